Context: an optimization exercise on an open-source flow, tuned for small area, a short achievable clock period and few clock cycles per item. The choices shown serve that exercise and are no tape-out recipe. Where RTL was checked, it was by simulation tests only, not by an equivalence proof against the original. Order is by start time. A run may have started before the one above it ended, and the first run may already hold edits. Not every run is shown, and edits may drop behaviour that the tests do not exercise. For runs 3 to 12, 14, 15, 17 to 19, 22 and 23, only the layout was checked, not whether the RTL still works. No activity file was given, so power comes from the tool's default toggle rates.

### flow/design.v
`timescale 1ns / 1ps
module MedianFilter(
    input reset,
    input enable,
    input CLK,
	 input Nxt_block_sig,
    input [7:0]height,
    input [7:0]width,
    input [8:0]data,
	 output [8:0]data_out,
    output [15:0]index,
    output [7:0]addr_x0,
    output [7:0]addr_y0,
    output [7:0]gdata,
    output Gvector_sig,
	 output reg swmv
    );
reg [2:0]state;
reg [2:0]next_state;
parameter idle = 3'd0;
parameter cout = 3'd1;
parameter gen = 3'd2;
parameter mfgen = 3'd3;
parameter waiting = 3'd4;
reg cout_fin; 
reg halt;
reg gen_fin; 
reg mfgen_start;
reg mfgen_fin;
assign addr_x0 = center_x;
assign addr_y0 = center_y;
assign gdata = swmv  ? medfilt_data : idata;
assign Gvector_sig = (state == waiting);
always @(posedge CLK or posedge reset)
	begin
		if (reset)
			state <= idle;
		else
			state <= next_state;
	end
always @(*)
	begin
		case (state)
			idle :
				begin
					if (enable == 1'b1) 
						next_state <= cout;
					else	
						next_state <= idle;
				end
			cout :
				begin
					if (cout_fin)
						next_state <= gen;
					else
						next_state <= cout;
				end
			gen :
				if (gen_fin && mfgen_start)
					next_state <= mfgen;
				else if (gen_fin)
					next_state <= waiting;
				else 
					next_state <= gen;
			mfgen :
				if (mfgen_fin)
					next_state <= waiting;
				else
					next_state <= mfgen;
			waiting :
				begin
					if (Nxt_block_sig && halt)
						next_state <= idle;
					else if (Nxt_block_sig)
						next_state <= cout;
					else
						next_state <= waiting;
				end
			default :
				next_state <= idle;
		endcase
	end
reg [7:0]center_x;  
reg [7:0]center_y;
reg [1:0]c0;
always @(posedge CLK)
	begin
		if (state == idle)
			begin
				cout_fin <= 1'b0;
				center_x <= 8'd0;
				center_y <= 8'd1;
				c0 <= 1'd0;
				halt <= 0;
			end
		else if(state == cout) 
			begin
				case (c0)
					2'd0 : 
						begin
							c0 <= 1'd1;
							if(center_x == width)
								begin
									center_x <= 8'd1;
									center_y <= center_y + 8'd1;
								end
							else
								center_x <= center_x + 8'd1;
							cout_fin <= 1'b1;
						end
					2'd1 :
						begin
							c0 <= 2'd0;
							cout_fin <= 1'b0;
							halt <= (center_x == width && center_y == height);
						end
				endcase
			end
	end
reg [8:0]idata;
reg data_fin;
reg [1:0]dataState;
reg rise;
parameter s0 = 2'd0;
parameter s1 = 2'd1;
parameter s2 = 2'd2;
assign index = swmv?(addr_y0-1)*width + addr_x0-1:(addr_row-1)*width + addr_col-1; 
assign data_out = medfilt_data;
always @(posedge CLK or posedge reset)
	begin
		if (reset)
			begin
				idata <= 9'd0;
				data_fin <= 1'b0;
				dataState <= s0;
				swmv <= 1'b0;
			end
		else
			case (dataState)
				s0 :
					begin
						if ( state == gen && data_call )
							begin
								swmv <= 1'b0;
								if (addr_col < 8'b1 
								|| addr_col > width 
								|| addr_row < 8'b1 
								|| addr_row >height ) 
									begin
										idata <= 9'd0;
										data_fin <= 1'b1;
										dataState <= s2;
									end
								else
									begin
										dataState <= s1;
									end
							end
						else if ( mfgen_fin )
							begin
								idata <= medfilt_data;
								dataState <= s1;
								swmv <= 1'b1;
							end
						else
							dataState <= s0;
					end
				s1 :
					begin
						swmv <= 1'b0;
						if( data_call ) 
							begin
								idata <= data;
								data_fin <= 1'b1;
							end
						dataState <= s2;
					end
				s2 :
					begin
						swmv <= 1'b0;
						data_fin <= 1'b0;
						dataState <= s0;
					end
			endcase
	end
reg [4:0]c1;
reg [7:0]addr_col;
reg [7:0]addr_row;
reg data_call;
reg [3:0]nncounter;
reg [8:0]r_data[0:7];
parameter endstate = 5'd10;
always @(posedge CLK)
	begin
		if (state == idle)
			begin
				gen_fin <= 1'b0;
				mfgen_start <= 1'b0;
				c1 <= 5'd0;
				data_call <= 1'b0;
				addr_col <= 8'd0;
				addr_row <= 8'd0;
				nncounter <= 4'd0;
			end
		else if(state == gen)
			begin
				case (c1)
					5'd0 :
						begin
							c1 <= c1 + 5'd1;	
							gen_fin <= 1'b0;
							mfgen_start <= 1'b0;
							addr_col <= center_x;
							addr_row <= center_y;
							data_call <= 1'b1;
							nncounter <= 4'd0;;
						end
					5'd1 :
						if (data_fin)
							begin
								if (idata[8]==1'b1) 
									begin
										c1 <= c1 + 5'd1;
										addr_col <= center_x - 8'd1;
										addr_row <= center_y - 8'd1;
										data_call <= 1'b1;
									end
								else
									begin
										gen_fin <= 1'b1;
										data_call <= 1'b0;
										c1 <= 5'd10;
									end
							end
					5'd2 :
						if (data_fin)
							begin
								c1 <= c1 + 5'd1;
								addr_col <= center_x;
								data_call <= 1'b1;
								if (idata[8]!=1'b1) 
									begin
										r_data[nncounter] <= idata;
										nncounter <= nncounter + 4'd1;
									end
							end
					5'd3 :
						if (data_fin)
							begin
								c1 <= c1 + 5'd1;
								addr_col <= center_x + 8'd1;
								data_call <= 1'b1;
								if (idata[8]!=1'b1) 
									begin
										r_data[nncounter] <= idata;
										nncounter <= nncounter + 4'd1;
									end
							end
					5'd4 :
						if (data_fin)
							begin
								c1 <= c1 + 5'd1;
								addr_col <= center_x - 8'd1;
								addr_row <= center_y;
								data_call <= 1'b1;
								if (idata[8]!=1'b1) 
									begin
										r_data[nncounter] <= idata;
										nncounter <= nncounter + 4'd1;
									end
							end
					5'd5 :
						if (data_fin)
							begin
								c1 <= c1 + 5'd1;
								addr_col <= center_x + 8'd1;
								data_call <= 1'b1;
								if (idata[8]!=1'b1) 
									begin
										r_data[nncounter] <= idata;
										nncounter <= nncounter + 4'd1;
									end
							end
					5'd6 :
						if (data_fin)
							begin
								c1 <= c1 + 5'd1;
								addr_col <= center_x - 8'd1;
								addr_row <= center_y + 8'd1;
								data_call <= 1'b1;
								if (idata[8]!=1'b1) 
									begin
										r_data[nncounter] <= idata;
										nncounter <= nncounter + 4'd1;
									end
							end
					5'd7 :
						if (data_fin)
							begin
								c1 <= c1 + 5'd1;
								addr_col <= center_x;
								data_call <= 1'b1;
								if (idata[8]!=1'b1) 
									begin
										r_data[nncounter] <= idata;
										nncounter <= nncounter + 4'd1;
									end
							end
					5'd8 :
						if (data_fin)
							begin
								c1 <= c1 + 5'd1;
								addr_col <= center_x + 8'd1;
								data_call <= 1'b1;
								if (idata[8]!=1'b1) 
									begin
										r_data[nncounter] <= idata;
										nncounter <= nncounter + 4'd1;
									end
							end
					5'd9 :
						if (data_fin)
							begin
								gen_fin <= 1'b1; 
								mfgen_start <= 1'b1;
								c1 <= c1 + 5'd1;
								data_call <= 1'b0;
								if (idata[8]!=1'b1) 
									begin
										r_data[nncounter] <= idata;
										nncounter <= nncounter + 4'd1;
									end
							end
					5'd10 :
						begin
							c1 <= 5'd0;
							gen_fin <= 1'b0;
							mfgen_start <= 1'b0;
						end
				endcase
			end
	end
reg [8:0]tmp_data[0:8];
reg [3:0]c2;
reg [8:0]medfilt_data;
always @(posedge CLK)
	begin
		if (state == idle)
			begin
				c2 <= 4'd0;
				mfgen_fin <= 1'b0;
			end
		else if(state == mfgen)
			case (c2)
				4'd0 :
					begin
						mfgen_fin <= 1'b0;
						c2 <= c2 + 4'd1;
						tmp_data[0] <= (nncounter>0)?r_data[0]:9'd0;
						tmp_data[1] <= (nncounter>1)?r_data[1]:9'b011111111;
						tmp_data[2] <= (nncounter>2)?r_data[2]:9'd0;
						tmp_data[3] <= (nncounter>3)?r_data[3]:9'b011111111;
						tmp_data[4] <= (nncounter>4)?r_data[4]:9'd0;
						tmp_data[5] <= (nncounter>5)?r_data[5]:9'b011111111;
						tmp_data[6] <= (nncounter>6)?r_data[6]:9'd0;
						tmp_data[7] <= (nncounter>7)?r_data[7]:9'b011111111;
						tmp_data[8] <= 9'd0;
					end
				4'd1 :
					begin
						c2 <= c2 + 4'd1;
						tmp_data[0] <= max(tmp_data[0], tmp_data[1], tmp_data[2]); 
						tmp_data[1] <= max(tmp_data[3], tmp_data[4], tmp_data[5]); 
						tmp_data[2] <= max(tmp_data[6], tmp_data[7], tmp_data[8]);
						tmp_data[3] <= med(tmp_data[0], tmp_data[1], tmp_data[2]); 
						tmp_data[4] <= med(tmp_data[3], tmp_data[4], tmp_data[5]);
						tmp_data[5] <= med(tmp_data[6], tmp_data[7], tmp_data[8]);
						tmp_data[6] <= min(tmp_data[0], tmp_data[1], tmp_data[2]); 
						tmp_data[7] <= min(tmp_data[3], tmp_data[4], tmp_data[5]);
						tmp_data[8] <= min(tmp_data[6], tmp_data[7], tmp_data[8]);
					end
				4'd2 :
					begin
						c2 <= c2 + 4'd1;
						tmp_data[0] <= min(tmp_data[0], tmp_data[1], tmp_data[2]); 
						tmp_data[1] <= med(tmp_data[3], tmp_data[4], tmp_data[5]); 
						tmp_data[2] <= max(tmp_data[6], tmp_data[7], tmp_data[8]);
					end
				4'd3 :
					begin
						c2 <= c2 + 4'd1;
						mfgen_fin <= 1'b1;
						medfilt_data <= med(tmp_data[0], tmp_data[1], tmp_data[2]); 
					end
				4'd4 :
					begin
						c2 <= 4'd0;
						mfgen_fin <= 1'b0;
					end
			endcase
	end
function [7:0] max; 
  input [7:0] a, b, c;
  begin
    max = (((a >= b) ? a : b) >= c ) ?  ((a >= b) ? a : b) : c;
  end
endfunction
function [7:0] med;
  input [7:0] a, b, c;
  begin
     med = a < b ? (b < c ? b : a < c ? c : a) : (b > c ? b : a > c ? c : a);
  end
endfunction
function [7:0] min;
  input [7:0] a, b, c;
  begin
     min= (((a <= b) ? a : b) <= c ) ?  ((a <= b) ? a : b) : c;
  end
endfunction
endmodule
### flow/run.sh
#!/bin/bash
# synth_recipe.tcl (not shown) runs the flow's synth.tcl, then flattens the netlist and writes it again
# the make line also repeats each setting of config.mk as NAME=value (left out here)
make -C /OpenROAD-flow-scripts/flow DESIGN_CONFIG=/design/flow/config.mk WORK_HOME=/design/flow/orfs CLKGATE_MAP_FILE= SYNTH_SCRIPT=/design/flow/synth_recipe.tcl finish
### flow/config.mk
export PLATFORM = sky130hd
export DESIGN_NAME = MedianFilter
export DESIGN_NICKNAME = MedianFilter
export VERILOG_FILES = /design/flow/design.v
export SDC_FILE = /design/flow/constraint.sdc
export NUM_CORES = 4
export LEC_CHECK = 0
export CAP_MARGIN = 20
export CORE_MARGIN = 2
export CORE_UTILIZATION = 40
export PLACE_DENSITY = 0.6
export SLEW_MARGIN = 20
### flow/constraint.sdc
create_clock -name core_clock -period 11.0 [get_ports {CLK}]
set_input_delay 2.2000 -clock core_clock [delete_from_list [all_inputs] [get_ports {CLK}]]
set_output_delay 2.2000 -clock core_clock [all_outputs]
set_load 0.01 [all_outputs]
==> key figures, run 1 <==
Cells and area
  – Final net count: 2652
  – Area Growth Syn to Fin: 11.32%
  – Layout Cells excl Fill: a little under 3000
  – Layout cells sized above 1: between 6 and 7%
  – Antenna cell count: 0

Global routing
  – GRT Overall Usage: 21.37%
  – Pin count of the biggest net entering global routing: 43
  – GR Util met1: 26.57%
  – First-pass GRT wire length: 90760 um
  – Most used routing layer: met2
  – Number of global-route vias before repair: 16716
  – Grt met3 use: 2.050%
  – Met2 usage: between 30% and 40%
  – Grt ovf: 0
  – Initial antenna violation count: 0

Run
  – Max-Cap Viols: 0

Routing
  – Via count: 16298
  – 1st-iter DRT viols: ~1100
  – Routed WL: 56510 um
  – Wire per inst: between 15 and 20 um
  – Vias per inst: 5.523
  – Number of remaining DRC errors: 0
  – DRT Pass-1 Iters: 5
  – Routed Antenna Nets: 0

Worst setup path
  – Reg-to-reg setup timing slack: 6.10 ns
  – CP startpoint kind: primary input
  – Arr. time, crit path: roughly 8.4 ns
  – Req. time, crit path: around 8.8 ns
  – Reg2reg path depth: 15
  – Max FO, Critical Path: 10
  – Crit Path Class: primary input to primary output
  – Crit end category: primary output

Floorplan
  – Row cnt: 83
  – Initial Util: 40.21%
  – Die W: 230.6 um
  – Core Box Area: 51090 sq um
  – Die H: 230.6 um
  – Die area: roughly 53000 sq um
  – Num ports: 80

Synthesis
  – Mapped Cells: 2201
  – Number of synthesized register bits: between 200 and 250
  – Compound-Gate Fraction of Synth Area: between 10% and 20%
  – Syn Nets: 2600
  – Distinct cell type count after synthesis: 77
  – Mux contribution to synthesized area: approximately 6.3%
  – Register area share after synthesis: 27.96%
  – Adder-Cell Fraction of Synth Area: 27.36%
  – Fraction of synthesized cell area in xor and xnor cells: ~3.5%
  – Cell Area, Synth: between 20000 and 25000 sq um
  – Post-synth top flop: edfxtp_1
  – Largest family of logic cells by synthesized area: adder cells
  – Synth Warn #: 2
  – EDFF count, synth: 144
  – Synth Area in Simple Gates: ~14%
  – Syn Area/Cell: 9.335 sq um
  – Asr flop ratio synth: under 10%

Status
  – Run status: timing/DRC/antenna clean

Placement
  – # placed instances: 2907
  – Detailed placement HPWL: between 40000 and 50000 um
  – Buffers on Ports: 78
  – Routability cong.: 0.8872

STA
  – Rel. slew slack: 29.59%
  – Max-slew violation count: 0
  – Final hold viol count: 0
  – Fmax: 0.09456 GHz
  – RSZ-0062 raised after global routing: no
  – Setup violators final: 0
  – Tightest Pin Transition: between 1 and 1.5 ns
  – Setup TNS: 0 ns
  – Clk_skew: roughly 0.026 ns
  – Final period utilization: 96.14%
  – Crit path time final: ~11 ns

Clock network
  – Deepest clock path buffer count: 3
  – CTS tree: done
  – Root Buffer: clkbuf_16
  – CTS sink count: 211
  – H-tree levels: 1
  – Setup bufs post-CTS: 0
  – Clock Pin Slew Worst Setup and Hold Paths: 0.05 ns
  – Cts bufs inserted: 24
  – Hold-fix buffers, CTS: 0
  – Worst skew pair latency: 0.53 ns

Hold path
  – Hold depth: 2
  – Hold WC Path Type: flop to flop
path summary, 6_finish.rpt:
kind / end / from
setup / recovery: index[15] / width[1]
hold / removal: halt$_SDFFE_PP0P_ / halt$_SDFFE_PP0P_
setup reg to reg: tmp_data[1][6]$_DFFE_PP_ / tmp_data[3][5]$_DFFE_PP_
hold reg to reg: halt$_SDFFE_PP0P_ / halt$_SDFFE_PP0P_
max in group asynchronous: data_fin$_DFFE_PP0P_ / reset
min in group asynchronous: idata[2]$_DFFE_PP0P_ / reset
stage by stage:
| stage | area [sq um] | util (%) | setup WS, ns | hold WS [ns] |
|---|---|---|---|---|
| after floorplan | 20550 | - | 1.605 | 0.4452 |
| after detailed placement | 22080 | 43.22 | 0.2869 | 0.5001 |
| after CTS | 22860 | 44.74 | 0.2737 | 0.5106 |
| final | 22870 | 44.76 | 0.4248 | 0.5095 |
| after global routing | 22870 | 44.76 | 0.09287 | 0.5475 |
| after global placement | 22080 | 43.21 | 0.3640 | 0.4792 |
critical path, stage by stage:
cell	delay [ns]
clkdlybuf4s50_1	0.68
buf_4	0.26
nand2_1	0.09
fa_1	0.53
inv_1	0.06
fa_1	0.51
fa_1	0.44
fa_1	0.54
inv_1	0.05
fa_1	0.49
inv_1	0.04
ha_1	0.34
or3_1	0.33
o21ai_0	0.13
o31ai_1	0.20
o41ai_1	0.43
o21ai_0	0.19
xnor2_1	0.16
mux2i_1	0.13
clkdlybuf4s50_1	0.56
routing by layer:
layer  up-vias  share of wire [%]
met2       427                 51
li1       7768                  -
met1      8012                 43
met4         0                2.4
met3        91                4.1
met5         -                  0
cells by family (layout without fill, tap and decap cells):
| logic type | after synthesis | in the layout |
|---|---|---|
| fa+ha+maj | 370 | 370 |
| simple gates | 617 | 617 |
| other cells | 1 | 1 |
| buf+inv | 363 | 433 |
| flops | 211 | 211 |
| xor+xnor | 81 | 81 |
| compound gates | 437 | 437 |
| mux | 121 | 121 |
cell usage in the layout (no fill, tap or decap), drive strengths merged, types with 27 or more instances in the layout:
cell           count
inv              288
ha               238
nand2            192
nor2             174
edfxtp           144
fa               132
o21ai            106
a21oi             97
clkdlybuf4s50     77
mux2              69
and2              56
mux2i             52
xnor2             52
dfxtp             51
a21o              40
nor3              36
nand4             32
nand3             31
clkbuf            31
nand2b            29
xor2              29
o21a              27
state kept, by name, indices dropped and copies added, names as in the netlist, 3 cells and up:
| signal | count |
|---|---|
| addr_col | 8 |
| addr_row | 8 |
| c1 | 5 |
| c2 | 4 |
| center_x | 8 |
| center_y | 8 |
| idata | 9 |
| medfilt_data | 8 |
| nncounter | 4 |
| r_data | 64 |
| state | 3 |
| tmp_data | 72 |
repair_timing:
action                     in CTS  in global routing
hold endpoints to repair        0                  0
setup endpoints to repair       0                  2
gates resized for setup         0                  3
cells in the mapped netlist (27+ instances only):
cell	instances	area share [%]
nand3_1	31	0.76
o21ai_0	103	2.5
inv_1	288	5.3
nor2_1	173	3.2
ha_1	238	14
nand2b_1	29	0.88
edfxtp_1	144	21
mux2i_1	52	2.5
nor3_1	35	0.85
xnor2_1	52	2.2
a21oi_1	97	2.4
nand4_1	32	0.97
o21a_1	27	0.99
mux2_2	69	3.8
clkbuf_1	65	1.2
dfxtp_1	51	5.0
nand2_1	192	3.5
a21o_1	40	1.5
and2_1	56	1.7
xor2_1	29	1.2
fa_1	132	13
area by class of cell:
class                   instances  area [sq um]
clock buffers                  31         626.9
flip-flops and latches        211          5746
repair buffers                100         948.4
multi-input cells            1627         13470
clock inverters                13         148.9
well taps                     680         850.8
fillers                      4910         28220
inverters                     289          1085
Testbench counts, summed over its fixed seeds: cycles 75,321, blocks 5,411.
Power of run 1 is not shown: default switching activity piles up to over one toggle a cycle in this logic, so the estimate is an artifact.
==> run 2, diff against run 1 <==
==> flow/design.v (replaced) <==
`timescale 1ns / 1ps
module MedianFilter(
    input reset,
    input enable,
    input CLK,
    input Nxt_block_sig,
    input [7:0]height,
    input [7:0]width,
    input [8:0]data,
    output [8:0]data_out,
    output [15:0]index,
    output [7:0]addr_x0,
    output [7:0]addr_y0,
    output [7:0]gdata,
    output Gvector_sig,
    output reg swmv
    );
localparam IDLE = 2'd0, PEND = 2'd1, NUL = 2'd2, PRES = 2'd3;
localparam MA = 3'd0, MB = 3'd1, MC = 3'd2, MP = 3'd3, MX = 3'd4;
localparam SU = 4'd0, SUL = 4'd1, SUR = 4'd2, SD = 4'd3, SDL = 4'd4,
           SDR = 4'd5, SXR = 4'd6, SPF1 = 4'd7, SPF2 = 4'd8;
reg [1:0]  st;
reg [2:0]  md;
reg [1:0]  pc;
reg [3:0]  sq;
reg [7:0]  ox, oy;      
reg [15:0] na;          
reg [15:0] ix;
reg [7:0]  gd;
reg        Gv;
reg [8:0]  dreg;
reg        t1, td, t2, f1, f2, needx;
reg [7:0]  s0, s1, s2, s3;
reg [3:0]  m;
assign index       = ix;
assign addr_x0     = ox;
assign addr_y0     = oy;
assign gdata       = gd;
assign data_out    = {1'b0, gd};
assign Gvector_sig = Gv;
wire xf = (ox == 8'd1);
wire xl = (ox == width);
wire yf = (oy == 8'd1);
wire yl = (oy == height);
wire last = xl & yl;
wire [7:0] wm1 = width - 8'd1;
reg  [2:0] bsel;
reg        cin;
reg [15:0] bop;
always @(*) begin
  case (bsel)
    3'd0: bop = 16'd0;
    3'd1: bop = 16'd1;
    3'd2: bop = 16'd2;
    3'd3: bop = {8'hFF, ~width};    
    3'd4: bop = {8'hFF, ~wm1};      
    3'd5: bop = {8'h00, wm1};       
    3'd6: bop = {8'h00, width};     
    default: bop = 16'd0;
  endcase
end
wire [15:0] asum = na + bop + {15'd0, cin};
wire up_p = xl | ~yf;       
wire up_h = ~yf;            
wire up = ~yf;
wire [6:0] sv;
assign sv[0] = up;
assign sv[1] = up & ~xf;
assign sv[2] = up & ~xl;
assign sv[3] = ~yl;
assign sv[4] = ~yl & ~xf;
assign sv[5] = ~yl & ~xl;
assign sv[6] = needx & ~xl;
reg [3:0] nsl;
always @(*) begin
  nsl = SPF1;
  if      (sq < 4'd1 && sv[1]) nsl = SUL;
  else if (sq < 4'd2 && sv[2]) nsl = SUR;
  else if (sq < 4'd3 && sv[3]) nsl = SD;
  else if (sq < 4'd4 && sv[4]) nsl = SDL;
  else if (sq < 4'd5 && sv[5]) nsl = SDR;
  else if (sq < 4'd6 && sv[6]) nsl = SXR;
end
always @(*) begin
  bsel = 3'd0; cin = 1'b0;
  case (st)
    PEND:
      case (pc)
        2'd0: begin bsel = 3'd0; cin = 1'b1; end
        2'd1: begin bsel = 3'd1; cin = 1'b1; end
        default:
          if (!dreg[8])  begin bsel = 3'd2; cin = 1'b1; end
          else if (up_h) begin bsel = 3'd3; cin = 1'b1; end
          else           begin bsel = 3'd5; cin = 1'b1; end
      endcase
    PRES:
      if (md == MB) begin bsel = 3'd1; cin = 1'b1; end
      else if (dreg[8]) begin
        if (up_p) begin bsel = 3'd3; cin = 1'b1; end
        else      begin bsel = 3'd5; cin = 1'b1; end
      end
      else if (md == MA) begin bsel = 3'd2; cin = 1'b1; end
      else begin bsel = 3'd1; cin = 1'b1; end
    NUL:
      if (sq == SPF1)      begin bsel = 3'd1; cin = 1'b1; end
      else if (sq == SPF2) begin bsel = 3'd0; cin = 1'b0; end
      else
        case (nsl)
          SUL:  begin bsel = 3'd3; cin = 1'b0; end
          SUR:  begin bsel = 3'd4; cin = 1'b1; end
          SD:   begin bsel = 3'd5; cin = 1'b1; end
          SDL:  begin bsel = 3'd5; cin = 1'b0; end
          SDR:  begin bsel = 3'd6; cin = 1'b1; end
          default: begin bsel = 3'd0; cin = 1'b1; end    
        endcase
    default: ;
  endcase
end
reg  [7:0] iv;
reg        ivp;
always @(*) begin
  if (f1) begin
    iv  = xl ? 8'd0 : dreg[7:0];
    ivp = xl | (~needx & ~dreg[8]);
  end else if (f2) begin
    iv  = xf ? 8'd0 : gd;
    ivp = 1'b1;
  end else begin
    iv  = dreg[7:0];
    ivp = t2 & ~dreg[8];
  end
end
wire lt0 = ivp & (iv < s0);
wire lt1 = ivp & (iv < s1);
wire lt2 = ivp & (iv < s2);
wire lt3 = ivp & (iv < s3);
wire [7:0] n0 = lt0 ? iv : s0;
wire [7:0] n1 = lt1 ? (lt0 ? s0 : iv) : s1;
wire [7:0] n2 = lt2 ? (lt1 ? s1 : iv) : s2;
wire [7:0] n3 = lt3 ? (lt2 ? s2 : iv) : s3;
wire [3:0] nm = m + {3'd0, ivp};
wire [2:0] xo = {2'd0, xf} + {2'd0, xl};
wire [3:0] z  = (yf ? 4'd3 : {1'b0, xo}) + (yl ? 4'd3 : {1'b0, xo});
wire [3:0] nn = z + nm;
wire [3:0] kk = (nn + 4'd1) >> 1;
wire [3:0] jj = kk - z - 4'd1;
reg  [7:0] med;
always @(*) begin
  if (kk <= z) med = 8'd0;
  else
    case (jj[1:0])
      2'd0: med = n0;
      2'd1: med = n1;
      2'd2: med = n2;
      default: med = n3;
    endcase
end
always @(posedge CLK) begin
  dreg <= data;
  if (st == NUL) begin
    s0 <= n0; s1 <= n1; s2 <= n2; s3 <= n3; m <= nm;
  end else begin
    s0 <= 8'hFF; s1 <= 8'hFF; s2 <= 8'hFF; s3 <= 8'hFF; m <= 4'd0;
  end
end
always @(posedge CLK or posedge reset) begin
  if (reset) begin
    st <= IDLE; md <= MA; pc <= 2'd0; sq <= SU;
    ox <= 8'd1; oy <= 8'd1; na <= 16'd0; ix <= 16'd0;
    gd <= 8'd0; Gv <= 1'b0; swmv <= 1'b0;
    t1 <= 1'b0; td <= 1'b0; t2 <= 1'b0; f1 <= 1'b0; f2 <= 1'b0; needx <= 1'b0;
  end else begin
    td <= t1;
    t2 <= td;
    t1 <= 1'b0;
    f1 <= 1'b0;
    f2 <= 1'b0;
    case (st)
      IDLE: begin
        Gv <= 1'b0; swmv <= 1'b0;
        ox <= 8'd1; oy <= 8'd1; na <= 16'd0;
        if (enable) begin
          st <= PEND; pc <= 2'd1; ix <= 16'd1;
        end else
          ix <= 16'd0;
      end
      PEND: begin
        case (pc)
          2'd0: begin pc <= 2'd1; ix <= asum; end
          2'd1: begin pc <= 2'd2; ix <= asum; end
          default: begin
            ix <= asum;
            if (!dreg[8]) begin
              st <= PRES; md <= MA; Gv <= 1'b1; gd <= dreg[7:0];
              na <= na + 16'd1;
            end else begin
              st <= NUL; needx <= 1'b0; f1 <= 1'b1;
              sq <= up_h ? SU : SD;
              t1 <= up_h | ~yl;
            end
          end
        endcase
      end
      NUL: begin
        f2 <= f1;
        ix <= asum;
        if (sq == SPF2) begin
          st <= PRES; md <= MP; Gv <= 1'b1; swmv <= 1'b1;
          gd <= med; na <= na + 16'd1;
        end else if (sq == SPF1) begin
          sq <= SPF2;
        end else begin
          sq <= nsl;
          t1 <= (nsl != SPF1);
        end
      end
      PRES: begin
        swmv <= 1'b0;
        if (Nxt_block_sig) begin
          if (last) begin
            st <= IDLE; Gv <= 1'b0; ix <= 16'd0; na <= 16'd0;
            ox <= 8'd1; oy <= 8'd1;
          end else begin
            if (xl) begin ox <= 8'd1; oy <= oy + 8'd1; end
            else ox <= ox + 8'd1;
            case (md)
              MB: begin
                st <= PEND; pc <= 2'd2; Gv <= 1'b0; ix <= asum;
              end
              MX: begin
                st <= PEND; pc <= 2'd0; Gv <= 1'b0;
              end
              default: begin    
                ix <= asum;
                if (!dreg[8]) begin
                  gd <= dreg[7:0]; na <= na + 16'd1;
                  md <= (md == MA) ? MA : (md == MC) ? MB : MC;
                end else begin
                  st <= NUL; Gv <= 1'b0; f1 <= 1'b1;
                  needx <= (md == MC);
                  sq <= up_p ? SU : SD;
                  t1 <= up_p | ~yl;
                end
              end
            endcase
          end
        end else begin
          md <= MX; ix <= na;
        end
      end
    endcase
  end
end
endmodule
==> key figures, run 2 <==
Status
  – Run status: timing/DRC/antenna clean

STA
  – Tightest Pin Transition: 0.9100 ns (-0.1461 ns)
  – Final hold slack: 0.3480 ns (-0.1615 ns)
  – Setup TNS: 0 ns (unchanged)
  – Fmax: 0.1380 GHz (+46%)
  – RSZ-0062 raised after global routing: no
  – Setup ws final: 3.753 ns (+3.328 ns)
  – Setup violators final: 0 (unchanged)
  – Crit path time final: 7.247 ns (-3.328 ns)
  – Final hold viol count: 0 (unchanged)
  – Rel. slew slack: 39.33% (+9.7 points)
  – Final period utilization: 65.88% (-30 points)
  – Clk_skew: 0.009166 ns (-0.01717 ns)
  – Max-slew violation count: 0 (unchanged)

Placement
  – Area after DPL: 9759 sq um (-56%)
  – Detailed placement HPWL: 16370 um (-63%)
  – Buffers on Ports: 78 (unchanged)
  – Routability cong.: 0.9319 (+5.0%)
  – Pre-CTS setup slack: 3.364 ns (+3.077 ns)
  – # placed instances: 1352 (-53%)

Routing
  – Wire per inst: 16.74 um (-13%)
  – Vias per inst: 5.578 (+0.99%)
  – Number of remaining DRC errors: 0 (unchanged)
  – 1st-iter DRT viols: 485 (-56%)
  – DRT Pass-1 Iters: 5 (unchanged)
  – Routed WL: 23180 um (-59%)
  – Via count: 7725 (-53%)
  – Routed Antenna Nets: 0 (unchanged)

Worst setup path
  – Reg-to-reg setup timing slack: 5.40 ns (-0.70 ns)
  – Arr. time, crit path: 7.56 ns (-0.82 ns)
  – Crit Path Class: primary input to flop
  – CP startpoint kind: primary input
  – CP max stage cell: clkdlybuf4s50_1
  – Setup crit start: width[3]
  – Crit end category: flop
  – Req. time, crit path: 11.31 ns (+2.51 ns)
  – Most used cell, CP: o21ai_0
  – FF-to-FF End: ix[14]$_DFFE_PP0P_
  – CP cell instances: clkdlybuf4s50_1, xor2_1, nor4_4, a2111o_1, a21boi_2, nand4_1, o311a_4, inv_1, maj3_1, o21ai_0, nand2_1, fa_1, fa_1, nor2b_1, o21ai_0, a21boi_0, o21ai_0, a21oi_1, o21a_1, o31ai_1, a21oi_1, mux2i_1, nand2_1
  – CP top delay family: compound AO/OA/AOI/OAI gates
  – CP max stage delay: 0.63 ns (-0.05 ns)
  – Max FO, Critical Path: 14 (+4)
  – Crit path buffers/inverters: 2 (-4)
  – R2R Path Start: ox[1]$_DFFE_PP0P_
  – Reg2reg path depth: 24 (+9)

Cells and area
  – Most frequent cells in the layout: nand2_1, clkdlybuf4s50_1, o21ai_0
  – Post-route cell area: 10420 sq um (-54%)
  – Layout Cells excl Fill: 1385 (-53%)
  – Antenna cell count: 0 (unchanged)
  – Final net count: 1188 (-55%)
  – Most common cell after layout, fill and taps aside: nand2_1
  – Layout cells sized above 1: 8.416% (+1.8 points)
  – Fillcell total: 2126 (-57%)
  – Area Growth Syn to Fin: 17.89%
  – Largest registers: ix x16, na x16, dreg x9
  – Final Util: 47.91% (+3.1 points)

Floorplan
  – Num ports: 80 (unchanged)
  – Core Box Area: 21760 sq um (-57%)
  – Die H: 152.7 um (-34%)
  – Row cnt: 54 (-35%)
  – Initial Util: 40.64% (+0.43 points)
  – Die area: 23310 sq um (-56%)
  – Die W: 152.7 um (-34%)

Clock network
  – Cts repair resizes: 0 (unchanged)
  – Hold-fix buffers, CTS: 0 (unchanged)
  – Setup bufs post-CTS: 0 (unchanged)
  – H-tree levels: 4 (+3)
  – Worst skew pair latency: 0.43 ns (-0.10 ns)
  – CTS sink count: 120 (-43%)
  – Deepest clock path buffer count: 2 (-1)
  – Clock Pin Slew Worst Setup and Hold Paths: 0.06 ns (about the same)
  – Root Buffer: clkbuf_16
  – CTS tree: done
  – Cts bufs inserted: 17 (-29%)

Synthesis
  – Distinct cell type count after synthesis: 83 (+7.8%)
  – Mapped Cells: 1042 (-53%)
  – Syn Area/Cell: 8.485 sq um (-9.1%)
  – Top-count cell post-synth: nand2_1
  – Asr flop ratio synth: 62.50% (+55 points)
  – Post-synth top flop: dfrtp_1
  – Synth Warn #: 1 (-1)
  – Cell Area, Synth: 8841 sq um (-57%)
  – EDFF count, synth: 0 (-100%)
  – Top cell type's share of synthesized area: 20.66% (-0.38 points)
  – Top cells by instance count after synthesis: nand2_1, o21ai_0, dfrtp_1
  – Syn Nets: 1138 (-56%)
  – Register area share after synthesis: 31.45% (+3.5 points)
  – Largest cells by area after synthesis: dfrtp_1, dfxtp_1, ha_1
  – Number of synthesized register bits: 120 (-43%)
  – Synth area leader: dfrtp_1

Global routing
  – Pin count of the biggest net entering global routing: 76 (+77%)
  – Number of global-route vias before repair: 7659 (-54%)
  – First-pass GRT wire length: 38790 um (-57%)
  – GRT Overall Usage: 20.37% (-1.0 points)
  – Grt ovf: 0 (unchanged)
  – Initial antenna violation count: 0 (unchanged)

Power
  – Leakage: 4.782 nW
  – PwrDens: 313.3 nW/um^2
  – Pwr Total: 3.265 mW
  – Max VDD drop: roughly 340 uV

Run
  – Max-Cap Viols: 0 (unchanged)

Hold path
  – Hold depth: 0 (-2)
  – Hold WC Path Type: flop to flop
  – Hold Path End: td$_DFF_PP0_
  – Hold Crit Start: t1$_DFF_PP0_
run 2: power by group:
part	internal, mW	total, mW	switching (mW)
Clock	0.395	0.612	0.217
Combinational	0.826	2.03	1.21
Sequential	0.531	0.620	0.0893
Total	1.75	3.26	1.51
run 2: metal layers:
metal / vias to the layer above / GRT usage (%) / routed length [um]
met3: 27 / 3.925 / 1085
li1: 3807 / - / -
met2: 200 / 33.48 / 10940
met5: - / 0 / 0
met4: 0 / 7.055 / 450
met1: 3691 / 26.85 / 10710
run 2: final cells by class:
cell class | count | area [sq um] | share of cell area, %
Clock buffer | 25 | 549.3 | 5.270
Clock inverter | 7 | 98.84 | 0.9484
Inverter | 59 | 225.2 | 2.161
Multi-Input combinational cell | 807 | 5563 | 53.37
Sequential cell | 120 | 2780 | 26.67
Tap cell | 280 | 350.3 | 3.361
Timing Repair Buffer | 87 | 855.8 | 8.211
run 2: kinds of logic after synthesis:
kind of cell | after synthesis | synth area share (%)
flip-flops | 120 | 31.45
multiplexers | 64 | 7.699
AND/OR/NAND/NOR | 357 | 20.21
AO/OA/AOI/OAI | 271 | 20.25
XOR/XNOR | 46 | 4.642
buffers and inverters | 115 | 5.774
adder cells (fa/ha/maj) | 68 | 9.935
other | 1 | 0.04242
run 2: worst reg2reg max path: cells and delay by family (launching register included):
kind / cells / cell delay [ns]
AOI/OAI and AO/OA: 10 / 1.87
adders and majority gates: 4 / 1.38
buffers and inverters: 3 / 0.45
DFF: 1 / 0.47
muxes: 1 / 0.21
and+or+nand+nor: 6 / 1.12
run 2: worst max-delay path by stage:
stage,cells after the start,to
3_5_place_dp,23,ix[14]$_DFFE_PP0P_
4_1_cts,23,ix[14]$_DFFE_PP0P_
2_1_floorplan,24,ix[14]$_DFFE_PP0P_
5_1_grt,22,ix[12]$_DFFE_PP0P_
6_report,23,ix[14]$_DFFE_PP0P_
3_3_place_gp,23,ix[14]$_DFFE_PP0P_
Testbench counts for the RTL of run 2, summed over its fixed seeds: cycles 14,489, blocks 5,411.
==> run 3, diff against run 2 <==
==> flow/design.v (replaced) <==
`timescale 1ns / 1ps
module MedianFilter(
    input reset,
    input enable,
    input CLK,
    input Nxt_block_sig,
    input [7:0]height,
    input [7:0]width,
    input [8:0]data,
    output [8:0]data_out,
    output [15:0]index,
    output [7:0]addr_x0,
    output [7:0]addr_y0,
    output [7:0]gdata,
    output Gvector_sig,
    output reg swmv
    );
localparam IDLE = 2'd0, PEND = 2'd1, NUL = 2'd2, PRES = 2'd3;
localparam MA = 3'd0, MB = 3'd1, MC = 3'd2, MP = 3'd3, MX = 3'd4;
localparam SU = 4'd0, SUL = 4'd1, SUR = 4'd2, SD = 4'd3, SDL = 4'd4,
           SDR = 4'd5, SXR = 4'd6, SPF1 = 4'd7, SPF2 = 4'd8, SFIN = 4'd9;
reg [1:0]  st;
reg        Gv;
reg [2:0]  md;
reg [1:0]  pc;          
reg [3:0]  nsq;         
reg [7:0]  ox, oy;      
reg        xf, xl, yf, yl;    
reg [15:0] na;          
reg [15:0] ix;
reg [7:0]  gd;
reg [8:0]  dreg;
reg        t1, td, t2;  
reg        f1, f2;      
reg        needx;       
reg [7:0]  s0, s1, s2, s3;
reg [3:0]  m;
reg [7:0]  wr, hr, wm1;
assign index       = ix;
assign addr_x0     = ox;
assign addr_y0     = oy;
assign gdata       = gd;
assign data_out    = {1'b0, gd};
assign Gvector_sig = Gv;
wire ack = Nxt_block_sig;           
wire [7:0] oxi = ox + 8'd1;
wire [15:0] nai = na + 16'd1;
wire [7:0] oyi = oy + 8'd1;
wire xf_a = xl;
wire xl_a = xl ? (wr == 8'd1) : (oxi == wr);
wire yf_a = xl ? 1'b0 : yf;
wire yl_a = xl ? (oyi == hr) : yl;
wire pres = (st == PRES);
wire hxf = pres ? xf_a : xf;
wire hxl = pres ? xl_a : xl;
wire hyf = pres ? yf_a : yf;
wire hyl = pres ? yl_a : yl;
wire hnx = pres & (md == MC);
function [3:0] next_slot;
  input [3:0] s;
  input fxf, fxl, fyf, fyl, fnx;
  reg [6:0] v;
  begin
    v[0] = ~fyf;
    v[1] = ~fyf & ~fxf;
    v[2] = ~fyf & ~fxl;
    v[3] = ~fyl;
    v[4] = ~fyl & ~fxf;
    v[5] = ~fyl & ~fxl;
    v[6] = fnx & ~fxl;
    if      (s == SPF1) next_slot = SPF2;
    else if (s == SPF2) next_slot = SFIN;
    else if (s < SUL && v[1]) next_slot = SUL;
    else if (s < SUR && v[2]) next_slot = SUR;
    else if (s < SD  && v[3]) next_slot = SD;
    else if (s < SDL && v[4]) next_slot = SDL;
    else if (s < SDR && v[5]) next_slot = SDR;
    else if (s < SXR && v[6]) next_slot = SXR;
    else next_slot = SPF1;
  end
endfunction
wire [3:0] first = hyf ? SD : SU;
wire [3:0] nsq_e = next_slot(first, hxf, hxl, hyf, hyl, hnx);
wire [3:0] nsq_n = next_slot(nsq, xf, xl, yf, yl, needx);
reg  [2:0] bsel;
reg        cin;
reg [15:0] bop;
always @(*) begin
  case (bsel)
    3'd0: bop = 16'd0;
    3'd1: bop = 16'd1;
    3'd2: bop = 16'd2;
    3'd3: bop = {8'hFF, ~wr};       
    3'd4: bop = {8'hFF, ~wm1};      
    3'd5: bop = {8'h00, wm1};       
    3'd6: bop = {8'h00, wr};        
    default: bop = 16'd0;
  endcase
end
wire [15:0] asum = na + bop + {15'd0, cin};
always @(*) begin
  bsel = 3'd0; cin = 1'b0;
  if (st == NUL)
    case (nsq)
      SU:   begin bsel = 3'd3; cin = 1'b1; end
      SUL:  begin bsel = 3'd3; cin = 1'b0; end
      SUR:  begin bsel = 3'd4; cin = 1'b1; end
      SD:   begin bsel = 3'd6; cin = 1'b0; end
      SDL:  begin bsel = 3'd5; cin = 1'b0; end
      SDR:  begin bsel = 3'd6; cin = 1'b1; end
      SPF2: begin bsel = 3'd1; cin = 1'b1; end
      SFIN: begin bsel = 3'd0; cin = 1'b0; end
      default: begin bsel = 3'd0; cin = 1'b1; end    
    endcase
  else if (st == PEND && pc == 2'd0) begin bsel = 3'd0; cin = 1'b1; end
  else if (st == PEND && pc == 2'd1) begin bsel = 3'd1; cin = 1'b1; end
  else if (st == PRES && md == MB)   begin bsel = 3'd1; cin = 1'b1; end
  else if (dreg[8]) begin
    if (hyf) begin bsel = 3'd6; cin = 1'b0; end
    else     begin bsel = 3'd3; cin = 1'b1; end
  end
  else if (st == PEND || md == MA) begin bsel = 3'd2; cin = 1'b1; end
  else begin bsel = 3'd1; cin = 1'b1; end
end
reg  [3:0] zh;    
always @(*)
  case ({hyf, hyl})
    2'b11:   zh = 4'd6 + {3'd0, hxf} + {3'd0, hxl};
    2'b10,
    2'b01:   zh = 4'd3 + {2'd0, hxf, 1'b0} + {2'd0, hxl, 1'b0} - {3'd0, hxf & hxl};
    default: zh = {2'd0, hxf, hxf} + {2'd0, hxl, hxl} - {3'd0, hxf & hxl};
  endcase
wire [7:0] iv  = f2 ? gd : dreg[7:0];
wire       ivp = f1 ? (~xl & ~needx & ~dreg[8]) :
                 f2 ? ~xf : (t2 & ~dreg[8]);
wire lt0 = ivp & (iv < s0);
wire lt1 = ivp & (iv < s1);
wire lt2 = ivp & (iv < s2);
wire lt3 = ivp & (iv < s3);
wire [7:0] n0 = lt0 ? iv : s0;
wire [7:0] n1 = lt1 ? (lt0 ? s0 : iv) : s1;
wire [7:0] n2 = lt2 ? (lt1 ? s1 : iv) : s2;
wire [7:0] n3 = lt3 ? (lt2 ? s2 : iv) : s3;
wire [3:0] nm = m + {3'd0, ivp};
wire [3:0] jm = nm - 4'd1;
reg  [7:0] med;
always @(*) begin
  if (nm == 4'd0) med = 8'd0;
  else
    case (jm[2:1])
      2'd0: med = n0;
      2'd1: med = n1;
      2'd2: med = n2;
      default: med = n3;
    endcase
end
wire fin = (st == NUL) && (nsq == SFIN);
always @(posedge CLK or posedge reset) begin
  if (reset) begin
    st <= IDLE; Gv <= 1'b0; swmv <= 1'b0;
  end else begin
    case (st)
      IDLE: begin
        Gv <= 1'b0; swmv <= 1'b0;
        if (enable) st <= PEND;
      end
      PEND:
        if (pc == 2'd2) begin
          if (!dreg[8]) begin st <= PRES; Gv <= 1'b1; end
          else st <= NUL;
        end
      NUL:
        if (fin) begin st <= PRES; Gv <= 1'b1; swmv <= 1'b1; end
      PRES: begin
        swmv <= 1'b0;
        if (ack) begin
          if (xl && yl) begin st <= IDLE; Gv <= 1'b0; end
          else if (md == MB || md == MX) begin st <= PEND; Gv <= 1'b0; end
          else if (dreg[8]) begin st <= NUL; Gv <= 1'b0; end
        end
      end
    endcase
  end
end
always @(posedge CLK) begin
  dreg <= data;
  wm1  <= wr - 8'd1;
  td   <= t1;
  t2   <= td;
  t1   <= 1'b0;
  f1   <= 1'b0;
  f2   <= 1'b0;
  if (st == NUL) begin
    s0 <= n0; s1 <= n1; s2 <= n2; s3 <= n3; m <= nm;
  end else begin
    s0 <= (zh > 4'd0) ? 8'h00 : 8'hFF;
    s1 <= (zh > 4'd1) ? 8'h00 : 8'hFF;
    s2 <= (zh > 4'd2) ? 8'h00 : 8'hFF;
    s3 <= (zh > 4'd3) ? 8'h00 : 8'hFF;
    m  <= zh;
  end
  case (st)
    IDLE: begin
      ox <= 8'd1; oy <= 8'd1; na <= 16'd0;
      xf <= 1'b1; yf <= 1'b1;
      xl <= (width == 8'd1); yl <= (height == 8'd1);
      wr <= width; hr <= height;
      if (enable && !reset) begin
        pc <= 2'd1; ix <= 16'd1;
      end else
        ix <= 16'd0;
    end
    PEND: begin
      ix <= asum;
      case (pc)
        2'd0: pc <= 2'd1;
        2'd1: pc <= 2'd2;
        default:
          if (!dreg[8]) begin
            md <= MA; gd <= dreg[7:0];
            na <= nai;
          end else begin
            needx <= 1'b0; f1 <= 1'b1;
            nsq <= nsq_e;
            t1 <= ~hyf | ~hyl;
          end
      endcase
    end
    NUL: begin
      f2 <= f1;
      ix <= asum;
      nsq <= nsq_n;
      t1 <= (nsq < SPF1);
      if (fin) begin
        md <= MP; gd <= med; na <= nai;
      end
    end
    PRES: begin
      if (ack) begin
        if (xl && yl) begin
          ix <= 16'd0;
        end else begin
          ox <= xl ? 8'd1 : oxi;
          if (xl) oy <= oyi;
          xf <= xf_a; xl <= xl_a; yf <= yf_a; yl <= yl_a;
          case (md)
            MB: begin pc <= 2'd2; ix <= asum; end
            MX: pc <= 2'd0;
            default: begin    
              ix <= asum;
              if (!dreg[8]) begin
                gd <= dreg[7:0]; na <= nai;
                md <= (md == MA) ? MA : (md == MC) ? MB : MC;
              end else begin
                f1 <= 1'b1;
                needx <= hnx;
                nsq <= nsq_e;
                t1 <= ~hyf | ~hyl;
              end
            end
          endcase
        end
      end else begin
        md <= MX; ix <= na;
      end
    end
  endcase
end
endmodule
==> flow/flow/run.sh (new file) <==
#!/bin/bash
set -euo pipefail
bash standard.sh "BUFFER_PORTS_ARGS=-buffer_cell sky130_fd_sc_hd__buf_4" finish > standard_flow.log 2>&1
==> flow/standard.sh (new file) <==
#!/bin/bash
# synth_recipe.tcl (not shown) runs the flow's synth.tcl, then flattens the netlist and writes it again
# the make line also repeats each setting of config.mk as NAME=value (left out here)
make -C /OpenROAD-flow-scripts/flow DESIGN_CONFIG=/design/flow/config.mk WORK_HOME=/design/flow/orfs CLKGATE_MAP_FILE= SYNTH_SCRIPT=/design/flow/synth_recipe.tcl "${@:-finish}"
removed: flow/run.sh
==> key figures, run 3 <==
Status
  – Run status: timing/DRC/antenna clean

Cells and area
  – Most frequent cells in the layout: edfxtp_1, buf_4, nor2_1
  – Final net count: 1190 (+0.17%)
  – Largest registers: ix x16, na x16, dreg x9
  – Antenna cell count: 0 (unchanged)
  – Layout cells sized above 1: 14.75% (+6.3 points)
  – Area Growth Syn to Fin: 14.03%
  – Layout Cells excl Fill: 1436 (+3.7%)

Global routing
  – First-pass GRT wire length: 40450 um (+4.3%)
  – Grt met3 use: 4.135% (+0.21 points)
  – Met2 usage: 30.52% (-3.0 points)
  – GR Util met1: 27.53% (+0.68 points)
  – Most used routing layer: met2
  – Grt ovf: 0 (unchanged)
  – Number of global-route vias before repair: 7529 (-1.7%)
  – Initial antenna violation count: 0 (unchanged)
  – Pin count of the biggest net entering global routing: 58 (-24%)
  – GRT Overall Usage: 19.59% (-0.78 points)

Hold path
  – Hold WC Path Type: flop to flop
  – Hold Crit Start: t1$_DFF_P_

STA
  – Rel. slew slack: 34.30% (-5.0 points)
  – Final period utilization: 50.22% (-16 points)
  – Clk_skew: 0.01095 ns (+0.001785 ns)
  – Tightest Pin Transition: 0.9819 ns (+0.07186 ns)
  – Fmax: 0.1810 GHz (+31%)
  – RSZ-0062 raised after global routing: no
  – Final hold slack: 0.3294 ns (-0.01858 ns)
  – Final hold viol count: 0 (unchanged)
  – Crit path time final: 5.524 ns (-1.723 ns)
  – Setup TNS: 0 ns (unchanged)
  – Setup violators final: 0 (unchanged)
  – Max-slew violation count: 0 (unchanged)

Synthesis
  – Cell Area, Synth: 9899 sq um (+12%)
  – Synth Area in Simple Gates: 15.03% (-5.2 points)
  – Top-count cell post-synth: edfxtp_1
  – Mapped Cells: 1048 (+0.58%)
  – Compound-Gate Fraction of Synth Area: 21.60% (+1.3 points)
  – Register area share after synthesis: 39.64% (+8.2 points)
  – Syn Area/Cell: 9.446 sq um (+11%)
  – Top cell type's share of synthesized area: 26.09% (+5.4 points)
  – Largest cells by area after synthesis: edfxtp_1, dfxtp_1, ha_1
  – Synth area leader: edfxtp_1
  – EDFF count, synth: 86 (+86)
  – Top cells by instance count after synthesis: edfxtp_1, nor2_1, nand2_1
  – Adder-Cell Fraction of Synth Area: 8.089% (-1.8 points)
  – Post-synth top flop: edfxtp_1
  – Largest family of logic cells by synthesized area: compound AO/OA/AOI/OAI gates
  – Asr flop ratio synth: 2.632% (-60 points)
  – Synth Warn #: 1 (unchanged)
  – Distinct cell type count after synthesis: 82 (-1.2%)
  – Syn Nets: 1139 (+0.088%)
  – Mux contribution to synthesized area: 4.259% (-3.4 points)
  – Fraction of synthesized cell area in xor and xnor cells: 6.041% (+1.4 points)
  – Number of synthesized register bits: 152 (+27%)

Floorplan
  – Num ports: 80 (unchanged)
  – Initial Util: 40.71% (+0.069 points)
  – Row cnt: 57 (+5.6%)
  – Die area: 26020 sq um (+12%)
  – Die H: 161.3 um (+5.7%)
  – Core Box Area: 24320 sq um (+12%)
  – Die W: 161.3 um (+5.7%)

Clock network
  – Worst skew pair latency: 0.42 ns (about the same)
  – Deepest clock path buffer count: 2 (unchanged)
  – Root Buffer: clkbuf_16
  – CTS tree: done
  – CTS sink count: 152 (+27%)
  – Setup bufs post-CTS: 0 (unchanged)
  – Hold-fix buffers, CTS: 0 (unchanged)
  – H-tree levels: 4 (unchanged)
  – Cts repair resizes: 0 (unchanged)
  – Clock Pin Slew Worst Setup and Hold Paths: 0.06 ns (about the same)
  – Cts bufs inserted: 17 (unchanged)

Placement
  – Detailed placement HPWL: 18110 um (+11%)
  – Routability cong.: 0.8810 (-5.5%)
  – Buffers on Ports: 78 (unchanged)
  – # placed instances: 1404 (+3.8%)

Routing
  – Wire per inst: 17.46 um (+4.3%)
  – Routed WL: 25070 um (+8.1%)
  – DRT Pass-1 Iters: 5 (unchanged)
  – Routed Antenna Nets: 0 (unchanged)
  – Vias per inst: 5.556 (-0.39%)
  – Via count: 7978 (+3.3%)
  – Number of remaining DRC errors: 0 (unchanged)
  – 1st-iter DRT viols: 612 (+26%)

Worst setup path
  – CP startpoint kind: flop
  – Crit Path Class: flop to flop
  – Setup crit start: st[0]$_DFFE_PP0P_
  – Arr. time, crit path: 5.69 ns (-1.87 ns)
  – Max FO, Critical Path: 20 (+6)
  – Crit end category: flop
  – Req. time, crit path: 11.17 ns (-0.14 ns)
  – R2R Path Start: st[0]$_DFFE_PP0P_
  – Reg-to-reg setup timing slack: 5.48 ns (+0.08 ns)

Run
  – Max-Cap Viols: 0 (unchanged)
## run 3: worst paths after layout
path,endpoint,cells after the start
worst min register to register,td$_DFF_P_,0
worst max-delay path,ix[14]$_DFFE_PP_,20
worst max register to register,ix[14]$_DFFE_PP_,20
worst min-delay path,td$_DFF_P_,0
min in group asynchronous,swmv$_DFFE_PP0P_,2
max in group asynchronous,st[0]$_DFFE_PP0P_,2
## run 3: per-stage QoR
step           cell area [sq um]  util, %  worst slack (ns)
2_1_floorplan               9899        -             6.345
3_3_place_gp               10700    44.00             5.695
3_5_place_dp               10700    44.00             5.612
4_1_cts                    11280    46.37             5.540
5_1_grt                    11290    46.42             5.076
6_report                   11290    46.42             5.476
## run 3: kinds of logic (layout without fill, tap and decap cells)
group,count (synthesis),after routing
simple gates,299,299
flops,152,152
buf+inv,124,188
xor+xnor,62,62
mux,40,40
fa+ha+maj,63,63
compound gates,307,307
other cells,1,1
## run 3: area by class of cell
type                            count  area, sq um
Tap cell                          324        405.4
Fill cell                        2295        13030
Inverter                           70        262.8
Clock buffer                       19        432.9
Clock inverter                     13        143.9
Timing Repair Buffer               86        645.6
Multi-Input combinational cell    772         5474
Sequential cell                   152         3924
## run 3: worst max-delay path, stage by stage (launching register included)
cell and delay (ns):
dfrtp_1 0.42, ha_1 0.61, nor3b_1 0.26, o32ai_1 0.17, a22oi_1 0.66, a21oi_1 0.17, nor2_1 0.12, a21oi_1 0.05
o31ai_1 0.10, fa_1 0.26, inv_1 0.06, fa_1 0.41, a21o_1 0.18, a21oi_1 0.22, o21bai_1 0.12, a211oi_1 0.31
nor3_1 0.12, or3_1 0.43, a41oi_1 0.33, nor4_1 0.08, nand3b_1 0.18
## run 3: per-layer routing
metal / wire length, um / vias to the layer above
li1: - / 3933
met1: 12020 / 3781
met2: 11290 / 234
met3: 1321 / 30
met4: 437 / 0
met5: 0 / -
Power of run 3 is not shown: the default activity estimate is doubtful for this run.
==> run 4, diff against run 3 <==
==> flow/flow/run.sh (replaced) <==
#!/bin/bash
set -euo pipefail
bash standard.sh "BUFFER_PORTS_ARGS=-buffer_cell sky130_fd_sc_hd__buf_4" SETUP_SLACK_MARGIN=7 finish > standard_flow.log 2>&1
==> key figures, run 4 <==
Floorplan
  – Initial Util: 40.71% (unchanged)
  – Die W: 161.3 um (unchanged)
  – Die area: 26020 sq um (unchanged)
  – Die H: 161.3 um (unchanged)
  – Row cnt: 57 (unchanged)
  – Core Box Area: 24320 sq um (unchanged)
  – Num ports: 80 (unchanged)

Synthesis
  – Register area share after synthesis: 39.64% (unchanged)
  – Top-count cell post-synth: edfxtp_1
  – Synth area leader: edfxtp_1
  – Post-synth top flop: edfxtp_1
  – Number of synthesized register bits: 152 (unchanged)
  – Asr flop ratio synth: 2.632% (unchanged)
  – Distinct cell type count after synthesis: 82 (unchanged)
  – Largest cells by area after synthesis: edfxtp_1, dfxtp_1, ha_1
  – Synth Warn #: 1 (unchanged)
  – Mapped Cells: 1048 (unchanged)
  – Cell Area, Synth: 9899 sq um (unchanged)
  – Syn Nets: 1139 (unchanged)
  – Syn Area/Cell: 9.446 sq um (unchanged)
  – Top cells by instance count after synthesis: edfxtp_1, nor2_1, nand2_1
  – Top cell type's share of synthesized area: 26.09% (unchanged)
  – EDFF count, synth: 86 (unchanged)

Routing
  – Routed WL: 25920 um (+3.4%)
  – Via count: 8233 (+3.2%)
  – Wire per inst: 17.55 um (+0.51%)
  – DRT Pass-1 Iters: 5 (unchanged)
  – Routed Antenna Nets: 0 (unchanged)
  – Vias per inst: 5.574 (+0.33%)
  – Number of remaining DRC errors: 0 (unchanged)
  – 1st-iter DRT viols: 483 (-21%)

Placement
  – Routability cong.: 0.8656 (-1.7%)
  – # placed instances: 1405 (+0.071%)
  – Detailed placement HPWL: 17920 um (-1.1%)
  – Buffers on Ports: 78 (unchanged)

Cells and area
  – Fillcell total: 2295 (unchanged)
  – Area Growth Syn to Fin: 20.01%
  – Layout cells sized above 1: 22.20% (+7.5 points)
  – Layout Cells excl Fill: 1477 (+2.9%)
  – Most common cell after layout, fill and taps aside: buf_4
  – Final net count: 1231 (+3.4%)
  – Antenna cell count: 0 (unchanged)
  – Largest registers: ix x16, na x16, dreg x9
  – Most frequent cells in the layout: buf_4, edfxtp_1, nor2_1

Hold path
  – Hold depth: 0 (unchanged)
  – Hold Path End: td$_DFF_P_
  – Hold Crit Start: t1$_DFF_P_
  – Hold WC Path Type: flop to flop

STA
  – Max-slew violation count: 0 (unchanged)
  – Fmax: 0.2361 GHz (+30%)
  – Final hold slack: 0.3278 ns (-0.001605 ns)
  – Crit path time final: 4.235 ns (-1.289 ns)
  – Tightest Pin Transition: 0.8827 ns (-0.09913 ns)
  – RSZ-0062 raised after global routing: yes
  – Clk_skew: 0.01222 ns (+0.001269 ns)
  – Rel. slew slack: 40.99% (+6.7 points)
  – Final hold viol count: 0 (unchanged)
  – Final period utilization: 38.50% (-12 points)
  – Setup TNS: 0 ns (unchanged)
  – Setup violators final: 0 (unchanged)

Clock network
  – Clock Pin Slew Worst Setup and Hold Paths: 0.06 ns (about the same)
  – Cts bufs inserted: 17 (unchanged)
  – Root Buffer: clkbuf_16
  – Deepest clock path buffer count: 2 (unchanged)
  – Hold-fix buffers, CTS: 0 (unchanged)
  – H-tree levels: 4 (unchanged)
  – CTS tree: done
  – Worst skew pair latency: 0.44 ns (+0.02 ns)
  – CTS sink count: 152 (unchanged)

Run
  – Max-Cap Viols: 0 (unchanged)

Global routing
  – GRT Overall Usage: 19.95% (+0.36 points)
  – Pin count of the biggest net entering global routing: 43 (-26%)
  – First-pass GRT wire length: 41200 um (+1.8%)
  – Grt ovf: 0 (unchanged)
  – Initial antenna violation count: 0 (unchanged)
  – Number of global-route vias before repair: 7766 (+3.1%)

Worst setup path
  – Reg-to-reg setup timing slack: 6.76 ns (+1.29 ns)
  – CP max stage cell: dfrtp_2
  – CP cell instances: ha_4, nor3b_4, o32ai_2, buf_4, a22oi_2, a21oi_4, nor2_4, a21oi_2, o31ai_4, fa_2, inv_2, fa_2, a21o_1, a21oi_2, o21bai_2, a211oi_2, nor3_2, or3_4, a21o_1, a32oi_1, nor2_1
  – Crit end category: flop
  – Reg2reg path depth: 21 (+5.0%)
  – Arr. time, crit path: 4.42 ns (-1.27 ns)
  – Max FO, Critical Path: 5 (-75%)
  – FF-to-FF End: ix[12]$_DFFE_PP_
  – R2R Path Start: st[0]$_DFFE_PP0P_
  – Req. time, crit path: 11.18 ns (about the same)
  – CP top delay family: compound AO/OA/AOI/OAI gates
  – Crit Path Class: flop to flop
  – CP startpoint kind: flop
  – Crit path buffers/inverters: 2 (+1)
  – CP max stage delay: 0.45 ns (-0.21 ns)

Status
  – Run status: timing/DRC/antenna clean
run 4: kinds of logic after synthesis:
logic type	count (synthesis)	share of synthesized area (%)
compound gates	307	21.60
xor+xnor	62	6.042
fa+ha+maj	63	8.089
buf+inv	124	5.308
flops	152	39.64
mux	40	4.259
other cells	1	0.03788
simple gates	299	15.03
run 4: final cells by class:
| type | instances | area [sq um] | share of cell area, % |
|---|---|---|---|
| sequential | 152 | 3929 | 33.07 |
| multi-input combinational | 772 | 5744 | 48.35 |
| clock buffer | 17 | 425.4 | 3.581 |
| clock inverter | 15 | 117.6 | 0.9900 |
| timing repair buffer | 127 | 993.5 | 8.362 |
| tap | 324 | 405.4 | 3.412 |
| inverter | 70 | 265.3 | 2.233 |
run 4: per-layer routing:
layer  vias to the layer above  global-route usage (%)  routed length, um
met4                         0                   6.818                582
met5                         -                       0                  0
met1                      3929                   26.99              11820
met3                        49                   3.338               1403
li1                       4011                       -                  -
met2                       244                   32.42              12120
run 4: what timing repair did:
action / CTS / global route
gates resized for setup: 38 / 26
pin swaps: 19 / 30
endpoints found under the setup margin: 28 / 42
setup buffers: 25 / 15
hold endpoints to repair: 0 / 0
run 4: worst max-delay path by stage:
| stage | start | to | cells after the start |
|---|---|---|---|
| 2_1_floorplan | st[1]$_DFFE_PP0P_ | ix[12]$_DFFE_PP_ | 22 |
| 3_3_place_gp | st[1]$_DFFE_PP0P_ | ix[12]$_DFFE_PP_ | 21 |
| 3_5_place_dp | st[1]$_DFFE_PP0P_ | ix[12]$_DFFE_PP_ | 21 |
| 4_1_cts | st[0]$_DFFE_PP0P_ | ix[12]$_DFFE_PP_ | 20 |
| 5_1_grt | st[0]$_DFFE_PP0P_ | ix[12]$_DFFE_PP_ | 21 |
| 6_report | st[0]$_DFFE_PP0P_ | ix[12]$_DFFE_PP_ | 21 |
run 4: metrics by stage:
step	utilization (%)	worst slack, ns	area [sq um]
floorplan	-	6.878	9977
global placement	44.25	6.259	10760
detailed placement	44.25	6.150	10760
CTS	47.92	6.761	11650
global route	48.85	6.540	11880
finish	48.85	6.765	11880
Power of run 4 is not shown: the default activity estimate is doubtful for this run.
==> run 5, diff against run 4 <==
--- a/flow/design.v
+++ b/flow/design.v
@@ -42,16 +42,13 @@
 assign gdata       = gd;
 assign data_out    = {1'b0, gd};
 assign Gvector_sig = Gv;
-wire ack = Nxt_block_sig;           
 wire [7:0] oxi = ox + 8'd1;
-wire [15:0] nai = na + 16'd1;
 wire [7:0] oyi = oy + 8'd1;
-wire xf_a = xl;
 wire xl_a = xl ? (wr == 8'd1) : (oxi == wr);
 wire yf_a = xl ? 1'b0 : yf;
 wire yl_a = xl ? (oyi == hr) : yl;
 wire pres = (st == PRES);
-wire hxf = pres ? xf_a : xf;
+wire hxf = pres ? xl   : xf;
 wire hxl = pres ? xl_a : xl;
 wire hyf = pres ? yf_a : yf;
 wire hyl = pres ? yl_a : yl;
@@ -82,46 +79,44 @@
 wire [3:0] first = hyf ? SD : SU;
 wire [3:0] nsq_e = next_slot(first, hxf, hxl, hyf, hyl, hnx);
 wire [3:0] nsq_n = next_slot(nsq, xf, xl, yf, yl, needx);
-reg  [2:0] bsel;
-reg        cin;
-reg [15:0] bop;
+wire [7:0] nhi  = na[15:8];
+wire [7:0] nhii = nhi + 8'd1;
+wire [7:0] nhid = nhi - 8'd1;
+reg  [7:0] blo;
+reg        bneg, cin;
 always @(*) begin
-  case (bsel)
-    3'd0: bop = 16'd0;
-    3'd1: bop = 16'd1;
-    3'd2: bop = 16'd2;
-    3'd3: bop = {8'hFF, ~wr};       
-    3'd4: bop = {8'hFF, ~wm1};      
-    3'd5: bop = {8'h00, wm1};       
-    3'd6: bop = {8'h00, wr};        
-    default: bop = 16'd0;
-  endcase
-end
-wire [15:0] asum = na + bop + {15'd0, cin};
-always @(*) begin
-  bsel = 3'd0; cin = 1'b0;
+  bneg = 1'b0; blo = 8'd0; cin = 1'b0;
   if (st == NUL)
     case (nsq)
-      SU:   begin bsel = 3'd3; cin = 1'b1; end
-      SUL:  begin bsel = 3'd3; cin = 1'b0; end
-      SUR:  begin bsel = 3'd4; cin = 1'b1; end
-      SD:   begin bsel = 3'd6; cin = 1'b0; end
-      SDL:  begin bsel = 3'd5; cin = 1'b0; end
-      SDR:  begin bsel = 3'd6; cin = 1'b1; end
-      SPF2: begin bsel = 3'd1; cin = 1'b1; end
-      SFIN: begin bsel = 3'd0; cin = 1'b0; end
-      default: begin bsel = 3'd0; cin = 1'b1; end    
+      SU:   begin bneg = 1'b1; blo = ~wr;  cin = 1'b1; end    
+      SUL:  begin bneg = 1'b1; blo = ~wr;  cin = 1'b0; end    
+      SUR:  begin bneg = 1'b1; blo = ~wm1; cin = 1'b1; end    
+      SD:   begin blo = wr;  cin = 1'b0; end                  
+      SDL:  begin blo = wm1; cin = 1'b0; end                  
+      SDR:  begin blo = wr;  cin = 1'b1; end                  
+      SPF2: begin blo = 8'd1; cin = 1'b1; end                 
+      SFIN: begin blo = 8'd0; cin = 1'b0; end                 
+      default: begin blo = 8'd0; cin = 1'b1; end              
     endcase
-  else if (st == PEND && pc == 2'd0) begin bsel = 3'd0; cin = 1'b1; end
-  else if (st == PEND && pc == 2'd1) begin bsel = 3'd1; cin = 1'b1; end
-  else if (st == PRES && md == MB)   begin bsel = 3'd1; cin = 1'b1; end
-  else if (dreg[8]) begin
-    if (hyf) begin bsel = 3'd6; cin = 1'b0; end
-    else     begin bsel = 3'd3; cin = 1'b1; end
-  end
-  else if (st == PEND || md == MA) begin bsel = 3'd2; cin = 1'b1; end
-  else begin bsel = 3'd1; cin = 1'b1; end
-end
+  else if (hyf) begin blo = wr; cin = 1'b0; end               
+  else begin bneg = 1'b1; blo = ~wr; cin = 1'b1; end          
+end
+wire [8:0]  mlo  = {1'b0, na[7:0]} + {1'b0, blo} + {8'd0, cin};
+wire [7:0]  mhi  = bneg ? (mlo[8] ? nhi : nhid) : (mlo[8] ? nhii : nhi);
+wire [15:0] amain = {mhi, mlo[7:0]};
+reg [1:0] sk;
+always @(*) begin
+  if (st == PEND) sk = (pc == 2'd0) ? 2'd1 : (pc == 2'd1) ? 2'd2 : 2'd3;
+  else if (md == MA) sk = 2'd3;
+  else if (md == MX) sk = 2'd0;
+  else sk = 2'd2;
+end
+wire [8:0]  slo = {1'b0, na[7:0]} + {7'd0, sk};
+wire [15:0] astr = {slo[8] ? nhii : nhi, slo[7:0]};
+wire [8:0]  ilo = {1'b0, na[7:0]} + 9'd1;
+wire [15:0] nai = {ilo[8] ? nhii : nhi, ilo[7:0]};
+wire usemain = (st == NUL) | (dreg[8] & ((st == PEND && pc == 2'd2) | (st == PRES && md != MB && md != MX)));
+wire [15:0] anext = usemain ? amain : astr;
 reg  [3:0] zh;    
 always @(*)
   case ({hyf, hyl})
@@ -142,19 +137,24 @@
 wire [7:0] n2 = lt2 ? (lt1 ? s1 : iv) : s2;
 wire [7:0] n3 = lt3 ? (lt2 ? s2 : iv) : s3;
 wire [3:0] nm = m + {3'd0, ivp};
-wire [3:0] jm = nm - 4'd1;
+wire [3:0] mm1 = m - 4'd1;
+wire [1:0] j0  = mm1[2:1];
+wire [1:0] j1  = m[2:1];
+wire [1:0] jj  = ivp ? j1 : j0;
+wire       mz  = ~ivp & (m == 4'd0);
 reg  [7:0] med;
 always @(*) begin
-  if (nm == 4'd0) med = 8'd0;
+  if (mz) med = 8'd0;
   else
-    case (jm[2:1])
+    case (jj)
       2'd0: med = n0;
       2'd1: med = n1;
       2'd2: med = n2;
       default: med = n3;
     endcase
 end
-wire fin = (st == NUL) && (nsq == SFIN);
+wire fin  = (st == NUL) && (nsq == SFIN);
+wire last = xl & yl;
 always @(posedge CLK or posedge reset) begin
   if (reset) begin
     st <= IDLE; Gv <= 1'b0; swmv <= 1'b0;
@@ -173,8 +173,8 @@
         if (fin) begin st <= PRES; Gv <= 1'b1; swmv <= 1'b1; end
       PRES: begin
         swmv <= 1'b0;
-        if (ack) begin
-          if (xl && yl) begin st <= IDLE; Gv <= 1'b0; end
+        if (Nxt_block_sig) begin
+          if (last) begin st <= IDLE; Gv <= 1'b0; end
           else if (md == MB || md == MX) begin st <= PEND; Gv <= 1'b0; end
           else if (dreg[8]) begin st <= NUL; Gv <= 1'b0; end
         end
@@ -211,7 +211,7 @@
         ix <= 16'd0;
     end
     PEND: begin
-      ix <= asum;
+      ix <= anext;
       case (pc)
         2'd0: pc <= 2'd1;
         2'd1: pc <= 2'd2;
@@ -228,7 +228,7 @@
     end
     NUL: begin
       f2 <= f1;
-      ix <= asum;
+      ix <= anext;
       nsq <= nsq_n;
       t1 <= (nsq < SPF1);
       if (fin) begin
@@ -236,18 +236,18 @@
       end
     end
     PRES: begin
-      if (ack) begin
-        if (xl && yl) begin
+      if (Nxt_block_sig) begin
+        if (last) begin
           ix <= 16'd0;
         end else begin
           ox <= xl ? 8'd1 : oxi;
           if (xl) oy <= oyi;
-          xf <= xf_a; xl <= xl_a; yf <= yf_a; yl <= yl_a;
+          xf <= xl; xl <= xl_a; yf <= yf_a; yl <= yl_a;
+          ix <= anext;
           case (md)
-            MB: begin pc <= 2'd2; ix <= asum; end
+            MB: pc <= 2'd2;
             MX: pc <= 2'd0;
-            default: begin    
-              ix <= asum;
+            default:    
               if (!dreg[8]) begin
                 gd <= dreg[7:0]; na <= nai;
                 md <= (md == MA) ? MA : (md == MC) ? MB : MC;
@@ -257,7 +257,6 @@
                 nsq <= nsq_e;
                 t1 <= ~hyf | ~hyl;
               end
-            end
           endcase
         end
       end else begin
==> key figures, run 5 <==
Status
  – Run status: timing/DRC/antenna clean

Clock network
  – H-tree levels: 4 (unchanged)
  – Clock Pin Slew Worst Setup and Hold Paths: 0.06 ns (about the same)
  – Hold-fix buffers, CTS: 0 (unchanged)
  – Worst skew pair latency: 0.44 ns (about the same)
  – CTS sink count: 148 (-2.6%)
  – CTS tree: done
  – Root Buffer: clkbuf_16
  – Deepest clock path buffer count: 2 (unchanged)
  – Cts bufs inserted: 17 (unchanged)

Cells and area
  – Fillcell total: 2337 (+1.8%)
  – Final net count: 1278 (+3.8%)
  – Layout cells sized above 1: 15.00% (-7.2 points)
  – Most frequent cells in the layout: nand2_1, o21ai_0, buf_4
  – Most common cell after layout, fill and taps aside: nand2_1
  – Antenna cell count: 0 (unchanged)
  – Area Growth Syn to Fin: 14.74%
  – Largest registers: ix x16, na x16, dreg x9

Worst setup path
  – Crit path buffers/inverters: 3 (+1)
  – CP max stage cell: dfrtp_2
  – CP top delay family: compound AO/OA/AOI/OAI gates
  – Reg-to-reg setup timing slack: 7.23 ns (+0.47 ns)
  – Req. time, crit path: 11.35 ns (+0.17 ns)
  – Crit end category: flop
  – CP startpoint kind: flop
  – Max FO, Critical Path: 10 (+5)
  – Setup crit start: st[1]$_DFFE_PP0P_
  – Crit Path Class: flop to flop
  – Arr. time, crit path: 4.11 ns (-0.31 ns)
  – CP max stage delay: 0.44 ns (about the same)
  – R2R Path Start: st[1]$_DFFE_PP0P_
  – CP cell instances: ha_1, nand2_2, nand2_2, clkinvlp_4, buf_4, o21ai_0, fa_1, fa_1, a21o_1, a21oi_2, o21ai_1, a21oi_2, buf_4, a22oi_1, a2111o_1, o211ai_1

Global routing
  – Grt ovf: 0 (unchanged)
  – Initial antenna violation count: 0 (unchanged)
  – Number of global-route vias before repair: 8147 (+4.9%)
  – GRT Overall Usage: 20.62% (+0.67 points)
  – First-pass GRT wire length: 43310 um (+5.1%)
  – Pin count of the biggest net entering global routing: 40 (-7.0%)

STA
  – Setup TNS: 0 ns (unchanged)
  – Final hold viol count: 0 (unchanged)
  – Rel. slew slack: 27.38% (-14 points)
  – Final period utilization: 34.24% (-4.3 points)
  – Setup violators final: 0 (unchanged)
  – Crit path time final: 3.766 ns (-0.4689 ns)
  – Tightest Pin Transition: 1.087 ns (+0.2038 ns)
  – Clk_skew: 0.01484 ns (+0.002623 ns)
  – Fmax: 0.2655 GHz (+12%)
  – Max-slew violation count: 0 (unchanged)
  – RSZ-0062 raised after global routing: no

Hold path
  – Hold WC Path Type: flop to flop
  – Hold Crit Start: t1$_DFF_P_

Placement
  – Routability cong.: 0.8669 (+0.15%)
  – Detailed placement HPWL: 18820 um (+5.0%)
  – Buffers on Ports: 78 (unchanged)

Floorplan
  – Initial Util: 40.97% (+0.27 points)
  – Die area: 26340 sq um (+1.2%)
  – Die H: 162.3 um (+0.61%)
  – Die W: 162.3 um (+0.61%)
  – Core Box Area: 24460 sq um (+0.59%)
  – Num ports: 80 (unchanged)
  – Row cnt: 57 (unchanged)

Synthesis
  – Syn Nets: 1236 (+8.5%)
  – Register area share after synthesis: 36.75% (-2.9 points)
  – Largest cells by area after synthesis: edfxtp_1, dfxtp_1, ha_1
  – Top-count cell post-synth: nand2_1
  – Syn Area/Cell: 8.754 sq um (-7.3%)
  – Mapped Cells: 1145 (+9.3%)
  – Synth area leader: edfxtp_1
  – Cell Area, Synth: 10020 sq um (+1.3%)
  – Synth Warn #: 1 (unchanged)
  – Asr flop ratio synth: 2.703% (+0.071 points)
  – Top cell type's share of synthesized area: 20.97% (-5.1 points)
  – Top cells by instance count after synthesis: nand2_1, o21ai_0, nor2_1
  – Number of synthesized register bits: 148 (-2.6%)
  – Distinct cell type count after synthesis: 86 (+4.9%)
  – EDFF count, synth: 70 (-19%)
  – Post-synth top flop: dfxtp_1

Run
  – Max-Cap Viols: 0 (unchanged)

Routing
  – 1st-iter DRT viols: 643 (+33%)
  – Routed WL: 26730 um (+3.1%)
  – Vias per inst: 5.632 (+1.0%)
  – Via count: 8583 (+4.3%)
  – DRT Pass-1 Iters: 5 (unchanged)
  – Wire per inst: 17.54 um (about the same)
  – Number of remaining DRC errors: 0 (unchanged)
  – Routed Antenna Nets: 0 (unchanged)
==> run 5: cell types whose count changed after synthesis, moves of 10 or more <==
cell / before / now
nand4_1: 3 / 14
nand2_1: 78 / 100
a211oi_1: 31 / 4
a21o_1: 27 / 17
o21ai_0: 62 / 98
a22oi_1: 20 / 3
nor2_1: 82 / 97
a21oi_1: 50 / 78
a211o_1: 14 / 1
dfxtp_1: 62 / 74
edfxtp_1: 86 / 70
clkbuf_1: 29 / 56
==> run 5: metal layers <==
| metal | track usage (%) | share of wire (%) | vias to the layer above |
|---|---|---|---|
| li1 | - | - | 4227 |
| met1 | 28.06 | 46 | 4068 |
| met2 | 34.06 | 47 | 251 |
| met3 | 2.962 | 4.8 | 37 |
| met4 | 6.235 | 1.7 | 0 |
| met5 | 0 | 0 | - |
==> run 5: repair_timing <==
item | in CTS | in global routing
pin swaps | 3 | 0
endpoints found under the setup margin | 28 | 46
resized for setup | 3 | 16
buffers inserted | 9 | 2
==> run 5: cell type report <==
cell class                      instances  area, sq um  area share [%]
Clock buffer                           21        440.4           3.829
Tap cell                              324        405.4           3.525
Inverter                               76        289.0           2.513
Multi-Input combinational cell        846         5764           50.12
Timing Repair Buffer                   98        737.0           6.408
Clock inverter                         11        176.4           1.534
Sequential cell                       148         3689           32.07
==> run 5: cells by family (layout without fill, tap and decap cells) <==
kind of cell	after synthesis	after routing	share of synthesized area (%)
AOI/OAI and AO/OA	328	328	21.36
xor gates and xnor gates	68	68	6.628
adders and majority gates	62	62	7.964
DFF	148	148	36.75
and+or+nand+nor	345	345	16.54
muxes	42	42	4.531
buffers and inverters	151	206	6.191
other	1	1	0.03741
==> run 5: worst paths after layout <==
kind	cells after the start	end
min in group asynchronous	2	st[1]$_DFFE_PP0P_
max reg2reg	16	ix[13]$_DFF_P_
min reg2reg	0	td$_DFF_P_
max	16	ix[13]$_DFF_P_
max in group asynchronous	2	st[1]$_DFFE_PP0P_
min	0	td$_DFF_P_
==> run 5: worst register-to-register path, stage by stage, from the launching register on <==
cell and delay (ns):
dfrtp_2 0.44, ha_1 0.21, nand2_2 0.11, nand2_2 0.10
clkinvlp_4 0.12, buf_4 0.21, o21ai_0 0.13, fa_1 0.43
fa_1 0.42, a21o_1 0.18, a21oi_2 0.22, o21ai_1 0.17
a21oi_2 0.20, buf_4 0.15, a22oi_1 0.09, a2111o_1 0.42
o211ai_1 0.10
==> run 5: metrics by stage <==
stage          cell area [sq um]  cells  hold slack (ns)  setup WS [ns]  util, %
6_report                   11500   1524           0.3266          7.234    47.02
5_1_grt                    11500   1524           0.3353          6.980    47.02
4_1_cts                    11440   1522           0.3267          6.979    46.76
3_5_place_dp               10750   1481           0.3121          6.549    43.94
3_3_place_gp               10750   1481           0.3130          6.675    43.94
2_1_floorplan              10020   1145           0.3096          7.024        -
Power of run 5 is not shown: the default activity estimate is doubtful for this run.
==> run 6, diff against run 5 <==
==> flow/flow/run.sh (replaced) <==
#!/bin/bash
set -euo pipefail
bash standard.sh "BUFFER_PORTS_ARGS=-buffer_cell sky130_fd_sc_hd__buf_4" SETUP_SLACK_MARGIN=8 finish > standard_flow.log 2>&1
==> key figures, run 6 <==
Cells and area
  – Largest registers: ix x16, na x16, dreg x9
  – Layout Cells excl Fill: 1654 (+8.5%)
  – Fillcell total: 2031 (-13%)
  – Most frequent cells in the layout: buf_4, nand2_1, nor2_1
  – Antenna cell count: 0 (unchanged)
  – Final net count: 1408 (+10%)
  – Most common cell after layout, fill and taps aside: buf_4
  – Layout cells sized above 1: 36.02% (+21 points)
  – Area Growth Syn to Fin: 39.78%

Synthesis
  – Adder-Cell Fraction of Synth Area: 7.964% (unchanged)
  – EDFF count, synth: 70 (unchanged)
  – Post-synth top flop: dfxtp_1
  – Syn Area/Cell: 8.754 sq um (unchanged)
  – Distinct cell type count after synthesis: 86 (unchanged)
  – Compound-Gate Fraction of Synth Area: 21.36% (unchanged)
  – Asr flop ratio synth: 2.703% (unchanged)
  – Mapped Cells: 1145 (unchanged)
  – Synth Warn #: 1 (unchanged)
  – Top cell type's share of synthesized area: 20.97% (unchanged)
  – Synth area leader: edfxtp_1
  – Fraction of synthesized cell area in xor and xnor cells: 6.628% (unchanged)
  – Top-count cell post-synth: nand2_1
  – Mux contribution to synthesized area: 4.531% (unchanged)
  – Register area share after synthesis: 36.75% (unchanged)
  – Top cells by instance count after synthesis: nand2_1, o21ai_0, nor2_1
  – Cell Area, Synth: 10020 sq um (unchanged)
  – Number of synthesized register bits: 148 (unchanged)
  – Syn Nets: 1236 (unchanged)
  – Synth Area in Simple Gates: 16.54% (unchanged)
  – Largest family of logic cells by synthesized area: compound AO/OA/AOI/OAI gates
  – Largest cells by area after synthesis: edfxtp_1, dfxtp_1, ha_1

Routing
  – Routed Antenna Nets: 0 (unchanged)
  – DRT Pass-1 Iters: 5 (unchanged)
  – Via count: 9687 (+13%)
  – 1st-iter DRT viols: 889 (+38%)
  – Wire per inst: 19.43 um (+11%)
  – Number of remaining DRC errors: 0 (unchanged)
  – Routed WL: 32140 um (+20%)
  – Vias per inst: 5.857 (+4.0%)

Floorplan
  – Row cnt: 57 (unchanged)
  – Num ports: 80 (unchanged)
  – Initial Util: 40.97% (unchanged)
  – Die W: 162.3 um (unchanged)
  – Die area: 26340 sq um (unchanged)
  – Core Box Area: 24460 sq um (unchanged)
  – Die H: 162.3 um (unchanged)

Global routing
  – Grt ovf: 0 (unchanged)
  – Number of global-route vias before repair: 9052 (+11%)
  – First-pass GRT wire length: 48000 um (+11%)
  – Pin count of the biggest net entering global routing: 40 (unchanged)
  – Initial antenna violation count: 0 (unchanged)
  – GRT Overall Usage: 22.93% (+2.3 points)

STA
  – Tightest Pin Transition: 0.7820 ns (-0.3045 ns)
  – Setup TNS: 0 ns (unchanged)
  – Final hold viol count: 0 (unchanged)
  – Max-slew violation count: 0 (unchanged)
  – RSZ-0062 raised after global routing: yes
  – Crit path time final: 3.364 ns (-0.4026 ns)
  – Final period utilization: 30.58% (-3.7 points)
  – Fmax: 0.2973 GHz (+12%)
  – Setup violators final: 0 (unchanged)
  – Rel. slew slack: 47.62% (+20 points)
  – Clk_skew: 0.01786 ns (+0.003017 ns)

Worst setup path
  – Crit path depth: 16 (unchanged)
  – Reg-to-reg setup timing slack: 7.64 ns (+0.40 ns)
  – R2R Path Start: st[1]$_DFFE_PP0P_
  – CP cell instances: ha_4, nand2_4, nand2_4, clkinvlp_4, xnor2_2, nor2_2, a31oi_2, fa_2, fa_2, a21o_1, a21oi_4, o21ai_4, a21oi_4, a22oi_2, a2111o_1, o211ai_1
  – CP startpoint kind: flop
  – Crit path buffers/inverters: 1 (-2)
  – Arr. time, crit path: 3.72 ns (-0.39 ns)
  – Crit Path Class: flop to flop
  – Reg2reg path depth: 16 (unchanged)
  – CP top delay family: compound AO/OA/AOI/OAI gates
  – CP max stage delay: 0.42 ns (-0.02 ns)
  – Crit end category: flop
  – Setup crit start: st[1]$_DFFE_PP0P_
  – CP max stage cell: a2111o_1
  – FF-to-FF End: ix[13]$_DFF_P_
  – Req. time, crit path: 11.36 ns (about the same)
  – Critical path endpoint: ix[13]$_DFF_P_
  – Max FO, Critical Path: 7 (-3)

Placement
  – Routability cong.: 0.8981 (+3.6%)
  – Detailed placement HPWL: 19150 um (+1.7%)
  – # placed instances: 1477 (-0.27%)
  – Buffers on Ports: 78 (unchanged)

Clock network
  – Clock Pin Slew Worst Setup and Hold Paths: 0.07 ns (about the same)
  – Cts bufs inserted: 17 (unchanged)
  – H-tree levels: 4 (unchanged)
  – Worst skew pair latency: 0.44 ns (about the same)
  – CTS sink count: 148 (unchanged)
  – Root Buffer: clkbuf_16
  – CTS tree: done
  – Deepest clock path buffer count: 2 (unchanged)

Run
  – Max-Cap Viols: 0 (unchanged)

Hold path
  – Hold WC Path Type: flop to flop

Status
  – Run status: timing/DRC/antenna clean
[run 6: metal layers]
metal  up-vias  routed length [um]  GRT usage (%)
li1       4499                   -              -
met1      4679               13620          30.75
met2       435               15520          37.18
met3        74                2198          3.958
met4         0                 804          8.488
met5         -                   0              0
[run 6: logic make-up (layout without fill, tap and decap cells)]
logic type | after synthesis | count (layout)
simple gates | 345 | 348
compound gates | 328 | 328
buf+inv | 151 | 333
flops | 148 | 148
xor+xnor | 68 | 68
fa+ha+maj | 62 | 62
mux | 42 | 42
other cells | 1 | 1
[run 6: layout make-up]
type / count / area [sq um] / area share, %
inverter: 76 / 292.8 / 2.090
clock buffer: 20 / 436.7 / 3.117
sequential: 148 / 3709 / 26.47
tap: 324 / 405.4 / 2.893
timing repair buffer: 225 / 2090 / 14.91
clock inverter: 12 / 85.08 / 0.6073
multi-input combinational: 849 / 6993 / 49.91
[run 6: worst min-delay path by stage]
stage	from	endpoint	slack [ns]	depth (start not counted)
final	td$_DFF_P_	t2$_DFF_P_	0.34	0
after global routing	td$_DFF_P_	t2$_DFF_P_	0.34	0
after CTS	td$_DFF_P_	t2$_DFF_P_	0.33	0
after detailed placement	td$_DFF_P_	t2$_DFF_P_	0.31	0
after global placement	t1$_DFF_P_	td$_DFF_P_	0.31	0
after floorplan	td$_DFF_P_	t2$_DFF_P_	0.31	0
[run 6: per-stage QoR]
| step | hold WS, ns | utilization (%) | setup slack (ns) | area, sq um |
|---|---|---|---|---|
| global placement | 0.3108 | 44.29 | 6.888 | 10830 |
| global route | 0.3404 | 57.28 | 7.469 | 14010 |
| floorplan | 0.3096 | - | 7.695 | 10200 |
| detailed placement | 0.3121 | 44.29 | 6.855 | 10830 |
| CTS | 0.3289 | 52.76 | 7.634 | 12910 |
| finish | 0.3352 | 57.28 | 7.636 | 14010 |
[run 6: timing repair]
item                       in CTS  in global routing
gates cloned                    1                  3
pin swaps                      42                 61
hold buffers                    0                  0
setup endpoints to repair     145                138
setup buffers                 100                 41
resized for setup             182                161
Power of run 6 is not shown: the default activity estimate is doubtful for this run.
==> run 7, diff against run 6 <==
--- a/flow/design.v
+++ b/flow/design.v
@@ -30,24 +30,66 @@
 reg [15:0] ix;
 reg [7:0]  gd;
 reg [8:0]  dreg;
-reg        t1, td, t2;  
-reg        f1, f2;      
+reg        dv;          
+reg        t1, td;      
+reg        f1;          
 reg        needx;       
 reg [7:0]  s0, s1, s2, s3;
 reg [3:0]  m;
-reg [7:0]  wr, hr, wm1;
+reg [7:0]  wr, wm1, hm1;    
 assign index       = ix;
 assign addr_x0     = ox;
 assign addr_y0     = oy;
 assign gdata       = gd;
 assign data_out    = {1'b0, gd};
 assign Gvector_sig = Gv;
-wire [7:0] oxi = ox + 8'd1;
-wire [7:0] oyi = oy + 8'd1;
-wire xl_a = xl ? (wr == 8'd1) : (oxi == wr);
+function [8:0] add8;
+  input [7:0] a, b;
+  input       c;
+  reg [7:0] g, p, gg, pp, g2, p2;
+  reg [8:0] cc;
+  integer i;
+  begin
+    g = a & b; p = a ^ b;
+    gg = g; pp = p;
+    for (i = 1; i < 8; i = i + 1) begin g2[i] = gg[i] | (pp[i] & gg[i-1]); p2[i] = pp[i] & pp[i-1]; end
+    g2[0] = gg[0]; p2[0] = pp[0]; gg = g2; pp = p2;
+    for (i = 2; i < 8; i = i + 1) begin g2[i] = gg[i] | (pp[i] & gg[i-2]); p2[i] = pp[i] & pp[i-2]; end
+    gg = g2; pp = p2;
+    for (i = 4; i < 8; i = i + 1) begin g2[i] = gg[i] | (pp[i] & gg[i-4]); p2[i] = pp[i] & pp[i-4]; end
+    gg = g2; pp = p2;
+    cc[0] = c;
+    for (i = 0; i < 8; i = i + 1) cc[i+1] = gg[i] | (pp[i] & c);
+    add8 = {cc[8], p ^ cc[7:0]};
+  end
+endfunction
+function [7:0] inc8;
+  input [7:0] a;
+  integer i;
+  reg [7:0] c;
+  begin
+    c[0] = 1'b1;
+    for (i = 1; i < 8; i = i + 1) c[i] = &(a | ~((8'd1 << i) - 8'd1));
+    inc8 = a ^ c;
+  end
+endfunction
+function [7:0] dec8;
+  input [7:0] a;
+  integer i;
+  reg [7:0] c;
+  begin
+    c[0] = 1'b1;
+    for (i = 1; i < 8; i = i + 1) c[i] = ~|(a & ((8'd1 << i) - 8'd1));
+    dec8 = a ^ c;
+  end
+endfunction
+wire [7:0] oxi = inc8(ox);
+wire [7:0] oyi = inc8(oy);
+wire xl_a = xl ? (wm1 == 8'd0) : (ox == wm1);
 wire yf_a = xl ? 1'b0 : yf;
-wire yl_a = xl ? (oyi == hr) : yl;
+wire yl_a = xl ? (oy == hm1) : yl;
 wire pres = (st == PRES);
+wire isnul = (st == NUL);
 wire hxf = pres ? xl   : xf;
 wire hxl = pres ? xl_a : xl;
 wire hyf = pres ? yf_a : yf;
@@ -76,32 +118,16 @@
     else next_slot = SPF1;
   end
 endfunction
-wire [3:0] first = hyf ? SD : SU;
-wire [3:0] nsq_e = next_slot(first, hxf, hxl, hyf, hyl, hnx);
+wire [3:0] nsq_e = next_slot(SU, hxf, hxl, hyf, hyl, hnx);
 wire [3:0] nsq_n = next_slot(nsq, xf, xl, yf, yl, needx);
 wire [7:0] nhi  = na[15:8];
-wire [7:0] nhii = nhi + 8'd1;
-wire [7:0] nhid = nhi - 8'd1;
-reg  [7:0] blo;
-reg        bneg, cin;
-always @(*) begin
-  bneg = 1'b0; blo = 8'd0; cin = 1'b0;
-  if (st == NUL)
-    case (nsq)
-      SU:   begin bneg = 1'b1; blo = ~wr;  cin = 1'b1; end    
-      SUL:  begin bneg = 1'b1; blo = ~wr;  cin = 1'b0; end    
-      SUR:  begin bneg = 1'b1; blo = ~wm1; cin = 1'b1; end    
-      SD:   begin blo = wr;  cin = 1'b0; end                  
-      SDL:  begin blo = wm1; cin = 1'b0; end                  
-      SDR:  begin blo = wr;  cin = 1'b1; end                  
-      SPF2: begin blo = 8'd1; cin = 1'b1; end                 
-      SFIN: begin blo = 8'd0; cin = 1'b0; end                 
-      default: begin blo = 8'd0; cin = 1'b1; end              
-    endcase
-  else if (hyf) begin blo = wr; cin = 1'b0; end               
-  else begin bneg = 1'b1; blo = ~wr; cin = 1'b1; end          
-end
-wire [8:0]  mlo  = {1'b0, na[7:0]} + {1'b0, blo} + {8'd0, cin};
+wire [7:0] nhii = inc8(nhi);
+wire [7:0] nhid = dec8(nhi);
+reg bf_neg, bf_w, bf_wm, bf_one, bf_cin;
+wire [7:0] blo  = bf_w ? ((bf_wm ? wm1 : wr) ^ {8{bf_neg}}) : {7'd0, bf_one};
+wire       bneg = bf_neg;
+wire       cin  = bf_cin;
+wire [8:0]  mlo  = add8(na[7:0], blo, cin);
 wire [7:0]  mhi  = bneg ? (mlo[8] ? nhi : nhid) : (mlo[8] ? nhii : nhi);
 wire [15:0] amain = {mhi, mlo[7:0]};
 reg [1:0] sk;
@@ -111,11 +137,11 @@
   else if (md == MX) sk = 2'd0;
   else sk = 2'd2;
 end
-wire [8:0]  slo = {1'b0, na[7:0]} + {7'd0, sk};
+wire [8:0]  slo = add8(na[7:0], {6'd0, sk}, 1'b0);
 wire [15:0] astr = {slo[8] ? nhii : nhi, slo[7:0]};
-wire [8:0]  ilo = {1'b0, na[7:0]} + 9'd1;
-wire [15:0] nai = {ilo[8] ? nhii : nhi, ilo[7:0]};
-wire usemain = (st == NUL) | (dreg[8] & ((st == PEND && pc == 2'd2) | (st == PRES && md != MB && md != MX)));
+wire [7:0]  ilo = inc8(na[7:0]);
+wire [15:0] nai = {(&na[7:0]) ? nhii : nhi, ilo};
+wire usemain = isnul | (dreg[8] & ((st == PEND && pc == 2'd2) | (pres && md != MB && md != MX)));
 wire [15:0] anext = usemain ? amain : astr;
 reg  [3:0] zh;    
 always @(*)
@@ -125,9 +151,8 @@
     2'b01:   zh = 4'd3 + {2'd0, hxf, 1'b0} + {2'd0, hxl, 1'b0} - {3'd0, hxf & hxl};
     default: zh = {2'd0, hxf, hxf} + {2'd0, hxl, hxl} - {3'd0, hxf & hxl};
   endcase
-wire [7:0] iv  = f2 ? gd : dreg[7:0];
-wire       ivp = f1 ? (~xl & ~needx & ~dreg[8]) :
-                 f2 ? ~xf : (t2 & ~dreg[8]);
+wire [7:0] iv  = dreg[7:0];
+wire       ivp = dv & ~dreg[8];
 wire lt0 = ivp & (iv < s0);
 wire lt1 = ivp & (iv < s1);
 wire lt2 = ivp & (iv < s2);
@@ -138,9 +163,7 @@
 wire [7:0] n3 = lt3 ? (lt2 ? s2 : iv) : s3;
 wire [3:0] nm = m + {3'd0, ivp};
 wire [3:0] mm1 = m - 4'd1;
-wire [1:0] j0  = mm1[2:1];
-wire [1:0] j1  = m[2:1];
-wire [1:0] jj  = ivp ? j1 : j0;
+wire [1:0] jj  = ivp ? m[2:1] : mm1[2:1];
 wire       mz  = ~ivp & (m == 4'd0);
 reg  [7:0] med;
 always @(*) begin
@@ -153,8 +176,24 @@
       default: med = n3;
     endcase
 end
-wire fin  = (st == NUL) && (nsq == SFIN);
+function [4:0] slot_op;
+  input [3:0] s;
+  case (s)
+    SU:   slot_op = 5'b11001;    
+    SUL:  slot_op = 5'b11000;    
+    SUR:  slot_op = 5'b11101;    
+    SD:   slot_op = 5'b01000;    
+    SDL:  slot_op = 5'b01100;    
+    SDR:  slot_op = 5'b01001;    
+    SPF2: slot_op = 5'b00011;    
+    SFIN: slot_op = 5'b00000;    
+    default: slot_op = 5'b00001;  
+  endcase
+endfunction
+wire fin  = isnul && (nsq == SFIN);
 wire last = xl & yl;
+wire ent_p = (st == PEND) && (pc == 2'd2) && dreg[8];
+wire ent_r = pres && !last && md != MB && md != MX && dreg[8];
 always @(posedge CLK or posedge reset) begin
   if (reset) begin
     st <= IDLE; Gv <= 1'b0; swmv <= 1'b0;
@@ -182,15 +221,25 @@
     endcase
   end
 end
+wire ent  = ent_p | (ent_r & Nxt_block_sig);
+wire [3:0] nsq_x = ent ? nsq_e : nsq_n;
+wire [4:0] bf_x  = (ent | (isnul & ~fin)) ? slot_op(nsq_x) : 5'b11001;
 always @(posedge CLK) begin
-  dreg <= data;
-  wm1  <= wr - 8'd1;
+  {bf_neg, bf_w, bf_wm, bf_one, bf_cin} <= bf_x;
+  if (f1) begin
+    dreg <= {1'b0, gd};
+    dv   <= ~xf;
+  end else if (ent_p || (ent_r && Nxt_block_sig)) begin
+    dreg <= data;
+    dv   <= ~hxl & ~hnx;
+  end else begin
+    dreg <= data;
+    dv   <= td;
+  end
   td   <= t1;
-  t2   <= td;
   t1   <= 1'b0;
   f1   <= 1'b0;
-  f2   <= 1'b0;
-  if (st == NUL) begin
+  if (isnul) begin
     s0 <= n0; s1 <= n1; s2 <= n2; s3 <= n3; m <= nm;
   end else begin
     s0 <= (zh > 4'd0) ? 8'h00 : 8'hFF;
@@ -204,7 +253,7 @@
       ox <= 8'd1; oy <= 8'd1; na <= 16'd0;
       xf <= 1'b1; yf <= 1'b1;
       xl <= (width == 8'd1); yl <= (height == 8'd1);
-      wr <= width; hr <= height;
+      wr <= width; wm1 <= width - 8'd1; hm1 <= height - 8'd1;
       if (enable && !reset) begin
         pc <= 2'd1; ix <= 16'd1;
       end else
@@ -222,12 +271,11 @@
           end else begin
             needx <= 1'b0; f1 <= 1'b1;
             nsq <= nsq_e;
-            t1 <= ~hyf | ~hyl;
+            t1 <= ~hyf;
           end
       endcase
     end
     NUL: begin
-      f2 <= f1;
       ix <= anext;
       nsq <= nsq_n;
       t1 <= (nsq < SPF1);
@@ -255,7 +303,7 @@
                 f1 <= 1'b1;
                 needx <= hnx;
                 nsq <= nsq_e;
-                t1 <= ~hyf | ~hyl;
+                t1 <= ~hyf;
               end
           endcase
         end
==> flow/flow/run.sh (replaced) <==
#!/bin/bash
set -euo pipefail
bash standard.sh "BUFFER_PORTS_ARGS=-buffer_cell sky130_fd_sc_hd__buf_4" SETUP_SLACK_MARGIN=7 finish > standard_flow.log 2>&1
==> key figures, run 7 <==
STA
  – Setup violators final: 0 (unchanged)
  – Final hold viol count: 0 (unchanged)
  – Fmax: 0.2692 GHz (-9.4%)
  – Max-slew violation count: 0 (unchanged)
  – Rel. slew slack: 28.79% (-19 points)
  – Final period utilization: 33.76% (+3.2 points)
  – Setup TNS: 0 ns (unchanged)
  – RSZ-0062 raised after global routing: no
  – Crit path time final: 3.714 ns (+0.3504 ns)
  – Tightest Pin Transition: 1.041 ns (+0.2592 ns)
  – Clk_skew: 0.009522 ns (-0.008338 ns)

Synthesis
  – Syn Nets: 1212 (-1.9%)
  – Asr flop ratio synth: 2.632% (-0.071 points)
  – Synth Warn #: 1 (unchanged)
  – Register area share after synthesis: 38.53% (+1.8 points)
  – Cell Area, Synth: 9975 sq um (-0.49%)
  – Top cells by instance count after synthesis: nor2_1, a21oi_1, inv_1
  – Largest cells by area after synthesis: edfxtp_1, dfxtp_1, ha_1
  – Distinct cell type count after synthesis: 82 (-4.7%)
  – Mapped Cells: 1109 (-3.1%)
  – Syn Area/Cell: 8.994 sq um (+2.7%)
  – Post-synth top flop: edfxtp_1
  – EDFF count, synth: 78 (+11%)
  – Top cell type's share of synthesized area: 23.48% (+2.5 points)
  – Top-count cell post-synth: nor2_1
  – Synth area leader: edfxtp_1
  – Number of synthesized register bits: 152 (+2.7%)

Cells and area
  – Most common cell after layout, fill and taps aside: nor2_1
  – Multi-input gate area: 5539 sq um (-21%)
  – Fillcell total: 2407 (+19%)
  – Layout cells sized above 1: 14.42% (-22 points)
  – Sequential cell area: 3845 sq um (+3.7%)
  – Area Growth Syn to Fin: 14.65%
  – Largest registers: ix x16, na x16, dreg x9
  – Antenna cell count: 0 (unchanged)
  – Final net count: 1262 (-10%)
  – Most frequent cells in the layout: nor2_1, buf_4, inv_1, a21oi_1, edfxtp_1

Worst setup path
  – Setup crit start: st[0]$_DFFE_PP0P_
  – Reg-to-reg setup timing slack: 7.29 ns (-0.35 ns)
  – Crit end category: flop
  – Crit Path Class: flop to flop
  – Arr. time, crit path: 4.09 ns (+0.37 ns)
  – CP startpoint kind: flop
  – Max FO, Critical Path: 26 (+19)
  – Req. time, crit path: 11.37 ns (about the same)
  – R2R Path Start: st[0]$_DFFE_PP0P_
  – FF-to-FF End: s2[2]$_DFF_P_
  – Critical path endpoint: s2[2]$_DFF_P_
  – Reg2reg path depth: 13 (-3)

Status
  – Run status: timing/DRC/antenna clean

Routing
  – DRT Pass-1 Iters: 5 (unchanged)
  – Vias per inst: 5.529 (-5.6%)
  – Routed Antenna Nets: 0 (unchanged)
  – Met3 wire len: 1372 um (-38%)
  – 1st-iter DRT viols: 655 (-26%)
  – Number of remaining DRC errors: 0 (unchanged)
  – Routed WL: 25720 um (-20%)
  – Highest routed layer: met4
  – M1 wire length: 11990 um (-12%)
  – Via count: 8272 (-15%)
  – Met2 wire length: 11880 um (-23%)
  – Wire per inst: 17.20 um (-12%)

Clock network
  – Clock Pin Slew Worst Setup and Hold Paths: 0.07 ns (about the same)
  – Worst skew pair latency: 0.43 ns (about the same)
  – Deepest clock path buffer count: 2 (unchanged)
  – Cts bufs inserted: 17 (unchanged)
  – Setup bufs post-CTS: 0 (-100%)
  – H-tree levels: 4 (unchanged)
  – Root Buffer: clkbuf_16
  – CTS sink count: 152 (+2.7%)
  – CTS tree: done

Placement
  – Routability cong.: 0.8407 (-6.4%)
  – Buffers on Ports: 78 (unchanged)
  – Detailed placement HPWL: 18590 um (-2.9%)

Global routing
  – GRT Overall Usage: 19.80% (-3.1 points)
  – Grt ovf: 0 (unchanged)
  – First-pass GRT wire length: 41290 um (-14%)
  – Pin count of the biggest net entering global routing: 48 (+20%)
  – Initial antenna violation count: 0 (unchanged)
  – Number of global-route vias before repair: 7911 (-13%)

Floorplan
  – Die area: 26210 sq um (-0.48%)
  – Die W: 161.9 um (-0.24%)
  – Core Box Area: 24390 sq um (-0.29%)
  – Num ports: 80 (unchanged)
  – Initial Util: 40.89% (-0.080 points)
  – Row cnt: 57 (unchanged)
  – Die H: 161.9 um (-0.24%)

Run
  – Max-Cap Viols: 0 (unchanged)

Hold path
  – Hold WC Path Type: flop to flop
==> run 7: changes by cell type after synthesis, sizes merged, moves of 9 or more <==
cell	previous run	this run
clkbuf	56	32
mux2i	18	30
ha	59	72
nor2	98	113
o21ai	100	66
a21oi	79	88
xnor2	33	43
nand2	100	72
a21o	17	32
inv	75	88
mux2	24	11
==> run 7: cells by family after synthesis <==
family | after synthesis | share of synthesized area [%]
buffers and inverters | 149 | 6.347
AND/OR/NAND/NOR | 327 | 15.83
adder cells (fa/ha/maj) | 74 | 9.433
AO/OA/AOI/OAI | 299 | 19.73
other | 1 | 0.03760
flip-flops | 152 | 38.53
XOR/XNOR | 66 | 5.795
multiplexers | 41 | 4.290
==> run 7: worst max-delay path, cell delays in order, from the launching register on <==
cell and delay (ns):
dfrtp_1 0.43, ha_4 0.34, inv_2 0.14, nor2_2 0.25, inv_1 0.18, o41ai_4 0.46, a21o_1 0.25, ha_1 0.30
inv_1 0.08, a311oi_1 0.08, nor3_1 0.32, and2_2 0.34, o21a_2 0.34, a21o_1 0.12
==> run 7: per-layer routing <==
metal / GRT usage, % / up-vias
li1: - / 4074
met1: 26.77 / 3900
met2: 32.03 / 264
met3: 3.958 / 34
met4: 6.114 / 0
met5: 0 / -
==> run 7: how the worst min path moves through the flow <==
| stage | from | end | cells past startpoint |
|---|---|---|---|
| after detailed placement | t1$_DFF_P_ | td$_DFF_P_ | 0 |
| after global routing | t1$_DFF_P_ | td$_DFF_P_ | 0 |
| after floorplan | t1$_DFF_P_ | td$_DFF_P_ | 0 |
| final | t1$_DFF_P_ | td$_DFF_P_ | 0 |
| after CTS | t1$_DFF_P_ | td$_DFF_P_ | 0 |
| after global placement | t1$_DFF_P_ | td$_DFF_P_ | 0 |
==> run 7: cell type report <==
type / count / area share, %
clock buffers: 18 / 3.753
clock inverters: 14 / 1.740
inverters: 90 / 2.998
multi-input cells: 808 / 48.44
flip-flops and latches: 152 / 33.62
well taps: 324 / 3.545
repair buffers: 90 / 5.908
==> run 7: timing repair <==
| item | CTS | global route |
|---|---|---|
| setup endpoints to repair | 32 | 20 |
| pin swaps | 0 | 0 |
| hold buffers | 0 | 0 |
| resized for setup | 4 | 4 |
==> run 7: stage by stage <==
stage	instance area [sq um]	setup WS (ns)	instances	util [%]	hold slack (ns)
after floorplan	9975	7.344	1109	-	0.3096
after global placement	10770	6.652	1464	44.16	0.3133
after detailed placement	10780	6.457	1464	44.18	0.3160
after CTS	11420	7.080	1496	46.82	0.3389
after global routing	11440	7.006	1496	46.89	0.3429
final	11440	7.286	1496	46.89	0.3345
Power of run 7 is not shown: the default activity estimate is doubtful for this run.
==> run 8, diff against run 7 <==
==> flow/flow/run.sh (replaced) <==
#!/bin/bash
set -euo pipefail
bash standard.sh "BUFFER_PORTS_ARGS=-buffer_cell sky130_fd_sc_hd__buf_4" SETUP_SLACK_MARGIN=0 finish > standard_flow.log 2>&1
==> key figures, run 8 <==
STA
  – Final hold viol count: 0 (unchanged)
  – Setup TNS: 0 ns (unchanged)
  – Tightest Pin Transition: 1.089 ns (+0.04768 ns)
  – Final hold slack: 0.3360 ns (+0.001445 ns)
  – Fmax: 0.2197 GHz (-18%)
  – Final period utilization: 41.37% (+7.6 points)
  – Crit path time final: 4.551 ns (+0.8371 ns)
  – Rel. slew slack: 25.53% (-3.3 points)
  – RSZ-0062 raised after global routing: no
  – Setup violators final: 0 (unchanged)
  – Clk_skew: 0.01300 ns (+0.003474 ns)
  – Max-slew violation count: 0 (unchanged)

Floorplan
  – Die W: 161.9 um (unchanged)
  – Num ports: 80 (unchanged)
  – Die area: 26210 sq um (unchanged)
  – Row cnt: 57 (unchanged)
  – Core Box Area: 24390 sq um (unchanged)
  – Initial Util: 40.89% (unchanged)
  – Die H: 161.9 um (unchanged)

Worst setup path
  – Setup crit start: st[0]$_DFFE_PP0P_
  – Crit path buffers/inverters: 3 (unchanged)
  – Crit Path Class: flop to flop
  – Max FO, Critical Path: 26 (unchanged)
  – CP startpoint kind: flop
  – Crit end category: flop
  – Req. time, crit path: 11.37 ns (about the same)
  – CP cell instances: ha_1, inv_2, nor2_2, inv_1, o41ai_2, a21o_1, ha_1, inv_1, a311oi_1, nor3_1, and2_1, o21a_1, a21o_1
  – R2R Path Start: st[0]$_DFFE_PP0P_
  – CP max stage delay: 0.76 ns (+0.30 ns)
  – Arr. time, crit path: 4.93 ns (+0.84 ns)
  – CP top delay family: compound AO/OA/AOI/OAI gates
  – CP max stage cell: ha_1

Synthesis
  – Post-synth top flop: edfxtp_1
  – Top-count cell post-synth: nor2_1
  – Register area share after synthesis: 38.53% (unchanged)
  – Mapped Cells: 1109 (unchanged)
  – Synth Warn #: 1 (unchanged)
  – Cell Area, Synth: 9975 sq um (unchanged)
  – Asr flop ratio synth: 2.632% (unchanged)
  – Number of synthesized register bits: 152 (unchanged)
  – EDFF count, synth: 78 (unchanged)
  – Synth area leader: edfxtp_1
  – Syn Area/Cell: 8.994 sq um (unchanged)
  – Top cell type's share of synthesized area: 23.48% (unchanged)
  – Syn Nets: 1212 (unchanged)
  – Largest cells by area after synthesis: edfxtp_1, dfxtp_1, ha_1
  – Top cells by instance count after synthesis: nor2_1, a21oi_1, inv_1
  – Distinct cell type count after synthesis: 82 (unchanged)

Global routing
  – First-pass GRT wire length: 41270 um (about the same)
  – Grt ovf: 0 (unchanged)
  – Pin count of the biggest net entering global routing: 48 (unchanged)
  – Number of global-route vias before repair: 7916 (+0.063%)
  – GRT Overall Usage: 19.78% (about the same)
  – Initial antenna violation count: 0 (unchanged)

Cells and area
  – Post-route cell area: 11400 sq um (-0.27%)
  – Final net count: 1262 (unchanged)
  – Largest registers: ix x16, na x16, dreg x9
  – Most frequent cells in the layout: nor2_1, buf_4, inv_1, a21oi_1, edfxtp_1
  – Area Growth Syn to Fin: 14.34%
  – Antenna cell count: 0 (unchanged)
  – Layout cells sized above 1: 13.91% (-0.51 points)
  – Fillcell total: 2408 (+0.042%)
  – Most common cell after layout, fill and taps aside: nor2_1
  – Final Util: 46.76% (-0.13 points)

Clock network
  – Clock Pin Slew Worst Setup and Hold Paths: 0.07 ns (about the same)
  – Cts bufs inserted: 17 (unchanged)
  – Deepest clock path buffer count: 2 (unchanged)
  – Hold-fix buffers, CTS: 0 (unchanged)
  – Setup bufs post-CTS: 0 (unchanged)
  – Cts repair resizes: 0 (-4)
  – Worst skew pair latency: 0.43 ns (about the same)
  – Root Buffer: clkbuf_16
  – H-tree levels: 4 (unchanged)
  – CTS tree: done
  – CTS sink count: 152 (unchanged)

Routing
  – Met2 wire length: 11880 um (about the same)
  – Number of remaining DRC errors: 0 (unchanged)
  – Via count: 8268 (-0.048%)
  – 1st-iter DRT viols: 628 (-4.1%)
  – Met3 wire len: 1482 um (+8.0%)
  – DRT Pass-1 Iters: 5 (unchanged)
  – Routed Antenna Nets: 0 (unchanged)
  – Routed WL: 25760 um (+0.15%)
  – M1 wire length: 11880 um (-0.97%)
  – Vias per inst: 5.527 (about the same)
  – Wire per inst: 17.22 um (+0.15%)
  – Highest routed layer: met4

Hold path
  – Hold WC Path Type: flop to flop
  – Hold Crit Start: t1$_DFF_P_

Placement
  – Detailed placement HPWL: 18590 um (unchanged)
  – Routability cong.: 0.8407 (unchanged)
  – Buffers on Ports: 78 (unchanged)
  – Area after DPL: 10780 sq um (unchanged)

Status
  – Run status: timing/DRC/antenna clean

Run
  – Max-Cap Viols: 0 (unchanged)
==> run 8: metrics by stage <==
step | setup WS (ns) | instances
floorplan | 7.344 | 1109
global placement | 6.652 | 1464
detailed placement | 6.457 | 1464
CTS | 6.451 | 1496
global route | 6.092 | 1496
finish | 6.449 | 1496
==> run 8: worst register-to-register path, cell delays in order, from the launching register on <==
cell	delay [ns]
dfrtp_1	0.38
ha_1	0.76
inv_2	0.22
nor2_2	0.28
inv_1	0.17
o41ai_2	0.55
a21o_1	0.26
ha_1	0.30
inv_1	0.08
a311oi_1	0.08
nor3_1	0.35
and2_1	0.45
o21a_1	0.47
a21o_1	0.14
==> run 8: final timing paths <==
kind	cells after the start	end	slack, ns
hold / removal	0	td$_DFF_P_	0.34
setup reg to reg	13	s2[2]$_DFF_P_	6.45
setup / recovery	13	s2[2]$_DFF_P_	6.45
min in group asynchronous	2	st[1]$_DFFE_PP0P_	1.67
hold reg to reg	0	td$_DFF_P_	0.34
max in group asynchronous	2	swmv$_DFFE_PP0P_	9.16
==> run 8: per-layer routing <==
metal	GRT usage (%)	vias up
met3	3.958	38
li1	-	4077
met4	6.114	0
met2	32.05	269
met5	0	-
met1	26.70	3884
==> run 8: final cells by class <==
cell class	count	area, sq um	share of cell area [%]
Timing Repair Buffer	90	675.6	5.924
Sequential cell	152	3844	33.70
Inverter	90	342.8	3.006
Clock buffer	18	429.2	3.763
Clock inverter	14	198.9	1.744
Multi-Input combinational cell	808	5509	48.30
Tap cell	324	405.4	3.555
==> run 8: cell families after synthesis <==
group | after synthesis | synth area share, %
other | 1 | 0.03760
buffers and inverters | 149 | 6.347
adder cells (fa/ha/maj) | 74 | 9.433
AO/OA/AOI/OAI | 299 | 19.73
AND/OR/NAND/NOR | 327 | 15.83
flip-flops | 152 | 38.53
multiplexers | 41 | 4.290
XOR/XNOR | 66 | 5.795
Power of run 8 is not shown: the default activity estimate is doubtful for this run.
==> run 9, diff against run 8 <==
--- a/flow/design.v
+++ b/flow/design.v
@@ -17,7 +17,7 @@
     );
 localparam IDLE = 2'd0, PEND = 2'd1, NUL = 2'd2, PRES = 2'd3;
 localparam MA = 3'd0, MB = 3'd1, MC = 3'd2, MP = 3'd3, MX = 3'd4;
-localparam SU = 4'd0, SUL = 4'd1, SUR = 4'd2, SD = 4'd3, SDL = 4'd4,
+localparam SU = 4'd0, SD = 4'd1, SUL = 4'd2, SUR = 4'd3, SDL = 4'd4,
            SDR = 4'd5, SXR = 4'd6, SPF1 = 4'd7, SPF2 = 4'd8, SFIN = 4'd9;
 reg [1:0]  st;
 reg        Gv;
@@ -32,11 +32,12 @@
 reg [8:0]  dreg;
 reg        dv;          
 reg        t1, td;      
-reg        f1;          
+reg        eu;          
 reg        needx;       
 reg [7:0]  s0, s1, s2, s3;
 reg [3:0]  m;
 reg [7:0]  wr, wm1, hm1;    
+reg        bf_neg, bf_w, bf_wm, bf_one, bf_cin;    
 assign index       = ix;
 assign addr_x0     = ox;
 assign addr_y0     = oy;
@@ -88,7 +89,7 @@
 wire xl_a = xl ? (wm1 == 8'd0) : (ox == wm1);
 wire yf_a = xl ? 1'b0 : yf;
 wire yl_a = xl ? (oy == hm1) : yl;
-wire pres = (st == PRES);
+wire pres  = (st == PRES);
 wire isnul = (st == NUL);
 wire hxf = pres ? xl   : xf;
 wire hxl = pres ? xl_a : xl;
@@ -100,35 +101,47 @@
   input fxf, fxl, fyf, fyl, fnx;
   reg [6:0] v;
   begin
-    v[0] = ~fyf;
-    v[1] = ~fyf & ~fxf;
-    v[2] = ~fyf & ~fxl;
-    v[3] = ~fyl;
-    v[4] = ~fyl & ~fxf;
-    v[5] = ~fyl & ~fxl;
-    v[6] = fnx & ~fxl;
+    v[SU]  = ~fyf;
+    v[SD]  = ~fyl;
+    v[SUL] = ~fyf & ~fxf;
+    v[SUR] = ~fyf & ~fxl;
+    v[SDL] = ~fyl & ~fxf;
+    v[SDR] = ~fyl & ~fxl;
+    v[SXR] = fnx & ~fxl;
     if      (s == SPF1) next_slot = SPF2;
     else if (s == SPF2) next_slot = SFIN;
-    else if (s < SUL && v[1]) next_slot = SUL;
-    else if (s < SUR && v[2]) next_slot = SUR;
-    else if (s < SD  && v[3]) next_slot = SD;
-    else if (s < SDL && v[4]) next_slot = SDL;
-    else if (s < SDR && v[5]) next_slot = SDR;
-    else if (s < SXR && v[6]) next_slot = SXR;
+    else if (s < SD  && v[SD])  next_slot = SD;
+    else if (s < SUL && v[SUL]) next_slot = SUL;
+    else if (s < SUR && v[SUR]) next_slot = SUR;
+    else if (s < SDL && v[SDL]) next_slot = SDL;
+    else if (s < SDR && v[SDR]) next_slot = SDR;
+    else if (s < SXR && v[SXR]) next_slot = SXR;
     else next_slot = SPF1;
   end
 endfunction
-wire [3:0] nsq_e = next_slot(SU, hxf, hxl, hyf, hyl, hnx);
+localparam [4:0] OP_U = 5'b11001, OP_D = 5'b01000, OP_UP = 5'b11101;
+function [4:0] slot_op;
+  input [3:0] s;
+  case (s)
+    SU:   slot_op = OP_U;        
+    SD:   slot_op = OP_D;        
+    SUL:  slot_op = 5'b11000;    
+    SUR:  slot_op = 5'b11101;    
+    SDL:  slot_op = 5'b01100;    
+    SDR:  slot_op = 5'b01001;    
+    SPF2: slot_op = 5'b00011;    
+    SFIN: slot_op = 5'b00000;    
+    default: slot_op = 5'b00001;  
+  endcase
+endfunction
+wire [3:0] nsq_e = next_slot(eu ? SD : SU, hxf, hxl, hyf, hyl, hnx);
 wire [3:0] nsq_n = next_slot(nsq, xf, xl, yf, yl, needx);
 wire [7:0] nhi  = na[15:8];
 wire [7:0] nhii = inc8(nhi);
 wire [7:0] nhid = dec8(nhi);
-reg bf_neg, bf_w, bf_wm, bf_one, bf_cin;
-wire [7:0] blo  = bf_w ? ((bf_wm ? wm1 : wr) ^ {8{bf_neg}}) : {7'd0, bf_one};
-wire       bneg = bf_neg;
-wire       cin  = bf_cin;
-wire [8:0]  mlo  = add8(na[7:0], blo, cin);
-wire [7:0]  mhi  = bneg ? (mlo[8] ? nhi : nhid) : (mlo[8] ? nhii : nhi);
+wire [7:0]  blo   = bf_w ? ((bf_wm ? wm1 : wr) ^ {8{bf_neg}}) : {7'd0, bf_one};
+wire [8:0]  mlo   = add8(na[7:0], blo, bf_cin);
+wire [7:0]  mhi   = bf_neg ? (mlo[8] ? nhi : nhid) : (mlo[8] ? nhii : nhi);
 wire [15:0] amain = {mhi, mlo[7:0]};
 reg [1:0] sk;
 always @(*) begin
@@ -137,12 +150,10 @@
   else if (md == MX) sk = 2'd0;
   else sk = 2'd2;
 end
-wire [8:0]  slo = add8(na[7:0], {6'd0, sk}, 1'b0);
+wire [8:0]  slo  = add8(na[7:0], {6'd0, sk}, 1'b0);
 wire [15:0] astr = {slo[8] ? nhii : nhi, slo[7:0]};
 wire [7:0]  ilo = inc8(na[7:0]);
 wire [15:0] nai = {(&na[7:0]) ? nhii : nhi, ilo};
-wire usemain = isnul | (dreg[8] & ((st == PEND && pc == 2'd2) | (pres && md != MB && md != MX)));
-wire [15:0] anext = usemain ? amain : astr;
 reg  [3:0] zh;    
 always @(*)
   case ({hyf, hyl})
@@ -151,6 +162,7 @@
     2'b01:   zh = 4'd3 + {2'd0, hxf, 1'b0} + {2'd0, hxl, 1'b0} - {3'd0, hxf & hxl};
     default: zh = {2'd0, hxf, hxf} + {2'd0, hxl, hxl} - {3'd0, hxf & hxl};
   endcase
+wire hp = ~hxf;   
 wire [7:0] iv  = dreg[7:0];
 wire       ivp = dv & ~dreg[8];
 wire lt0 = ivp & (iv < s0);
@@ -176,24 +188,20 @@
       default: med = n3;
     endcase
 end
-function [4:0] slot_op;
-  input [3:0] s;
-  case (s)
-    SU:   slot_op = 5'b11001;    
-    SUL:  slot_op = 5'b11000;    
-    SUR:  slot_op = 5'b11101;    
-    SD:   slot_op = 5'b01000;    
-    SDL:  slot_op = 5'b01100;    
-    SDR:  slot_op = 5'b01001;    
-    SPF2: slot_op = 5'b00011;    
-    SFIN: slot_op = 5'b00000;    
-    default: slot_op = 5'b00001;  
-  endcase
-endfunction
 wire fin  = isnul && (nsq == SFIN);
 wire last = xl & yl;
+wire ack  = Nxt_block_sig;
+wire mav  = (md == MA) | (md == MP);           
 wire ent_p = (st == PEND) && (pc == 2'd2) && dreg[8];
-wire ent_r = pres && !last && md != MB && md != MX && dreg[8];
+wire ent_r = pres && !last && (mav || md == MC) && dreg[8];
+wire ent   = ent_p | (ent_r & ack);
+wire erl_r = pres && !last && ((mav && !dreg[8]) || md == MB) && data[8];
+wire erl   = ((st == PEND) && (pc == 2'd1) && data[8]) | (erl_r & ack);
+wire upl_x = ((st == PEND) && (pc == 2'd2) && !dreg[8]) | fin |
+             (pres && ack && !last && md == MA && !dreg[8]);
+wire [3:0] nsq_x = ent ? nsq_e : nsq_n;
+wire [4:0] bf_x  = (ent | (isnul & ~fin)) ? slot_op(nsq_x) :
+                   erl ? OP_D : (upl_x & ~data[8]) ? OP_UP : OP_U;
 always @(posedge CLK or posedge reset) begin
   if (reset) begin
     st <= IDLE; Gv <= 1'b0; swmv <= 1'b0;
@@ -212,7 +220,7 @@
         if (fin) begin st <= PRES; Gv <= 1'b1; swmv <= 1'b1; end
       PRES: begin
         swmv <= 1'b0;
-        if (Nxt_block_sig) begin
+        if (ack) begin
           if (last) begin st <= IDLE; Gv <= 1'b0; end
           else if (md == MB || md == MX) begin st <= PEND; Gv <= 1'b0; end
           else if (dreg[8]) begin st <= NUL; Gv <= 1'b0; end
@@ -221,32 +229,23 @@
     endcase
   end
 end
-wire ent  = ent_p | (ent_r & Nxt_block_sig);
-wire [3:0] nsq_x = ent ? nsq_e : nsq_n;
-wire [4:0] bf_x  = (ent | (isnul & ~fin)) ? slot_op(nsq_x) : 5'b11001;
 always @(posedge CLK) begin
   {bf_neg, bf_w, bf_wm, bf_one, bf_cin} <= bf_x;
-  if (f1) begin
-    dreg <= {1'b0, gd};
-    dv   <= ~xf;
-  end else if (ent_p || (ent_r && Nxt_block_sig)) begin
-    dreg <= data;
-    dv   <= ~hxl & ~hnx;
-  end else begin
-    dreg <= data;
-    dv   <= td;
-  end
-  td   <= t1;
-  t1   <= 1'b0;
-  f1   <= 1'b0;
+  dreg <= data;
+  if (ent) dv <= ~hxl & ~hnx;
+  else     dv <= td;
+  if (ent & eu) td <= ~hyf;
+  else          td <= t1;
+  t1 <= 1'b0;
+  eu <= 1'b0;
   if (isnul) begin
     s0 <= n0; s1 <= n1; s2 <= n2; s3 <= n3; m <= nm;
   end else begin
-    s0 <= (zh > 4'd0) ? 8'h00 : 8'hFF;
-    s1 <= (zh > 4'd1) ? 8'h00 : 8'hFF;
-    s2 <= (zh > 4'd2) ? 8'h00 : 8'hFF;
-    s3 <= (zh > 4'd3) ? 8'h00 : 8'hFF;
-    m  <= zh;
+    s0 <= (zh > 4'd0) ? 8'h00 : (hp && zh == 4'd0) ? gd : 8'hFF;
+    s1 <= (zh > 4'd1) ? 8'h00 : (hp && zh == 4'd1) ? gd : 8'hFF;
+    s2 <= (zh > 4'd2) ? 8'h00 : (hp && zh == 4'd2) ? gd : 8'hFF;
+    s3 <= (zh > 4'd3) ? 8'h00 : (hp && zh == 4'd3) ? gd : 8'hFF;
+    m  <= zh + {3'd0, hp};
   end
   case (st)
     IDLE: begin
@@ -260,7 +259,8 @@
         ix <= 16'd0;
     end
     PEND: begin
-      ix <= anext;
+      ix <= (erl || ent) ? amain : astr;
+      if (erl) begin eu <= 1'b1; t1 <= 1'b1; end
       case (pc)
         2'd0: pc <= 2'd1;
         2'd1: pc <= 2'd2;
@@ -269,14 +269,14 @@
             md <= MA; gd <= dreg[7:0];
             na <= nai;
           end else begin
-            needx <= 1'b0; f1 <= 1'b1;
+            needx <= 1'b0;
             nsq <= nsq_e;
-            t1 <= ~hyf;
+            t1 <= eu ? ~hyl : ~hyf;
           end
       endcase
     end
     NUL: begin
-      ix <= anext;
+      ix <= amain;
       nsq <= nsq_n;
       t1 <= (nsq < SPF1);
       if (fin) begin
@@ -284,14 +284,15 @@
       end
     end
     PRES: begin
-      if (Nxt_block_sig) begin
+      if (ack) begin
         if (last) begin
           ix <= 16'd0;
         end else begin
           ox <= xl ? 8'd1 : oxi;
           if (xl) oy <= oyi;
           xf <= xl; xl <= xl_a; yf <= yf_a; yl <= yl_a;
-          ix <= anext;
+          ix <= (erl_r || ent_r) ? amain : astr;
+          if (erl_r) begin eu <= 1'b1; t1 <= 1'b1; end
           case (md)
             MB: pc <= 2'd2;
             MX: pc <= 2'd0;
@@ -300,10 +301,9 @@
                 gd <= dreg[7:0]; na <= nai;
                 md <= (md == MA) ? MA : (md == MC) ? MB : MC;
               end else begin
-                f1 <= 1'b1;
                 needx <= hnx;
                 nsq <= nsq_e;
-                t1 <= ~hyf;
+                t1 <= eu ? ~hyl : ~hyf;
               end
           endcase
         end
==> flow/flow/run.sh (replaced) <==
#!/bin/bash
set -euo pipefail
bash standard.sh "BUFFER_PORTS_ARGS=-buffer_cell sky130_fd_sc_hd__buf_4" SETUP_SLACK_MARGIN=7 finish > standard_flow.log 2>&1
==> key figures, run 9 <==
Synthesis
  – Syn Area/Cell: 8.829 sq um (-1.8%)
  – Syn Nets: 1246 (+2.8%)
  – Top-count cell post-synth: nor2_1
  – Number of synthesized register bits: 152 (unchanged)
  – Post-synth top flop: edfxtp_1
  – Fraction of synthesized cell area in xor and xnor cells: 5.830% (+0.035 points)
  – Asr flop ratio synth: 2.632% (unchanged)
  – Mapped Cells: 1140 (+2.8%)
  – Synth Area in Simple Gates: 17.27% (+1.4 points)
  – Adder-Cell Fraction of Synth Area: 9.833% (+0.40 points)
  – Mux contribution to synthesized area: 4.040% (-0.25 points)
  – Top cell type's share of synthesized area: 23.27% (-0.21 points)
  – Register area share after synthesis: 38.19% (-0.34 points)
  – Distinct cell type count after synthesis: 82 (unchanged)
  – Top cells by instance count after synthesis: nor2_1, nand2_1, inv_1
  – Synth Warn #: 1 (unchanged)
  – Largest family of logic cells by synthesized area: compound AO/OA/AOI/OAI gates
  – Synth area leader: edfxtp_1
  – EDFF count, synth: 78 (unchanged)
  – Largest cells by area after synthesis: edfxtp_1, dfxtp_1, ha_1
  – Cell Area, Synth: 10060 sq um (+0.90%)
  – Compound-Gate Fraction of Synth Area: 18.75% (-0.98 points)

Placement
  – Buffers on Ports: 78 (unchanged)
  – Pre-CTS setup slack: 6.599 ns (+0.1422 ns)
  – Routability cong.: 0.8851 (+5.3%)
  – Detailed placement HPWL: 19340 um (+4.0%)
  – Area after DPL: 10840 sq um (+0.60%)

Routing
  – Routed WL: 26570 um (+3.1%)
  – Met2 wire length: 11600 um (-2.4%)
  – Via count: 8518 (+3.0%)
  – Highest routed layer: met4
  – Wire per inst: 17.34 um (+0.70%)
  – Routed Antenna Nets: 0 (unchanged)
  – Number of remaining DRC errors: 0 (unchanged)
  – Met3 wire len: 2127 um (+44%)
  – DRT Pass-1 Iters: 5 (unchanged)
  – 1st-iter DRT viols: 736 (+17%)
  – M1 wire length: 12270 um (+3.3%)
  – Vias per inst: 5.560 (+0.60%)

Clock network
  – Worst skew pair latency: 0.43 ns (about the same)
  – Deepest clock path buffer count: 2 (unchanged)
  – Clock Pin Slew Worst Setup and Hold Paths: 0.07 ns (about the same)
  – Hold-fix buffers, CTS: 0 (unchanged)
  – Root Buffer: clkbuf_16
  – CTS sink count: 152 (unchanged)
  – H-tree levels: 4 (unchanged)
  – Cts bufs inserted: 17 (unchanged)
  – CTS tree: done

Worst setup path
  – CP max stage cell: or4_1
  – Req. time, crit path: 11.31 ns (-0.06 ns)
  – Max FO, Critical Path: 10 (-62%)
  – Most used cell, CP: nand2_1
  – CP max stage delay: 0.64 ns (-0.12 ns)
  – Crit path buffers/inverters: 1 (-2)
  – Crit end category: flop
  – Setup crit start: Nxt_block_sig
  – CP top delay family: simple AND/OR/NAND/NOR gates
  – Crit Path Class: primary input to flop
  – CP cell instances: buf_4, nand2_1, nor4_2, o21a_2, or4_1, nand2_1, nor3_1, o21ai_0, o211ai_1
  – CP startpoint kind: primary input
  – R2R Path Start: st[0]$_DFFE_PP0P_
  – Arr. time, crit path: 4.21 ns (-0.72 ns)

Global routing
  – Grt ovf: 0 (unchanged)
  – GRT Overall Usage: 20.52% (+0.73 points)
  – Pin count of the biggest net entering global routing: 61 (+27%)
  – Initial antenna violation count: 0 (unchanged)
  – Number of global-route vias before repair: 7910 (-0.076%)
  – First-pass GRT wire length: 42840 um (+3.8%)

STA
  – Crit path time final: 3.905 ns (-0.6466 ns)
  – Final period utilization: 35.50% (-5.9 points)
  – Tightest Pin Transition: 0.9841 ns (-0.1049 ns)
  – Setup ws final: 7.095 ns (+0.6466 ns)
  – Setup TNS: 0 ns (unchanged)
  – Final hold viol count: 0 (unchanged)
  – RSZ-0062 raised after global routing: no
  – Fmax: 0.2561 GHz (+17%)
  – Setup violators final: 0 (unchanged)
  – Rel. slew slack: 34.31% (+8.8 points)
  – Clk_skew: 0.01234 ns (-0.0006580 ns)
  – Max-slew violation count: 0 (unchanged)

Floorplan
  – Die area: 26450 sq um (+0.89%)
  – Row cnt: 58 (+1.8%)
  – Initial Util: 40.32% (-0.58 points)
  – Num ports: 80 (unchanged)
  – Die W: 162.6 um (+0.44%)
  – Core Box Area: 24960 sq um (+2.3%)
  – Die H: 162.6 um (+0.44%)

Cells and area
  – Fillcell total: 2483 (+3.1%)
  – Post-route cell area: 11500 sq um (+0.88%)
  – Most common cell after layout, fill and taps aside: nor2_1
  – Most frequent cells in the layout: nor2_1, nand2_1, buf_4
  – Area Growth Syn to Fin: 14.31% (about the same)
  – Final net count: 1295 (+2.6%)
  – Largest registers: ix x16, na x16, dreg x9
  – Antenna cell count: 0 (unchanged)
  – Layout cells sized above 1: 13.31% (-0.60 points)

Status
  – Run status: timing/DRC/antenna clean

Hold path
  – Hold Crit Start: td$_DFF_P_
  – Hold WC Path Type: flop to flop

Run
  – Max-Cap Viols: 0 (unchanged)
-- run 9: changes by cell type after synthesis, moves of 7 or more --
cell / before / now
a31oi_1: 6 / 15
a21oi_1: 88 / 66
o21ai_0: 64 / 76
o21ai_1: 2 / 9
a21o_1: 32 / 8
nor2_1: 111 / 123
and3_1: 8 / 16
inv_1: 87 / 79
xor2_1: 23 / 30
o22ai_1: 10 / 25
nand2_1: 72 / 96
a221oi_1: 1 / 9
-- run 9: final timing paths --
kind / to / slack, ns / depth (start not counted)
setup / recovery: ix[10]$_DFF_P_ / 7.10 / 9
hold / removal: dv$_DFF_P_ / 0.46 / 2
setup reg to reg: s2[0]$_DFF_P_ / 7.27 / 16
hold reg to reg: dv$_DFF_P_ / 0.46 / 2
max in group asynchronous: swmv$_DFFE_PP0P_ / 9.13 / 2
min in group asynchronous: Gv$_DFFE_PP0P_ / 1.69 / 2
-- run 9: tightest hold or removal path, stage by stage (launching register included) --
cell and delay, ns:
dfxtp_1 0.31, nand2_1 0.05, o31ai_1 0.07
-- run 9: stage by stage --
step / util (%) / std cells / hold slack, ns
floorplan: - / 1140 / 0.4014
global placement: 43.43 / 1498 / 0.4702
detailed placement: 43.43 / 1498 / 0.4502
CTS: 45.87 / 1530 / 0.4652
global route: 46.09 / 1532 / 0.5194
finish: 46.09 / 1532 / 0.4646
-- run 9: routing by layer --
metal	vias to the layer above	track usage [%]
met2	342	31.59
met3	32	4.533
li1	4185	-
met5	-	0
met4	0	6.154
met1	3959	28.88
-- run 9: kinds of logic (layout without fill, tap and decap cells) --
logic type / Yosys count / count (layout)
AO/OA/AOI/OAI: 292 / 292
XOR/XNOR: 67 / 67
adder cells (fa/ha/maj): 78 / 78
buffers and inverters: 141 / 203
flip-flops: 152 / 152
multiplexers: 40 / 40
other: 1 / 1
AND/OR/NAND/NOR: 369 / 369
-- run 9: area by class of cell --
cell class | instances | area (sq um) | share of cell area, %
Clock buffer | 19 | 464.2 | 4.035
Clock inverter | 13 | 132.6 | 1.153
Inverter | 81 | 305.3 | 2.654
Multi-Input combinational cell | 847 | 5670 | 49.29
Sequential cell | 152 | 3844 | 33.41
Tap cell | 330 | 412.9 | 3.589
Timing Repair Buffer | 90 | 675.6 | 5.873
-- run 9: timing repair --
item | in CTS | in global routing
setup buffers | 0 | 2
endpoints found under the hold margin | 0 | 0
resized for setup | 4 | 11
endpoints found under the setup margin | 36 | 40
pin swaps | 0 | 0
Power of run 9 is not shown: the default activity estimate is doubtful for this run.
==> run 10, diff against run 9 <==
--- a/flow/design.v
+++ b/flow/design.v
@@ -37,7 +37,9 @@
 reg [7:0]  s0, s1, s2, s3;
 reg [3:0]  m;
 reg [7:0]  wr, wm1, hm1;    
-reg        bf_neg, bf_w, bf_wm, bf_one, bf_cin;    
+reg [7:0]  blo;        
+reg        bneg, bcin;  
+reg        xla, yla, w1;    
 assign index       = ix;
 assign addr_x0     = ox;
 assign addr_y0     = oy;
@@ -86,10 +88,10 @@
 endfunction
 wire [7:0] oxi = inc8(ox);
 wire [7:0] oyi = inc8(oy);
-wire xl_a = xl ? (wm1 == 8'd0) : (ox == wm1);
+wire xl_a = xl ? w1 : xla;
 wire yf_a = xl ? 1'b0 : yf;
-wire yl_a = xl ? (oy == hm1) : yl;
-wire pres  = (st == PRES);
+wire yl_a = xl ? yla : yl;
+wire pres  = Gv;    
 wire isnul = (st == NUL);
 wire hxf = pres ? xl   : xf;
 wire hxl = pres ? xl_a : xl;
@@ -139,9 +141,8 @@
 wire [7:0] nhi  = na[15:8];
 wire [7:0] nhii = inc8(nhi);
 wire [7:0] nhid = dec8(nhi);
-wire [7:0]  blo   = bf_w ? ((bf_wm ? wm1 : wr) ^ {8{bf_neg}}) : {7'd0, bf_one};
-wire [8:0]  mlo   = add8(na[7:0], blo, bf_cin);
-wire [7:0]  mhi   = bf_neg ? (mlo[8] ? nhi : nhid) : (mlo[8] ? nhii : nhi);
+wire [8:0]  mlo   = add8(na[7:0], blo, bcin);
+wire [7:0]  mhi   = bneg ? (mlo[8] ? nhi : nhid) : (mlo[8] ? nhii : nhi);
 wire [15:0] amain = {mhi, mlo[7:0]};
 reg [1:0] sk;
 always @(*) begin
@@ -230,7 +231,9 @@
   end
 end
 always @(posedge CLK) begin
-  {bf_neg, bf_w, bf_wm, bf_one, bf_cin} <= bf_x;
+  bneg <= bf_x[4];
+  blo  <= bf_x[3] ? ((bf_x[2] ? wm1 : wr) ^ {8{bf_x[4]}}) : {7'd0, bf_x[1]};
+  bcin <= bf_x[0];
   dreg <= data;
   if (ent) dv <= ~hxl & ~hnx;
   else     dv <= td;
@@ -252,6 +255,7 @@
       ox <= 8'd1; oy <= 8'd1; na <= 16'd0;
       xf <= 1'b1; yf <= 1'b1;
       xl <= (width == 8'd1); yl <= (height == 8'd1);
+      w1 <= (width == 8'd1); xla <= (width == 8'd2); yla <= (height == 8'd2);
       wr <= width; wm1 <= width - 8'd1; hm1 <= height - 8'd1;
       if (enable && !reset) begin
         pc <= 2'd1; ix <= 16'd1;
@@ -290,6 +294,8 @@
         end else begin
           ox <= xl ? 8'd1 : oxi;
           if (xl) oy <= oyi;
+          xla <= xl ? (wm1 == 8'd1) : (oxi == wm1);
+          if (xl) yla <= (oyi == hm1);
           xf <= xl; xl <= xl_a; yf <= yf_a; yl <= yl_a;
           ix <= (erl_r || ent_r) ? amain : astr;
           if (erl_r) begin eu <= 1'b1; t1 <= 1'b1; end
==> key figures, run 10 <==
Global routing
  – First-pass GRT wire length: 44570 um (+4.0%)
  – Number of global-route vias before repair: 8656 (+9.4%)
  – Grt ovf: 0 (unchanged)
  – Pin count of the biggest net entering global routing: 45 (-26%)
  – Initial antenna violation count: 0 (unchanged)
  – GRT Overall Usage: 19.73% (-0.79 points)

Worst setup path
  – CP cell instances: buf_12, a41oi_4, nor2_4, nor2_1, a21o_1, inv_1, ha_4, o2111a_1, nor4_4, nor2_4, mux2i_1, mux2i_1
  – CP max stage delay: 0.29 ns (-0.35 ns)
  – Crit path buffers/inverters: 2 (+1)
  – Crit end category: flop
  – Setup crit start: Nxt_block_sig
  – R2R Path Start: st[0]$_DFFE_PP0P_
  – FF-to-FF End: blo[5]$_SDFF_PP0_
  – Max FO, Critical Path: 7 (-3)
  – Req. time, crit path: 11.36 ns (+0.05 ns)
  – CP max stage cell: nor2_4
  – CP top delay family: simple AND/OR/NAND/NOR gates
  – CP startpoint kind: primary input
  – Reg2reg path depth: 10 (-6)
  – Crit Path Class: primary input to flop
  – Reg-to-reg setup timing slack: 7.31 ns (+0.04 ns)
  – Arr. time, crit path: 4.27 ns (+0.06 ns)

Placement
  – Routability cong.: 0.8811 (-0.45%)
  – Buffers on Ports: 78 (unchanged)
  – Detailed placement HPWL: 19660 um (+1.7%)

Cells and area
  – Fillcell total: 2495 (+0.48%)
  – Final net count: 1324 (+2.2%)
  – Antenna cell count: 0 (unchanged)
  – Largest registers: ix x16, na x16, dreg x9
  – Area Growth Syn to Fin: 14.38% (about the same)
  – Layout cells sized above 1: 13.11% (-0.20 points)
  – Most common cell after layout, fill and taps aside: nor2_1
  – Most frequent cells in the layout: nor2_1, buf_4, inv_1

Routing
  – Vias per inst: 5.628 (+1.2%)
  – Number of remaining DRC errors: 0 (unchanged)
  – 1st-iter DRT viols: 539 (-27%)
  – Routed Antenna Nets: 0 (unchanged)
  – Routed WL: 27350 um (+2.9%)
  – Via count: 8796 (+3.3%)
  – DRT Pass-1 Iters: 7 (+2)
  – Wire per inst: 17.50 um (+0.90%)

Synthesis
  – Top cell type's share of synthesized area: 23.07% (-0.21 points)
  – Asr flop ratio synth: 2.500% (-0.13 points)
  – Synth area leader: edfxtp_1
  – EDFF count, synth: 81 (+3.8%)
  – Mapped Cells: 1165 (+2.2%)
  – Largest cells by area after synthesis: edfxtp_1, dfxtp_1, ha_1
  – Distinct cell type count after synthesis: 74 (-9.8%)
  – Top cells by instance count after synthesis: nor2_1, inv_1, edfxtp_1
  – Syn Area/Cell: 9.052 sq um (+2.5%)
  – Synth Warn #: 1 (unchanged)
  – Syn Nets: 1274 (+2.2%)
  – Top-count cell post-synth: nor2_1
  – Cell Area, Synth: 10550 sq um (+4.8%)
  – Register area share after synthesis: 38.25% (+0.063 points)
  – Post-synth top flop: edfxtp_1
  – Number of synthesized register bits: 160 (+5.3%)

STA
  – Tightest Pin Transition: 1.073 ns (+0.08872 ns)
  – Crit path time final: 3.918 ns (+0.01357 ns)
  – Final hold viol count: 0 (unchanged)
  – Setup TNS: 0 ns (unchanged)
  – Clk_skew: 0.01185 ns (-0.0004921 ns)
  – Fmax: 0.2552 GHz (-0.35%)
  – Final period utilization: 35.62% (+0.12 points)
  – Setup violators final: 0 (unchanged)
  – Max-slew violation count: 0 (unchanged)
  – RSZ-0062 raised after global routing: yes
  – Rel. slew slack: 27.93% (-6.4 points)

Hold path
  – Hold Crit Start: td$_DFF_P_
  – Hold WC Path Type: flop to flop
  – Hold depth: 1 (-1)
  – Hold Path End: dv$_DFF_P_

Floorplan
  – Core Box Area: 25980 sq um (+4.1%)
  – Die W: 166.4 um (+2.3%)
  – Die area: 27680 sq um (+4.7%)
  – Num ports: 80 (unchanged)
  – Row cnt: 59 (+1.7%)
  – Die H: 166.4 um (+2.3%)
  – Initial Util: 40.58% (+0.26 points)

Clock network
  – Cts bufs inserted: 17 (unchanged)
  – Hold-fix buffers, CTS: 0 (unchanged)
  – Root Buffer: clkbuf_16
  – CTS tree: done
  – Clock Pin Slew Worst Setup and Hold Paths: 0.07 ns (about the same)
  – CTS sink count: 160 (+5.3%)
  – Worst skew pair latency: 0.43 ns (about the same)
  – H-tree levels: 4 (unchanged)
  – Deepest clock path buffer count: 2 (unchanged)

Run
  – Max-Cap Viols: 0 (unchanged)

Status
  – Run status: timing/DRC/antenna clean
==> run 10: cell types whose count changed after synthesis, moves of 8 or more <==
cell	previous run	this run
o21ai_1	9	1
o211ai_1	8	16
and2_1	18	8
nand2b_1	11	19
clkbuf_1	26	35
o21ai_0	76	67
nand2_1	96	79
a221o_1	2	11
xnor2_1	37	29
nor2_1	123	109
mux2i_1	35	49
==> run 10: per-layer routing <==
layer	track usage (%)	routed length (um)	vias to the layer above
met5	0	0	-
li1	-	-	4316
met1	25.85	12520	4218
met2	33.60	13250	229
met3	3.241	1157	33
met4	5.697	432	0
==> run 10: repair_timing <==
action                                  CTS  global route
endpoints found under the setup margin   12            11
pin swaps                                 2             6
resized for setup                         3             6
buffers inserted                          5             6
==> run 10: worst reg2reg max path, delay by kind of cell, from the launching register on <==
| kind | cells | cell delay (ns) |
|---|---|---|
| compound gates | 1 | 0.36 |
| buf+inv | 3 | 1.16 |
| simple gates | 3 | 1.04 |
| mux | 2 | 0.48 |
| fa+ha+maj | 1 | 0.17 |
| flops | 1 | 0.40 |
==> run 10: per-stage QoR <==
step | util [%] | cell area [sq um] | setup slack, ns | hold slack (ns) | std cells
after floorplan | - | 10620 | 6.896 | 0.4035 | 1165
after global placement | 43.73 | 11360 | 5.920 | 0.4165 | 1520
after detailed placement | 43.73 | 11360 | 5.831 | 0.4273 | 1520
after CTS | 46.14 | 11990 | 7.065 | 0.4500 | 1557
after global routing | 46.42 | 12060 | 6.981 | 0.4538 | 1563
final | 46.42 | 12060 | 7.082 | 0.4401 | 1563
==> run 10: worst max-delay path by stage <==
stage,depth (start not counted),end,slack (ns)
floorplan,11,blo[1]$_SDFF_PP0_,6.90
global placement,11,blo[5]$_SDFF_PP0_,5.92
detailed placement,11,blo[6]$_SDFF_PP0_,5.83
CTS,14,ix[8]$_DFF_P_,7.06
global route,11,blo[4]$_SDFF_PP0_,6.98
finish,12,blo[5]$_SDFF_PP0_,7.08
==> run 10: cells by family after synthesis <==
family | after synthesis | synth area share (%)
muxes | 56 | 5.399
AOI/OAI and AO/OA | 290 | 18.17
adders and majority gates | 80 | 9.635
xor gates and xnor gates | 65 | 5.399
other | 1 | 0.03556
and+or+nand+nor | 362 | 17.06
buffers and inverters | 151 | 6.051
DFF | 160 | 38.25
==> run 10: layout make-up <==
cell class	count	area [sq um]	share of cell area (%)
Sequential cell	160	4034	33.44
Clock buffer	19	442.9	3.672
Tap cell	335	419.2	3.475
Timing Repair Buffer	96	733.2	6.079
Inverter	86	322.8	2.676
Multi-Input combinational cell	854	5966	49.46
Clock inverter	13	143.9	1.193
Power of run 10 is not shown: the default activity estimate is doubtful for this run.
==> run 11, diff against run 10 <==
==> flow/flow/run.sh (replaced) <==
#!/bin/bash
set -euo pipefail
bash standard.sh "BUFFER_PORTS_ARGS=-buffer_cell sky130_fd_sc_hd__buf_4" SETUP_SLACK_MARGIN=7.4 finish > standard_flow.log 2>&1
==> key figures, run 11 <==
Worst setup path
  – CP startpoint kind: primary input
  – CP max stage delay: 0.35 ns (+0.06 ns)
  – Arr. time, crit path: 4.12 ns (-0.15 ns)
  – CP max stage cell: mux2_4
  – Crit path buffers/inverters: 2 (unchanged)
  – Req. time, crit path: 11.32 ns (-0.04 ns)
  – Crit Path Class: primary input to flop
  – CP cell instances: buf_12, a41oi_4, nor2_4, mux2_4, ha_4, o2111a_1, nor4_4, buf_4, o21a_1, nor3_1, nand3b_1
  – Max FO, Critical Path: 6 (-1)
  – Crit end category: flop
  – CP top delay family: simple AND/OR/NAND/NOR gates

Cells and area
  – Antenna cell count: 0 (unchanged)
  – Most frequent cells in the layout: nor2_1, buf_4, inv_1
  – Largest registers: ix x16, na x16, dreg x9
  – Area Growth Syn to Fin: 15.78%
  – Multi-input gate area: 6062 sq um (+1.6%)
  – Fillcell total: 2510 (+0.60%)
  – Sequential cell area: 4034 sq um (unchanged)
  – Most common cell after layout, fill and taps aside: nor2_1
  – Final net count: 1334 (+0.76%)
  – Layout cells sized above 1: 14.94% (+1.8 points)

Routing
  – 1st-iter DRT viols: 660 (+22%)
  – Routed WL: 27780 um (+1.6%)
  – Routed Antenna Nets: 0 (unchanged)
  – Wire per inst: 17.66 um (+0.94%)
  – Vias per inst: 5.671 (+0.78%)
  – DRT Pass-1 Iters: 5 (-2)
  – Number of remaining DRC errors: 0 (unchanged)
  – Via count: 8921 (+1.4%)

Global routing
  – Initial antenna violation count: 0 (unchanged)
  – Grt ovf: 0 (unchanged)
  – First-pass GRT wire length: 45020 um (+1.0%)
  – Pin count of the biggest net entering global routing: 45 (unchanged)
  – GRT Overall Usage: 19.90% (+0.18 points)
  – Number of global-route vias before repair: 8595 (-0.70%)

Synthesis
  – Register area share after synthesis: 38.25% (unchanged)
  – Top cell type's share of synthesized area: 23.07% (unchanged)
  – Number of synthesized register bits: 160 (unchanged)
  – Syn Area/Cell: 9.052 sq um (unchanged)
  – Syn Nets: 1274 (unchanged)
  – Post-synth top flop: edfxtp_1
  – Adder-Cell Fraction of Synth Area: 9.635% (unchanged)
  – Largest family of logic cells by synthesized area: compound AO/OA/AOI/OAI gates
  – Top cells by instance count after synthesis: nor2_1, inv_1, edfxtp_1
  – Asr flop ratio synth: 2.500% (unchanged)
  – EDFF count, synth: 81 (unchanged)
  – Top-count cell post-synth: nor2_1
  – Distinct cell type count after synthesis: 74 (unchanged)
  – Compound-Gate Fraction of Synth Area: 18.17% (unchanged)
  – Synth Area in Simple Gates: 17.06% (unchanged)
  – Synth Warn #: 1 (unchanged)
  – Synth area leader: edfxtp_1
  – Mapped Cells: 1165 (unchanged)
  – Largest cells by area after synthesis: edfxtp_1, dfxtp_1, ha_1
  – Fraction of synthesized cell area in xor and xnor cells: 5.399% (unchanged)
  – Mux contribution to synthesized area: 5.399% (unchanged)
  – Cell Area, Synth: 10550 sq um (unchanged)

Placement
  – Detailed placement HPWL: 19450 um (-1.1%)
  – Routability cong.: 0.8686 (-1.4%)
  – Buffers on Ports: 78 (unchanged)

Floorplan
  – Initial Util: 40.58% (unchanged)
  – Die H: 166.4 um (unchanged)
  – Core Box Area: 25980 sq um (unchanged)
  – Die area: 27680 sq um (unchanged)
  – Die W: 166.4 um (unchanged)
  – Num ports: 80 (unchanged)
  – Row cnt: 59 (unchanged)

STA
  – Tightest Pin Transition: 0.9659 ns (-0.1069 ns)
  – Rel. slew slack: 35.54% (+7.6 points)
  – Setup TNS: 0 ns (unchanged)
  – Max-slew violation count: 0 (unchanged)
  – Crit path time final: 3.807 ns (-0.1114 ns)
  – Setup violators final: 0 (unchanged)
  – Final period utilization: 34.61% (-1.0 points)
  – RSZ-0062 raised after global routing: yes
  – Final hold viol count: 0 (unchanged)
  – Clk_skew: 0.01144 ns (-0.0004074 ns)
  – Fmax: 0.2627 GHz (+2.9%)

Hold path
  – Hold WC Path Type: flop to flop

Clock network
  – Worst skew pair latency: 0.43 ns (about the same)
  – H-tree levels: 4 (unchanged)
  – CTS sink count: 160 (unchanged)
  – CTS tree: done
  – Clock Pin Slew Worst Setup and Hold Paths: 0.07 ns (about the same)
  – Hold-fix buffers, CTS: 0 (unchanged)
  – Deepest clock path buffer count: 2 (unchanged)
  – Root Buffer: clkbuf_16
  – Cts bufs inserted: 17 (unchanged)

Run
  – Max-Cap Viols: 0 (unchanged)

Status
  – Run status: timing/DRC/antenna clean
-- run 11: what timing repair did --
| action | in CTS | in global routing |
|---|---|---|
| cloned | 0 | 1 |
| resized for setup | 15 | 10 |
| pin swaps | 11 | 5 |
| setup buffers | 13 | 6 |
| endpoints found under the setup margin | 31 | 32 |
-- run 11: worst paths after layout --
check / from / endpoint / slack [ns] / depth (start not counted)
setup / recovery: Nxt_block_sig / blo[0]$_DFF_P_ / 7.19 / 11
hold / removal: td$_DFF_P_ / dv$_DFF_P_ / 0.44 / 1
setup reg to reg: st[0]$_DFFE_PP0P_ / blo[0]$_DFF_P_ / 7.49 / 11
hold reg to reg: td$_DFF_P_ / dv$_DFF_P_ / 0.44 / 1
max in group asynchronous: reset / Gv$_DFFE_PP0P_ / 9.14 / 2
min in group asynchronous: reset / st[1]$_DFFE_PP0P_ / 1.68 / 2
-- run 11: per-layer routing --
| metal | up-vias | share of wire (%) | global-route usage, % |
|---|---|---|---|
| li1 | 4330 | - | - |
| met3 | 46 | 4.8 | 2.979 |
| met5 | - | 0 | 0 |
| met2 | 272 | 47 | 32.66 |
| met1 | 4273 | 46 | 27.09 |
| met4 | 0 | 1.9 | 6.297 |
-- run 11: kinds of logic after synthesis --
logic type / count (synthesis)
AOI/OAI and AO/OA: 290
xor gates and xnor gates: 65
adders and majority gates: 80
buffers and inverters: 151
DFF: 160
muxes: 56
other: 1
and+or+nand+nor: 362
-- run 11: layout make-up --
class,count,area share [%]
clock buffer,18,3.515
clock inverter,14,1.179
inverter,86,2.644
multi-input combinational,855,49.65
sequential,160,33.04
tap,335,3.433
timing repair buffer,105,6.538
-- run 11: through the flow --
step                      utilization [%]  setup WS [ns]  area [sq um]  hold slack (ns)  instances
after global placement              43.80          5.942         11380           0.4115       1520
after CTS                           46.58          7.225         12100           0.4340       1565
after detailed placement            43.80          5.855         11380           0.4166       1520
after floorplan                         -          6.896         10650           0.4035       1165
final                               46.99          7.193         12210           0.4361       1573
after global routing                46.99          7.061         12210           0.4768       1573
Power of run 11 is not shown: the default activity estimate is doubtful for this run.
==> run 12, diff against run 11 <==
==> flow/flow/run.sh (replaced) <==
#!/bin/bash
set -euo pipefail
bash standard.sh "BUFFER_PORTS_ARGS=-buffer_cell sky130_fd_sc_hd__buf_4" SETUP_SLACK_MARGIN=7.7 finish > standard_flow.log 2>&1
==> key figures, run 12 <==
Worst setup path
  – Reg2reg path depth: 10 (-1)
  – Crit Path Class: primary input to flop
  – Req. time, crit path: 11.35 ns (+0.03 ns)
  – R2R Path Start: st[0]$_DFFE_PP0P_
  – FF-to-FF End: blo[7]$_SDFF_PP0_
  – Reg-to-reg setup timing slack: 7.50 ns (about the same)
  – CP startpoint kind: primary input
  – Arr. time, crit path: 4.17 ns (+0.05 ns)
  – Crit end category: flop
  – Max FO, Critical Path: 7 (+1)

Clock network
  – H-tree levels: 4 (unchanged)
  – CTS tree: done
  – Root Buffer: clkbuf_16
  – Cts bufs inserted: 17 (unchanged)
  – Worst skew pair latency: 0.43 ns (about the same)
  – Hold-fix buffers, CTS: 0 (unchanged)
  – CTS sink count: 160 (unchanged)
  – Clock Pin Slew Worst Setup and Hold Paths: 0.06 ns (about the same)
  – Deepest clock path buffer count: 2 (unchanged)

Run
  – Max-Cap Viols: 0 (unchanged)

Cells and area
  – Fillcell total: 2465 (-1.8%)
  – Most common cell after layout, fill and taps aside: buf_4
  – Sequential cell area: 4035 sq um (about the same)
  – Largest registers: ix x16, na x16, dreg x9
  – Most frequent cells in the layout: buf_4, nor2_1, inv_1
  – Final Util: 48.28% (+1.3 points)
  – Area Growth Syn to Fin: 18.96%
  – Antenna cell count: 0 (unchanged)
  – Final net count: 1354 (+1.5%)
  – Post-route cell area: 12540 sq um (+2.7%)
  – Layout cells sized above 1: 18.04% (+3.1 points)
  – Multi-input gate area: 6172 sq um (+1.8%)

Global routing
  – Grt ovf: 0 (unchanged)
  – Number of global-route vias before repair: 8374 (-2.6%)
  – Initial antenna violation count: 0 (unchanged)
  – First-pass GRT wire length: 43990 um (-2.3%)
  – Pin count of the biggest net entering global routing: 46 (+2.2%)
  – GRT Overall Usage: 19.60% (-0.31 points)

Placement
  – Routability cong.: 0.8504 (-2.1%)
  – Area after DPL: 11420 sq um (+0.38%)
  – Detailed placement HPWL: 19500 um (+0.26%)
  – Buffers on Ports: 78 (unchanged)
  – Pre-CTS setup slack: 5.903 ns (+0.04746 ns)

Synthesis
  – Syn Nets: 1274 (unchanged)
  – Register area share after synthesis: 38.25% (unchanged)
  – Cell Area, Synth: 10550 sq um (unchanged)
  – Syn Area/Cell: 9.052 sq um (unchanged)
  – Top cells by instance count after synthesis: nor2_1, inv_1, edfxtp_1
  – Synth area leader: edfxtp_1
  – Distinct cell type count after synthesis: 74 (unchanged)
  – EDFF count, synth: 81 (unchanged)
  – Top-count cell post-synth: nor2_1
  – Post-synth top flop: edfxtp_1
  – Top cell type's share of synthesized area: 23.07% (unchanged)
  – Largest cells by area after synthesis: edfxtp_1, dfxtp_1, ha_1
  – Mapped Cells: 1165 (unchanged)
  – Synth Warn #: 1 (unchanged)
  – Asr flop ratio synth: 2.500% (unchanged)
  – Number of synthesized register bits: 160 (unchanged)

Floorplan
  – Die area: 27680 sq um (unchanged)
  – Initial Util: 40.58% (unchanged)
  – Core Box Area: 25980 sq um (unchanged)
  – Row cnt: 59 (unchanged)
  – Num ports: 80 (unchanged)
  – Die W: 166.4 um (unchanged)
  – Die H: 166.4 um (unchanged)

Routing
  – Wire per inst: 17.63 um (-0.20%)
  – DRT Pass-1 Iters: 5 (unchanged)
  – Via count: 8920 (-0.011%)
  – 1st-iter DRT viols: 575 (-13%)
  – Number of remaining DRC errors: 0 (unchanged)
  – Routed WL: 28080 um (+1.1%)
  – Routed Antenna Nets: 0 (unchanged)
  – Vias per inst: 5.599 (-1.3%)

STA
  – Setup TNS: 0 ns (unchanged)
  – Crit path time final: 3.822 ns (+0.01572 ns)
  – Final hold viol count: 0 (unchanged)
  – Setup ws final: 7.178 ns (-0.01572 ns)
  – Clk_skew: 0.01366 ns (+0.002220 ns)
  – Tightest Pin Transition: 1.044 ns (+0.07856 ns)
  – Rel. slew slack: 30.37% (-5.2 points)
  – Final period utilization: 34.75% (+0.14 points)
  – Setup violators final: 0 (unchanged)
  – Fmax: 0.2616 GHz (-0.41%)
  – RSZ-0062 raised after global routing: yes
  – Max-slew violation count: 0 (unchanged)

Status
  – Run status: timing/DRC/antenna clean

Hold path
  – Hold Path End: dv$_DFF_P_
  – Hold depth: 1 (unchanged)
  – Hold Crit Start: td$_DFF_P_
  – Hold WC Path Type: flop to flop
==> run 12: layout make-up <==
cell class                 count  area share, %
multi-input combinational    856          49.20
sequential                   160          32.17
timing repair buffer         123          7.989
clock buffer                  18          3.421
tap                          335          3.341
inverter                      86          2.603
clock inverter                14          1.237
timing repair inverter         1        0.03990
==> run 12: cells by family (layout without fill, tap and decap cells) <==
group | after synthesis | count (layout) | synth area share, %
multiplexers | 56 | 56 | 5.399
XOR/XNOR | 65 | 65 | 5.399
flip-flops | 160 | 160 | 38.25
other | 1 | 1 | 0.03556
adder cells (fa/ha/maj) | 80 | 80 | 9.635
AO/OA/AOI/OAI | 290 | 291 | 18.17
AND/OR/NAND/NOR | 362 | 363 | 17.06
buffers and inverters | 151 | 242 | 6.051
==> run 12: repair_timing <==
item / CTS / global route
gates resized for setup: 29 / 16
cloned: 1 / 2
endpoints found under the setup margin: 94 / 69
pin swaps: 14 / 7
buffers inserted: 26 / 13
==> run 12: per-layer routing <==
metal  part of all wire, %  GRT usage, %  vias to the layer above
met3                   4.2         3.575                       29
met2                    49         33.83                      213
met1                    45         25.46                     4308
met5                     0             0                        -
met4                   1.4         4.685                        0
li1                      -             -                     4370
==> run 12: worst max path at each step <==
stage	cells past startpoint	slack (ns)	start	endpoint
after CTS	10	7.20	Nxt_block_sig	blo[7]$_SDFF_PP0_
after global routing	12	7.08	Nxt_block_sig	blo[7]$_SDFF_PP0_
after global placement	11	5.93	Nxt_block_sig	blo[3]$_SDFF_PP0_
after detailed placement	11	5.90	Nxt_block_sig	blo[1]$_SDFF_PP0_
final	10	7.18	Nxt_block_sig	blo[7]$_SDFF_PP0_
after floorplan	11	6.90	Nxt_block_sig	blo[1]$_SDFF_PP0_
==> run 12: stage by stage <==
stage	hold WS, ns	std cells
finish	0.4270	1593
global route	0.4402	1593
CTS	0.4283	1577
detailed placement	0.4145	1518
global placement	0.4181	1518
floorplan	0.4035	1165
==> run 12: critical path, stage by stage <==
cell and delay, ns:
buf_8 0.08, a41oi_4 0.13, nor2_4 0.21, mux2_4 0.35, ha_4 0.17, o21a_1 0.10
a211oi_2 0.33, nor2_4 0.14, mux2i_2 0.22, mux2i_1 0.22
Power of run 12 is not shown: the default activity estimate is doubtful for this run.
==> run 13, diff against run 12 <==
--- a/flow/design.v
+++ b/flow/design.v
@@ -26,6 +26,7 @@
 reg [3:0]  nsq;         
 reg [7:0]  ox, oy;      
 reg        xf, xl, yf, yl;    
+reg        xla, yla, w1;      
 reg [15:0] na;          
 reg [15:0] ix;
 reg [7:0]  gd;
@@ -37,9 +38,8 @@
 reg [7:0]  s0, s1, s2, s3;
 reg [3:0]  m;
 reg [7:0]  wr, wm1, hm1;    
-reg [7:0]  blo;        
+reg [7:0]  blo;         
 reg        bneg, bcin;  
-reg        xla, yla, w1;    
 assign index       = ix;
 assign addr_x0     = ox;
 assign addr_y0     = oy;
@@ -93,6 +93,7 @@
 wire yl_a = xl ? yla : yl;
 wire pres  = Gv;    
 wire isnul = (st == NUL);
+wire ispend = (st == PEND);
 wire hxf = pres ? xl   : xf;
 wire hxl = pres ? xl_a : xl;
 wire hyf = pres ? yf_a : yf;
@@ -138,6 +139,8 @@
 endfunction
 wire [3:0] nsq_e = next_slot(eu ? SD : SU, hxf, hxl, hyf, hyl, hnx);
 wire [3:0] nsq_n = next_slot(nsq, xf, xl, yf, yl, needx);
+wire [4:0] op_e  = slot_op(nsq_e);
+wire [4:0] op_n  = slot_op(nsq_n);
 wire [7:0] nhi  = na[15:8];
 wire [7:0] nhii = inc8(nhi);
 wire [7:0] nhid = dec8(nhi);
@@ -146,7 +149,7 @@
 wire [15:0] amain = {mhi, mlo[7:0]};
 reg [1:0] sk;
 always @(*) begin
-  if (st == PEND) sk = (pc == 2'd0) ? 2'd1 : (pc == 2'd1) ? 2'd2 : 2'd3;
+  if (ispend) sk = (pc == 2'd0) ? 2'd1 : (pc == 2'd1) ? 2'd2 : 2'd3;
   else if (md == MA) sk = 2'd3;
   else if (md == MX) sk = 2'd0;
   else sk = 2'd2;
@@ -192,26 +195,44 @@
 wire fin  = isnul && (nsq == SFIN);
 wire last = xl & yl;
 wire ack  = Nxt_block_sig;
-wire mav  = (md == MA) | (md == MP);           
-wire ent_p = (st == PEND) && (pc == 2'd2) && dreg[8];
-wire ent_r = pres && !last && (mav || md == MC) && dreg[8];
-wire ent   = ent_p | (ent_r & ack);
-wire erl_r = pres && !last && ((mav && !dreg[8]) || md == MB) && data[8];
-wire erl   = ((st == PEND) && (pc == 2'd1) && data[8]) | (erl_r & ack);
-wire upl_x = ((st == PEND) && (pc == 2'd2) && !dreg[8]) | fin |
-             (pres && ack && !last && md == MA && !dreg[8]);
-wire [3:0] nsq_x = ent ? nsq_e : nsq_n;
-wire [4:0] bf_x  = (ent | (isnul & ~fin)) ? slot_op(nsq_x) :
-                   erl ? OP_D : (upl_x & ~data[8]) ? OP_UP : OP_U;
+wire d8   = data[8];                      
+wire mav  = (md == MA) | (md == MP);      
+wire p2   = ispend && (pc == 2'd2);
+wire ent_p = p2 && dreg[8];
+wire ent_r = !last && (mav || md == MC) && dreg[8];
+wire take_p = p2 && !dreg[8];
+wire take_r = !last && (mav || md == MC) && !dreg[8];
+wire erl_p = ispend && (pc == 2'd1);
+wire erl_r = !last && ((mav && !dreg[8]) || md == MB);
+wire upl_o = take_p | fin;
+wire upl_r = !last && md == MA && !dreg[8];
+wire [4:0] op_a = ent_r ? op_e : (erl_r & d8) ? OP_D : (upl_r & ~d8) ? OP_UP : OP_U;
+wire [4:0] op_o = ent_p ? op_e : (isnul & ~fin) ? op_n : (erl_p & d8) ? OP_D :
+                  (upl_o & ~d8) ? OP_UP : OP_U;
+wire [4:0] op_x = pres ? (ack ? op_a : OP_U) : op_o;
+wire [15:0] ix_a = last ? 16'd0 : (ent_r | (erl_r & d8)) ? amain : astr;
+reg  [15:0] ix_o;
+always @(*) begin
+  case (st)
+    IDLE:    ix_o = (enable && !reset) ? 16'd1 : 16'd0;
+    NUL:     ix_o = amain;
+    default: ix_o = (ent_p | (erl_p & d8)) ? amain : astr;
+  endcase
+end
+wire [15:0] ix_x = pres ? (ack ? ix_a : na) : ix_o;
 always @(posedge CLK or posedge reset) begin
   if (reset) begin
     st <= IDLE; Gv <= 1'b0; swmv <= 1'b0;
+  end else if (pres) begin
+    swmv <= 1'b0;
+    if (ack) begin
+      if (last) begin st <= IDLE; Gv <= 1'b0; end
+      else if (md == MB || md == MX) begin st <= PEND; Gv <= 1'b0; end
+      else if (dreg[8]) begin st <= NUL; Gv <= 1'b0; end
+    end
   end else begin
     case (st)
-      IDLE: begin
-        Gv <= 1'b0; swmv <= 1'b0;
-        if (enable) st <= PEND;
-      end
+      IDLE: if (enable) st <= PEND;
       PEND:
         if (pc == 2'd2) begin
           if (!dreg[8]) begin st <= PRES; Gv <= 1'b1; end
@@ -219,28 +240,27 @@
         end
       NUL:
         if (fin) begin st <= PRES; Gv <= 1'b1; swmv <= 1'b1; end
-      PRES: begin
-        swmv <= 1'b0;
-        if (ack) begin
-          if (last) begin st <= IDLE; Gv <= 1'b0; end
-          else if (md == MB || md == MX) begin st <= PEND; Gv <= 1'b0; end
-          else if (dreg[8]) begin st <= NUL; Gv <= 1'b0; end
-        end
-      end
+      default: ;
     endcase
   end
 end
 always @(posedge CLK) begin
-  bneg <= bf_x[4];
-  blo  <= bf_x[3] ? ((bf_x[2] ? wm1 : wr) ^ {8{bf_x[4]}}) : {7'd0, bf_x[1]};
-  bcin <= bf_x[0];
+  bneg <= op_x[4];
+  blo  <= op_x[3] ? ((op_x[2] ? wm1 : wr) ^ {8{op_x[4]}}) : {7'd0, op_x[1]};
+  bcin <= op_x[0];
+  ix   <= ix_x;
   dreg <= data;
-  if (ent) dv <= ~hxl & ~hnx;
-  else     dv <= td;
-  if (ent & eu) td <= ~hyf;
-  else          td <= t1;
-  t1 <= 1'b0;
-  eu <= 1'b0;
+  if (pres) begin
+    dv    <= ack ? (ent_r ? ~xl_a & ~hnx : td) : td;
+    td    <= ack ? ((ent_r & eu) ? ~yf_a : t1) : t1;
+    t1    <= ack & ((ent_r & (eu ? ~yl_a : ~yf_a)) | (erl_r & d8));
+    eu    <= ack & erl_r & d8;
+  end else begin
+    dv    <= ent_p ? ~xl : td;
+    td    <= (ent_p & eu) ? ~yf : t1;
+    t1    <= ent_p ? (eu ? ~yl : ~yf) : (erl_p & d8) | (isnul & (nsq < SPF1));
+    eu    <= erl_p & d8;
+  end
   if (isnul) begin
     s0 <= n0; s1 <= n1; s2 <= n2; s3 <= n3; m <= nm;
   end else begin
@@ -250,73 +270,59 @@
     s3 <= (zh > 4'd3) ? 8'h00 : (hp && zh == 4'd3) ? gd : 8'hFF;
     m  <= zh + {3'd0, hp};
   end
-  case (st)
-    IDLE: begin
-      ox <= 8'd1; oy <= 8'd1; na <= 16'd0;
-      xf <= 1'b1; yf <= 1'b1;
-      xl <= (width == 8'd1); yl <= (height == 8'd1);
-      w1 <= (width == 8'd1); xla <= (width == 8'd2); yla <= (height == 8'd2);
-      wr <= width; wm1 <= width - 8'd1; hm1 <= height - 8'd1;
-      if (enable && !reset) begin
-        pc <= 2'd1; ix <= 16'd1;
-      end else
-        ix <= 16'd0;
-    end
-    PEND: begin
-      ix <= (erl || ent) ? amain : astr;
-      if (erl) begin eu <= 1'b1; t1 <= 1'b1; end
-      case (pc)
-        2'd0: pc <= 2'd1;
-        2'd1: pc <= 2'd2;
-        default:
-          if (!dreg[8]) begin
-            md <= MA; gd <= dreg[7:0];
-            na <= nai;
-          end else begin
-            needx <= 1'b0;
-            nsq <= nsq_e;
-            t1 <= eu ? ~hyl : ~hyf;
-          end
+  if (pres) begin
+    if (ack) begin
+      if (!last) begin
+        ox <= xl ? 8'd1 : oxi;
+        if (xl) oy <= oyi;
+        xf <= xl; xl <= xl_a; yf <= yf_a; yl <= yl_a;
+        xla <= xl ? (wm1 == 8'd1) : (oxi == wm1);
+        if (xl) yla <= (oyi == hm1);
+      end
+      if (ent_r) begin
+        needx <= hnx;
+        nsq <= nsq_e;
+      end
+      if (take_r) begin
+        gd <= dreg[7:0]; na <= nai;
+      end
+      case (md)
+        MA: md <= MA;
+        MC: md <= MB;
+        MP: md <= MC;
+        default: ;
       endcase
-    end
-    NUL: begin
-      ix <= amain;
-      nsq <= nsq_n;
-      t1 <= (nsq < SPF1);
-      if (fin) begin
-        md <= MP; gd <= med; na <= nai;
+      if (md == MB) pc <= 2'd2;
+      if (md == MX) pc <= 2'd0;
+    end else
+      md <= MX;
+  end else
+    case (st)
+      IDLE: begin
+        ox <= 8'd1; oy <= 8'd1; na <= 16'd0;
+        xf <= 1'b1; yf <= 1'b1;
+        xl <= (width == 8'd1); yl <= (height == 8'd1);
+        w1 <= (width == 8'd1); xla <= (width == 8'd2); yla <= (height == 8'd2);
+        wr <= width; wm1 <= width - 8'd1; hm1 <= height - 8'd1;
+        pc <= 2'd1;
       end
-    end
-    PRES: begin
-      if (ack) begin
-        if (last) begin
-          ix <= 16'd0;
-        end else begin
-          ox <= xl ? 8'd1 : oxi;
-          if (xl) oy <= oyi;
-          xla <= xl ? (wm1 == 8'd1) : (oxi == wm1);
-          if (xl) yla <= (oyi == hm1);
-          xf <= xl; xl <= xl_a; yf <= yf_a; yl <= yl_a;
-          ix <= (erl_r || ent_r) ? amain : astr;
-          if (erl_r) begin eu <= 1'b1; t1 <= 1'b1; end
-          case (md)
-            MB: pc <= 2'd2;
-            MX: pc <= 2'd0;
-            default:    
-              if (!dreg[8]) begin
-                gd <= dreg[7:0]; na <= nai;
-                md <= (md == MA) ? MA : (md == MC) ? MB : MC;
-              end else begin
-                needx <= hnx;
-                nsq <= nsq_e;
-                t1 <= eu ? ~hyl : ~hyf;
-              end
-          endcase
+      PEND: begin
+        if (pc != 2'd2) pc <= pc + 2'd1;
+        if (take_p) begin
+          md <= MA; gd <= dreg[7:0]; na <= nai;
+        end
+        if (ent_p) begin
+          needx <= 1'b0;
+          nsq <= nsq_e;
         end
-      end else begin
-        md <= MX; ix <= na;
       end
-    end
-  endcase
+      NUL: begin
+        nsq <= nsq_n;
+        if (fin) begin
+          md <= MP; gd <= med; na <= nai;
+        end
+      end
+      default: ;
+    endcase
 end
 endmodule
==> flow/flow/run.sh (replaced) <==
#!/bin/bash
set -euo pipefail
bash standard.sh "BUFFER_PORTS_ARGS=-buffer_cell sky130_fd_sc_hd__buf_4" SETUP_SLACK_MARGIN=0 finish > standard_flow.log 2>&1
==> key figures, run 13 <==
Synthesis
  – Synth Warn #: 1 (unchanged)
  – Synth Area in Simple Gates: 17.10% (+0.041 points)
  – EDFF count, synth: 81 (unchanged)
  – Top-count cell post-synth: nor2_1
  – Compound-Gate Fraction of Synth Area: 21.42% (+3.3 points)
  – Mux contribution to synthesized area: 4.270% (-1.1 points)
  – Register area share after synthesis: 36.91% (-1.3 points)
  – Number of synthesized register bits: 160 (unchanged)
  – Synth area leader: edfxtp_1
  – Mapped Cells: 1220 (+4.7%)
  – Distinct cell type count after synthesis: 94 (+27%)
  – Largest cells by area after synthesis: edfxtp_1, dfxtp_1, ha_1
  – Top cells by instance count after synthesis: nor2_1, nand2_1, ha_1
  – Largest family of logic cells by synthesized area: compound AO/OA/AOI/OAI gates
  – Syn Nets: 1334 (+4.7%)
  – Fraction of synthesized cell area in xor and xnor cells: 4.728% (-0.67 points)
  – Asr flop ratio synth: 2.500% (unchanged)
  – Post-synth top flop: edfxtp_1
  – Cell Area, Synth: 10930 sq um (+3.6%)
  – Adder-Cell Fraction of Synth Area: 9.868% (+0.23 points)
  – Syn Area/Cell: 8.958 sq um (-1.0%)
  – Top cell type's share of synthesized area: 22.26% (-0.81 points)

Clock network
  – Clock Pin Slew Worst Setup and Hold Paths: 0.07 ns (about the same)
  – Cts repair resizes: 0 (-100%)
  – CTS tree: done
  – Root Buffer: clkbuf_16
  – Hold-fix buffers, CTS: 0 (unchanged)
  – H-tree levels: 4 (unchanged)
  – Cts bufs inserted: 17 (unchanged)
  – CTS sink count: 160 (unchanged)
  – Worst skew pair latency: 0.44 ns (about the same)
  – Setup bufs post-CTS: 0 (-100%)
  – Deepest clock path buffer count: 2 (unchanged)

Power
  – Flop pwr share: approximately 32%
  – Internal power: ~2.1 mW
  – Switching share of power: 45.32%
  – Leakage: 5.020 nW
  – PwrDens: ~310 nW/um^2
  – Combinational power share: 51.8%
  – Sw power: about 1.7 mW
  – Max VDD drop: roughly 180 uV
  – Clock network fraction of total power: around 16%

STA
  – Tightest Pin Transition: 1.032 ns (-0.01256 ns)
  – Final period utilization: 36.05% (+1.3 points)
  – Max-slew violation count: 0 (unchanged)
  – Crit path time final: 3.965 ns (+0.1426 ns)
  – Setup ws final: 7.035 ns (-0.1426 ns)
  – Clk_skew: 0.01306 ns (-0.0006029 ns)
  – Setup violators final: 0 (unchanged)
  – Fmax: 0.2522 GHz (-3.6%)
  – RSZ-0062 raised after global routing: no
  – Final hold viol count: 0 (unchanged)
  – Setup TNS: 0 ns (unchanged)
  – Rel. slew slack: 31.14% (+0.76 points)

Cells and area
  – Sequential cell area: 4034 sq um (about the same)
  – Fillcell total: 2602 (+5.6%)
  – Antenna cell count: 0 (unchanged)
  – Most common cell after layout, fill and taps aside: nor2_1
  – Most frequent cells in the layout: nor2_1, nand2_1, ha_1, buf_4, edfxtp_1
  – Final net count: 1370 (+1.2%)
  – Layout Cells excl Fill: 1610 (+1.1%)
  – Layout cells sized above 1: 12.77% (-5.3 points)
  – Multi-input gate area: 6285 sq um (+1.8%)
  – Area Growth Syn to Fin: 12.19%
  – Largest registers: ix x16, na x16, dreg x9
  – Final Util: 45.62% (-2.7 points)

Worst setup path
  – FF-to-FF End: blo[5]$_SDFF_PN0_
  – CP startpoint kind: flop
  – Reg2reg path depth: 13 (+3)
  – Max FO, Critical Path: 43 (+36)
  – Crit Path Class: flop to flop
  – Reg-to-reg setup timing slack: 7.03 ns (-0.47 ns)
  – R2R Path Start: Gv$_DFF_PP0_
  – Arr. time, crit path: 4.33 ns (+0.16 ns)
  – Crit end category: flop
  – Req. time, crit path: 11.37 ns (+0.02 ns)

Placement
  – # placed instances: 1578 (+4.0%)
  – Buffers on Ports: 78 (unchanged)
  – Detailed placement HPWL: 21630 um (+11%)
  – Routability cong.: 0.8555 (+0.60%)
  – Pre-CTS setup slack: 6.689 ns (+0.7859 ns)

Floorplan
  – Initial Util: 40.67% (+0.084 points)
  – Die W: 169.3 um (+1.8%)
  – Row cnt: 60 (+1.7%)
  – Die area: 28660 sq um (+3.6%)
  – Num ports: 80 (unchanged)
  – Die H: 169.3 um (+1.8%)
  – Core Box Area: 26880 sq um (+3.4%)

Global routing
  – First-pass GRT wire length: 47240 um (+7.4%)
  – GRT Overall Usage: 20.73% (+1.1 points)
  – Grt ovf: 0 (unchanged)
  – Number of global-route vias before repair: 8748 (+4.5%)
  – Initial antenna violation count: 0 (unchanged)
  – Pin count of the biggest net entering global routing: 44 (-4.3%)

Run
  – Max-Cap Viols: 0 (unchanged)

Routing
  – Vias per inst: 5.717 (+2.1%)
  – Routed Antenna Nets: 0 (unchanged)
  – 1st-iter DRT viols: 651 (+13%)
  – Via count: 9204 (+3.2%)
  – DRT Pass-1 Iters: 5 (unchanged)
  – Number of remaining DRC errors: 0 (unchanged)
  – Routed WL: 29420 um (+4.8%)
  – Wire per inst: 18.27 um (+3.7%)

Hold path
  – Hold WC Path Type: flop to flop
  – Hold depth: 1 (unchanged)
  – Hold Path End: swmv$_DFFE_PP0P_
  – Hold Crit Start: Gv$_DFF_PP0_

Status
  – Run status: timing/DRC/antenna clean
==> run 13: worst max-delay path, cell delays in order (launching register included) <==
cell      delay, ns
dfrtp_1        0.37
buf_4          0.41
inv_2          0.29
a21boi_1       0.47
inv_1          0.35
mux2_2         0.35
a21oi_1        0.11
o22ai_1        0.18
ha_1           0.23
mux2i_1        0.22
o32ai_2        0.15
nor2_4         0.27
mux2i_1        0.28
mux2i_1        0.19
==> run 13: per-layer routing <==
| metal | wire length [um] | global-route usage [%] |
|---|---|---|
| met1 | 13470 | 27.64 |
| met2 | 14080 | 35.28 |
| met3 | 1456 | 3.312 |
| met4 | 413 | 4.942 |
| met5 | 0 | 0 |
==> run 13: worst max-delay path by stage <==
stage / from / endpoint / slack (ns)
final: Gv$_DFF_PP0_ / blo[5]$_SDFF_PN0_ / 7.03
after floorplan: data[8] / blo[0]$_DFF_P_ / 7.18
after global routing: Gv$_DFF_PP0_ / blo[5]$_SDFF_PN0_ / 6.58
after CTS: Gv$_DFF_PP0_ / blo[5]$_SDFF_PN0_ / 7.01
after global placement: data[8] / ix[10]$_DFF_P_ / 6.75
after detailed placement: data[8] / ix[12]$_DFF_P_ / 6.69
==> run 13: through the flow <==
| stage | hold slack [ns] | power (mW) | area (sq um) |
|---|---|---|---|
| global placement | 0.4432 | 3.205 | 11670 |
| CTS | 0.4646 | 3.855 | 12260 |
| detailed placement | 0.4517 | 3.231 | 11670 |
| finish | 0.4575 | 3.847 | 12260 |
| global route | 0.4987 | 4.161 | 12260 |
| floorplan | 0.4153 | 2.629 | 10930 |
==> run 13: cell families (layout without fill, tap and decap cells) <==
family,after synthesis,count (layout)
other cells,1,1
buf+inv,147,196
compound gates,338,338
flops,160,160
simple gates,384,384
mux,46,46
fa+ha+maj,85,85
xor+xnor,59,59
==> run 13: cell type report <==
cell class | instances | area share [%]
multi-input combinational | 913 | 51.25
sequential | 160 | 32.90
timing repair buffer | 83 | 5.082
clock buffer | 18 | 3.500
tap | 341 | 3.480
inverter | 81 | 2.480
clock inverter | 14 | 1.306
==> run 13: power groups by stage <==
stage | Sequential [mW] | Combinational, mW | Clock (mW)
2_1_floorplan | 1.15 | 1.48 | 0
3_3_place_gp | 1.25 | 1.95 | 0
3_5_place_dp | 1.25 | 1.98 | 0
4_1_cts | 1.24 | 1.99 | 0.623
5_1_grt | 1.28 | 2.23 | 0.647
6_report | 1.24 | 1.99 | 0.611
Testbench counts for the RTL of run 13, summed over its fixed seeds: cycles 13,979, blocks 5,411.
==> run 14, diff against run 13 <==
--- a/flow/design.v
+++ b/flow/design.v
@@ -37,7 +37,6 @@
 reg        needx;       
 reg [7:0]  s0, s1, s2, s3;
 reg [3:0]  m;
-reg [7:0]  wr, wm1, hm1;    
 reg [7:0]  blo;         
 reg        bneg, bcin;  
 assign index       = ix;
@@ -88,6 +87,8 @@
 endfunction
 wire [7:0] oxi = inc8(ox);
 wire [7:0] oyi = inc8(oy);
+wire [7:0] wr  = width;
+wire [7:0] wm1 = dec8(width);
 wire xl_a = xl ? w1 : xla;
 wire yf_a = xl ? 1'b0 : yf;
 wire yl_a = xl ? yla : yl;
@@ -276,8 +277,8 @@
         ox <= xl ? 8'd1 : oxi;
         if (xl) oy <= oyi;
         xf <= xl; xl <= xl_a; yf <= yf_a; yl <= yl_a;
-        xla <= xl ? (wm1 == 8'd1) : (oxi == wm1);
-        if (xl) yla <= (oyi == hm1);
+        xla <= xl ? (width == 8'd2) : (oxi == wm1);
+        if (xl) yla <= (inc8(oyi) == height);
       end
       if (ent_r) begin
         needx <= hnx;
@@ -303,7 +304,6 @@
         xf <= 1'b1; yf <= 1'b1;
         xl <= (width == 8'd1); yl <= (height == 8'd1);
         w1 <= (width == 8'd1); xla <= (width == 8'd2); yla <= (height == 8'd2);
-        wr <= width; wm1 <= width - 8'd1; hm1 <= height - 8'd1;
         pc <= 2'd1;
       end
       PEND: begin
==> flow/flow/run.sh (replaced) <==
#!/bin/bash
set -euo pipefail
bash standard.sh "BUFFER_PORTS_ARGS=-buffer_cell sky130_fd_sc_hd__buf_4" SETUP_SLACK_MARGIN=7.4  finish > standard_flow.log 2>&1
==> key figures, run 14 <==
Status
  – Run status: timing/DRC/antenna clean

Routing
  – Number of remaining DRC errors: 0 (unchanged)
  – Routed WL: 28860 um (-1.9%)
  – Routed Antenna Nets: 0 (unchanged)
  – Wire per inst: 17.71 um (-3.1%)
  – 1st-iter DRT viols: 673 (+3.4%)
  – DRT Pass-1 Iters: 5 (unchanged)
  – Via count: 9228 (+0.26%)
  – Vias per inst: 5.661 (-0.97%)

Floorplan
  – Row cnt: 58 (-3.3%)
  – Die W: 163.8 um (-3.2%)
  – Die area: 26840 sq um (-6.3%)
  – Num ports: 80 (unchanged)
  – Initial Util: 40.70% (about the same)
  – Core Box Area: 25110 sq um (-6.6%)
  – Die H: 163.8 um (-3.2%)

STA
  – Setup violators final: 0 (unchanged)
  – Final hold viol count: 0 (unchanged)
  – Max-slew violation count: 0 (unchanged)
  – Crit path time final: 3.651 ns (-0.3145 ns)
  – Rel. slew slack: 30.50% (-0.63 points)
  – Clk_skew: 0.01504 ns (+0.001980 ns)
  – RSZ-0062 raised after global routing: yes
  – Fmax: 0.2739 GHz (+8.6%)
  – Tightest Pin Transition: 1.042 ns (+0.01063 ns)
  – Setup TNS: 0 ns (unchanged)
  – Final period utilization: 33.19% (-2.9 points)

Cells and area
  – Area Growth Syn to Fin: 18.58%
  – Most common cell after layout, fill and taps aside: buf_4
  – Antenna cell count: 0 (unchanged)
  – Layout cells sized above 1: 16.69% (+3.9 points)
  – Most frequent cells in the layout: buf_4, nand2_1, nor2_1
  – Final net count: 1402 (+2.3%)
  – Largest registers: ix x16, na x16, dreg x9
  – Fillcell total: 2446 (-6.0%)

Worst setup path
  – Crit Path Class: primary input to flop
  – CP max stage cell: o21ai_1
  – Req. time, crit path: 11.36 ns (about the same)
  – CP cell instances: buf_4, a22o_1, nand2_2, nand3_1, o21ai_1, nand2_1, o22a_1, a21oi_1
  – Crit end category: flop
  – CP startpoint kind: primary input
  – CP top delay family: compound AO/OA/AOI/OAI gates
  – Reg-to-reg setup timing slack: 7.46 ns (+0.43 ns)
  – Arr. time, crit path: 4.01 ns (-0.32 ns)
  – CP max stage delay: 0.52 ns (+0.05 ns)
  – Crit path buffers/inverters: 1 (-2)
  – Max FO, Critical Path: 8 (-81%)

Clock network
  – Worst skew pair latency: 0.43 ns (about the same)
  – H-tree levels: 4 (unchanged)
  – CTS tree: done
  – CTS sink count: 136 (-15%)
  – Clock Pin Slew Worst Setup and Hold Paths: 0.06 ns (about the same)
  – Cts bufs inserted: 17 (unchanged)
  – Deepest clock path buffer count: 2 (unchanged)
  – Root Buffer: clkbuf_16

Synthesis
  – Syn Area/Cell: 8.439 sq um (-5.8%)
  – Synth Warn #: 1 (unchanged)
  – Distinct cell type count after synthesis: 85 (-9.6%)
  – Asr flop ratio synth: 2.941% (+0.44 points)
  – Largest cells by area after synthesis: edfxtp_1, dfxtp_1, ha_1
  – Mapped Cells: 1211 (-0.74%)
  – Number of synthesized register bits: 136 (-15%)
  – Cell Area, Synth: 10220 sq um (-6.5%)
  – Top-count cell post-synth: nand2_1
  – Register area share after synthesis: 32.42% (-4.5 points)
  – Syn Nets: 1326 (-0.60%)
  – Post-synth top flop: dfxtp_1
  – Top cells by instance count after synthesis: nand2_1, nor2_1, ha_1
  – EDFF count, synth: 57 (-30%)
  – Top cell type's share of synthesized area: 16.75% (-5.5 points)
  – Synth area leader: edfxtp_1

Hold path
  – Hold WC Path Type: flop to flop

Global routing
  – Pin count of the biggest net entering global routing: 61 (+39%)
  – Number of global-route vias before repair: 8739 (-0.10%)
  – GRT Overall Usage: 21.81% (+1.1 points)
  – First-pass GRT wire length: 46600 um (-1.4%)
  – Initial antenna violation count: 0 (unchanged)
  – Grt ovf: 0 (unchanged)

Placement
  – Routability cong.: 0.9049 (+5.8%)
  – Detailed placement HPWL: 20280 um (-6.2%)
  – Buffers on Ports: 78 (unchanged)

Run
  – Max-Cap Viols: 0 (unchanged)
## run 14: final timing paths
check,end,startpoint,cells after the start
hold / removal,td$_DFF_P_,t1$_DFF_P_,2
setup / recovery,ix[15]$_DFF_P_,data[8],8
max in group asynchronous,Gv$_DFF_PP0_,reset,2
hold reg to reg,td$_DFF_P_,t1$_DFF_P_,2
setup reg to reg,blo[7]$_SDFF_PN0_,xl$_DFFE_PP_,14
min in group asynchronous,st[1]$_DFFE_PP0P_,reset,2
## run 14: metrics by stage
step | hold slack [ns] | cell area (sq um) | util, % | setup WS (ns) | cells
2_1_floorplan | 0.4233 | 10260 | - | 7.086 | 1211
3_3_place_gp | 0.4707 | 11000 | 43.83 | 6.194 | 1559
3_5_place_dp | 0.4692 | 11010 | 43.86 | 6.540 | 1559
4_1_cts | 0.4991 | 11860 | 47.23 | 7.360 | 1609
5_1_grt | 0.5086 | 12120 | 48.27 | 7.322 | 1630
6_report | 0.5077 | 12120 | 48.27 | 7.349 | 1630
## run 14: kinds of logic after synthesis
family | after synthesis | synth area share (%)
DFF | 136 | 32.42
buffers and inverters | 149 | 6.195
xor gates and xnor gates | 59 | 5.056
and+or+nand+nor | 412 | 19.42
adders and majority gates | 88 | 10.87
muxes | 53 | 5.375
AOI/OAI and AO/OA | 313 | 20.63
other | 1 | 0.03669
## run 14: cell type report
class | count | area [sq um] | area share (%)
multi-input combinational | 926 | 6454 | 53.25
clock buffer | 17 | 425.4 | 3.510
timing repair buffer | 126 | 978.4 | 8.074
tap | 330 | 412.9 | 3.407
clock inverter | 15 | 224.0 | 1.848
inverter | 80 | 310.3 | 2.560
sequential | 136 | 3314 | 27.35
## run 14: worst register-to-register path, stage by stage (launching register included)
cell	delay, ns
edfxtp_1	0.52
buf_4	0.20
a2111oi_0	0.32
a2bb2oi_1	0.21
a21oi_1	0.07
o21a_1	0.18
o22ai_1	0.33
inv_1	0.11
ha_1	0.24
a2111oi_2	0.33
o221ai_4	0.18
buf_6	0.17
xnor2_2	0.13
or3_1	0.34
a21oi_1	0.14
## run 14: routing by layer
| metal | track usage [%] | part of all wire, % | up-vias |
|---|---|---|---|
| met5 | 0 | 0 | - |
| met2 | 36.10 | 48 | 280 |
| met4 | 5.423 | 1.1 | 0 |
| li1 | - | - | 4526 |
| met1 | 29.70 | 46 | 4396 |
| met3 | 3.535 | 5.6 | 26 |
## run 14: repair_timing
| item | CTS | global route |
|---|---|---|
| gates resized for setup | 16 | 21 |
| hold buffers | 0 | 0 |
| pin swaps | 4 | 7 |
| endpoints found under the setup margin | 52 | 42 |
| setup buffers | 18 | 21 |
Power of run 14 is not shown: the default activity estimate is doubtful for this run.
==> run 15, diff against run 14 <==
==> flow/flow/run.sh (replaced) <==
#!/bin/bash
set -euo pipefail
bash standard.sh "BUFFER_PORTS_ARGS=-buffer_cell sky130_fd_sc_hd__buf_4" SETUP_SLACK_MARGIN=7.4 CORE_UTILIZATION=60 PLACE_DENSITY=0.7 CTS_CLUSTER_SIZE=40 CTS_CLUSTER_DIAMETER=100 finish > standard_flow.log 2>&1
==> key figures, run 15 <==
Floorplan
  – Row cnt: 47 (-19%)
  – Die W: 134.5 um (-18%)
  – Die area: 18090 sq um (-33%)
  – Die H: 134.5 um (-18%)
  – Core Box Area: 16640 sq um (-34%)
  – Initial Util: 61.41% (+21 points)
  – Num ports: 80 (unchanged)

Synthesis
  – Number of synthesized register bits: 136 (unchanged)
  – Register area share after synthesis: 32.42% (unchanged)
  – Synth Area in Simple Gates: 19.42% (unchanged)
  – Top-count cell post-synth: nand2_1
  – Synth area leader: edfxtp_1
  – Post-synth top flop: dfxtp_1
  – Mapped Cells: 1211 (unchanged)
  – EDFF count, synth: 57 (unchanged)
  – Syn Area/Cell: 8.439 sq um (unchanged)
  – Compound-Gate Fraction of Synth Area: 20.63% (unchanged)
  – Largest cells by area after synthesis: edfxtp_1, dfxtp_1, ha_1
  – Distinct cell type count after synthesis: 85 (unchanged)
  – Syn Nets: 1326 (unchanged)
  – Largest family of logic cells by synthesized area: compound AO/OA/AOI/OAI gates
  – Synth Warn #: 1 (unchanged)
  – Asr flop ratio synth: 2.941% (unchanged)
  – Top cell type's share of synthesized area: 16.75% (unchanged)
  – Cell Area, Synth: 10220 sq um (unchanged)
  – Adder-Cell Fraction of Synth Area: 10.87% (unchanged)
  – Top cells by instance count after synthesis: nand2_1, nor2_1, ha_1
  – Fraction of synthesized cell area in xor and xnor cells: 5.056% (unchanged)
  – Mux contribution to synthesized area: 5.375% (unchanged)

STA
  – Clk_skew: 0.01161 ns (-0.003422 ns)
  – Final hold slack: 0.5190 ns (+0.01127 ns)
  – Fmax: 0.2748 GHz (+0.32%)
  – Max-slew violation count: 0 (unchanged)
  – Rel. slew slack: 28.63% (-1.9 points)
  – Setup TNS: 0 ns (unchanged)
  – RSZ-0062 raised after global routing: yes
  – Tightest Pin Transition: 1.070 ns (+0.02802 ns)
  – Setup violators final: 0 (unchanged)
  – Final hold viol count: 0 (unchanged)
  – Final period utilization: 33.08% (-0.11 points)
  – Crit path time final: 3.639 ns (-0.01161 ns)

Clock network
  – CTS sink count: 136 (unchanged)
  – CTS tree: done
  – Worst skew pair latency: 0.43 ns (about the same)
  – Deepest clock path buffer count: 2 (unchanged)
  – H-tree levels: 4 (unchanged)
  – Hold-fix buffers, CTS: 0 (unchanged)
  – Cts bufs inserted: 17 (unchanged)
  – Clock Pin Slew Worst Setup and Hold Paths: 0.06 ns (about the same)
  – Root Buffer: clkbuf_16

Worst setup path
  – Crit end category: flop
  – FF-to-FF End: ix[10]$_DFF_P_
  – Reg2reg path depth: 13 (-1)
  – Critical path endpoint: blo[2]$_SDFF_PN0_
  – Arr. time, crit path: 3.94 ns (-0.07 ns)
  – Crit Path Class: primary input to flop
  – R2R Path Start: st[1]$_DFFE_PP0P_
  – Setup crit start: Nxt_block_sig
  – Reg-to-reg setup timing slack: 7.52 ns (+0.06 ns)
  – Max FO, Critical Path: 8 (unchanged)
  – Req. time, crit path: 11.30 ns (-0.06 ns)
  – CP startpoint kind: primary input

Cells and area
  – Layout cells sized above 1: 16.85% (+0.15 points)
  – Antenna cell count: 0 (unchanged)
  – Most frequent cells in the layout: nand2_1, buf_4, nor2_1
  – Largest registers: ix x16, na x16, dreg x9
  – Final net count: 1396 (-0.43%)
  – Area Growth Syn to Fin: 17.08%
  – Most common cell after layout, fill and taps aside: nand2_1

Placement
  – Detailed placement HPWL: 20280 um (about the same)
  – Routability cong.: 0.9280 (+2.6%)
  – Buffers on Ports: 78 (unchanged)

Global routing
  – Pin count of the biggest net entering global routing: 61 (unchanged)
  – Initial antenna violation count: 0 (unchanged)
  – GRT Overall Usage: 31.86% (+10 points)
  – Number of global-route vias before repair: 8993 (+2.9%)
  – First-pass GRT wire length: 46050 um (-1.2%)
  – Grt ovf: 0 (unchanged)

Routing
  – 1st-iter DRT viols: 966 (+44%)
  – Routed WL: 28920 um (+0.21%)
  – DRT Pass-1 Iters: 6 (+1)
  – Wire per inst: 19.10 um (+7.9%)
  – Number of remaining DRC errors: 0 (unchanged)
  – Vias per inst: 6.209 (+9.7%)
  – Routed Antenna Nets: 0 (unchanged)
  – Via count: 9401 (+1.9%)

Status
  – Run status: timing/DRC/antenna clean

Hold path
  – Hold WC Path Type: flop to flop

Run
  – Max-Cap Viols: 0 (unchanged)
## run 15: cell counts after synthesis
Identical to the previous run, type by type.
## run 15: area by class of cell
class / count / area (sq um)
inverter: 80 / 306.5
sequential: 136 / 3314
timing repair buffer: 119 / 948.4
tap: 220 / 275.3
fill: 1317 / 4677
multi-input combinational: 927 / 6486
clock buffer: 21 / 493.0
clock inverter: 11 / 141.4
## run 15: logic make-up after synthesis
family | Yosys count
AOI/OAI and AO/OA | 313
xor gates and xnor gates | 59
buffers and inverters | 149
other | 1
DFF | 136
adders and majority gates | 88
and+or+nand+nor | 412
muxes | 53
## run 15: routing by layer
| metal | routed length, um | GRT usage [%] | up-vias | part of all wire [%] |
|---|---|---|---|---|
| met3 | 1746 | 5.330 | 66 | 6.0 |
| met2 | 13840 | 52.07 | 349 | 48 |
| li1 | - | - | 4518 | - |
| met5 | 0 | 0 | - | 0 |
| met4 | 780 | 12.69 | 0 | 2.7 |
| met1 | 12550 | 42.28 | 4468 | 43 |
## run 15: worst min-delay path by stage
stage	from	end	slack (ns)	cells after the start
final	st[0]$_DFFE_PP0P_	st[0]$_DFFE_PP0P_	0.52	2
after global routing	td$_DFF_P_	dv$_DFF_P_	0.54	2
after floorplan	td$_DFF_P_	dv$_DFF_P_	0.42	2
after global placement	t1$_DFF_P_	td$_DFF_P_	0.48	2
after CTS	td$_DFF_P_	dv$_DFF_P_	0.51	2
after detailed placement	td$_DFF_P_	dv$_DFF_P_	0.47	2
## run 15: timing repair
action / CTS / global route
endpoints found under the hold margin: 0 / 0
endpoints found under the setup margin: 26 / 49
setup buffers: 17 / 13
pin swaps: 11 / 14
cloned: 0 / 1
gates resized for setup: 21 / 32
## run 15: critical path, cell delays in order
cell	delay, ns
buf_8	0.09
nand2_8	0.05
or4b_4	0.51
and2_4	0.18
o221ai_4	0.24
inv_4	0.11
buf_6	0.14
and2_4	0.15
o21ai_2	0.16
o311ai_2	0.12
## run 15: metrics by stage
stage	area (sq um)	util [%]	worst slack [ns]	cells
after floorplan	10260	-	7.086	1211
after global placement	10880	65.39	6.720	1451
after detailed placement	10880	65.39	6.678	1451
after CTS	11740	70.52	7.369	1500
after global routing	11970	71.90	7.326	1514
final	11970	71.90	7.361	1514
Power of run 15 is not shown: the default activity estimate is doubtful for this run.
==> run 16, diff against run 15 <==
--- a/flow/design.v
+++ b/flow/design.v
@@ -37,6 +37,7 @@
 reg        needx;       
 reg [7:0]  s0, s1, s2, s3;
 reg [3:0]  m;
+reg [7:0]  wr, wm1, hm1;    
 reg [7:0]  blo;         
 reg        bneg, bcin;  
 assign index       = ix;
@@ -87,8 +88,6 @@
 endfunction
 wire [7:0] oxi = inc8(ox);
 wire [7:0] oyi = inc8(oy);
-wire [7:0] wr  = width;
-wire [7:0] wm1 = dec8(width);
 wire xl_a = xl ? w1 : xla;
 wire yf_a = xl ? 1'b0 : yf;
 wire yl_a = xl ? yla : yl;
@@ -277,8 +276,8 @@
         ox <= xl ? 8'd1 : oxi;
         if (xl) oy <= oyi;
         xf <= xl; xl <= xl_a; yf <= yf_a; yl <= yl_a;
-        xla <= xl ? (width == 8'd2) : (oxi == wm1);
-        if (xl) yla <= (inc8(oyi) == height);
+        xla <= xl ? (wm1 == 8'd1) : (oxi == wm1);
+        if (xl) yla <= (oyi == hm1);
       end
       if (ent_r) begin
         needx <= hnx;
@@ -304,6 +303,7 @@
         xf <= 1'b1; yf <= 1'b1;
         xl <= (width == 8'd1); yl <= (height == 8'd1);
         w1 <= (width == 8'd1); xla <= (width == 8'd2); yla <= (height == 8'd2);
+        wr <= width; wm1 <= width - 8'd1; hm1 <= height - 8'd1;
         pc <= 2'd1;
       end
       PEND: begin
==> flow/flow/run.sh (replaced) <==
#!/bin/bash
set -euo pipefail
bash standard.sh "BUFFER_PORTS_ARGS=-buffer_cell sky130_fd_sc_hd__buf_4" SETUP_SLACK_MARGIN=7.4 finish > standard_flow.log 2>&1
==> key figures, run 16 <==
Status
  – Run status: timing/DRC/antenna clean

Placement
  – Routability cong.: 0.8926 (-3.8%)
  – Buffers on Ports: 78 (unchanged)
  – Detailed placement HPWL: 21620 um (+6.6%)
  – Pre-CTS setup slack: 6.785 ns (+0.1070 ns)
  – Area after DPL: 11710 sq um (+7.6%)

Routing
  – Routed WL: 29620 um (+2.4%)
  – 1st-iter DRT viols: 736 (-24%)
  – Wire per inst: 18.28 um (-4.3%)
  – Vias per inst: 5.759 (-7.2%)
  – Routed Antenna Nets: 0 (unchanged)
  – DRT Pass-1 Iters: 6 (unchanged)
  – Number of remaining DRC errors: 0 (unchanged)
  – Via count: 9336 (-0.69%)

Floorplan
  – Die H: 169.3 um (+26%)
  – Initial Util: 40.67% (-21 points)
  – Die W: 169.3 um (+26%)
  – Die area: 28660 sq um (+58%)
  – Core Box Area: 26880 sq um (+61%)
  – Num ports: 80 (unchanged)
  – Row cnt: 60 (+28%)

Cells and area
  – Layout cells sized above 1: 14.92% (-1.9 points)
  – Post-route cell area: 12450 sq um (+4.1%)
  – Final Util: 46.33% (-26 points)
  – Most common cell after layout, fill and taps aside: nor2_1
  – Area Growth Syn to Fin: 13.92%
  – Antenna cell count: 0 (unchanged)
  – Most frequent cells in the layout: nor2_1, buf_4, nand2_1
  – Largest registers: ix x16, na x16, dreg x9
  – Final net count: 1381 (-1.1%)

Synthesis
  – Adder-Cell Fraction of Synth Area: 9.868% (-1.0 points)
  – Compound-Gate Fraction of Synth Area: 21.42% (+0.79 points)
  – Post-synth top flop: edfxtp_1
  – Top cell type's share of synthesized area: 22.26% (+5.5 points)
  – Mux contribution to synthesized area: 4.270% (-1.1 points)
  – Top-count cell post-synth: nor2_1
  – Top cells by instance count after synthesis: nor2_1, nand2_1, ha_1
  – Fraction of synthesized cell area in xor and xnor cells: 4.728% (-0.33 points)
  – Asr flop ratio synth: 2.500% (-0.44 points)
  – Mapped Cells: 1220 (+0.74%)
  – Cell Area, Synth: 10930 sq um (+6.9%)
  – EDFF count, synth: 81 (+42%)
  – Syn Area/Cell: 8.958 sq um (+6.2%)
  – Synth Area in Simple Gates: 17.10% (-2.3 points)
  – Register area share after synthesis: 36.91% (+4.5 points)
  – Distinct cell type count after synthesis: 94 (+11%)
  – Synth area leader: edfxtp_1
  – Synth Warn #: 1 (unchanged)
  – Number of synthesized register bits: 160 (+18%)
  – Largest family of logic cells by synthesized area: compound AO/OA/AOI/OAI gates
  – Syn Nets: 1334 (+0.60%)
  – Largest cells by area after synthesis: edfxtp_1, dfxtp_1, ha_1

STA
  – Clk_skew: 0.01582 ns (+0.004210 ns)
  – Rel. slew slack: 43.43% (+15 points)
  – RSZ-0062 raised after global routing: yes
  – Setup TNS: 0 ns (unchanged)
  – Crit path time final: 3.506 ns (-0.1330 ns)
  – Max-slew violation count: 0 (unchanged)
  – Final hold slack: 0.4716 ns (-0.04744 ns)
  – Final hold viol count: 0 (unchanged)
  – Final period utilization: 31.87% (-1.2 points)
  – Fmax: 0.2852 GHz (+3.8%)
  – Setup ws final: 7.494 ns (+0.1330 ns)
  – Setup violators final: 0 (unchanged)
  – Tightest Pin Transition: 0.8454 ns (-0.2251 ns)

Clock network
  – Cts bufs inserted: 17 (unchanged)
  – CTS sink count: 160 (+18%)
  – Deepest clock path buffer count: 2 (unchanged)
  – Clock Pin Slew Worst Setup and Hold Paths: 0.07 ns (about the same)
  – Root Buffer: clkbuf_16
  – Worst skew pair latency: 0.45 ns (+0.02 ns)
  – CTS tree: done
  – H-tree levels: 4 (unchanged)

Run
  – Max-Cap Viols: 0 (unchanged)

Worst setup path
  – Crit end category: flop
  – CP cell instances: buf_4, nand2_1, or2_2, or3_4, a21oi_2, nor2_4, mux2i_1, mux2i_1
  – Arr. time, crit path: 3.88 ns (-0.06 ns)
  – Most used cell, CP: mux2i_1
  – CP startpoint kind: primary input
  – CP max stage cell: or2_2
  – CP max stage delay: 0.37 ns (-0.14 ns)
  – Req. time, crit path: 11.37 ns (+0.07 ns)
  – Crit Path Class: primary input to flop
  – Max FO, Critical Path: 7 (-1)

Global routing
  – GRT Overall Usage: 20.99% (-11 points)
  – Grt ovf: 0 (unchanged)
  – Number of global-route vias before repair: 8810 (-2.0%)
  – Met2 usage: 35.16% (-17 points)
  – Pin count of the biggest net entering global routing: 44 (-28%)
  – Grt met3 use: 3.358% (-2.0 points)
  – GR Util met1: 28.03% (-14 points)
  – Initial antenna violation count: 0 (unchanged)
  – Most used routing layer: met2
  – First-pass GRT wire length: 47660 um (+3.5%)

Power
  – PwrDens: 312.6 nW/um^2
  – Max VDD drop: 177.1 uV
  – Leakage: 5.099 nW

Hold path
  – Hold WC Path Type: flop to flop
[run 16: changes by cell type after synthesis, sizes merged, moves of 9 or more]
cell / before / now
and2: 29 / 18
a211o: 6 / 18
xor2: 22 / 33
edfxtp: 57 / 81
nand2: 120 / 89
xnor2: 37 / 26
nor2: 103 / 119
a21o: 10 / 19
mux2: 15 / 5
[run 16: logic make-up after synthesis]
logic type      count (synthesis)
simple gates                  384
compound gates                338
flops                         160
buf+inv                       147
fa+ha+maj                      85
xor+xnor                       59
mux                            46
other cells                     1
[run 16: repair_timing]
action / in CTS / in global routing
hold buffers: 0 / 0
setup buffers: 1 / 9
endpoints found under the setup margin: 41 / 65
resized for setup: 6 / 14
[run 16: worst paths after layout]
kind                                startpoint                 to  slack (ns)  cells past startpoint
hold / removal                      td$_DFF_P_         dv$_DFF_P_        0.47                      2
max in group asynchronous                reset   swmv$_DFFE_PP0P_        9.11                      2
setup / recovery                 Nxt_block_sig  blo[3]$_SDFF_PN0_        7.49                      8
setup reg to reg           md[2]$_SDFFCE_PN0P_     ix[15]$_DFF_P_        7.66                     12
hold reg to reg                     td$_DFF_P_         dv$_DFF_P_        0.47                      2
min in group asynchronous                reset  st[0]$_DFFE_PP0P_        1.68                      2
[run 16: where the power goes]
part           switching [mW]  total [mW]  internal, mW
Clock                   0.298       0.604         0.305
Sequential              0.271        1.23         0.962
Combinational            1.21        2.06         0.848
[run 16: routing by layer]
metal	part of all wire [%]	up-vias	wire length (um)
li1	-	4552	-
met5	0	-	0
met4	1.8	0	541
met2	48	296	14230
met1	45	4450	13240
met3	5.4	38	1604
[run 16: area by class of cell]
type,instances,area [sq um]
clock buffer,17,425.4
clock inverter,15,165.2
fill,2630,14430
inverter,81,306.5
multi-input combinational,913,6382
sequential,160,4035
tap,341,426.7
timing repair buffer,94,709.4
[run 16: metrics by stage]
stage                     cells  total power [mW]
after floorplan            1220             2.639
after global placement     1579             3.219
after detailed placement   1579             3.236
after CTS                  1612             3.861
after global routing       1621             4.208
final                      1621             3.893
[run 16: worst max-delay path, delay by kind of cell]
family	cells	cell delay [ns]
muxes	2	0.42
AOI/OAI and AO/OA	1	0.20
buffers and inverters	1	0.12
and+or+nand+nor	4	0.94
Testbench counts for the RTL of run 16, summed over its fixed seeds: cycles 13,979, blocks 5,411.
==> run 17, diff against run 16 <==
--- a/flow/design.v
+++ b/flow/design.v
@@ -37,7 +37,6 @@
 reg        needx;       
 reg [7:0]  s0, s1, s2, s3;
 reg [3:0]  m;
-reg [7:0]  wr, wm1, hm1;    
 reg [7:0]  blo;         
 reg        bneg, bcin;  
 assign index       = ix;
@@ -88,6 +87,8 @@
 endfunction
 wire [7:0] oxi = inc8(ox);
 wire [7:0] oyi = inc8(oy);
+wire [7:0] wr  = width;
+wire [7:0] wm1 = dec8(width);
 wire xl_a = xl ? w1 : xla;
 wire yf_a = xl ? 1'b0 : yf;
 wire yl_a = xl ? yla : yl;
@@ -137,10 +138,9 @@
     default: slot_op = 5'b00001;  
   endcase
 endfunction
-wire [3:0] nsq_e = next_slot(eu ? SD : SU, hxf, hxl, hyf, hyl, hnx);
-wire [3:0] nsq_n = next_slot(nsq, xf, xl, yf, yl, needx);
-wire [4:0] op_e  = slot_op(nsq_e);
-wire [4:0] op_n  = slot_op(nsq_n);
+wire [3:0] nsq_x = next_slot(isnul ? nsq : (eu ? SD : SU), hxf, hxl, hyf, hyl,
+                             isnul ? needx : hnx);
+wire [4:0] op_s  = slot_op(nsq_x);
 wire [7:0] nhi  = na[15:8];
 wire [7:0] nhii = inc8(nhi);
 wire [7:0] nhid = dec8(nhi);
@@ -158,15 +158,15 @@
 wire [15:0] astr = {slo[8] ? nhii : nhi, slo[7:0]};
 wire [7:0]  ilo = inc8(na[7:0]);
 wire [15:0] nai = {(&na[7:0]) ? nhii : nhi, ilo};
-reg  [3:0] zh;    
+wire hp = ~hxf;   
+reg  [3:0] z;     
 always @(*)
-  case ({hyf, hyl})
-    2'b11:   zh = 4'd6 + {3'd0, hxf} + {3'd0, hxl};
+  case ({yf, yl})
+    2'b11:   z = 4'd6 + {3'd0, xf} + {3'd0, xl};
     2'b10,
-    2'b01:   zh = 4'd3 + {2'd0, hxf, 1'b0} + {2'd0, hxl, 1'b0} - {3'd0, hxf & hxl};
-    default: zh = {2'd0, hxf, hxf} + {2'd0, hxl, hxl} - {3'd0, hxf & hxl};
+    2'b01:   z = 4'd3 + {2'd0, xf, 1'b0} + {2'd0, xl, 1'b0};
+    default: z = {2'd0, xf, xf} + {2'd0, xl, xl};
   endcase
-wire hp = ~hxf;   
 wire [7:0] iv  = dreg[7:0];
 wire       ivp = dv & ~dreg[8];
 wire lt0 = ivp & (iv < s0);
@@ -178,9 +178,12 @@
 wire [7:0] n2 = lt2 ? (lt1 ? s1 : iv) : s2;
 wire [7:0] n3 = lt3 ? (lt2 ? s2 : iv) : s3;
 wire [3:0] nm = m + {3'd0, ivp};
-wire [3:0] mm1 = m - 4'd1;
-wire [1:0] jj  = ivp ? m[2:1] : mm1[2:1];
-wire       mz  = ~ivp & (m == 4'd0);
+wire [3:0] k0  = (z + m + 4'd1) >> 1;
+wire [3:0] k1  = (z + m + 4'd2) >> 1;
+wire [3:0] j0  = k0 - z - 4'd1;
+wire [3:0] j1  = k1 - z - 4'd1;
+wire [1:0] jj  = ivp ? j1[1:0] : j0[1:0];
+wire       mz  = ivp ? (k1 <= z) : (k0 <= z);
 reg  [7:0] med;
 always @(*) begin
   if (mz) med = 8'd0;
@@ -206,20 +209,21 @@
 wire erl_r = !last && ((mav && !dreg[8]) || md == MB);
 wire upl_o = take_p | fin;
 wire upl_r = !last && md == MA && !dreg[8];
-wire [4:0] op_a = ent_r ? op_e : (erl_r & d8) ? OP_D : (upl_r & ~d8) ? OP_UP : OP_U;
-wire [4:0] op_o = ent_p ? op_e : (isnul & ~fin) ? op_n : (erl_p & d8) ? OP_D :
-                  (upl_o & ~d8) ? OP_UP : OP_U;
-wire [4:0] op_x = pres ? (ack ? op_a : OP_U) : op_o;
-wire [15:0] ix_a = last ? 16'd0 : (ent_r | (erl_r & d8)) ? amain : astr;
-reg  [15:0] ix_o;
-always @(*) begin
-  case (st)
-    IDLE:    ix_o = (enable && !reset) ? 16'd1 : 16'd0;
-    NUL:     ix_o = amain;
-    default: ix_o = (ent_p | (erl_p & d8)) ? amain : astr;
-  endcase
-end
-wire [15:0] ix_x = pres ? (ack ? ix_a : na) : ix_o;
+wire s_am, s_na, s_as, s_one, s_os, s_d, s_up;
+late_sel u_sel (.ack(ack), .d8(d8), .pres(pres),
+  .ent_r(ent_r), .erl_r(erl_r), .upl_r(upl_r), .last(last),
+  .slot_o(ent_p | (isnul & ~fin)), .am_o(isnul | ent_p), .erl_p(erl_p), .upl_o(upl_o),
+  .one_o((st == IDLE) & enable & ~reset), .idle(st == IDLE),
+  .s_am(s_am), .s_na(s_na), .s_as(s_as), .s_one(s_one),
+  .s_os(s_os), .s_d(s_d), .s_up(s_up));
+wire [7:0] blo_s = op_s[3] ? ((op_s[2] ? wm1 : wr) ^ {8{op_s[4]}}) : {7'd0, op_s[1]};
+wire       s_u   = ~s_os & ~s_d & ~s_up;
+wire [7:0] blo_x = ({8{s_os}} & blo_s) | ({8{s_d}} & wr) | ({8{s_up}} & ~wm1) |
+                   ({8{s_u}} & ~wr);
+wire       bneg_x = (s_os & op_s[4]) | s_up | s_u;
+wire       bcin_x = (s_os & op_s[0]) | s_up | s_u;
+wire [15:0] ix_x = ({16{s_am}} & amain) | ({16{s_na}} & na) | ({16{s_as}} & astr) |
+                   {15'd0, s_one};
 always @(posedge CLK or posedge reset) begin
   if (reset) begin
     st <= IDLE; Gv <= 1'b0; swmv <= 1'b0;
@@ -245,9 +249,9 @@
   end
 end
 always @(posedge CLK) begin
-  bneg <= op_x[4];
-  blo  <= op_x[3] ? ((op_x[2] ? wm1 : wr) ^ {8{op_x[4]}}) : {7'd0, op_x[1]};
-  bcin <= op_x[0];
+  bneg <= bneg_x;
+  blo  <= blo_x;
+  bcin <= bcin_x;
   ix   <= ix_x;
   dreg <= data;
   if (pres) begin
@@ -264,11 +268,11 @@
   if (isnul) begin
     s0 <= n0; s1 <= n1; s2 <= n2; s3 <= n3; m <= nm;
   end else begin
-    s0 <= (zh > 4'd0) ? 8'h00 : (hp && zh == 4'd0) ? gd : 8'hFF;
-    s1 <= (zh > 4'd1) ? 8'h00 : (hp && zh == 4'd1) ? gd : 8'hFF;
-    s2 <= (zh > 4'd2) ? 8'h00 : (hp && zh == 4'd2) ? gd : 8'hFF;
-    s3 <= (zh > 4'd3) ? 8'h00 : (hp && zh == 4'd3) ? gd : 8'hFF;
-    m  <= zh + {3'd0, hp};
+    s0 <= hp ? gd : 8'hFF;
+    s1 <= 8'hFF;
+    s2 <= 8'hFF;
+    s3 <= 8'hFF;
+    m  <= {3'd0, hp};
   end
   if (pres) begin
     if (ack) begin
@@ -276,12 +280,12 @@
         ox <= xl ? 8'd1 : oxi;
         if (xl) oy <= oyi;
         xf <= xl; xl <= xl_a; yf <= yf_a; yl <= yl_a;
-        xla <= xl ? (wm1 == 8'd1) : (oxi == wm1);
-        if (xl) yla <= (oyi == hm1);
+        xla <= xl ? (width == 8'd2) : (oxi == wm1);
+        if (xl) yla <= (inc8(oyi) == height);
       end
       if (ent_r) begin
         needx <= hnx;
-        nsq <= nsq_e;
+        nsq <= nsq_x;
       end
       if (take_r) begin
         gd <= dreg[7:0]; na <= nai;
@@ -303,7 +307,6 @@
         xf <= 1'b1; yf <= 1'b1;
         xl <= (width == 8'd1); yl <= (height == 8'd1);
         w1 <= (width == 8'd1); xla <= (width == 8'd2); yla <= (height == 8'd2);
-        wr <= width; wm1 <= width - 8'd1; hm1 <= height - 8'd1;
         pc <= 2'd1;
       end
       PEND: begin
@@ -313,11 +316,11 @@
         end
         if (ent_p) begin
           needx <= 1'b0;
-          nsq <= nsq_e;
+          nsq <= nsq_x;
         end
       end
       NUL: begin
-        nsq <= nsq_n;
+        nsq <= nsq_x;
         if (fin) begin
           md <= MP; gd <= med; na <= nai;
         end
@@ -326,3 +329,19 @@
     endcase
 end
 endmodule
+module late_sel (
+    input  ack, d8, pres,
+    input  ent_r, erl_r, upl_r, last,         
+    input  slot_o, am_o, erl_p, upl_o, one_o, idle,    
+    output s_am, s_na, s_as, s_one, s_os, s_d, s_up
+    );
+wire a = pres & ack;
+wire o = ~pres;
+assign s_am  = (a & (ent_r | (erl_r & d8))) | (o & (am_o | (erl_p & d8)));
+assign s_na  = pres & ~ack;
+assign s_one = o & one_o;
+assign s_as  = (a & ~last & ~s_am) | (o & ~idle & ~s_am);
+assign s_os  = (a & ent_r) | (o & slot_o);
+assign s_d   = (a & ~ent_r & erl_r & d8) | (o & ~slot_o & erl_p & d8);
+assign s_up  = (a & ~ent_r & upl_r & ~d8) | (o & ~slot_o & upl_o & ~d8);
+endmodule
--- a/flow/config.mk
+++ b/flow/config.mk
@@ -7,6 +7,10 @@
 export LEC_CHECK = 0
 export CAP_MARGIN = 20
 export CORE_MARGIN = 2
-export CORE_UTILIZATION = 40
-export PLACE_DENSITY = 0.6
+export CORE_UTILIZATION = 60
+export CTS_CLUSTER_DIAMETER = 100
+export CTS_CLUSTER_SIZE = 40
+export PLACE_DENSITY = 0.7
 export SLEW_MARGIN = 20
+export SYNTH_HIERARCHICAL = 1
+export SYNTH_MINIMUM_KEEP_SIZE = 0
==> key figures, run 17 <==
Floorplan
  – Die area: 18150 sq um (-37%)
  – Die W: 134.7 um (-20%)
  – Die H: 134.7 um (-20%)
  – Initial Util: 61.60% (+21 points)
  – Core Box Area: 16640 sq um (-38%)
  – Num ports: 80 (unchanged)
  – Row cnt: 47 (-22%)

Global routing
  – First-pass GRT wire length: 44270 um (-7.1%)
  – Pin count of the biggest net entering global routing: 48 (+9.1%)
  – Grt ovf: 0 (unchanged)
  – GRT Overall Usage: 30.18% (+9.2 points)
  – Number of global-route vias before repair: 8843 (+0.37%)
  – Initial antenna violation count: 0 (unchanged)

Worst setup path
  – Crit end category: flop
  – FF-to-FF End: gd[6]$_DFFE_PP_
  – R2R Path Start: xl$_DFFE_PP_
  – CP startpoint kind: flop
  – Arr. time, crit path: 4.22 ns (+0.34 ns)
  – Crit Path Class: flop to flop
  – Reg-to-reg setup timing slack: 7.01 ns (-0.65 ns)
  – Req. time, crit path: 11.23 ns (-0.14 ns)
  – Reg2reg path depth: 15 (+3)
  – Max FO, Critical Path: 8 (+1)

Placement
  – Buffers on Ports: 78 (unchanged)
  – # placed instances: 1447 (-8.4%)
  – Detailed placement HPWL: 18930 um (-12%)
  – Routability cong.: 0.9013 (+0.97%)

Routing
  – Met2 wire length: 12490 um (-12%)
  – Highest routed layer: met4
  – Vias per inst: 6.202 (+7.7%)
  – Wire per inst: 17.97 um (-1.7%)
  – 1st-iter DRT viols: 932 (+27%)
  – Via count: 9316 (-0.21%)
  – M1 wire length: 12080 um (-8.8%)
  – Met3 wire len: 1846 um (+15%)
  – DRT Pass-1 Iters: 7 (+1)
  – Routed Antenna Nets: 0 (unchanged)
  – Routed WL: 26990 um (-8.9%)
  – Number of remaining DRC errors: 0 (unchanged)

Clock network
  – Hold-fix buffers, CTS: 0 (unchanged)
  – H-tree levels: 4 (unchanged)
  – Deepest clock path buffer count: 2 (unchanged)
  – CTS tree: done
  – Worst skew pair latency: 0.43 ns (-0.02 ns)
  – CTS sink count: 136 (-15%)
  – Cts bufs inserted: 17 (unchanged)
  – Root Buffer: clkbuf_16
  – Clock Pin Slew Worst Setup and Hold Paths: 0.06 ns (about the same)

Hold path
  – Hold depth: 2 (unchanged)
  – Hold WC Path Type: flop to flop
  – Hold Crit Start: s3[6]$_SDFF_PP1_
  – Hold Path End: s3[6]$_SDFF_PP1_

Synthesis
  – Cell Area, Synth: 10250 sq um (-6.2%)
  – Top cell type's share of synthesized area: 16.70% (-5.6 points)
  – Distinct cell type count after synthesis: 82 (-13%)
  – Largest cells by area after synthesis: edfxtp_1, dfxtp_1, ha_1
  – Asr flop ratio synth: 2.941% (+0.44 points)
  – Register area share after synthesis: 32.32% (-4.6 points)
  – Synth area leader: edfxtp_1
  – Mapped Cells: 1212 (-0.66%)
  – Synth Warn #: 7 (+6)
  – Number of synthesized register bits: 136 (-15%)
  – Top cells by instance count after synthesis: nand2_1, nor2_1, ha_1
  – Syn Nets: 1337 (+0.22%)
  – Syn Area/Cell: 8.458 sq um (-5.6%)
  – Top-count cell post-synth: nand2_1
  – Post-synth top flop: dfxtp_1
  – EDFF count, synth: 57 (-30%)

Cells and area
  – Most common cell after layout, fill and taps aside: nand2_1
  – Layout Cells excl Fill: 1502 (-7.3%)
  – Fillcell total: 1326 (-50%)
  – Final net count: 1394 (+0.94%)
  – Final Util: 72.02% (+26 points)
  – Layout cells sized above 1: 17.63% (+2.7 points)
  – Antenna cell count: 0 (unchanged)
  – Area Growth Syn to Fin: 16.92%
  – Largest registers: ix x16, na x16, dreg x9
  – Most frequent cells in the layout: nand2_1, buf_4, nor2_1

STA
  – RSZ-0062 raised after global routing: yes
  – Setup TNS: 0 ns (unchanged)
  – Setup violators final: 0 (unchanged)
  – Final period utilization: 36.26% (+4.4 points)
  – Clk_skew: 0.009770 ns (-0.006053 ns)
  – Final hold viol count: 0 (unchanged)
  – Max-slew violation count: 0 (unchanged)
  – Rel. slew slack: 36.88% (-6.5 points)
  – Crit path time final: 3.988 ns (+0.4825 ns)
  – Fmax: 0.2507 GHz (-12%)
  – Tightest Pin Transition: 0.9448 ns (+0.09943 ns)

Run
  – Max-Cap Viols: 0 (unchanged)

Status
  – Run status: timing/DRC/antenna clean
-- run 17: final cells by class --
type	count	area (sq um)	area share, %
timing repair buffer	108	868.3	7.245
clock inverter	6	38.79	0.3236
multi-input combinational	923	6569	54.81
inverter	83	322.8	2.693
sequential	136	3317	27.68
clock buffer	26	594.3	4.959
tap	220	275.3	2.297
-- run 17: worst max-delay path by stage --
stage	from	to	slack, ns	cells past startpoint
4_1_cts	xl$_DFFE_PP_	gd[7]$_DFFE_PP_	7.07	16
6_report	xl$_DFFE_PP_	gd[6]$_DFFE_PP_	7.01	15
3_5_place_dp	xl$_DFFE_PP_	gd[1]$_DFFE_PP_	6.47	14
3_3_place_gp	xl$_DFFE_PP_	gd[1]$_DFFE_PP_	6.60	14
5_1_grt	xl$_DFFE_PP_	gd[6]$_DFFE_PP_	6.88	17
2_1_floorplan	xl$_DFFE_PP_	gd[7]$_DFFE_PP_	7.20	16
-- run 17: kinds of logic (layout without fill, tap and decap cells) --
logic type / count (synthesis) / count (layout) / synth area share [%]
buffers and inverters: 153 / 223 / 6.676
multiplexers: 19 / 19 / 1.990
AND/OR/NAND/NOR: 372 / 372 / 17.72
XOR/XNOR: 65 / 65 / 5.700
adder cells (fa/ha/maj): 97 / 97 / 12.03
other: 1 / 1 / 0.03658
AO/OA/AOI/OAI: 369 / 369 / 23.52
flip-flops: 136 / 136 / 32.32
-- run 17: Yosys stat by module, one instance, submodules excluded --
module / area (sq um) / cells / flops+latches / times used
MedianFilter: 10120 / 1193 / 136 / 1
late_sel: 127.6 / 19 / 0 / 1
-- run 17: critical path, stage by stage (launching register included) --
cell,delay [ns]
edfxtp_1,0.49
inv_4,0.11
ha_4,0.20
or2_4,0.24
ha_4,0.17
fa_2,0.65
ha_4,0.16
nand2_1,0.06
xor2_1,0.16
ha_1,0.31
o21a_1,0.15
o211ai_1,0.09
a211o_2,0.42
a31oi_1,0.20
a21oi_1,0.06
nor4bb_1,0.32
-- run 17: repair_timing --
action	in CTS	in global routing
cloned	0	1
gates resized for setup	26	26
buffers inserted	17	5
setup endpoints to repair	24	37
pin swaps	23	18
-- run 17: layer usage --
metal  GRT usage (%)  vias to the layer above
met2           48.82                      407
met5               0                        -
met1           41.82                     4359
li1                -                     4495
met4           7.719                        0
met3           5.518                       55
-- run 17: per-stage QoR --
stage / setup slack [ns] / instance area [sq um] / hold slack, ns
5_1_grt: 6.880 / 11990 / 0.5140
3_3_place_gp: 6.602 / 10930 / 0.4681
3_5_place_dp: 6.474 / 10930 / 0.4761
2_1_floorplan: 7.202 / 10400 / 0.4549
4_1_cts: 7.072 / 11790 / 0.4889
6_report: 7.012 / 11990 / 0.4822
Power of run 17 is not shown: the default activity estimate is doubtful for this run.
==> run 18, diff against run 17 <==
--- a/flow/design.v
+++ b/flow/design.v
@@ -209,21 +209,20 @@
 wire erl_r = !last && ((mav && !dreg[8]) || md == MB);
 wire upl_o = take_p | fin;
 wire upl_r = !last && md == MA && !dreg[8];
-wire s_am, s_na, s_as, s_one, s_os, s_d, s_up;
-late_sel u_sel (.ack(ack), .d8(d8), .pres(pres),
-  .ent_r(ent_r), .erl_r(erl_r), .upl_r(upl_r), .last(last),
-  .slot_o(ent_p | (isnul & ~fin)), .am_o(isnul | ent_p), .erl_p(erl_p), .upl_o(upl_o),
-  .one_o((st == IDLE) & enable & ~reset), .idle(st == IDLE),
-  .s_am(s_am), .s_na(s_na), .s_as(s_as), .s_one(s_one),
-  .s_os(s_os), .s_d(s_d), .s_up(s_up));
-wire [7:0] blo_s = op_s[3] ? ((op_s[2] ? wm1 : wr) ^ {8{op_s[4]}}) : {7'd0, op_s[1]};
-wire       s_u   = ~s_os & ~s_d & ~s_up;
-wire [7:0] blo_x = ({8{s_os}} & blo_s) | ({8{s_d}} & wr) | ({8{s_up}} & ~wm1) |
-                   ({8{s_u}} & ~wr);
-wire       bneg_x = (s_os & op_s[4]) | s_up | s_u;
-wire       bcin_x = (s_os & op_s[0]) | s_up | s_u;
-wire [15:0] ix_x = ({16{s_am}} & amain) | ({16{s_na}} & na) | ({16{s_as}} & astr) |
-                   {15'd0, s_one};
+wire [4:0] op_a = ent_r ? op_s : (erl_r & d8) ? OP_D : (upl_r & ~d8) ? OP_UP : OP_U;
+wire [4:0] op_o = (ent_p | (isnul & ~fin)) ? op_s : (erl_p & d8) ? OP_D :
+                  (upl_o & ~d8) ? OP_UP : OP_U;
+wire [4:0] op_x = pres ? (ack ? op_a : OP_U) : op_o;
+wire [15:0] ix_a = last ? 16'd0 : (ent_r | (erl_r & d8)) ? amain : astr;
+reg  [15:0] ix_o;
+always @(*) begin
+  case (st)
+    IDLE:    ix_o = (enable && !reset) ? 16'd1 : 16'd0;
+    NUL:     ix_o = amain;
+    default: ix_o = (ent_p | (erl_p & d8)) ? amain : astr;
+  endcase
+end
+wire [15:0] ix_x = pres ? (ack ? ix_a : na) : ix_o;
 always @(posedge CLK or posedge reset) begin
   if (reset) begin
     st <= IDLE; Gv <= 1'b0; swmv <= 1'b0;
@@ -249,9 +248,9 @@
   end
 end
 always @(posedge CLK) begin
-  bneg <= bneg_x;
-  blo  <= blo_x;
-  bcin <= bcin_x;
+  bneg <= op_x[4];
+  blo  <= op_x[3] ? ((op_x[2] ? wm1 : wr) ^ {8{op_x[4]}}) : {7'd0, op_x[1]};
+  bcin <= op_x[0];
   ix   <= ix_x;
   dreg <= data;
   if (pres) begin
@@ -329,19 +328,3 @@
     endcase
 end
 endmodule
-module late_sel (
-    input  ack, d8, pres,
-    input  ent_r, erl_r, upl_r, last,         
-    input  slot_o, am_o, erl_p, upl_o, one_o, idle,    
-    output s_am, s_na, s_as, s_one, s_os, s_d, s_up
-    );
-wire a = pres & ack;
-wire o = ~pres;
-assign s_am  = (a & (ent_r | (erl_r & d8))) | (o & (am_o | (erl_p & d8)));
-assign s_na  = pres & ~ack;
-assign s_one = o & one_o;
-assign s_as  = (a & ~last & ~s_am) | (o & ~idle & ~s_am);
-assign s_os  = (a & ent_r) | (o & slot_o);
-assign s_d   = (a & ~ent_r & erl_r & d8) | (o & ~slot_o & erl_p & d8);
-assign s_up  = (a & ~ent_r & upl_r & ~d8) | (o & ~slot_o & upl_o & ~d8);
-endmodule
--- a/flow/config.mk
+++ b/flow/config.mk
@@ -12,5 +12,3 @@
 export CTS_CLUSTER_SIZE = 40
 export PLACE_DENSITY = 0.7
 export SLEW_MARGIN = 20
-export SYNTH_HIERARCHICAL = 1
-export SYNTH_MINIMUM_KEEP_SIZE = 0
==> key figures, run 18 <==
Cells and area
  – Most common cell after layout, fill and taps aside: nand2_1
  – Antenna cell count: 0 (unchanged)
  – Final net count: 1346 (-3.4%)
  – Area Growth Syn to Fin: 19.94%
  – Most frequent cells in the layout: nand2_1, buf_4, nor2_1
  – Largest registers: ix x16, na x16, dreg x9
  – Layout cells sized above 1: 20.47% (+2.8 points)
  – Final Util: 73.07% (+1.1 points)

Worst setup path
  – FF-to-FF End: gd[1]$_DFFE_PP_
  – R2R Path Start: yf$_SDFFCE_PN1P_
  – Reg2reg path depth: 16 (+1)
  – CP top delay family: adder cells
  – Critical path endpoint: gd[1]$_DFFE_PP_
  – Req. time, crit path: 11.19 ns (-0.04 ns)
  – CP cell instances: inv_2, ha_4, or2_4, ha_4, fa_2, ha_4, xor2_1, ha_1, xnor2_2, nor2_2, or2_4, nand2_4, or2_4, o22ai_4, o41ai_2, a21o_1
  – Crit path buffers/inverters: 1 (unchanged)
  – Setup crit start: yf$_SDFFCE_PN1P_
  – CP startpoint kind: flop
  – Crit path depth: 16 (+1)
  – Crit Path Class: flop to flop
  – CP max stage cell: fa_2
  – Max FO, Critical Path: 5 (-3)
  – Reg-to-reg setup timing slack: 7.09 ns (+0.07 ns)
  – Crit end category: flop
  – Arr. time, crit path: 4.10 ns (-0.12 ns)
  – CP max stage delay: 0.49 ns (-0.16 ns)

STA
  – Setup violators final: 0 (unchanged)
  – Clk_skew: 0.008688 ns (-0.001082 ns)
  – Crit path time final: 3.914 ns (-0.07491 ns)
  – RSZ-0062 raised after global routing: yes
  – Max-slew violation count: 0 (unchanged)
  – Final period utilization: 35.58% (-0.68 points)
  – Final hold viol count: 0 (unchanged)
  – Setup TNS: 0 ns (unchanged)
  – Fmax: 0.2555 GHz (+1.9%)
  – Tightest Pin Transition: 1.052 ns (+0.1069 ns)
  – Rel. slew slack: 29.89% (-7.0 points)

Placement
  – Routability cong.: 0.8899 (-1.3%)
  – Detailed placement HPWL: 18750 um (-0.94%)
  – Buffers on Ports: 78 (unchanged)

Floorplan
  – Row cnt: 47 (unchanged)
  – Die area: 17710 sq um (-2.4%)
  – Die W: 133.1 um (-1.2%)
  – Die H: 133.1 um (-1.2%)
  – Num ports: 80 (unchanged)
  – Core Box Area: 16410 sq um (-1.4%)
  – Initial Util: 60.92% (-0.67 points)

Hold path
  – Hold WC Path Type: flop to flop

Synthesis
  – Synth area leader: edfxtp_1
  – Cell Area, Synth: 9996 sq um (-2.5%)
  – Synth Warn #: 1 (-6)
  – Number of synthesized register bits: 136 (unchanged)
  – Mapped Cells: 1153 (-4.9%)
  – Top-count cell post-synth: nand2_1
  – Syn Area/Cell: 8.669 sq um (+2.5%)
  – Top cell type's share of synthesized area: 17.12% (+0.43 points)
  – EDFF count, synth: 57 (unchanged)
  – Distinct cell type count after synthesis: 82 (unchanged)
  – Asr flop ratio synth: 2.941% (unchanged)
  – Post-synth top flop: dfxtp_1
  – Register area share after synthesis: 33.15% (+0.83 points)
  – Syn Nets: 1276 (-4.6%)
  – Top cells by instance count after synthesis: nand2_1, nor2_1, ha_1
  – Largest cells by area after synthesis: edfxtp_1, dfxtp_1, ha_1

Global routing
  – Initial antenna violation count: 0 (unchanged)
  – First-pass GRT wire length: 42350 um (-4.3%)
  – Number of global-route vias before repair: 8208 (-7.2%)
  – GRT Overall Usage: 30.02% (-0.16 points)
  – Pin count of the biggest net entering global routing: 62 (+29%)
  – Grt ovf: 0 (unchanged)

Clock network
  – Clock Pin Slew Worst Setup and Hold Paths: 0.06 ns (about the same)
  – Deepest clock path buffer count: 2 (unchanged)
  – Worst skew pair latency: 0.43 ns (about the same)
  – H-tree levels: 4 (unchanged)
  – CTS sink count: 136 (unchanged)
  – Root Buffer: clkbuf_16
  – CTS tree: done
  – Cts bufs inserted: 17 (unchanged)

Routing
  – Routed WL: 26600 um (-1.4%)
  – 1st-iter DRT viols: 862 (-7.5%)
  – Via count: 8883 (-4.6%)
  – Wire per inst: 18.27 um (+1.7%)
  – Vias per inst: 6.101 (-1.6%)
  – DRT Pass-1 Iters: 5 (-2)
  – Routed Antenna Nets: 0 (unchanged)
  – Number of remaining DRC errors: 0 (unchanged)

Run
  – Max-Cap Viols: 0 (unchanged)

Status
  – Run status: timing/DRC/antenna clean
## run 18: cell count changes in the layout (fill, tap and decap cells not counted), moves of 7 or more
| cell | previous run | this run |
|---|---|---|
| a211oi_1 | 26 | 9 |
| a21boi_0 | 7 | 0 |
| a21oi_1 | 78 | 61 |
| a31oi_1 | 24 | 10 |
| mux2i_1 | 10 | 30 |
| nand2_1 | 119 | 111 |
| nor2_4 | 0 | 7 |
| nor3_1 | 14 | 26 |
| o21ai_0 | 82 | 56 |
| o221ai_1 | 6 | 14 |
## run 18: worst register-to-register path: cells and delay by family, from the launching register on
family          cells  cell delay [ns]
compound gates      3             0.45
xor+xnor            2             0.31
fa+ha+maj           5             1.41
buf+inv             1             0.10
flops               1             0.44
simple gates        5             0.97
## run 18: through the flow
step	std cells	worst slack [ns]	hold slack (ns)	instance area (sq um)
2_1_floorplan	1153	7.051	0.4562	10250
3_3_place_gp	1397	6.760	0.4671	10810
3_5_place_dp	1397	6.671	0.4762	10810
4_1_cts	1446	7.163	0.4845	11770
5_1_grt	1456	6.983	0.5108	11990
6_report	1456	7.086	0.4834	11990
## run 18: layout make-up
| class | count | area [sq um] |
|---|---|---|
| Multi-Input combinational cell | 877 | 6605 |
| Fill cell | 1233 | 4418 |
| Sequential cell | 136 | 3314 |
| Timing Repair Buffer | 111 | 860.8 |
| Clock buffer | 25 | 581.8 |
| Inverter | 80 | 306.5 |
| Tap cell | 220 | 275.3 |
| Clock inverter | 7 | 45.04 |
## run 18: cell families after synthesis
family / synth area share, %
AOI/OAI and AO/OA: 19.30
xor gates and xnor gates: 6.459
adders and majority gates: 11.99
buffers and inverters: 6.046
DFF: 33.15
muxes: 4.807
other: 0.03752
and+or+nand+nor: 18.21
## run 18: timing repair
action / CTS / global route
hold endpoints to repair: 0 / 0
hold buffers: 0 / 0
setup endpoints to repair: 19 / 33
gates resized for setup: 52 / 30
setup buffers: 17 / 10
pin swaps: 23 / 28
## run 18: routing by layer
layer	part of all wire (%)	track usage (%)	vias up
met3	6.6	6.360	42
met2	45	46.60	324
met1	46	42.47	4217
met5	0	0	-
li1	-	-	4300
met4	1.6	8.303	0
## run 18: how the worst min path moves through the flow
stage	start	end	slack (ns)	cells after the start
6_report	td$_DFF_P_	dv$_DFF_P_	0.48	2
5_1_grt	td$_DFF_P_	dv$_DFF_P_	0.51	2
4_1_cts	td$_DFF_P_	dv$_DFF_P_	0.48	2
3_5_place_dp	td$_DFF_P_	dv$_DFF_P_	0.48	2
3_3_place_gp	td$_DFF_P_	dv$_DFF_P_	0.47	2
2_1_floorplan	td$_DFF_P_	dv$_DFF_P_	0.46	2
Power of run 18 is not shown: the default activity estimate is doubtful for this run.
==> run 19, diff against run 18 <==
--- a/flow/design.v
+++ b/flow/design.v
@@ -16,25 +16,26 @@
     output reg swmv
     );
 localparam IDLE = 2'd0, PEND = 2'd1, NUL = 2'd2, PRES = 2'd3;
-localparam MA = 3'd0, MB = 3'd1, MC = 3'd2, MP = 3'd3, MX = 3'd4;
-localparam SU = 4'd0, SD = 4'd1, SUL = 4'd2, SUR = 4'd3, SDL = 4'd4,
-           SDR = 4'd5, SXR = 4'd6, SPF1 = 4'd7, SPF2 = 4'd8, SFIN = 4'd9;
+localparam MA = 2'd0, MQ = 2'd1, MP = 2'd2, MX = 2'd3;
+localparam SUR = 4'd0, SU = 4'd1, SD = 4'd2, SUL = 4'd3, SDL = 4'd4, SDR = 4'd5,
+           SPF1 = 4'd6, SPF2 = 4'd7, SFIN = 4'd8;
 reg [1:0]  st;
 reg        Gv;
-reg [2:0]  md;
+reg [1:0]  md;
 reg [1:0]  pc;          
 reg [3:0]  nsq;         
 reg [7:0]  ox, oy;      
 reg        xf, xl, yf, yl;    
 reg        xla, yla, w1;      
-reg [15:0] na;          
+reg [15:0] na;
 reg [15:0] ix;
 reg [7:0]  gd;
-reg [8:0]  dreg;
+reg [8:0]  dreg;        
+reg [8:0]  xb;          
 reg        dv;          
 reg        t1, td;      
 reg        eu;          
-reg        needx;       
+reg        needu;       
 reg [7:0]  s0, s1, s2, s3;
 reg [3:0]  m;
 reg [7:0]  blo;         
@@ -92,68 +93,58 @@
 wire xl_a = xl ? w1 : xla;
 wire yf_a = xl ? 1'b0 : yf;
 wire yl_a = xl ? yla : yl;
-wire pres  = Gv;    
-wire isnul = (st == NUL);
+wire pres   = Gv;    
+wire isnul  = (st == NUL);
 wire ispend = (st == PEND);
 wire hxf = pres ? xl   : xf;
 wire hxl = pres ? xl_a : xl;
 wire hyf = pres ? yf_a : yf;
 wire hyl = pres ? yl_a : yl;
-wire hnx = pres & (md == MC);
 function [3:0] next_slot;
   input [3:0] s;
-  input fxf, fxl, fyf, fyl, fnx;
-  reg [6:0] v;
+  input fxf, fxl, fyf, fyl, fnu;
+  reg [5:0] v;
   begin
-    v[SU]  = ~fyf;
+    v[SU]  = ~fyf & fnu;
     v[SD]  = ~fyl;
     v[SUL] = ~fyf & ~fxf;
-    v[SUR] = ~fyf & ~fxl;
     v[SDL] = ~fyl & ~fxf;
     v[SDR] = ~fyl & ~fxl;
-    v[SXR] = fnx & ~fxl;
     if      (s == SPF1) next_slot = SPF2;
     else if (s == SPF2) next_slot = SFIN;
+    else if (s < SU  && v[SU])  next_slot = SU;
     else if (s < SD  && v[SD])  next_slot = SD;
     else if (s < SUL && v[SUL]) next_slot = SUL;
-    else if (s < SUR && v[SUR]) next_slot = SUR;
     else if (s < SDL && v[SDL]) next_slot = SDL;
     else if (s < SDR && v[SDR]) next_slot = SDR;
-    else if (s < SXR && v[SXR]) next_slot = SXR;
     else next_slot = SPF1;
   end
 endfunction
-localparam [4:0] OP_U = 5'b11001, OP_D = 5'b01000, OP_UP = 5'b11101;
-function [4:0] slot_op;
+localparam [5:0] OP_U = 6'b110001, OP_UP = 6'b111001;
+function [5:0] slot_op;
   input [3:0] s;
   case (s)
-    SU:   slot_op = OP_U;        
-    SD:   slot_op = OP_D;        
-    SUL:  slot_op = 5'b11000;    
-    SUR:  slot_op = 5'b11101;    
-    SDL:  slot_op = 5'b01100;    
-    SDR:  slot_op = 5'b01001;    
-    SPF2: slot_op = 5'b00011;    
-    SFIN: slot_op = 5'b00000;    
-    default: slot_op = 5'b00001;  
+    SUR:  slot_op = OP_UP;        
+    SU:   slot_op = OP_U;         
+    SD:   slot_op = 6'b010000;    
+    SUL:  slot_op = 6'b110000;    
+    SDL:  slot_op = 6'b011000;    
+    SDR:  slot_op = 6'b010001;    
+    SPF1: slot_op = 6'b000011;    
+    SPF2: slot_op = 6'b000101;    
+    default: slot_op = 6'b000000;  
   endcase
 endfunction
-wire [3:0] nsq_x = next_slot(isnul ? nsq : (eu ? SD : SU), hxf, hxl, hyf, hyl,
-                             isnul ? needx : hnx);
-wire [4:0] op_s  = slot_op(nsq_x);
+wire [3:0] nsq_x = next_slot(isnul ? nsq : SUR, hxf, hxl, hyf, hyl,
+                             isnul ? needu : ~eu);
+wire [5:0] op_s  = slot_op(nsq_x);
 wire [7:0] nhi  = na[15:8];
 wire [7:0] nhii = inc8(nhi);
 wire [7:0] nhid = dec8(nhi);
 wire [8:0]  mlo   = add8(na[7:0], blo, bcin);
 wire [7:0]  mhi   = bneg ? (mlo[8] ? nhi : nhid) : (mlo[8] ? nhii : nhi);
 wire [15:0] amain = {mhi, mlo[7:0]};
-reg [1:0] sk;
-always @(*) begin
-  if (ispend) sk = (pc == 2'd0) ? 2'd1 : (pc == 2'd1) ? 2'd2 : 2'd3;
-  else if (md == MA) sk = 2'd3;
-  else if (md == MX) sk = 2'd0;
-  else sk = 2'd2;
-end
+wire [1:0]  sk   = ispend ? pc + 2'd1 : (md == MX) ? 2'd0 : 2'd3;
 wire [8:0]  slo  = add8(na[7:0], {6'd0, sk}, 1'b0);
 wire [15:0] astr = {slo[8] ? nhii : nhi, slo[7:0]};
 wire [7:0]  ilo = inc8(na[7:0]);
@@ -199,30 +190,25 @@
 wire last = xl & yl;
 wire ack  = Nxt_block_sig;
 wire d8   = data[8];                      
-wire mav  = (md == MA) | (md == MP);      
-wire p2   = ispend && (pc == 2'd2);
-wire ent_p = p2 && dreg[8];
-wire ent_r = !last && (mav || md == MC) && dreg[8];
+wire [8:0] hc = (md == MP) ? xb : dreg;
+wire       p2 = ispend && (pc == 2'd2);
+wire ent_p  = p2 && dreg[8];
+wire ent_r  = !last && md != MX && hc[8];
 wire take_p = p2 && !dreg[8];
-wire take_r = !last && (mav || md == MC) && !dreg[8];
-wire erl_p = ispend && (pc == 2'd1);
-wire erl_r = !last && ((mav && !dreg[8]) || md == MB);
-wire upl_o = take_p | fin;
-wire upl_r = !last && md == MA && !dreg[8];
-wire [4:0] op_a = ent_r ? op_s : (erl_r & d8) ? OP_D : (upl_r & ~d8) ? OP_UP : OP_U;
-wire [4:0] op_o = (ent_p | (isnul & ~fin)) ? op_s : (erl_p & d8) ? OP_D :
-                  (upl_o & ~d8) ? OP_UP : OP_U;
-wire [4:0] op_x = pres ? (ack ? op_a : OP_U) : op_o;
-wire [15:0] ix_a = last ? 16'd0 : (ent_r | (erl_r & d8)) ? amain : astr;
-reg  [15:0] ix_o;
-always @(*) begin
-  case (st)
-    IDLE:    ix_o = (enable && !reset) ? 16'd1 : 16'd0;
-    NUL:     ix_o = amain;
-    default: ix_o = (ent_p | (erl_p & d8)) ? amain : astr;
-  endcase
-end
-wire [15:0] ix_x = pres ? (ack ? ix_a : na) : ix_o;
+wire take_r = !last && md != MX && !hc[8];
+wire erl_p  = ispend && (pc == 2'd1);
+wire erl_d  = take_r && md == MA;
+wire erl_q  = take_r && ((md == MQ && xb[8]) || (md == MP && dreg[8]));
+wire s_am, s_na, s_as, s_one, s_os;
+late_sel u_sel (.ack(ack), .d8(d8), .pres(pres),
+  .ent_r(ent_r), .erl_d(erl_d), .erl_q(erl_q), .last(last),
+  .slot_o(ent_p | (isnul & ~fin)), .am_o(isnul | ent_p), .erl_p(erl_p),
+  .one_o((st == IDLE) & enable & ~reset), .idle(st == IDLE),
+  .s_am(s_am), .s_na(s_na), .s_as(s_as), .s_one(s_one), .s_os(s_os));
+wire [5:0] op_x = s_os ? op_s :
+                  (((st == IDLE) || (ispend && pc == 2'd0)) ? OP_U : OP_UP);
+wire [15:0] ix_x = ({16{s_am}} & amain) | ({16{s_na}} & na) | ({16{s_as}} & astr) |
+                   {15'd0, s_one};
 always @(posedge CLK or posedge reset) begin
   if (reset) begin
     st <= IDLE; Gv <= 1'b0; swmv <= 1'b0;
@@ -230,8 +216,8 @@
     swmv <= 1'b0;
     if (ack) begin
       if (last) begin st <= IDLE; Gv <= 1'b0; end
-      else if (md == MB || md == MX) begin st <= PEND; Gv <= 1'b0; end
-      else if (dreg[8]) begin st <= NUL; Gv <= 1'b0; end
+      else if (md == MX) begin st <= PEND; Gv <= 1'b0; end
+      else if (hc[8]) begin st <= NUL; Gv <= 1'b0; end
     end
   end else begin
     case (st)
@@ -248,21 +234,27 @@
   end
 end
 always @(posedge CLK) begin
-  bneg <= op_x[4];
-  blo  <= op_x[3] ? ((op_x[2] ? wm1 : wr) ^ {8{op_x[4]}}) : {7'd0, op_x[1]};
+  bneg <= op_x[5];
+  blo  <= op_x[4] ? ((op_x[3] ? wm1 : wr) ^ {8{op_x[5]}}) : {6'd0, op_x[2:1]};
   bcin <= op_x[0];
   ix   <= ix_x;
-  dreg <= data;
   if (pres) begin
-    dv    <= ack ? (ent_r ? ~xl_a & ~hnx : td) : td;
-    td    <= ack ? ((ent_r & eu) ? ~yf_a : t1) : t1;
-    t1    <= ack & ((ent_r & (eu ? ~yl_a : ~yf_a)) | (erl_r & d8));
-    eu    <= ack & erl_r & d8;
+    if (ack && md == MQ)      dreg <= xb;
+    else if (!(ack && md == MP)) dreg <= data;
+    if (ack && ent_r && md == MA) xb <= data;
+    else if (ack && ent_r && md == MP) xb <= dreg;
+    else if (ack && take_r && md == MP) xb <= data;
+    dv <= ack ? (ent_r ? ~xl_a : td) : td;
+    td <= ack ? ((ent_r & eu) ? ~yf_a : t1) : t1;
+    t1 <= ack & ((ent_r & ~hyf & ~hxl) | erl_q | (erl_d & d8));
+    eu <= ack & (erl_q | (erl_d & d8));
   end else begin
-    dv    <= ent_p ? ~xl : td;
-    td    <= (ent_p & eu) ? ~yf : t1;
-    t1    <= ent_p ? (eu ? ~yl : ~yf) : (erl_p & d8) | (isnul & (nsq < SPF1));
-    eu    <= erl_p & d8;
+    dreg <= data;
+    if (ent_p) xb <= data;
+    dv <= ent_p ? ~xl : td;
+    td <= (ent_p & eu) ? ~yf : t1;
+    t1 <= ent_p ? (~yf & ~xl) : (erl_p & d8) | (isnul & (nsq < SPF1));
+    eu <= erl_p & d8;
   end
   if (isnul) begin
     s0 <= n0; s1 <= n1; s2 <= n2; s3 <= n3; m <= nm;
@@ -283,20 +275,13 @@
         if (xl) yla <= (inc8(oyi) == height);
       end
       if (ent_r) begin
-        needx <= hnx;
+        needu <= ~eu;
         nsq <= nsq_x;
       end
       if (take_r) begin
-        gd <= dreg[7:0]; na <= nai;
+        gd <= hc[7:0]; na <= nai;
+        md <= (md == MP) ? MQ : MA;
       end
-      case (md)
-        MA: md <= MA;
-        MC: md <= MB;
-        MP: md <= MC;
-        default: ;
-      endcase
-      if (md == MB) pc <= 2'd2;
-      if (md == MX) pc <= 2'd0;
     end else
       md <= MX;
   end else
@@ -314,7 +299,7 @@
           md <= MA; gd <= dreg[7:0]; na <= nai;
         end
         if (ent_p) begin
-          needx <= 1'b0;
+          needu <= ~eu;
           nsq <= nsq_x;
         end
       end
@@ -326,5 +311,20 @@
       end
       default: ;
     endcase
+  if (pres && ack && md == MX) pc <= 2'd0;
 end
 endmodule
+module late_sel (
+    input  ack, d8, pres,
+    input  ent_r, erl_d, erl_q, last,              
+    input  slot_o, am_o, erl_p, one_o, idle,       
+    output s_am, s_na, s_as, s_one, s_os
+    );
+wire a = pres & ack;
+wire o = ~pres;
+assign s_am  = (a & (ent_r | erl_q | (erl_d & d8))) | (o & (am_o | (erl_p & d8)));
+assign s_na  = pres & ~ack;
+assign s_one = o & one_o;
+assign s_as  = (a & ~last & ~s_am) | (o & ~idle & ~s_am);
+assign s_os  = (a & ent_r) | (o & slot_o);
+endmodule
--- a/flow/config.mk
+++ b/flow/config.mk
@@ -12,3 +12,5 @@
 export CTS_CLUSTER_SIZE = 40
 export PLACE_DENSITY = 0.7
 export SLEW_MARGIN = 20
+export SYNTH_HIERARCHICAL = 1
+export SYNTH_MINIMUM_KEEP_SIZE = 0
==> key figures, run 19 <==
STA
  – Max-slew violation count: 0 (unchanged)
  – Setup violators final: 0 (unchanged)
  – Final period utilization: 36.50% (+0.92 points)
  – RSZ-0062 raised after global routing: yes
  – Final hold viol count: 0 (unchanged)
  – Setup TNS: 0 ns (unchanged)
  – Crit path time final: 4.015 ns (+0.1010 ns)
  – Tightest Pin Transition: 0.9855 ns (-0.06622 ns)
  – Rel. slew slack: 34.16% (+4.3 points)
  – Clk_skew: 0.007703 ns (-0.0009857 ns)
  – Fmax: 0.2491 GHz (-2.5%)
  – Final hold slack: 0.5030 ns (+0.01961 ns)

Cells and area
  – Area Growth Syn to Fin: 18.32%
  – Post-route cell area: 11990 sq um (about the same)
  – Final net count: 1346 (unchanged)
  – Final Util: 72.58% (-0.50 points)
  – Most common cell after layout, fill and taps aside: nand2_1
  – Antenna cell count: 0 (unchanged)
  – Layout cells sized above 1: 18.95% (-1.5 points)
  – Most frequent cells in the layout: nand2_1, nor2_1, buf_4
  – Largest registers: ix x16, na x16

Status
  – Run status: timing/DRC/antenna clean

Synthesis
  – Synth Warn #: 7 (+6)
  – Synth area leader: edfxtp_1
  – EDFF count, synth: 72 (+26%)
  – Fraction of synthesized cell area in xor and xnor cells: 6.135% (-0.32 points)
  – Adder-Cell Fraction of Synth Area: 11.33% (-0.66 points)
  – Mux contribution to synthesized area: 4.740% (-0.066 points)
  – Register area share after synthesis: 35.75% (+2.6 points)
  – Cell Area, Synth: 10140 sq um (+1.4%)
  – Syn Area/Cell: 8.708 sq um (+0.44%)
  – Top cell type's share of synthesized area: 21.33% (+4.2 points)
  – Synth Area in Simple Gates: 17.95% (-0.26 points)
  – Top cells by instance count after synthesis: nand2_1, nor2_1, a21oi_1
  – Largest cells by area after synthesis: edfxtp_1, dfxtp_1, ha_1
  – Asr flop ratio synth: 2.778% (-0.16 points)
  – Largest family of logic cells by synthesized area: compound AO/OA/AOI/OAI gates
  – Compound-Gate Fraction of Synth Area: 18.06% (-1.2 points)
  – Mapped Cells: 1164 (+0.95%)
  – Top-count cell post-synth: nand2_1
  – Distinct cell type count after synthesis: 73 (-11%)
  – Post-synth top flop: edfxtp_1
  – Number of synthesized register bits: 144 (+5.9%)
  – Syn Nets: 1283 (+0.55%)

Global routing
  – Pin count of the biggest net entering global routing: 62 (unchanged)
  – Initial antenna violation count: 0 (unchanged)
  – Grt ovf: 0 (unchanged)
  – First-pass GRT wire length: 40460 um (-4.4%)
  – Number of global-route vias before repair: 8139 (-0.84%)
  – GRT Overall Usage: 27.95% (-2.1 points)

Floorplan
  – Die H: 134.0 um (+0.68%)
  – Die W: 134.0 um (+0.68%)
  – Initial Util: 61.34% (+0.41 points)
  – Row cnt: 47 (unchanged)
  – Core Box Area: 16520 sq um (+0.72%)
  – Die area: 17950 sq um (+1.4%)
  – Num ports: 80 (unchanged)

Worst setup path
  – CP startpoint kind: flop
  – Reg-to-reg setup timing slack: 6.99 ns (-0.10 ns)
  – Most used cell, CP: ha_4
  – Crit path buffers/inverters: 1 (unchanged)
  – CP max stage cell: fa_2
  – Req. time, crit path: 11.25 ns (+0.06 ns)
  – Crit Path Class: flop to flop
  – CP max stage delay: 0.64 ns (+0.15 ns)
  – Crit end category: flop
  – CP cell instances: inv_4, ha_4, or2_4, ha_4, fa_2, ha_4, xor2_4, ha_4, xor2_4, mux2i_4, nor3_4, a221oi_4, nor2_1, o31ai_1
  – Arr. time, crit path: 4.26 ns (+0.16 ns)
  – CP top delay family: adder cells
  – Max FO, Critical Path: 6 (+1)

Routing
  – Via count: 8592 (-3.3%)
  – Vias per inst: 5.885 (-3.5%)
  – 1st-iter DRT viols: 659 (-24%)
  – Routed WL: 24890 um (-6.4%)
  – Routed Antenna Nets: 0 (unchanged)
  – Number of remaining DRC errors: 0 (unchanged)
  – DRT Pass-1 Iters: 5 (unchanged)
  – Wire per inst: 17.05 um (-6.7%)

Clock network
  – Cts bufs inserted: 17 (unchanged)
  – Hold-fix buffers, CTS: 0 (unchanged)
  – CTS tree: done
  – Deepest clock path buffer count: 2 (unchanged)
  – CTS sink count: 144 (+5.9%)
  – Clock Pin Slew Worst Setup and Hold Paths: 0.06 ns (about the same)
  – Root Buffer: clkbuf_16
  – H-tree levels: 4 (unchanged)
  – Worst skew pair latency: 0.42 ns (about the same)

Placement
  – Routability cong.: 0.8560 (-3.8%)
  – Buffers on Ports: 78 (unchanged)
  – Area after DPL: 10870 sq um (+0.59%)
  – Detailed placement HPWL: 17420 um (-7.1%)

Run
  – Max-Cap Viols: 0 (unchanged)

Hold path
  – Hold WC Path Type: flop to flop
run 19: cell count changes after synthesis, sizes merged, moves of 10 or more:
cell    delta
nor2      +16
o31ai     +10
a21oi     +25
o21ai     -16
edfxtp    +15
mux2      +15
mux2i     -14
run 19: per-module statistics from Yosys, one instance, submodules excluded:
module        area, sq um  copies in the design  cells inside
late_sel            71.32                     1            12
MedianFilter        10060                     1          1152
run 19: path summary, 6_finish.rpt:
kind                       cells after the start                to         start
max in group asynchronous                      2      Gv$_DFF_PP0_         reset
setup / recovery                              14   gd[2]$_DFFE_PP_  xl$_DFFE_PP_
hold / removal                                 1   needu$_DFFE_PP_    eu$_DFF_P_
setup reg to reg                              14   gd[2]$_DFFE_PP_  xl$_DFFE_PP_
min in group asynchronous                      2  swmv$_DFFE_PP0P_         reset
hold reg to reg                                1   needu$_DFFE_PP_    eu$_DFF_P_
run 19: kinds of logic (layout without fill, tap and decap cells):
| logic type | count (synthesis) | in the layout |
|---|---|---|
| compound gates | 277 | 277 |
| simple gates | 386 | 386 |
| buf+inv | 150 | 225 |
| other cells | 1 | 1 |
| fa+ha+maj | 90 | 90 |
| mux | 45 | 46 |
| xor+xnor | 71 | 71 |
| flops | 144 | 144 |
run 19: final cells by class:
cell class              instances  area, sq um
multi-input cells             871         6331
inverters                      88        336.6
clock inverters                 6        38.79
well taps                     220        275.3
flip-flops and latches        144         3625
fillers                      1270         4532
clock buffers                  26        574.3
repair buffers                105        812.0
run 19: repair_timing:
action | 4_1_cts | 5_1_grt
resized for setup | 29 | 32
setup endpoints to repair | 31 | 30
setup buffers | 17 | 5
pin swaps | 23 | 29
gates cloned | 1 | 0
run 19: per-layer routing:
layer | vias to the layer above | GRT usage (%) | routed length, um
met2 | 267 | 46.81 | 11880
met5 | - | 0 | 0
met1 | 4038 | 37.51 | 11300
met4 | 0 | 9.161 | 486
li1 | 4252 | - | -
met3 | 35 | 3.817 | 1215
run 19: per-stage QoR:
stage	std cells	worst slack, ns
6_report	1460	6.985
5_1_grt	1460	6.823
4_1_cts	1455	7.091
3_5_place_dp	1405	6.049
3_3_place_gp	1405	6.228
2_1_floorplan	1164	7.089
Power of run 19 is not shown: the default activity estimate is doubtful for this run.
==> run 20, diff against run 19 <==
--- a/flow/design.v
+++ b/flow/design.v
@@ -21,6 +21,7 @@
            SPF1 = 4'd6, SPF2 = 4'd7, SFIN = 4'd8;
 reg [1:0]  st;
 reg        Gv;
+reg        gvo;         
 reg [1:0]  md;
 reg [1:0]  pc;          
 reg [3:0]  nsq;         
@@ -45,7 +46,7 @@
 assign addr_y0     = oy;
 assign gdata       = gd;
 assign data_out    = {1'b0, gd};
-assign Gvector_sig = Gv;
+assign Gvector_sig = gvo;
 function [8:0] add8;
   input [7:0] a, b;
   input       c;
@@ -150,13 +151,25 @@
 wire [7:0]  ilo = inc8(na[7:0]);
 wire [15:0] nai = {(&na[7:0]) ? nhii : nhi, ilo};
 wire hp = ~hxf;   
-reg  [3:0] z;     
+reg  [3:0] zh;    
 always @(*)
-  case ({yf, yl})
-    2'b11:   z = 4'd6 + {3'd0, xf} + {3'd0, xl};
-    2'b10,
-    2'b01:   z = 4'd3 + {2'd0, xf, 1'b0} + {2'd0, xl, 1'b0};
-    default: z = {2'd0, xf, xf} + {2'd0, xl, xl};
+  case ({hyf, hyl, hxf, hxl})
+    4'b0000: zh = 4'd0;
+    4'b0001: zh = 4'd3;
+    4'b0010: zh = 4'd3;
+    4'b0011: zh = 4'd6;
+    4'b0100: zh = 4'd3;
+    4'b0101: zh = 4'd5;
+    4'b0110: zh = 4'd5;
+    4'b0111: zh = 4'd7;
+    4'b1000: zh = 4'd3;
+    4'b1001: zh = 4'd5;
+    4'b1010: zh = 4'd5;
+    4'b1011: zh = 4'd7;
+    4'b1100: zh = 4'd6;
+    4'b1101: zh = 4'd7;
+    4'b1110: zh = 4'd7;
+    default: zh = 4'd8;
   endcase
 wire [7:0] iv  = dreg[7:0];
 wire       ivp = dv & ~dreg[8];
@@ -169,12 +182,9 @@
 wire [7:0] n2 = lt2 ? (lt1 ? s1 : iv) : s2;
 wire [7:0] n3 = lt3 ? (lt2 ? s2 : iv) : s3;
 wire [3:0] nm = m + {3'd0, ivp};
-wire [3:0] k0  = (z + m + 4'd1) >> 1;
-wire [3:0] k1  = (z + m + 4'd2) >> 1;
-wire [3:0] j0  = k0 - z - 4'd1;
-wire [3:0] j1  = k1 - z - 4'd1;
-wire [1:0] jj  = ivp ? j1[1:0] : j0[1:0];
-wire       mz  = ivp ? (k1 <= z) : (k0 <= z);
+wire [3:0] mm1 = m - 4'd1;
+wire [1:0] jj  = ivp ? m[2:1] : mm1[2:1];
+wire       mz  = ~ivp & (m == 4'd0);
 reg  [7:0] med;
 always @(*) begin
   if (mz) med = 8'd0;
@@ -211,24 +221,24 @@
                    {15'd0, s_one};
 always @(posedge CLK or posedge reset) begin
   if (reset) begin
-    st <= IDLE; Gv <= 1'b0; swmv <= 1'b0;
+    st <= IDLE; Gv <= 1'b0; gvo <= 1'b0; swmv <= 1'b0;
   end else if (pres) begin
     swmv <= 1'b0;
     if (ack) begin
-      if (last) begin st <= IDLE; Gv <= 1'b0; end
-      else if (md == MX) begin st <= PEND; Gv <= 1'b0; end
-      else if (hc[8]) begin st <= NUL; Gv <= 1'b0; end
+      if (last) begin st <= IDLE; Gv <= 1'b0; gvo <= 1'b0; end
+      else if (md == MX) begin st <= PEND; Gv <= 1'b0; gvo <= 1'b0; end
+      else if (hc[8]) begin st <= NUL; Gv <= 1'b0; gvo <= 1'b0; end
     end
   end else begin
     case (st)
       IDLE: if (enable) st <= PEND;
       PEND:
         if (pc == 2'd2) begin
-          if (!dreg[8]) begin st <= PRES; Gv <= 1'b1; end
+          if (!dreg[8]) begin st <= PRES; Gv <= 1'b1; gvo <= 1'b1; end
           else st <= NUL;
         end
       NUL:
-        if (fin) begin st <= PRES; Gv <= 1'b1; swmv <= 1'b1; end
+        if (fin) begin st <= PRES; Gv <= 1'b1; gvo <= 1'b1; swmv <= 1'b1; end
       default: ;
     endcase
   end
@@ -259,11 +269,11 @@
   if (isnul) begin
     s0 <= n0; s1 <= n1; s2 <= n2; s3 <= n3; m <= nm;
   end else begin
-    s0 <= hp ? gd : 8'hFF;
-    s1 <= 8'hFF;
-    s2 <= 8'hFF;
-    s3 <= 8'hFF;
-    m  <= {3'd0, hp};
+    s0 <= (zh > 4'd0) ? 8'h00 : hp ? gd : 8'hFF;
+    s1 <= (zh > 4'd1) ? 8'h00 : (hp && zh == 4'd1) ? gd : 8'hFF;
+    s2 <= (zh > 4'd2) ? 8'h00 : (hp && zh == 4'd2) ? gd : 8'hFF;
+    s3 <= (zh > 4'd3) ? 8'h00 : (hp && zh == 4'd3) ? gd : 8'hFF;
+    m  <= zh + {3'd0, hp};
   end
   if (pres) begin
     if (ack) begin
==> key figures, run 20 <==
Status
  – Run status: timing/DRC/antenna clean

Cells and area
  – Layout cells sized above 1: 14.18% (-4.8 points)
  – Area Growth Syn to Fin: 12.25%
  – Antenna cell count: 0 (unchanged)
  – Largest registers: ix x16, na x16
  – Most common cell after layout, fill and taps aside: nand2_1
  – Final net count: 1363 (+1.3%)
  – Final Util: 69.14% (-3.4 points)
  – Most frequent cells in the layout: nand2_1, nor2_1, buf_4

Synthesis
  – Asr flop ratio synth: 3.448% (+0.67 points)
  – Syn Area/Cell: 8.587 sq um (-1.4%)
  – Distinct cell type count after synthesis: 93 (+27%)
  – EDFF count, synth: 72 (unchanged)
  – Largest cells by area after synthesis: edfxtp_1, dfxtp_1, ha_1
  – Post-synth top flop: edfxtp_1
  – Syn Nets: 1305 (+1.7%)
  – Synth area leader: edfxtp_1
  – Synth Warn #: 7 (unchanged)
  – Top cell type's share of synthesized area: 21.02% (-0.31 points)
  – Mapped Cells: 1198 (+2.9%)
  – Cell Area, Synth: 10290 sq um (+1.5%)
  – Top cells by instance count after synthesis: nand2_1, nor2_1, inv_1
  – Number of synthesized register bits: 145 (+0.69%)
  – Register area share after synthesis: 35.47% (-0.28 points)
  – Top-count cell post-synth: nand2_1

Clock network
  – Root Buffer: clkbuf_16
  – Cts bufs inserted: 17 (unchanged)
  – H-tree levels: 4 (unchanged)
  – Worst skew pair latency: 0.42 ns (about the same)
  – CTS tree: done
  – Deepest clock path buffer count: 2 (unchanged)
  – Hold-fix buffers, CTS: 0 (unchanged)
  – CTS sink count: 145 (+0.69%)
  – Clock Pin Slew Worst Setup and Hold Paths: 0.06 ns (about the same)

Placement
  – Detailed placement HPWL: 19260 um (+11%)
  – Buffers on Ports: 78 (unchanged)
  – Routability cong.: 0.9001 (+5.2%)

Worst setup path
  – CP max stage cell: edfxtp_1
  – Crit end category: primary output
  – Req. time, crit path: 8.80 ns (-2.45 ns)
  – CP top delay family: flip-flops
  – CP startpoint kind: flop
  – CP max stage delay: 0.66 ns (+0.02 ns)
  – Crit Path Class: flop to primary output
  – CP cell instances: buf_4
  – Arr. time, crit path: 1.30 ns (-2.96 ns)
  – Max FO, Critical Path: 6 (unchanged)
  – Crit path buffers/inverters: 1 (unchanged)

Routing
  – Routed Antenna Nets: 0 (unchanged)
  – 1st-iter DRT viols: 778 (+18%)
  – Routed WL: 26480 um (+6.4%)
  – Vias per inst: 5.974 (+1.5%)
  – Wire per inst: 17.79 um (+4.3%)
  – DRT Pass-1 Iters: 5 (unchanged)
  – Via count: 8895 (+3.5%)
  – Number of remaining DRC errors: 0 (unchanged)

Floorplan
  – Row cnt: 47 (unchanged)
  – Num ports: 80 (unchanged)
  – Core Box Area: 16700 sq um (+1.1%)
  – Die H: 134.9 um (+0.72%)
  – Initial Util: 61.60% (+0.26 points)
  – Die area: 18210 sq um (+1.4%)
  – Die W: 134.9 um (+0.72%)

STA
  – Fmax: 0.2859 GHz (+15%)
  – Final period utilization: 31.80% (-4.7 points)
  – Crit path time final: 3.498 ns (-0.5163 ns)
  – Clk_skew: 0.007282 ns (-0.0004212 ns)
  – Tightest Pin Transition: 0.8865 ns (-0.09904 ns)
  – Final hold viol count: 0 (unchanged)
  – Final hold slack: 0.4833 ns (-0.01967 ns)
  – RSZ-0062 raised after global routing: no
  – Max-slew violation count: 0 (unchanged)
  – Setup TNS: 0 ns (unchanged)
  – Setup violators final: 0 (unchanged)
  – Rel. slew slack: 40.84% (+6.7 points)

Power
  – Max VDD drop: 182.5 uV
  – PwrDens: 303.7 nW/um^2
  – Leakage: 4.726 nW
  – Pwr Total: about 3.5 mW

Global routing
  – GRT Overall Usage: 29.70% (+1.7 points)
  – Number of global-route vias before repair: 8403 (+3.2%)
  – First-pass GRT wire length: 43080 um (+6.5%)
  – Grt ovf: 0 (unchanged)
  – Pin count of the biggest net entering global routing: 49 (-21%)
  – Initial antenna violation count: 0 (unchanged)

Hold path
  – Hold WC Path Type: flop to flop

Run
  – Max-Cap Viols: 0 (unchanged)
## run 20: cell count changes after synthesis, sizes merged, moves of 7 or more
| cell | previous run | this run |
|---|---|---|
| mux2i | 21 | 14 |
| a41oi | 0 | 7 |
| buf | 16 | 30 |
| o21ai | 57 | 88 |
| xor2 | 32 | 24 |
| ha | 87 | 76 |
| o22ai | 6 | 19 |
| clkbuf | 46 | 25 |
| mux2 | 24 | 17 |
| nand2 | 117 | 135 |
| a21oi | 90 | 80 |
| o221ai | 14 | 5 |
| nor2 | 111 | 121 |
## run 20: routing by layer
metal  part of all wire (%)  vias to the layer above  global-route usage (%)
met3                    6.5                       37                   5.968
met4                    1.5                        0                   8.102
met1                     47                     4190                   42.42
li1                       -                     4400                       -
met2                     45                      268                   46.11
met5                      0                        -                       0
## run 20: what timing repair did
item / in CTS / in global routing
pin swaps: 0 / 1
cloned: 0 / 0
gates resized for setup: 2 / 9
endpoints found under the setup margin: 3 / 41
buffers inserted: 0 / 6
endpoints found under the hold margin: 0 / 0
## run 20: final timing paths
| kind | from | end | slack [ns] | cells past startpoint |
|---|---|---|---|---|
| hold / removal | gvo$_DFFE_PP0P_ | gvo$_DFFE_PP0P_ | 0.48 | 1 |
| max in group asynchronous | reset | Gv$_DFF_PP0_ | 9.08 | 2 |
| hold reg to reg | gvo$_DFFE_PP0P_ | gvo$_DFFE_PP0P_ | 0.48 | 1 |
| setup reg to reg | Gv$_DFF_PP0_ | s2[4]$_DFF_P_ | 7.61 | 9 |
| min in group asynchronous | reset | st[0]$_DFFE_PP0P_ | 1.72 | 2 |
| setup / recovery | gd[4]$_DFFE_PP_ | data_out[4] | 7.50 | 1 |
## run 20: metrics by stage
| step | cells | setup WS (ns) | instance area [sq um] |
|---|---|---|---|
| after floorplan | 1198 | 7.207 | 10290 |
| after global placement | 1451 | 6.917 | 10930 |
| after detailed placement | 1451 | 6.887 | 10930 |
| after CTS | 1483 | 7.428 | 11470 |
| after global routing | 1489 | 7.391 | 11550 |
| final | 1489 | 7.502 | 11550 |
## run 20: cell families (layout without fill, tap and decap cells)
logic type	Yosys count	after routing	share of synthesized area (%)
buffers and inverters	139	210	6.008
muxes	31	31	3.503
DFF	145	145	35.47
adders and majority gates	79	79	9.730
AOI/OAI and AO/OA	315	315	20.34
and+or+nand+nor	423	423	19.39
xor gates and xnor gates	65	65	5.534
other	1	1	0.03645
## run 20: final cells by class
type / instances / area, sq um
multi-input cells: 914 / 6063
clock buffers: 17 / 425.4
flip-flops and latches: 145 / 3649
repair buffers: 94 / 705.7
clock inverters: 15 / 110.1
well taps: 220 / 275.3
inverters: 84 / 319.1
fillers: 1458 / 5154
## run 20: power breakdown
part	internal [mW]	switching (mW)
Combinational	0.782	1.13
Clock	0.290	0.246
Sequential	0.839	0.222
Total	1.91	1.60
## run 20: Yosys stat by module (local to each module, per instance)
module / times used / cell area (sq um)
MedianFilter: 1 / 10220
late_sel: 1 / 71.32
Testbench counts for the RTL of run 20, summed over its fixed seeds: cycles 13,213, blocks 5,411.
==> run 21, diff against run 20 <==
==> flow/flow/run.sh (replaced) <==
#!/bin/bash
set -euo pipefail
bash standard.sh "BUFFER_PORTS_ARGS=-buffer_cell sky130_fd_sc_hd__buf_4" SETUP_SLACK_MARGIN=7.8 finish > standard_flow.log 2>&1
==> key figures, run 21 <==
Status
  – Run status: timing/DRC/antenna clean

STA
  – RSZ-0062 raised after global routing: yes
  – Tightest Pin Transition: 0.7470 ns (-0.1394 ns)
  – Setup violators final: 0 (unchanged)
  – Final period utilization: 30.46% (-1.3 points)
  – Setup ws final: 7.650 ns (+0.1480 ns)
  – Final hold viol count: 0 (unchanged)
  – Max-slew violation count: 0 (unchanged)
  – Setup TNS: 0 ns (unchanged)
  – Clk_skew: 0.01056 ns (+0.003274 ns)
  – Final hold slack: 0.5057 ns (+0.02240 ns)
  – Fmax: 0.2985 GHz (+4.4%)
  – Crit path time final: 3.350 ns (-0.1480 ns)
  – Rel. slew slack: 50.20% (+9.4 points)

Synthesis
  – Asr flop ratio synth: 3.448% (unchanged)
  – Adder-Cell Fraction of Synth Area: 9.730% (unchanged)
  – Largest family of logic cells by synthesized area: compound AO/OA/AOI/OAI gates
  – Largest cells by area after synthesis: edfxtp_1, dfxtp_1, ha_1
  – Syn Area/Cell: 8.587 sq um (unchanged)
  – Post-synth top flop: edfxtp_1
  – Syn Nets: 1305 (unchanged)
  – Mux contribution to synthesized area: 3.503% (unchanged)
  – Top-count cell post-synth: nand2_1
  – Synth Area in Simple Gates: 19.39% (unchanged)
  – Fraction of synthesized cell area in xor and xnor cells: 5.534% (unchanged)
  – Cell Area, Synth: 10290 sq um (unchanged)
  – Top cell type's share of synthesized area: 21.02% (unchanged)
  – Distinct cell type count after synthesis: 93 (unchanged)
  – Synth area leader: edfxtp_1
  – Compound-Gate Fraction of Synth Area: 20.34% (unchanged)
  – EDFF count, synth: 72 (unchanged)
  – Register area share after synthesis: 35.47% (unchanged)
  – Top cells by instance count after synthesis: nand2_1, nor2_1, inv_1
  – Synth Warn #: 7 (unchanged)
  – Mapped Cells: 1198 (unchanged)
  – Number of synthesized register bits: 145 (unchanged)

Floorplan
  – Die area: 18210 sq um (unchanged)
  – Die H: 134.9 um (unchanged)
  – Die W: 134.9 um (unchanged)
  – Core Box Area: 16700 sq um (unchanged)
  – Initial Util: 61.60% (unchanged)
  – Num ports: 80 (unchanged)
  – Row cnt: 47 (unchanged)

Worst setup path
  – Crit path buffers/inverters: 1 (unchanged)
  – CP cell instances: buf_6
  – Req. time, crit path: 8.80 ns (about the same)
  – CP max stage delay: 0.53 ns (-0.13 ns)
  – CP max stage cell: edfxtp_1
  – Arr. time, crit path: 1.15 ns (-0.15 ns)
  – CP startpoint kind: flop
  – CP top delay family: flip-flops
  – Crit Path Class: flop to primary output
  – Max FO, Critical Path: 6 (unchanged)
  – Crit end category: primary output

Cells and area
  – Largest registers: ix x16, na x16
  – Most common cell after layout, fill and taps aside: nand2_1
  – Final Util: 75.07% (+5.9 points)
  – Final net count: 1425 (+4.5%)
  – Layout Cells excl Fill: 1551 (+4.2%)
  – Post-route cell area: 12540 sq um (+8.6%)
  – Fillcell total: 1283 (-12%)
  – Area Growth Syn to Fin: 21.87%
  – Most frequent cells in the layout: nand2_1, buf_4, nor2_1
  – Layout cells sized above 1: 21.49% (+7.3 points)
  – Antenna cell count: 0 (unchanged)

Global routing
  – Initial antenna violation count: 0 (unchanged)
  – GRT Overall Usage: 31.68% (+2.0 points)
  – Pin count of the biggest net entering global routing: 56 (+14%)
  – Grt ovf: 0 (unchanged)
  – First-pass GRT wire length: 46000 um (+6.8%)
  – Number of global-route vias before repair: 8899 (+5.9%)

Clock network
  – CTS sink count: 145 (unchanged)
  – Clock Pin Slew Worst Setup and Hold Paths: 0.06 ns (about the same)
  – Deepest clock path buffer count: 2 (unchanged)
  – Worst skew pair latency: 0.43 ns (about the same)
  – Cts bufs inserted: 17 (unchanged)
  – Hold-fix buffers, CTS: 0 (unchanged)
  – H-tree levels: 4 (unchanged)
  – CTS tree: done
  – Root Buffer: clkbuf_16

Routing
  – 1st-iter DRT viols: 908 (+17%)
  – Vias per inst: 6.079 (+1.8%)
  – Routed WL: 28590 um (+8.0%)
  – DRT Pass-1 Iters: 5 (unchanged)
  – Wire per inst: 18.44 um (+3.7%)
  – Number of remaining DRC errors: 0 (unchanged)
  – Via count: 9429 (+6.0%)
  – Routed Antenna Nets: 0 (unchanged)

Run
  – Max-Cap Viols: 0 (unchanged)

Power
  – Max VDD drop: 206.4 uV (+13%)
  – PwrDens: 298.9 nW/um^2 (-1.6%)
  – Pwr Total: 3.747 mW (+6.9%)
  – Leakage: 5.147 nW (+8.9%)

Placement
  – Area after DPL: 11110 sq um (+1.6%)
  – Routability cong.: 0.9015 (+0.16%)
  – Buffers on Ports: 78 (unchanged)
  – # placed instances: 1449 (-0.14%)
  – Detailed placement HPWL: 19590 um (+1.7%)
  – Pre-CTS setup slack: 7.002 ns (+0.1145 ns)

Hold path
  – Hold WC Path Type: flop to flop
-- run 21: changes by cell type in the layout (fill, tap and decap cells not counted), sizes merged --
cell    previous run  this run
buf               94       155
clkbuf            17        18
clkinv             6         7
inv               87        85
o21a               8         9
-- run 21: what timing repair did --
item | in CTS | in global routing
gates resized for setup | 55 | 36
setup endpoints to repair | 92 | 90
endpoints found under the hold margin | 0 | 0
buffers inserted | 36 | 33
gates cloned | 0 | 1
pin swaps | 8 | 16
-- run 21: kinds of logic after synthesis --
group,Yosys count
AO/OA/AOI/OAI,315
XOR/XNOR,65
adder cells (fa/ha/maj),79
buffers and inverters,139
flip-flops,145
multiplexers,31
other,1
AND/OR/NAND/NOR,423
-- run 21: per-layer routing --
layer  wire length, um  share of wire [%]  GRT usage (%)  up-vias
li1                  -                  -              -     4537
met1             12740                 45          45.29     4451
met2             13000                 45          49.21      395
met3              2400                8.4          6.344       46
met4               453                1.6          8.507        0
met5                 0                  0              0        -
-- run 21: path summary, 6_finish.rpt --
kind / start / to / slack (ns) / cells past startpoint
worst max-delay path: gd[7]$_DFFE_PP_ / data_out[7] / 7.65 / 1
worst min-delay path: gvo$_DFFE_PP0P_ / gvo$_DFFE_PP0P_ / 0.51 / 1
worst max register to register: dreg[1]$_DFFE_PP_ / gd[3]$_DFFE_PP_ / 7.92 / 8
worst min register to register: gvo$_DFFE_PP0P_ / gvo$_DFFE_PP0P_ / 0.51 / 1
max in group asynchronous: reset / Gv$_DFF_PP0_ / 9.03 / 2
min in group asynchronous: reset / st[1]$_DFFE_PP0P_ / 1.72 / 2
-- run 21: Yosys stat by module, one instance, submodules excluded --
| module | flip-flops and latches | cells inside |
|---|---|---|
| MedianFilter | 145 | 1186 |
| late_sel | 0 | 12 |
-- run 21: layout make-up --
class	instances	area (sq um)	area share (%)
Multi-Input combinational cell	915	6419	51.20
Sequential cell	145	3650	29.11
Timing Repair Buffer	155	1325	10.57
Clock buffer	18	429.2	3.423
Inverter	84	347.8	2.774
Tap cell	220	275.3	2.196
Clock inverter	14	91.34	0.7285
-- run 21: report_power, final --
group          internal [mW]  total, mW  switching, mW  leakage (nW)
registers              0.840       1.05          0.208          1.30
clock network          0.286      0.532          0.246         0.242
logic                  0.912       2.17           1.26          3.61
==> run 22, diff against run 21 <==
--- a/flow/design.v
+++ b/flow/design.v
@@ -151,25 +151,27 @@
 wire [7:0]  ilo = inc8(na[7:0]);
 wire [15:0] nai = {(&na[7:0]) ? nhii : nhi, ilo};
 wire hp = ~hxf;   
-reg  [3:0] zh;    
+wire h_any = hyf | hyl | hxf | hxl;
+wire h_two = (hyf & hyl) | (hxf & hxl) | ((hyf | hyl) & (hxf | hxl));
+reg  [3:0] m_i;   
 always @(*)
   case ({hyf, hyl, hxf, hxl})
-    4'b0000: zh = 4'd0;
-    4'b0001: zh = 4'd3;
-    4'b0010: zh = 4'd3;
-    4'b0011: zh = 4'd6;
-    4'b0100: zh = 4'd3;
-    4'b0101: zh = 4'd5;
-    4'b0110: zh = 4'd5;
-    4'b0111: zh = 4'd7;
-    4'b1000: zh = 4'd3;
-    4'b1001: zh = 4'd5;
-    4'b1010: zh = 4'd5;
-    4'b1011: zh = 4'd7;
-    4'b1100: zh = 4'd6;
-    4'b1101: zh = 4'd7;
-    4'b1110: zh = 4'd7;
-    default: zh = 4'd8;
+    4'b0000: m_i = 4'd1;
+    4'b0001: m_i = 4'd4;
+    4'b0010: m_i = 4'd3;
+    4'b0011: m_i = 4'd6;
+    4'b0100: m_i = 4'd4;
+    4'b0101: m_i = 4'd6;
+    4'b0110: m_i = 4'd5;
+    4'b0111: m_i = 4'd7;
+    4'b1000: m_i = 4'd4;
+    4'b1001: m_i = 4'd6;
+    4'b1010: m_i = 4'd5;
+    4'b1011: m_i = 4'd7;
+    4'b1100: m_i = 4'd7;
+    4'b1101: m_i = 4'd8;
+    4'b1110: m_i = 4'd7;
+    default: m_i = 4'd8;
   endcase
 wire [7:0] iv  = dreg[7:0];
 wire       ivp = dv & ~dreg[8];
@@ -215,8 +217,11 @@
   .slot_o(ent_p | (isnul & ~fin)), .am_o(isnul | ent_p), .erl_p(erl_p),
   .one_o((st == IDLE) & enable & ~reset), .idle(st == IDLE),
   .s_am(s_am), .s_na(s_na), .s_as(s_as), .s_one(s_one), .s_os(s_os));
-wire [5:0] op_x = s_os ? op_s :
-                  (((st == IDLE) || (ispend && pc == 2'd0)) ? OP_U : OP_UP);
+wire [7:0] blo_s = op_s[4] ? ((op_s[3] ? wm1 : wr) ^ {8{op_s[5]}}) : {6'd0, op_s[2:1]};
+wire [7:0] blo_c = ((st == IDLE) || (ispend && pc == 2'd0)) ? ~wr : ~wm1;
+wire [7:0] blo_x = ({8{s_os}} & blo_s) | ({8{~s_os}} & blo_c);
+wire       bneg_x = s_os ? op_s[5] : 1'b1;
+wire       bcin_x = s_os ? op_s[0] : 1'b1;
 wire [15:0] ix_x = ({16{s_am}} & amain) | ({16{s_na}} & na) | ({16{s_as}} & astr) |
                    {15'd0, s_one};
 always @(posedge CLK or posedge reset) begin
@@ -243,10 +248,12 @@
     endcase
   end
 end
+wire [7:0] gd_x = (pres & ack & take_r) ? hc[7:0] : take_p ? dreg[7:0] : fin ? med : gd;
 always @(posedge CLK) begin
-  bneg <= op_x[5];
-  blo  <= op_x[4] ? ((op_x[3] ? wm1 : wr) ^ {8{op_x[5]}}) : {6'd0, op_x[2:1]};
-  bcin <= op_x[0];
+  gd   <= gd_x;
+  bneg <= bneg_x;
+  blo  <= blo_x;
+  bcin <= bcin_x;
   ix   <= ix_x;
   if (pres) begin
     if (ack && md == MQ)      dreg <= xb;
@@ -269,11 +276,11 @@
   if (isnul) begin
     s0 <= n0; s1 <= n1; s2 <= n2; s3 <= n3; m <= nm;
   end else begin
-    s0 <= (zh > 4'd0) ? 8'h00 : hp ? gd : 8'hFF;
-    s1 <= (zh > 4'd1) ? 8'h00 : (hp && zh == 4'd1) ? gd : 8'hFF;
-    s2 <= (zh > 4'd2) ? 8'h00 : (hp && zh == 4'd2) ? gd : 8'hFF;
-    s3 <= (zh > 4'd3) ? 8'h00 : (hp && zh == 4'd3) ? gd : 8'hFF;
-    m  <= zh + {3'd0, hp};
+    s0 <= h_any ? 8'h00 : gd;
+    s1 <= h_any ? 8'h00 : 8'hFF;
+    s2 <= h_any ? 8'h00 : 8'hFF;
+    s3 <= h_two ? 8'h00 : (h_any & hp) ? gd : 8'hFF;
+    m  <= m_i;
   end
   if (pres) begin
     if (ack) begin
@@ -289,7 +296,7 @@
         nsq <= nsq_x;
       end
       if (take_r) begin
-        gd <= hc[7:0]; na <= nai;
+        na <= nai;
         md <= (md == MP) ? MQ : MA;
       end
     end else
@@ -306,7 +313,7 @@
       PEND: begin
         if (pc != 2'd2) pc <= pc + 2'd1;
         if (take_p) begin
-          md <= MA; gd <= dreg[7:0]; na <= nai;
+          md <= MA; na <= nai;
         end
         if (ent_p) begin
           needu <= ~eu;
@@ -316,7 +323,7 @@
       NUL: begin
         nsq <= nsq_x;
         if (fin) begin
-          md <= MP; gd <= med; na <= nai;
+          md <= MP; na <= nai;
         end
       end
       default: ;
==> flow/flow/run.sh (replaced) <==
#!/bin/bash
set -euo pipefail
bash standard.sh "BUFFER_PORTS_ARGS=-buffer_cell sky130_fd_sc_hd__buf_4" SETUP_SLACK_MARGIN=7.4 finish > standard_flow.log 2>&1
==> key figures, run 22 <==
Floorplan
  – Core Box Area: 16640 sq um (-0.35%)
  – Row cnt: 47 (unchanged)
  – Die H: 134.8 um (about the same)
  – Die area: 18180 sq um (-0.18%)
  – Initial Util: 61.70% (+0.10 points)
  – Num ports: 80 (unchanged)
  – Die W: 134.8 um (about the same)

Worst setup path
  – CP cell instances: buf_12, inv_12, ha_4, and3_4, or3b_1, or3_4, a22o_1, xor2_1, o22ai_1
  – CP max stage delay: 0.40 ns (-0.13 ns)
  – CP startpoint kind: primary input
  – CP max stage cell: or3_4
  – Arr. time, crit path: 3.84 ns (+2.69 ns)
  – CP top delay family: simple AND/OR/NAND/NOR gates
  – Crit Path Class: primary input to flop
  – Crit path buffers/inverters: 2 (+1)
  – Crit end category: flop
  – Max FO, Critical Path: 3 (-3)
  – Req. time, crit path: 11.29 ns (+2.49 ns)

Cells and area
  – Post-route cell area: 11750 sq um (-6.3%)
  – Most frequent cells in the layout: nand2_1, nor2_1, buf_4
  – Antenna cell count: 0 (unchanged)
  – Layout Cells excl Fill: 1438 (-7.3%)
  – Largest registers: ix x16, na x16
  – Final net count: 1309 (-8.1%)
  – Final Util: 70.58% (-4.5 points)
  – Most common cell after layout, fill and taps aside: nand2_1
  – Layout cells sized above 1: 15.68% (-5.8 points)
  – Area Growth Syn to Fin: 14.39%

STA
  – Final hold viol count: 0 (unchanged)
  – Final period utilization: 32.30% (+1.8 points)
  – Crit path time final: 3.553 ns (+0.2023 ns)
  – Fmax: 0.2815 GHz (-5.7%)
  – Clk_skew: 0.01027 ns (-0.0002856 ns)
  – Tightest Pin Transition: 1.077 ns (+0.3299 ns)
  – Setup ws final: 7.447 ns (-0.2023 ns)
  – Rel. slew slack: 27.98% (-22 points)
  – Setup TNS: 0 ns (unchanged)
  – Max-slew violation count: 0 (unchanged)
  – RSZ-0062 raised after global routing: yes
  – Setup violators final: 0 (unchanged)
  – Final hold slack: 0.5055 ns (-0.0001880 ns)

Power
  – Combinational power share: 49.9% (-7.9 points)
  – Internal power: 1.959 mW (-3.9%)
  – Max VDD drop: 204.0 uV (-1.2%)
  – Switching share of power: 42.18% (-3.4 points)
  – Sw power: 1.429 mW (-16%)
  – Pwr Total: 3.387 mW (-9.6%)
  – PwrDens: 288.4 nW/um^2 (-3.5%)
  – Clock network fraction of total power: 19.4% (+5.2 points)
  – Leakage: 4.696 nW (-8.8%)
  – Flop pwr share: 30.7% (+2.7 points)

Synthesis
  – Top-count cell post-synth: nand2_1
  – Cell Area, Synth: 10270 sq um (-0.18%)
  – Top cells by instance count after synthesis: nand2_1, nor2_1, inv_1
  – Syn Area/Cell: 8.845 sq um (+3.0%)
  – Mapped Cells: 1161 (-3.1%)
  – Synth area leader: edfxtp_1
  – Register area share after synthesis: 35.53% (+0.065 points)
  – Post-synth top flop: edfxtp_1
  – Synth Warn #: 7 (unchanged)
  – Number of synthesized register bits: 145 (unchanged)
  – EDFF count, synth: 72 (unchanged)
  – Largest cells by area after synthesis: edfxtp_1, dfxtp_1, ha_1
  – Asr flop ratio synth: 3.448% (unchanged)
  – Top cell type's share of synthesized area: 21.06% (+0.038 points)
  – Syn Nets: 1265 (-3.1%)
  – Distinct cell type count after synthesis: 78 (-16%)

Placement
  – Detailed placement HPWL: 19140 um (-2.3%)
  – # placed instances: 1401 (-3.3%)
  – Routability cong.: 0.9193 (+2.0%)
  – Pre-CTS setup slack: 6.455 ns (-0.5471 ns)
  – Buffers on Ports: 78 (unchanged)
  – Area after DPL: 10920 sq um (-1.7%)

Global routing
  – GRT Overall Usage: 30.10% (-1.6 points)
  – Pin count of the biggest net entering global routing: 33 (-41%)
  – Grt ovf: 0 (unchanged)
  – Initial antenna violation count: 0 (unchanged)
  – First-pass GRT wire length: 43140 um (-6.2%)
  – Number of global-route vias before repair: 8434 (-5.2%)

Run
  – Max-Cap Viols: 0 (unchanged)

Clock network
  – Cts bufs inserted: 17 (unchanged)
  – Root Buffer: clkbuf_16
  – Clock Pin Slew Worst Setup and Hold Paths: 0.06 ns (about the same)
  – Hold-fix buffers, CTS: 0 (unchanged)
  – CTS sink count: 145 (unchanged)
  – Deepest clock path buffer count: 2 (unchanged)
  – Worst skew pair latency: 0.43 ns (about the same)
  – H-tree levels: 4 (unchanged)
  – CTS tree: done

Routing
  – 1st-iter DRT viols: 784 (-14%)
  – Wire per inst: 18.61 um (+0.97%)
  – Vias per inst: 6.145 (+1.1%)
  – Via count: 8837 (-6.3%)
  – Routed Antenna Nets: 0 (unchanged)
  – DRT Pass-1 Iters: 6 (+1)
  – Number of remaining DRC errors: 0 (unchanged)
  – Routed WL: 26770 um (-6.4%)

Status
  – Run status: timing/DRC/antenna clean

Hold path
  – Hold WC Path Type: flop to flop
run 22: layout make-up:
type	instances	area [sq um]
multi-input cells	873	6128
fillers	1305	4896
flip-flops and latches	145	3650
repair buffers	90	700.7
clock buffers	25	529.3
inverters	78	319.1
well taps	220	275.3
clock inverters	7	143.9
run 22: timing repair:
item | 4_1_cts | 5_1_grt
setup buffers | 1 | 4
resized for setup | 6 | 20
setup endpoints to repair | 22 | 37
hold endpoints to repair | 0 | 0
pin swaps | 0 | 5
run 22: per-module statistics from Yosys (local to each module, per instance):
| module | cells inside | times used | flops+latches | cell area, sq um |
|---|---|---|---|---|
| MedianFilter | 1149 | 1 | 145 | 10200 |
| late_sel | 12 | 1 | 0 | 71.32 |
run 22: per-layer routing:
layer | up-vias | wire (um) | GRT usage, %
met5 | - | 0 | 0
met4 | 0 | 659 | 11.23
met3 | 61 | 1785 | 5.255
met2 | 346 | 12550 | 49.89
met1 | 4152 | 11780 | 39.47
li1 | 4278 | - | -
run 22: power by group through the flow:
stage / clock, mW / sequential [mW] / combinational, mW
after floorplan: 0 / 0.975 / 1.26
after global placement: 0 / 1.04 / 1.61
after detailed placement: 0 / 1.04 / 1.64
after CTS: 0.662 / 1.03 / 1.66
after global routing: 0.684 / 1.07 / 1.88
final: 0.656 / 1.04 / 1.69
run 22: worst paths after layout:
| check | cells past startpoint | startpoint | slack (ns) | endpoint |
|---|---|---|---|---|
| max | 9 | width[1] | 7.45 | blo[7]$_DFF_P_ |
| min | 1 | eu$_DFF_P_ | 0.51 | needu$_DFFE_PP_ |
| max reg2reg | 7 | dreg[5]$_DFFE_PP_ | 7.65 | gd[0]$_DFFE_PP_ |
| min reg2reg | 1 | eu$_DFF_P_ | 0.51 | needu$_DFFE_PP_ |
| max in group asynchronous | 2 | reset | 9.11 | Gv$_DFF_PP0_ |
| min in group asynchronous | 2 | reset | 1.68 | swmv$_DFFE_PP0P_ |
run 22: cells by family (layout without fill, tap and decap cells):
logic type                 count (synthesis)  after routing  synth area share, %
xor gates and xnor gates                  65             65                5.544
other                                      1              1              0.03652
and+or+nand+nor                          372            372                17.41
DFF                                      145            145                35.53
buffers and inverters                    143            200                5.958
AOI/OAI and AO/OA                        289            289                18.84
adders and majority gates                 78             78                9.577
muxes                                     68             68                7.104
==> run 23, diff against run 22 <==
--- a/flow/design.v
+++ b/flow/design.v
@@ -31,6 +31,7 @@
 reg [15:0] na;
 reg [15:0] ix;
 reg [7:0]  gd;
+reg [7:0]  gdo;         
 reg [8:0]  dreg;        
 reg [8:0]  xb;          
 reg        dv;          
@@ -44,8 +45,8 @@
 assign index       = ix;
 assign addr_x0     = ox;
 assign addr_y0     = oy;
-assign gdata       = gd;
-assign data_out    = {1'b0, gd};
+assign gdata       = gdo;
+assign data_out    = {1'b0, gdo};
 assign Gvector_sig = gvo;
 function [8:0] add8;
   input [7:0] a, b;
@@ -251,6 +252,7 @@
 wire [7:0] gd_x = (pres & ack & take_r) ? hc[7:0] : take_p ? dreg[7:0] : fin ? med : gd;
 always @(posedge CLK) begin
   gd   <= gd_x;
+  gdo  <= isnul ? med : gd_x;
   bneg <= bneg_x;
   blo  <= blo_x;
   bcin <= bcin_x;
==> key figures, run 23 <==
Routing
  – Vias per inst: 6.242 (+1.6%)
  – DRT Pass-1 Iters: 6 (unchanged)
  – Routed Antenna Nets: 0 (unchanged)
  – Wire per inst: 18.65 um (+0.17%)
  – Via count: 9787 (+11%)
  – Number of remaining DRC errors: 0 (unchanged)
  – Routed WL: 29240 um (+9.2%)
  – 1st-iter DRT viols: 927 (+18%)

STA
  – Clk_skew: 0.009605 ns (-0.0006650 ns)
  – Final period utilization: 31.40% (-0.89 points)
  – Tightest Pin Transition: 1.002 ns (-0.07461 ns)
  – Setup violators final: 0 (unchanged)
  – Rel. slew slack: 32.96% (+5.0 points)
  – Fmax: 0.2895 GHz (+2.8%)
  – Crit path time final: 3.454 ns (-0.09816 ns)
  – Setup TNS: 0 ns (unchanged)
  – RSZ-0062 raised after global routing: no
  – Final hold viol count: 0 (unchanged)
  – Max-slew violation count: 0 (unchanged)

Cells and area
  – Final net count: 1430 (+9.2%)
  – Fillcell total: 1547 (+19%)
  – Area Growth Syn to Fin: 11.75%
  – Largest registers: ix x16, na x16
  – Layout cells sized above 1: 13.44% (-2.2 points)
  – Multi-input gate area: 6636 sq um (+8.3%)
  – Most common cell after layout, fill and taps aside: nor2_1
  – Sequential cell area: 3730 sq um (+2.2%)
  – Most frequent cells in the layout: nor2_1, nand2_1, a21oi_1
  – Antenna cell count: 0 (unchanged)
  – Final Util: 68.32% (-2.3 points)

Power
  – PwrDens: 306.0 nW/um^2 (+6.1%)
  – Switching share of power: 45.59% (+3.4 points)
  – Pwr Total: 3.755 mW (+11%)
  – Combinational power share: 55.5% (+5.6 points)
  – Leakage: 4.915 nW (+4.7%)
  – Sw power: 1.712 mW (+20%)
  – Max VDD drop: 178.4 uV (-13%)
  – Flop pwr share: 28.9% (-1.8 points)
  – Internal power: 2.043 mW (+4.3%)
  – Clock network fraction of total power: 15.5% (-3.9 points)

Synthesis
  – Top cells by instance count after synthesis: nor2_1, nand2_1, a21oi_1
  – Top-count cell post-synth: nor2_1
  – Top cell type's share of synthesized area: 17.50% (-3.6 points)
  – Mapped Cells: 1292 (+11%)
  – Cell Area, Synth: 10980 sq um (+7.0%)
  – Largest cells by area after synthesis: edfxtp_1, dfxtp_1, ha_1
  – Syn Area/Cell: 8.501 sq um (-3.9%)
  – EDFF count, synth: 64 (-11%)
  – Register area share after synthesis: 33.95% (-1.6 points)
  – Synth area leader: edfxtp_1
  – Post-synth top flop: dfxtp_1
  – Synth Warn #: 7 (unchanged)
  – Syn Nets: 1396 (+10%)
  – Distinct cell type count after synthesis: 81 (+3.8%)
  – Asr flop ratio synth: 3.268% (-0.18 points)
  – Number of synthesized register bits: 153 (+5.5%)

Global routing
  – Number of global-route vias before repair: 9082 (+7.7%)
  – GRT Overall Usage: 30.12% (about the same)
  – Initial antenna violation count: 0 (unchanged)
  – Met2 usage: 46.88% (-3.0 points)
  – Most used routing layer: met2
  – Pin count of the biggest net entering global routing: 57 (+73%)
  – First-pass GRT wire length: 47270 um (+9.6%)
  – GR Util met1: 42.43% (+3.0 points)
  – Grt met3 use: 5.816% (+0.56 points)
  – Grt ovf: 0 (unchanged)

Floorplan
  – Row cnt: 49 (+4.3%)
  – Die area: 19400 sq um (+6.7%)
  – Die W: 139.3 um (+3.3%)
  – Core Box Area: 17960 sq um (+7.9%)
  – Num ports: 80 (unchanged)
  – Die H: 139.3 um (+3.3%)
  – Initial Util: 61.14% (-0.56 points)

Worst setup path
  – Arr. time, crit path: 3.53 ns (-0.31 ns)
  – CP startpoint kind: primary input
  – Req. time, crit path: 11.07 ns (-0.22 ns)
  – Most used cell, CP: and2_1
  – Max FO, Critical Path: 14 (+11)
  – Crit Path Class: primary input to flop
  – CP cell instances: buf_4, and2_1, nand2_1, nand2b_2, and2_1
  – Reg-to-reg setup timing slack: 7.56 ns (-0.09 ns)
  – CP max stage delay: 0.47 ns (+0.07 ns)
  – Crit end category: flop
  – CP max stage cell: and2_1

Placement
  – Detailed placement HPWL: 21280 um (+11%)
  – Routability cong.: 0.9107 (-0.94%)
  – Buffers on Ports: 78 (unchanged)

Run
  – Max-Cap Viols: 0 (unchanged)

Status
  – Run status: timing/DRC/antenna clean

Clock network
  – Hold-fix buffers, CTS: 0 (unchanged)
  – Worst skew pair latency: 0.43 ns (about the same)
  – H-tree levels: 4 (unchanged)
  – CTS sink count: 153 (+5.5%)
  – Clock Pin Slew Worst Setup and Hold Paths: 0.06 ns (about the same)
  – CTS tree: done
  – Root Buffer: clkbuf_16
  – Deepest clock path buffer count: 2 (unchanged)
  – Cts bufs inserted: 17 (unchanged)

Hold path
  – Hold WC Path Type: flop to flop
==> run 23: changes by cell type in the layout (fill, tap and decap cells not counted), sizes merged, moves of 11 or more <==
cell    previous run  this run
inv               75        86
a31oi             11        43
nor2b             13        24
a21oi             63        95
a211oi             4        17
o221ai            17         5
dfxtp             68        84
xor2              30        17
nand2            113        98
==> run 23: metal layers <==
metal  routed length, um  share of wire, %
met4                 823               2.8
met2               13210                45
met1               13230                45
met3                1977               6.8
met5                   0                 0
==> run 23: logic make-up (layout without fill, tap and decap cells) <==
| group | count (synthesis) | count (layout) | synth area share, % |
|---|---|---|---|
| compound gates | 398 | 398 | 23.57 |
| xor+xnor | 56 | 56 | 4.466 |
| fa+ha+maj | 76 | 76 | 8.772 |
| buf+inv | 165 | 211 | 6.243 |
| flops | 153 | 153 | 33.95 |
| mux | 62 | 62 | 6.038 |
| other cells | 1 | 1 | 0.03414 |
| simple gates | 381 | 382 | 16.93 |
==> run 23: per-module statistics from Yosys, one instance, submodules excluded <==
module        cells inside  times used  area [sq um]
late_sel                12           1         71.32
MedianFilter          1280           1         10910
==> run 23: final timing paths <==
path	cells after the start	startpoint	endpoint
worst max-delay path	5	Nxt_block_sig	yla$_DFFE_PP_
worst min-delay path	2	t1$_DFF_P_	td$_DFF_P_
worst max register to register	8	dreg[6]$_DFFE_PP_	gdo[6]$_DFF_P_
worst min register to register	2	t1$_DFF_P_	td$_DFF_P_
max in group asynchronous	2	reset	Gv$_DFF_PP0_
min in group asynchronous	2	reset	swmv$_DFFE_PP0P_
==> run 23: what timing repair did <==
action	in CTS	in global routing
setup endpoints to repair	34	25
gates cloned	1	1
pin swaps	1	1
resized for setup	3	6
buffers inserted	1	0
==> run 23: area by class of cell <==
class	instances	area share, %
Sequential cell	153	30.39
Tap cell	229	2.335
Timing Repair inverter	1	0.04078
Timing Repair Buffer	90	5.638
Multi-Input combinational cell	975	54.07
Inverter	88	2.722
Clock buffer	25	4.302
Clock inverter	7	0.4995
==> run 23: through the flow <==
| step | setup WS [ns] | hold WS (ns) | cells | area, sq um |
|---|---|---|---|---|
| after floorplan | 7.417 | 0.4550 | 1292 | 11010 |
| after global placement | 6.872 | 0.4810 | 1533 | 11630 |
| after CTS | 7.430 | 0.4951 | 1567 | 12250 |
| final | 7.546 | 0.4924 | 1568 | 12270 |
| after global routing | 7.406 | 0.5156 | 1568 | 12270 |
| after detailed placement | 6.809 | 0.4849 | 1533 | 11630 |
==> run 23: critical path, delay by kind of cell <==
family / cells / cell delay (ns)
buf+inv: 1 / 0.14
simple gates: 4 / 1.18
==> run 23: power by group through the flow <==
| stage | combinational, mW | sequential, mW | clock (mW) |
|---|---|---|---|
| 6_report | 2.09 | 1.09 | 0.584 |
| 5_1_grt | 2.32 | 1.12 | 0.612 |
| 4_1_cts | 2.05 | 1.08 | 0.591 |
| 3_5_place_dp | 2.02 | 1.09 | 0 |
| 3_3_place_gp | 1.99 | 1.09 | 0 |
| 2_1_floorplan | 1.53 | 1.02 | 0 |
==> run 24, diff against run 23 <==
==> flow/design.v: back to that of run 20 <==
--- a/flow/config.mk
+++ b/flow/config.mk
@@ -8,6 +8,7 @@
 export CAP_MARGIN = 20
 export CORE_MARGIN = 2
 export CORE_UTILIZATION = 60
+export CTS_BUF_LIST = sky130_fd_sc_hd__clkbuf_8
 export CTS_CLUSTER_DIAMETER = 100
 export CTS_CLUSTER_SIZE = 40
 export PLACE_DENSITY = 0.7
==> key figures, run 24 <==
Synthesis
  – Largest cells by area after synthesis: edfxtp_1, dfxtp_1, ha_1
  – Number of synthesized register bits: 145 (-5.2%)
  – Distinct cell type count after synthesis: 93 (+15%)
  – Top-count cell post-synth: nand2_1
  – EDFF count, synth: 72 (+13%)
  – Post-synth top flop: edfxtp_1
  – Syn Nets: 1305 (-6.5%)
  – Mapped Cells: 1198 (-7.3%)
  – Synth Warn #: 7 (unchanged)
  – Asr flop ratio synth: 3.448% (+0.18 points)
  – Register area share after synthesis: 35.47% (+1.5 points)
  – Top cells by instance count after synthesis: nand2_1, nor2_1, inv_1
  – Syn Area/Cell: 8.587 sq um (+1.0%)
  – Top cell type's share of synthesized area: 21.02% (+3.5 points)
  – Synth area leader: edfxtp_1
  – Cell Area, Synth: 10290 sq um (-6.3%)

Worst setup path
  – Crit path buffers/inverters: 1 (unchanged)
  – Crit Path Class: flop to primary output
  – Arr. time, crit path: 1.35 ns (-2.18 ns)
  – CP max stage delay: 0.68 ns (+0.21 ns)
  – CP cell instances: buf_4
  – Req. time, crit path: 8.80 ns (-2.27 ns)
  – CP max stage cell: edfxtp_1
  – Crit end category: primary output
  – CP startpoint kind: flop
  – Max FO, Critical Path: 6 (-8)
  – CP top delay family: flip-flops

Clock network
  – CTS sink count: 145 (-5.2%)
  – H-tree levels: 4 (unchanged)
  – Worst skew pair latency: 0.46 ns (+0.03 ns)
  – Clock Pin Slew Worst Setup and Hold Paths: 0.09 ns (+0.03 ns)
  – Cts bufs inserted: 17 (unchanged)
  – Root Buffer: clkbuf_8
  – CTS tree: done
  – Deepest clock path buffer count: 2 (unchanged)

STA
  – Crit path time final: 3.551 ns (+0.09654 ns)
  – Tightest Pin Transition: 0.9512 ns (-0.05111 ns)
  – Setup TNS: 0 ns (unchanged)
  – Max-slew violation count: 0 (unchanged)
  – Fmax: 0.2816 GHz (-2.7%)
  – Final hold viol count: 0 (unchanged)
  – Setup ws final: 7.449 ns (-0.09654 ns)
  – Setup violators final: 0 (unchanged)
  – RSZ-0062 raised after global routing: no
  – Final period utilization: 32.28% (+0.88 points)
  – Clk_skew: 0.009676 ns (+0.00007124 ns)
  – Rel. slew slack: 36.52% (+3.6 points)
  – Final hold slack: 0.4874 ns (-0.004969 ns)

Power
  – PwrDens: 294.2 nW/um^2 (-3.9%)
  – Switching share of power: 46.98% (+1.4 points)
  – Internal power: 1.767 mW (-14%)
  – Flop pwr share: 31.8% (+2.9 points)
  – Leakage: 4.625 nW (-5.9%)
  – Combinational power share: 56.6% (+1.1 points)
  – Max VDD drop: 142.2 uV (-20%)
  – Clock network fraction of total power: 11.6% (-3.9 points)
  – Sw power: 1.566 mW (-8.5%)

Floorplan
  – Die area: 18210 sq um (-6.2%)
  – Die H: 134.9 um (-3.1%)
  – Core Box Area: 16700 sq um (-7.0%)
  – Initial Util: 61.60% (+0.46 points)
  – Die W: 134.9 um (-3.1%)
  – Num ports: 80 (unchanged)
  – Row cnt: 47 (-4.1%)

Placement
  – Buffers on Ports: 78 (unchanged)
  – Detailed placement HPWL: 19260 um (-9.5%)
  – Pre-CTS setup slack: 6.887 ns (+0.07814 ns)
  – Routability cong.: 0.9001 (-1.2%)
  – Area after DPL: 10930 sq um (-6.0%)

Routing
  – Wire per inst: 17.63 um (-5.5%)
  – Routed Antenna Nets: 0 (unchanged)
  – 1st-iter DRT viols: 820 (-12%)
  – Via count: 8868 (-9.4%)
  – DRT Pass-1 Iters: 5 (-1)
  – Vias per inst: 5.968 (-4.4%)
  – Number of remaining DRC errors: 0 (unchanged)
  – Routed WL: 26190 um (-10%)

Global routing
  – First-pass GRT wire length: 42530 um (-10%)
  – Number of global-route vias before repair: 8261 (-9.0%)
  – Pin count of the biggest net entering global routing: 49 (-14%)
  – Grt ovf: 0 (unchanged)
  – Initial antenna violation count: 0 (unchanged)
  – GRT Overall Usage: 29.34% (-0.78 points)

Cells and area
  – Antenna cell count: 0 (unchanged)
  – Post-route cell area: 11330 sq um (-7.7%)
  – Largest registers: ix x16, na x16
  – Layout cells sized above 1: 13.98% (+0.54 points)
  – Area Growth Syn to Fin: 10.16%
  – Most common cell after layout, fill and taps aside: nand2_1
  – Most frequent cells in the layout: nand2_1, nor2_1, buf_4
  – Final net count: 1360 (-4.9%)
  – Final Util: 67.85% (-0.47 points)

Hold path
  – Hold WC Path Type: flop to flop

Status
  – Run status: timing/DRC/antenna clean

Run
  – Max-Cap Viols: 0 (unchanged)
run 24: power groups by stage:
stage	combinational, mW	sequential [mW]	clock (mW)
6_report	1.89	1.06	0.387
5_1_grt	2.12	1.08	0.415
4_1_cts	1.84	1.05	0.391
3_5_place_dp	1.83	1.06	0
3_3_place_gp	1.81	1.06	0
2_1_floorplan	1.37	1.01	0
run 24: cell type report:
cell class,count,area [sq um]
Multi-Input combinational cell,914,6062
Fill cell,1495,5369
Sequential cell,145,3649
Timing Repair Buffer,91,683.2
Inverter,84,319.1
Tap cell,220,275.3
Clock buffer,17,234.0
Clock inverter,15,110.1
run 24: logic make-up after synthesis:
family	after synthesis	share of synthesized area [%]
adder cells (fa/ha/maj)	79	9.730
multiplexers	31	3.503
other	1	0.03645
buffers and inverters	139	6.008
AND/OR/NAND/NOR	423	19.39
flip-flops	145	35.47
AO/OA/AOI/OAI	315	20.34
XOR/XNOR	65	5.534
run 24: metrics by stage:
stage               power (mW)  cells
finish                   3.333   1486
global route             3.619   1486
CTS                      3.288   1483
detailed placement       2.897   1451
global placement         2.870   1451
floorplan                2.384   1198
run 24: per-module statistics from Yosys, one instance, submodules excluded:
| module | times used | cells inside | area, sq um |
|---|---|---|---|
| late_sel | 1 | 12 | 71.32 |
| MedianFilter | 1 | 1186 | 10220 |
run 24: repair_timing:
action                                  4_1_cts  5_1_grt
resized for setup                             1        9
pin swaps                                     0        1
hold buffers                                  0        0
cloned                                        0        0
setup buffers                                 0        3
endpoints found under the setup margin        2       36
run 24: metal layers:
layer | GRT usage, % | part of all wire (%) | vias up | wire length, um
li1 | - | - | 4399 | -
met1 | 42.57 | 47 | 4142 | 12330
met2 | 44.87 | 44 | 291 | 11610
met3 | 5.931 | 7.1 | 36 | 1869
met4 | 7.813 | 1.5 | 0 | 383
met5 | 0 | 0 | - | 0
run 24: final timing paths:
path,start,endpoint,slack (ns),cells past startpoint
max,gd[4]$_DFFE_PP_,gdata[4],7.45,1
min,gvo$_DFFE_PP0P_,gvo$_DFFE_PP0P_,0.49,1
max reg2reg,Gv$_DFF_PP0_,gd[6]$_DFFE_PP_,7.64,9
min reg2reg,gvo$_DFFE_PP0P_,gvo$_DFFE_PP0P_,0.49,1
max in group asynchronous,reset,Gv$_DFF_PP0_,9.12,2
min in group asynchronous,reset,gvo$_DFFE_PP0P_,1.68,2
Testbench counts for the RTL of run 24, summed over its fixed seeds: cycles 13,213, blocks 5,411.
==> run 25, diff against run 24 <==
==> flow/flow/run.sh (replaced) <==
#!/bin/bash
set -euo pipefail
bash standard.sh "BUFFER_PORTS_ARGS=-buffer_cell sky130_fd_sc_hd__buf_2" SETUP_SLACK_MARGIN=7.4 finish > standard_flow.log 2>&1
--- a/flow/config.mk
+++ b/flow/config.mk
@@ -8,7 +8,6 @@
 export CAP_MARGIN = 20
 export CORE_MARGIN = 2
 export CORE_UTILIZATION = 60
-export CTS_BUF_LIST = sky130_fd_sc_hd__clkbuf_8
 export CTS_CLUSTER_DIAMETER = 100
 export CTS_CLUSTER_SIZE = 40
 export PLACE_DENSITY = 0.7
==> key figures, run 25 <==
Floorplan
  – Num ports: 80 (unchanged)
  – Die H: 134.9 um (unchanged)
  – Initial Util: 61.60% (unchanged)
  – Row cnt: 47 (unchanged)
  – Die W: 134.9 um (unchanged)
  – Die area: 18210 sq um (unchanged)
  – Core Box Area: 16700 sq um (unchanged)

Synthesis
  – Largest cells by area after synthesis: edfxtp_1, dfxtp_1, ha_1
  – Asr flop ratio synth: 3.448% (unchanged)
  – Syn Area/Cell: 8.587 sq um (unchanged)
  – Fraction of synthesized cell area in xor and xnor cells: 5.534% (unchanged)
  – Adder-Cell Fraction of Synth Area: 9.730% (unchanged)
  – Distinct cell type count after synthesis: 93 (unchanged)
  – Compound-Gate Fraction of Synth Area: 20.34% (unchanged)
  – Mux contribution to synthesized area: 3.503% (unchanged)
  – Cell Area, Synth: 10290 sq um (unchanged)
  – Synth area leader: edfxtp_1
  – Top-count cell post-synth: nand2_1
  – Synth Warn #: 7 (unchanged)
  – Synth Area in Simple Gates: 19.39% (unchanged)
  – Number of synthesized register bits: 145 (unchanged)
  – Register area share after synthesis: 35.47% (unchanged)
  – Mapped Cells: 1198 (unchanged)
  – Syn Nets: 1305 (unchanged)
  – Post-synth top flop: edfxtp_1
  – EDFF count, synth: 72 (unchanged)
  – Top cell type's share of synthesized area: 21.02% (unchanged)
  – Largest family of logic cells by synthesized area: compound AO/OA/AOI/OAI gates
  – Top cells by instance count after synthesis: nand2_1, nor2_1, inv_1

Clock network
  – Clock Pin Slew Worst Setup and Hold Paths: 0.06 ns (-0.03 ns)
  – Root Buffer: clkbuf_16
  – CTS tree: done
  – Cts bufs inserted: 17 (unchanged)
  – Deepest clock path buffer count: 2 (unchanged)
  – Hold-fix buffers, CTS: 0 (unchanged)
  – H-tree levels: 4 (unchanged)
  – Worst skew pair latency: 0.43 ns (-0.03 ns)
  – CTS sink count: 145 (unchanged)

Power
  – PwrDens: 304.1 nW/um^2 (+3.4%)
  – Pwr Total: 3.443 mW (+3.3%)
  – Sw power: 1.572 mW (+0.40%)
  – Switching share of power: 45.67% (-1.3 points)
  – Internal power: 1.870 mW (+5.8%)
  – Flop pwr share: 30.7% (-1.1 points)
  – Combinational power share: 53.7% (-2.9 points)
  – Clock network fraction of total power: 15.6% (+4.0 points)
  – Leakage: 4.649 nW (+0.51%)
  – Max VDD drop: 171.7 uV (+21%)

Status
  – Run status: timing/DRC/antenna clean

Hold path
  – Hold Path End: gvo$_DFFE_PP0P_
  – Hold depth: 1 (unchanged)
  – Hold Crit Start: gvo$_DFFE_PP0P_
  – Hold WC Path Type: flop to flop

Global routing
  – Pin count of the biggest net entering global routing: 56 (+14%)
  – GRT Overall Usage: 29.79% (+0.45 points)
  – Number of global-route vias before repair: 8371 (+1.3%)
  – Initial antenna violation count: 0 (unchanged)
  – First-pass GRT wire length: 42970 um (+1.0%)
  – Grt ovf: 0 (unchanged)

Routing
  – Via count: 9076 (+2.3%)
  – Wire per inst: 17.94 um (+1.8%)
  – Routed Antenna Nets: 0 (unchanged)
  – DRT Pass-1 Iters: 6 (+1)
  – 1st-iter DRT viols: 942 (+15%)
  – Vias per inst: 6.116 (+2.5%)
  – Number of remaining DRC errors: 0 (unchanged)
  – Routed WL: 26630 um (+1.7%)

Cells and area
  – Final Util: 67.79% (about the same)
  – Largest registers: ix x16, na x16
  – Area Growth Syn to Fin: 10.05% (about the same)
  – Most frequent cells in the layout: nand2_1, nor2_1, inv_1
  – Layout Cells excl Fill: 1484 (-0.13%)
  – Layout cells sized above 1: 13.69% (-0.29 points)
  – Most common cell after layout, fill and taps aside: nand2_1
  – Antenna cell count: 0 (unchanged)
  – Final net count: 1358 (-0.15%)

Worst setup path
  – Crit path buffers/inverters: 1 (unchanged)
  – Reg-to-reg setup timing slack: 7.65 ns (about the same)
  – Setup crit start: gd[4]$_DFFE_PP_
  – Crit Path Class: flop to primary output
  – CP startpoint kind: flop
  – Req. time, crit path: 8.80 ns (about the same)
  – Reg2reg path depth: 9 (unchanged)
  – CP cell instances: buf_2
  – Max FO, Critical Path: 6 (unchanged)
  – Crit end category: primary output
  – FF-to-FF End: gd[3]$_DFFE_PP_
  – R2R Path Start: dreg[5]$_DFFE_PP_
  – Arr. time, crit path: 1.33 ns (-0.02 ns)
  – CP max stage cell: edfxtp_1
  – CP max stage delay: 0.67 ns (about the same)
  – CP top delay family: flip-flops

STA
  – Tightest Pin Transition: 0.9772 ns (+0.02601 ns)
  – RSZ-0062 raised after global routing: no
  – Crit path time final: 3.529 ns (-0.02199 ns)
  – Setup TNS: 0 ns (unchanged)
  – Clk_skew: 0.009657 ns (-0.00001854 ns)
  – Final hold viol count: 0 (unchanged)
  – Final period utilization: 32.08% (-0.20 points)
  – Max-slew violation count: 0 (unchanged)
  – Rel. slew slack: 34.78% (-1.7 points)
  – Setup ws final: 7.471 ns (+0.02199 ns)
  – Setup violators final: 0 (unchanged)
  – Fmax: 0.2834 GHz (+0.62%)

Placement
  – Pre-CTS setup slack: 6.861 ns (-0.02657 ns)
  – Detailed placement HPWL: 19490 um (+1.2%)
  – # placed instances: 1450 (-0.069%)
  – Buffers on Ports: 78 (unchanged)
  – Routability cong.: 0.8919 (-0.91%)

Run
  – Max-Cap Viols: 0 (unchanged)
==> run 25: power groups by stage <==
stage                     Combinational, mW  Clock (mW)  Sequential [mW]
final                                  1.85       0.537             1.06
after global placement                 1.77           0             1.06
after CTS                              1.82       0.543             1.05
after floorplan                        1.37           0             1.01
after detailed placement               1.81           0             1.06
after global routing                   2.06       0.563             1.08
==> run 25: per-module statistics from Yosys, one instance, submodules excluded <==
| module | area (sq um) | flip-flops and latches | times used | cells inside |
|---|---|---|---|---|
| MedianFilter | 10220 | 145 | 1 | 1186 |
| late_sel | 71.32 | 0 | 1 | 12 |
==> run 25: cells by family after synthesis <==
family	Yosys count
multiplexers	31
buffers and inverters	139
AND/OR/NAND/NOR	423
XOR/XNOR	65
other	1
AO/OA/AOI/OAI	315
adder cells (fa/ha/maj)	79
flip-flops	145
==> run 25: metal layers <==
metal  part of all wire, %  up-vias  track usage, %
li1                      -     4391               -
met3                   7.4       38           5.856
met5                     0        -               0
met1                    46     4305           42.86
met4                   1.8        0           9.375
met2                    45      342           45.35
==> run 25: final cells by class <==
class                           count  area [sq um]
Multi-Input combinational cell    914          6062
Fill cell                        1434          5380
Sequential cell                   145          3649
Clock buffer                       23         479.2
Timing Repair Buffer               89         476.7
Inverter                           84         322.8
Tap cell                          220         275.3
Clock inverter                      9         56.30
==> run 25: worst reg2reg max path: stages (launching register included) <==
cell and delay (ns):
edfxtp_1 0.58, ha_1 0.39, a21oi_1 0.15, nor2b_1 0.08
o21ai_0 0.48, nand2_2 0.47, or4_1 0.60, o211ai_1 0.15
a2111o_1 0.15, nand3_1 0.06
==> run 25: worst max-delay path by stage <==
stage / to / slack, ns / cells past startpoint
finish: gdata[4] / 7.47 / 1
global route: blo[7]$_SDFF_PP0_ / 7.37 / 10
CTS: s2[4]$_DFF_P_ / 7.41 / 10
detailed placement: ix[14]$_DFF_P_ / 6.86 / 8
global placement: ix[11]$_DFF_P_ / 6.94 / 9
floorplan: oy[0]$_SDFFCE_PN1P_ / 7.21 / 5
==> run 25: stage by stage <==
stage / hold WS, ns / instance area, sq um
2_1_floorplan: 0.4555 / 10290
3_3_place_gp: 0.4585 / 10720
3_5_place_dp: 0.4646 / 10720
4_1_cts: 0.4861 / 11270
5_1_grt: 0.4949 / 11320
6_report: 0.4836 / 11320
==> run 25: repair_timing <==
action | in CTS | in global routing
pin swaps | 0 | 1
gates cloned | 0 | 0
setup endpoints to repair | 20 | 52
gates resized for setup | 4 | 10
buffers inserted | 0 | 2
==> run 26, diff against run 25 <==
==> flow/flow/run.sh (replaced) <==
#!/bin/bash
set -euo pipefail
bash standard.sh "BUFFER_PORTS_ARGS=-buffer_cell sky130_fd_sc_hd__buf_1" SETUP_SLACK_MARGIN=7.4 finish > standard_flow.log 2>&1
--- a/flow/config.mk
+++ b/flow/config.mk
@@ -8,6 +8,7 @@
 export CAP_MARGIN = 20
 export CORE_MARGIN = 2
 export CORE_UTILIZATION = 60
+export CTS_BUF_LIST = sky130_fd_sc_hd__clkbuf_8
 export CTS_CLUSTER_DIAMETER = 100
 export CTS_CLUSTER_SIZE = 40
 export PLACE_DENSITY = 0.7
==> key figures, run 26 <==
Status
  – Run status: timing/DRC/antenna clean

Hold path
  – Hold WC Path Type: flop to flop

Floorplan
  – Initial Util: 61.60% (unchanged)
  – Num ports: 80 (unchanged)
  – Die area: 18210 sq um (unchanged)
  – Die H: 134.9 um (unchanged)
  – Core Box Area: 16700 sq um (unchanged)
  – Die W: 134.9 um (unchanged)
  – Row cnt: 47 (unchanged)

Routing
  – Routed Antenna Nets: 0 (unchanged)
  – Routed WL: 26410 um (-0.81%)
  – DRT Pass-1 Iters: 6 (unchanged)
  – Number of remaining DRC errors: 0 (unchanged)
  – 1st-iter DRT viols: 818 (-13%)
  – Vias per inst: 6.017 (-1.6%)
  – Via count: 8923 (-1.7%)
  – Wire per inst: 17.81 um (-0.74%)

Global routing
  – Initial antenna violation count: 0 (unchanged)
  – Grt ovf: 0 (unchanged)
  – Number of global-route vias before repair: 8328 (-0.51%)
  – GRT Overall Usage: 29.65% (-0.14 points)
  – Pin count of the biggest net entering global routing: 56 (unchanged)
  – First-pass GRT wire length: 42890 um (-0.18%)

Worst setup path
  – Crit Path Class: flop to primary output
  – Reg2reg path depth: 10 (+1)
  – Req. time, crit path: 8.80 ns (about the same)
  – CP max stage delay: 0.62 ns (-0.05 ns)
  – CP top delay family: flip-flops
  – Reg-to-reg setup timing slack: 7.58 ns (-0.07 ns)
  – Crit path depth: 1 (unchanged)
  – Crit end category: primary output
  – CP cell instances: buf_1
  – FF-to-FF End: s2[3]$_DFF_P_
  – Critical path endpoint: gdata[4]
  – Crit path buffers/inverters: 1 (unchanged)
  – CP max stage cell: edfxtp_1
  – Arr. time, crit path: 1.28 ns (-0.05 ns)
  – Setup crit start: gd[4]$_DFFE_PP_
  – CP startpoint kind: flop
  – Max FO, Critical Path: 6 (unchanged)
  – R2R Path Start: Gv$_DFF_PP0_

Clock network
  – CTS tree: done
  – Hold-fix buffers, CTS: 0 (unchanged)
  – Cts bufs inserted: 17 (unchanged)
  – Setup bufs post-CTS: 0 (unchanged)
  – CTS sink count: 145 (unchanged)
  – Root Buffer: clkbuf_8
  – Deepest clock path buffer count: 2 (unchanged)
  – Worst skew pair latency: 0.48 ns (+0.05 ns)
  – Clock Pin Slew Worst Setup and Hold Paths: 0.08 ns (+0.02 ns)
  – H-tree levels: 4 (unchanged)

Cells and area
  – Fillcell total: 1432 (-0.14%)
  – Sequential cell area: 3649 sq um (unchanged)
  – Post-route cell area: 11140 sq um (-1.6%)
  – Area Growth Syn to Fin: 8.307%
  – Most frequent cells in the layout: nand2_1, nor2_1, inv_1
  – Multi-input gate area: 6056 sq um (-0.10%)
  – Antenna cell count: 0 (unchanged)
  – Most common cell after layout, fill and taps aside: nand2_1
  – Largest registers: ix x16, na x16
  – Final net count: 1357 (-0.074%)
  – Layout cells sized above 1: 7.680% (-6.0 points)

STA
  – Setup TNS: 0 ns (unchanged)
  – Clk_skew: 0.01562 ns (+0.005958 ns)
  – Final hold viol count: 0 (unchanged)
  – Tightest Pin Transition: 0.9404 ns (-0.03686 ns)
  – Max-slew violation count: 0 (unchanged)
  – Final period utilization: 31.65% (-0.43 points)
  – Setup violators final: 0 (unchanged)
  – Setup ws final: 7.519 ns (+0.04782 ns)
  – Final hold slack: 0.4987 ns (+0.01509 ns)
  – Rel. slew slack: 37.18% (+2.4 points)
  – Crit path time final: 3.481 ns (-0.04782 ns)
  – RSZ-0062 raised after global routing: yes
  – Fmax: 0.2873 GHz (+1.4%)

Synthesis
  – Post-synth top flop: edfxtp_1
  – Top cell type's share of synthesized area: 21.02% (unchanged)
  – Top-count cell post-synth: nand2_1
  – Syn Nets: 1305 (unchanged)
  – Register area share after synthesis: 35.47% (unchanged)
  – Mapped Cells: 1198 (unchanged)
  – Syn Area/Cell: 8.587 sq um (unchanged)
  – Synth Warn #: 7 (unchanged)
  – Top cells by instance count after synthesis: nand2_1, nor2_1, inv_1
  – Distinct cell type count after synthesis: 93 (unchanged)
  – Asr flop ratio synth: 3.448% (unchanged)
  – Number of synthesized register bits: 145 (unchanged)
  – Synth area leader: edfxtp_1
  – Largest cells by area after synthesis: edfxtp_1, dfxtp_1, ha_1
  – EDFF count, synth: 72 (unchanged)
  – Cell Area, Synth: 10290 sq um (unchanged)

Power
  – Clock network fraction of total power: 15.1% (-0.5 points)
  – Pwr Total: 3.392 mW (-1.5%)
  – Combinational power share: 53.7% (about the same)
  – Internal power: 1.832 mW (-2.1%)
  – Sw power: 1.559 mW (-0.82%)
  – PwrDens: 304.4 nW/um^2 (about the same)
  – Leakage: 4.397 nW (-5.4%)
  – Switching share of power: 45.98% (+0.31 points)
  – Max VDD drop: 155.2 uV (-9.6%)
  – Flop pwr share: 31.1% (+0.4 points)

Placement
  – Detailed placement HPWL: 19280 um (-1.1%)
  – Routability cong.: 0.9110 (+2.1%)
  – Buffers on Ports: 78 (unchanged)
  – Area after DPL: 10630 sq um (-0.84%)
  – Pre-CTS setup slack: 6.837 ns (-0.02325 ns)

Run
  – Max-Cap Viols: 0 (unchanged)
run 26: cell counts after synthesis:
Identical to the previous run, type by type.
run 26: modules after synthesis (local to each module, per instance):
module,cells inside,flip-flops and latches
MedianFilter,1186,145
late_sel,12,0
run 26: kinds of logic (layout without fill, tap and decap cells):
kind of cell               Yosys count  in the layout  synth area share (%)
muxes                               31             31                 3.503
DFF                                145            145                 35.47
other                                1              1               0.03645
xor gates and xnor gates            65             65                 5.534
adders and majority gates           79             79                 9.730
buffers and inverters              139            204                 6.008
and+or+nand+nor                    423            423                 19.39
AOI/OAI and AO/OA                  315            315                 20.34
run 26: power groups by stage:
| stage | clock, mW | sequential (mW) | combinational [mW] |
|---|---|---|---|
| after detailed placement | 0 | 1.06 | 1.78 |
| after floorplan | 0 | 1.01 | 1.37 |
| after CTS | 0.517 | 1.05 | 1.80 |
| after global placement | 0 | 1.06 | 1.75 |
| after global routing | 0.539 | 1.08 | 2.04 |
| final | 0.513 | 1.06 | 1.82 |
run 26: worst min-delay path by stage:
stage,from,to,slack [ns],depth (start not counted)
after floorplan,eu$_DFF_P_,needu$_DFFE_PP_,0.46,1
after global placement,gvo$_DFFE_PP0P_,gvo$_DFFE_PP0P_,0.47,1
after detailed placement,swmv$_DFFE_PP0P_,swmv$_DFFE_PP0P_,0.48,2
after CTS,swmv$_DFFE_PP0P_,swmv$_DFFE_PP0P_,0.50,2
after global routing,swmv$_DFFE_PP0P_,swmv$_DFFE_PP0P_,0.52,2
final,swmv$_DFFE_PP0P_,swmv$_DFFE_PP0P_,0.50,2
run 26: repair_timing:
item | in CTS | in global routing
resized for setup | 5 | 8
endpoints found under the setup margin | 29 | 49
pin swaps | 0 | 1
run 26: through the flow:
step / cells / util, %
after floorplan: 1198 / -
after global placement: 1451 / 63.67
after detailed placement: 1451 / 63.67
after CTS: 1483 / 66.56
after global routing: 1483 / 66.71
final: 1483 / 66.71
run 26: area by class of cell:
class                   count  share of cell area, %
repair buffers             88                  3.324
inverters                  84                  2.875
flip-flops and latches    145                  32.75
multi-input cells         914                  54.35
clock inverters            15                  2.134
well taps                 220                  2.471
clock buffers              17                  2.100
run 26: worst reg2reg max path, delay by kind of cell, from the launching register on:
kind,cells,cell delay [ns]
AND/OR/NAND/NOR,3,0.96
AO/OA/AOI/OAI,3,0.54
multiplexers,1,0.53
flip-flops,1,0.33
adder cells (fa/ha/maj),1,0.24
buffers and inverters,2,0.72
run 26: layer usage:
metal	part of all wire, %	track usage [%]	wire length (um)	vias to the layer above
li1	-	-	-	4390
met1	46	42.73	12200	4165
met2	44	44.56	11650	324
met3	7.8	6.607	2050	44
met4	1.9	9.201	505	0
met5	0	0	0	-
==> run 27, diff against run 26 <==
==> flow/flow/run.sh (replaced) <==
#!/bin/bash
set -euo pipefail
bash standard.sh "BUFFER_PORTS_ARGS=-buffer_cell sky130_fd_sc_hd__buf_2" SETUP_SLACK_MARGIN=7.4 finish > standard_flow.log 2>&1
==> key figures, run 27 <==
STA
  – Max-slew violation count: 0 (unchanged)
  – Final period utilization: 32.03% (+0.38 points)
  – Tightest Pin Transition: 0.9832 ns (+0.04282 ns)
  – Setup TNS: 0 ns (unchanged)
  – RSZ-0062 raised after global routing: no
  – Crit path time final: 3.523 ns (+0.04198 ns)
  – Fmax: 0.2838 GHz (-1.2%)
  – Setup violators final: 0 (unchanged)
  – Final hold slack: 0.4886 ns (-0.01010 ns)
  – Rel. slew slack: 34.38% (-2.8 points)
  – Clk_skew: 0.009432 ns (-0.006183 ns)
  – Setup ws final: 7.477 ns (-0.04198 ns)
  – Final hold viol count: 0 (unchanged)

Worst setup path
  – CP max stage delay: 0.65 ns (+0.03 ns)
  – Max FO, Critical Path: 6 (unchanged)
  – FF-to-FF End: s2[4]$_DFF_P_
  – R2R Path Start: Gv$_DFF_PP0_
  – Crit Path Class: flop to primary output
  – CP top delay family: flip-flops
  – CP max stage cell: edfxtp_1
  – Arr. time, crit path: 1.32 ns (+0.04 ns)
  – Critical path endpoint: gdata[4]
  – Req. time, crit path: 8.80 ns (about the same)
  – Reg2reg path depth: 10 (unchanged)
  – CP startpoint kind: flop
  – Reg-to-reg setup timing slack: 7.63 ns (+0.05 ns)
  – Crit end category: primary output
  – Crit path buffers/inverters: 1 (unchanged)
  – Setup crit start: gd[4]$_DFFE_PP_
  – Crit path depth: 1 (unchanged)
  – CP cell instances: buf_2

Cells and area
  – Final Util: 66.68% (about the same)
  – Most common cell after layout, fill and taps aside: nand2_1
  – Area Growth Syn to Fin: 8.246% (about the same)
  – Largest registers: ix x16, na x16
  – Sequential cell area: 3649 sq um (unchanged)
  – Antenna cell count: 0 (unchanged)
  – Layout cells sized above 1: 13.68% (+6.0 points)
  – Final net count: 1359 (+0.15%)
  – Fillcell total: 1456 (+1.7%)
  – Layout Cells excl Fill: 1485 (+0.13%)
  – Multi-input gate area: 6058 sq um (about the same)
  – Most frequent cells in the layout: nand2_1, nor2_1, inv_1
  – Post-route cell area: 11140 sq um (about the same)

Placement
  – Detailed placement HPWL: 19490 um (+1.1%)
  – Pre-CTS setup slack: 6.861 ns (+0.02325 ns)
  – Buffers on Ports: 78 (unchanged)
  – Routability cong.: 0.8919 (-2.1%)
  – # placed instances: 1450 (-0.069%)
  – Area after DPL: 10720 sq um (+0.85%)

Power
  – PwrDens: 296.9 nW/um^2 (-2.5%)
  – Pwr Total: 3.306 mW (-2.5%)
  – Leakage: 4.585 nW (+4.3%)
  – Max VDD drop: 136.3 uV (-12%)

Routing
  – Number of remaining DRC errors: 0 (unchanged)
  – Routed Antenna Nets: 0 (unchanged)
  – Routed WL: 26460 um (+0.19%)
  – 1st-iter DRT viols: 870 (+6.4%)
  – Via count: 9018 (+1.1%)
  – DRT Pass-1 Iters: 6 (unchanged)
  – Vias per inst: 6.073 (+0.93%)
  – Wire per inst: 17.82 um (about the same)

Clock network
  – CTS sink count: 145 (unchanged)
  – Cts bufs inserted: 17 (unchanged)
  – CTS tree: done
  – Clock Pin Slew Worst Setup and Hold Paths: 0.08 ns (about the same)
  – Root Buffer: clkbuf_8
  – H-tree levels: 4 (unchanged)
  – Worst skew pair latency: 0.45 ns (-0.03 ns)
  – Hold-fix buffers, CTS: 0 (unchanged)
  – Deepest clock path buffer count: 2 (unchanged)

Synthesis
  – Synth Warn #: 7 (unchanged)
  – Syn Nets: 1305 (unchanged)
  – Top cell type's share of synthesized area: 21.02% (unchanged)
  – Mapped Cells: 1198 (unchanged)
  – Largest cells by area after synthesis: edfxtp_1, dfxtp_1, ha_1
  – Top cells by instance count after synthesis: nand2_1, nor2_1, inv_1
  – Distinct cell type count after synthesis: 93 (unchanged)
  – Syn Area/Cell: 8.587 sq um (unchanged)
  – Register area share after synthesis: 35.47% (unchanged)
  – Post-synth top flop: edfxtp_1
  – Number of synthesized register bits: 145 (unchanged)
  – EDFF count, synth: 72 (unchanged)
  – Top-count cell post-synth: nand2_1
  – Synth area leader: edfxtp_1
  – Cell Area, Synth: 10290 sq um (unchanged)
  – Asr flop ratio synth: 3.448% (unchanged)

Global routing
  – GRT Overall Usage: 29.70% (+0.051 points)
  – First-pass GRT wire length: 42910 um (about the same)
  – Grt ovf: 0 (unchanged)
  – Pin count of the biggest net entering global routing: 56 (unchanged)
  – Initial antenna violation count: 0 (unchanged)
  – Number of global-route vias before repair: 8332 (+0.048%)

Hold path
  – Hold WC Path Type: flop to flop

Floorplan
  – Die W: 134.9 um (unchanged)
  – Initial Util: 61.60% (unchanged)
  – Die H: 134.9 um (unchanged)
  – Num ports: 80 (unchanged)
  – Core Box Area: 16700 sq um (unchanged)
  – Die area: 18210 sq um (unchanged)
  – Row cnt: 47 (unchanged)

Run
  – Max-Cap Viols: 0 (unchanged)

Status
  – Run status: timing/DRC/antenna clean
## run 27: cell counts after synthesis
Identical to the previous run, type by type.
## run 27: cells by family (layout without fill, tap and decap cells)
| family | Yosys count | after routing | share of synthesized area [%] |
|---|---|---|---|
| AND/OR/NAND/NOR | 423 | 423 | 19.39 |
| AO/OA/AOI/OAI | 315 | 315 | 20.34 |
| flip-flops | 145 | 145 | 35.47 |
| buffers and inverters | 139 | 206 | 6.008 |
| adder cells (fa/ha/maj) | 79 | 79 | 9.730 |
| XOR/XNOR | 65 | 65 | 5.534 |
| multiplexers | 31 | 31 | 3.503 |
| other | 1 | 1 | 0.03645 |
## run 27: Yosys stat by module (local to each module, per instance)
module / copies in the design / cells / cell area [sq um] / flops+latches
late_sel: 1 / 12 / 71.32 / 0
MedianFilter: 1 / 1186 / 10220 / 145
## run 27: final cells by class
type	count	share of cell area, %
Clock buffer	18	2.225
Sequential cell	145	32.76
Clock inverter	14	0.9101
Tap cell	220	2.472
Inverter	84	2.876
Multi-Input combinational cell	914	54.40
Timing Repair Buffer	90	4.348
## run 27: repair_timing
action                                  CTS  global route
endpoints found under the setup margin   22            36
gates cloned                              0             0
pin swaps                                 0             2
resized for setup                         6             6
buffers inserted                          0             3
## run 27: worst min path at each step
stage,start,endpoint,cells after the start
after floorplan,eu$_DFF_P_,needu$_DFFE_PP_,1
final,gvo$_DFFE_PP0P_,gvo$_DFFE_PP0P_,1
after CTS,gvo$_DFFE_PP0P_,gvo$_DFFE_PP0P_,1
after global placement,gvo$_DFFE_PP0P_,gvo$_DFFE_PP0P_,1
after global routing,gvo$_DFFE_PP0P_,gvo$_DFFE_PP0P_,1
after detailed placement,gvo$_DFFE_PP0P_,gvo$_DFFE_PP0P_,1
## run 27: where the power goes
| group | switching (mW) | internal [mW] |
|---|---|---|
| clock | 0.210 | 0.180 |
| combinational | 1.13 | 0.734 |
| sequential | 0.215 | 0.838 |
## run 27: routing by layer
metal	up-vias	GRT usage, %	wire [um]
met4	0	7.465	417
li1	4392	-	-
met2	366	45.85	11840
met1	4221	42.95	12110
met5	-	0	0
met3	39	5.856	2102
==> run 28, diff against run 27 <==
==> flow/flow/run.sh (replaced) <==
#!/bin/bash
set -euo pipefail
bash standard.sh "BUFFER_PORTS_ARGS=-buffer_cell sky130_fd_sc_hd__buf_2" SETUP_SLACK_MARGIN=7.6 finish > standard_flow.log 2>&1
==> key figures, run 28 <==
Clock network
  – CTS sink count: 145 (unchanged)
  – Cts bufs inserted: 17 (unchanged)
  – Deepest clock path buffer count: 2 (unchanged)
  – Worst skew pair latency: 0.46 ns (about the same)
  – Clock Pin Slew Worst Setup and Hold Paths: 0.08 ns (about the same)
  – Root Buffer: clkbuf_8
  – Hold-fix buffers, CTS: 0 (unchanged)
  – CTS tree: done
  – H-tree levels: 4 (unchanged)

Worst setup path
  – CP top delay family: flip-flops
  – Arr. time, crit path: 1.22 ns (-0.10 ns)
  – CP max stage delay: 0.56 ns (-0.09 ns)
  – Req. time, crit path: 8.80 ns (about the same)
  – R2R Path Start: Gv$_DFF_PP0_
  – Max FO, Critical Path: 4 (-2)
  – CP max stage cell: edfxtp_1
  – Crit path buffers/inverters: 1 (unchanged)
  – CP cell instances: buf_2
  – Crit end category: primary output
  – CP startpoint kind: flop
  – Crit Path Class: flop to primary output
  – Setup crit start: gd[4]$_DFFE_PP_

Power
  – Switching share of power: 46.69% (-0.31 points)
  – Flop pwr share: 30.8% (-1.1 points)
  – PwrDens: 298.3 nW/um^2 (+0.47%)
  – Clock network fraction of total power: 12.2% (+0.4 points)
  – Max VDD drop: 135.8 uV (-0.35%)
  – Leakage: 4.661 nW (+1.7%)
  – Combinational power share: 57.0% (+0.6 points)
  – Sw power: 1.595 mW (+2.7%)
  – Internal power: 1.822 mW (+4.0%)
  – Pwr Total: 3.417 mW (+3.4%)

Floorplan
  – Row cnt: 47 (unchanged)
  – Die W: 134.9 um (unchanged)
  – Die area: 18210 sq um (unchanged)
  – Core Box Area: 16700 sq um (unchanged)
  – Initial Util: 61.60% (unchanged)
  – Num ports: 80 (unchanged)
  – Die H: 134.9 um (unchanged)

Global routing
  – First-pass GRT wire length: 42970 um (+0.14%)
  – Grt ovf: 0 (unchanged)
  – Number of global-route vias before repair: 8355 (+0.28%)
  – Pin count of the biggest net entering global routing: 50 (-11%)
  – Initial antenna violation count: 0 (unchanged)
  – GRT Overall Usage: 29.77% (+0.077 points)

STA
  – Max-slew violation count: 0 (unchanged)
  – Setup ws final: 7.577 ns (+0.1005 ns)
  – Setup TNS: 0 ns (unchanged)
  – Setup violators final: 0 (unchanged)
  – Rel. slew slack: 35.16% (+0.78 points)
  – Final period utilization: 31.12% (-0.91 points)
  – Final hold viol count: 0 (unchanged)
  – Crit path time final: 3.423 ns (-0.1005 ns)
  – Tightest Pin Transition: 0.9726 ns (-0.01061 ns)
  – Clk_skew: 0.01632 ns (+0.006889 ns)
  – RSZ-0062 raised after global routing: yes
  – Fmax: 0.2922 GHz (+2.9%)

Synthesis
  – Top cell type's share of synthesized area: 21.02% (unchanged)
  – Number of synthesized register bits: 145 (unchanged)
  – Compound-Gate Fraction of Synth Area: 20.34% (unchanged)
  – Syn Nets: 1305 (unchanged)
  – Synth Area in Simple Gates: 19.39% (unchanged)
  – Mux contribution to synthesized area: 3.503% (unchanged)
  – Fraction of synthesized cell area in xor and xnor cells: 5.534% (unchanged)
  – Synth area leader: edfxtp_1
  – Register area share after synthesis: 35.47% (unchanged)
  – Top cells by instance count after synthesis: nand2_1, nor2_1, inv_1
  – Distinct cell type count after synthesis: 93 (unchanged)
  – Post-synth top flop: edfxtp_1
  – Adder-Cell Fraction of Synth Area: 9.730% (unchanged)
  – Largest cells by area after synthesis: edfxtp_1, dfxtp_1, ha_1
  – Mapped Cells: 1198 (unchanged)
  – Cell Area, Synth: 10290 sq um (unchanged)
  – Asr flop ratio synth: 3.448% (unchanged)
  – Synth Warn #: 7 (unchanged)
  – Syn Area/Cell: 8.587 sq um (unchanged)
  – Top-count cell post-synth: nand2_1
  – Largest family of logic cells by synthesized area: compound AO/OA/AOI/OAI gates
  – EDFF count, synth: 72 (unchanged)

Routing
  – Via count: 9066 (+0.53%)
  – Vias per inst: 6.052 (-0.34%)
  – Routed Antenna Nets: 0 (unchanged)
  – Number of remaining DRC errors: 0 (unchanged)
  – DRT Pass-1 Iters: 5 (-1)
  – Routed WL: 26710 um (+0.93%)
  – Wire per inst: 17.83 um (about the same)
  – 1st-iter DRT viols: 886 (+1.8%)

Cells and area
  – Antenna cell count: 0 (unchanged)
  – Layout cells sized above 1: 16.35% (+2.7 points)
  – Most common cell after layout, fill and taps aside: nand2_1
  – Fillcell total: 1438 (-1.2%)
  – Area Growth Syn to Fin: 11.35%
  – Largest registers: ix x16, na x16
  – Final net count: 1372 (+0.96%)
  – Most frequent cells in the layout: nand2_1, nor2_1, inv_1

Placement
  – Routability cong.: 0.9132 (+2.4%)
  – Detailed placement HPWL: 19370 um (-0.61%)
  – Pre-CTS setup slack: 6.856 ns (-0.004850 ns)
  – Buffers on Ports: 78 (unchanged)

Hold path
  – Hold WC Path Type: flop to flop
  – Hold Crit Start: swmv$_DFFE_PP0P_

Status
  – Run status: timing/DRC/antenna clean

Run
  – Max-Cap Viols: 0 (unchanged)
## run 28: cell counts after synthesis
Identical to the previous run, type by type.
## run 28: path summary, 6_finish.rpt
| check | end | slack (ns) | depth (start not counted) |
|---|---|---|---|
| setup / recovery | gdata[4] | 7.58 | 1 |
| hold / removal | swmv$_DFFE_PP0P_ | 0.50 | 2 |
| setup reg to reg | gd[6]$_DFFE_PP_ | 7.68 | 9 |
| hold reg to reg | swmv$_DFFE_PP0P_ | 0.50 | 2 |
| max in group asynchronous | Gv$_DFF_PP0_ | 9.07 | 2 |
| min in group asynchronous | gvo$_DFFE_PP0P_ | 1.69 | 2 |
## run 28: stage by stage
stage               hold WS [ns]  instance area (sq um)  utilization, %  instances
floorplan                 0.4555                  10390               -       1198
global placement          0.4658                  10800           64.68       1447
detailed placement        0.4791                  10800           64.68       1447
CTS                       0.4990                  11270           67.49       1487
global route              0.5115                  11450           68.59       1498
finish                    0.5013                  11450           68.59       1498
## run 28: metal layers
layer / vias to the layer above / part of all wire [%] / global-route usage [%]
met3: 38 / 7.7 / 5.368
met1: 4243 / 46 / 43.62
met2: 351 / 44 / 45.49
li1: 4434 / - / -
met5: - / 0 / 0
met4: 0 / 1.4 / 7.986
## run 28: cell type report
| type | instances | area (sq um) | area share [%] |
|---|---|---|---|
| clock buffers | 17 | 234.0 | 2.043 |
| clock inverters | 15 | 142.6 | 1.245 |
| inverters | 84 | 346.6 | 3.026 |
| multi-input cells | 914 | 6213 | 54.24 |
| flip-flops and latches | 145 | 3650 | 31.86 |
| well taps | 220 | 275.3 | 2.403 |
| repair buffers | 103 | 593.1 | 5.178 |
## run 28: power groups by stage
stage | combinational [mW] | clock, mW | sequential, mW
6_report | 1.95 | 0.418 | 1.05
3_5_place_dp | 1.81 | 0 | 1.06
5_1_grt | 2.18 | 0.446 | 1.08
2_1_floorplan | 1.39 | 0 | 1.01
3_3_place_gp | 1.77 | 0 | 1.06
4_1_cts | 1.87 | 0.424 | 1.05
## run 28: what timing repair did
item | CTS | global route
buffers inserted | 8 | 11
resized for setup | 8 | 21
endpoints found under the setup margin | 36 | 72
pin swaps | 1 | 5
## run 28: Yosys stat by module (local to each module, per instance)
module        area (sq um)  copies in the design  flops+latches
MedianFilter         10220                     1            145
late_sel             71.32                     1              0
## run 28: kinds of logic (layout without fill, tap and decap cells)
logic type,after synthesis,in the layout
compound gates,315,315
xor+xnor,65,65
fa+ha+maj,79,79
buf+inv,139,219
flops,145,145
mux,31,31
other cells,1,1
simple gates,423,423
==> run 29, diff against run 28 <==
==> flow/flow/run.sh (replaced) <==
#!/bin/bash
set -euo pipefail
bash standard.sh "BUFFER_PORTS_ARGS=-buffer_cell sky130_fd_sc_hd__buf_2" SETUP_SLACK_MARGIN=7.4 finish > standard_flow.log 2>&1
--- a/flow/config.mk
+++ b/flow/config.mk
@@ -7,11 +7,11 @@
 export LEC_CHECK = 0
 export CAP_MARGIN = 20
 export CORE_MARGIN = 2
-export CORE_UTILIZATION = 60
+export CORE_UTILIZATION = 75
 export CTS_BUF_LIST = sky130_fd_sc_hd__clkbuf_8
 export CTS_CLUSTER_DIAMETER = 100
 export CTS_CLUSTER_SIZE = 40
-export PLACE_DENSITY = 0.7
+export PLACE_DENSITY = 0.85
 export SLEW_MARGIN = 20
 export SYNTH_HIERARCHICAL = 1
 export SYNTH_MINIMUM_KEEP_SIZE = 0
==> key figures, run 29 <==
Routing
  – Wire per inst: 18.81 um (+5.5%)
  – Vias per inst: 6.513 (+7.6%)
  – DRT Pass-1 Iters: 6 (+1)
  – Number of remaining DRC errors: 0 (unchanged)
  – Routed Antenna Nets: 0 (unchanged)
  – Routed WL: 27090 um (+1.4%)
  – 1st-iter DRT viols: 1081 (+22%)
  – Via count: 9378 (+3.4%)

Clock network
  – CTS tree: done
  – Worst skew pair latency: 0.47 ns (about the same)
  – Cts bufs inserted: 17 (unchanged)
  – Clock Pin Slew Worst Setup and Hold Paths: 0.08 ns (about the same)
  – Hold-fix buffers, CTS: 0 (unchanged)
  – H-tree levels: 4 (unchanged)
  – Deepest clock path buffer count: 2 (unchanged)
  – CTS sink count: 145 (unchanged)
  – Root Buffer: clkbuf_8

STA
  – Crit path time final: 3.519 ns (+0.09626 ns)
  – Fmax: 0.2842 GHz (-2.7%)
  – RSZ-0062 raised after global routing: no
  – Clk_skew: 0.01198 ns (-0.004344 ns)
  – Setup TNS: 0 ns (unchanged)
  – Max-slew violation count: 0 (unchanged)
  – Tightest Pin Transition: 0.9904 ns (+0.01778 ns)
  – Final period utilization: 31.99% (+0.88 points)
  – Setup ws final: 7.481 ns (-0.09626 ns)
  – Final hold viol count: 0 (unchanged)
  – Rel. slew slack: 33.90% (-1.3 points)
  – Setup violators final: 0 (unchanged)
  – Final hold slack: 0.5102 ns (+0.008928 ns)

Floorplan
  – Die W: 121.1 um (-10%)
  – Num ports: 80 (unchanged)
  – Die H: 121.1 um (-10%)
  – Row cnt: 42 (-11%)
  – Core Box Area: 13300 sq um (-20%)
  – Initial Util: 77.38% (+16 points)
  – Die area: 14670 sq um (-19%)

Global routing
  – Number of global-route vias before repair: 8697 (+4.1%)
  – Pin count of the biggest net entering global routing: 56 (+12%)
  – Initial antenna violation count: 0 (unchanged)
  – GRT Overall Usage: 37.12% (+7.4 points)
  – Grt ovf: 0 (unchanged)
  – First-pass GRT wire length: 42730 um (-0.56%)

Placement
  – Area after DPL: 10670 sq um (-1.2%)
  – # placed instances: 1406 (-2.8%)
  – Pre-CTS setup slack: 6.878 ns (+0.02179 ns)
  – Detailed placement HPWL: 19290 um (-0.40%)
  – Buffers on Ports: 78 (unchanged)
  – Routability cong.: 0.9792 (+7.2%)

Synthesis
  – Cell Area, Synth: 10290 sq um (unchanged)
  – Register area share after synthesis: 35.47% (unchanged)
  – EDFF count, synth: 72 (unchanged)
  – Mapped Cells: 1198 (unchanged)
  – Top cells by instance count after synthesis: nand2_1, nor2_1, inv_1
  – Syn Area/Cell: 8.587 sq um (unchanged)
  – Post-synth top flop: edfxtp_1
  – Synth Warn #: 7 (unchanged)
  – Asr flop ratio synth: 3.448% (unchanged)
  – Largest cells by area after synthesis: edfxtp_1, dfxtp_1, ha_1
  – Synth area leader: edfxtp_1
  – Syn Nets: 1305 (unchanged)
  – Top cell type's share of synthesized area: 21.02% (unchanged)
  – Distinct cell type count after synthesis: 93 (unchanged)
  – Top-count cell post-synth: nand2_1
  – Number of synthesized register bits: 145 (unchanged)

Cells and area
  – Most frequent cells in the layout: nand2_1, nor2_1, inv_1
  – Final net count: 1358 (-1.0%)
  – Post-route cell area: 11120 sq um (-2.9%)
  – Largest registers: ix x16, na x16
  – Final Util: 83.67% (+15 points)
  – Most common cell after layout, fill and taps aside: nand2_1
  – Layout cells sized above 1: 13.61% (-2.7 points)
  – Antenna cell count: 0 (unchanged)
  – Area Growth Syn to Fin: 8.137%
  – Layout Cells excl Fill: 1440 (-3.9%)

Power
  – Switching share of power: 46.81% (+0.11 points)
  – Flop pwr share: 31.4% (+0.6 points)
  – Max VDD drop: 170.7 uV (+26%)
  – Pwr Total: 3.368 mW (-1.4%)
  – Internal power: 1.792 mW (-1.6%)
  – Combinational power share: 55.7% (-1.3 points)
  – Leakage: 4.603 nW (-1.3%)
  – Sw power: 1.577 mW (-1.2%)
  – PwrDens: 302.8 nW/um^2 (+1.5%)
  – Clock network fraction of total power: 12.9% (+0.7 points)

Worst setup path
  – Crit Path Class: primary input to flop
  – Max FO, Critical Path: 13 (+9)
  – Req. time, crit path: 11.34 ns (+2.54 ns)
  – Arr. time, crit path: 3.86 ns (+2.64 ns)
  – CP startpoint kind: primary input
  – Reg2reg path depth: 9 (unchanged)
  – CP max stage delay: 0.42 ns (-0.14 ns)
  – CP cell instances: buf_2, a211oi_1, o22ai_1, buf_4, clkinvlp_4, nor2_1, a2111oi_0, o22ai_1
  – Most used cell, CP: o22ai_1
  – CP max stage cell: a2111oi_0
  – Crit end category: flop

Run
  – Max-Cap Viols: 0 (unchanged)

Hold path
  – Hold WC Path Type: flop to flop
  – Hold depth: 1 (-1)

Status
  – Run status: timing/DRC/antenna clean
-- run 29: changes by cell type in the layout (fill, tap and decap cells not counted), moves of 3 or more --
cell and change:
clkinvlp_4 -6, ha_1 +3, clkinv_2 +3, buf_4 -14, inv_1 +3
-- run 29: worst paths after layout --
path	startpoint	to	slack, ns
max in group asynchronous	reset	gvo$_DFFE_PP0P_	9.12
worst min-delay path	gvo$_DFFE_PP0P_	gvo$_DFFE_PP0P_	0.51
worst max register to register	dreg[4]$_DFFE_PP_	gd[1]$_DFFE_PP_	7.65
worst max-delay path	data[8]	ix[14]$_DFF_P_	7.48
min in group asynchronous	reset	st[0]$_DFFE_PP0P_	1.67
worst min register to register	gvo$_DFFE_PP0P_	gvo$_DFFE_PP0P_	0.51
-- run 29: area by class of cell --
cell class	instances	area, sq um
clock buffer	18	247.7
clock inverter	14	146.4
fill	849	2171
multi-input combinational	914	6065
tap	176	220.2
sequential	145	3649
timing repair buffer	89	476.7
inverter	84	320.3
-- run 29: power by group through the flow --
stage	registers (mW)	clock network, mW	logic [mW]
after floorplan	1.01	0	1.37
after detailed placement	1.06	0	1.80
final	1.06	0.435	1.88
after global placement	1.05	0	1.74
after CTS	1.05	0.431	1.83
after global routing	1.08	0.454	2.06
-- run 29: metal layers --
| metal | GRT usage (%) | vias to the layer above | wire (um) |
|---|---|---|---|
| met5 | 0 | - | 0 |
| met1 | 48.35 | 4387 | 10900 |
| met2 | 59.38 | 517 | 12660 |
| li1 | - | 4403 | - |
| met4 | 13.08 | 0 | 650 |
| met3 | 10.39 | 71 | 2875 |
-- run 29: timing repair --
action | CTS | global route
setup endpoints to repair | 27 | 17
gates resized for setup | 7 | 6
pin swaps | 0 | 1
buffers inserted | 0 | 2
-- run 29: per-module statistics from Yosys (local to each module, per instance) --
module / cells inside / copies in the design / area [sq um] / flops+latches
late_sel: 12 / 1 / 71.32 / 0
MedianFilter: 1186 / 1 / 10220 / 145
-- run 29: worst max-delay path, delay by kind of cell --
family | cells | cell delay, ns
buf+inv | 3 | 0.57
simple gates | 1 | 0.08
compound gates | 4 | 1.00
-- run 29: kinds of logic after synthesis --
kind of cell / share of synthesized area [%]
AND/OR/NAND/NOR: 19.39
AO/OA/AOI/OAI: 20.34
flip-flops: 35.47
buffers and inverters: 6.008
adder cells (fa/ha/maj): 9.730
XOR/XNOR: 5.534
multiplexers: 3.503
other: 0.03645
==> run 30, diff against run 29 <==
==> flow/flow/run.sh (replaced) <==
#!/bin/bash
set -euo pipefail
bash standard.sh "BUFFER_PORTS_ARGS=-buffer_cell sky130_fd_sc_hd__buf_2" SETUP_SLACK_MARGIN=7.7 finish > standard_flow.log 2>&1
--- a/flow/config.mk
+++ b/flow/config.mk
@@ -7,11 +7,12 @@
 export LEC_CHECK = 0
 export CAP_MARGIN = 20
 export CORE_MARGIN = 2
-export CORE_UTILIZATION = 75
+export CORE_UTILIZATION = 60
 export CTS_BUF_LIST = sky130_fd_sc_hd__clkbuf_8
 export CTS_CLUSTER_DIAMETER = 100
 export CTS_CLUSTER_SIZE = 40
-export PLACE_DENSITY = 0.85
+export PLACE_DENSITY = 0.7
 export SLEW_MARGIN = 20
 export SYNTH_HIERARCHICAL = 1
 export SYNTH_MINIMUM_KEEP_SIZE = 0
+export TNS_END_PERCENT = 5
==> key figures, run 30 <==
Placement
  – Detailed placement HPWL: 19370 um (+0.40%)
  – Buffers on Ports: 78 (unchanged)
  – Routability cong.: 0.9133 (-6.7%)

Worst setup path
  – CP cell instances: buf_2
  – Max FO, Critical Path: 6 (-7)
  – Crit Path Class: flop to primary output
  – Arr. time, crit path: 1.22 ns (-2.64 ns)
  – CP max stage cell: edfxtp_1
  – Crit end category: primary output
  – Crit path buffers/inverters: 1 (-2)
  – CP max stage delay: 0.57 ns (+0.15 ns)
  – CP startpoint kind: flop
  – CP top delay family: flip-flops
  – Req. time, crit path: 8.80 ns (-2.54 ns)

Routing
  – Routed WL: 26210 um (-3.2%)
  – Wire per inst: 17.58 um (-6.6%)
  – Vias per inst: 6.068 (-6.8%)
  – Routed Antenna Nets: 0 (unchanged)
  – Via count: 9047 (-3.5%)
  – Number of remaining DRC errors: 0 (unchanged)
  – DRT Pass-1 Iters: 5 (-1)
  – 1st-iter DRT viols: 760 (-30%)

Synthesis
  – Syn Area/Cell: 8.587 sq um (unchanged)
  – Post-synth top flop: edfxtp_1
  – Synth area leader: edfxtp_1
  – Mapped Cells: 1198 (unchanged)
  – Distinct cell type count after synthesis: 93 (unchanged)
  – Largest cells by area after synthesis: edfxtp_1, dfxtp_1, ha_1
  – Number of synthesized register bits: 145 (unchanged)
  – Cell Area, Synth: 10290 sq um (unchanged)
  – Register area share after synthesis: 35.47% (unchanged)
  – Top cells by instance count after synthesis: nand2_1, nor2_1, inv_1
  – Top-count cell post-synth: nand2_1
  – Asr flop ratio synth: 3.448% (unchanged)
  – EDFF count, synth: 72 (unchanged)
  – Syn Nets: 1305 (unchanged)
  – Top cell type's share of synthesized area: 21.02% (unchanged)
  – Synth Warn #: 7 (unchanged)

Power
  – Max VDD drop: 129.3 uV (-24%)
  – PwrDens: 296.4 nW/um^2 (-2.1%)
  – Leakage: 4.632 nW (+0.63%)

Hold path
  – Hold WC Path Type: flop to flop

Floorplan
  – Initial Util: 61.60% (-16 points)
  – Die area: 18210 sq um (+24%)
  – Row cnt: 47 (+12%)
  – Die H: 134.9 um (+11%)
  – Die W: 134.9 um (+11%)
  – Core Box Area: 16700 sq um (+26%)
  – Num ports: 80 (unchanged)

Cells and area
  – Final net count: 1365 (+0.52%)
  – Final Util: 67.70% (-16 points)
  – Area Growth Syn to Fin: 9.912%
  – Most frequent cells in the layout: nand2_1, nor2_1, inv_1
  – Fillcell total: 1443 (+70%)
  – Largest registers: ix x16, na x16
  – Layout cells sized above 1: 15.34% (+1.7 points)
  – Most common cell after layout, fill and taps aside: nand2_1
  – Antenna cell count: 0 (unchanged)

Status
  – Run status: timing/DRC/antenna clean

STA
  – Tightest Pin Transition: 0.9652 ns (-0.02516 ns)
  – Max-slew violation count: 0 (unchanged)
  – Rel. slew slack: 35.65% (+1.7 points)
  – RSZ-0062 raised after global routing: yes
  – Setup TNS: 0 ns (unchanged)
  – Setup violators final: 0 (unchanged)
  – Clk_skew: 0.01356 ns (+0.001585 ns)
  – Fmax: 0.2920 GHz (+2.8%)
  – Crit path time final: 3.425 ns (-0.09431 ns)
  – Final hold viol count: 0 (unchanged)
  – Final period utilization: 31.13% (-0.86 points)

Clock network
  – CTS sink count: 145 (unchanged)
  – Clock Pin Slew Worst Setup and Hold Paths: 0.08 ns (about the same)
  – Deepest clock path buffer count: 2 (unchanged)
  – Root Buffer: clkbuf_8
  – Worst skew pair latency: 0.45 ns (-0.02 ns)
  – Cts bufs inserted: 17 (unchanged)
  – CTS tree: done
  – H-tree levels: 4 (unchanged)
  – Hold-fix buffers, CTS: 0 (unchanged)

Global routing
  – First-pass GRT wire length: 42800 um (+0.16%)
  – Pin count of the biggest net entering global routing: 50 (-11%)
  – Number of global-route vias before repair: 8391 (-3.5%)
  – Grt ovf: 0 (unchanged)
  – Initial antenna violation count: 0 (unchanged)
  – GRT Overall Usage: 29.43% (-7.7 points)

Run
  – Max-Cap Viols: 0 (unchanged)
[run 30: cell count changes in the layout (fill, tap and decap cells not counted), sizes merged]
cell and change:
buf +6, bufinv -2, clkbuf +2, clkinv -4, clkinvlp +3, inv +2
[run 30: kinds of logic after synthesis]
family | share of synthesized area [%]
simple gates | 19.39
buf+inv | 6.008
compound gates | 20.34
flops | 35.47
fa+ha+maj | 9.730
xor+xnor | 5.534
mux | 3.503
other cells | 0.03645
[run 30: final timing paths]
| kind | startpoint | end | slack (ns) | depth (start not counted) |
|---|---|---|---|---|
| min in group asynchronous | reset | swmv$_DFFE_PP0P_ | 1.69 | 2 |
| max | gd[6]$_DFFE_PP_ | data_out[6] | 7.58 | 1 |
| min reg2reg | gvo$_DFFE_PP0P_ | gvo$_DFFE_PP0P_ | 0.49 | 1 |
| max in group asynchronous | reset | Gv$_DFF_PP0_ | 9.07 | 2 |
| max reg2reg | dreg[4]$_DFFE_PP_ | gd[0]$_DFFE_PP_ | 7.74 | 9 |
| min | gvo$_DFFE_PP0P_ | gvo$_DFFE_PP0P_ | 0.49 | 1 |
[run 30: timing repair]
item / 4_1_cts / 5_1_grt
pin swaps: 0 / 3
endpoints found under the setup margin: 84 / 130
resized for setup: 5 / 23
setup buffers: 3 / 8
endpoints found under the hold margin: 0 / 0
[run 30: area by class of cell]
class / instances / area, sq um / share of cell area [%]
sequential: 145 / 3650 / 32.28
inverter: 84 / 322.8 / 2.855
clock inverter: 13 / 97.59 / 0.8631
timing repair buffer: 96 / 528.0 / 4.670
multi-input combinational: 914 / 6172 / 54.59
tap: 220 / 275.3 / 2.434
clock buffer: 19 / 261.5 / 2.313
[run 30: where the power goes]
group	switching, mW	internal (mW)	total, mW
registers	0.217	0.839	1.06
clock network	0.209	0.187	0.396
logic	1.14	0.759	1.90
[run 30: routing by layer]
| metal | routed length [um] | share of wire (%) | GRT usage, % | vias up |
|---|---|---|---|---|
| li1 | - | - | - | 4399 |
| met1 | 12130 | 46 | 42.32 | 4288 |
| met2 | 11740 | 45 | 45.69 | 320 |
| met3 | 1940 | 7.4 | 5.405 | 40 |
| met4 | 400 | 1.5 | 8.044 | 0 |
| met5 | 0 | 0 | 0 | - |
[run 30: modules after synthesis (local to each module, per instance)]
| module | copies in the design | cells inside | flops+latches |
|---|---|---|---|
| late_sel | 1 | 12 | 0 |
| MedianFilter | 1 | 1186 | 145 |
[run 30: per-stage QoR]
step | cell area (sq um) | hold WS, ns | power (mW) | cells | setup slack [ns]
2_1_floorplan | 10340 | 0.4555 | 2.400 | 1198 | 7.495
3_3_place_gp | 10750 | 0.4652 | 2.837 | 1448 | 6.922
3_5_place_dp | 10750 | 0.4650 | 2.869 | 1448 | 6.798
4_1_cts | 11150 | 0.4861 | 3.291 | 1483 | 7.497
5_1_grt | 11310 | 0.5062 | 3.634 | 1491 | 7.531
6_report | 11310 | 0.4886 | 3.351 | 1491 | 7.575

## static timing again, ports no longer ideal
The results above use ideal ports. As a check the final layouts listed here were re-extracted and re-timed, cells and wires unchanged.
Step 1: set_driving_cell puts a clkbuf_16 on CLK and a buf_2 on each other input, an assumption about the parent block.
Step 2 adds t to the input delays and takes it off the output delays; t is the mean of the earliest and latest rising clock arrival at the registers after step 1. Input paths then give back, and output paths get back, about the clock's delay inside the block.
a / b / c = ideal ports / drivers / drivers and shift; a / b = the first two.
run	shift t [ns]	setup slack, ns	worst setup path at the end	cell pins on the clock port's net
run 1	0.563	0.425 / 0.403 / 0.403	input to output	1
run 2	0.472	3.753 / 3.777 / 3.305	input to register	1
run 3	0.465	5.476 / 5.476 / 5.476	register to register	1
run 4	0.482	6.765 / 6.765 / 6.702	input to register	1
run 5	0.481	7.234 / 7.234 / 7.044	input to register	1
run 6	0.477	7.636 / 7.636 / 7.541	input to register	1
run 7	0.468	7.286 / 7.286 / 7.064	input to register	1
run 8	0.471	6.449 / 6.449 / 6.449	register to register	1
run 9	0.470	7.095 / 7.078 / 6.608	input to register	1
run 10	0.473	7.082 / 7.038 / 6.565	input to register	1
run 11	0.473	7.193 / 7.149 / 6.676	input to register	1
run 12	0.475	7.178 / 7.144 / 6.670	input to register	1
run 13	0.481	7.035 / 7.035 / 6.662	input to register	1
run 14	0.470	7.349 / 7.358 / 6.888	input to register	1
run 15	0.474	7.361 / 7.352 / 6.878	input to register	1
run 16	0.493	7.494 / 7.472 / 6.979	input to register	1
run 17	0.474	7.012 / 7.012 / 7.012	register to register	1
run 18	0.472	7.086 / 7.086 / 7.034	input to register	1
run 19	0.470	6.985 / 6.985 / 6.985	register to register	1
run 20	0.467	7.502 / 7.455 / 7.057	input to register	1
run 21	0.475	7.650 / 7.602 / 7.317	input to register	1
run 22	0.475	7.447 / 7.444 / 6.969	input to register	1
run 23	0.467	7.546 / 7.556 / 7.089	input to register	1
run 24	0.494	7.449 / 7.410 / 7.059	input to register	1
run 25	0.469	7.471 / 7.424 / 7.074	input to register	1
run 26	0.507	7.519 / 7.479 / 7.016	input to register	1
run 27	0.484	7.477 / 7.435 / 7.046	input to register	1
run 28	0.497	7.577 / 7.535 / 7.171	input to register	1
run 29	0.500	7.481 / 7.490 / 6.990	input to register	1
run 30	0.490	7.575 / 7.533 / 7.119	input to register	1
After both steps setup and hold are still met in every run listed.
